Source: an optimization exercise on an open RTL-to-GDS flow (aim: small area, a short achievable clock period and few clock cycles). Production flows keep margins and buffers that such runs may drop.
At most, simulation tests tie the RTL to the original design; equivalence was not proved.
Runs are listed by start time; runs that overlapped did not see each other's results, and the first one shown may already differ from the original design.
The series may have gaps, and a smaller design here may also do less where the tests do not look.
The RTL of runs 2 to 4, 11 to 13, 16 to 19, 26 to 29 and 40 was laid out without a check of its function.

## design/flow/constraint.sdc

```tcl
create_clock -name core_clock -period 6.0 [get_ports {clk}]
set_input_delay 1.2000 -clock core_clock [delete_from_list [all_inputs] [get_ports {clk}]]
set_output_delay 1.2000 -clock core_clock [all_outputs]
set_load 0.01 [all_outputs]
```

## design/flow/design.v

```verilog
`timescale 1ns / 1ps
module iterative_divider (
    input  wire        clk,
    input  wire        resetn,
    input  wire        start,           
    input  wire [23:0] dividend,        
    input  wire [15:0] divisor,         
    output reg         valid,           
    output reg [15:0]  quotient         
);
    localparam ST_IDLE = 2'd0;
    localparam ST_DIV  = 2'd1;
    localparam ST_DONE = 2'd2;
    reg [1:0]  state;
    reg [4:0]  count;
    reg [23:0] dividend_reg;
    reg [16:0] divisor_reg;
    reg [16:0] remainder_reg;
    reg [23:0] quotient_reg;
    wire [16:0] next_rem = {remainder_reg[15:0], dividend_reg[23]};
    always @(posedge clk) begin
        if (!resetn) begin
            state    <= ST_IDLE;
            valid    <= 1'b0;
            quotient <= 16'd0;
        end else begin
            valid <= 1'b0;  
            case (state)
                ST_IDLE: begin
                    if (start) begin
                        if (divisor == 16'd0) begin
                            quotient <= 16'd0;
                            valid    <= 1'b1;
                        end else begin
                            dividend_reg  <= dividend;
                            divisor_reg   <= {1'b0, divisor};
                            remainder_reg <= 17'd0;
                            quotient_reg  <= 24'd0;
                            count         <= 5'd24;
                            state         <= ST_DIV;
                        end
                    end
                end
                ST_DIV: begin
                    if (next_rem >= divisor_reg) begin
                        remainder_reg <= next_rem - divisor_reg;
                        quotient_reg  <= {quotient_reg[22:0], 1'b1};
                    end else begin
                        remainder_reg <= next_rem;
                        quotient_reg  <= {quotient_reg[22:0], 1'b0};
                    end
                    dividend_reg <= {dividend_reg[22:0], 1'b0};
                    if (count == 5'd1) begin
                        state <= ST_DONE;
                    end else begin
                        count <= count - 5'd1;
                    end
                end
                ST_DONE: begin
                    quotient <= quotient_reg[15:0];
                    valid    <= 1'b1;
                    state    <= ST_IDLE;
                end
                default: state <= ST_IDLE;
            endcase
        end
    end
endmodule
`timescale 1ns / 1ps
module physics_engine #(
    parameter SCREEN_WIDTH = 320,
    parameter SCREEN_HEIGHT = 240
    ) (
    input  wire        clk,
    input  wire        resetn,
    input  wire        fire,            
    input  wire [15:0] axi_Z_dist,      
    input  wire [15:0] axi_arrow_vel,   
    input  wire [7:0]  wind_x_in,
    input  wire [7:0]  wind_y_in,
    input  wire [8:0]  aim_x,           
    input  wire [7:0]  aim_y,           
    output reg         result_valid,
    output reg [8:0]   land_x,          
    output reg [7:0]   land_y           
);
    localparam CENTER_X = SCREEN_WIDTH / 2;
    localparam CENTER_Y = SCREEN_HEIGHT / 2;
wire        div_valid;
wire [15:0] div_quotient;
iterative_divider divider_inst (
    .clk(clk),
    .resetn(resetn),
    .start(fire),
    .dividend({axi_Z_dist, 8'd0}),
    .divisor(axi_arrow_vel),
    .valid(div_valid),
    .quotient(div_quotient)
);
reg [6:0] cap_wx_mag, cap_wy_mag;
reg       cap_wx_neg, cap_wy_neg;
reg [8:0] cap_aim_x;
reg [7:0] cap_aim_y;
always @(posedge clk) begin
    if (!resetn) begin
        cap_wx_mag <= 7'd0;
        cap_wy_mag <= 7'd0;
        cap_wx_neg <= 1'b0;
        cap_wy_neg <= 1'b0;
        cap_aim_x  <= 9'd0;
        cap_aim_y  <= 8'd0;
    end else if (fire) begin
        cap_wx_mag <= wind_x_in[6:0];
        cap_wy_mag <= wind_y_in[6:0];
        cap_wx_neg <= wind_x_in[7];
        cap_wy_neg <= wind_y_in[7];
        cap_aim_x  <= aim_x;
        cap_aim_y  <= aim_y;
    end
end
reg [15:0] s1_inv_v;
reg [6:0]  s1_wx_mag, s1_wy_mag;
reg        s1_wx_neg, s1_wy_neg;
reg [8:0]  s1_aim_x;
reg [7:0]  s1_aim_y;
reg        s1_valid;
always @(posedge clk) begin
    if (!resetn) begin
        s1_valid <= 1'b0;
    end else begin
        s1_valid  <= div_valid;
        if (div_valid) begin
            s1_inv_v  <= div_quotient;
            s1_wx_mag <= cap_wx_mag;
            s1_wy_mag <= cap_wy_mag;
            s1_wx_neg <= cap_wx_neg;
            s1_wy_neg <= cap_wy_neg;
            s1_aim_x  <= cap_aim_x;
            s1_aim_y  <= cap_aim_y;
        end
    end
end
wire [22:0] dx_prod = s1_wx_mag * s1_inv_v;   
reg [22:0] s2_delta_x;   
reg [6:0]  s2_wy_mag;
reg        s2_wy_neg, s2_wx_neg;
reg [15:0] s2_inv_v;
reg [8:0]  s2_aim_x;
reg [7:0]  s2_aim_y;
reg        s2_valid;
always @(posedge clk) begin
    if (!resetn) begin
        s2_valid <= 1'b0;
    end else begin
        s2_valid   <= s1_valid;
        s2_delta_x <= dx_prod;          
        s2_wy_mag  <= s1_wy_mag;
        s2_wy_neg  <= s1_wy_neg;
        s2_wx_neg  <= s1_wx_neg;
        s2_inv_v   <= s1_inv_v;
        s2_aim_x   <= s1_aim_x;
        s2_aim_y   <= s1_aim_y;
    end
end
wire [22:0] dy_prod = s2_wy_mag * s2_inv_v;
reg [22:0] s3_delta_x, s3_delta_y;
reg        s3_wx_neg,  s3_wy_neg;
reg [8:0]  s3_aim_x;
reg [7:0]  s3_aim_y;
reg        s3_valid;
always @(posedge clk) begin
    if (!resetn) begin
        s3_valid <= 1'b0;
    end else begin
        s3_valid   <= s2_valid;
        s3_delta_x <= s2_delta_x;
        s3_delta_y <= dy_prod;          
        s3_wx_neg  <= s2_wx_neg;
        s3_wy_neg  <= s2_wy_neg;
        s3_aim_x   <= s2_aim_x;
        s3_aim_y   <= s2_aim_y;
    end
end
wire [14:0] dx_px = s3_delta_x[22:8];
wire [14:0] dy_px = s3_delta_y[22:8];
wire [15:0] x_add = {7'd0, s3_aim_x} + {1'b0, dx_px};
wire [15:0] x_sub = ({7'd0, s3_aim_x} >= {1'b0, dx_px}) ?
                    ({7'd0, s3_aim_x} -  {1'b0, dx_px}) : 16'd0;
wire [15:0] land_x_raw = s3_wx_neg ? x_sub : x_add;
wire [15:0] y_add = {8'd0, s3_aim_y} + {1'b0, dy_px};
wire [15:0] y_sub = ({8'd0, s3_aim_y} >= {1'b0, dy_px}) ?
                    ({8'd0, s3_aim_y} -  {1'b0, dy_px}) : 16'd0;
wire [15:0] land_y_raw = s3_wy_neg ? y_sub : y_add;
always @(posedge clk) begin
    if (!resetn) begin
        result_valid <= 1'b0;
        land_x       <= 9'd0;
        land_y       <= 8'd0;
    end else begin
        result_valid <= s3_valid;
        land_x <= (land_x_raw >= SCREEN_WIDTH) ? (SCREEN_WIDTH - 1) : land_x_raw[8:0];
        land_y <= (land_y_raw >= SCREEN_HEIGHT) ? (SCREEN_HEIGHT - 1) : land_y_raw[7:0];
    end
end
endmodule
```

## design/flow/config.mk

```make
export PLATFORM = sky130hd
export DESIGN_NAME = physics_engine
export DESIGN_NICKNAME = physics_engine
export VERILOG_FILES = /design/flow/design.v
export SDC_FILE = /design/flow/constraint.sdc
export NUM_CORES = 4
export LEC_CHECK = 0
export CAP_MARGIN = 20
export CORE_MARGIN = 2
export CORE_UTILIZATION = 40
export SLEW_MARGIN = 20
```

## design/flow/run.sh

```bash
#!/bin/bash
# synth_recipe.tcl (not shown) runs the flow's synth.tcl, then flattens the netlist and writes it again
# the make line also repeats each setting of config.mk as NAME=value (left out here)
make -C /OpenROAD-flow-scripts/flow DESIGN_CONFIG=/design/flow/config.mk WORK_HOME=/design/flow/orfs CLKGATE_MAP_FILE= SYNTH_SCRIPT=/design/flow/synth_recipe.tcl finish
```

==> reports/metrics.csv, run 1 <==
stage,metric,value,unit
run_status,status,timing/DRC/antenna clean,
timing,final_max_slew_viol_count,0,
drt,vias_per_cell,5.05,
global_route,grt_pass1_wl,66200,um
drt,dr.pass1.iters,5,
worst_setup_path,cp.depth,18,
worst_setup_path,critical-path-top-delay-family,adder cells,
drt,drt_iter0_drc,617,
global_route,grt_use_met2,0.283,
die,die-area,49800,sq um
min_path,hold_path_class,flip-flop to flip-flop,
worst_setup_path,worst_setup_path_start_kind,flip-flop,
logic_synthesis,synth.distinct_cells,72,
timing,finalSetupTns,0,ns
timing,setup_violations,0,
logic_synthesis,synth_commonest_cells,"224 x edfxtp_1, 218 x inv_1, 193 x and2_1, 154 x nand2_1, 141 x fa_1",
timing,final-hold-violation-count,0,
layout,nets,2193,
logic_synthesis,synth_fp_nets,2110,
worst_setup_path,crit_arrival,5.92,ns
cts,clock_latency,0.55,ns
worst_setup_path,critPathLaunch,s1_wx_mag[3],
global_route,grt.met1_usage,0.212,
die,die_w,223,um
placement,portBuffers,85,
worst_setup_path,path_buf_inv,4,
placement,gp_congestion,0.853,
global_route,grt.met3_usage,0.0273,
logic_synthesis,synth_top_flop_cell,edfxtp_1,
cts,h-tree-depth,2,
drt,via_count,12600,
worst_setup_path,slowest_stage,fa_1,
min_path,hold_depth,0,
die,dieHeight,223,um
logic_synthesis,synthTopCellsByArea,"edfxtp_1 35%, fa_1 15%, ha_1 8.5%, dfxtp_1 7.6%, and2_1 6.3%",
logic_synthesis,synth_seq_area_share,0.426,
layout,layout-drive-gt1-share,0.0553,
drt,ant_nets,0,
die,initial_core_util,0.404,
global_route,grt_antenna_before_repair,0,
cts,cts_made_buffers,36,
logic_synthesis,synth_top_area_share,0.350,
worst_setup_path,path_common_cell,fa_1,
logic_synthesis,syn-cell-area,19200,sq um
logic_synthesis,synth_edf_count,224,
global_route,grt-ovfl-total,0,
worst_setup_path,worst-r2r-cell-count,18,
logic_synthesis,synthCells,1771,
timing,finalCriticalPeriod,5.63,ns
placement,hpwl,29600,um
logic_synthesis,yosys.area.top_type,edfxtp_1,
layout,area_growth,14.7,%
drt,wire_per_inst,16.0,um
timing,period_share,0.938,
worst_setup_path,crit_type,flip-flop to flip-flop,
cts,clkSlewWorstSetupHoldPaths,0.06,ns
layout,n_antenna_cell,0,
logic_synthesis,synth-seq-cells,297,
timing,skew,0.0209,ns
die,ioPinCount,86,
cts,clk_root_buffer_cell,clkbuf_16,
logic_synthesis,async_reset_ff_frac,0,
cts,tritoncts,done,
cts,cts_hold_buf,0,
worst_setup_path,crit_chain,buf_4 > and2_1 > fa_1 > fa_1 > fa_1 > inv_1 > fa_1 > inv_1 > ha_1 > a2111oi_1 > nand2b_1 > o211ai_1 > a31oi_1 > a31o_2 > o41ai_1 > buf_4 > o21bai_1 > xor2_1,
logic_synthesis,syn_avg_cell_area,10.9,sq um
logic_synthesis,yosysMostFrequentCell,edfxtp_1,
global_route,grt_util_all_layers,0.165,
flow_run,cap_violations,0,
worst_setup_path,crit_fanout,12,
timing,slew_headroom,0.459,
min_path,hold_start,s1_wy_neg,
global_route,grt_pass1_vias,12900,
drt,drcViolationCount,0,
global_route,grt_start_max_net_pins,57,
worst_setup_path,worstSetupEndpointType,flip-flop,
global_route,grt-busiest-layer,met2,
timing,rsz0062_at_grt,false,
cts,clk_path_buf_depth,3,
timing,worst_pin_slew,0.812,ns
drt,routed_wl,40000,um
logic_synthesis,ys_warn_count,2,
timing,clock.fmax,178,MHz
layout,largest_reg_flops,32,
cts,cts_sinks,297,
die,core_area,47500,sq um
worst_setup_path,critPathRequiredTime,6.29,ns
layout,n_fill_cell,4374,
worst_setup_path,slowest_delay,0.56,ns
worst_setup_path,r2r-start,s1_wx_mag[3],
die,row_count,80,
cells by family after synthesis:
kind of cell | count (synthesis) | synth area share
muxes | 37 | 0.0193
and+or+nand+nor | 602 | 0.160
xor gates and xnor gates | 43 | 0.0196
AOI/OAI and AO/OA | 248 | 0.0901
DFF | 297 | 0.426
buffers and inverters | 273 | 0.0533
adders and majority gates | 271 | 0.231
stage by stage:
step / cells / instance area, sq um / hold slack, ns / utilization / worst slack (ns)
floorplan: 1771 / 19200 / 0.400 / - / 0.144
detailed placement: 2430 / 20800 / 0.405 / 0.437 / 0.258
global route: 2497 / 22000 / 0.422 / 0.464 / 0.0185
CTS: 2496 / 22000 / 0.418 / 0.463 / 0.244
global placement: 2430 / 20800 / 0.401 / 0.436 / 0.373
finish: 2497 / 22000 / 0.416 / 0.464 / 0.372
cell usage in the layout, fill, tap and decap left out, types with 64 or more instances in the layout:
cell             instances
edfxtp_1               224
inv_1                  217
and2_1                 192
nand2_1                154
fa_1                   141
ha_1                   130
nor2_1                 117
clkdlybuf4s50_1         83
dfxtp_1                 73
a21oi_1                 64
metal layers:
layer  up-vias  share of wire
met5         -              0
met4         0          0.025
met3        66          0.035
met2       208           0.48
met1      6145           0.46
li1       6192              -
final cells by class:
cell class	count	area, sq um	share of cell area
clock inverters	15	176	0.00800
well taps	615	769	0.0349
repair buffers	100	956	0.0434
flip-flops and latches	297	8190	0.371
multi-input cells	1201	10000	0.455
inverters	218	818	0.0371
clock buffers	51	1100	0.0501
what timing repair did:
action | 4_1_cts | 5_1_grt
resized for setup | 0 | 1
endpoints found under the hold margin | 0 | 0
buffers inserted | 0 | 1
endpoints found under the setup margin | 0 | 4
final timing paths:
| check | slack (ns) | endpoint |
|---|---|---|
| setup / recovery | 0.37 | s2_delta_x[21] |
| hold / removal | 0.42 | s2_wy_neg |
| setup reg to reg | 0.37 | s2_delta_x[21] |
| hold reg to reg | 0.42 | s2_wy_neg |
Testbench counts, summed over its fixed seeds: cycles 48,000.
Power of run 1 is not shown: the default activity estimate is doubtful for this run.
==> run 2: changes to the inputs <==
==> design/flow/design.v (replaced) <==
`timescale 1ns / 1ps
module iterative_divider #(
    parameter K = 2
) (
    input  wire [16:0] t_in,       
    input  wire [15:0] v,          
    input  wire [4:0]  pos,        
    input  wire [6:0]  wx,
    input  wire [6:0]  wy,
    input  wire [16:0] accx_in,
    input  wire        satx_in,
    input  wire [15:0] accy_in,
    input  wire        saty_in,
    output reg  [16:0] t_out,
    output reg  [16:0] accx_out,
    output reg         satx_out,
    output reg  [15:0] accy_out,
    output reg         saty_out
);
    integer i;
    reg [17:0] d;
    reg        q, qa;
    reg [18:0] ax;
    reg [17:0] ay;
    always @* begin
        t_out    = t_in;
        accx_out = accx_in;
        satx_out = satx_in;
        accy_out = accy_in;
        saty_out = saty_in;
        for (i = 0; i < K; i = i + 1) begin
            d  = {1'b0, t_out} - {2'b0, v};
            q  = ~d[17];
            t_out = q ? {d[15:0], 1'b0} : {t_out[15:0], 1'b0};
            qa = q & (pos < 5'd16 + i);
            ax = {1'b0, accx_out, 1'b0} + (qa ? {12'd0, wx} : 19'd0);
            ay = {1'b0, accy_out, 1'b0} + (qa ? {11'd0, wy} : 18'd0);
            if (pos >= i) begin
                accx_out = ax[16:0];
                satx_out = satx_out | (|ax[18:17]);
                accy_out = ay[15:0];
                saty_out = saty_out | (|ay[17:16]);
            end
        end
    end
endmodule
`timescale 1ns / 1ps
module physics_engine #(
    parameter SCREEN_WIDTH = 320,
    parameter SCREEN_HEIGHT = 240
    ) (
    input  wire        clk,
    input  wire        resetn,
    input  wire        fire,
    input  wire [15:0] axi_Z_dist,
    input  wire [15:0] axi_arrow_vel,
    input  wire [7:0]  wind_x_in,
    input  wire [7:0]  wind_y_in,
    input  wire [8:0]  aim_x,
    input  wire [7:0]  aim_y,
    output reg         result_valid,
    output reg [8:0]   land_x,
    output reg [7:0]   land_y
);
    localparam K = 3;
    function [19:0] norm16;      
        input [15:0] x;
        reg   [15:0] y;
        reg   [3:0]  n;
        begin
            y = x; n = 4'd0;
            if (y[15:8] == 8'd0) begin y = {y[7:0], 8'd0};  n[3] = 1'b1; end
            if (y[15:12] == 4'd0) begin y = {y[11:0], 4'd0}; n[2] = 1'b1; end
            if (y[15:14] == 2'd0) begin y = {y[13:0], 2'd0}; n[1] = 1'b1; end
            if (y[15] == 1'b0)    begin y = {y[14:0], 1'b0}; n[0] = 1'b1; end
            norm16 = {n, y};
        end
    endfunction
    wire [19:0] nz = norm16(axi_Z_dist);
    wire [19:0] nv = norm16(axi_arrow_vel);
    wire [5:0]  s  = 6'd8 + {2'b0, nv[19:16]} - {2'b0, nz[19:16]};
    wire        zero_q = (axi_arrow_vel == 16'd0) || (axi_Z_dist == 16'd0) || s[5];
    reg         busy;
    reg  [4:0]  pos;
    reg  [16:0] t;
    reg  [15:0] vn;
    reg  [6:0]  wxm, wym;
    reg         wxn, wyn;
    reg  [8:0]  ax;
    reg  [7:0]  ay;
    reg  [16:0] accx;
    reg  [15:0] accy;
    reg         satx, saty;
    wire [16:0] t_nx;
    wire [16:0] accx_nx;
    wire [15:0] accy_nx;
    wire        satx_nx, saty_nx;
    iterative_divider #(.K(K)) core (
        .t_in(t), .v(vn), .pos(pos), .wx(wxm), .wy(wym),
        .accx_in(accx), .satx_in(satx), .accy_in(accy), .saty_in(saty),
        .t_out(t_nx), .accx_out(accx_nx), .satx_out(satx_nx),
        .accy_out(accy_nx), .saty_out(saty_nx));
    wire last = (pos < K);
    always @(posedge clk) begin
        if (!resetn) begin
            busy         <= 1'b0;
            result_valid <= 1'b0;
        end else begin
            result_valid <= 1'b0;
            if (fire) begin
                busy         <= ~zero_q;
                result_valid <= zero_q;
            end else if (busy) begin
                if (last) begin
                    busy         <= 1'b0;
                    result_valid <= 1'b1;
                end
            end
        end
    end
    always @(posedge clk) begin
        if (fire) begin
            t    <= {1'b0, nz[15:0]};
            vn   <= nv[15:0];
            pos  <= s[4:0];
            wxm  <= wind_x_in[6:0];
            wym  <= wind_y_in[6:0];
            wxn  <= wind_x_in[7];
            wyn  <= wind_y_in[7];
            ax   <= aim_x;
            ay   <= aim_y;
            accx <= 17'd0;
            accy <= 16'd0;
            satx <= 1'b0;
            saty <= 1'b0;
        end else if (busy) begin
            t    <= t_nx;
            pos  <= pos - K;
            accx <= accx_nx;
            accy <= accy_nx;
            satx <= satx_nx;
            saty <= saty_nx;
        end
    end
    wire [8:0] dx = accx[16:8];
    wire [7:0] dy = accy[15:8];
    wire [9:0] sum_x = {1'b0, ax} + {1'b0, dx};
    wire [8:0] sum_y = {1'b0, ay} + {1'b0, dy};
    wire [8:0] dif_x = ax - dx;
    wire [7:0] dif_y = ay - dy;
    always @* begin
        if (wxn)
            land_x = (satx || dx > ax) ? 9'd0 :
                     (dif_x >= SCREEN_WIDTH) ? SCREEN_WIDTH - 1 : dif_x;
        else
            land_x = (satx || sum_x >= SCREEN_WIDTH) ? SCREEN_WIDTH - 1 : sum_x[8:0];
        if (wyn)
            land_y = (saty || dy > ay) ? 8'd0 :
                     (dif_y >= SCREEN_HEIGHT) ? SCREEN_HEIGHT - 1 : dif_y;
        else
            land_y = (saty || sum_y >= SCREEN_HEIGHT) ? SCREEN_HEIGHT - 1 : sum_y[7:0];
    end
endmodule
==> run 2 against run 1 <==
Setup slack lost 2.2 ns. The layout now fails its checks (negative setup slack). Critical endpoint is now satx. Via count rose by 11%. Synthesized area down 31%. Sequential cell count shrank 189. Design area down 17%.
==> reports/metrics.csv, run 2 <==
stage,metric,value,unit
worst_setup_path,worst-r2r-cell-count,36,
die,core_area,32600,sq um
worst_setup_path,crit_arrival,8.10,ns
die,dieHeight,186,um
logic_synthesis,synthCells,1668,
layout,n_antenna_cell,0,
timing,skew,0.0162,ns
worst_setup_path,reg2reg_to,satx,
logic_synthesis,synth_seq_area_share,0.216,
layout,area_growth,38.3,%
layout,nets,2242,
worst_setup_path,slowest_stage,or4_4,
timing,final-hold-violation-count,0,
drt,drt_iter0_drc,669,
timing,finalCriticalPeriod,7.87,ns
min_path,hold_path_class,flip-flop to flip-flop,
drt,routed_wl,42800,um
logic_synthesis,synth_top_flop_cell,edfxtp_1,
logic_synthesis,synth-seq-cells,108,
cts,clock_latency,0.40,ns
cts,clk_path_buf_depth,2,
logic_synthesis,yosysMostFrequentCell,a21oi_1,
global_route,grt-ovfl-total,0,
die,die-area,34700,sq um
worst_setup_path,worstSetupEndpointType,flip-flop,
global_route,grt_antenna_before_repair,0,
cts,tritoncts,done,
layout,reg_top3,"accx x17, t x17",
placement,gp_congestion,0.896,
cts,clkSlewWorstSetupHoldPaths,0.09,ns
timing,worst_pin_slew,1.11,ns
logic_synthesis,ys_warn_count,2,
worst_setup_path,crit_type,flip-flop to flip-flop,
logic_synthesis,synth.distinct_cells,87,
layout,fin_util,0.563,
cts,cts_made_buffers,9,
worst_setup_path,critPathRequiredTime,6.23,ns
global_route,grt_start_max_net_pins,73,
layout,final_cell_mix,"322 x buf_4, 129 x nand2_1, 121 x nor2_1",
timing,slew_headroom,0.255,
global_route,grt.met3_usage,0.0292,
worst_setup_path,r2r-start,t[5],
global_route,grt_util_all_layers,0.248,
drt,drcViolationCount,0,
logic_synthesis,synth_fp_nets,1876,
logic_synthesis,synth_edf_count,70,
layout,final_common_cell,buf_4,
worst_setup_path,slowest_delay,0.52,ns
placement,portBuffers,85,
cts,cts_hold_buf,0,
die,row_count,66,
worst_setup_path,path_common_cell,a21o_1,
drt,ant_nets,0,
drt,dr.pass1.iters,5,
min_path,hold_start,accx[2],
logic_synthesis,syn_avg_cell_area,7.96,sq um
worst_setup_path,rrSetupSlack,-1.87,ns
global_route,grt-busiest-layer,met2,
run_status,so.violations,negative setup slack,
logic_synthesis,syn-cell-area,13300,sq um
cts,cts_sinks,108,
worst_setup_path,worst_setup_path_start_kind,flip-flop,
cts,h-tree-depth,3,
timing,setup_violations,48,
global_route,grt.met1_usage,0.284,
timing,period_share,1.31,
global_route,grt_use_met2,0.456,
global_route,grt_pass1_vias,13800,
die,initial_core_util,0.407,
layout,n_fill_cell,3005,
die,ioPinCount,86,
min_path,hold-path-endpoint,accx[2],
drt,via_count,14000,
layout,layout-drive-gt1-share,0.279,
timing,clock.fmax,127,MHz
min_path,hold_depth,2,
logic_synthesis,yosys.area.top_type,edfxtp_1,
logic_synthesis,async_reset_ff_frac,0,
logic_synthesis,synth_top_area_share,0.158,
drt,vias_per_cell,5.65,
global_route,grt_pass1_wl,68400,um
cts,clk_root_buffer_cell,clkbuf_16,
timing,final_max_slew_viol_count,0,
run_status,status,finished with violations,
timing,rsz0062_at_grt,true,
die,die_w,186,um
flow_run,cap_violations,0,
drt,wire_per_inst,17.2,um
timing,setup_ws,-1.87,ns
logic_synthesis,synthTopCellsByArea,"edfxtp_1 16%, ha_1 12%, dfxtp_1 5.7%, a21oi_1 5.4%, xnor2_1 4.6%",
logic_synthesis,synth_commonest_cells,"142 x a21oi_1, 131 x nand2_1, 129 x nor2_1, 127 x ha_1, 115 x o21ai_0",
worst_setup_path,crit_fanout,5,
placement,hpwl,32200,um
run 2: cell types whose count changed in the layout (fill, tap and decap cells not counted), moves of 32 or more:
cell,delta
buf_4,+306
and2_1,-155
edfxtp_1,-154
fa_1,-132
inv_1,-126
o21ai_0,+77
a21oi_1,+52
dfxtp_1,-36
clkbuf_16,-32
run 2: metal layers:
| layer | wire (um) | part of all wire |
|---|---|---|
| met3 | 1410 | 0.033 |
| met5 | 0 | 0 |
| met2 | 21500 | 0.50 |
| met1 | 18000 | 0.42 |
| met4 | 1850 | 0.043 |
run 2: final cells by class:
class	instances	area (sq um)	share of cell area
Inverter	100	375	0.0204
Multi-Input combinational cell	1392	10800	0.590
Clock inverter	7	51.3	0.00279
Timing Repair Buffer	423	3460	0.188
Sequential cell	108	2860	0.156
Tap cell	442	553	0.0301
Clock buffer	9	225	0.0123
run 2: timing repair:
item | in CTS | in global routing
gates resized for setup | 95 | 69
buffers inserted | 58 | 15
pin swaps | 75 | 70
gates cloned | 1 | 0
setup endpoints to repair | 51 | 51
run 2: cell families (layout without fill, tap and decap cells):
group	count (synthesis)	after routing	synth area share
XOR/XNOR	97	97	0.0645
buffers and inverters	169	539	0.0486
AO/OA/AOI/OAI	559	559	0.278
adder cells (fa/ha/maj)	140	140	0.139
multiplexers	73	73	0.0586
flip-flops	108	108	0.216
AND/OR/NAND/NOR	522	523	0.195
run 2: worst max-delay path by stage:
stage / startpoint / to / slack, ns / depth (start not counted)
3_3_place_gp: vn[1] / saty / -2.08 / 40
4_1_cts: t[6] / satx / -1.74 / 36
2_1_floorplan: vn[1] / saty / -1.92 / 44
6_report: t[5] / satx / -1.87 / 36
5_1_grt: t[5] / accy[9] / -2.17 / 40
3_5_place_dp: vn[1] / saty / -2.26 / 40
run 2: through the flow:
stage          setup slack, ns  area (sq um)  cells  TNS [ns]  hold WS (ns)
4_1_cts                  -1.74         18100   2485    -42.28         0.486
3_5_place_dp             -2.26         16900   2412    -66.08         0.474
2_1_floorplan            -1.92         13700   1668    -43.93         0.432
3_3_place_gp             -2.08         16900   2412    -58.50         0.463
6_report                 -1.87         18400   2481    -46.97         0.483
5_1_grt                  -2.17         18400   2481    -61.84         0.518
run 2: worst max-delay path: cells and delay by family, from the launching register on:
kind,cells,cell delay (ns)
AO/OA/AOI/OAI,19,3.12
AND/OR/NAND/NOR,9,2.31
adder cells (fa/ha/maj),4,0.93
multiplexers,2,0.65
flip-flops,1,0.42
buffers and inverters,2,0.27
Power of run 2 is not shown: the default activity estimate is doubtful for this run.
==> run 3: changes to the inputs <==
--- a/design/flow/design.v
+++ b/design/flow/design.v
@@ -1,48 +1,63 @@
 `timescale 1ns / 1ps
-module iterative_divider #(
-    parameter K = 2
-) (
-    input  wire [16:0] t_in,       
-    input  wire [15:0] v,          
-    input  wire [4:0]  pos,        
+module iterative_divider (
+    input  wire [16:0] t_in,
+    input  wire        a_in,
+    input  wire [15:0] v,
+    input  wire        mask,       
     input  wire [6:0]  wx,
     input  wire [6:0]  wy,
     input  wire [16:0] accx_in,
     input  wire        satx_in,
     input  wire [15:0] accy_in,
     input  wire        saty_in,
-    output reg  [16:0] t_out,
-    output reg  [16:0] accx_out,
-    output reg         satx_out,
-    output reg  [15:0] accy_out,
-    output reg         saty_out
+    output wire [16:0] t_out,
+    output wire [16:0] accx_out,
+    output wire        satx_out,
+    output wire [15:0] accy_out,
+    output wire        saty_out
 );
-    integer i;
-    reg [17:0] d;
-    reg        q, qa;
-    reg [18:0] ax;
-    reg [17:0] ay;
+    wire [17:0] u  = {t_in, a_in};
+    wire [18:0] v1 = {3'b0, v};
+    wire [18:0] v2 = {2'b0, v, 1'b0};
+    wire [18:0] e1 = {1'b0, u} - v1;
+    wire [18:0] e2 = {1'b0, u} - v2;
+    wire [18:0] na = ~v1;
+    wire [18:0] nb = ~v2;
+    wire [18:0] uu = {1'b0, u};
+    wire [18:0] cs_s = uu ^ na ^ nb;
+    wire [18:0] cs_c = {(uu[17:0] & na[17:0]) | (uu[17:0] & nb[17:0]) | (na[17:0] & nb[17:0]), 1'b0};
+    wire [18:0] e3 = cs_s + cs_c + 19'd2;
+    wire g1 = ~e1[18];
+    wire g2 = ~e2[18];
+    wire g3 = ~e3[18];
+    wire [1:0] d = g3 ? 2'd3 : g2 ? 2'd2 : g1 ? 2'd1 : 2'd0;
+    wire [15:0] r = g3 ? e3[15:0] : g2 ? e2[15:0] : g1 ? e1[15:0] : u[15:0];
+    assign t_out = {r, 1'b0};
+    wire [8:0] wx3 = {2'b0, wx} + {1'b0, wx, 1'b0};
+    wire [8:0] wy3 = {2'b0, wy} + {1'b0, wy, 1'b0};
+    wire [19:0] cx0 = {1'b0, accx_in, 2'b0};
+    wire [19:0] cx1 = cx0 + {13'd0, wx};
+    wire [19:0] cx2 = cx0 + {12'd0, wx, 1'b0};
+    wire [19:0] cx3 = cx0 + {11'd0, wx3};
+    wire [18:0] cy0 = {1'b0, accy_in, 2'b0};
+    wire [18:0] cy1 = cy0 + {12'd0, wy};
+    wire [18:0] cy2 = cy0 + {11'd0, wy, 1'b0};
+    wire [18:0] cy3 = cy0 + {10'd0, wy3};
+    wire [1:0] dm = mask ? 2'd0 : d;
+    reg  [19:0] cx;
+    reg  [18:0] cy;
     always @* begin
-        t_out    = t_in;
-        accx_out = accx_in;
-        satx_out = satx_in;
-        accy_out = accy_in;
-        saty_out = saty_in;
-        for (i = 0; i < K; i = i + 1) begin
-            d  = {1'b0, t_out} - {2'b0, v};
-            q  = ~d[17];
-            t_out = q ? {d[15:0], 1'b0} : {t_out[15:0], 1'b0};
-            qa = q & (pos < 5'd16 + i);
-            ax = {1'b0, accx_out, 1'b0} + (qa ? {12'd0, wx} : 19'd0);
-            ay = {1'b0, accy_out, 1'b0} + (qa ? {11'd0, wy} : 18'd0);
-            if (pos >= i) begin
-                accx_out = ax[16:0];
-                satx_out = satx_out | (|ax[18:17]);
-                accy_out = ay[15:0];
-                saty_out = saty_out | (|ay[17:16]);
-            end
-        end
+        case (dm)
+            2'd0: begin cx = cx0; cy = cy0; end
+            2'd1: begin cx = cx1; cy = cy1; end
+            2'd2: begin cx = cx2; cy = cy2; end
+            default: begin cx = cx3; cy = cy3; end
+        endcase
     end
+    assign accx_out = cx[16:0];
+    assign satx_out = satx_in | (|cx[19:17]);
+    assign accy_out = cy[15:0];
+    assign saty_out = saty_in | (|cy[18:16]);
 endmodule
 `timescale 1ns / 1ps
 module physics_engine #(
@@ -62,7 +77,6 @@
     output reg [8:0]   land_x,
     output reg [7:0]   land_y
 );
-    localparam K = 3;
     function [19:0] norm16;      
         input [15:0] x;
         reg   [15:0] y;
@@ -81,9 +95,10 @@
     wire [5:0]  s  = 6'd8 + {2'b0, nv[19:16]} - {2'b0, nz[19:16]};
     wire        zero_q = (axi_arrow_vel == 16'd0) || (axi_Z_dist == 16'd0) || s[5];
     reg         busy;
-    reg  [4:0]  pos;
+    reg  [3:0]  cnt;         
     reg  [16:0] t;
-    reg  [15:0] vn;
+    reg         a;
+    reg  [14:0] vn;          
     reg  [6:0]  wxm, wym;
     reg         wxn, wyn;
     reg  [8:0]  ax;
@@ -95,12 +110,11 @@
     wire [16:0] accx_nx;
     wire [15:0] accy_nx;
     wire        satx_nx, saty_nx;
-    iterative_divider #(.K(K)) core (
-        .t_in(t), .v(vn), .pos(pos), .wx(wxm), .wy(wym),
+    iterative_divider core (
+        .t_in(t), .a_in(a), .v({1'b1, vn}), .mask(cnt[3]), .wx(wxm), .wy(wym),
         .accx_in(accx), .satx_in(satx), .accy_in(accy), .saty_in(saty),
         .t_out(t_nx), .accx_out(accx_nx), .satx_out(satx_nx),
         .accy_out(accy_nx), .saty_out(saty_nx));
-    wire last = (pos < K);
     always @(posedge clk) begin
         if (!resetn) begin
             busy         <= 1'b0;
@@ -110,19 +124,18 @@
             if (fire) begin
                 busy         <= ~zero_q;
                 result_valid <= zero_q;
-            end else if (busy) begin
-                if (last) begin
-                    busy         <= 1'b0;
-                    result_valid <= 1'b1;
-                end
+            end else if (busy && cnt == 4'd0) begin
+                busy         <= 1'b0;
+                result_valid <= 1'b1;
             end
         end
     end
     always @(posedge clk) begin
         if (fire) begin
-            t    <= {1'b0, nz[15:0]};
-            vn   <= nv[15:0];
-            pos  <= s[4:0];
+            t    <= s[0] ? {1'b0, nz[15:0]} : {2'b0, nz[15:1]};
+            a    <= s[0] ? 1'b0 : nz[0];
+            vn   <= nv[14:0];
+            cnt  <= s[4:1];
             wxm  <= wind_x_in[6:0];
             wym  <= wind_y_in[6:0];
             wxn  <= wind_x_in[7];
@@ -135,7 +148,8 @@
             saty <= 1'b0;
         end else if (busy) begin
             t    <= t_nx;
-            pos  <= pos - K;
+            a    <= 1'b0;
+            cnt  <= cnt - 4'd1;
             accx <= accx_nx;
             accy <= accy_nx;
             satx <= satx_nx;
--- a/design/flow/config.mk
+++ b/design/flow/config.mk
@@ -5,7 +5,9 @@
 export SDC_FILE = /design/flow/constraint.sdc
 export NUM_CORES = 4
 export LEC_CHECK = 0
+export ABC_CLOCK_PERIOD_IN_PS = 2500
 export CAP_MARGIN = 20
 export CORE_MARGIN = 2
 export CORE_UTILIZATION = 40
+export SETUP_SLACK_MARGIN = 3.5
 export SLEW_MARGIN = 20
==> run 3 against run 2 <==
The run now finishes clean. Cell count down 13%. Setup slack gained 2.3 ns. Die area shrank 4.4%. Hold slack better by 0.038 ns. Clock-buffer cell count rose by 3. Routed wire length is 5.7% lower. Via count down 11%. Clock skew up 0.0020 ns. Synthesized cell count fell by 10%. Critical path type unchanged. Critical endpoint is now accx[14]. Highest routed layer unchanged.
==> reports/metrics.csv, run 3 <==
stage,metric,value,unit
die,die_w,182,um
worst_setup_path,crit_fanout,7,
drt,vias_per_cell,5.79,
cts,clkSlewWorstSetupHoldPaths,0.08,ns
global_route,grt_util_all_layers,0.235,
layout,nets,1997,
timing,clock.fmax,180,MHz
worst_setup_path,worst_setup_path_start_kind,flip-flop,
global_route,grt_start_max_net_pins,56,
drt,dr.pass1.iters,5,
die,row_count,65,
logic_synthesis,yosys.area_share.simple,0.152,
layout,final_cell_mix,"148 x buf_4, 122 x inv_1, 112 x ha_1",
logic_synthesis,async_reset_ff_frac,0,
placement,hpwl,27600,um
layout,layout-drive-gt1-share,0.297,
timing,period_share,0.923,
logic_synthesis,synth_commonest_cells,"140 x ha_1, 139 x inv_1, 112 x nor2_1, 103 x a21oi_1, 101 x o21ai_0",
drt,wire_per_inst,18.7,um
die,initial_core_util,0.404,
timing,rsz0062_at_grt,true,
layout,finalNonFillerCells,2160,
logic_synthesis,syn_avg_cell_area,8.44,sq um
logic_synthesis,synth_fp_nets,1746,
logic_synthesis,synth_seq_area_share,0.224,
die,dieHeight,182,um
die,die-area,33100,sq um
logic_synthesis,yosys.area.top_type,edfxtp_1,
logic_synthesis,yosysMostFrequentCell,ha_1,
die,core_area,31400,sq um
placement,dp.cells,1954,
placement,gp_congestion,0.934,
timing,final_max_slew_viol_count,0,
logic_synthesis,synth_top_flop_cell,edfxtp_1,
cts,h-tree-depth,3,
global_route,grt_antenna_before_repair,0,
logic_synthesis,synthCells,1502,
global_route,grt_pass1_vias,12000,
logic_synthesis,synth_edf_count,70,
logic_synthesis,synth-seq-cells,107,
logic_synthesis,synth_compound_area_frac,0.269,
layout,n_antenna_cell,0,
logic_synthesis,synth_top_area_share,0.166,
timing,worst_pin_slew,1.21,ns
min_path,hold_path_class,flip-flop to flip-flop,
cts,clock_latency,0.38,ns
cts,cts_sinks,107,
global_route,grt_pass1_wl,63000,um
run_status,status,timing/DRC/antenna clean,
drt,drcViolationCount,0,
layout,final_common_cell,buf_4,
cts,clk_root_buffer_cell,clkbuf_16,
logic_synthesis,syn-cell-area,12700,sq um
drt,routed_wl,40300,um
logic_synthesis,synth_fa_ha_area_frac,0.195,
logic_synthesis,muxShareOfSynthArea,0.0475,
timing,setup_violations,0,
timing,slew_headroom,0.185,
timing,final-hold-violation-count,0,
die,ioPinCount,86,
cts,cts_hold_buf,0,
logic_synthesis,synth.distinct_cells,92,
layout,area_growth,36.9,%
logic_synthesis,ys_warn_count,2,
cts,tritoncts,done,
timing,finalSetupTns,0,ns
logic_synthesis,synthTopCellsByArea,"edfxtp_1 17%, ha_1 14%, dfxtp_1 5.8%, fa_1 5.7%, inv_1 4.1%",
timing,finalCriticalPeriod,5.54,ns
logic_synthesis,synthXorXnorAreaFrac,0.0497,
timing,skew,0.0182,ns
worst_setup_path,crit_type,flip-flop to flip-flop,
drt,ant_nets,0,
worst_setup_path,crit_arrival,5.83,ns
drt,via_count,12500,
timing,holdWs,0.521,ns
logic_synthesis,synth_top_family_by_area,compound AO/OA/AOI/OAI gates,
placement,portBuffers,85,
worst_setup_path,critPathRequiredTime,6.29,ns
global_route,grt-ovfl-total,0,
cts,cts_made_buffers,9,
worst_setup_path,worstSetupEndpointType,flip-flop,
drt,drt_iter0_drc,747,
flow_run,cap_violations,0,
cts,clk_path_buf_depth,2,
layout,reg_top3,"accx x17, t x17, accy x16",
## run 3: cell types whose count changed in the layout (fill, tap and decap cells not counted), moves of 16 or more
| cell | previous run | this run |
|---|---|---|
| buf_6 | 16 | 56 |
| buf_4 | 322 | 148 |
| o21ai_0 | 102 | 53 |
| clkdlybuf4s50_1 | 84 | 50 |
| fa_1 | 9 | 27 |
| buf_2 | 0 | 18 |
| inv_1 | 91 | 122 |
| a211oi_1 | 36 | 16 |
| nor2_1 | 121 | 105 |
| and2_1 | 37 | 9 |
| nand2_1 | 129 | 89 |
| o21ai_1 | 14 | 35 |
| a21oi_1 | 116 | 80 |
## run 3: cell families (layout without fill, tap and decap cells)
| family | count (synthesis) | count (layout) |
|---|---|---|
| AOI/OAI and AO/OA | 495 | 495 |
| xor gates and xnor gates | 72 | 72 |
| adders and majority gates | 176 | 176 |
| buffers and inverters | 203 | 459 |
| DFF | 107 | 107 |
| muxes | 58 | 58 |
| and+or+nand+nor | 391 | 391 |
## run 3: through the flow
step | setup slack, ns | area (sq um) | utilization
floorplan | 0.511 | 13100 | -
global placement | 0.155 | 14300 | 0.456
detailed placement | 0.105 | 14300 | 0.456
CTS | 0.487 | 16200 | 0.517
global route | 0.212 | 17400 | 0.553
finish | 0.459 | 17400 | 0.553
## run 3: critical path, stage by stage (launching register included)
cell,delay [ns]
edfxtp_1,0.46
fa_1,0.54
inv_2,0.04
ha_4,0.21
ha_4,0.16
fa_2,0.35
a211oi_2,0.21
o21ai_1,0.10
a31oi_2,0.18
buf_4,0.15
o211ai_1,0.10
a311oi_2,0.33
or2_4,0.19
nor3_4,0.04
buf_12,0.15
buf_6,0.11
mux2_4,0.19
ha_4,0.12
inv_2,0.03
fa_2,0.36
o21ai_4,0.17
a21o_1,0.14
a21o_1,0.14
and3_4,0.21
a32oi_4,0.12
or3_4,0.38
a311oi_2,0.27
## run 3: area by class of cell
class	count	area [sq um]
Clock inverter	4	23.8
Sequential cell	107	2870
Multi-Input combinational cell	1192	10500
Timing Repair inverter	1	6.26
Fill cell	2779	14000
Timing Repair Buffer	296	2660
Inverter	146	586
Tap cell	402	503
Clock buffer	12	268
## run 3: final timing paths
path / start / end / slack, ns / depth (start not counted)
hold reg to reg: accy[5] / accy[7] / 0.52 / 2
setup reg to reg: vn[2] / accx[14] / 0.46 / 26
setup / recovery: vn[2] / accx[14] / 0.46 / 26
hold / removal: accy[5] / accy[7] / 0.52 / 2
## run 3: timing repair
action / in CTS / in global routing
cloned: 2 / 0
setup buffers: 129 / 59
setup endpoints to repair: 113 / 92
gates resized for setup: 247 / 160
pin swaps: 112 / 104
## run 3: routing by layer
metal  wire length (um)  vias up  GRT usage  share of wire
met4                894        0     0.0603          0.022
met2              19400      352      0.404           0.48
met1              18100     6051      0.311           0.45
li1                   -     6052          -              -
met5                  0        -          0              0
met3               1950       61     0.0325          0.048
Power of run 3 is not shown: the default activity estimate is doubtful for this run.
==> run 4: changes to the inputs <==
==> design/flow/config.mk (replaced) <==
export PLATFORM = sky130hd
export DESIGN_NAME = physics_engine
export DESIGN_NICKNAME = physics_engine
export VERILOG_FILES = /design/flow/design.v
export SDC_FILE = /design/flow/constraint.sdc
export NUM_CORES = 4
export LEC_CHECK = 0
export ABC_CLOCK_PERIOD_IN_PS = 3000
export CAP_MARGIN = 20
export CORE_MARGIN = 2
export CORE_UTILIZATION = 40
export SLEW_MARGIN = 20
==> run 4 against run 3 <==
Sequential share of layout area grew 2.8 points. Fmax fell by 4.5%. Cell count shrank 7.5%. First-iteration DRC count fell by 6.6%. Critical path depth fell by 2. Core utilization is 8.5 points lower. Non-clock buffer count fell by 162. Synthesized area unchanged. Synthesized cell count stayed put. Critical path type unchanged. Largest cell class unchanged. Clock-buffer cell count is the same. Die area stayed put. Setup slack worse by 0.26 ns.
==> reports/metrics.csv, run 4 <==
stage,metric,value,unit
run_status,status,timing/DRC/antenna clean,
timing,rsz0062_at_grt,true,
logic_synthesis,synth_seq_area_share,0.224,
placement,portBuffers,85,
timing,final_max_slew_viol_count,0,
min_path,hold_path_class,flip-flop to flip-flop,
drt,routed_wl,36500,um
cts,cts_hold_buf,0,
global_route,grt-ovfl-total,0,
layout,layout-drive-gt1-share,0.102,
drt,vias_per_cell,5.84,
cts,clkSlewWorstSetupHoldPaths,0.08,ns
worst_setup_path,crit_arrival,6.07,ns
logic_synthesis,synth_edf_count,70,
die,die-area,33100,sq um
global_route,grt_util_all_layers,0.217,
logic_synthesis,synth.distinct_cells,92,
drt,wire_per_inst,18.3,um
layout,final_common_cell,inv_1,
die,die_w,182,um
cts,tritoncts,done,
timing,finalCriticalPeriod,5.80,ns
layout,area_growth,16.0,%
global_route,grt_pass1_vias,11200,
cts,h-tree-depth,3,
logic_synthesis,ys_warn_count,2,
worst_setup_path,slowest_delay,0.58,ns
drt,ant_nets,0,
logic_synthesis,synth_fp_nets,1746,
timing,setup_violations,0,
worst_setup_path,worst_setup_path_start_kind,flip-flop,
layout,n_antenna_cell,0,
timing,skew,0.0161,ns
die,core_area,31400,sq um
placement,gp_congestion,0.933,
die,dieHeight,182,um
flow_run,cap_violations,0,
die,initial_core_util,0.404,
min_path,hold_start,accy[5],
logic_synthesis,async_reset_ff_frac,0,
global_route,grt_pass1_wl,58000,um
layout,nets,1834,
layout,reg_top3,"accx x17, t x17, accy x16",
timing,worst_pin_slew,0.958,ns
cts,clk_root_buffer_cell,clkbuf_16,
layout,n_fill_cell,3085,
cts,cts_sinks,107,
worst_setup_path,crit_chain,fa_1 > inv_2 > ha_4 > ha_4 > fa_2 > a211oi_2 > o21ai_1 > a31oi_2 > o21a_1 > o22ai_2 > or2_4 > nor3_4 > buf_4 > mux2_2 > ha_1 > a21o_1 > a21o_1 > a2111oi_4 > buf_4 > nor3_4 > and3_1 > nand4_1 > a21oi_1 > a311o_1,
timing,final-hold-violation-count,0,
logic_synthesis,syn_avg_cell_area,8.44,sq um
worst_setup_path,worst-r2r-cell-count,24,
worst_setup_path,critPathRequiredTime,6.27,ns
layout,final_cell_mix,"136 x inv_1, 133 x ha_1, 112 x nor2_1",
cts,clk_path_buf_depth,2,
worst_setup_path,slowest_stage,fa_1,
worst_setup_path,worstSetupEndpointType,flip-flop,
worst_setup_path,crit_type,flip-flop to flip-flop,
drt,drt_iter0_drc,698,
logic_synthesis,synthTopCellsByArea,"edfxtp_1 17%, ha_1 14%, dfxtp_1 5.8%, fa_1 5.7%, inv_1 4.1%",
logic_synthesis,yosysMostFrequentCell,ha_1,
timing,period_share,0.967,
placement,placed_area,14000,sq um
timing,slew_headroom,0.359,
cts,clock_latency,0.39,ns
logic_synthesis,synth_top_area_share,0.166,
cts,cts_made_buffers,9,
worst_setup_path,r2r-start,vn[1],
logic_synthesis,synth_commonest_cells,"140 x ha_1, 139 x inv_1, 112 x nor2_1, 103 x a21oi_1, 101 x o21ai_0",
global_route,grt_antenna_before_repair,0,
placement,hpwl,27900,um
logic_synthesis,yosys.area.top_type,edfxtp_1,
worst_setup_path,crit_fanout,4,
worst_setup_path,rrSetupSlack,0.20,ns
logic_synthesis,synth_top_flop_cell,edfxtp_1,
min_path,hold-path-endpoint,accy[7],
timing,clock.fmax,172,MHz
die,row_count,65,
worst_setup_path,reg2reg_to,accx[13],
logic_synthesis,synth-seq-cells,107,
drt,via_count,11700,
logic_synthesis,syn-cell-area,12700,sq um
layout,finalInstanceArea,14700,sq um
min_path,hold_depth,2,
global_route,grt_start_max_net_pins,40,
drt,dr.pass1.iters,5,
drt,drcViolationCount,0,
logic_synthesis,synthCells,1502,
die,ioPinCount,86,
[run 4: cell counts after synthesis]
No cell type changed its count.
[run 4: final cells by class]
type | count | area, sq um | area share
clock buffer | 12 | 268 | 0.0182
sequential | 107 | 2840 | 0.193
tap | 402 | 503 | 0.0342
timing repair buffer | 134 | 1220 | 0.0830
inverter | 146 | 551 | 0.0374
multi-input combinational | 1192 | 9270 | 0.631
clock inverter | 4 | 47.5 | 0.00323
[run 4: routing by layer]
metal	GRT usage	wire, um
met5	0	0
met4	0.0658	753
met3	0.0307	1830
met2	0.357	16600
met1	0.296	17300
[run 4: how the worst max path moves through the flow]
stage / startpoint / to / cells past startpoint / slack (ns)
2_1_floorplan: vn[1] / accx[14] / 26 / 0.02
3_3_place_gp: vn[2] / accx[13] / 23 / 0.004
3_5_place_dp: vn[2] / accx[13] / 23 / -0.06
4_1_cts: vn[2] / accx[13] / 23 / 0.02
5_1_grt: vn[1] / accx[13] / 24 / -0.04
6_report: vn[1] / accx[13] / 24 / 0.20
[run 4: cell families (layout without fill, tap and decap cells)]
logic type               after synthesis  count (layout)  synth area share
AO/OA/AOI/OAI                        495             495             0.269
AND/OR/NAND/NOR                      391             391             0.152
buffers and inverters                203             296            0.0632
adder cells (fa/ha/maj)              176             176             0.195
flip-flops                           107             107             0.224
XOR/XNOR                              72              72            0.0497
multiplexers                          58              58            0.0475
[run 4: through the flow]
step                      setup slack, ns  instances  utilization  hold slack (ns)  setup TNS, ns
after floorplan                    0.0235       1502            -            0.471              0
after global placement            0.00441       1965        0.447            0.501              0
after detailed placement          -0.0596       1965        0.447            0.513        -0.0650
after CTS                          0.0178       1981        0.458            0.526              0
after global routing              -0.0383       1997        0.468            0.558        -0.0724
final                               0.201       1997        0.468            0.523              0
[run 4: what timing repair did]
| action | in CTS | in global routing |
|---|---|---|
| pin swaps | 0 | 24 |
| buffers inserted | 0 | 18 |
| endpoints found under the setup margin | 6 | 15 |
| resized for setup | 1 | 47 |
[run 4: worst max-delay path, delay by kind of cell (launching register included)]
kind / cells / cell delay, ns
AOI/OAI and AO/OA: 10 / 2.04
adders and majority gates: 5 / 1.59
muxes: 1 / 0.34
buffers and inverters: 3 / 0.41
DFF: 1 / 0.46
and+or+nand+nor: 5 / 0.87
Power of run 4 is not shown: the default activity estimate is doubtful for this run.
==> run 5: changes to the inputs <==
--- a/design/flow/design.v
+++ b/design/flow/design.v
@@ -30,34 +30,50 @@
     wire g1 = ~e1[18];
     wire g2 = ~e2[18];
     wire g3 = ~e3[18];
-    wire [1:0] d = g3 ? 2'd3 : g2 ? 2'd2 : g1 ? 2'd1 : 2'd0;
-    wire [15:0] r = g3 ? e3[15:0] : g2 ? e2[15:0] : g1 ? e1[15:0] : u[15:0];
+    wire s3 = g3;
+    wire s2 = g2 & ~g3;
+    wire s1 = g1 & ~g2;
+    wire s0 = ~g1;
+    wire [15:0] r = ({16{s3}} & e3[15:0]) | ({16{s2}} & e2[15:0]) |
+                    ({16{s1}} & e1[15:0]) | ({16{s0}} & u[15:0]);
     assign t_out = {r, 1'b0};
-    wire [8:0] wx3 = {2'b0, wx} + {1'b0, wx, 1'b0};
-    wire [8:0] wy3 = {2'b0, wy} + {1'b0, wy, 1'b0};
-    wire [19:0] cx0 = {1'b0, accx_in, 2'b0};
-    wire [19:0] cx1 = cx0 + {13'd0, wx};
-    wire [19:0] cx2 = cx0 + {12'd0, wx, 1'b0};
-    wire [19:0] cx3 = cx0 + {11'd0, wx3};
-    wire [18:0] cy0 = {1'b0, accy_in, 2'b0};
-    wire [18:0] cy1 = cy0 + {12'd0, wy};
-    wire [18:0] cy2 = cy0 + {11'd0, wy, 1'b0};
-    wire [18:0] cy3 = cy0 + {10'd0, wy3};
-    wire [1:0] dm = mask ? 2'd0 : d;
-    reg  [19:0] cx;
-    reg  [18:0] cy;
-    always @* begin
-        case (dm)
-            2'd0: begin cx = cx0; cy = cy0; end
-            2'd1: begin cx = cx1; cy = cy1; end
-            2'd2: begin cx = cx2; cy = cy2; end
-            default: begin cx = cx3; cy = cy3; end
-        endcase
-    end
-    assign accx_out = cx[16:0];
-    assign satx_out = satx_in | (|cx[19:17]);
-    assign accy_out = cy[15:0];
-    assign saty_out = saty_in | (|cy[18:16]);
+    wire m = ~mask;
+    horner4 #(.W(17)) hx (
+        .acc(accx_in), .sat(satx_in), .w(wx),
+        .s0(s0 | mask), .s1(s1 & m), .s2(s2 & m), .s3(s3 & m),
+        .acc_out(accx_out), .sat_out(satx_out));
+    horner4 #(.W(16)) hy (
+        .acc(accy_in), .sat(saty_in), .w(wy),
+        .s0(s0 | mask), .s1(s1 & m), .s2(s2 & m), .s3(s3 & m),
+        .acc_out(accy_out), .sat_out(saty_out));
+endmodule
+module horner4 #(
+    parameter W = 17
+) (
+    input  wire [W-1:0] acc,
+    input  wire         sat,
+    input  wire [6:0]   w,
+    input  wire         s0, s1, s2, s3,
+    output wire [W-1:0] acc_out,
+    output wire         sat_out
+);
+    localparam H = W - 7;                     
+    wire [8:0]   w1 = {2'b0, w};
+    wire [8:0]   w2 = {1'b0, w, 1'b0};
+    wire [8:0]   w3 = w1 + w2;
+    wire [7:0]   l1 = {1'b0, acc[6:0]} + {3'b0, w1[8:2]};
+    wire [7:0]   l2 = {1'b0, acc[6:0]} + {2'b0, w2[8:2]};
+    wire [7:0]   l3 = {1'b0, acc[6:0]} + {1'b0, w3[8:2]};
+    wire [H-1:0] hi  = acc[W-1:7];
+    wire [H-1:0] hi1 = hi + 1'b1;
+    wire top = |hi[H-1:H-2];
+    wire all1 = &hi[H-3:0];
+    wire [W-1:0] c0 = {hi[H-3:0], acc[6:0], 2'b00};
+    wire [W-1:0] c1 = {l1[7] ? hi1[H-3:0] : hi[H-3:0], l1[6:0], w1[1:0]};
+    wire [W-1:0] c2 = {l2[7] ? hi1[H-3:0] : hi[H-3:0], l2[6:0], w2[1:0]};
+    wire [W-1:0] c3 = {l3[7] ? hi1[H-3:0] : hi[H-3:0], l3[6:0], w3[1:0]};
+    assign acc_out = ({W{s0}} & c0) | ({W{s1}} & c1) | ({W{s2}} & c2) | ({W{s3}} & c3);
+    assign sat_out = sat | top | (all1 & ((s1 & l1[7]) | (s2 & l2[7]) | (s3 & l3[7])));
 endmodule
 `timescale 1ns / 1ps
 module physics_engine #(
@@ -93,7 +109,7 @@
     wire [19:0] nz = norm16(axi_Z_dist);
     wire [19:0] nv = norm16(axi_arrow_vel);
     wire [5:0]  s  = 6'd8 + {2'b0, nv[19:16]} - {2'b0, nz[19:16]};
-    wire        zero_q = (axi_arrow_vel == 16'd0) || (axi_Z_dist == 16'd0) || s[5];
+    wire        zero_q = ~nv[15] | ~nz[15] | s[5];
     reg         busy;
     reg  [3:0]  cnt;         
     reg  [16:0] t;
@@ -132,21 +148,25 @@
     end
     always @(posedge clk) begin
         if (fire) begin
-            t    <= s[0] ? {1'b0, nz[15:0]} : {2'b0, nz[15:1]};
-            a    <= s[0] ? 1'b0 : nz[0];
             vn   <= nv[14:0];
-            cnt  <= s[4:1];
             wxm  <= wind_x_in[6:0];
             wym  <= wind_y_in[6:0];
             wxn  <= wind_x_in[7];
             wyn  <= wind_y_in[7];
             ax   <= aim_x;
             ay   <= aim_y;
+        end
+    end
+    always @(posedge clk) begin
+        if (fire) begin
+            t    <= s[0] ? {1'b0, nz[15:0]} : {2'b0, nz[15:1]};
+            a    <= ~s[0] & nz[0];
+            cnt  <= s[4:1];
             accx <= 17'd0;
             accy <= 16'd0;
             satx <= 1'b0;
             saty <= 1'b0;
-        end else if (busy) begin
+        end else begin
             t    <= t_nx;
             a    <= 1'b0;
             cnt  <= cnt - 4'd1;
@@ -156,22 +176,24 @@
             saty <= saty_nx;
         end
     end
-    wire [8:0] dx = accx[16:8];
-    wire [7:0] dy = accy[15:8];
-    wire [9:0] sum_x = {1'b0, ax} + {1'b0, dx};
-    wire [8:0] sum_y = {1'b0, ay} + {1'b0, dy};
-    wire [8:0] dif_x = ax - dx;
-    wire [7:0] dif_y = ay - dy;
+    wire [10:0] px = wxn ? {2'b0, ax} - {2'b0, accx[16:8]} : {2'b0, ax} + {2'b0, accx[16:8]};
+    wire [9:0]  py = wyn ? {2'b0, ay} - {2'b0, accy[15:8]} : {2'b0, ay} + {2'b0, accy[15:8]};
     always @* begin
-        if (wxn)
-            land_x = (satx || dx > ax) ? 9'd0 :
-                     (dif_x >= SCREEN_WIDTH) ? SCREEN_WIDTH - 1 : dif_x;
+        if (satx)
+            land_x = wxn ? 9'd0 : SCREEN_WIDTH - 1;
+        else if (px[10])
+            land_x = 9'd0;
+        else if (px >= SCREEN_WIDTH)
+            land_x = SCREEN_WIDTH - 1;
         else
-            land_x = (satx || sum_x >= SCREEN_WIDTH) ? SCREEN_WIDTH - 1 : sum_x[8:0];
-        if (wyn)
-            land_y = (saty || dy > ay) ? 8'd0 :
-                     (dif_y >= SCREEN_HEIGHT) ? SCREEN_HEIGHT - 1 : dif_y;
+            land_x = px[8:0];
+        if (saty)
+            land_y = wyn ? 8'd0 : SCREEN_HEIGHT - 1;
+        else if (py[9])
+            land_y = 8'd0;
+        else if (py >= SCREEN_HEIGHT)
+            land_y = SCREEN_HEIGHT - 1;
         else
-            land_y = (saty || sum_y >= SCREEN_HEIGHT) ? SCREEN_HEIGHT - 1 : sum_y[7:0];
+            land_y = py[7:0];
     end
 endmodule
--- a/design/flow/config.mk
+++ b/design/flow/config.mk
@@ -5,7 +5,7 @@
 export SDC_FILE = /design/flow/constraint.sdc
 export NUM_CORES = 4
 export LEC_CHECK = 0
-export ABC_CLOCK_PERIOD_IN_PS = 3000
+export ABC_CLOCK_PERIOD_IN_PS = 3500
 export CAP_MARGIN = 20
 export CORE_MARGIN = 2
 export CORE_UTILIZATION = 40
==> run 5 against run 4 <==
Register-to-register slack improved by 1.1 ns. Largest cell class unchanged. Via count decreased by 7.1%. Hold slack got worse by 0.035 ns. Cell count down 4.0%. Critical path type is now flip-flop to output pin. Core utilization is 0.81 points lower. Non-clock buffer count is 39 lower. Highest routed layer unchanged. Synthesized cell count shrank 2.8%. Clock-buffer cell count decreased by 3.
==> reports/metrics.csv, run 5 <==
stage,metric,value,unit
run_status,status,timing/DRC/antenna clean,
worst_setup_path,critPathRequiredTime,4.80,ns
layout,reg_top3,"accx x17, t x17, accy x16",
worst_setup_path,path_common_cell,a21o_1,
layout,area_growth,12.5,%
die,die_w,179,um
logic_synthesis,synth_commonest_cells,"162 x ha_1, 142 x inv_1, 126 x o21ai_0, 122 x a21oi_1",
logic_synthesis,synth-seq-cells,107,
layout,layout-drive-gt1-share,0.0458,
drt,drcViolationCount,0,
cts,cts_hold_buf,0,
worst_setup_path,slowest_stage,clkdlybuf4s50_1,
logic_synthesis,synth_fp_nets,1720,
cts,cts_setup_buffers,0,
logic_synthesis,yosysMostFrequentCell,ha_1,
placement,portBuffers,85,
timing,setup_violations,0,
layout,final_cell_mix,"162 x ha_1, 142 x inv_1, 126 x o21ai_0",
flow_run,cap_violations,0,
logic_synthesis,ys_warn_count,1,
timing,skew,0.0102,ns
timing,finalSetupTns,0,ns
worst_setup_path,critical-path-top-delay-family,compound AO/OA/AOI/OAI gates,
cts,h-tree-depth,3,
worst_setup_path,worstSetupEndpointType,output pin,
logic_synthesis,syn_avg_cell_area,8.35,sq um
timing,period_share,0.855,
drt,ant_nets,0,
layout,nets,1782,
worst_setup_path,worst_setup_path_start_kind,flip-flop,
global_route,grt_pass1_vias,10500,
logic_synthesis,syn-cell-area,12200,sq um
cts,ctsResizeCount,0,
global_route,grt_util_all_layers,0.204,
drt,dr.pass1.iters,5,
die,core_area,29800,sq um
drt,drt_iter0_drc,640,
drt,via_count,10800,
timing,clock.fmax,195,MHz
drt,routed_wl,31700,um
cts,tritoncts,done,
cts,clk_path_buf_depth,2,
cts,cts_sinks,107,
logic_synthesis,synth.distinct_cells,92,
worst_setup_path,path_buf_inv,2,
cts,clk_root_buffer_cell,clkbuf_16,
cts,cts_made_buffers,9,
cts,clock_latency,0.37,ns
logic_synthesis,synth_edf_count,48,
timing,finalCriticalPeriod,5.13,ns
die,ioPinCount,86,
worst_setup_path,crit_type,flip-flop to output pin,
layout,n_antenna_cell,0,
global_route,grt-ovfl-total,0,
timing,slew_headroom,0.355,
die,die-area,31900,sq um
placement,gp_congestion,0.908,
global_route,grt_pass1_wl,52500,um
die,dieHeight,179,um
logic_synthesis,async_reset_ff_frac,0,
drt,wire_per_inst,16.5,um
layout,final_common_cell,ha_1,
die,row_count,63,
die,initial_core_util,0.409,
placement,hpwl,24800,um
worst_setup_path,crit_chain,inv_1 > fa_1 > a21o_1 > a21o_1 > a21o_1 > a21oi_1 > nor2b_1 > o311a_1 > a211oi_2 > o21ba_2 > o21ai_0 > clkdlybuf4s50_1,
global_route,grt_start_max_net_pins,66,
drt,vias_per_cell,5.65,
worst_setup_path,crit_fanout,8,
timing,final-hold-violation-count,0,
logic_synthesis,synth_top_flop_cell,dfxtp_1,
logic_synthesis,synth_seq_area_share,0.215,
logic_synthesis,synthCells,1460,
logic_synthesis,synthTopCellsByArea,"ha_1 17%, edfxtp_1 12%, dfxtp_1 9.7%, o21ai_0 5.2%, a21oi_1 5.0%",
logic_synthesis,yosys.area.top_type,ha_1,
cts,clkSlewWorstSetupHoldPaths,0.07,ns
global_route,grt_antenna_before_repair,0,
worst_setup_path,slowest_delay,0.56,ns
worst_setup_path,crit_arrival,3.93,ns
logic_synthesis,synth_top_area_share,0.166,
min_path,hold_path_class,flip-flop to flip-flop,
timing,worst_pin_slew,0.964,ns
timing,rsz0062_at_grt,false,
timing,final_max_slew_viol_count,0,
[run 5: worst reg2reg max path, cell delays in order, from the launching register on]
cell and delay [ns]:
edfxtp_1 0.43, inv_1 0.18, fa_1 0.54, inv_1 0.04
ha_1 0.16, inv_1 0.05, ha_1 0.18, inv_1 0.07
fa_1 0.45, nor2b_4 0.16, o31a_4 0.16, o21ai_4 0.09
o211a_1 0.27, nor3_4 0.29, or2_2 0.42, a311oi_2 0.33
or4_1 0.59, a41oi_1 0.21
[run 5: cell families after synthesis]
| logic type | after synthesis | synth area share |
|---|---|---|
| compound gates | 478 | 0.260 |
| xor+xnor | 80 | 0.0574 |
| mux | 36 | 0.0321 |
| simple gates | 380 | 0.159 |
| buf+inv | 187 | 0.0609 |
| flops | 107 | 0.215 |
| fa+ha+maj | 192 | 0.215 |
[run 5: final cells by class]
cell class              count  area, sq um
clock buffers               9          225
clock inverters             7         75.1
fillers                  2925        16100
inverters                 143          537
multi-input cells        1166         8840
flip-flops and latches    107         2620
well taps                 390          488
repair buffers             95          923
[run 5: worst paths after layout]
check | startpoint | end | slack (ns) | cells past startpoint
max | accy[9] | land_y[5] | 0.87 | 12
min | cnt[0] | cnt[0] | 0.49 | 1
max reg2reg | vn[1] | satx | 1.32 | 17
min reg2reg | cnt[0] | cnt[0] | 0.49 | 1
[run 5: per-stage QoR]
stage | setup slack, ns | cells | instance area [sq um] | hold slack (ns) | utilization
6_report | 0.870 | 1917 | 13700 | 0.488 | 0.460
5_1_grt | 0.551 | 1917 | 13700 | 0.545 | 0.460
4_1_cts | 0.846 | 1917 | 13700 | 0.492 | 0.460
3_5_place_dp | 0.929 | 1901 | 13400 | 0.479 | 0.450
3_3_place_gp | 1.07 | 1901 | 13400 | 0.483 | 0.450
2_1_floorplan | 1.76 | 1460 | 12200 | 0.450 | -
[run 5: layer usage]
metal  global-route usage  routed length (um)  vias to the layer above
li1                     -                   -                     5468
met1                0.267               14800                     5072
met2                0.351               14800                      260
met3               0.0279                1480                       36
met4               0.0528                 582                        0
met5                    0                   0                        -
Testbench counts for the RTL of run 5, summed over its fixed seeds: cycles 10,198.
Power of run 5 is not shown: the default activity estimate is doubtful for this run.
==> run 6: changes to the inputs <==
--- a/design/flow/config.mk
+++ b/design/flow/config.mk
@@ -8,5 +8,6 @@
 export ABC_CLOCK_PERIOD_IN_PS = 3500
 export CAP_MARGIN = 20
 export CORE_MARGIN = 2
-export CORE_UTILIZATION = 40
+export CORE_UTILIZATION = 60
+export SETUP_SLACK_MARGIN = 2.0
 export SLEW_MARGIN = 20
==> run 6 against run 5 <==
Highest routed layer unchanged. Still clean on timing, DRC and antenna. Global-route usage grew 9.1 points. Clock skew grew 0.0018 ns. Fmax grew 8.1%. Non-clock buffer count grew 79. Critical endpoint is now land_x[5].
==> reports/metrics.csv, run 6 <==
stage,metric,value,unit
run_status,status,timing/DRC/antenna clean,
logic_synthesis,ys_warn_count,1,
logic_synthesis,synthXorXnorAreaFrac,0.0574,
timing,worst_pin_slew,0.978,ns
logic_synthesis,synth-seq-cells,107,
layout,n_antenna_cell,0,
logic_synthesis,synth_compound_area_frac,0.260,
timing,finalSetupTns,0,ns
timing,final-hold-violation-count,0,
min_path,hold_depth,2,
global_route,grt_antenna_before_repair,0,
drt,ant_nets,0,
timing,period_share,0.791,
drt,wire_per_inst,17.5,um
layout,area_growth,20.5,%
min_path,hold_start,busy,
die,row_count,52,
global_route,grt_util_all_layers,0.295,
timing,rsz0062_at_grt,true,
drt,routed_wl,32800,um
cts,clkSlewWorstSetupHoldPaths,0.08,ns
worst_setup_path,crit_type,flip-flop to output pin,
logic_synthesis,synthCells,1460,
cts,cts_hold_buf,0,
cts,clk_path_buf_depth,2,
timing,clock.fmax,211,MHz
timing,slew_headroom,0.348,
die,die-area,21500,sq um
timing,finalCriticalPeriod,4.74,ns
placement,gp_congestion,0.911,
logic_synthesis,yosys.area.top_type,ha_1,
drt,via_count,11500,
die,ioPinCount,86,
worst_setup_path,crit_arrival,3.54,ns
layout,reg_top3,"accx x17, t x17, accy x16",
layout,nets,1862,
worst_setup_path,crit_fanout,5,
logic_synthesis,synth_commonest_cells,"162 x ha_1, 142 x inv_1, 126 x o21ai_0, 122 x a21oi_1",
logic_synthesis,async_reset_ff_frac,0,
drt,drcViolationCount,0,
die,die_w,147,um
drt,dr.pass1.iters,5,
layout,finalNonFillerCells,1877,
global_route,grt_pass1_vias,10900,
logic_synthesis,synth_edf_count,48,
timing,setup_violations,0,
die,core_area,20100,sq um
worst_setup_path,worst-r2r-cell-count,17,
logic_synthesis,synth_fa_ha_area_frac,0.215,
logic_synthesis,synth.distinct_cells,92,
worst_setup_path,reg2reg_to,accx[13],
global_route,grt-ovfl-total,0,
layout,final_cell_mix,"150 x ha_1, 132 x inv_1, 114 x a21oi_1",
worst_setup_path,r2r-start,vn[2],
drt,vias_per_cell,6.10,
logic_synthesis,yosysMostFrequentCell,ha_1,
logic_synthesis,yosys.area_share.simple,0.159,
layout,final_common_cell,ha_1,
worst_setup_path,slowest_stage,or4_4,
die,dieHeight,147,um
min_path,hold-path-endpoint,result_valid,
logic_synthesis,synth_top_flop_cell,dfxtp_1,
cts,clock_latency,0.38,ns
logic_synthesis,syn-cell-area,12200,sq um
global_route,grt_start_max_net_pins,70,
logic_synthesis,syn_avg_cell_area,8.35,sq um
placement,hpwl,23900,um
timing,final_max_slew_viol_count,0,
worst_setup_path,rrSetupSlack,1.98,ns
logic_synthesis,muxShareOfSynthArea,0.0321,
drt,drt_iter0_drc,638,
layout,n_fill_cell,1559,
logic_synthesis,synthTopCellsByArea,"ha_1 17%, edfxtp_1 12%, dfxtp_1 9.7%, o21ai_0 5.2%, a21oi_1 5.0%",
cts,tritoncts,done,
worst_setup_path,critPathRequiredTime,4.80,ns
min_path,hold_path_class,flip-flop to flip-flop,
die,initial_core_util,0.607,
cts,h-tree-depth,3,
worst_setup_path,worst_setup_path_start_kind,flip-flop,
placement,dp.cells,1781,
cts,cts_made_buffers,9,
layout,fin_util,0.731,
worst_setup_path,crit_chain,buf_4 > fa_2 > a21oi_2 > o21bai_2 > a21oi_2 > nor2b_1 > o311a_1 > or4_4 > o311ai_4 > a41oi_2 > buf_4 > o21bai_1 > buf_2,
logic_synthesis,synth_seq_area_share,0.215,
logic_synthesis,synth_fp_nets,1720,
logic_synthesis,synth_top_area_share,0.166,
layout,layout-drive-gt1-share,0.159,
global_route,grt_pass1_wl,52200,um
cts,clk_root_buffer_cell,clkbuf_16,
flow_run,cap_violations,0,
worst_setup_path,slowest_delay,0.51,ns
worst_setup_path,worstSetupEndpointType,output pin,
logic_synthesis,synth_top_family_by_area,compound AO/OA/AOI/OAI gates,
timing,skew,0.0119,ns
placement,portBuffers,85,
cts,cts_sinks,107,
run 6: cells by family (layout without fill, tap and decap cells):
group	count (synthesis)	after routing
mux	36	36
buf+inv	187	333
flops	107	107
xor+xnor	80	80
compound gates	478	479
simple gates	380	380
fa+ha+maj	192	192
run 6: metrics by stage:
step | setup slack, ns | hold WS (ns) | instance area [sq um]
floorplan | 2.01 | 0.450 | 12200
global placement | 1.08 | 0.480 | 13300
detailed placement | 1.01 | 0.489 | 13300
CTS | 1.28 | 0.507 | 14100
global route | 1.07 | 0.519 | 14700
finish | 1.26 | 0.505 | 14700
run 6: worst max-delay path by stage:
stage / from / slack, ns / depth (start not counted) / to
finish: ax[1] / 1.26 / 13 / land_x[5]
global route: ax[0] / 1.07 / 15 / land_x[5]
CTS: ax[0] / 1.28 / 15 / land_x[5]
detailed placement: axi_arrow_vel[8] / 1.01 / 12 / t[7]
global placement: axi_arrow_vel[8] / 1.08 / 13 / t[11]
floorplan: axi_arrow_vel[8] / 2.01 / 14 / result_valid
run 6: worst max-delay path, delay by kind of cell (launching register included):
| family | cells | cell delay [ns] |
|---|---|---|
| compound gates | 7 | 1.19 |
| buf+inv | 3 | 0.53 |
| flops | 1 | 0.48 |
| fa+ha+maj | 1 | 0.39 |
| simple gates | 2 | 0.58 |
run 6: final cells by class:
| class | instances | area (sq um) | area share |
|---|---|---|---|
| Multi-Input combinational cell | 1167 | 9350 | 0.636 |
| Sequential cell | 107 | 2630 | 0.179 |
| Timing Repair Buffer | 174 | 1550 | 0.105 |
| Inverter | 143 | 542 | 0.0368 |
| Tap cell | 270 | 338 | 0.0230 |
| Clock buffer | 9 | 225 | 0.0153 |
| Clock inverter | 7 | 66.3 | 0.00451 |
run 6: per-layer routing:
metal | vias up | GRT usage | routed length, um
met1 | 5359 | 0.375 | 14400
met4 | 0 | 0.101 | 1000
met3 | 76 | 0.0459 | 1720
met5 | - | 0 | 0
li1 | 5649 | - | -
met2 | 370 | 0.510 | 15700
run 6: timing repair:
action	CTS	global route
endpoints found under the setup margin	57	62
cloned	2	1
gates resized for setup	149	83
buffers inserted	44	33
pin swaps	45	55
Power of run 6 is not shown: the default activity estimate is doubtful for this run.
==> run 7: changes to the inputs <==
--- a/design/flow/config.mk
+++ b/design/flow/config.mk
@@ -8,6 +8,6 @@
 export ABC_CLOCK_PERIOD_IN_PS = 3500
 export CAP_MARGIN = 20
 export CORE_MARGIN = 2
-export CORE_UTILIZATION = 60
-export SETUP_SLACK_MARGIN = 2.0
+export CORE_UTILIZATION = 40
+export SETUP_SLACK_MARGIN = 3.0
 export SLEW_MARGIN = 20
==> run 7 against run 6 <==
Still clean on timing, DRC and antenna. Critical path depth rose by 3. Register-to-register slack got worse by 0.15 ns. Synthesized area is the same. Clock-buffer cell count increased by 1. Hold slack lost 0.0055 ns. Highest routed layer unchanged.
==> reports/metrics.csv, run 7 <==
stage,metric,value,unit
timing,finalCriticalPeriod,4.75,ns
layout,reg_top3,"accx x17, t x17, accy x16",
cts,tritoncts,done,
cts,clk_root_buffer_cell,clkbuf_16,
drt,wire_per_inst,18.1,um
worst_setup_path,critPathRequiredTime,4.80,ns
logic_synthesis,synth_edf_count,48,
drt,vias_per_cell,5.73,
min_path,hold-path-endpoint,result_valid,
placement,hpwl,25800,um
timing,clock.fmax,210,MHz
timing,worst_pin_slew,1.00,ns
global_route,grt_antenna_before_repair,0,
layout,nets,1923,
layout,n_antenna_cell,0,
layout,area_growth,36.6,%
worst_setup_path,r2r-start,vn[1],
layout,final_common_cell,ha_1,
die,initial_core_util,0.409,
global_route,grt-ovfl-total,0,
worst_setup_path,worst-r2r-cell-count,19,
cts,clock_latency,0.38,ns
run_status,status,timing/DRC/antenna clean,
min_path,hold_start,busy,
cts,cts_sinks,107,
die,dieHeight,179,um
worst_setup_path,worstSetupEndpointType,output pin,
layout,final_cell_mix,"149 x ha_1, 133 x inv_1, 99 x a21oi_1",
global_route,grt_util_all_layers,0.229,
die,ioPinCount,86,
layout,finalNonFillerCells,2058,
drt,via_count,11800,
die,die_w,179,um
drt,ant_nets,0,
logic_synthesis,syn_avg_cell_area,8.35,sq um
logic_synthesis,synth_seq_area_share,0.215,
min_path,hold_depth,2,
worst_setup_path,crit_type,flip-flop to output pin,
layout,layout-drive-gt1-share,0.263,
logic_synthesis,yosysMostFrequentCell,ha_1,
timing,setup_ws,1.25,ns
worst_setup_path,worst_setup_path_start_kind,flip-flop,
logic_synthesis,synthCells,1460,
global_route,grt_pass1_vias,11500,
worst_setup_path,reg2reg_to,accx[12],
layout,n_fill_cell,2625,
timing,finalSetupTns,0,ns
logic_synthesis,synth_top_flop_cell,dfxtp_1,
drt,drt_iter0_drc,832,
timing,final-hold-violation-count,0,
timing,period_share,0.792,
die,row_count,63,
logic_synthesis,synth_fp_nets,1720,
die,core_area,29800,sq um
cts,h-tree-depth,3,
logic_synthesis,synth-seq-cells,107,
logic_synthesis,async_reset_ff_frac,0,
logic_synthesis,synthTopCellsByArea,"ha_1 17%, edfxtp_1 12%, dfxtp_1 9.7%, o21ai_0 5.2%, a21oi_1 5.0%",
logic_synthesis,synth_top_area_share,0.166,
logic_synthesis,yosys.area.top_type,ha_1,
timing,slew_headroom,0.329,
placement,portBuffers,85,
worst_setup_path,rrSetupSlack,1.83,ns
placement,dpl_worst_slack,1.30,ns
timing,setup_violations,0,
drt,routed_wl,37200,um
worst_setup_path,crit_arrival,3.55,ns
cts,clkSlewWorstSetupHoldPaths,0.09,ns
placement,gp_congestion,0.869,
global_route,grt_start_max_net_pins,60,
drt,dr.pass1.iters,5,
logic_synthesis,synth.distinct_cells,92,
worst_setup_path,crit_fanout,6,
cts,cts_made_buffers,9,
global_route,grt_pass1_wl,58800,um
min_path,hold_path_class,flip-flop to flip-flop,
flow_run,cap_violations,0,
logic_synthesis,syn-cell-area,12200,sq um
die,die-area,31900,sq um
placement,dp.cells,1903,
logic_synthesis,synth_commonest_cells,"162 x ha_1, 142 x inv_1, 126 x o21ai_0, 122 x a21oi_1",
timing,final_max_slew_viol_count,0,
logic_synthesis,ys_warn_count,1,
cts,clk_path_buf_depth,2,
cts,cts_hold_buf,0,
timing,skew,0.0191,ns
drt,drcViolationCount,0,
timing,rsz0062_at_grt,true,
-- run 7: what timing repair did --
| item | in CTS | in global routing |
|---|---|---|
| resized for setup | 336 | 90 |
| setup buffers | 90 | 40 |
| cloned | 8 | 1 |
| setup endpoints to repair | 91 | 91 |
| pin swaps | 113 | 70 |
| endpoints found under the hold margin | 0 | 0 |
-- run 7: cells by family after synthesis --
family / Yosys count / share of synthesized area
multiplexers: 36 / 0.0321
flip-flops: 107 / 0.215
AND/OR/NAND/NOR: 380 / 0.159
AO/OA/AOI/OAI: 478 / 0.260
buffers and inverters: 187 / 0.0609
adder cells (fa/ha/maj): 192 / 0.215
XOR/XNOR: 80 / 0.0574
-- run 7: how the worst max path moves through the flow --
stage / from / to / slack (ns) / cells after the start
CTS: ax[0] / land_x[3] / 1.25 / 15
floorplan: axi_arrow_vel[8] / result_valid / 2.14 / 14
finish: ax[0] / land_x[0] / 1.25 / 16
global route: ax[0] / land_x[3] / 1.12 / 15
global placement: axi_Z_dist[8] / result_valid / 1.37 / 12
detailed placement: axi_Z_dist[8] / result_valid / 1.30 / 12
-- run 7: stage by stage --
step	util	cell area, sq um	hold WS [ns]
floorplan	-	12700	0.450
global route	0.559	16700	0.519
finish	0.559	16700	0.500
detailed placement	0.465	13800	0.478
CTS	0.534	15900	0.478
global placement	0.465	13800	0.473
-- run 7: critical path, cell delays in order (launching register included) --
cell	delay, ns
edfxtp_1	0.40
inv_1	0.08
ha_2	0.19
inv_2	0.04
fa_2	0.35
a21oi_2	0.12
o21bai_1	0.09
a21oi_1	0.18
nor2b_1	0.07
o311a_1	0.32
or4_4	0.55
o311ai_4	0.09
a41oi_2	0.15
buf_6	0.17
buf_4	0.12
o21bai_4	0.15
buf_6	0.12
-- run 7: area by class of cell --
cell class / count / area [sq um] / area share
Tap cell: 390 / 488 / 0.0293
Multi-Input combinational cell: 1169 / 10400 / 0.624
Clock buffer: 10 / 250 / 0.0150
Inverter: 143 / 544 / 0.0327
Clock inverter: 6 / 62.6 / 0.00375
Timing Repair Buffer: 233 / 2290 / 0.137
Sequential cell: 107 / 2630 / 0.158
-- run 7: routing by layer --
| metal | track usage | vias up | share of wire |
|---|---|---|---|
| met3 | 0.0239 | 74 | 0.041 |
| met1 | 0.300 | 5608 | 0.45 |
| met4 | 0.0888 | 0 | 0.032 |
| li1 | - | 5779 | - |
| met5 | 0 | - | 0 |
| met2 | 0.386 | 334 | 0.48 |
Power of run 7 is not shown: the default activity estimate is doubtful for this run.
==> run 8: changes to the inputs <==
==> design/flow/design.v (replaced) <==
`timescale 1ns / 1ps
module iterative_divider (
    input  wire [16:0] t_in,
    input  wire        a_in,
    input  wire [15:0] v,
    input  wire [3:0]  cnt,        
    input  wire [6:0]  wx,
    input  wire [6:0]  wy,
    input  wire [16:0] px_in,
    input  wire        satx_in,
    input  wire [15:0] py_in,
    input  wire        saty_in,
    output wire [16:0] t_out,
    output wire [16:0] px_out,
    output wire        satx_out,
    output wire [15:0] py_out,
    output wire        saty_out
);
    wire [17:0] u  = {t_in, a_in};
    wire [18:0] v1 = {3'b0, v};
    wire [18:0] v2 = {2'b0, v, 1'b0};
    wire [18:0] e1 = {1'b0, u} - v1;
    wire [18:0] e2 = {1'b0, u} - v2;
    wire [18:0] na = ~v1;
    wire [18:0] nb = ~v2;
    wire [18:0] uu = {1'b0, u};
    wire [18:0] cs_s = uu ^ na ^ nb;
    wire [18:0] cs_c = {(uu[17:0] & na[17:0]) | (uu[17:0] & nb[17:0]) | (na[17:0] & nb[17:0]), 1'b0};
    wire [18:0] e3 = cs_s + cs_c + 19'd2;
    wire g1 = ~e1[18];
    wire g2 = ~e2[18];
    wire g3 = ~e3[18];
    wire s3 = g3;
    wire s2 = g2 & ~g3;
    wire s1 = g1 & ~g2;
    wire s0 = ~g1;
    wire [15:0] r = ({16{s3}} & e3[15:0]) | ({16{s2}} & e2[15:0]) |
                    ({16{s1}} & e1[15:0]) | ({16{s0}} & u[15:0]);
    assign t_out = {r, 1'b0};
    wire m = ~cnt[3];
    mac4 #(.W(17)) mx (
        .p(px_in), .sat(satx_in), .w(wx), .sh(cnt[2:0]),
        .s0(s0 | ~m), .s1(s1 & m), .s2(s2 & m), .s3(s3 & m),
        .p_out(px_out), .sat_out(satx_out));
    mac4 #(.W(16)) my (
        .p(py_in), .sat(saty_in), .w(wy), .sh(cnt[2:0]),
        .s0(s0 | ~m), .s1(s1 & m), .s2(s2 & m), .s3(s3 & m),
        .p_out(py_out), .sat_out(saty_out));
endmodule
module mac4 #(
    parameter W = 17
) (
    input  wire [W-1:0] p,
    input  wire         sat,
    input  wire [6:0]   w,
    input  wire [2:0]   sh,
    input  wire         s0, s1, s2, s3,
    output wire [W-1:0] p_out,
    output wire         sat_out
);
    wire [8:0]  w3 = {2'b0, w} + {1'b0, w, 1'b0};
    wire [23:0] m1 = {17'd0, w} << {sh, 1'b0};
    wire [23:0] m2 = {16'd0, w, 1'b0} << {sh, 1'b0};
    wire [23:0] m3 = {15'd0, w3} << {sh, 1'b0};
    wire [W:0]  a1 = {1'b0, p} + {1'b0, m1[W-1:0]};
    wire [W:0]  a2 = {1'b0, p} + {1'b0, m2[W-1:0]};
    wire [W:0]  a3 = {1'b0, p} + {1'b0, m3[W-1:0]};
    wire        o1 = a1[W] | (|m1[23:W]);
    wire        o2 = a2[W] | (|m2[23:W]);
    wire        o3 = a3[W] | (|m3[23:W]);
    assign p_out = ({W{s0}} & p) | ({W{s1}} & a1[W-1:0]) |
                   ({W{s2}} & a2[W-1:0]) | ({W{s3}} & a3[W-1:0]);
    assign sat_out = sat | (s1 & o1) | (s2 & o2) | (s3 & o3);
endmodule
`timescale 1ns / 1ps
module physics_engine #(
    parameter SCREEN_WIDTH = 320,
    parameter SCREEN_HEIGHT = 240
    ) (
    input  wire        clk,
    input  wire        resetn,
    input  wire        fire,
    input  wire [15:0] axi_Z_dist,
    input  wire [15:0] axi_arrow_vel,
    input  wire [7:0]  wind_x_in,
    input  wire [7:0]  wind_y_in,
    input  wire [8:0]  aim_x,
    input  wire [7:0]  aim_y,
    output wire        result_valid,
    output reg [8:0]   land_x,
    output reg [7:0]   land_y
);
    function [19:0] norm16;      
        input [15:0] x;
        reg   [15:0] y;
        reg   [3:0]  n;
        begin
            y = x; n = 4'd0;
            if (y[15:8] == 8'd0) begin y = {y[7:0], 8'd0};  n[3] = 1'b1; end
            if (y[15:12] == 4'd0) begin y = {y[11:0], 4'd0}; n[2] = 1'b1; end
            if (y[15:14] == 2'd0) begin y = {y[13:0], 2'd0}; n[1] = 1'b1; end
            if (y[15] == 1'b0)    begin y = {y[14:0], 1'b0}; n[0] = 1'b1; end
            norm16 = {n, y};
        end
    endfunction
    wire [19:0] nz = norm16(axi_Z_dist);
    wire [19:0] nv = norm16(axi_arrow_vel);
    wire [5:0]  s  = 6'd8 + {2'b0, nv[19:16]} - {2'b0, nz[19:16]};
    wire        zero_q = ~nv[15] | ~nz[15] | s[5];
    reg         busy;        
    reg         fin;         
    reg  [3:0]  cnt;         
    reg  [16:0] t;
    reg         a;
    reg  [14:0] vn;          
    reg  [6:0]  wxm, wym;
    reg         wxn, wyn;
    reg  [8:0]  ax;
    reg  [7:0]  ay;
    reg  [16:0] prx;         
    reg  [15:0] pry;
    reg         satx, saty;  
    wire [16:0] t_nx;
    wire [16:0] prx_nx;
    wire [15:0] pry_nx;
    wire        satx_nx, saty_nx;
    iterative_divider core (
        .t_in(t), .a_in(a), .v({1'b1, vn}), .cnt(cnt), .wx(wxm), .wy(wym),
        .px_in(prx), .satx_in(satx), .py_in(pry), .saty_in(saty),
        .t_out(t_nx), .px_out(prx_nx), .satx_out(satx_nx),
        .py_out(pry_nx), .saty_out(saty_nx));
    wire [10:0] qx = wxn ? {2'b0, ax} - {2'b0, prx[16:8]} : {2'b0, ax} + {2'b0, prx[16:8]};
    wire [9:0]  qy = wyn ? {2'b0, ay} - {2'b0, pry[15:8]} : {2'b0, ay} + {2'b0, pry[15:8]};
    wire x_lo = wxn & (satx | qx[10]);
    wire x_hi = ~x_lo & ((~wxn & satx) | qx >= SCREEN_WIDTH);
    wire y_lo = wyn & (saty | qy[9]);
    wire y_hi = ~y_lo & ((~wyn & saty) | qy >= SCREEN_HEIGHT);
    always @* begin
        land_x = x_lo ? 9'd0 : x_hi ? SCREEN_WIDTH - 1 : qx[8:0];
        land_y = y_lo ? 8'd0 : y_hi ? SCREEN_HEIGHT - 1 : qy[7:0];
    end
    wire det_x = (wxm == 7'd0) | (wxn ? (x_lo | qx == 11'd0) : x_hi);
    wire det_y = (wym == 7'd0) | (wyn ? (y_lo | qy == 10'd0) : y_hi);
    wire det   = det_x & det_y;
    assign result_valid = fin | (busy & det);
    always @(posedge clk) begin
        if (!resetn) begin
            busy <= 1'b0;
            fin  <= 1'b0;
        end else if (fire) begin
            busy <= ~zero_q;
            fin  <= zero_q;
        end else begin
            busy <= busy & ~det & (cnt != 4'd0);
            fin  <= busy & ~det & (cnt == 4'd0);
        end
    end
    always @(posedge clk) begin
        if (fire) begin
            vn   <= nv[14:0];
            wxm  <= wind_x_in[6:0];
            wym  <= wind_y_in[6:0];
            wxn  <= wind_x_in[7];
            wyn  <= wind_y_in[7];
            ax   <= aim_x;
            ay   <= aim_y;
        end
    end
    always @(posedge clk) begin
        if (fire) begin
            t    <= s[0] ? {1'b0, nz[15:0]} : {2'b0, nz[15:1]};
            a    <= ~s[0] & nz[0];
            cnt  <= s[4:1];
            prx  <= 17'd0;
            pry  <= 16'd0;
            satx <= 1'b0;
            saty <= 1'b0;
        end else begin
            t    <= t_nx;
            a    <= 1'b0;
            cnt  <= cnt - 4'd1;
            prx  <= prx_nx;
            pry  <= pry_nx;
            satx <= satx_nx;
            saty <= saty_nx;
        end
    end
endmodule
--- a/design/flow/config.mk
+++ b/design/flow/config.mk
@@ -9,5 +9,5 @@
 export CAP_MARGIN = 20
 export CORE_MARGIN = 2
 export CORE_UTILIZATION = 40
-export SETUP_SLACK_MARGIN = 3.0
+export SETUP_SLACK_MARGIN = 1.5
 export SLEW_MARGIN = 20
==> run 8 against run 7 <==
Register-to-register slack got worse by 0.21 ns. Synthesized cell count increased by 38%. Critical path depth stayed put. Non-clock buffer count shrank 51. Fmax is 0.48% higher. Synthesized area is 29% higher. Critical endpoint is now result_valid. Largest cell class unchanged. Highest routed layer unchanged.
==> reports/metrics.csv, run 8 <==
stage,metric,value,unit
logic_synthesis,ys_warn_count,1,
logic_synthesis,synth-seq-cells,107,
logic_synthesis,synthTopCellsByArea,"ha_1 18%, edfxtp_1 9.1%, dfxtp_1 7.5%, a21oi_1 6.2%, xnor2_1 5.1%",
timing,setup_violations,0,
layout,n_antenna_cell,0,
placement,portBuffers,85,
logic_synthesis,synth_edf_count,48,
timing,finalCriticalPeriod,4.73,ns
worst_setup_path,r2r-start,wxm[1],
worst_setup_path,path_buf_inv,4,
timing,final-hold-violation-count,0,
placement,gp_congestion,0.883,
cts,cts_made_buffers,9,
run_status,status,timing/DRC/antenna clean,
timing,setup_ws,1.27,ns
logic_synthesis,muxShareOfSynthArea,0.0438,
drt,drcViolationCount,0,
cts,h-tree-depth,3,
timing,slew_headroom,0.415,
placement,dp.cells,2574,
logic_synthesis,synth_commonest_cells,"225 x ha_1, 195 x a21oi_1, 177 x nand2_1, 157 x nor2_1, 145 x inv_1",
worst_setup_path,worst-r2r-cell-count,20,
placement,hpwl,35000,um
timing,final_max_slew_viol_count,0,
logic_synthesis,synth_compound_area_frac,0.273,
layout,finalInstanceArea,18600,sq um
timing,worst_pin_slew,0.877,ns
logic_synthesis,yosysMostFrequentCell,ha_1,
timing,clock.fmax,211,MHz
cts,clk_root_buffer_cell,clkbuf_16,
logic_synthesis,yosys.area_share.simple,0.173,
layout,finalNonFillerCells,2667,
logic_synthesis,syn_avg_cell_area,7.81,sq um
cts,clock_latency,0.39,ns
worst_setup_path,slowest_delay,0.41,ns
die,initial_core_util,0.406,
worst_setup_path,slowest_stage,edfxtp_1,
logic_synthesis,yosys.area.top_type,ha_1,
placement,dpl_worst_slack,0.608,ns
logic_synthesis,synth_top_family_by_area,compound AO/OA/AOI/OAI gates,
worst_setup_path,crit_type,flip-flop to output pin,
placement,placed_area,17200,sq um
drt,routed_wl,46900,um
worst_setup_path,crit_chain,inv_2 > ha_4 > inv_2 > fa_2 > a21o_1 > a21oi_2 > o21a_1 > mux2i_1 > xnor2_1 > nand3_1 > buf_6 > a211oi_4 > or2_4 > a32oi_4 > a21o_1 > buf_6,
die,dieHeight,203,um
worst_setup_path,critical-path-top-delay-family,compound AO/OA/AOI/OAI gates,
cts,clkSlewWorstSetupHoldPaths,0.08,ns
layout,area_growth,18.0,%
min_path,hold_path_class,flip-flop to flip-flop,
layout,final_cell_mix,"212 x ha_1, 179 x a21oi_1, 176 x nand2_1",
min_path,hold_start,busy,
layout,nets,2467,
logic_synthesis,synth_fp_nets,2343,
timing,period_share,0.788,
global_route,grt_pass1_wl,74600,um
worst_setup_path,rrSetupSlack,1.62,ns
logic_synthesis,async_reset_ff_frac,0,
worst_setup_path,worstSetupEndpointType,output pin,
global_route,grt-ovfl-total,0,
logic_synthesis,synthCells,2020,
drt,wire_per_inst,17.6,um
cts,tritoncts,done,
layout,final_common_cell,ha_1,
layout,layout-drive-gt1-share,0.128,
timing,skew,0.0144,ns
global_route,grt_pass1_vias,14500,
global_route,grt_util_all_layers,0.222,
worst_setup_path,reg2reg_to,prx[16],
die,core_area,38800,sq um
die,die_w,203,um
drt,dr.pass1.iters,8,
global_route,grt_antenna_before_repair,0,
worst_setup_path,worst_setup_path_start_kind,flip-flop,
timing,finalSetupTns,0,ns
global_route,grt_start_max_net_pins,62,
timing,rsz0062_at_grt,true,
logic_synthesis,synth_top_area_share,0.178,
die,row_count,72,
drt,drt_iter0_drc,1081,
min_path,hold_depth,2,
logic_synthesis,synth.distinct_cells,87,
cts,cts_sinks,107,
worst_setup_path,crit_arrival,3.53,ns
die,ioPinCount,86,
layout,reg_top3,"prx x17, t x17, pry x16",
logic_synthesis,synthXorXnorAreaFrac,0.0738,
min_path,hold-path-endpoint,fin,
worst_setup_path,crit_fanout,2,
cts,clk_path_buf_depth,2,
flow_run,cap_violations,0,
logic_synthesis,synth_seq_area_share,0.166,
drt,ant_nets,0,
logic_synthesis,syn-cell-area,15800,sq um
drt,via_count,15400,
worst_setup_path,critPathRequiredTime,4.80,ns
logic_synthesis,synth_fa_ha_area_frac,0.216,
drt,vias_per_cell,5.77,
die,die-area,41100,sq um
logic_synthesis,synth_top_flop_cell,dfxtp_1,
==> run 8: changes by cell type after synthesis, moves of 12 or more <==
cell / before / now
o21ai_0: 126 / 141
clkbuf_1: 29 / 45
ha_1: 162 / 225
nand3_1: 30 / 42
nand2_1: 91 / 177
a21oi_1: 122 / 195
mux2i_1: 29 / 60
a31oi_1: 12 / 35
xor2_1: 27 / 42
nor3_1: 38 / 62
or3_1: 6 / 18
xnor2_1: 53 / 91
nor2_1: 91 / 157
==> run 8: layout make-up <==
class,count,area (sq um)
Fill cell,3782,20200
Tap cell,518,648
Inverter,149,568
Timing Repair Buffer,182,1610
Clock inverter,4,27.5
Clock buffer,12,236
Multi-Input combinational cell,1695,12900
Sequential cell,107,2640
==> run 8: worst min-delay path, delay by kind of cell, from the launching register on <==
family,cells,cell delay (ns)
compound gates,1,0.05
simple gates,1,0.06
flops,1,0.33
==> run 8: how the worst max path moves through the flow <==
stage / from / endpoint / slack, ns / cells past startpoint
2_1_floorplan: axi_arrow_vel[8] / fin / 1.56 / 15
3_3_place_gp: pry[8] / result_valid / 0.64 / 14
3_5_place_dp: axi_arrow_vel[12] / fin / 0.61 / 14
4_1_cts: ax[0] / result_valid / 1.30 / 14
5_1_grt: ax[1] / result_valid / 1.03 / 14
6_report: ax[0] / result_valid / 1.27 / 16
==> run 8: repair_timing <==
action                                  4_1_cts  5_1_grt
gates cloned                                  0        1
pin swaps                                    23       53
gates resized for setup                     113      111
setup buffers                                40       36
hold buffers                                  0        0
endpoints found under the setup margin       45       54
==> run 8: per-layer routing <==
metal / GRT usage / routed length (um) / up-vias
li1: - / - / 7673
met1: 0.297 / 21700 / 7311
met2: 0.380 / 22500 / 344
met3: 0.0228 / 1840 / 48
met4: 0.0592 / 889 / 0
met5: 0 / 0 / -
==> run 8: through the flow <==
stage | utilization | hold slack (ns)
floorplan | - | 0.454
global route | 0.480 | 0.510
CTS | 0.463 | 0.478
global placement | 0.442 | 0.464
finish | 0.480 | 0.476
detailed placement | 0.442 | 0.472
==> run 8: cell families (layout without fill, tap and decap cells) <==
group / after synthesis / count (layout)
adder cells (fa/ha/maj): 255 / 255
XOR/XNOR: 133 / 133
multiplexers: 68 / 68
AND/OR/NAND/NOR: 578 / 578
flip-flops: 107 / 107
buffers and inverters: 218 / 347
AO/OA/AOI/OAI: 661 / 661
Testbench counts for the RTL of run 8, summed over its fixed seeds: cycles 7,520.
Power of run 8 is not shown: the default activity estimate is doubtful for this run.
==> run 9: changes to the inputs <==
==> design/flow/config.mk (replaced) <==
export PLATFORM = sky130hd
export DESIGN_NAME = physics_engine
export DESIGN_NICKNAME = physics_engine
export VERILOG_FILES = /design/flow/design.v
export SDC_FILE = /design/flow/constraint.sdc
export NUM_CORES = 4
export LEC_CHECK = 0
export ABC_CLOCK_PERIOD_IN_PS = 3000
export CAP_MARGIN = 20
export CORE_MARGIN = 2
export CORE_UTILIZATION = 40
export SETUP_SLACK_MARGIN = 2.0
export SLEW_MARGIN = 20
==> run 9 against run 8 <==
Register-to-register slack worse by 0.04 ns. Global-route usage up 1.8 points. Setup slack better by 0.019 ns. Die area unchanged. Critical path type unchanged. Critical endpoint unchanged. Non-clock buffer count up 82. Fmax up 0.39%.
==> reports/metrics.csv, run 9 <==
stage,metric,value,unit
run_status,status,timing/DRC/antenna clean,
timing,final-hold-violation-count,0,
timing,finalSetupTns,0,ns
global_route,grt_util_all_layers,0.239,
die,row_count,72,
logic_synthesis,ys_warn_count,1,
drt,drcViolationCount,0,
layout,finalNonFillerCells,2749,
logic_synthesis,synth_seq_area_share,0.166,
worst_setup_path,rrSetupSlack,1.58,ns
die,die_w,203,um
cts,h-tree-depth,3,
logic_synthesis,yosys.area.top_type,ha_1,
cts,cts_sinks,107,
global_route,grt_start_max_net_pins,77,
layout,final_cell_mix,"190 x ha_1, 166 x nand2_1, 146 x a21oi_1",
drt,via_count,16000,
drt,vias_per_cell,5.83,
cts,cts_hold_buf,0,
worst_setup_path,worstSetupEndpointType,output pin,
logic_synthesis,synth_edf_count,48,
flow_run,cap_violations,0,
worst_setup_path,slowest_delay,0.44,ns
logic_synthesis,synth_top_area_share,0.178,
die,dieHeight,203,um
worst_setup_path,crit_arrival,3.51,ns
drt,drt_iter0_drc,1004,
logic_synthesis,async_reset_ff_frac,0,
logic_synthesis,synth_fp_nets,2343,
worst_setup_path,critPathRequiredTime,4.80,ns
logic_synthesis,syn_avg_cell_area,7.81,sq um
placement,hpwl,37100,um
worst_setup_path,slowest_stage,or4_1,
cts,clock_latency,0.39,ns
layout,fin_util,0.529,
timing,slew_headroom,0.298,
cts,clkSlewWorstSetupHoldPaths,0.08,ns
timing,finalCriticalPeriod,4.71,ns
global_route,grt-ovfl-total,0,
min_path,hold_path_class,flip-flop to flip-flop,
layout,reg_top3,"prx x17, t x17, pry x16",
worst_setup_path,crit_type,flip-flop to output pin,
placement,dp.cells,2576,
worst_setup_path,crit_fanout,3,
cts,cts_made_buffers,9,
timing,worst_pin_slew,1.05,ns
timing,clock.fmax,212,MHz
worst_setup_path,crit_chain,inv_1 > ha_1 > inv_1 > fa_2 > a21o_1 > a21oi_2 > o21a_1 > mux2i_1 > xnor2_1 > nand3_1 > or4_1 > a32oi_2 > buf_4 > a21o_1 > buf_4,
timing,holdWs,0.485,ns
timing,period_share,0.785,
layout,final_common_cell,ha_1,
placement,gp_congestion,0.928,
worst_setup_path,worst_setup_path_start_kind,flip-flop,
logic_synthesis,yosysMostFrequentCell,ha_1,
die,core_area,38800,sq um
logic_synthesis,syn-cell-area,15800,sq um
cts,clk_path_buf_depth,2,
logic_synthesis,synth_top_flop_cell,dfxtp_1,
die,initial_core_util,0.406,
cts,clk_root_buffer_cell,clkbuf_16,
timing,setup_violations,0,
placement,portBuffers,85,
layout,layout-drive-gt1-share,0.238,
die,ioPinCount,86,
drt,dr.pass1.iters,6,
logic_synthesis,synthTopCellsByArea,"ha_1 18%, edfxtp_1 9.1%, dfxtp_1 7.5%, a21oi_1 6.2%, xnor2_1 5.1%",
die,die-area,41100,sq um
logic_synthesis,synthCells,2020,
timing,skew,0.0158,ns
layout,n_antenna_cell,0,
logic_synthesis,synth.distinct_cells,87,
drt,ant_nets,0,
layout,area_growth,30.2,%
logic_synthesis,synth_commonest_cells,"225 x ha_1, 195 x a21oi_1, 177 x nand2_1, 157 x nor2_1, 145 x inv_1",
timing,final_max_slew_viol_count,0,
cts,tritoncts,done,
logic_synthesis,synth-seq-cells,107,
global_route,grt_pass1_vias,15500,
global_route,grt_pass1_wl,79900,um
drt,wire_per_inst,19.0,um
layout,nets,2549,
global_route,grt_antenna_before_repair,1,
timing,rsz0062_at_grt,true,
drt,routed_wl,52200,um
[run 9: cell types whose count changed in the layout (fill, tap and decap cells not counted), sizes merged]
cell / previous run / this run
bufinv: 0 / 1
clkinvlp: 4 / 1
clkinv: 2 / 3
buf: 107 / 191
bufbuf: 0 / 1
inv: 147 / 151
clkbuf: 16 / 22
dlymetal6s2s: 3 / 9
clkdlybuf4s50: 65 / 44
clkdlybuf4s15: 0 / 3
[run 9: routing by layer]
layer	track usage	vias up	routed length, um
li1	-	7820	-
met1	0.291	7635	21900
met2	0.429	473	25900
met3	0.0287	107	2470
met4	0.0954	2	1960
met5	0	-	12
[run 9: final cells by class]
type                    instances  area [sq um]
well taps                     518           648
flip-flops and latches        107          2650
inverters                     149           571
clock buffers                   9           225
fillers                      3637         18300
multi-input cells            1695         13800
clock inverters                 7          82.6
repair buffers                264          2530
[run 9: final timing paths]
check          from      endpoint  depth (start not counted)
min          pry[0]        pry[0]                          2
max reg2reg  wxm[1]       prx[15]                         21
min reg2reg  pry[0]        pry[0]                          2
max           ax[0]  result_valid                         15
[run 9: cell families after synthesis]
| logic type | synth area share |
|---|---|
| compound gates | 0.273 |
| xor+xnor | 0.0738 |
| fa+ha+maj | 0.216 |
| buf+inv | 0.0546 |
| flops | 0.166 |
| mux | 0.0438 |
| simple gates | 0.173 |
[run 9: stage by stage]
stage | setup slack, ns | area, sq um
after floorplan | 1.84 | 15900
after global placement | 0.876 | 17200
after detailed placement | 0.734 | 17200
after CTS | 1.32 | 19100
after global routing | 1.15 | 20500
final | 1.29 | 20500
[run 9: what timing repair did]
action,4_1_cts,5_1_grt
setup buffers,90,58
endpoints found under the setup margin,82,68
pin swaps,92,119
resized for setup,287,223
hold endpoints to repair,0,0
cloned,3,6
[run 9: critical path, delay by kind of cell, from the launching register on]
kind	cells	cell delay [ns]
AO/OA/AOI/OAI	5	0.80
XOR/XNOR	1	0.24
adder cells (fa/ha/maj)	2	0.52
buffers and inverters	4	0.45
flip-flops	1	0.41
multiplexers	1	0.08
AND/OR/NAND/NOR	2	0.61
Power of run 9 is not shown: the default activity estimate is doubtful for this run.
==> run 10: changes to the inputs <==
==> design/flow/design.v: back to that of run 5 <==
==> design/flow/config.mk (replaced) <==
export PLATFORM = sky130hd
export DESIGN_NAME = physics_engine
export DESIGN_NICKNAME = physics_engine
export VERILOG_FILES = /design/flow/design.v
export SDC_FILE = /design/flow/constraint.sdc
export NUM_CORES = 4
export LEC_CHECK = 0
export ABC_CLOCK_PERIOD_IN_PS = 3500
export CAP_MARGIN = 20
export CORE_MARGIN = 2
export CORE_UTILIZATION = 40
export SETUP_SLACK_MARGIN = 1.5
export SLEW_MARGIN = 20
==> run 10 against run 9 <==
Clock skew fell by 0.0067 ns. Critical path depth is 2 higher. Critical path type unchanged. Routed wire length shrank 38%. Setup slack improved by 0.078 ns. Highest routed layer is now met4. Cell count is 29% lower. Design area is 31% lower. Synthesized cell count decreased by 28%. Sequential cell count stayed put.
==> reports/metrics.csv, run 10 <==
stage,metric,value,unit
worst_setup_path,crit_type,flip-flop to output pin,
cts,cts_sinks,107,
logic_synthesis,async_reset_ff_frac,0,
worst_setup_path,worstSetupEndpointType,output pin,
worst_setup_path,crit_fanout,4,
logic_synthesis,synth_compound_area_frac,0.260,
logic_synthesis,yosys.area.top_type,ha_1,
layout,area_growth,15.7,%
drt,wl_met1,15000,um
drt,top_layer,met4,
worst_setup_path,crit_arrival,3.43,ns
timing,clock.fmax,216,MHz
die,initial_core_util,0.409,
drt,vias_per_cell,5.67,
die,die_w,179,um
logic_synthesis,synth.distinct_cells,92,
cts,clkSlewWorstSetupHoldPaths,0.08,ns
logic_synthesis,synth-seq-cells,107,
drt,routed_wl,32600,um
drt,dr.pass1.iters,5,
die,dieHeight,179,um
logic_synthesis,synth_top_flop_cell,dfxtp_1,
logic_synthesis,yosys.area_share.simple,0.159,
drt,wl_met3,1530,um
cts,cts_made_buffers,9,
logic_synthesis,muxShareOfSynthArea,0.0321,
cts,h-tree-depth,3,
worst_setup_path,path_common_cell,a21o_1,
global_route,grt_pass1_vias,10700,
timing,finalCriticalPeriod,4.63,ns
layout,nets,1809,
layout,final_common_cell,ha_1,
worst_setup_path,path_buf_inv,6,
logic_synthesis,synthXorXnorAreaFrac,0.0574,
worst_setup_path,slowest_delay,0.40,ns
logic_synthesis,synth_fp_nets,1720,
layout,final_cell_mix,"159 x ha_1, 138 x inv_1, 116 x a21oi_1, 116 x o21ai_0, 90 x nor2_1",
timing,slew_headroom,0.348,
layout,layout-drive-gt1-share,0.102,
layout,multi_input_area,9100,sq um
logic_synthesis,syn-cell-area,12200,sq um
layout,regArea,2630,sq um
drt,via_count,11000,
worst_setup_path,critPathRequiredTime,4.80,ns
timing,final_max_slew_viol_count,0,
logic_synthesis,synth_top_family_by_area,compound AO/OA/AOI/OAI gates,
global_route,grt-ovfl-total,0,
placement,gp_congestion,0.908,
drt,drcViolationCount,0,
logic_synthesis,synth_fa_ha_area_frac,0.215,
logic_synthesis,synthTopCellsByArea,"ha_1 17%, edfxtp_1 12%, dfxtp_1 9.7%, o21ai_0 5.2%, a21oi_1 5.0%",
timing,finalSetupTns,0,ns
drt,drt_iter0_drc,668,
cts,clk_root_buffer_cell,clkbuf_16,
logic_synthesis,yosysMostFrequentCell,ha_1,
timing,worst_pin_slew,0.974,ns
drt,wire_per_inst,16.8,um
placement,hpwl,24800,um
min_path,hold_path_class,flip-flop to flip-flop,
logic_synthesis,synth_seq_area_share,0.215,
logic_synthesis,synth_top_area_share,0.166,
flow_run,cap_violations,0,
layout,n_fill_cell,2904,
global_route,grt_start_max_net_pins,66,
die,die-area,31900,sq um
global_route,grt_util_all_layers,0.207,
cts,clk_path_buf_depth,2,
logic_synthesis,synth_commonest_cells,"162 x ha_1, 142 x inv_1, 126 x o21ai_0, 122 x a21oi_1",
global_route,grt_antenna_before_repair,0,
layout,n_antenna_cell,0,
logic_synthesis,ys_warn_count,1,
die,ioPinCount,86,
timing,rsz0062_at_grt,true,
cts,tritoncts,done,
worst_setup_path,worst_setup_path_start_kind,flip-flop,
timing,skew,0.00912,ns
drt,ant_nets,0,
run_status,status,timing/DRC/antenna clean,
timing,setup_violations,0,
worst_setup_path,critical-path-top-delay-family,compound AO/OA/AOI/OAI gates,
logic_synthesis,syn_avg_cell_area,8.35,sq um
cts,clock_latency,0.37,ns
logic_synthesis,synth_edf_count,48,
worst_setup_path,crit_chain,inv_1 > ha_2 > inv_2 > fa_2 > a21o_1 > a21o_1 > a21o_1 > a21oi_2 > nor2b_1 > o311a_1 > a211oi_4 > buf_4 > buf_6 > buf_6 > a21oi_2 > o221ai_2 > buf_2,
worst_setup_path,slowest_stage,edfxtp_1,
drt,met2WireLength,15500,um
logic_synthesis,synthCells,1460,
layout,reg_top3,"accx x17, t x17, accy x16",
timing,period_share,0.772,
cts,cts_hold_buf,0,
timing,final-hold-violation-count,0,
placement,portBuffers,85,
die,core_area,29800,sq um
die,row_count,63,
global_route,grt_pass1_wl,53400,um
## run 10: cell types whose count changed in the layout (fill, tap and decap cells not counted), sizes merged, moves of 15 or more
cell           change
a21oi             -73
a31oi             -25
buf              -141
clkdlybuf4s50     +20
ha                -63
mux2i             -31
nand2             -84
nor2              -64
nor3              -24
o21ai             -19
xnor2             -38
xor2              -15
## run 10: metrics by stage
step | utilization | hold WS, ns | instance area, sq um | instances | worst slack, ns
finish | 0.474 | 0.485 | 14100 | 1944 | 1.37
CTS | 0.465 | 0.492 | 13900 | 1929 | 1.36
global placement | 0.450 | 0.483 | 13400 | 1901 | 1.07
detailed placement | 0.450 | 0.479 | 13400 | 1901 | 0.929
global route | 0.474 | 0.541 | 14100 | 1944 | 1.15
floorplan | - | 0.450 | 12200 | 1460 | 1.76
## run 10: worst paths after layout
path | startpoint | to | slack [ns] | cells after the start
max reg2reg | vn[2] | t[10] | 1.70 | 16
min | cnt[0] | cnt[0] | 0.48 | 1
min reg2reg | cnt[0] | cnt[0] | 0.48 | 1
max | ay[0] | land_y[1] | 1.37 | 17
## run 10: cell families (layout without fill, tap and decap cells)
logic type | count (synthesis) | after routing
muxes | 36 | 36
adders and majority gates | 192 | 192
DFF | 107 | 107
AOI/OAI and AO/OA | 478 | 479
xor gates and xnor gates | 80 | 80
buffers and inverters | 187 | 279
and+or+nand+nor | 380 | 381
## run 10: area by class of cell
class / instances / share of cell area
clock buffer: 9 / 0.0160
clock inverter: 7 / 0.00532
inverter: 143 / 0.0380
multi-input combinational: 1168 / 0.645
sequential: 107 / 0.186
tap: 390 / 0.0346
timing repair buffer: 120 / 0.0745
## run 10: per-layer routing
layer  vias to the layer above  GRT usage
li1                       5527          -
met1                      5190      0.270
met2                       266      0.358
met3                        33     0.0296
met4                         0     0.0512
met5                         -          0
## run 10: repair_timing
| action | 4_1_cts | 5_1_grt |
|---|---|---|
| pin swaps | 14 | 24 |
| buffers inserted | 11 | 14 |
| gates cloned | 1 | 1 |
| resized for setup | 83 | 62 |
| setup endpoints to repair | 43 | 53 |
Testbench counts for the RTL of run 10, summed over its fixed seeds: cycles 10,198.
Power of run 10 is not shown: the default activity estimate is doubtful for this run.
==> run 11: changes to the inputs <==
--- a/design/flow/design.v
+++ b/design/flow/design.v
@@ -89,7 +89,7 @@
     input  wire [7:0]  wind_y_in,
     input  wire [8:0]  aim_x,
     input  wire [7:0]  aim_y,
-    output reg         result_valid,
+    output wire        result_valid,
     output reg [8:0]   land_x,
     output reg [7:0]   land_y
 );
@@ -106,11 +106,21 @@
             norm16 = {n, y};
         end
     endfunction
+    function [4:0] bitlen;
+        input [16:0] x;
+        integer i;
+        begin
+            bitlen = 5'd0;
+            for (i = 0; i < 17; i = i + 1)
+                if (x[i]) bitlen = i + 1;
+        end
+    endfunction
     wire [19:0] nz = norm16(axi_Z_dist);
     wire [19:0] nv = norm16(axi_arrow_vel);
     wire [5:0]  s  = 6'd8 + {2'b0, nv[19:16]} - {2'b0, nz[19:16]};
     wire        zero_q = ~nv[15] | ~nz[15] | s[5];
-    reg         busy;
+    reg         busy;        
+    reg         fin;         
     reg  [3:0]  cnt;         
     reg  [16:0] t;
     reg         a;
@@ -131,19 +141,54 @@
         .accx_in(accx), .satx_in(satx), .accy_in(accy), .saty_in(saty),
         .t_out(t_nx), .accx_out(accx_nx), .satx_out(satx_nx),
         .accy_out(accy_nx), .saty_out(saty_nx));
+    wire [8:0] tx_in = wind_x_in[7] ? aim_x : SCREEN_WIDTH - aim_x;
+    wire [8:0] ty_in = wind_y_in[7] ? {1'b0, aim_y} : SCREEN_HEIGHT - {1'b0, aim_y};
+    wire d0x_in = (wind_x_in[6:0] == 7'd0) |
+                  (wind_x_in[7] ? (aim_x == 9'd0) : (aim_x >= SCREEN_WIDTH));
+    wire d0y_in = (wind_y_in[6:0] == 7'd0) |
+                  (wind_y_in[7] ? (aim_y == 8'd0) : ({1'b0, aim_y} >= SCREEN_HEIGHT));
+    reg  [3:0] jx, jy;
+    reg        d0x, d0y;
+    always @(posedge clk) begin
+        if (fire) begin
+            jx  <= bitlen({8'd0, tx_in}) ;
+            jy  <= bitlen({8'd0, ty_in}) ;
+            d0x <= d0x_in;
+            d0y <= d0y_in;
+        end
+    end
+    wire [4:0] bx = bitlen(accx);
+    wire [4:0] by = bitlen({1'b0, accy});
+    wire [5:0] lx = {1'b0, bx} + {1'b0, cnt, 1'b0};
+    wire [5:0] ly = {1'b0, by} + {1'b0, cnt, 1'b0};
+    wire big_x = satx | ((bx != 5'd0) & (lx >= {2'b0, jx} + 6'd7));
+    wire big_y = saty | ((by != 5'd0) & (ly >= {2'b0, jy} + 6'd7));
+    wire det_x = d0x | big_x;
+    wire det_y = d0y | big_y;
+    wire det   = det_x & det_y;
+    assign result_valid = fin | (busy & det);
+    wire [10:0] qx = wxn ? {2'b0, ax} - {2'b0, accx[16:8]} : {2'b0, ax} + {2'b0, accx[16:8]};
+    wire [9:0]  qy = wyn ? {2'b0, ay} - {2'b0, accy[15:8]} : {2'b0, ay} + {2'b0, accy[15:8]};
+    wire fx = busy & big_x;
+    wire fy = busy & big_y;
+    wire x_lo = wxn & (satx | fx | qx[10]);
+    wire x_hi = ~x_lo & ((~wxn & (satx | fx)) | qx >= SCREEN_WIDTH);
+    wire y_lo = wyn & (saty | fy | qy[9]);
+    wire y_hi = ~y_lo & ((~wyn & (saty | fy)) | qy >= SCREEN_HEIGHT);
+    always @* begin
+        land_x = x_lo ? 9'd0 : x_hi ? SCREEN_WIDTH - 1 : qx[8:0];
+        land_y = y_lo ? 8'd0 : y_hi ? SCREEN_HEIGHT - 1 : qy[7:0];
+    end
     always @(posedge clk) begin
         if (!resetn) begin
-            busy         <= 1'b0;
-            result_valid <= 1'b0;
+            busy <= 1'b0;
+            fin  <= 1'b0;
+        end else if (fire) begin
+            busy <= ~zero_q;
+            fin  <= zero_q;
         end else begin
-            result_valid <= 1'b0;
-            if (fire) begin
-                busy         <= ~zero_q;
-                result_valid <= zero_q;
-            end else if (busy && cnt == 4'd0) begin
-                busy         <= 1'b0;
-                result_valid <= 1'b1;
-            end
+            busy <= busy & ~det & (cnt != 4'd0);
+            fin  <= busy & ~det & (cnt == 4'd0);
         end
     end
     always @(posedge clk) begin
@@ -176,24 +221,4 @@
             saty <= saty_nx;
         end
     end
-    wire [10:0] px = wxn ? {2'b0, ax} - {2'b0, accx[16:8]} : {2'b0, ax} + {2'b0, accx[16:8]};
-    wire [9:0]  py = wyn ? {2'b0, ay} - {2'b0, accy[15:8]} : {2'b0, ay} + {2'b0, accy[15:8]};
-    always @* begin
-        if (satx)
-            land_x = wxn ? 9'd0 : SCREEN_WIDTH - 1;
-        else if (px[10])
-            land_x = 9'd0;
-        else if (px >= SCREEN_WIDTH)
-            land_x = SCREEN_WIDTH - 1;
-        else
-            land_x = px[8:0];
-        if (saty)
-            land_y = wyn ? 8'd0 : SCREEN_HEIGHT - 1;
-        else if (py[9])
-            land_y = 8'd0;
-        else if (py >= SCREEN_HEIGHT)
-            land_y = SCREEN_HEIGHT - 1;
-        else
-            land_y = py[7:0];
-    end
 endmodule
==> run 11 against run 10 <==
Critical path depth increased by 1. Synthesized cell count increased by 13%. Routed wire length increased by 23%. Core utilization increased by 0.58 points. Highest routed layer unchanged. Clock-buffer cell count increased by 11. Cell count increased by 15%. Setup slack got worse by 0.79 ns. Non-clock buffer count increased by 28. Die area increased by 13%. Hold slack improved by 0.031 ns. Global-route usage increased by 1.3 points. Fmax decreased by 15%.
==> reports/metrics.csv, run 11 <==
stage,metric,value,unit
layout,fin_util,0.479,
timing,clock.fmax,184,MHz
layout,final_common_cell,ha_1,
logic_synthesis,synth_fp_nets,1942,
logic_synthesis,synth-seq-cells,117,
logic_synthesis,syn_avg_cell_area,8.33,sq um
drt,wire_per_inst,17.8,um
placement,gp_congestion,0.936,
global_route,grt_start_max_net_pins,68,
die,core_area,34300,sq um
layout,nets,2060,
global_route,grt_pass1_vias,12200,
drt,routed_wl,40000,um
global_route,grt_pass1_wl,63400,um
logic_synthesis,synth_seq_area_share,0.212,
drt,ant_nets,0,
layout,n_antenna_cell,0,
worst_setup_path,worstSetupEndpointType,output pin,
drt,dr.pass1.iters,5,
layout,layout-drive-gt1-share,0.132,
flow_run,cap_violations,0,
min_path,hold_path_class,flip-flop to flip-flop,
die,row_count,68,
drt,vias_per_cell,5.76,
die,dieHeight,190,um
die,initial_core_util,0.403,
timing,setup_ws,0.576,ns
worst_setup_path,crit_type,flip-flop to output pin,
logic_synthesis,synthTopCellsByArea,"ha_1 17%, edfxtp_1 13%, dfxtp_1 8.6%, a21oi_1 5.5%, fa_1 4.6%",
global_route,grt_util_all_layers,0.219,
logic_synthesis,ys_warn_count,1,
logic_synthesis,async_reset_ff_frac,0,
worst_setup_path,worst_setup_path_start_kind,flip-flop,
cts,clk_root_buffer_cell,clkbuf_16,
global_route,grt-ovfl-total,0,
global_route,grt_antenna_before_repair,0,
placement,portBuffers,85,
timing,slew_headroom,0.249,
cts,clk_path_buf_depth,2,
logic_synthesis,synth.distinct_cells,98,
run_status,status,timing/DRC/antenna clean,
logic_synthesis,synth_edf_count,58,
timing,finalCriticalPeriod,5.42,ns
cts,clkSlewWorstSetupHoldPaths,0.06,ns
logic_synthesis,synth_commonest_cells,"185 x ha_1, 153 x a21oi_1, 138 x nor2_1, 114 x inv_1, 107 x o21ai_0",
cts,clock_latency,0.45,ns
timing,worst_pin_slew,1.12,ns
timing,final_max_slew_viol_count,0,
cts,cts_made_buffers,17,
layout,reg_top3,"accx x17, t x17, accy x16",
logic_synthesis,synth_top_area_share,0.168,
placement,hpwl,30000,um
die,ioPinCount,86,
cts,cts_hold_buf,0,
timing,final-hold-violation-count,0,
layout,final_cell_mix,"182 x ha_1, 142 x a21oi_1, 132 x nor2_1",
placement,dpl_worst_slack,0.365,ns
cts,h-tree-depth,4,
timing,finalSetupTns,0,ns
timing,setup_violations,0,
timing,rsz0062_at_grt,true,
cts,tritoncts,done,
logic_synthesis,synthCells,1657,
logic_synthesis,yosysMostFrequentCell,ha_1,
layout,area_growth,19.0,%
worst_setup_path,crit_fanout,4,
cts,cts_sinks,117,
drt,drcViolationCount,0,
worst_setup_path,crit_arrival,4.22,ns
logic_synthesis,syn-cell-area,13800,sq um
die,die_w,190,um
timing,period_share,0.904,
die,die-area,36000,sq um
timing,skew,0.0144,ns
drt,via_count,12900,
worst_setup_path,critPathRequiredTime,4.80,ns
logic_synthesis,yosys.area.top_type,ha_1,
logic_synthesis,synth_top_flop_cell,dfxtp_1,
drt,drt_iter0_drc,1054,
[run 11: worst paths after layout]
check / startpoint / to / slack (ns) / depth (start not counted)
worst max register to register: vn[1] / accx[14] / 1.67 / 15
worst min-delay path: wym[0] / accy[0] / 0.52 / 1
worst max-delay path: accx[3] / land_x[1] / 0.58 / 18
worst min register to register: wym[0] / accy[0] / 0.52 / 1
[run 11: cell type report]
type	instances	area (sq um)
multi-input cells	1374	10600
repair buffers	148	1280
flip-flops and latches	117	2950
fillers	3311	17900
clock buffers	20	437
well taps	455	569
clock inverters	12	139
inverters	117	448
[run 11: metrics by stage]
stage                     cells  area, sq um  hold WS (ns)
after floorplan            1657        13900         0.473
after global placement     2164        15200         0.494
after detailed placement   2164        15200         0.510
after CTS                  2223        16100         0.520
after global routing       2243        16400         0.567
final                      2243        16400         0.516
[run 11: per-layer routing]
metal,part of all wire,global-route usage,up-vias
met3,0.051,0.0273,48
met2,0.44,0.338,352
met4,0.016,0.0626,0
met1,0.50,0.320,6139
li1,-,-,6378
met5,0,0,-
[run 11: cell families (layout without fill, tap and decap cells)]
family | after synthesis | in the layout | share of synthesized area
simple gates | 471 | 472 | 0.173
xor+xnor | 101 | 101 | 0.0641
compound gates | 550 | 550 | 0.263
buf+inv | 167 | 297 | 0.0495
flops | 117 | 117 | 0.212
fa+ha+maj | 217 | 217 | 0.214
mux | 34 | 34 | 0.0251
[run 11: critical path, cell delays in order, from the launching register on]
cell	delay, ns
dfxtp_4	0.35
nor2_4	0.11
o21ai_2	0.06
a211o_1	0.28
a211oi_2	0.25
nor3_2	0.05
nor2_1	0.11
ha_2	0.19
fa_1	0.41
ha_1	0.28
a21o_1	0.15
a21o_1	0.18
a221oi_2	0.24
a31oi_1	0.09
a211o_2	0.38
nor3_4	0.23
buf_4	0.16
a22oi_2	0.07
buf_2	0.17
[run 11: what timing repair did]
| action | in CTS | in global routing |
|---|---|---|
| buffers inserted | 27 | 18 |
| gates cloned | 0 | 2 |
| resized for setup | 134 | 42 |
| pin swaps | 14 | 18 |
| setup endpoints to repair | 63 | 47 |
Power of run 11 is not shown: the default activity estimate is doubtful for this run.
==> run 12: changes to the inputs <==
--- a/design/flow/design.v
+++ b/design/flow/design.v
@@ -157,12 +157,17 @@
             d0y <= d0y_in;
         end
     end
-    wire [4:0] bx = bitlen(accx);
-    wire [4:0] by = bitlen({1'b0, accy});
-    wire [5:0] lx = {1'b0, bx} + {1'b0, cnt, 1'b0};
-    wire [5:0] ly = {1'b0, by} + {1'b0, cnt, 1'b0};
-    wire big_x = satx | ((bx != 5'd0) & (lx >= {2'b0, jx} + 6'd7));
-    wire big_y = saty | ((by != 5'd0) & (ly >= {2'b0, jy} + 6'd7));
+    wire signed [6:0] ex = $signed({3'b0, jx}) + 7'sd6 - $signed({2'b0, cnt, 1'b0});
+    wire signed [6:0] ey = $signed({3'b0, jy}) + 7'sd6 - $signed({2'b0, cnt, 1'b0});
+    reg  [16:0] mkx;
+    reg  [15:0] mky;
+    integer i;
+    always @* begin
+        for (i = 0; i < 17; i = i + 1) mkx[i] = (ex <= i);
+        for (i = 0; i < 16; i = i + 1) mky[i] = (ey <= i);
+    end
+    wire big_x = satx | (|(accx & mkx));
+    wire big_y = saty | (|(accy & mky));
     wire det_x = d0x | big_x;
     wire det_y = d0y | big_y;
     wire det   = det_x & det_y;
==> run 12 against run 11 <==
Critical path type unchanged. Design area is 1.5% higher. Sequential cell count stayed put. Hold slack better by 0.020 ns. Still clean on timing, DRC and antenna. Critical endpoint is now land_y[4]. Synthesized cell count is 3.3% higher. Largest cell class unchanged.
==> reports/metrics.csv, run 12 <==
stage,metric,value,unit
run_status,status,timing/DRC/antenna clean,
placement,gp_congestion,0.878,
die,core_area,34500,sq um
drt,dr.pass1.iters,5,
logic_synthesis,yosys.area.top_type,ha_1,
logic_synthesis,synth_top_flop_cell,dfxtp_1,
layout,n_fill_cell,3349,
global_route,grt_pass1_wl,64900,um
layout,n_antenna_cell,0,
logic_synthesis,synth-seq-cells,117,
logic_synthesis,ys_warn_count,1,
cts,clock_latency,0.43,ns
worst_setup_path,critPathRequiredTime,4.80,ns
die,dieHeight,191,um
timing,slew_headroom,0.317,
worst_setup_path,rrSetupSlack,1.71,ns
timing,period_share,0.831,
worst_setup_path,crit_arrival,3.78,ns
worst_setup_path,crit_fanout,5,
logic_synthesis,synth.distinct_cells,88,
logic_synthesis,syn_avg_cell_area,8.20,sq um
timing,final-hold-violation-count,0,
drt,drcViolationCount,0,
global_route,grt_start_max_net_pins,69,
layout,multi_input_area,10800,sq um
cts,tritoncts,done,
cts,clkSlewWorstSetupHoldPaths,0.06,ns
drt,via_count,13300,
logic_synthesis,synth_fp_nets,1992,
die,ioPinCount,86,
timing,final_max_slew_viol_count,0,
drt,ant_nets,0,
placement,dp.cells,2213,
die,initial_core_util,0.406,
worst_setup_path,crit_type,flip-flop to output pin,
logic_synthesis,synth_edf_count,58,
layout,layout-drive-gt1-share,0.110,
drt,vias_per_cell,5.80,
logic_synthesis,synthTopCellsByArea,"ha_1 16%, edfxtp_1 12%, dfxtp_1 8.4%, a21oi_1 5.3%, fa_1 4.6%",
logic_synthesis,synth_commonest_cells,"181 x ha_1, 148 x a21oi_1, 133 x inv_1, 132 x nor2_1, 125 x nand2_1",
die,die_w,191,um
min_path,hold_path_class,flip-flop to flip-flop,
timing,skew,0.0124,ns
logic_synthesis,yosysMostFrequentCell,ha_1,
logic_synthesis,syn-cell-area,14000,sq um
drt,routed_wl,40400,um
timing,finalCriticalPeriod,4.98,ns
layout,final_cell_mix,"174 x ha_1, 146 x a21oi_1, 129 x nor2_1",
logic_synthesis,synthCells,1711,
cts,clk_root_buffer_cell,clkbuf_16,
placement,portBuffers,85,
timing,setup_violations,0,
cts,cts_made_buffers,17,
worst_setup_path,worstSetupEndpointType,output pin,
worst_setup_path,worst_setup_path_start_kind,flip-flop,
layout,reg_top3,"accx x17, t x17, accy x16",
global_route,grt_util_all_layers,0.220,
layout,final_common_cell,ha_1,
layout,finalNonFillerCells,2285,
cts,h-tree-depth,4,
layout,regArea,2930,sq um
die,row_count,68,
timing,finalSetupTns,0,ns
timing,worst_pin_slew,1.03,ns
timing,rsz0062_at_grt,true,
cts,clk_path_buf_depth,2,
global_route,grt_pass1_vias,12700,
timing,clock.fmax,201,MHz
cts,cts_sinks,117,
logic_synthesis,synth_seq_area_share,0.208,
logic_synthesis,synth_top_area_share,0.161,
layout,nets,2098,
flow_run,cap_violations,0,
logic_synthesis,async_reset_ff_frac,0,
drt,drt_iter0_drc,1084,
global_route,grt-ovfl-total,0,
drt,wire_per_inst,17.7,um
layout,area_growth,18.9,%
die,die-area,36600,sq um
placement,hpwl,31000,um
global_route,grt_antenna_before_repair,1,
-- run 12: cell types whose count changed after synthesis, moves of 7 or more --
cell,delta
and2_1,+7
a21o_1,-11
nand2_1,+33
clkbuf_1,+8
a211oi_1,+8
or4_1,+12
xor2_1,-12
o21ai_0,-9
a222oi_1,+13
a31oi_1,+8
nor3_1,-13
inv_1,+19
o211ai_1,+12
-- run 12: metrics by stage --
stage | hold slack (ns) | instance area, sq um | setup WS [ns] | util
finish | 0.536 | 16700 | 1.02 | 0.483
global route | 0.576 | 16700 | 0.888 | 0.483
CTS | 0.535 | 16300 | 1.05 | 0.472
detailed placement | 0.537 | 15300 | 0.554 | 0.444
global placement | 0.521 | 15300 | 0.649 | 0.444
floorplan | 0.477 | 14000 | 1.56 | -
-- run 12: final cells by class --
| class | instances | area share |
|---|---|---|
| multi-input combinational | 1407 | 0.650 |
| sequential | 117 | 0.176 |
| timing repair buffer | 138 | 0.0723 |
| tap | 455 | 0.0341 |
| inverter | 136 | 0.0311 |
| clock buffer | 18 | 0.0257 |
| clock inverter | 14 | 0.0107 |
-- run 12: worst max-delay path: stages, from the launching register on --
cell and delay (ns):
edfxtp_1 0.37, inv_2 0.07, ha_4 0.20, fa_2 0.51
nor4b_2 0.28, o2bb2ai_1 0.14, a21oi_1 0.08, o32ai_1 0.29
o211ai_1 0.17, buf_4 0.20, a2111oi_4 0.41, buf_4 0.18
o21ba_4 0.16, and3_4 0.18, buf_6 0.09
-- run 12: logic make-up (layout without fill, tap and decap cells) --
logic type	Yosys count	count (layout)	synth area share
compound gates	573	573	0.276
simple gates	493	494	0.173
fa+ha+maj	213	213	0.207
buf+inv	188	306	0.0513
flops	117	117	0.208
xor+xnor	87	87	0.0543
mux	40	40	0.0302
-- run 12: what timing repair did --
action,in CTS,in global routing
setup endpoints to repair,41,50
pin swaps,26,19
resized for setup,110,42
hold buffers,0,0
setup buffers,18,19
hold endpoints to repair,0,0
gates cloned,0,2
-- run 12: metal layers --
layer / track usage / part of all wire / routed length [um]
met4: 0.0657 / 0.023 / 916
met1: 0.286 / 0.46 / 18600
met2: 0.369 / 0.47 / 18900
met5: 0 / 0 / 0
met3: 0.0404 / 0.052 / 2110
-- run 12: path summary, 6_finish.rpt --
check	endpoint	depth (start not counted)	from
setup / recovery	land_y[4]	14	jy[2]
hold / removal	accx[15]	2	accx[13]
setup reg to reg	accx[16]	15	vn[7]
hold reg to reg	accx[15]	2	accx[13]
Power of run 12 is not shown: the default activity estimate is doubtful for this run.
==> run 13: changes to the inputs <==
--- a/design/flow/config.mk
+++ b/design/flow/config.mk
@@ -9,5 +9,5 @@
 export CAP_MARGIN = 20
 export CORE_MARGIN = 2
 export CORE_UTILIZATION = 40
-export SETUP_SLACK_MARGIN = 1.5
+export SETUP_SLACK_MARGIN = 1.0
 export SLEW_MARGIN = 20
==> run 13 against run 12 <==
Setup slack improved by 0.047 ns. Still clean. First-iteration DRC count fell by 6.5%. Clock-buffer cell count is 1 higher. Design area decreased by 2.1%. Register-to-register slack worse by 0.32 ns.
==> reports/metrics.csv, run 13 <==
stage,metric,value,unit
layout,n_fill_cell,3400,
layout,multi_input_area,10700,sq um
logic_synthesis,syn-cell-area,14000,sq um
global_route,grt_pass1_wl,65100,um
worst_setup_path,crit_arrival,3.74,ns
global_route,grt_start_max_net_pins,73,
timing,finalSetupTns,0,ns
layout,area_growth,16.4,%
worst_setup_path,worstSetupEndpointType,output pin,
die,die_w,191,um
placement,hpwl,31000,um
drt,ant_nets,0,
die,core_area,34500,sq um
cts,cts_hold_buf,0,
worst_setup_path,critPathLaunch,jy[1],
logic_synthesis,synth_seq_area_share,0.208,
logic_synthesis,yosys.area.top_type,ha_1,
global_route,grt-ovfl-total,0,
worst_setup_path,worst_setup_path_start_kind,flip-flop,
timing,finalCriticalPeriod,4.94,ns
drt,routed_wl,40200,um
drt,drt_iter0_drc,1013,
timing,slew_headroom,0.318,
die,row_count,68,
layout,regArea,2930,sq um
logic_synthesis,synth_edf_count,58,
logic_synthesis,syn_avg_cell_area,8.20,sq um
placement,gp_congestion,0.890,
timing,period_share,0.823,
layout,final_common_cell,ha_1,
worst_setup_path,endpoint,land_y[1],
logic_synthesis,ys_warn_count,1,
logic_synthesis,synth_fp_nets,1992,
drt,via_count,13200,
layout,layout-drive-gt1-share,0.0786,
timing,clock.fmax,203,MHz
cts,h-tree-depth,4,
timing,setup_violations,0,
layout,finalInstanceArea,16300,sq um
logic_synthesis,async_reset_ff_frac,0,
die,ioPinCount,86,
logic_synthesis,synth-seq-cells,117,
layout,fin_util,0.473,
logic_synthesis,synth_top_flop_cell,dfxtp_1,
worst_setup_path,crit_fanout,6,
timing,final-hold-violation-count,0,
run_status,status,timing/DRC/antenna clean,
cts,clkSlewWorstSetupHoldPaths,0.06,ns
logic_synthesis,synth_top_area_share,0.161,
worst_setup_path,r2r-start,vn[1],
timing,worst_pin_slew,1.02,ns
global_route,grt_antenna_before_repair,1,
worst_setup_path,critPathRequiredTime,4.80,ns
cts,clk_root_buffer_cell,clkbuf_16,
worst_setup_path,worst-r2r-cell-count,15,
die,initial_core_util,0.406,
cts,clock_latency,0.42,ns
global_route,grt-busiest-layer,met2,
layout,final_cell_mix,"173 x ha_1, 146 x a21oi_1, 132 x nor2_1",
logic_synthesis,synth.distinct_cells,88,
global_route,grt.met3_usage,0.0336,
cts,clk_path_buf_depth,2,
logic_synthesis,yosysMostFrequentCell,ha_1,
timing,final_max_slew_viol_count,0,
worst_setup_path,reg2reg_to,accx[13],
die,die-area,36600,sq um
die,dieHeight,191,um
logic_synthesis,synth_commonest_cells,"181 x ha_1, 148 x a21oi_1, 133 x inv_1, 132 x nor2_1, 125 x nand2_1",
min_path,hold_path_class,flip-flop to flip-flop,
logic_synthesis,synthTopCellsByArea,"ha_1 16%, edfxtp_1 12%, dfxtp_1 8.4%, a21oi_1 5.3%, fa_1 4.6%",
worst_setup_path,rrSetupSlack,1.39,ns
layout,reg_top3,"accx x17, t x17, accy x16",
logic_synthesis,synthCells,1711,
drt,dr.pass1.iters,5,
global_route,grt_util_all_layers,0.220,
timing,skew,0.0103,ns
global_route,grt_pass1_vias,12900,
placement,portBuffers,85,
placement,placed_area,15400,sq um
cts,cts_sinks,117,
flow_run,cap_violations,0,
drt,wire_per_inst,17.8,um
global_route,grt_use_met2,0.376,
cts,tritoncts,done,
drt,vias_per_cell,5.84,
cts,cts_made_buffers,17,
layout,nets,2074,
drt,drcViolationCount,0,
global_route,grt.met1_usage,0.284,
worst_setup_path,crit_type,flip-flop to output pin,
timing,rsz0062_at_grt,true,
==> run 13: cell counts after synthesis <==
No cell type changed its count.
==> run 13: layout make-up <==
type | instances | area share
diodes | 1 | 0.000153
clock buffers | 19 | 0.0265
clock inverters | 13 | 0.0112
inverters | 136 | 0.0312
multi-input cells | 1406 | 0.653
flip-flops and latches | 117 | 0.179
well taps | 455 | 0.0348
repair buffers | 115 | 0.0641
==> run 13: routing by layer <==
metal | routed length [um] | share of wire
met1 | 18300 | 0.46
met2 | 19300 | 0.48
met3 | 1790 | 0.045
met4 | 815 | 0.020
met5 | 0 | 0
==> run 13: how the worst min path moves through the flow <==
stage	start	endpoint	slack, ns	cells after the start
3_5_place_dp	accx[13]	accx[15]	0.52	2
5_1_grt	accx[13]	accx[15]	0.55	2
6_report	accx[13]	accx[15]	0.52	2
2_1_floorplan	accy[7]	accy[9]	0.48	2
3_3_place_gp	accx[13]	accx[15]	0.51	2
4_1_cts	accx[13]	accx[15]	0.53	2
==> run 13: through the flow <==
step | setup WS, ns | std cells | hold WS (ns)
4_1_cts | 0.921 | 2256 | 0.526
3_3_place_gp | 0.828 | 2214 | 0.513
3_5_place_dp | 0.659 | 2214 | 0.520
2_1_floorplan | 1.46 | 1711 | 0.477
6_report | 1.06 | 2262 | 0.524
5_1_grt | 0.897 | 2262 | 0.546
==> run 13: critical path, stage by stage, from the launching register on <==
cell       delay [ns]
edfxtp_1         0.37
inv_2            0.08
ha_4             0.21
fa_2             0.51
nor4b_2          0.23
o2bb2ai_1        0.15
a21oi_1          0.12
o32ai_2          0.30
o211ai_1         0.15
buf_4            0.19
a2111oi_4        0.28
buf_4            0.17
buf_4            0.10
nand2b_1         0.05
a211o_1          0.29
clkbuf_2         0.13
==> run 13: cells by family (layout without fill, tap and decap cells) <==
logic type,count (synthesis),after routing,synth area share
flip-flops,117,117,0.208
AND/OR/NAND/NOR,493,493,0.173
other,0,1,0
XOR/XNOR,87,87,0.0543
buffers and inverters,188,283,0.0513
multiplexers,40,40,0.0302
adder cells (fa/ha/maj),213,213,0.207
AO/OA/AOI/OAI,573,573,0.276
==> run 13: what timing repair did <==
action | in CTS | in global routing
pin swaps | 10 | 13
setup endpoints to repair | 26 | 30
resized for setup | 43 | 43
buffers inserted | 10 | 5
Power of run 13 is not shown: the default activity estimate is doubtful for this run.
==> run 14: changes to the inputs <==
==> design/flow/design.v: back to that of run 5 <==
==> run 14 against run 13 <==
Synthesized cell count is 15% lower. Register-to-register slack lost 0.09 ns. Hold slack worse by 0.039 ns. Design area down 16%. Via count decreased by 18%. Synthesized area fell by 13%. Global-route usage is 1.6 points lower. Critical path depth decreased by 3. Sequential cell count is 10 lower. Sequential share of layout area increased by 1.1 points. Critical path type unchanged. Critical endpoint is now land_x[0]. Highest routed layer unchanged.
==> reports/metrics.csv, run 14 <==
stage,metric,value,unit
logic_synthesis,yosys.area.top_type,ha_1,
timing,finalCriticalPeriod,4.97,ns
placement,gp_congestion,0.908,
logic_synthesis,ys_warn_count,1,
layout,final_cell_mix,"162 x ha_1, 142 x inv_1, 125 x o21ai_0",
layout,n_antenna_cell,0,
timing,finalSetupTns,0,ns
die,die_w,179,um
drt,wl_met1,14900,um
logic_synthesis,synth_top_flop_cell,dfxtp_1,
global_route,grt_pass1_vias,10500,
layout,reg_top3,"accx x17, t x17, accy x16",
drt,wl_met3,1510,um
die,row_count,63,
logic_synthesis,async_reset_ff_frac,0,
worst_setup_path,crit_chain,ha_1 > inv_1 > fa_1 > o21bai_1 > a21oi_1 > o211ai_1 > a2111oi_1 > or4_1 > o311ai_1 > a41oi_2 > o21bai_1 > clkdlybuf4s50_1,
die,ioPinCount,86,
worst_setup_path,crit_arrival,3.77,ns
cts,cts_hold_buf,0,
die,dieHeight,179,um
worst_setup_path,slowest_stage,or4_1,
drt,wire_per_inst,16.6,um
logic_synthesis,synth_top_area_share,0.166,
die,core_area,29800,sq um
global_route,grt-ovfl-total,0,
global_route,grt_pass1_wl,52600,um
global_route,grt_antenna_before_repair,0,
cts,tritoncts,done,
drt,routed_wl,31900,um
drt,vias_per_cell,5.64,
drt,drcViolationCount,0,
cts,clk_path_buf_depth,2,
placement,portBuffers,85,
timing,final_max_slew_viol_count,0,
logic_synthesis,synth_edf_count,48,
cts,clkSlewWorstSetupHoldPaths,0.08,ns
cts,cts_sinks,107,
worst_setup_path,crit_type,flip-flop to output pin,
drt,met2WireLength,14900,um
cts,clock_latency,0.37,ns
placement,dp.cells,1901,
die,die-area,31900,sq um
logic_synthesis,synth_seq_area_share,0.215,
timing,period_share,0.828,
run_status,status,timing/DRC/antenna clean,
layout,finalInstanceArea,13800,sq um
layout,nets,1787,
drt,ant_nets,0,
cts,h-tree-depth,3,
worst_setup_path,critical-path-top-delay-family,compound AO/OA/AOI/OAI gates,
logic_synthesis,synth-seq-cells,107,
logic_synthesis,syn-cell-area,12200,sq um
logic_synthesis,synthCells,1460,
drt,via_count,10800,
global_route,grt_start_max_net_pins,66,
cts,clk_root_buffer_cell,clkbuf_16,
cts,cts_made_buffers,9,
layout,area_growth,13.2,%
timing,skew,0.0119,ns
worst_setup_path,worst_setup_path_start_kind,flip-flop,
global_route,grt_util_all_layers,0.204,
logic_synthesis,synth_commonest_cells,"162 x ha_1, 142 x inv_1, 126 x o21ai_0, 122 x a21oi_1",
layout,n_fill_cell,2914,
timing,final-hold-violation-count,0,
layout,fin_util,0.463,
placement,placed_area,13400,sq um
logic_synthesis,synth_fp_nets,1720,
min_path,hold_path_class,flip-flop to flip-flop,
layout,layout-drive-gt1-share,0.0542,
worst_setup_path,worstSetupEndpointType,output pin,
timing,clock.fmax,201,MHz
timing,slew_headroom,0.358,
timing,setup_violations,0,
die,initial_core_util,0.409,
worst_setup_path,slowest_delay,0.57,ns
layout,finalNonFillerCells,1922,
worst_setup_path,crit_fanout,5,
placement,hpwl,24800,um
drt,top_layer,met4,
timing,worst_pin_slew,0.959,ns
drt,dr.pass1.iters,5,
layout,final_common_cell,ha_1,
logic_synthesis,synth.distinct_cells,92,
worst_setup_path,path_buf_inv,2,
worst_setup_path,path_common_cell,o21bai_1,
logic_synthesis,synthTopCellsByArea,"ha_1 17%, edfxtp_1 12%, dfxtp_1 9.7%, o21ai_0 5.2%, a21oi_1 5.0%",
timing,rsz0062_at_grt,true,
drt,drt_iter0_drc,634,
flow_run,cap_violations,0,
worst_setup_path,critPathRequiredTime,4.80,ns
logic_synthesis,yosysMostFrequentCell,ha_1,
logic_synthesis,syn_avg_cell_area,8.35,sq um
[run 14: cell count changes in the layout (fill, tap and decap cells not counted), sizes merged, moves of 12 or more]
cell	previous run	this run
a21oi	148	123
a222oi	18	3
a31oi	39	12
buf	33	16
clkbuf	24	11
ha	181	162
nand2	125	93
nand2b	30	17
nor2	133	93
o211ai	24	9
o21ai	104	133
o31ai	16	4
[run 14: metal layers]
layer / up-vias / global-route usage
met1: 5047 / 0.267
met2: 274 / 0.351
met3: 38 / 0.0279
met5: - / 0
li1: 5479 / -
met4: 0 / 0.0528
[run 14: kinds of logic after synthesis]
logic type,after synthesis,share of synthesized area
AO/OA/AOI/OAI,478,0.260
AND/OR/NAND/NOR,380,0.159
adder cells (fa/ha/maj),192,0.215
buffers and inverters,187,0.0609
flip-flops,107,0.215
XOR/XNOR,80,0.0574
multiplexers,36,0.0321
[run 14: final timing paths]
path,start,slack (ns),endpoint,cells past startpoint
worst max register to register,vn[1],1.30,t[13],18
worst min-delay path,cnt[0],0.48,cnt[0],1
worst min register to register,cnt[0],0.48,cnt[0],1
worst max-delay path,accx[8],1.03,land_x[0],12
[run 14: repair_timing]
item	CTS	global route
gates resized for setup	6	22
endpoints found under the setup margin	11	17
pin swaps	2	2
endpoints found under the hold margin	0	0
cloned	0	0
setup buffers	0	5
[run 14: area by class of cell]
cell class                      count  area (sq um)  share of cell area
Inverter                          143           537              0.0389
Multi-Input combinational cell   1166          8880               0.643
Tap cell                          390           488              0.0354
Clock inverter                      7          75.1             0.00544
Clock buffer                        9           225              0.0163
Timing Repair Buffer              100           973              0.0705
Sequential cell                   107          2620               0.190
[run 14: stage by stage]
step / hold WS [ns] / setup slack (ns)
detailed placement: 0.479 / 0.929
floorplan: 0.450 / 1.76
global placement: 0.483 / 1.07
global route: 0.545 / 0.767
CTS: 0.492 / 0.971
finish: 0.485 / 1.03
Testbench counts for the RTL of run 14, summed over its fixed seeds: cycles 10,198.
Power of run 14 is not shown: the default activity estimate is doubtful for this run.
==> run 15: changes to the inputs <==
--- a/design/flow/config.mk
+++ b/design/flow/config.mk
@@ -9,5 +9,6 @@
 export CAP_MARGIN = 20
 export CORE_MARGIN = 2
 export CORE_UTILIZATION = 40
-export SETUP_SLACK_MARGIN = 1.0
+export CTS_BUF_LIST = sky130_fd_sc_hd__clkbuf_4 sky130_fd_sc_hd__clkbuf_8
+export SETUP_SLACK_MARGIN = 1.5
 export SLEW_MARGIN = 20
==> run 15 against run 14 <==
Routed wire length rose by 2.6%. Critical path depth rose by 3. Global-route usage rose by 0.24 points. Non-clock buffer count rose by 17. Cell count rose by 1.0%. Via count rose by 1.7%. Register-to-register slack improved by 0.39 ns.
==> reports/metrics.csv, run 15 <==
stage,metric,value,unit
run_status,status,timing/DRC/antenna clean,
logic_synthesis,synthCells,1460,
drt,routed_wl,32700,um
timing,holdWs,0.490,ns
worst_setup_path,crit_fanout,5,
timing,final_max_slew_viol_count,0,
die,dieHeight,179,um
cts,clkSlewWorstSetupHoldPaths,0.12,ns
worst_setup_path,critPathRequiredTime,4.80,ns
worst_setup_path,slowest_delay,0.46,ns
global_route,grt_util_all_layers,0.206,
layout,area_growth,14.8,%
worst_setup_path,worst-r2r-cell-count,16,
logic_synthesis,synth.distinct_cells,92,
cts,h-tree-depth,3,
logic_synthesis,async_reset_ff_frac,0,
min_path,hold_depth,1,
placement,portBuffers,85,
cts,clock_latency,0.41,ns
timing,finalSetupTns,0,ns
placement,dpl_worst_slack,0.929,ns
global_route,grt_pass1_wl,53200,um
cts,cts_hold_buf,0,
logic_synthesis,ys_warn_count,1,
timing,setup_ws,1.31,ns
worst_setup_path,crit_chain,inv_1 > ha_2 > inv_2 > fa_2 > a21oi_2 > o21bai_2 > a21oi_2 > nor2b_1 > o311a_1 > or4_4 > o311ai_4 > a41oi_2 > buf_4 > o21bai_1 > buf_2,
die,die-area,31900,sq um
logic_synthesis,synth_fp_nets,1720,
layout,nets,1807,
logic_synthesis,synth_commonest_cells,"162 x ha_1, 142 x inv_1, 126 x o21ai_0, 122 x a21oi_1",
cts,clk_root_buffer_cell,clkbuf_8,
die,row_count,63,
worst_setup_path,rrSetupSlack,1.69,ns
die,initial_core_util,0.409,
cts,clk_path_buf_depth,2,
layout,layout-drive-gt1-share,0.101,
layout,reg_top3,"accx x17, t x17, accy x16",
worst_setup_path,reg2reg_to,t[10],
worst_setup_path,slowest_stage,or4_4,
layout,final_cell_mix,"159 x ha_1, 138 x inv_1, 116 x a21oi_1, 116 x o21ai_0, 90 x nor2_1",
worst_setup_path,path_buf_inv,4,
timing,period_share,0.782,
drt,drt_iter0_drc,657,
worst_setup_path,cp.depth,15,
worst_setup_path,crit_arrival,3.49,ns
drt,wire_per_inst,16.8,um
logic_synthesis,synth_seq_area_share,0.215,
placement,hpwl,24800,um
min_path,hold_start,cnt[0],
cts,cts_made_buffers,9,
layout,fin_util,0.470,
timing,slew_headroom,0.346,
layout,final_common_cell,ha_1,
worst_setup_path,critical-path-top-delay-family,compound AO/OA/AOI/OAI gates,
worst_setup_path,crit_type,flip-flop to output pin,
drt,ant_nets,0,
placement,gp_congestion,0.908,
global_route,grt_pass1_vias,10700,
timing,finalCriticalPeriod,4.69,ns
drt,via_count,11000,
logic_synthesis,synth_edf_count,48,
die,core_area,29800,sq um
drt,vias_per_cell,5.67,
logic_synthesis,yosys.area.top_type,ha_1,
logic_synthesis,syn-cell-area,12200,sq um
flow_run,cap_violations,0,
logic_synthesis,synth_top_area_share,0.166,
drt,drcViolationCount,0,
timing,setup_violations,0,
timing,final-hold-violation-count,0,
logic_synthesis,synthTopCellsByArea,"ha_1 17%, edfxtp_1 12%, dfxtp_1 9.7%, o21ai_0 5.2%, a21oi_1 5.0%",
timing,clock.fmax,213,MHz
cts,tritoncts,done,
timing,rsz0062_at_grt,true,
logic_synthesis,synth-seq-cells,107,
timing,skew,0.0133,ns
logic_synthesis,synth_top_flop_cell,dfxtp_1,
cts,cts_sinks,107,
layout,n_antenna_cell,0,
global_route,grt_start_max_net_pins,66,
global_route,grt_antenna_before_repair,0,
timing,worst_pin_slew,0.977,ns
logic_synthesis,yosysMostFrequentCell,ha_1,
die,ioPinCount,86,
global_route,grt-ovfl-total,0,
min_path,hold_path_class,flip-flop to flip-flop,
min_path,hold-path-endpoint,cnt[0],
drt,dr.pass1.iters,7,
worst_setup_path,r2r-start,vn[2],
logic_synthesis,syn_avg_cell_area,8.35,sq um
worst_setup_path,worstSetupEndpointType,output pin,
worst_setup_path,path_common_cell,a21oi_2,
worst_setup_path,worst_setup_path_start_kind,flip-flop,
die,die_w,179,um
## run 15: cell counts after synthesis
Identical to the previous run, type by type.
## run 15: worst max-delay path by stage
| stage | slack, ns | end | startpoint |
|---|---|---|---|
| 3_3_place_gp | 1.07 | result_valid | axi_Z_dist[8] |
| 2_1_floorplan | 1.76 | result_valid | axi_arrow_vel[8] |
| 6_report | 1.31 | land_x[0] | ax[0] |
| 5_1_grt | 1.11 | land_y[2] | ay[0] |
| 3_5_place_dp | 0.93 | result_valid | axi_Z_dist[8] |
| 4_1_cts | 1.32 | land_x[0] | ax[0] |
## run 15: per-layer routing
layer / vias up / global-route usage / part of all wire
met2: 288 / 0.358 / 0.47
met3: 36 / 0.0286 / 0.051
li1: 5519 / - / -
met5: - / 0 / 0
met4: 0 / 0.0512 / 0.017
met1: 5177 / 0.269 / 0.46
## run 15: repair_timing
item                       4_1_cts  5_1_grt
setup endpoints to repair       42       53
pin swaps                       16       24
buffers inserted                 9       13
gates cloned                     0        3
resized for setup               82       58
## run 15: per-stage QoR
step                cells  instance area (sq um)
finish               1942                  14000
global route         1942                  14000
CTS                  1926                  13700
detailed placement   1901                  13400
global placement     1901                  13400
floorplan            1460                  12200
## run 15: final cells by class
cell class	count	area, sq um
tap	390	488
clock inverter	7	75.1
timing repair buffer	117	1030
fill	2916	15800
inverter	143	537
sequential	107	2630
multi-input combinational	1169	9120
clock buffer	9	124
## run 15: cell families after synthesis
kind of cell             Yosys count  share of synthesized area
buffers and inverters            187                     0.0609
flip-flops                       107                      0.215
adder cells (fa/ha/maj)          192                      0.215
AND/OR/NAND/NOR                  380                      0.159
XOR/XNOR                          80                     0.0574
multiplexers                      36                     0.0321
AO/OA/AOI/OAI                    478                      0.260
Power of run 15 is not shown: the default activity estimate is doubtful for this run.
==> run 16: changes to the inputs <==
==> design/flow/design.v: back to that of run 12 <==
==> design/flow/config.mk (replaced) <==
export PLATFORM = sky130hd
export DESIGN_NAME = physics_engine
export DESIGN_NICKNAME = physics_engine
export VERILOG_FILES = /design/flow/design.v
export SDC_FILE = /design/flow/constraint.sdc
export NUM_CORES = 4
export LEC_CHECK = 0
export ABC_CLOCK_PERIOD_IN_PS = 4500
export CAP_MARGIN = 20
export CORE_MARGIN = 2
export CORE_UTILIZATION = 40
export SETUP_SLACK_MARGIN = 1.0
export SLEW_MARGIN = 20
==> run 16 against run 15 <==
Sequential cell count up 10. Cell count is 16% higher. Via count grew 20%. Sequential share of layout area shrank 0.83 points. Critical path depth unchanged. Fmax decreased by 5.0%. Setup slack worse by 0.25 ns. Clock-buffer cell count grew 10.
==> reports/metrics.csv, run 16 <==
stage,metric,value,unit
run_status,status,timing/DRC/antenna clean,
layout,reg_top3,"accx x17, t x17, accy x16",
logic_synthesis,synth_top_flop_cell,dfxtp_1,
logic_synthesis,synth_fa_ha_area_frac,0.207,
logic_synthesis,synth_compound_area_frac,0.276,
placement,portBuffers,85,
logic_synthesis,synth.distinct_cells,88,
global_route,grt_pass1_wl,65100,um
layout,area_growth,16.4,%
logic_synthesis,synth_commonest_cells,"181 x ha_1, 148 x a21oi_1, 133 x inv_1, 132 x nor2_1, 125 x nand2_1",
layout,finalInstanceArea,16300,sq um
timing,rsz0062_at_grt,true,
logic_synthesis,yosysMostFrequentCell,ha_1,
drt,vias_per_cell,5.84,
drt,drcViolationCount,0,
logic_synthesis,async_reset_ff_frac,0,
cts,tritoncts,done,
placement,dpl_worst_slack,0.659,ns
logic_synthesis,synth_top_area_share,0.161,
cts,cts_made_buffers,17,
timing,final-hold-violation-count,0,
drt,drt_iter0_drc,1013,
timing,finalSetupTns,0,ns
drt,wire_per_inst,17.8,um
worst_setup_path,crit_fanout,6,
cts,clkSlewWorstSetupHoldPaths,0.06,ns
placement,hpwl,31000,um
die,initial_core_util,0.406,
logic_synthesis,yosys.area.top_type,ha_1,
logic_synthesis,synth_edf_count,58,
drt,routed_wl,40200,um
placement,placed_area,15400,sq um
logic_synthesis,synthXorXnorAreaFrac,0.0543,
layout,final_cell_mix,"173 x ha_1, 146 x a21oi_1, 132 x nor2_1",
logic_synthesis,ys_warn_count,1,
global_route,grt_util_all_layers,0.220,
global_route,grt-ovfl-total,0,
timing,slew_headroom,0.318,
cts,cts_sinks,117,
worst_setup_path,worst_setup_path_start_kind,flip-flop,
logic_synthesis,synthTopCellsByArea,"ha_1 16%, edfxtp_1 12%, dfxtp_1 8.4%, a21oi_1 5.3%, fa_1 4.6%",
timing,final_max_slew_viol_count,0,
cts,clock_latency,0.42,ns
cts,cts_hold_buf,0,
logic_synthesis,synthCells,1711,
worst_setup_path,crit_type,flip-flop to output pin,
timing,skew,0.0103,ns
die,core_area,34500,sq um
cts,clk_root_buffer_cell,clkbuf_16,
cts,h-tree-depth,4,
die,dieHeight,191,um
timing,period_share,0.823,
logic_synthesis,synth_top_family_by_area,compound AO/OA/AOI/OAI gates,
die,die-area,36600,sq um
drt,via_count,13200,
timing,setup_ws,1.06,ns
logic_synthesis,muxShareOfSynthArea,0.0302,
worst_setup_path,worstSetupEndpointType,output pin,
global_route,grt_pass1_vias,12900,
global_route,grt_start_max_net_pins,73,
layout,final_common_cell,ha_1,
worst_setup_path,crit_arrival,3.74,ns
cts,clk_path_buf_depth,2,
die,ioPinCount,86,
placement,gp_congestion,0.890,
timing,clock.fmax,203,MHz
timing,finalCriticalPeriod,4.94,ns
logic_synthesis,synth-seq-cells,117,
die,die_w,191,um
drt,dr.pass1.iters,5,
worst_setup_path,critPathRequiredTime,4.80,ns
drt,ant_nets,0,
layout,nets,2074,
logic_synthesis,synth_seq_area_share,0.208,
logic_synthesis,yosys.area_share.simple,0.173,
flow_run,cap_violations,0,
timing,worst_pin_slew,1.02,ns
layout,layout-drive-gt1-share,0.0786,
die,row_count,68,
min_path,hold_path_class,flip-flop to flip-flop,
global_route,grt_antenna_before_repair,1,
logic_synthesis,syn-cell-area,14000,sq um
logic_synthesis,synth_fp_nets,1992,
timing,setup_violations,0,
logic_synthesis,syn_avg_cell_area,8.20,sq um
run 16: cell count changes after synthesis, sizes merged, moves of 13 or more:
cell	before	now
nor2	93	133
nand2	93	125
o21ai	133	104
a31oi	12	39
a21oi	123	148
ha	162	181
a222oi	3	18
o211ai	9	24
clkbuf	29	43
nand2b	17	30
run 16: through the flow:
step	hold WS (ns)	std cells	utilization
3_3_place_gp	0.513	2214	0.445
3_5_place_dp	0.520	2214	0.445
6_report	0.524	2262	0.473
4_1_cts	0.526	2256	0.468
5_1_grt	0.546	2262	0.473
2_1_floorplan	0.477	1711	-
run 16: logic make-up after synthesis:
kind of cell               after synthesis
buffers and inverters                  188
and+or+nand+nor                        493
AOI/OAI and AO/OA                      573
xor gates and xnor gates                87
muxes                                   40
DFF                                    117
adders and majority gates              213
run 16: worst paths after layout:
path / startpoint / to / slack, ns / cells past startpoint
setup / recovery: jy[1] / land_y[1] / 1.06 / 15
hold reg to reg: accx[13] / accx[15] / 0.52 / 2
hold / removal: accx[13] / accx[15] / 0.52 / 2
setup reg to reg: vn[1] / accx[13] / 1.39 / 15
run 16: final cells by class:
cell class / instances / area (sq um)
Clock buffer: 19 / 433
Sequential cell: 117 / 2930
Antenna cell: 1 / 2.50
Timing Repair Buffer: 115 / 1050
Clock inverter: 13 / 183
Inverter: 136 / 510
Multi-Input combinational cell: 1406 / 10700
Fill cell: 3400 / 18200
Tap cell: 455 / 569
run 16: repair_timing:
item | CTS | global route
resized for setup | 43 | 43
setup buffers | 10 | 5
setup endpoints to repair | 26 | 30
pin swaps | 10 | 13
run 16: critical path, stage by stage, from the launching register on:
cell and delay, ns:
edfxtp_1 0.37, inv_2 0.08, ha_4 0.21, fa_2 0.51, nor4b_2 0.23, o2bb2ai_1 0.15
a21oi_1 0.12, o32ai_2 0.30, o211ai_1 0.15, buf_4 0.19, a2111oi_4 0.28, buf_4 0.17
buf_4 0.10, nand2b_1 0.05, a211o_1 0.29, clkbuf_2 0.13
run 16: metal layers:
| metal | track usage | up-vias | part of all wire |
|---|---|---|---|
| li1 | - | 6572 | - |
| met1 | 0.284 | 6244 | 0.46 |
| met2 | 0.376 | 340 | 0.48 |
| met3 | 0.0336 | 56 | 0.045 |
| met4 | 0.0686 | 0 | 0.020 |
| met5 | 0 | - | 0 |
Power of run 16 is not shown: the default activity estimate is doubtful for this run.
==> run 17: changes to the inputs <==
==> design/flow/config.mk (replaced) <==
export PLATFORM = sky130hd
export DESIGN_NAME = physics_engine
export DESIGN_NICKNAME = physics_engine
export VERILOG_FILES = /design/flow/design.v
export SDC_FILE = /design/flow/constraint.sdc
export NUM_CORES = 4
export LEC_CHECK = 0
export ABC_CLOCK_PERIOD_IN_PS = 3500
export CAP_MARGIN = 20
export CORE_MARGIN = 2
export CORE_UTILIZATION = 40
export SETUP_SLACK_MARGIN = 0.7
export SLEW_MARGIN = 20
==> run 17 against run 16 <==
Clock skew fell by 0.00054 ns. Synthesized area did not move. Core utilization fell by 0.46 points. Critical path depth fell by 2. Synthesized cell count did not move. Non-clock buffer count fell by 8. Global-route usage fell by 0.20 points. Clock-buffer cell count did not move. Critical path type unchanged. Largest cell class unchanged.
==> reports/metrics.csv, run 17 <==
stage,metric,value,unit
drt,met2WireLength,19200,um
timing,skew,0.00975,ns
global_route,grt_start_max_net_pins,73,
drt,wl_met3,1700,um
drt,drcViolationCount,0,
drt,wl_met1,18400,um
die,core_area,34500,sq um
placement,dp.cells,2214,
global_route,grt_pass1_wl,64500,um
drt,drt_iter0_drc,1008,
layout,nets,2066,
worst_setup_path,slowest_stage,clkdlybuf4s50_1,
timing,finalSetupTns,0,ns
timing,rsz0062_at_grt,true,
die,die-area,36600,sq um
global_route,grt_antenna_before_repair,1,
worst_setup_path,crit_arrival,4.15,ns
cts,cts_hold_buf,0,
layout,final_cell_mix,"178 x ha_1, 146 x a21oi_1, 133 x inv_1",
flow_run,cap_violations,0,
worst_setup_path,critPathRequiredTime,4.80,ns
global_route,grt_pass1_vias,12700,
logic_synthesis,synth_top_area_share,0.161,
layout,reg_top3,"accx x17, t x17, accy x16",
cts,h-tree-depth,4,
timing,final-hold-violation-count,0,
die,die_w,191,um
global_route,grt_util_all_layers,0.218,
timing,finalCriticalPeriod,5.35,ns
logic_synthesis,synth.distinct_cells,88,
logic_synthesis,yosysMostFrequentCell,ha_1,
cts,cts_made_buffers,17,
logic_synthesis,synth_top_flop_cell,dfxtp_1,
logic_synthesis,async_reset_ff_frac,0,
logic_synthesis,synth_seq_area_share,0.208,
worst_setup_path,worstSetupEndpointType,output pin,
logic_synthesis,yosys.area.top_type,ha_1,
logic_synthesis,synth-seq-cells,117,
logic_synthesis,ys_warn_count,1,
timing,final_max_slew_viol_count,0,
timing,clock.fmax,187,MHz
logic_synthesis,synth_edf_count,58,
logic_synthesis,synthCells,1711,
min_path,hold_path_class,flip-flop to flip-flop,
cts,clk_root_buffer_cell,clkbuf_16,
logic_synthesis,synth_fp_nets,1992,
timing,slew_headroom,0.322,
die,ioPinCount,86,
cts,tritoncts,done,
drt,vias_per_cell,5.84,
worst_setup_path,worst_setup_path_start_kind,flip-flop,
drt,wire_per_inst,17.7,um
drt,routed_wl,39900,um
placement,hpwl,31000,um
drt,dr.pass1.iters,5,
layout,finalNonFillerCells,2254,
layout,area_growth,15.3,%
cts,clock_latency,0.42,ns
timing,worst_pin_slew,1.01,ns
placement,gp_congestion,0.890,
cts,clkSlewWorstSetupHoldPaths,0.06,ns
placement,portBuffers,85,
drt,via_count,13200,
die,initial_core_util,0.406,
drt,top_layer,met4,
layout,final_common_cell,ha_1,
logic_synthesis,synthTopCellsByArea,"ha_1 16%, edfxtp_1 12%, dfxtp_1 8.4%, a21oi_1 5.3%, fa_1 4.6%",
timing,period_share,0.891,
worst_setup_path,crit_chain,inv_1 > ha_1 > ha_2 > xor2_1 > nor4_2 > a21oi_1 > o32ai_2 > o211ai_1 > buf_4 > a2111oi_4 > o21ba_2 > a21oi_1 > clkdlybuf4s50_1,
worst_setup_path,path_common_cell,a21oi_1,
drt,ant_nets,0,
worst_setup_path,crit_fanout,7,
run_status,status,timing/DRC/antenna clean,
logic_synthesis,synth_commonest_cells,"181 x ha_1, 148 x a21oi_1, 133 x inv_1, 132 x nor2_1, 125 x nand2_1",
logic_synthesis,syn-cell-area,14000,sq um
logic_synthesis,syn_avg_cell_area,8.20,sq um
global_route,grt-ovfl-total,0,
timing,setup_violations,0,
die,dieHeight,191,um
cts,cts_sinks,117,
worst_setup_path,slowest_delay,0.55,ns
die,row_count,68,
worst_setup_path,crit_type,flip-flop to output pin,
layout,layout-drive-gt1-share,0.0612,
cts,clk_path_buf_depth,2,
[run 17: cell types whose count changed in the layout (fill, tap and decap cells not counted), moves of 4 or more]
cell,previous run,this run
clkdlybuf4s50_1,66,77
ha_4,6,2
ha_1,173,178
dlygate4sd2_1,6,0
buf_4,30,22
clkbuf_2,5,1
[run 17: through the flow]
stage	worst slack (ns)	utilization	instance area [sq um]	hold WS (ns)
floorplan	1.46	-	14000	0.477
global placement	0.828	0.445	15400	0.513
detailed placement	0.659	0.445	15400	0.520
CTS	0.701	0.465	16100	0.526
global route	0.446	0.468	16200	0.547
finish	0.655	0.468	16200	0.523
[run 17: timing repair]
item | in CTS | in global routing
buffers inserted | 4 | 2
resized for setup | 12 | 20
endpoints found under the hold margin | 0 | 0
pin swaps | 4 | 4
endpoints found under the setup margin | 18 | 17
cloned | 0 | 0
[run 17: layout make-up]
class                           count  area (sq um)
Tap cell                          455           569
Clock inverter                     13           183
Sequential cell                   117          2930
Antenna cell                        1          2.50
Multi-Input combinational cell   1406         10500
Inverter                          136           510
Timing Repair Buffer              107          1030
Fill cell                        3408         18400
Clock buffer                       19           433
[run 17: kinds of logic (layout without fill, tap and decap cells)]
kind of cell | after synthesis | in the layout | share of synthesized area
AND/OR/NAND/NOR | 493 | 493 | 0.173
multiplexers | 40 | 40 | 0.0302
AO/OA/AOI/OAI | 573 | 573 | 0.276
other | 0 | 1 | 0
buffers and inverters | 188 | 275 | 0.0513
adder cells (fa/ha/maj) | 213 | 213 | 0.207
XOR/XNOR | 87 | 87 | 0.0543
flip-flops | 117 | 117 | 0.208
[run 17: worst paths after layout]
check	start	endpoint	slack, ns	cells after the start
setup / recovery	cnt[2]	land_y[0]	0.65	13
hold / removal	accx[13]	accx[15]	0.52	2
setup reg to reg	vn[1]	accx[14]	1.19	15
hold reg to reg	accx[13]	accx[15]	0.52	2
[run 17: worst max-delay path: cells and delay by family, from the launching register on]
family / cells / cell delay [ns]
and+or+nand+nor: 1 / 0.37
buffers and inverters: 3 / 0.84
AOI/OAI and AO/OA: 6 / 1.32
DFF: 1 / 0.36
xor gates and xnor gates: 1 / 0.21
adders and majority gates: 2 / 0.64
[run 17: routing by layer]
metal | vias up | global-route usage
met5 | - | 0
met4 | 0 | 0.0607
met3 | 42 | 0.0312
met2 | 333 | 0.375
met1 | 6252 | 0.284
li1 | 6545 | -
Power of run 17 is not shown: the default activity estimate is doubtful for this run.
==> run 18: changes to the inputs <==
--- a/design/flow/design.v
+++ b/design/flow/design.v
@@ -170,16 +170,22 @@
     wire big_y = saty | (|(accy & mky));
     wire det_x = d0x | big_x;
     wire det_y = d0y | big_y;
-    wire det   = det_x & det_y;
-    assign result_valid = fin | (busy & det);
+    reg  done;
+    always @(posedge clk) begin
+        if (!resetn)
+            done <= 1'b0;
+        else if (fire)
+            done <= d0x_in & d0y_in;
+        else
+            done <= busy & ~done & det_x & det_y;
+    end
+    assign result_valid = fin | (busy & done);
     wire [10:0] qx = wxn ? {2'b0, ax} - {2'b0, accx[16:8]} : {2'b0, ax} + {2'b0, accx[16:8]};
     wire [9:0]  qy = wyn ? {2'b0, ay} - {2'b0, accy[15:8]} : {2'b0, ay} + {2'b0, accy[15:8]};
-    wire fx = busy & big_x;
-    wire fy = busy & big_y;
-    wire x_lo = wxn & (satx | fx | qx[10]);
-    wire x_hi = ~x_lo & ((~wxn & (satx | fx)) | qx >= SCREEN_WIDTH);
-    wire y_lo = wyn & (saty | fy | qy[9]);
-    wire y_hi = ~y_lo & ((~wyn & (saty | fy)) | qy >= SCREEN_HEIGHT);
+    wire x_lo = wxn & (satx | qx[10]);
+    wire x_hi = ~x_lo & ((~wxn & satx) | qx >= SCREEN_WIDTH);
+    wire y_lo = wyn & (saty | qy[9]);
+    wire y_hi = ~y_lo & ((~wyn & saty) | qy >= SCREEN_HEIGHT);
     always @* begin
         land_x = x_lo ? 9'd0 : x_hi ? SCREEN_WIDTH - 1 : qx[8:0];
         land_y = y_lo ? 8'd0 : y_hi ? SCREEN_HEIGHT - 1 : qy[7:0];
@@ -192,8 +198,8 @@
             busy <= ~zero_q;
             fin  <= zero_q;
         end else begin
-            busy <= busy & ~det & (cnt != 4'd0);
-            fin  <= busy & ~det & (cnt == 4'd0);
+            busy <= busy & ~done & (cnt != 4'd0);
+            fin  <= busy & ~done & (cnt == 4'd0);
         end
     end
     always @(posedge clk) begin
@@ -222,8 +228,8 @@
             cnt  <= cnt - 4'd1;
             accx <= accx_nx;
             accy <= accy_nx;
-            satx <= satx_nx;
-            saty <= saty_nx;
+            satx <= satx_nx | big_x;
+            saty <= saty_nx | big_y;
         end
     end
 endmodule
--- a/design/flow/config.mk
+++ b/design/flow/config.mk
@@ -9,5 +9,5 @@
 export CAP_MARGIN = 20
 export CORE_MARGIN = 2
 export CORE_UTILIZATION = 40
-export SETUP_SLACK_MARGIN = 0.7
+export SETUP_SLACK_MARGIN = 1.0
 export SLEW_MARGIN = 20
==> run 18 against run 17 <==
Design area decreased by 0.76%. Clock-buffer cell count increased by 1. Routed wire length increased by 0.64%. Critical endpoint is now land_y[4]. Clock skew about the same. Global-route usage increased by 0.31 points. Die area decreased by 1.0%. Hold slack got worse by 0.0097 ns. Core utilization decreased by 0.12 points. Sequential share of layout area increased by 0.30 points. Critical path depth decreased by 2. Non-clock buffer count increased by 8.
==> reports/metrics.csv, run 18 <==
stage,metric,value,unit
run_status,status,timing/DRC/antenna clean,
timing,clock.fmax,207,MHz
logic_synthesis,synth_top_area_share,0.163,
logic_synthesis,syn-cell-area,13900,sq um
layout,reg_top3,"accx x17, t x17, accy x16",
worst_setup_path,crit_chain,ha_1 > nor2b_1 > o21ai_1 > a21oi_1 > o21a_1 > o21ai_0 > a221oi_2 > or3_1 > a41oi_2 > and3_1 > clkdlybuf4s50_1,
worst_setup_path,worst_setup_path_start_kind,flip-flop,
timing,finalSetupTns,0,ns
logic_synthesis,synth_seq_area_share,0.212,
cts,clk_path_buf_depth,2,
drt,routed_wl,40200,um
flow_run,cap_violations,0,
logic_synthesis,synth-seq-cells,118,
global_route,grt_pass1_vias,12500,
drt,via_count,13000,
global_route,grt_util_all_layers,0.221,
worst_setup_path,worst-r2r-cell-count,18,
layout,final_cell_mix,"180 x ha_1, 155 x inv_1, 143 x a21oi_1",
drt,drt_iter0_drc,796,
cts,h-tree-depth,4,
die,core_area,34400,sq um
worst_setup_path,crit_arrival,3.63,ns
layout,finalNonFillerCells,2251,
worst_setup_path,crit_type,flip-flop to output pin,
die,die_w,190,um
worst_setup_path,critPathRequiredTime,4.80,ns
drt,ant_nets,0,
layout,nets,2064,
timing,slew_headroom,0.338,
drt,dr.pass1.iters,5,
placement,hpwl,31500,um
logic_synthesis,yosys.area.top_type,ha_1,
worst_setup_path,reg2reg_to,accy[12],
logic_synthesis,async_reset_ff_frac,0,
timing,worst_pin_slew,0.984,ns
layout,n_antenna_cell,0,
logic_synthesis,synth_fp_nets,1976,
layout,final_common_cell,ha_1,
logic_synthesis,synth_edf_count,58,
global_route,grt_antenna_before_repair,0,
worst_setup_path,crit_fanout,4,
logic_synthesis,synthCells,1695,
logic_synthesis,ys_warn_count,1,
global_route,grt_pass1_wl,64100,um
timing,skew,0.00989,ns
layout,n_fill_cell,3372,
timing,final_max_slew_viol_count,0,
cts,cts_sinks,118,
drt,vias_per_cell,5.77,
die,ioPinCount,86,
cts,cts_hold_buf,0,
worst_setup_path,r2r-start,vn[1],
placement,dp.cells,2213,
global_route,grt-ovfl-total,0,
logic_synthesis,syn_avg_cell_area,8.19,sq um
min_path,hold_start,a,
layout,layout-drive-gt1-share,0.0685,
die,row_count,68,
timing,setup_violations,0,
worst_setup_path,slowest_delay,0.52,ns
logic_synthesis,synthTopCellsByArea,"ha_1 16%, edfxtp_1 13%, dfxtp_1 8.7%, a21oi_1 5.4%, fa_1 4.6%",
die,initial_core_util,0.404,
worst_setup_path,path_buf_inv,1,
logic_synthesis,synth.distinct_cells,91,
die,die-area,36200,sq um
layout,fin_util,0.467,
cts,clkSlewWorstSetupHoldPaths,0.06,ns
min_path,hold_depth,2,
logic_synthesis,yosysMostFrequentCell,ha_1,
timing,period_share,0.805,
placement,portBuffers,85,
global_route,grt_start_max_net_pins,67,
worst_setup_path,critical-path-top-delay-family,compound AO/OA/AOI/OAI gates,
min_path,hold-path-endpoint,t[1],
min_path,hold_path_class,flip-flop to flip-flop,
die,dieHeight,190,um
logic_synthesis,synth_commonest_cells,"181 x ha_1, 155 x inv_1, 150 x a21oi_1, 125 x nor2_1, 102 x nand2_1",
logic_synthesis,synth_top_flop_cell,dfxtp_1,
timing,finalCriticalPeriod,4.83,ns
worst_setup_path,slowest_stage,edfxtp_1,
placement,gp_congestion,0.912,
cts,cts_made_buffers,17,
cts,clock_latency,0.44,ns
worst_setup_path,rrSetupSlack,1.31,ns
layout,area_growth,15.6,%
timing,final-hold-violation-count,0,
cts,clk_root_buffer_cell,clkbuf_16,
cts,tritoncts,done,
worst_setup_path,worstSetupEndpointType,output pin,
drt,wire_per_inst,17.9,um
drt,drcViolationCount,0,
timing,rsz0062_at_grt,false,
[run 18: cell count changes in the layout (fill, tap and decap cells not counted), moves of 12 or more]
cell      change
a222oi_1     -17
nand2_1      -23
a221oi_1     +12
or4_1        -13
nor3_1       +13
inv_1        +22
[run 18: final cells by class]
type                    count  area [sq um]  share of cell area
multi-input cells        1370         10300               0.640
flip-flops and latches    118          2950               0.184
repair buffers            115          1090              0.0681
inverters                 161           607              0.0378
well taps                 455           569              0.0355
clock buffers              20           457              0.0284
clock inverters            12           103             0.00639
[run 18: cell families after synthesis]
family,count (synthesis),share of synthesized area
buffers and inverters,207,0.0574
AOI/OAI and AO/OA,551,0.263
and+or+nand+nor,478,0.172
adders and majority gates,213,0.209
muxes,41,0.0310
DFF,118,0.212
xor gates and xnor gates,87,0.0549
[run 18: routing by layer]
metal	GRT usage	wire, um	up-vias
met5	0	0	-
met4	0.0671	820	0
met3	0.0293	1550	56
met2	0.394	19900	282
met1	0.277	17900	6187
li1	-	-	6463
[run 18: metrics by stage]
step	cell area (sq um)	setup WS (ns)	hold slack, ns
after CTS	15900	1.02	0.515
after detailed placement	15300	0.615	0.502
after global placement	15300	0.658	0.497
after global routing	16100	1.00	0.570
final	16100	1.17	0.513
after floorplan	13900	1.43	0.474
[run 18: worst register-to-register path: stages, from the launching register on]
cell,delay (ns)
edfxtp_1,0.44
inv_1,0.19
fa_1,0.53
inv_1,0.04
ha_1,0.16
inv_1,0.05
ha_1,0.15
inv_1,0.05
fa_1,0.39
nand2b_1,0.18
a21oi_1,0.15
buf_4,0.15
o2111ai_1,0.22
a21oi_2,0.33
or3_1,0.22
nand3_2,0.36
a221o_1,0.55
a221oi_1,0.25
a211oi_1,0.11
[run 18: timing repair]
item / CTS / global route
buffers inserted: 0 / 6
pin swaps: 0 / 6
endpoints found under the setup margin: 10 / 37
endpoints found under the hold margin: 0 / 0
cloned: 0 / 0
gates resized for setup: 5 / 38
[run 18: worst max-delay path by stage]
stage	slack (ns)	startpoint	cells after the start	end
after floorplan	1.43	axi_arrow_vel[12]	13	t[9]
after global placement	0.66	axi_Z_dist[15]	12	t[9]
after detailed placement	0.62	axi_Z_dist[15]	12	t[9]
after CTS	1.02	accy[9]	12	land_y[4]
after global routing	1.00	ay[1]	11	land_y[4]
final	1.17	ay[1]	11	land_y[4]
Power of run 18 is not shown: the default activity estimate is doubtful for this run.
==> run 19: changes to the inputs <==
--- a/design/flow/config.mk
+++ b/design/flow/config.mk
@@ -9,5 +9,5 @@
 export CAP_MARGIN = 20
 export CORE_MARGIN = 2
 export CORE_UTILIZATION = 40
-export SETUP_SLACK_MARGIN = 1.0
+export SETUP_SLACK_MARGIN = 1.5
 export SLEW_MARGIN = 20
==> run 19 against run 18 <==
Die area stayed put. Setup slack better by 0.40 ns. Largest cell class unchanged. Global-route usage is 0.57 points higher. Sequential share of layout area is 0.33 points lower. Synthesized cell count stayed put. Routed wire length is 1.9% higher. Sequential cell count stayed put. Register-to-register slack better by 0.39 ns. Still clean. First-iteration DRC count is 14% lower. Clock skew is 0.0057 ns higher.
==> reports/metrics.csv, run 19 <==
stage,metric,value,unit
cts,clkSlewWorstSetupHoldPaths,0.06,ns
logic_synthesis,synth_fp_nets,1976,
cts,tritoncts,done,
die,dieHeight,190,um
logic_synthesis,synth_edf_count,58,
layout,final_cell_mix,"178 x ha_1, 150 x inv_1, 135 x a21oi_1",
logic_synthesis,synthTopCellsByArea,"ha_1 16%, edfxtp_1 13%, dfxtp_1 8.7%, a21oi_1 5.4%, fa_1 4.6%",
drt,ant_nets,0,
timing,period_share,0.738,
logic_synthesis,yosys.area.top_type,ha_1,
die,ioPinCount,86,
global_route,grt-ovfl-total,0,
drt,dr.pass1.iters,5,
layout,nets,2090,
placement,placed_area,15300,sq um
worst_setup_path,worstSetupEndpointType,output pin,
layout,n_antenna_cell,0,
timing,final-hold-violation-count,0,
layout,final_common_cell,ha_1,
timing,setup_violations,0,
placement,portBuffers,85,
logic_synthesis,yosysMostFrequentCell,ha_1,
timing,finalSetupTns,0,ns
run_status,status,timing/DRC/antenna clean,
drt,routed_wl,41000,um
cts,cts_hold_buf,0,
worst_setup_path,crit_type,flip-flop to output pin,
logic_synthesis,async_reset_ff_frac,0,
logic_synthesis,synthCells,1695,
drt,vias_per_cell,5.76,
logic_synthesis,synth_top_flop_cell,dfxtp_1,
layout,area_growth,17.9,%
global_route,grt_pass1_vias,12700,
placement,gp_congestion,0.900,
worst_setup_path,crit_arrival,3.23,ns
timing,clock.fmax,226,MHz
drt,drcViolationCount,0,
timing,finalCriticalPeriod,4.43,ns
cts,clk_root_buffer_cell,clkbuf_16,
layout,finalInstanceArea,16400,sq um
worst_setup_path,crit_fanout,4,
worst_setup_path,critPathRequiredTime,4.80,ns
flow_run,cap_violations,0,
timing,slew_headroom,0.358,
cts,cts_made_buffers,17,
cts,clk_path_buf_depth,2,
timing,worst_pin_slew,0.963,ns
die,initial_core_util,0.404,
logic_synthesis,syn_avg_cell_area,8.19,sq um
logic_synthesis,synth_seq_area_share,0.212,
logic_synthesis,synth_commonest_cells,"181 x ha_1, 155 x inv_1, 150 x a21oi_1, 125 x nor2_1, 102 x nand2_1",
layout,layout-drive-gt1-share,0.115,
logic_synthesis,synth_top_area_share,0.163,
min_path,hold_path_class,flip-flop to flip-flop,
die,core_area,34400,sq um
global_route,grt_pass1_wl,66000,um
drt,drt_iter0_drc,681,
timing,rsz0062_at_grt,true,
global_route,grt_start_max_net_pins,76,
placement,hpwl,31800,um
global_route,grt_util_all_layers,0.227,
die,row_count,68,
logic_synthesis,syn-cell-area,13900,sq um
cts,clock_latency,0.44,ns
die,die-area,36200,sq um
drt,via_count,13100,
timing,final_max_slew_viol_count,0,
drt,wire_per_inst,18.0,um
die,die_w,190,um
worst_setup_path,worst_setup_path_start_kind,flip-flop,
logic_synthesis,synth-seq-cells,118,
cts,cts_sinks,118,
global_route,grt_antenna_before_repair,0,
layout,n_fill_cell,3404,
logic_synthesis,ys_warn_count,1,
timing,skew,0.0155,ns
layout,reg_top3,"accx x17, t x17, accy x16",
cts,h-tree-depth,4,
logic_synthesis,synth.distinct_cells,91,
## run 19: cell counts after synthesis
Identical to the previous run, type by type.
## run 19: logic make-up after synthesis
logic type                 count (synthesis)  synth area share
AOI/OAI and AO/OA                        551             0.263
xor gates and xnor gates                  87            0.0549
adders and majority gates                213             0.209
buffers and inverters                    207            0.0574
DFF                                      118             0.212
muxes                                     41            0.0310
and+or+nand+nor                          478             0.172
## run 19: worst paths after layout
kind	startpoint	endpoint	slack (ns)	cells after the start
max	ay[1]	land_y[3]	1.57	13
max reg2reg	vn[1]	accy[12]	1.70	20
min reg2reg	accx[10]	accx[12]	0.51	1
min	accx[10]	accx[12]	0.51	1
## run 19: critical path: stages (launching register included)
cell	delay (ns)
edfxtp_1	0.47
buf_4	0.18
fa_2	0.39
a21oi_2	0.13
o21bai_1	0.09
a21oi_1	0.15
o21bai_1	0.08
and2_1	0.16
or3_1	0.35
o2111a_2	0.17
a41oi_4	0.26
buf_6	0.13
o221ai_2	0.06
buf_2	0.16
## run 19: per-layer routing
metal / vias to the layer above / global-route usage / share of wire
met5: - / 0 / 0
met4: 0 / 0.0793 / 0.027
met3: 74 / 0.0280 / 0.036
met2: 289 / 0.406 / 0.50
met1: 6258 / 0.280 / 0.43
li1: 6487 / - / -
## run 19: what timing repair did
| item | in CTS | in global routing |
|---|---|---|
| buffers inserted | 18 | 17 |
| resized for setup | 73 | 88 |
| endpoints found under the setup margin | 61 | 65 |
| pin swaps | 13 | 27 |
## run 19: layout make-up
type	count	area (sq um)	share of cell area
clock buffers	20	437	0.0267
clock inverters	12	81.3	0.00497
inverters	161	614	0.0375
multi-input cells	1370	10500	0.641
flip-flops and latches	118	2960	0.181
well taps	455	569	0.0348
repair buffers	141	1220	0.0747
## run 19: stage by stage
| step | hold WS [ns] | std cells | setup WS [ns] | utilization |
|---|---|---|---|---|
| 2_1_floorplan | 0.474 | 1695 | 1.50 | - |
| 3_3_place_gp | 0.492 | 2210 | 0.761 | 0.445 |
| 3_5_place_dp | 0.518 | 2210 | 0.707 | 0.445 |
| 4_1_cts | 0.526 | 2260 | 1.48 | 0.468 |
| 5_1_grt | 0.540 | 2277 | 1.37 | 0.476 |
| 6_report | 0.513 | 2277 | 1.57 | 0.476 |
Power of run 19 is not shown: the default activity estimate is doubtful for this run.
==> run 20: changes to the inputs <==
--- a/design/flow/design.v
+++ b/design/flow/design.v
@@ -157,14 +157,14 @@
             d0y <= d0y_in;
         end
     end
-    wire signed [6:0] ex = $signed({3'b0, jx}) + 7'sd6 - $signed({2'b0, cnt, 1'b0});
-    wire signed [6:0] ey = $signed({3'b0, jy}) + 7'sd6 - $signed({2'b0, cnt, 1'b0});
+    wire [5:0] fx = {2'b0, jx} + 6'd22 - {1'b0, cnt, 1'b0};
+    wire [5:0] fy = {2'b0, jy} + 6'd22 - {1'b0, cnt, 1'b0};
     reg  [16:0] mkx;
     reg  [15:0] mky;
     integer i;
     always @* begin
-        for (i = 0; i < 17; i = i + 1) mkx[i] = (ex <= i);
-        for (i = 0; i < 16; i = i + 1) mky[i] = (ey <= i);
+        for (i = 0; i < 17; i = i + 1) mkx[i] = (fx <= i + 16);
+        for (i = 0; i < 16; i = i + 1) mky[i] = (fy <= i + 16);
     end
     wire big_x = satx | (|(accx & mkx));
     wire big_y = saty | (|(accy & mky));
==> run 20 against run 19 <==
Sequential share of layout area increased by 0.24 points. Die area about the same. Non-clock buffer count decreased by 20. Clock skew decreased by 0.0021 ns. Register-to-register slack got worse by 0.07 ns. Hold slack got worse by 0.013 ns. Largest cell class unchanged.
==> reports/metrics.csv, run 20 <==
stage,metric,value,unit
run_status,status,timing/DRC/antenna clean,
global_route,grt_pass1_vias,12500,
layout,final_common_cell,ha_1,
die,row_count,68,
logic_synthesis,synth_compound_area_frac,0.268,
worst_setup_path,crit_chain,clkdlybuf4s50_1 > or4_4 > nor3_4 > buf_4 > a21oi_1 > o31ai_2 > nor2_2 > buf_4 > ha_1 > ha_1 > fa_1 > a211oi_1 > a211o_1 > a32o_1,
layout,reg_top3,"accx x17, t x17, accy x16",
layout,multi_input_area,10300,sq um
drt,dr.pass1.iters,6,
logic_synthesis,synth_top_area_share,0.163,
cts,clkSlewWorstSetupHoldPaths,0.06,ns
cts,cts_made_buffers,17,
cts,tritoncts,done,
logic_synthesis,yosys.area.top_type,ha_1,
die,die_w,190,um
logic_synthesis,synth_commonest_cells,"181 x ha_1, 168 x inv_1, 167 x a21oi_1, 124 x nor2_1, 101 x o21ai_0",
die,dieHeight,190,um
die,core_area,34400,sq um
cts,clk_path_buf_depth,2,
timing,final_max_slew_viol_count,0,
logic_synthesis,syn_avg_cell_area,8.22,sq um
drt,drt_iter0_drc,870,
layout,area_growth,16.7,%
logic_synthesis,synth_edf_count,58,
worst_setup_path,crit_arrival,4.77,ns
timing,clock.fmax,228,MHz
global_route,grt_antenna_before_repair,0,
layout,n_antenna_cell,0,
global_route,grt-ovfl-total,0,
placement,hpwl,29600,um
min_path,hold_path_class,flip-flop to flip-flop,
worst_setup_path,crit_type,input pin to flip-flop,
logic_synthesis,yosysMostFrequentCell,ha_1,
logic_synthesis,synthTopCellsByArea,"ha_1 16%, edfxtp_1 13%, dfxtp_1 8.7%, a21oi_1 6.0%, fa_1 4.6%",
drt,routed_wl,38600,um
worst_setup_path,worstSetupEndpointType,flip-flop,
timing,rsz0062_at_grt,true,
timing,finalCriticalPeriod,4.39,ns
layout,layout-drive-gt1-share,0.0970,
drt,top_layer,met4,
logic_synthesis,yosys.area_share.simple,0.157,
global_route,grt_start_max_net_pins,77,
cts,clock_latency,0.44,ns
logic_synthesis,synthCells,1687,
cts,cts_hold_buf,0,
drt,wl_met1,18300,um
worst_setup_path,worst_setup_path_start_kind,input pin,
worst_setup_path,rrSetupSlack,1.63,ns
timing,period_share,0.732,
worst_setup_path,slowest_stage,or4_4,
drt,ant_nets,0,
drt,met2WireLength,18100,um
drt,vias_per_cell,5.70,
flow_run,cap_violations,0,
timing,finalSetupTns,0,ns
worst_setup_path,slowest_delay,0.54,ns
layout,final_cell_mix,"178 x ha_1, 165 x inv_1, 153 x a21oi_1",
timing,setup_violations,0,
drt,wl_met3,1520,um
cts,cts_sinks,118,
worst_setup_path,critical-path-top-delay-family,compound AO/OA/AOI/OAI gates,
timing,slew_headroom,0.325,
placement,portBuffers,85,
worst_setup_path,path_buf_inv,3,
die,initial_core_util,0.403,
logic_synthesis,synth_seq_area_share,0.212,
timing,skew,0.0134,ns
cts,clk_root_buffer_cell,clkbuf_16,
logic_synthesis,synth_fa_ha_area_frac,0.209,
logic_synthesis,syn-cell-area,13900,sq um
logic_synthesis,synth.distinct_cells,88,
logic_synthesis,synth_top_family_by_area,compound AO/OA/AOI/OAI gates,
layout,n_fill_cell,3358,
timing,worst_pin_slew,1.01,ns
cts,h-tree-depth,4,
drt,drcViolationCount,0,
die,die-area,36200,sq um
global_route,grt_pass1_wl,62500,um
worst_setup_path,crit_fanout,17,
worst_setup_path,critPathRequiredTime,6.38,ns
drt,wire_per_inst,17.1,um
global_route,grt_util_all_layers,0.213,
drt,via_count,12800,
layout,regArea,2960,sq um
logic_synthesis,synth_top_flop_cell,dfxtp_1,
layout,nets,2062,
logic_synthesis,synth-seq-cells,118,
logic_synthesis,synthXorXnorAreaFrac,0.0606,
placement,gp_congestion,0.886,
logic_synthesis,muxShareOfSynthArea,0.0309,
logic_synthesis,ys_warn_count,1,
die,ioPinCount,86,
logic_synthesis,synth_fp_nets,1968,
logic_synthesis,async_reset_ff_frac,0,
timing,final-hold-violation-count,0,
run 20: changes by cell type in the layout (fill, tap and decap cells not counted), sizes merged, moves of 9 or more:
cell    delta
a31oi     -20
a21o      +12
a211oi     -9
a21oi     +19
o211ai    -10
nand3     -16
o22ai     +11
nor2b     -10
nor3      -17
o21ai     +11
buf       -27
inv       +10
run 20: path summary, 6_finish.rpt:
| kind | from | end | depth (start not counted) |
|---|---|---|---|
| setup reg to reg | vn[6] | accx[13] | 16 |
| hold / removal | accx[12] | accx[14] | 1 |
| setup / recovery | axi_arrow_vel[15] | fin | 14 |
| hold reg to reg | accx[12] | accx[14] | 1 |
run 20: cell families (layout without fill, tap and decap cells):
kind of cell               Yosys count  after routing
DFF                                118            118
buffers and inverters              217            324
muxes                               42             42
and+or+nand+nor                    435            435
adders and majority gates          213            213
xor gates and xnor gates            96             96
AOI/OAI and AO/OA                  566            566
run 20: through the flow:
step | hold slack (ns) | area, sq um | setup slack (ns) | std cells | utilization
3_5_place_dp | 0.528 | 15200 | 0.564 | 2193 | 0.441
2_1_floorplan | 0.459 | 13900 | 1.58 | 1687 | -
5_1_grt | 0.535 | 16200 | 1.44 | 2249 | 0.471
6_report | 0.499 | 16200 | 1.61 | 2249 | 0.471
3_3_place_gp | 0.514 | 15200 | 0.680 | 2193 | 0.441
4_1_cts | 0.529 | 16000 | 1.37 | 2237 | 0.464
run 20: final cells by class:
class	instances	area share
repair buffers	121	0.0666
flip-flops and latches	118	0.183
inverters	171	0.0399
well taps	455	0.0352
clock buffers	22	0.0326
multi-input cells	1352	0.637
clock inverters	10	0.00541
run 20: what timing repair did:
item / CTS / global route
gates resized for setup: 44 / 74
setup endpoints to repair: 62 / 65
setup buffers: 12 / 12
pin swaps: 10 / 23
run 20: layer usage:
| metal | track usage | up-vias |
|---|---|---|
| met4 | 0.0614 | 0 |
| met1 | 0.286 | 6092 |
| met3 | 0.0253 | 49 |
| met5 | 0 | - |
| met2 | 0.361 | 298 |
| li1 | - | 6377 |
run 20: worst register-to-register path: stages (launching register included):
cell and delay [ns]:
edfxtp_1 0.44, buf_4 0.18, fa_1 0.39, inv_1 0.07, ha_1 0.23, ha_1 0.34
a21o_1 0.20, or3_1 0.33, o211a_1 0.28, or4_4 0.56, a32oi_2 0.21, buf_6 0.21
nand2_8 0.12, o21ai_4 0.28, buf_4 0.17, nand3_1 0.09, o22ai_1 0.21
Testbench counts for the RTL of run 20, summed over its fixed seeds: cycles 8,553.
Power of run 20 is not shown: the default activity estimate is doubtful for this run.
==> run 21: changes to the inputs <==
--- a/design/flow/config.mk
+++ b/design/flow/config.mk
@@ -8,6 +8,6 @@
 export ABC_CLOCK_PERIOD_IN_PS = 3500
 export CAP_MARGIN = 20
 export CORE_MARGIN = 2
-export CORE_UTILIZATION = 40
+export CORE_UTILIZATION = 50
 export SETUP_SLACK_MARGIN = 1.5
 export SLEW_MARGIN = 20
==> run 21 against run 20 <==
Still clean on timing, DRC and antenna. Synthesized area did not move. Synthesized cell count did not move. Design area fell by 0.21%. Die area fell by 20%. Routed wire length down 1.3%. Largest cell class unchanged.
==> reports/metrics.csv, run 21 <==
stage,metric,value,unit
placement,gp_congestion,0.890,
logic_synthesis,synth_commonest_cells,"181 x ha_1, 168 x inv_1, 167 x a21oi_1, 124 x nor2_1, 101 x o21ai_0",
drt,via_count,12700,
drt,wire_per_inst,17.5,um
global_route,grt.met1_usage,0.368,
cts,clock_latency,0.43,ns
layout,layout-drive-gt1-share,0.100,
worst_setup_path,crit_fanout,5,
cts,h-tree-depth,4,
layout,reg_top3,"accx x17, t x17, accy x16",
worst_setup_path,worst_setup_path_start_kind,flip-flop,
worst_setup_path,critPathRequiredTime,4.80,ns
worst_setup_path,crit_chain,buf_6 > fa_2 > nand2b_1 > a21oi_2 > o21ai_2 > a31oi_2 > o41ai_2 > buf_4 > o21a_1 > nor3_4 > buf_6 > a21oi_4 > a21oi_1 > clkbuf_2,
global_route,grt_util_all_layers,0.265,
layout,area_growth,16.5,%
worst_setup_path,reg2reg_to,t[3],
worst_setup_path,crit_arrival,3.23,ns
layout,nets,2068,
logic_synthesis,syn-cell-area,13900,sq um
timing,slew_headroom,0.394,
drt,dr.pass1.iters,7,
die,dieHeight,171,um
die,core_area,27100,sq um
cts,clk_path_buf_depth,2,
worst_setup_path,crit_type,flip-flop to output pin,
logic_synthesis,synthTopCellsByArea,"ha_1 16%, edfxtp_1 13%, dfxtp_1 8.7%, a21oi_1 6.0%, fa_1 4.6%",
global_route,grt-busiest-layer,met2,
timing,skew,0.00857,ns
timing,holdWs,0.505,ns
worst_setup_path,worstSetupEndpointType,output pin,
worst_setup_path,path_common_cell,buf_6,
logic_synthesis,synth_edf_count,58,
drt,routed_wl,38100,um
timing,rsz0062_at_grt,true,
worst_setup_path,path_buf_inv,4,
timing,final_max_slew_viol_count,0,
cts,clkSlewWorstSetupHoldPaths,0.06,ns
logic_synthesis,async_reset_ff_frac,0,
min_path,hold_path_class,flip-flop to flip-flop,
cts,cts_hold_buf,0,
timing,setup_violations,0,
min_path,hold-path-endpoint,accx[12],
drt,ant_nets,0,
drt,drcViolationCount,0,
worst_setup_path,worst-r2r-cell-count,12,
placement,placed_area,15100,sq um
timing,finalSetupTns,0,ns
logic_synthesis,yosysMostFrequentCell,ha_1,
logic_synthesis,synth_seq_area_share,0.212,
global_route,grt_start_max_net_pins,71,
timing,clock.fmax,226,MHz
placement,hpwl,29400,um
worst_setup_path,rrSetupSlack,1.69,ns
die,initial_core_util,0.512,
global_route,grt_use_met2,0.437,
worst_setup_path,slowest_stage,edfxtp_1,
logic_synthesis,ys_warn_count,1,
die,die_w,171,um
worst_setup_path,critical-path-top-delay-family,compound AO/OA/AOI/OAI gates,
cts,clk_root_buffer_cell,clkbuf_16,
drt,vias_per_cell,5.83,
drt,drt_iter0_drc,771,
die,ioPinCount,86,
global_route,grt-ovfl-total,0,
logic_synthesis,synth_top_area_share,0.163,
logic_synthesis,syn_avg_cell_area,8.22,sq um
die,row_count,60,
timing,final-hold-violation-count,0,
global_route,grt_pass1_vias,12100,
placement,portBuffers,85,
cts,cts_sinks,118,
min_path,hold_start,accx[10],
timing,worst_pin_slew,0.900,ns
logic_synthesis,synth_top_flop_cell,dfxtp_1,
logic_synthesis,yosys.area.top_type,ha_1,
layout,n_antenna_cell,0,
layout,final_common_cell,ha_1,
cts,tritoncts,done,
cts,cts_made_buffers,17,
global_route,grt_pass1_wl,62000,um
logic_synthesis,synth_fp_nets,1968,
global_route,grt.met3_usage,0.0289,
layout,finalInstanceArea,16200,sq um
min_path,hold_depth,1,
layout,final_cell_mix,"177 x ha_1, 163 x inv_1, 152 x a21oi_1",
logic_synthesis,synth.distinct_cells,88,
timing,period_share,0.739,
run_status,status,timing/DRC/antenna clean,
placement,dp.cells,2111,
layout,finalNonFillerCells,2172,
logic_synthesis,synthCells,1687,
timing,finalCriticalPeriod,4.43,ns
die,die-area,29100,sq um
flow_run,cap_violations,0,
worst_setup_path,slowest_delay,0.44,ns
worst_setup_path,r2r-start,vn[6],
logic_synthesis,synth-seq-cells,118,
global_route,grt_antenna_before_repair,0,
==> run 21: kinds of logic after synthesis <==
group | count (synthesis) | share of synthesized area
muxes | 42 | 0.0309
AOI/OAI and AO/OA | 566 | 0.268
DFF | 118 | 0.212
xor gates and xnor gates | 96 | 0.0606
adders and majority gates | 213 | 0.209
buffers and inverters | 217 | 0.0616
and+or+nand+nor | 435 | 0.157
==> run 21: through the flow <==
step,util,setup slack (ns)
after CTS,0.583,1.40
after detailed placement,0.556,0.466
after global routing,0.596,1.38
after global placement,0.556,0.594
final,0.596,1.57
after floorplan,-,1.58
==> run 21: cell type report <==
type                            instances  area [sq um]
Fill cell                            2463         10900
Multi-Input combinational cell       1352         10300
Sequential cell                       118          2950
Timing Repair Buffer                  127          1140
Inverter                              171           648
Tap cell                              372           465
Clock buffer                           17           425
Clock inverter                         15           178
==> run 21: per-layer routing <==
layer	part of all wire	wire [um]
met1	0.49	18500
met2	0.47	17700
met3	0.031	1170
met4	0.018	671
met5	0	0
==> run 21: how the worst max path moves through the flow <==
stage / start / to / slack [ns] / cells after the start
3_5_place_dp: axi_arrow_vel[12] / fin / 0.47 / 15
3_3_place_gp: axi_arrow_vel[12] / fin / 0.59 / 15
2_1_floorplan: axi_arrow_vel[12] / fin / 1.58 / 13
6_report: ax[1] / land_x[0] / 1.57 / 14
4_1_cts: ax[0] / land_x[2] / 1.40 / 13
5_1_grt: ax[0] / land_x[0] / 1.38 / 14
==> run 21: timing repair <==
item                       in CTS  in global routing
pin swaps                       7                 22
buffers inserted               10                 19
gates resized for setup        34                 83
setup endpoints to repair      46                 70
Power of run 21 is not shown: the default activity estimate is doubtful for this run.
==> run 22: changes to the inputs <==
--- a/design/flow/design.v
+++ b/design/flow/design.v
@@ -141,22 +141,30 @@
         .accx_in(accx), .satx_in(satx), .accy_in(accy), .saty_in(saty),
         .t_out(t_nx), .accx_out(accx_nx), .satx_out(satx_nx),
         .accy_out(accy_nx), .saty_out(saty_nx));
-    wire [8:0] tx_in = wind_x_in[7] ? aim_x : SCREEN_WIDTH - aim_x;
-    wire [8:0] ty_in = wind_y_in[7] ? {1'b0, aim_y} : SCREEN_HEIGHT - {1'b0, aim_y};
-    wire d0x_in = (wind_x_in[6:0] == 7'd0) |
-                  (wind_x_in[7] ? (aim_x == 9'd0) : (aim_x >= SCREEN_WIDTH));
-    wire d0y_in = (wind_y_in[6:0] == 7'd0) |
-                  (wind_y_in[7] ? (aim_y == 8'd0) : ({1'b0, aim_y} >= SCREEN_HEIGHT));
-    reg  [3:0] jx, jy;
-    reg        d0x, d0y;
-    always @(posedge clk) begin
-        if (fire) begin
-            jx  <= bitlen({8'd0, tx_in}) ;
-            jy  <= bitlen({8'd0, ty_in}) ;
-            d0x <= d0x_in;
-            d0y <= d0y_in;
-        end
-    end
+    function [3:0] jpos_x;       
+        input [8:0] a;
+        begin
+            jpos_x = (a <= 9'd64)  ? 4'd9 : (a <= 9'd192) ? 4'd8 :
+                     (a <= 9'd256) ? 4'd7 : (a <= 9'd288) ? 4'd6 :
+                     (a <= 9'd304) ? 4'd5 : (a <= 9'd312) ? 4'd4 :
+                     (a <= 9'd316) ? 4'd3 : (a <= 9'd318) ? 4'd2 : 4'd1;
+        end
+    endfunction
+    function [3:0] jpos_y;       
+        input [7:0] a;
+        begin
+            jpos_y = (a <= 8'd112) ? 4'd8 : (a <= 8'd176) ? 4'd7 :
+                     (a <= 8'd208) ? 4'd6 : (a <= 8'd224) ? 4'd5 :
+                     (a <= 8'd232) ? 4'd4 : (a <= 8'd236) ? 4'd3 :
+                     (a <= 8'd238) ? 4'd2 : 4'd1;
+        end
+    endfunction
+    wire [3:0] jx = wxn ? bitlen({8'd0, ax}) : jpos_x(ax);
+    wire [3:0] jy = wyn ? bitlen({9'd0, ay}) : jpos_y(ay);
+    wire d0x = (wxm == 7'd0);
+    wire d0y = (wym == 7'd0);
+    wire d0x_in = (wind_x_in[6:0] == 7'd0);
+    wire d0y_in = (wind_y_in[6:0] == 7'd0);
     wire [5:0] fx = {2'b0, jx} + 6'd22 - {1'b0, cnt, 1'b0};
     wire [5:0] fy = {2'b0, jy} + 6'd22 - {1'b0, cnt, 1'b0};
     reg  [16:0] mkx;
--- a/design/flow/config.mk
+++ b/design/flow/config.mk
@@ -8,6 +8,6 @@
 export ABC_CLOCK_PERIOD_IN_PS = 3500
 export CAP_MARGIN = 20
 export CORE_MARGIN = 2
-export CORE_UTILIZATION = 50
+export CORE_UTILIZATION = 40
 export SETUP_SLACK_MARGIN = 1.5
 export SLEW_MARGIN = 20
==> run 22 against run 21 <==
Core utilization decreased by 11 points. Cell count increased by 3.8%. Synthesized cell count decreased by 0.71%. Critical path type unchanged. Clock skew increased by 0.0076 ns. Still clean on timing, DRC and antenna.
==> reports/metrics.csv, run 22 <==
stage,metric,value,unit
worst_setup_path,r2r-start,ax[0],
layout,layout-drive-gt1-share,0.123,
layout,n_fill_cell,3295,
flow_run,cap_violations,0,
die,core_area,33500,sq um
timing,final_max_slew_viol_count,0,
worst_setup_path,rrSetupSlack,1.48,ns
logic_synthesis,synth_edf_count,48,
die,row_count,67,
min_path,hold_start,a,
worst_setup_path,reg2reg_to,done,
logic_synthesis,synth_commonest_cells,"185 x ha_1, 146 x a21oi_1, 124 x inv_1, 121 x nand2_1, 114 x nor2_1",
worst_setup_path,crit_arrival,3.38,ns
cts,clkSlewWorstSetupHoldPaths,0.08,ns
cts,clk_root_buffer_cell,clkbuf_16,
logic_synthesis,synth-seq-cells,108,
layout,final_cell_mix,"177 x ha_1, 141 x a21oi_1, 119 x inv_1",
timing,finalCriticalPeriod,4.58,ns
logic_synthesis,synth_seq_area_share,0.194,
worst_setup_path,worstSetupEndpointType,output pin,
worst_setup_path,crit_chain,buf_6 > inv_4 > ha_4 > inv_2 > fa_2 > a21oi_2 > o21bai_2 > a21o_1 > a21o_1 > a22oi_2 > xnor2_1 > and3_1 > o21a_1 > buf_6 > buf_6 > o211ai_1 > buf_2,
min_path,hold-path-endpoint,t[1],
timing,period_share,0.764,
cts,cts_hold_buf,0,
global_route,grt_pass1_vias,12500,
cts,cts_made_buffers,9,
worst_setup_path,slowest_delay,0.46,ns
drt,vias_per_cell,5.76,
logic_synthesis,synth_top_flop_cell,dfxtp_1,
logic_synthesis,synthTopCellsByArea,"ha_1 17%, edfxtp_1 11%, dfxtp_1 8.8%, a21oi_1 5.4%, fa_1 4.7%",
timing,clock.fmax,218,MHz
logic_synthesis,syn_avg_cell_area,8.14,sq um
placement,hpwl,29300,um
timing,slew_headroom,0.374,
cts,tritoncts,done,
placement,portBuffers,85,
min_path,hold_path_class,flip-flop to flip-flop,
global_route,grt_antenna_before_repair,0,
die,initial_core_util,0.407,
global_route,grt-ovfl-total,0,
cts,clock_latency,0.38,ns
run_status,status,timing/DRC/antenna clean,
layout,n_antenna_cell,0,
worst_setup_path,critPathRequiredTime,4.80,ns
worst_setup_path,crit_type,flip-flop to output pin,
timing,finalSetupTns,0,ns
logic_synthesis,synth_fp_nets,1960,
worst_setup_path,path_buf_inv,6,
logic_synthesis,async_reset_ff_frac,0,
cts,clk_path_buf_depth,2,
drt,wire_per_inst,17.3,um
timing,worst_pin_slew,0.939,ns
timing,setup_violations,0,
drt,routed_wl,39000,um
cts,h-tree-depth,3,
worst_setup_path,path_common_cell,buf_6,
cts,cts_sinks,108,
layout,nets,2086,
drt,drt_iter0_drc,745,
die,dieHeight,189,um
die,die_w,189,um
worst_setup_path,slowest_stage,edfxtp_1,
min_path,hold_depth,2,
layout,reg_top3,"accx x17, t x17, accy x16",
logic_synthesis,synthCells,1675,
placement,gp_congestion,0.901,
global_route,grt_pass1_wl,64300,um
global_route,grt_start_max_net_pins,65,
logic_synthesis,syn-cell-area,13600,sq um
worst_setup_path,critical-path-top-delay-family,compound AO/OA/AOI/OAI gates,
layout,final_common_cell,ha_1,
die,ioPinCount,86,
timing,rsz0062_at_grt,true,
die,die-area,35600,sq um
layout,area_growth,18.6,%
global_route,grt_util_all_layers,0.219,
logic_synthesis,synth.distinct_cells,87,
logic_synthesis,yosysMostFrequentCell,ha_1,
drt,drcViolationCount,0,
logic_synthesis,ys_warn_count,1,
drt,dr.pass1.iters,5,
drt,via_count,13000,
worst_setup_path,worst-r2r-cell-count,18,
timing,final-hold-violation-count,0,
worst_setup_path,worst_setup_path_start_kind,flip-flop,
timing,skew,0.0162,ns
drt,ant_nets,0,
logic_synthesis,synth_top_area_share,0.170,
worst_setup_path,crit_fanout,3,
logic_synthesis,yosys.area.top_type,ha_1,
run 22: cell types whose count changed in the layout (fill, tap and decap cells not counted), sizes merged, moves of 19 or more:
cell   before  now
nand3      32   51
nand2      97  121
buf        44   89
inv       172  126
a21oi     170  147
run 22: how the worst max path moves through the flow:
stage,cells past startpoint,endpoint,startpoint
after floorplan,14,busy,axi_arrow_vel[8]
after global placement,13,busy,axi_arrow_vel[8]
after detailed placement,13,busy,axi_arrow_vel[8]
after CTS,16,land_x[3],ax[0]
after global routing,17,land_x[4],ax[0]
final,17,land_x[4],ax[0]
run 22: layout make-up:
class / count / area, sq um / share of cell area
repair buffers: 165 / 1440 / 0.0891
inverters: 127 / 492 / 0.0304
flip-flops and latches: 108 / 2660 / 0.165
multi-input cells: 1390 / 10700 / 0.661
clock inverters: 5 / 63.8 / 0.00394
well taps: 448 / 561 / 0.0347
clock buffers: 11 / 264 / 0.0163
run 22: repair_timing:
action | CTS | global route
buffers inserted | 29 | 33
resized for setup | 97 | 69
setup endpoints to repair | 60 | 65
pin swaps | 22 | 26
run 22: stage by stage:
step | std cells | setup slack, ns | utilization | instance area (sq um) | hold WS [ns]
floorplan | 1675 | 1.67 | - | 13600 | 0.474
global placement | 2176 | 0.560 | 0.447 | 15000 | 0.523
detailed placement | 2176 | 0.485 | 0.447 | 15000 | 0.538
CTS | 2221 | 1.40 | 0.470 | 15800 | 0.548
global route | 2254 | 1.27 | 0.482 | 16200 | 0.558
finish | 2254 | 1.42 | 0.482 | 16200 | 0.539
run 22: kinds of logic after synthesis:
family	synth area share
AOI/OAI and AO/OA	0.261
xor gates and xnor gates	0.0584
adders and majority gates	0.217
buffers and inverters	0.0503
DFF	0.194
muxes	0.0386
and+or+nand+nor	0.181
run 22: tightest hold or removal path, stage by stage (launching register included):
cell,delay (ns)
dfxtp_1,0.33
o21ai_0,0.08
a31oi_1,0.08
run 22: routing by layer:
metal	up-vias	wire, um	track usage
met4	0	682	0.0529
met5	-	0	0
li1	6463	-	-
met2	355	18300	0.367
met3	39	1880	0.0296
met1	6132	18200	0.299
Testbench counts for the RTL of run 22, summed over its fixed seeds: cycles 8,553.
Power of run 22 is not shown: the default activity estimate is doubtful for this run.
==> run 23: changes to the inputs <==
--- a/design/flow/design.v
+++ b/design/flow/design.v
@@ -141,30 +141,22 @@
         .accx_in(accx), .satx_in(satx), .accy_in(accy), .saty_in(saty),
         .t_out(t_nx), .accx_out(accx_nx), .satx_out(satx_nx),
         .accy_out(accy_nx), .saty_out(saty_nx));
-    function [3:0] jpos_x;       
-        input [8:0] a;
-        begin
-            jpos_x = (a <= 9'd64)  ? 4'd9 : (a <= 9'd192) ? 4'd8 :
-                     (a <= 9'd256) ? 4'd7 : (a <= 9'd288) ? 4'd6 :
-                     (a <= 9'd304) ? 4'd5 : (a <= 9'd312) ? 4'd4 :
-                     (a <= 9'd316) ? 4'd3 : (a <= 9'd318) ? 4'd2 : 4'd1;
-        end
-    endfunction
-    function [3:0] jpos_y;       
-        input [7:0] a;
-        begin
-            jpos_y = (a <= 8'd112) ? 4'd8 : (a <= 8'd176) ? 4'd7 :
-                     (a <= 8'd208) ? 4'd6 : (a <= 8'd224) ? 4'd5 :
-                     (a <= 8'd232) ? 4'd4 : (a <= 8'd236) ? 4'd3 :
-                     (a <= 8'd238) ? 4'd2 : 4'd1;
-        end
-    endfunction
-    wire [3:0] jx = wxn ? bitlen({8'd0, ax}) : jpos_x(ax);
-    wire [3:0] jy = wyn ? bitlen({9'd0, ay}) : jpos_y(ay);
-    wire d0x = (wxm == 7'd0);
-    wire d0y = (wym == 7'd0);
-    wire d0x_in = (wind_x_in[6:0] == 7'd0);
-    wire d0y_in = (wind_y_in[6:0] == 7'd0);
+    wire [8:0] tx_in = wind_x_in[7] ? aim_x : SCREEN_WIDTH - aim_x;
+    wire [8:0] ty_in = wind_y_in[7] ? {1'b0, aim_y} : SCREEN_HEIGHT - {1'b0, aim_y};
+    wire d0x_in = (wind_x_in[6:0] == 7'd0) |
+                  (wind_x_in[7] ? (aim_x == 9'd0) : (aim_x >= SCREEN_WIDTH));
+    wire d0y_in = (wind_y_in[6:0] == 7'd0) |
+                  (wind_y_in[7] ? (aim_y == 8'd0) : ({1'b0, aim_y} >= SCREEN_HEIGHT));
+    reg  [3:0] jx, jy;
+    reg        d0x, d0y;
+    always @(posedge clk) begin
+        if (fire) begin
+            jx  <= bitlen({8'd0, tx_in}) ;
+            jy  <= bitlen({8'd0, ty_in}) ;
+            d0x <= d0x_in;
+            d0y <= d0y_in;
+        end
+    end
     wire [5:0] fx = {2'b0, jx} + 6'd22 - {1'b0, cnt, 1'b0};
     wire [5:0] fy = {2'b0, jy} + 6'd22 - {1'b0, cnt, 1'b0};
     reg  [16:0] mkx;
--- a/design/flow/config.mk
+++ b/design/flow/config.mk
@@ -9,5 +9,5 @@
 export CAP_MARGIN = 20
 export CORE_MARGIN = 2
 export CORE_UTILIZATION = 40
-export SETUP_SLACK_MARGIN = 1.5
+export SETUP_SLACK_MARGIN = 1.25
 export SLEW_MARGIN = 20
==> run 23 against run 22 <==
Critical endpoint is now fin. Synthesized area rose by 1.7%. Core utilization is 1.8 points lower. Critical path depth decreased by 3. Sequential share of layout area is 2.1 points higher. Design area fell by 1.4%. Register-to-register slack worse by 0.02 ns.
==> reports/metrics.csv, run 23 <==
stage,metric,value,unit
run_status,status,timing/DRC/antenna clean,
logic_synthesis,ys_warn_count,1,
cts,clk_root_buffer_cell,clkbuf_16,
die,initial_core_util,0.403,
layout,final_cell_mix,"180 x ha_1, 166 x inv_1, 163 x a21oi_1",
drt,drt_iter0_drc,773,
cts,tritoncts,done,
logic_synthesis,synth_fp_nets,1968,
timing,rsz0062_at_grt,true,
logic_synthesis,synthTopCellsByArea,"ha_1 16%, edfxtp_1 13%, dfxtp_1 8.7%, a21oi_1 6.0%, fa_1 4.6%",
die,ioPinCount,86,
worst_setup_path,crit_arrival,4.99,ns
timing,clock.fmax,217,MHz
logic_synthesis,yosysMostFrequentCell,ha_1,
placement,portBuffers,85,
global_route,grt_antenna_before_repair,0,
timing,finalCriticalPeriod,4.61,ns
worst_setup_path,r2r-start,vn[6],
timing,period_share,0.768,
timing,worst_pin_slew,1.04,ns
timing,final_max_slew_viol_count,0,
logic_synthesis,synth-seq-cells,118,
die,die_w,190,um
layout,final_common_cell,ha_1,
cts,cts_sinks,118,
worst_setup_path,crit_fanout,17,
drt,routed_wl,38200,um
layout,area_growth,15.0,%
worst_setup_path,worst-r2r-cell-count,14,
worst_setup_path,critPathRequiredTime,6.38,ns
worst_setup_path,reg2reg_to,accx[16],
global_route,grt_util_all_layers,0.212,
drt,via_count,12700,
cts,clk_path_buf_depth,2,
drt,wire_per_inst,17.1,um
layout,n_antenna_cell,0,
logic_synthesis,synth_top_area_share,0.163,
min_path,hold_depth,1,
worst_setup_path,worst_setup_path_start_kind,input pin,
placement,gp_congestion,0.886,
timing,finalSetupTns,0,ns
die,die-area,36200,sq um
min_path,hold_path_class,flip-flop to flip-flop,
die,core_area,34400,sq um
cts,clkSlewWorstSetupHoldPaths,0.06,ns
cts,clock_latency,0.44,ns
die,row_count,68,
timing,final-hold-violation-count,0,
placement,hpwl,29600,um
timing,slew_headroom,0.294,
worst_setup_path,critPathLaunch,axi_arrow_vel[12],
logic_synthesis,async_reset_ff_frac,0,
logic_synthesis,synthCells,1687,
drt,ant_nets,0,
global_route,grt_pass1_vias,12400,
logic_synthesis,synth_commonest_cells,"181 x ha_1, 168 x inv_1, 167 x a21oi_1, 124 x nor2_1, 101 x o21ai_0",
layout,reg_top3,"accx x17, t x17, accy x16",
layout,multi_input_area,10200,sq um
logic_synthesis,synth_top_flop_cell,dfxtp_1,
drt,dr.pass1.iters,5,
cts,h-tree-depth,4,
logic_synthesis,syn_avg_cell_area,8.22,sq um
layout,finalInstanceArea,16000,sq um
global_route,grt_pass1_wl,62400,um
worst_setup_path,worstSetupEndpointType,flip-flop,
worst_setup_path,rrSetupSlack,1.46,ns
global_route,grt-ovfl-total,0,
layout,regArea,2950,sq um
layout,fin_util,0.464,
drt,drcViolationCount,0,
die,dieHeight,190,um
layout,n_fill_cell,3373,
logic_synthesis,synth_edf_count,58,
global_route,grt_start_max_net_pins,77,
timing,skew,0.0124,ns
layout,nets,2046,
worst_setup_path,crit_type,input pin to flip-flop,
layout,finalNonFillerCells,2233,
logic_synthesis,yosys.area.top_type,ha_1,
flow_run,cap_violations,0,
placement,placed_area,15200,sq um
worst_setup_path,endpoint,fin,
cts,cts_made_buffers,17,
placement,dp.cells,2193,
logic_synthesis,synth_seq_area_share,0.212,
drt,vias_per_cell,5.70,
layout,layout-drive-gt1-share,0.0641,
logic_synthesis,syn-cell-area,13900,sq um
logic_synthesis,synth.distinct_cells,88,
timing,setup_violations,0,
[run 23: cell count changes after synthesis, moves of 12 or more]
cell and change:
nand2_1 -27, a221oi_1 +13, inv_1 +44, a31oi_1 -13
or3_1 -12, nand3_1 -19, a21oi_1 +21
[run 23: layout make-up]
type                    count  area share
flip-flops and latches    118       0.185
well taps                 455      0.0357
clock buffers              22      0.0331
inverters                 171      0.0402
repair buffers            105      0.0631
clock inverters            10     0.00549
multi-input cells        1352       0.637
[run 23: stage by stage]
step	setup slack, ns	hold slack [ns]
floorplan	1.58	0.459
global placement	0.680	0.514
detailed placement	0.564	0.528
CTS	1.27	0.529
global route	1.23	0.542
finish	1.39	0.515
[run 23: worst min-delay path by stage]
| stage | end | start | slack (ns) |
|---|---|---|---|
| CTS | accx[14] | accx[12] | 0.53 |
| global placement | accx[14] | accx[12] | 0.51 |
| global route | accx[12] | accx[10] | 0.54 |
| detailed placement | accx[14] | accx[12] | 0.53 |
| finish | accx[12] | accx[10] | 0.52 |
| floorplan | accx[14] | accx[12] | 0.46 |
[run 23: worst max-delay path: stages]
cell and delay (ns):
clkdlybuf4s50_1 0.46, or4_4 0.59, nor3_4 0.29, buf_4 0.21
a21oi_1 0.10, o31ai_2 0.33, nor2_2 0.07, buf_4 0.20
ha_1 0.30, ha_1 0.24, fa_1 0.40, a211oi_1 0.26
a211o_1 0.17, a32o_1 0.16
[run 23: cells by family after synthesis]
family | synth area share
mux | 0.0309
buf+inv | 0.0616
compound gates | 0.268
xor+xnor | 0.0606
fa+ha+maj | 0.209
flops | 0.212
simple gates | 0.157
[run 23: layer usage]
metal | up-vias | global-route usage | wire length [um]
met3 | 45 | 0.0251 | 1490
met4 | 0 | 0.0540 | 585
li1 | 6354 | - | -
met5 | - | 0 | 0
met1 | 6040 | 0.285 | 18400
met2 | 294 | 0.362 | 17700
[run 23: what timing repair did]
action / in CTS / in global routing
setup buffers: 2 / 6
hold buffers: 0 / 0
setup endpoints to repair: 32 / 62
cloned: 0 / 0
pin swaps: 2 / 6
resized for setup: 20 / 21
Testbench counts for the RTL of run 23, summed over its fixed seeds: cycles 8,553.
Power of run 23 is not shown: the default activity estimate is doubtful for this run.
==> run 24: changes to the inputs <==
--- a/design/flow/config.mk
+++ b/design/flow/config.mk
@@ -9,5 +9,5 @@
 export CAP_MARGIN = 20
 export CORE_MARGIN = 2
 export CORE_UTILIZATION = 40
-export SETUP_SLACK_MARGIN = 1.25
+export SETUP_SLACK_MARGIN = 1.75
 export SLEW_MARGIN = 20
==> run 24 against run 23 <==
Synthesized area stayed put. Sequential cell count did not move. Design area increased by 4.2%. Largest cell class unchanged.
==> reports/metrics.csv, run 24 <==
stage,metric,value,unit
cts,cts_made_buffers,17,
drt,routed_wl,38900,um
placement,portBuffers,85,
global_route,grt_util_all_layers,0.217,
cts,h-tree-depth,4,
timing,skew,0.0169,ns
worst_setup_path,worst_setup_path_start_kind,flip-flop,
worst_setup_path,critPathLaunch,accx[8],
logic_synthesis,synth_top_area_share,0.163,
global_route,grt_pass1_vias,12600,
global_route,grt_antenna_before_repair,2,
worst_setup_path,worst-r2r-cell-count,15,
timing,finalSetupTns,0,ns
timing,setup_violations,0,
logic_synthesis,ys_warn_count,1,
layout,final_cell_mix,"170 x ha_1, 159 x inv_1, 152 x a21oi_1",
drt,drcViolationCount,0,
cts,cts_hold_buf,0,
run_status,status,timing/DRC/antenna clean,
layout,multi_input_area,10500,sq um
logic_synthesis,async_reset_ff_frac,0,
logic_synthesis,yosys.area.top_type,ha_1,
global_route,grt_pass1_wl,63700,um
timing,finalCriticalPeriod,4.35,ns
die,initial_core_util,0.403,
die,die-area,36200,sq um
worst_setup_path,r2r-start,vn[6],
layout,area_growth,19.9,%
placement,gp_congestion,0.912,
timing,worst_pin_slew,1.11,ns
worst_setup_path,rrSetupSlack,1.86,ns
min_path,hold_path_class,flip-flop to flip-flop,
worst_setup_path,crit_arrival,3.15,ns
drt,drt_iter0_drc,878,
min_path,hold_start,accx[10],
worst_setup_path,worstSetupEndpointType,output pin,
drt,ant_nets,0,
cts,cts_sinks,118,
logic_synthesis,synth_top_flop_cell,dfxtp_1,
timing,final-hold-violation-count,0,
layout,n_fill_cell,3329,
die,die_w,190,um
logic_synthesis,syn-cell-area,13900,sq um
logic_synthesis,synthTopCellsByArea,"ha_1 16%, edfxtp_1 13%, dfxtp_1 8.7%, a21oi_1 6.0%, fa_1 4.6%",
layout,final_common_cell,ha_1,
logic_synthesis,synth_commonest_cells,"181 x ha_1, 168 x inv_1, 167 x a21oi_1, 124 x nor2_1, 101 x o21ai_0",
drt,wire_per_inst,17.1,um
logic_synthesis,synth-seq-cells,118,
die,dieHeight,190,um
timing,clock.fmax,230,MHz
drt,vias_per_cell,5.67,
layout,regArea,2960,sq um
logic_synthesis,yosysMostFrequentCell,ha_1,
layout,nets,2085,
worst_setup_path,crit_fanout,6,
drt,dr.pass1.iters,5,
timing,period_share,0.726,
logic_synthesis,synth.distinct_cells,88,
logic_synthesis,synth_seq_area_share,0.212,
logic_synthesis,synth_fp_nets,1968,
timing,rsz0062_at_grt,true,
worst_setup_path,reg2reg_to,accy[15],
layout,layout-drive-gt1-share,0.132,
global_route,grt_start_max_net_pins,64,
drt,via_count,12900,
die,row_count,68,
timing,final_max_slew_viol_count,0,
flow_run,cap_violations,0,
global_route,grt-ovfl-total,0,
timing,slew_headroom,0.249,
logic_synthesis,synthCells,1687,
cts,clk_path_buf_depth,2,
layout,reg_top3,"accx x17, t x17, accy x16",
cts,clock_latency,0.45,ns
worst_setup_path,crit_type,flip-flop to output pin,
placement,hpwl,29600,um
cts,clkSlewWorstSetupHoldPaths,0.06,ns
worst_setup_path,critPathRequiredTime,4.80,ns
logic_synthesis,synth_edf_count,58,
min_path,hold_depth,1,
min_path,hold-path-endpoint,accx[12],
die,core_area,34400,sq um
cts,clk_root_buffer_cell,clkbuf_16,
cts,tritoncts,done,
logic_synthesis,syn_avg_cell_area,8.22,sq um
die,ioPinCount,86,
==> run 24: cell types whose count changed in the layout (fill, tap and decap cells not counted), moves of 6 or more <==
cell | previous run | this run
buf_4 | 21 | 50
buf_2 | 0 | 9
buf_6 | 0 | 10
ha_1 | 180 | 170
a21oi_2 | 5 | 15
nand2_1 | 94 | 88
clkdlybuf4s50_1 | 73 | 62
a21oi_1 | 163 | 152
inv_1 | 166 | 159
==> run 24: how the worst max path moves through the flow <==
stage,endpoint,cells past startpoint
finish,land_x[0],14
global route,land_x[0],15
CTS,land_x[4],19
detailed placement,fin,13
global placement,fin,13
floorplan,fin,13
==> run 24: kinds of logic after synthesis <==
logic type | synth area share
multiplexers | 0.0309
flip-flops | 0.212
buffers and inverters | 0.0616
XOR/XNOR | 0.0606
AND/OR/NAND/NOR | 0.157
adder cells (fa/ha/maj) | 0.209
AO/OA/AOI/OAI | 0.268
==> run 24: critical path: stages (launching register included) <==
cell	delay (ns)
dfxtp_2	0.43
ha_2	0.22
inv_2	0.04
fa_2	0.38
a21o_1	0.17
a21oi_2	0.20
o21ai_2	0.10
a21oi_2	0.15
a21oi_2	0.08
nor3_2	0.29
nor3_4	0.09
buf_6	0.13
a21oi_4	0.19
a21oi_1	0.09
buf_2	0.14
==> run 24: layer usage <==
| metal | part of all wire | vias to the layer above | GRT usage |
|---|---|---|---|
| li1 | - | 6439 | - |
| met2 | 0.48 | 245 | 0.365 |
| met5 | 0 | - | 0 |
| met1 | 0.46 | 6156 | 0.283 |
| met3 | 0.038 | 59 | 0.0349 |
| met4 | 0.027 | 0 | 0.0748 |
==> run 24: per-stage QoR <==
| step | instance area [sq um] | worst slack [ns] | utilization | cells | hold slack [ns] |
|---|---|---|---|---|---|
| after global routing | 16600 | 1.51 | 0.484 | 2272 | 0.525 |
| after global placement | 15200 | 0.705 | 0.442 | 2192 | 0.504 |
| after CTS | 16200 | 1.69 | 0.471 | 2254 | 0.503 |
| after floorplan | 13900 | 1.79 | - | 1687 | 0.459 |
| after detailed placement | 15200 | 0.612 | 0.442 | 2192 | 0.517 |
| final | 16600 | 1.65 | 0.484 | 2273 | 0.500 |
==> run 24: layout make-up <==
cell class / count / area share
flip-flops and latches: 118 / 0.178
well taps: 455 / 0.0342
repair buffers: 144 / 0.0780
multi-input cells: 1352 / 0.634
diodes: 1 / 0.000151
inverters: 171 / 0.0391
clock inverters: 10 / 0.00715
clock buffers: 22 / 0.0292
==> run 24: repair_timing <==
item | CTS | global route
setup buffers | 30 | 18
resized for setup | 109 | 82
pin swaps | 31 | 45
setup endpoints to repair | 76 | 66
Power of run 24 is not shown: the default activity estimate is doubtful for this run.
==> run 25: changes to the inputs <==
--- a/design/flow/config.mk
+++ b/design/flow/config.mk
@@ -8,6 +8,6 @@
 export ABC_CLOCK_PERIOD_IN_PS = 3500
 export CAP_MARGIN = 20
 export CORE_MARGIN = 2
-export CORE_UTILIZATION = 40
-export SETUP_SLACK_MARGIN = 1.75
+export CORE_UTILIZATION = 30
+export SETUP_SLACK_MARGIN = 1.5
 export SLEW_MARGIN = 20
==> run 25 against run 24 <==
Fmax is 1.1% lower. Synthesized cell count stayed put. Still clean. Routed wire length is 0.58% higher. Critical endpoint is now land_x[5]. Core utilization is 12 points lower. Via count is 0.90% lower. Highest routed layer unchanged. Clock-buffer cell count is 2 lower. Sequential cell count stayed put. Register-to-register slack worse by 0.25 ns. Die area is 33% higher. Cell count is 5.2% higher.
==> reports/metrics.csv, run 25 <==
stage,metric,value,unit
run_status,status,timing/DRC/antenna clean,
timing,final_max_slew_viol_count,0,
timing,finalCriticalPeriod,4.41,ns
layout,nets,2059,
die,ioPinCount,86,
timing,holdWs,0.516,ns
worst_setup_path,worst_setup_path_start_kind,flip-flop,
logic_synthesis,synth_commonest_cells,"181 x ha_1, 168 x inv_1, 167 x a21oi_1, 124 x nor2_1, 101 x o21ai_0",
timing,setup_violations,0,
layout,layout-drive-gt1-share,0.0955,
layout,n_antenna_cell,0,
cts,clk_path_buf_depth,2,
die,core_area,45500,sq um
timing,skew,0.00798,ns
cts,clk_root_buffer_cell,clkbuf_16,
drt,via_count,12800,
placement,portBuffers,85,
placement,gp_congestion,0.926,
drt,routed_wl,39100,um
global_route,grt_pass1_wl,63400,um
die,row_count,78,
global_route,grt_pass1_vias,12500,
worst_setup_path,path_buf_inv,5,
worst_setup_path,slowest_stage,edfxtp_1,
timing,finalSetupTns,0,ns
timing,period_share,0.734,
logic_synthesis,synth-seq-cells,118,
worst_setup_path,crit_type,flip-flop to output pin,
logic_synthesis,yosysMostFrequentCell,ha_1,
drt,drt_iter0_drc,778,
global_route,grt_start_max_net_pins,65,
logic_synthesis,ys_warn_count,1,
global_route,grt-ovfl-total,0,
layout,multi_input_area,10400,sq um
logic_synthesis,synth_fp_nets,1968,
timing,rsz0062_at_grt,true,
worst_setup_path,crit_arrival,3.21,ns
cts,tritoncts,done,
timing,setup_ws,1.59,ns
drt,ant_nets,0,
logic_synthesis,syn_avg_cell_area,8.22,sq um
worst_setup_path,slowest_delay,0.40,ns
worst_setup_path,path_common_cell,a21oi_2,
worst_setup_path,critPathRequiredTime,4.80,ns
timing,worst_pin_slew,1.07,ns
timing,clock.fmax,227,MHz
logic_synthesis,synth_top_area_share,0.163,
logic_synthesis,synth_edf_count,58,
layout,reg_top3,"accx x17, t x17, accy x16",
layout,final_cell_mix,"177 x ha_1, 164 x inv_1, 154 x a21oi_1",
worst_setup_path,worstSetupEndpointType,output pin,
worst_setup_path,crit_fanout,5,
logic_synthesis,async_reset_ff_frac,0,
cts,cts_made_buffers,17,
cts,clock_latency,0.44,ns
cts,h-tree-depth,4,
logic_synthesis,syn-cell-area,13900,sq um
cts,cts_sinks,118,
layout,final_common_cell,ha_1,
logic_synthesis,synth_seq_area_share,0.212,
logic_synthesis,synthCells,1687,
die,initial_core_util,0.305,
logic_synthesis,synthTopCellsByArea,"ha_1 16%, edfxtp_1 13%, dfxtp_1 8.7%, a21oi_1 6.0%, fa_1 4.6%",
placement,hpwl,30600,um
flow_run,cap_violations,0,
min_path,hold_path_class,flip-flop to flip-flop,
die,die_w,219,um
worst_setup_path,crit_chain,inv_1 > ha_2 > inv_1 > fa_2 > a21o_1 > a21oi_2 > o21ai_2 > a21oi_2 > a21oi_2 > o21a_1 > nor3_4 > buf_6 > a21oi_4 > buf_4 > a21oi_2 > buf_2,
logic_synthesis,synth.distinct_cells,88,
timing,slew_headroom,0.286,
global_route,grt_antenna_before_repair,0,
worst_setup_path,critical-path-top-delay-family,compound AO/OA/AOI/OAI gates,
drt,drcViolationCount,0,
global_route,grt_util_all_layers,0.163,
logic_synthesis,synth_top_flop_cell,dfxtp_1,
layout,n_fill_cell,4655,
die,dieHeight,219,um
layout,area_growth,18.5,%
timing,final-hold-violation-count,0,
worst_setup_path,rrSetupSlack,1.61,ns
drt,dr.pass1.iters,4,
layout,regArea,2950,sq um
layout,fin_util,0.361,
drt,wire_per_inst,16.4,um
die,die-area,48000,sq um
drt,vias_per_cell,5.35,
placement,dpl_worst_slack,0.610,ns
logic_synthesis,yosys.area.top_type,ha_1,
cts,clkSlewWorstSetupHoldPaths,0.06,ns
-- run 25: cells by family after synthesis --
logic type | count (synthesis) | share of synthesized area
DFF | 118 | 0.212
buffers and inverters | 217 | 0.0616
muxes | 42 | 0.0309
xor gates and xnor gates | 96 | 0.0606
AOI/OAI and AO/OA | 566 | 0.268
and+or+nand+nor | 435 | 0.157
adders and majority gates | 213 | 0.209
-- run 25: worst reg2reg max path: stages, from the launching register on --
cell	delay, ns
edfxtp_1	0.51
fa_1	0.55
inv_1	0.04
ha_1	0.26
ha_1	0.23
inv_1	0.07
fa_1	0.20
nand2b_1	0.18
a21oi_1	0.14
o211a_1	0.31
or4_4	0.56
and2_2	0.34
a221o_1	0.38
a221oi_1	0.38
a221oi_1	0.10
-- run 25: worst paths after layout --
kind             from        end  cells past startpoint
max             ax[0]  land_x[5]                     16
min          accx[11]   accx[13]                      1
max reg2reg     vn[2]       t[3]                     14
min reg2reg  accx[11]   accx[13]                      1
-- run 25: cell type report --
cell class / instances / share of cell area
multi-input cells: 1352 / 0.630
flip-flops and latches: 118 / 0.180
inverters: 171 / 0.0393
clock buffers: 20 / 0.0278
clock inverters: 12 / 0.0107
repair buffers: 118 / 0.0666
well taps: 600 / 0.0457
-- run 25: what timing repair did --
item / in CTS / in global routing
endpoints found under the hold margin: 0 / 0
hold buffers: 0 / 0
setup endpoints to repair: 40 / 69
buffers inserted: 9 / 11
gates cloned: 0 / 0
pin swaps: 9 / 28
gates resized for setup: 43 / 84
-- run 25: metal layers --
layer | wire length [um] | track usage
met5 | 0 | 0
met1 | 18300 | 0.212
met4 | 803 | 0.0559
met2 | 18500 | 0.275
met3 | 1570 | 0.0236
-- run 25: stage by stage --
step	cells	area [sq um]
2_1_floorplan	1687	13900
3_3_place_gp	2339	15400
3_5_place_dp	2339	15400
4_1_cts	2380	16100
5_1_grt	2391	16400
6_report	2391	16400
Power of run 25 is not shown: the default activity estimate is doubtful for this run.
==> run 26: changes to the inputs <==
--- a/design/flow/design.v
+++ b/design/flow/design.v
@@ -118,7 +118,10 @@
     wire [19:0] nz = norm16(axi_Z_dist);
     wire [19:0] nv = norm16(axi_arrow_vel);
     wire [5:0]  s  = 6'd8 + {2'b0, nv[19:16]} - {2'b0, nz[19:16]};
-    wire        zero_q = ~nv[15] | ~nz[15] | s[5];
+    wire [5:0]  s2 = 6'd6 + {2'b0, nv[19:16]} - {2'b0, nz[19:16]};
+    wire        lt = nz[14:12] < nv[14:12];
+    wire        skip = ~s[0] & lt;
+    wire        zero_q = ~nv[15] | ~nz[15] | s[5] | (skip & s2[5]);
     reg         busy;        
     reg         fin;         
     reg  [3:0]  cnt;         
@@ -215,9 +218,9 @@
     end
     always @(posedge clk) begin
         if (fire) begin
-            t    <= s[0] ? {1'b0, nz[15:0]} : {2'b0, nz[15:1]};
-            a    <= ~s[0] & nz[0];
-            cnt  <= s[4:1];
+            t    <= skip ? {nz[15:0], 1'b0} : s[0] ? {1'b0, nz[15:0]} : {2'b0, nz[15:1]};
+            a    <= ~s[0] & ~lt & nz[0];
+            cnt  <= skip ? s2[4:1] : s[4:1];
             accx <= 17'd0;
             accy <= 16'd0;
             satx <= 1'b0;
--- a/design/flow/config.mk
+++ b/design/flow/config.mk
@@ -8,6 +8,6 @@
 export ABC_CLOCK_PERIOD_IN_PS = 3500
 export CAP_MARGIN = 20
 export CORE_MARGIN = 2
-export CORE_UTILIZATION = 30
+export CORE_UTILIZATION = 40
 export SETUP_SLACK_MARGIN = 1.5
 export SLEW_MARGIN = 20
==> run 26 against run 25 <==
Still clean. Routed wire length up 10%. Clock skew up 0.0011 ns. First-iteration DRC count grew 35%. Sequential share of layout area is 0.89 points lower. Synthesized area grew 5.3%.
==> reports/metrics.csv, run 26 <==
stage,metric,value,unit
worst_setup_path,reg2reg_to,accy[11],
logic_synthesis,synth_seq_area_share,0.201,
timing,slew_headroom,0.384,
logic_synthesis,synth_fp_nets,2086,
die,dieHeight,195,um
worst_setup_path,slowest_stage,edfxtp_1,
drt,drcViolationCount,0,
logic_synthesis,yosys.area.top_type,ha_1,
cts,cts_made_buffers,17,
drt,routed_wl,43100,um
cts,clk_root_buffer_cell,clkbuf_16,
logic_synthesis,synth_commonest_cells,"189 x ha_1, 181 x inv_1, 156 x nor2_1, 153 x a21oi_1, 103 x o21ai_0",
flow_run,cap_violations,0,
worst_setup_path,critical-path-top-delay-family,compound AO/OA/AOI/OAI gates,
worst_setup_path,crit_arrival,3.38,ns
cts,cts_hold_buf,0,
timing,final-hold-violation-count,0,
worst_setup_path,worst_setup_path_start_kind,flip-flop,
worst_setup_path,worstSetupEndpointType,output pin,
logic_synthesis,synth_edf_count,58,
logic_synthesis,yosysMostFrequentCell,ha_1,
logic_synthesis,synth.distinct_cells,85,
worst_setup_path,slowest_delay,0.45,ns
timing,setup_violations,0,
min_path,hold_depth,2,
timing,clock.fmax,218,MHz
logic_synthesis,synthCells,1795,
logic_synthesis,syn-cell-area,14600,sq um
placement,portBuffers,85,
global_route,grt_antenna_before_repair,0,
die,row_count,69,
layout,n_antenna_cell,0,
die,die_w,195,um
cts,clk_path_buf_depth,2,
timing,period_share,0.763,
die,die-area,38100,sq um
run_status,status,timing/DRC/antenna clean,
cts,clkSlewWorstSetupHoldPaths,0.05,ns
layout,nets,2211,
worst_setup_path,r2r-start,t[1],
logic_synthesis,async_reset_ff_frac,0,
logic_synthesis,syn_avg_cell_area,8.14,sq um
global_route,grt_start_max_net_pins,69,
layout,reg_top3,"accx x17, t x17, accy x16",
drt,ant_nets,0,
layout,area_growth,18.7,%
cts,tritoncts,done,
timing,skew,0.00909,ns
die,core_area,35700,sq um
timing,finalSetupTns,0,ns
placement,gp_congestion,0.901,
layout,layout-drive-gt1-share,0.113,
drt,vias_per_cell,5.86,
logic_synthesis,synth-seq-cells,118,
min_path,hold-path-endpoint,accx[12],
worst_setup_path,rrSetupSlack,1.77,ns
global_route,grt_pass1_wl,68400,um
layout,final_cell_mix,"183 x ha_1, 175 x inv_1, 152 x nor2_1",
worst_setup_path,critPathRequiredTime,4.80,ns
placement,hpwl,32300,um
layout,final_common_cell,ha_1,
worst_setup_path,path_common_cell,o21a_1,
global_route,grt_util_all_layers,0.219,
cts,h-tree-depth,4,
logic_synthesis,ys_warn_count,1,
global_route,grt_pass1_vias,13100,
min_path,hold_start,accx[10],
logic_synthesis,synth_top_area_share,0.162,
die,initial_core_util,0.409,
global_route,grt-ovfl-total,0,
drt,drt_iter0_drc,1053,
worst_setup_path,path_buf_inv,2,
cts,cts_sinks,118,
logic_synthesis,synth_top_flop_cell,dfxtp_1,
drt,wire_per_inst,18.0,um
cts,clock_latency,0.44,ns
worst_setup_path,worst-r2r-cell-count,16,
min_path,hold_path_class,flip-flop to flip-flop,
worst_setup_path,crit_type,flip-flop to output pin,
die,ioPinCount,86,
timing,final_max_slew_viol_count,0,
timing,rsz0062_at_grt,true,
logic_synthesis,synthTopCellsByArea,"ha_1 16%, edfxtp_1 12%, dfxtp_1 8.2%, a21oi_1 5.2%, fa_1 4.7%",
worst_setup_path,crit_fanout,4,
worst_setup_path,crit_chain,ha_4 > nor2b_2 > o21ai_2 > a21boi_2 > o21a_1 > o21a_1 > or3_4 > a2111oi_4 > nand4_1 > buf_4 > a31oi_1 > buf_2,
layout,n_fill_cell,3511,
timing,worst_pin_slew,0.923,ns
drt,dr.pass1.iters,5,
timing,finalCriticalPeriod,4.58,ns
drt,via_count,14000,
## run 26: changes by cell type in the layout (fill, tap and decap cells not counted), moves of 11 or more
cell	change
nor2b_1	+15
clkdlybuf4s50_1	-11
inv_1	+11
a211oi_1	+14
nor2_1	+31
buf_4	+43
## run 26: how the worst max path moves through the flow
stage / startpoint / to / slack, ns / depth (start not counted)
floorplan: axi_Z_dist[12] / t[2] / 1.55 / 15
global placement: axi_Z_dist[7] / t[7] / 0.52 / 14
detailed placement: axi_Z_dist[7] / cnt[3] / 0.54 / 14
CTS: ax[0] / land_x[7] / 1.47 / 15
global route: ay[1] / land_y[2] / 1.26 / 14
finish: ay[1] / land_y[2] / 1.42 / 12
## run 26: cells by family after synthesis
logic type                 Yosys count  share of synthesized area
muxes                               42                     0.0319
adders and majority gates          224                      0.209
and+or+nand+nor                    483                      0.165
buffers and inverters              238                     0.0632
AOI/OAI and AO/OA                  600                      0.275
DFF                                118                      0.201
xor gates and xnor gates            90                     0.0540
## run 26: metal layers
layer	wire, um	vias to the layer above	share of wire	GRT usage
met4	821	0	0.019	0.0588
met2	20200	362	0.47	0.371
met1	20200	6741	0.47	0.292
met5	0	-	0	0
met3	1770	56	0.041	0.0320
li1	-	6875	-	-
## run 26: per-stage QoR
step                      cell area [sq um]  std cells  setup WS, ns  hold WS, ns  utilization
after floorplan                       14600       1795          1.55        0.468            -
after global placement                15900       2300         0.518        0.511        0.445
after detailed placement              15900       2300         0.538        0.517        0.445
after CTS                             17000       2368          1.47        0.518        0.475
after global routing                  17300       2394          1.26        0.531        0.485
final                                 17300       2394          1.42        0.518        0.485
## run 26: area by class of cell
type                       count  area, sq um  area share
clock buffer                  25          528      0.0304
clock inverter                 7         86.3     0.00498
inverter                     182          689      0.0398
multi-input combinational   1441        11100       0.640
sequential                   118         2960       0.171
tap                          461          577      0.0333
timing repair buffer         160         1410      0.0811
## run 26: worst reg2reg max path: stages, from the launching register on
cell      delay, ns
dfxtp_1        0.45
inv_1          0.09
fa_1           0.49
inv_1          0.04
ha_1           0.27
ha_1           0.19
inv_1          0.06
fa_1           0.40
nor2b_1        0.14
o21a_1         0.18
o21ai_2        0.10
a21oi_2        0.27
o31a_1         0.28
nand3_1        0.30
o221ai_2       0.40
nor2_1         0.14
o311ai_0       0.30
## run 26: what timing repair did
item                                    in CTS  in global routing
pin swaps                                   25                 37
resized for setup                           85                 79
endpoints found under the hold margin        0                  0
endpoints found under the setup margin      67                 57
gates cloned                                 0                  2
buffers inserted                            36                 24
Power of run 26 is not shown: the default activity estimate is doubtful for this run.
==> run 27: changes to the inputs <==
--- a/design/flow/design.v
+++ b/design/flow/design.v
@@ -118,10 +118,7 @@
     wire [19:0] nz = norm16(axi_Z_dist);
     wire [19:0] nv = norm16(axi_arrow_vel);
     wire [5:0]  s  = 6'd8 + {2'b0, nv[19:16]} - {2'b0, nz[19:16]};
-    wire [5:0]  s2 = 6'd6 + {2'b0, nv[19:16]} - {2'b0, nz[19:16]};
-    wire        lt = nz[14:12] < nv[14:12];
-    wire        skip = ~s[0] & lt;
-    wire        zero_q = ~nv[15] | ~nz[15] | s[5] | (skip & s2[5]);
+    wire        zero_q = ~nv[15] | ~nz[15] | s[5];
     reg         busy;        
     reg         fin;         
     reg  [3:0]  cnt;         
@@ -144,22 +141,30 @@
         .accx_in(accx), .satx_in(satx), .accy_in(accy), .saty_in(saty),
         .t_out(t_nx), .accx_out(accx_nx), .satx_out(satx_nx),
         .accy_out(accy_nx), .saty_out(saty_nx));
-    wire [8:0] tx_in = wind_x_in[7] ? aim_x : SCREEN_WIDTH - aim_x;
-    wire [8:0] ty_in = wind_y_in[7] ? {1'b0, aim_y} : SCREEN_HEIGHT - {1'b0, aim_y};
-    wire d0x_in = (wind_x_in[6:0] == 7'd0) |
-                  (wind_x_in[7] ? (aim_x == 9'd0) : (aim_x >= SCREEN_WIDTH));
-    wire d0y_in = (wind_y_in[6:0] == 7'd0) |
-                  (wind_y_in[7] ? (aim_y == 8'd0) : ({1'b0, aim_y} >= SCREEN_HEIGHT));
-    reg  [3:0] jx, jy;
-    reg        d0x, d0y;
-    always @(posedge clk) begin
-        if (fire) begin
-            jx  <= bitlen({8'd0, tx_in}) ;
-            jy  <= bitlen({8'd0, ty_in}) ;
-            d0x <= d0x_in;
-            d0y <= d0y_in;
-        end
-    end
+    function [3:0] jpos_x;       
+        input [8:0] a;
+        begin
+            jpos_x = (a <= 9'd64)  ? 4'd9 : (a <= 9'd192) ? 4'd8 :
+                     (a <= 9'd256) ? 4'd7 : (a <= 9'd288) ? 4'd6 :
+                     (a <= 9'd304) ? 4'd5 : (a <= 9'd312) ? 4'd4 :
+                     (a <= 9'd316) ? 4'd3 : (a <= 9'd318) ? 4'd2 : 4'd1;
+        end
+    endfunction
+    function [3:0] jpos_y;       
+        input [7:0] a;
+        begin
+            jpos_y = (a <= 8'd112) ? 4'd8 : (a <= 8'd176) ? 4'd7 :
+                     (a <= 8'd208) ? 4'd6 : (a <= 8'd224) ? 4'd5 :
+                     (a <= 8'd232) ? 4'd4 : (a <= 8'd236) ? 4'd3 :
+                     (a <= 8'd238) ? 4'd2 : 4'd1;
+        end
+    endfunction
+    wire [3:0] jx = wxn ? bitlen({8'd0, ax}) : jpos_x(ax);
+    wire [3:0] jy = wyn ? bitlen({9'd0, ay}) : jpos_y(ay);
+    wire d0x = (wxm == 7'd0);
+    wire d0y = (wym == 7'd0);
+    wire d0x_in = (wind_x_in[6:0] == 7'd0);
+    wire d0y_in = (wind_y_in[6:0] == 7'd0);
     wire [5:0] fx = {2'b0, jx} + 6'd22 - {1'b0, cnt, 1'b0};
     wire [5:0] fy = {2'b0, jy} + 6'd22 - {1'b0, cnt, 1'b0};
     reg  [16:0] mkx;
@@ -183,8 +188,8 @@
             done <= busy & ~done & det_x & det_y;
     end
     assign result_valid = fin | (busy & done);
-    wire [10:0] qx = wxn ? {2'b0, ax} - {2'b0, accx[16:8]} : {2'b0, ax} + {2'b0, accx[16:8]};
-    wire [9:0]  qy = wyn ? {2'b0, ay} - {2'b0, accy[15:8]} : {2'b0, ay} + {2'b0, accy[15:8]};
+    wire [10:0] qx = {2'b0, ax} + ({2'b0, accx[16:8]} ^ {11{wxn}}) + {10'd0, wxn};
+    wire [9:0]  qy = {2'b0, ay} + ({2'b0, accy[15:8]} ^ {10{wyn}}) + {9'd0, wyn};
     wire x_lo = wxn & (satx | qx[10]);
     wire x_hi = ~x_lo & ((~wxn & satx) | qx >= SCREEN_WIDTH);
     wire y_lo = wyn & (saty | qy[9]);
@@ -218,9 +223,9 @@
     end
     always @(posedge clk) begin
         if (fire) begin
-            t    <= skip ? {nz[15:0], 1'b0} : s[0] ? {1'b0, nz[15:0]} : {2'b0, nz[15:1]};
-            a    <= ~s[0] & ~lt & nz[0];
-            cnt  <= skip ? s2[4:1] : s[4:1];
+            t    <= s[0] ? {1'b0, nz[15:0]} : {2'b0, nz[15:1]};
+            a    <= ~s[0] & nz[0];
+            cnt  <= s[4:1];
             accx <= 17'd0;
             accy <= 16'd0;
             satx <= 1'b0;
==> run 27 against run 26 <==
Critical endpoint is now land_x[3]. Synthesized cell count is 8.9% lower. Critical path depth rose by 2. Hold slack improved by 0.039 ns. Sequential share of layout area shrank 0.47 points. Setup slack worse by 0.048 ns. Sequential cell count shrank 10. Synthesized area is 7.9% lower.
==> reports/metrics.csv, run 27 <==
stage,metric,value,unit
run_status,status,timing/DRC/antenna clean,
cts,cts_made_buffers,9,
timing,holdWs,0.557,ns
timing,final_max_slew_viol_count,0,
drt,dr.pass1.iters,6,
drt,wire_per_inst,18.2,um
worst_setup_path,worst_setup_path_start_kind,flip-flop,
worst_setup_path,crit_type,flip-flop to output pin,
timing,finalSetupTns,0,ns
worst_setup_path,slowest_stage,edfxtp_1,
drt,drcViolationCount,0,
cts,clk_path_buf_depth,2,
layout,area_growth,18.6,%
global_route,grt.met3_usage,0.0308,
logic_synthesis,synth_seq_area_share,0.196,
logic_synthesis,synth_fp_nets,1899,
global_route,grt_antenna_before_repair,0,
logic_synthesis,syn_avg_cell_area,8.23,sq um
timing,setup_violations,0,
global_route,grt_pass1_vias,12300,
cts,h-tree-depth,3,
logic_synthesis,synth.distinct_cells,93,
min_path,hold_depth,1,
layout,final_common_cell,ha_1,
global_route,grt_pass1_wl,63700,um
global_route,grt-busiest-layer,met2,
worst_setup_path,crit_fanout,7,
layout,layout-drive-gt1-share,0.132,
worst_setup_path,rrSetupSlack,1.64,ns
die,die-area,35100,sq um
timing,skew,0.0193,ns
worst_setup_path,worstSetupEndpointType,output pin,
min_path,hold_start,wym[0],
worst_setup_path,worst-r2r-cell-count,15,
layout,reg_top3,"accx x17, t x17, accy x16",
worst_setup_path,reg2reg_to,accy[15],
timing,clock.fmax,216,MHz
timing,finalCriticalPeriod,4.63,ns
worst_setup_path,r2r-start,vn[0],
logic_synthesis,syn-cell-area,13500,sq um
global_route,grt_util_all_layers,0.221,
min_path,hold-path-endpoint,accy[0],
logic_synthesis,synth_edf_count,48,
die,dieHeight,187,um
layout,nets,2013,
worst_setup_path,critPathRequiredTime,4.80,ns
die,initial_core_util,0.403,
cts,cts_sinks,108,
logic_synthesis,synthTopCellsByArea,"ha_1 15%, edfxtp_1 11%, dfxtp_1 8.9%, a21oi_1 5.0%, fa_1 4.5%",
timing,slew_headroom,0.387,
layout,n_antenna_cell,0,
global_route,grt_use_met2,0.339,
cts,clock_latency,0.38,ns
logic_synthesis,synthCells,1635,
layout,finalNonFillerCells,2202,
cts,tritoncts,done,
global_route,grt_start_max_net_pins,74,
cts,cts_hold_buf,0,
drt,drt_iter0_drc,913,
worst_setup_path,crit_chain,buf_6 > xor2_2 > fa_2 > a21o_1 > a21oi_2 > o21bai_2 > buf_4 > a2111oi_4 > o31ai_2 > a21oi_4 > o21ai_2 > buf_6 > o21a_1 > clkbuf_2,
logic_synthesis,synth_top_flop_cell,dfxtp_1,
cts,clkSlewWorstSetupHoldPaths,0.09,ns
die,core_area,33400,sq um
logic_synthesis,ys_warn_count,1,
timing,final-hold-violation-count,0,
die,die_w,187,um
drt,vias_per_cell,5.97,
logic_synthesis,async_reset_ff_frac,0,
worst_setup_path,crit_arrival,3.43,ns
placement,portBuffers,85,
worst_setup_path,path_common_cell,buf_6,
timing,period_share,0.771,
layout,final_cell_mix,"164 x ha_1, 125 x a21oi_1, 115 x nor2_1",
drt,via_count,13100,
logic_synthesis,yosysMostFrequentCell,ha_1,
placement,gp_congestion,0.934,
global_route,grt-ovfl-total,0,
logic_synthesis,synth_commonest_cells,"166 x ha_1, 135 x a21oi_1, 116 x nor2_1, 110 x nand2_1, 108 x inv_1",
logic_synthesis,synth-seq-cells,108,
timing,worst_pin_slew,0.918,ns
logic_synthesis,yosys.area.top_type,ha_1,
timing,rsz0062_at_grt,true,
die,row_count,67,
cts,clk_root_buffer_cell,clkbuf_16,
worst_setup_path,slowest_delay,0.50,ns
drt,routed_wl,40100,um
flow_run,cap_violations,0,
placement,dp.cells,2126,
drt,ant_nets,0,
placement,hpwl,29300,um
min_path,hold_path_class,flip-flop to flip-flop,
logic_synthesis,synth_top_area_share,0.154,
die,ioPinCount,86,
global_route,grt.met1_usage,0.322,
run 27: how the worst max path moves through the flow:
stage	startpoint	end	slack [ns]	cells past startpoint
2_1_floorplan	wxn	land_x[0]	1.50	12
4_1_cts	wxn	land_x[2]	1.32	15
3_3_place_gp	ax[0]	land_x[5]	0.87	12
5_1_grt	wxn	land_x[2]	1.26	13
6_report	wxn	land_x[3]	1.37	14
3_5_place_dp	ax[0]	land_x[2]	0.68	12
run 27: worst max-delay path: cells and delay by family, from the launching register on:
family                   cells  cell delay (ns)
flip-flops                   1             0.50
XOR/XNOR                     1             0.15
buffers and inverters        4             0.60
AO/OA/AOI/OAI                8             1.40
adder cells (fa/ha/maj)      1             0.40
run 27: per-stage QoR:
stage	utilization	worst slack [ns]	cell area [sq um]
3_5_place_dp	0.441	0.676	14700
5_1_grt	0.479	1.26	16000
4_1_cts	0.463	1.32	15500
2_1_floorplan	-	1.50	13500
3_3_place_gp	0.441	0.867	14700
6_report	0.479	1.37	16000
run 27: logic make-up (layout without fill, tap and decap cells):
group                    after synthesis  count (layout)  synth area share
multiplexers                          44              44            0.0351
AND/OR/NAND/NOR                      447             448             0.165
flip-flops                           108             108             0.196
adder cells (fa/ha/maj)              196             196             0.199
AO/OA/AOI/OAI                        566             566             0.285
XOR/XNOR                             107             107            0.0696
buffers and inverters                167             285            0.0498
run 27: area by class of cell:
cell class	count	area, sq um
repair buffers	159	1390
well taps	448	561
fillers	3256	17400
flip-flops and latches	108	2650
clock buffers	10	229
repair inverters	1	7.51
clock inverters	6	68.8
multi-input cells	1361	10600
inverters	109	422
run 27: routing by layer:
metal | vias up | wire length (um)
li1 | 6369 | -
met1 | 6236 | 19500
met2 | 469 | 17300
met3 | 66 | 2560
met4 | 0 | 752
met5 | - | 0
run 27: timing repair:
action,CTS,global route
setup buffers,28,30
gates resized for setup,73,100
endpoints found under the hold margin,0,0
endpoints found under the setup margin,67,53
pin swaps,13,37
cloned,0,2
Power of run 27 is not shown: the default activity estimate is doubtful for this run.
==> run 28: changes to the inputs <==
--- a/design/flow/design.v
+++ b/design/flow/design.v
@@ -14,7 +14,10 @@
     output wire [16:0] accx_out,
     output wire        satx_out,
     output wire [15:0] accy_out,
-    output wire        saty_out
+    output wire        saty_out,
+    output wire        acc_any,    
+    output wire [16:0] accx_lo1,   
+    output wire [15:0] accy_lo1    
 );
     wire [17:0] u  = {t_in, a_in};
     wire [18:0] v1 = {3'b0, v};
@@ -38,14 +41,15 @@
                     ({16{s1}} & e1[15:0]) | ({16{s0}} & u[15:0]);
     assign t_out = {r, 1'b0};
     wire m = ~mask;
+    assign acc_any = g1 & m;
     horner4 #(.W(17)) hx (
         .acc(accx_in), .sat(satx_in), .w(wx),
         .s0(s0 | mask), .s1(s1 & m), .s2(s2 & m), .s3(s3 & m),
-        .acc_out(accx_out), .sat_out(satx_out));
+        .acc_out(accx_out), .sat_out(satx_out), .c1_out(accx_lo1));
     horner4 #(.W(16)) hy (
         .acc(accy_in), .sat(saty_in), .w(wy),
         .s0(s0 | mask), .s1(s1 & m), .s2(s2 & m), .s3(s3 & m),
-        .acc_out(accy_out), .sat_out(saty_out));
+        .acc_out(accy_out), .sat_out(saty_out), .c1_out(accy_lo1));
 endmodule
 module horner4 #(
     parameter W = 17
@@ -55,7 +59,8 @@
     input  wire [6:0]   w,
     input  wire         s0, s1, s2, s3,
     output wire [W-1:0] acc_out,
-    output wire         sat_out
+    output wire         sat_out,
+    output wire [W-1:0] c1_out
 );
     localparam H = W - 7;                     
     wire [8:0]   w1 = {2'b0, w};
@@ -72,6 +77,7 @@
     wire [W-1:0] c1 = {l1[7] ? hi1[H-3:0] : hi[H-3:0], l1[6:0], w1[1:0]};
     wire [W-1:0] c2 = {l2[7] ? hi1[H-3:0] : hi[H-3:0], l2[6:0], w2[1:0]};
     wire [W-1:0] c3 = {l3[7] ? hi1[H-3:0] : hi[H-3:0], l3[6:0], w3[1:0]};
+    assign c1_out = c1;
     assign acc_out = ({W{s0}} & c0) | ({W{s1}} & c1) | ({W{s2}} & c2) | ({W{s3}} & c3);
     assign sat_out = sat | top | (all1 & ((s1 & l1[7]) | (s2 & l2[7]) | (s3 & l3[7])));
 endmodule
@@ -118,7 +124,10 @@
     wire [19:0] nz = norm16(axi_Z_dist);
     wire [19:0] nv = norm16(axi_arrow_vel);
     wire [5:0]  s  = 6'd8 + {2'b0, nv[19:16]} - {2'b0, nz[19:16]};
-    wire        zero_q = ~nv[15] | ~nz[15] | s[5];
+    wire [5:0]  s2 = 6'd6 + {2'b0, nv[19:16]} - {2'b0, nz[19:16]};
+    wire        lt = nz[14:12] < nv[14:12];
+    wire        skip = ~s[0] & lt;
+    wire        zero_q = ~nv[15] | ~nz[15] | s[5] | (skip & s2[5]);
     reg         busy;        
     reg         fin;         
     reg  [3:0]  cnt;         
@@ -136,37 +145,33 @@
     wire [16:0] accx_nx;
     wire [15:0] accy_nx;
     wire        satx_nx, saty_nx;
+    wire        acc_any;
+    wire [16:0] accx_lo1;
+    wire [15:0] accy_lo1;
     iterative_divider core (
         .t_in(t), .a_in(a), .v({1'b1, vn}), .mask(cnt[3]), .wx(wxm), .wy(wym),
         .accx_in(accx), .satx_in(satx), .accy_in(accy), .saty_in(saty),
         .t_out(t_nx), .accx_out(accx_nx), .satx_out(satx_nx),
-        .accy_out(accy_nx), .saty_out(saty_nx));
-    function [3:0] jpos_x;       
-        input [8:0] a;
-        begin
-            jpos_x = (a <= 9'd64)  ? 4'd9 : (a <= 9'd192) ? 4'd8 :
-                     (a <= 9'd256) ? 4'd7 : (a <= 9'd288) ? 4'd6 :
-                     (a <= 9'd304) ? 4'd5 : (a <= 9'd312) ? 4'd4 :
-                     (a <= 9'd316) ? 4'd3 : (a <= 9'd318) ? 4'd2 : 4'd1;
-        end
-    endfunction
-    function [3:0] jpos_y;       
-        input [7:0] a;
-        begin
-            jpos_y = (a <= 8'd112) ? 4'd8 : (a <= 8'd176) ? 4'd7 :
-                     (a <= 8'd208) ? 4'd6 : (a <= 8'd224) ? 4'd5 :
-                     (a <= 8'd232) ? 4'd4 : (a <= 8'd236) ? 4'd3 :
-                     (a <= 8'd238) ? 4'd2 : 4'd1;
-        end
-    endfunction
-    wire [3:0] jx = wxn ? bitlen({8'd0, ax}) : jpos_x(ax);
-    wire [3:0] jy = wyn ? bitlen({9'd0, ay}) : jpos_y(ay);
-    wire d0x = (wxm == 7'd0);
-    wire d0y = (wym == 7'd0);
-    wire d0x_in = (wind_x_in[6:0] == 7'd0);
-    wire d0y_in = (wind_y_in[6:0] == 7'd0);
-    wire [5:0] fx = {2'b0, jx} + 6'd22 - {1'b0, cnt, 1'b0};
-    wire [5:0] fy = {2'b0, jy} + 6'd22 - {1'b0, cnt, 1'b0};
+        .accy_out(accy_nx), .saty_out(saty_nx),
+        .acc_any(acc_any), .accx_lo1(accx_lo1), .accy_lo1(accy_lo1));
+    wire [8:0] tx_in = wind_x_in[7] ? aim_x : SCREEN_WIDTH - aim_x;
+    wire [8:0] ty_in = wind_y_in[7] ? {1'b0, aim_y} : SCREEN_HEIGHT - {1'b0, aim_y};
+    wire d0x_in = (wind_x_in[6:0] == 7'd0) |
+                  (wind_x_in[7] ? (aim_x == 9'd0) : (aim_x >= SCREEN_WIDTH));
+    wire d0y_in = (wind_y_in[6:0] == 7'd0) |
+                  (wind_y_in[7] ? (aim_y == 8'd0) : ({1'b0, aim_y} >= SCREEN_HEIGHT));
+    reg  [3:0] jx, jy;
+    reg        d0x, d0y;
+    always @(posedge clk) begin
+        if (fire) begin
+            jx  <= bitlen({8'd0, tx_in}) ;
+            jy  <= bitlen({8'd0, ty_in}) ;
+            d0x <= d0x_in;
+            d0y <= d0y_in;
+        end
+    end
+    wire [5:0] fx = {2'b0, jx} + 6'd24 - {1'b0, cnt, 1'b0};
+    wire [5:0] fy = {2'b0, jy} + 6'd24 - {1'b0, cnt, 1'b0};
     reg  [16:0] mkx;
     reg  [15:0] mky;
     integer i;
@@ -174,8 +179,10 @@
         for (i = 0; i < 17; i = i + 1) mkx[i] = (fx <= i + 16);
         for (i = 0; i < 16; i = i + 1) mky[i] = (fy <= i + 16);
     end
-    wire big_x = satx | (|(accx & mkx));
-    wire big_y = saty | (|(accy & mky));
+    wire [16:0] lbx = acc_any ? accx_lo1 : {accx[14:0], 2'b00};
+    wire [15:0] lby = acc_any ? accy_lo1 : {accy[13:0], 2'b00};
+    wire big_x = satx_nx | (|(lbx & mkx));
+    wire big_y = saty_nx | (|(lby & mky));
     wire det_x = d0x | big_x;
     wire det_y = d0y | big_y;
     reg  done;
@@ -188,8 +195,8 @@
             done <= busy & ~done & det_x & det_y;
     end
     assign result_valid = fin | (busy & done);
-    wire [10:0] qx = {2'b0, ax} + ({2'b0, accx[16:8]} ^ {11{wxn}}) + {10'd0, wxn};
-    wire [9:0]  qy = {2'b0, ay} + ({2'b0, accy[15:8]} ^ {10{wyn}}) + {9'd0, wyn};
+    wire [10:0] qx = wxn ? {2'b0, ax} - {2'b0, accx[16:8]} : {2'b0, ax} + {2'b0, accx[16:8]};
+    wire [9:0]  qy = wyn ? {2'b0, ay} - {2'b0, accy[15:8]} : {2'b0, ay} + {2'b0, accy[15:8]};
     wire x_lo = wxn & (satx | qx[10]);
     wire x_hi = ~x_lo & ((~wxn & satx) | qx >= SCREEN_WIDTH);
     wire y_lo = wyn & (saty | qy[9]);
@@ -223,9 +230,9 @@
     end
     always @(posedge clk) begin
         if (fire) begin
-            t    <= s[0] ? {1'b0, nz[15:0]} : {2'b0, nz[15:1]};
-            a    <= ~s[0] & nz[0];
-            cnt  <= s[4:1];
+            t    <= skip ? {nz[15:0], 1'b0} : s[0] ? {1'b0, nz[15:0]} : {2'b0, nz[15:1]};
+            a    <= ~s[0] & ~lt & nz[0];
+            cnt  <= skip ? s2[4:1] : s[4:1];
             accx <= 17'd0;
             accy <= 16'd0;
             satx <= 1'b0;
@@ -236,8 +243,8 @@
             cnt  <= cnt - 4'd1;
             accx <= accx_nx;
             accy <= accy_nx;
-            satx <= satx_nx | big_x;
-            saty <= saty_nx | big_y;
+            satx <= big_x;
+            saty <= big_y;
         end
     end
 endmodule
==> run 28 against run 27 <==
Register-to-register slack lost 0.03 ns. Fmax grew 1.0%. Hold slack lost 0.070 ns. Core utilization shrank 0.20 points. Routed wire length grew 13%. Synthesized cell count grew 14%. Design area grew 9.8%.
==> reports/metrics.csv, run 28 <==
stage,metric,value,unit
cts,clk_root_buffer_cell,clkbuf_16,
timing,setup_violations,0,
logic_synthesis,synth_edf_count,58,
drt,routed_wl,45400,um
timing,slew_headroom,0.353,
timing,final_max_slew_viol_count,0,
worst_setup_path,slowest_stage,edfxtp_1,
logic_synthesis,synth_commonest_cells,"189 x ha_1, 186 x inv_1, 182 x a21oi_1, 166 x nor2_1, 118 x nand2_1",
layout,nets,2260,
min_path,hold_start,cnt[0],
layout,final_cell_mix,"186 x ha_1, 183 x inv_1, 170 x a21oi_1",
global_route,grt_pass1_wl,71400,um
drt,dr.pass1.iters,5,
worst_setup_path,worstSetupEndpointType,output pin,
worst_setup_path,critical-path-top-delay-family,compound AO/OA/AOI/OAI gates,
die,core_area,36800,sq um
worst_setup_path,crit_type,flip-flop to output pin,
timing,rsz0062_at_grt,true,
logic_synthesis,synth.distinct_cells,93,
worst_setup_path,worst_setup_path_start_kind,flip-flop,
die,die-area,39100,sq um
die,row_count,70,
logic_synthesis,synth_top_area_share,0.157,
timing,skew,0.0126,ns
layout,n_fill_cell,3594,
worst_setup_path,r2r-start,vn[1],
worst_setup_path,crit_chain,inv_1 > ha_2 > inv_2 > fa_2 > a21o_1 > a21o_1 > a21o_1 > a21o_1 > a21oi_1 > a21oi_1 > a221oi_2 > xnor2_2 > a31oi_4 > buf_6 > a21oi_1 > buf_2,
timing,period_share,0.764,
logic_synthesis,ys_warn_count,1,
logic_synthesis,synthCells,1872,
timing,holdWs,0.487,ns
layout,n_antenna_cell,0,
worst_setup_path,worst-r2r-cell-count,17,
flow_run,cap_violations,0,
placement,gp_congestion,0.949,
cts,h-tree-depth,4,
timing,worst_pin_slew,0.961,ns
logic_synthesis,synthTopCellsByArea,"ha_1 16%, edfxtp_1 12%, dfxtp_1 8.0%, a21oi_1 6.1%, inv_1 4.6%",
timing,finalSetupTns,0,ns
layout,area_growth,16.6,%
timing,final-hold-violation-count,0,
placement,portBuffers,85,
layout,final_common_cell,ha_1,
worst_setup_path,path_common_cell,a21o_1,
layout,finalInstanceArea,17500,sq um
drt,drt_iter0_drc,1124,
min_path,hold_path_class,flip-flop to flip-flop,
drt,vias_per_cell,5.80,
placement,placed_area,16400,sq um
die,initial_core_util,0.409,
cts,cts_sinks,118,
worst_setup_path,critPathRequiredTime,4.80,ns
cts,clock_latency,0.44,ns
global_route,grt_start_max_net_pins,85,
cts,cts_hold_buf,0,
drt,wire_per_inst,18.5,um
logic_synthesis,syn-cell-area,15000,sq um
logic_synthesis,synth-seq-cells,118,
die,die_w,198,um
logic_synthesis,syn_avg_cell_area,8.03,sq um
placement,hpwl,35200,um
logic_synthesis,yosysMostFrequentCell,ha_1,
global_route,grt_antenna_before_repair,0,
worst_setup_path,crit_fanout,3,
worst_setup_path,crit_arrival,3.38,ns
die,ioPinCount,86,
die,dieHeight,198,um
min_path,hold_depth,1,
cts,clk_path_buf_depth,2,
worst_setup_path,path_buf_inv,4,
timing,clock.fmax,218,MHz
cts,clkSlewWorstSetupHoldPaths,0.06,ns
run_status,status,timing/DRC/antenna clean,
drt,drcViolationCount,0,
worst_setup_path,rrSetupSlack,1.61,ns
logic_synthesis,synth_fp_nets,2163,
logic_synthesis,synth_top_flop_cell,dfxtp_1,
logic_synthesis,synth_seq_area_share,0.196,
min_path,hold-path-endpoint,cnt[0],
cts,tritoncts,done,
cts,cts_made_buffers,17,
layout,layout-drive-gt1-share,0.116,
layout,reg_top3,"accx x17, t x17, accy x16",
drt,via_count,14200,
worst_setup_path,slowest_delay,0.43,ns
global_route,grt_pass1_vias,13200,
global_route,grt-ovfl-total,0,
worst_setup_path,reg2reg_to,accx[16],
drt,ant_nets,0,
timing,finalCriticalPeriod,4.58,ns
logic_synthesis,async_reset_ff_frac,0,
logic_synthesis,yosys.area.top_type,ha_1,
global_route,grt_util_all_layers,0.228,
-- run 28: changes by cell type after synthesis, moves of 16 or more --
cell | before | now
nor2_1 | 116 | 166
a221oi_1 | 13 | 29
a21oi_1 | 135 | 182
inv_1 | 108 | 186
ha_1 | 166 | 189
-- run 28: cells by family (layout without fill, tap and decap cells) --
group,count (synthesis),after routing,synth area share
compound gates,612,612,0.271
simple gates,517,517,0.170
buf+inv,246,356,0.0634
fa+ha+maj,223,223,0.203
flops,118,118,0.196
xor+xnor,107,107,0.0624
mux,49,49,0.0346
-- run 28: per-layer routing --
layer	track usage	vias up	wire length, um
li1	-	7045	-
met1	0.332	6740	22000
met2	0.366	395	20600
met3	0.0232	35	2300
met4	0.0457	0	477
met5	0	-	0
-- run 28: worst max path at each step --
stage                       from        end  slack (ns)  depth (start not counted)
2_1_floorplan  axi_arrow_vel[10]       busy        1.56                         16
3_3_place_gp   axi_arrow_vel[10]       t[3]        0.69                         18
3_5_place_dp   axi_arrow_vel[10]       t[3]        0.57                         18
4_1_cts                    ax[0]  land_x[0]        1.39                         16
5_1_grt                    ax[0]  land_x[4]        1.27                         16
6_report                   ax[0]  land_x[4]        1.42                         16
-- run 28: final cells by class --
cell class	instances	area, sq um	area share
well taps	468	586	0.0334
inverters	188	711	0.0405
flip-flops and latches	118	2960	0.169
repair buffers	136	1230	0.0703
clock buffers	19	443	0.0253
multi-input cells	1508	11500	0.655
clock inverters	13	121	0.00692
-- run 28: worst reg2reg max path, stage by stage (launching register included) --
cell	delay [ns]
edfxtp_1	0.43
fa_1	0.55
inv_1	0.04
ha_1	0.29
ha_1	0.22
inv_1	0.07
fa_1	0.41
nor2b_2	0.15
o31a_1	0.22
o2111ai_2	0.20
a31oi_2	0.26
o22ai_1	0.18
buf_6	0.21
o22ai_1	0.27
nand2_1	0.18
o21ai_2	0.17
a41oi_1	0.17
nor3_2	0.28
-- run 28: metrics by stage --
step / setup WS, ns / util / instances
after floorplan: 1.56 / - / 1872
after detailed placement: 0.574 / 0.445 / 2388
final: 1.42 / 0.476 / 2450
after global routing: 1.27 / 0.476 / 2450
after CTS: 1.39 / 0.467 / 2437
after global placement: 0.689 / 0.445 / 2388
-- run 28: what timing repair did --
action	CTS	global route
resized for setup	94	75
setup buffers	17	13
pin swaps	22	25
cloned	0	0
endpoints found under the setup margin	57	60
Power of run 28 is not shown: the default activity estimate is doubtful for this run.
==> run 29: changes to the inputs <==
--- a/design/flow/design.v
+++ b/design/flow/design.v
@@ -124,10 +124,7 @@
     wire [19:0] nz = norm16(axi_Z_dist);
     wire [19:0] nv = norm16(axi_arrow_vel);
     wire [5:0]  s  = 6'd8 + {2'b0, nv[19:16]} - {2'b0, nz[19:16]};
-    wire [5:0]  s2 = 6'd6 + {2'b0, nv[19:16]} - {2'b0, nz[19:16]};
-    wire        lt = nz[14:12] < nv[14:12];
-    wire        skip = ~s[0] & lt;
-    wire        zero_q = ~nv[15] | ~nz[15] | s[5] | (skip & s2[5]);
+    wire        zero_q = ~nv[15] | ~nz[15] | s[5];
     reg         busy;        
     reg         fin;         
     reg  [3:0]  cnt;         
@@ -230,9 +227,9 @@
     end
     always @(posedge clk) begin
         if (fire) begin
-            t    <= skip ? {nz[15:0], 1'b0} : s[0] ? {1'b0, nz[15:0]} : {2'b0, nz[15:1]};
-            a    <= ~s[0] & ~lt & nz[0];
-            cnt  <= skip ? s2[4:1] : s[4:1];
+            t    <= s[0] ? {1'b0, nz[15:0]} : {2'b0, nz[15:1]};
+            a    <= ~s[0] & nz[0];
+            cnt  <= s[4:1];
             accx <= 17'd0;
             accy <= 16'd0;
             satx <= 1'b0;
==> run 29 against run 28 <==
Still clean. Global-route usage is 0.17 points lower. Sequential cell count stayed put. Setup slack worse by 0.18 ns. Non-clock buffer count is 13 higher. Fmax is 3.8% lower. Routed wire length is 4.6% lower.
==> reports/metrics.csv, run 29 <==
stage,metric,value,unit
logic_synthesis,async_reset_ff_frac,0,
timing,final-hold-violation-count,0,
global_route,grt_pass1_wl,70200,um
die,core_area,35500,sq um
logic_synthesis,ys_warn_count,1,
min_path,hold_path_class,flip-flop to flip-flop,
layout,final_cell_mix,"178 x ha_1, 171 x a21oi_1, 155 x inv_1",
layout,n_fill_cell,3436,
timing,rsz0062_at_grt,true,
timing,final_max_slew_viol_count,0,
worst_setup_path,critPathRequiredTime,4.80,ns
logic_synthesis,syn-cell-area,14400,sq um
timing,clock.fmax,210,MHz
cts,cts_hold_buf,0,
die,row_count,69,
logic_synthesis,synth-seq-cells,118,
logic_synthesis,synth_edf_count,58,
layout,final_common_cell,ha_1,
logic_synthesis,synth_top_area_share,0.157,
timing,finalCriticalPeriod,4.76,ns
worst_setup_path,crit_fanout,3,
layout,multi_input_area,10900,sq um
layout,regArea,2950,sq um
die,die-area,37500,sq um
die,die_w,194,um
logic_synthesis,synth.distinct_cells,92,
layout,n_antenna_cell,0,
timing,finalSetupTns,0,ns
logic_synthesis,syn_avg_cell_area,8.06,sq um
cts,clkSlewWorstSetupHoldPaths,0.06,ns
cts,clock_latency,0.43,ns
placement,gp_congestion,0.934,
worst_setup_path,crit_type,flip-flop to output pin,
layout,layout-drive-gt1-share,0.115,
cts,tritoncts,done,
die,dieHeight,194,um
drt,via_count,13900,
placement,hpwl,33300,um
global_route,grt_pass1_vias,13600,
drt,drcViolationCount,0,
global_route,grt_start_max_net_pins,43,
cts,cts_made_buffers,17,
logic_synthesis,synth_seq_area_share,0.205,
worst_setup_path,crit_arrival,3.56,ns
timing,slew_headroom,0.231,
timing,period_share,0.794,
flow_run,cap_violations,0,
drt,dr.pass1.iters,6,
cts,clk_path_buf_depth,2,
logic_synthesis,synth_fp_nets,2066,
global_route,grt_antenna_before_repair,0,
layout,area_growth,18.2,%
drt,routed_wl,43300,um
run_status,status,timing/DRC/antenna clean,
min_path,hold_start,accy[10],
drt,vias_per_cell,5.83,
logic_synthesis,synth_commonest_cells,"182 x a21oi_1, 181 x ha_1, 160 x inv_1, 153 x nor2_1, 121 x nand2_1",
logic_synthesis,synth_top_flop_cell,dfxtp_1,
cts,h-tree-depth,4,
worst_setup_path,critPathLaunch,ax[0],
logic_synthesis,synthCells,1785,
worst_setup_path,worst_setup_path_start_kind,flip-flop,
layout,reg_top3,"accx x17, t x17, accy x16",
timing,worst_pin_slew,1.14,ns
logic_synthesis,yosys.area.top_type,ha_1,
global_route,grt_util_all_layers,0.227,
drt,drt_iter0_drc,1024,
worst_setup_path,worstSetupEndpointType,output pin,
logic_synthesis,synthTopCellsByArea,"ha_1 16%, edfxtp_1 12%, dfxtp_1 8.4%, a21oi_1 6.3%, fa_1 4.5%",
worst_setup_path,r2r-start,vn[1],
cts,clk_root_buffer_cell,clkbuf_16,
die,initial_core_util,0.405,
placement,portBuffers,85,
die,ioPinCount,86,
timing,skew,0.0141,ns
global_route,grt-ovfl-total,0,
logic_synthesis,yosysMostFrequentCell,a21oi_1,
layout,nets,2188,
timing,setup_violations,0,
drt,wire_per_inst,18.2,um
drt,ant_nets,0,
cts,cts_sinks,118,
-- run 29: cell count changes after synthesis, sizes merged, moves of 10 or more --
cell	change
nor2	-15
a221oi	-14
mux2i	+11
clkbuf	-19
mux2	-13
a31oi	-10
inv	-23
-- run 29: stage by stage --
step | instance area [sq um] | setup WS [ns] | std cells | util | hold slack, ns
5_1_grt | 17000 | 1.14 | 2381 | 0.479 | 0.569
4_1_cts | 16700 | 1.19 | 2361 | 0.470 | 0.559
3_3_place_gp | 15700 | 0.805 | 2307 | 0.443 | 0.554
3_5_place_dp | 15700 | 0.719 | 2307 | 0.444 | 0.546
2_1_floorplan | 14400 | 1.54 | 1785 | - | 0.491
6_report | 17000 | 1.24 | 2381 | 0.479 | 0.542
-- run 29: kinds of logic (layout without fill, tap and decap cells) --
group	after synthesis	count (layout)	synth area share
AOI/OAI and AO/OA	599	599	0.272
and+or+nand+nor	492	492	0.164
xor gates and xnor gates	103	103	0.0627
buffers and inverters	212	347	0.0604
adders and majority gates	213	213	0.202
muxes	48	48	0.0349
DFF	118	118	0.205
-- run 29: layout make-up --
class,count,area share
tap,461,0.0339
sequential,118,0.174
clock inverter,15,0.0113
timing repair buffer,149,0.0781
inverter,166,0.0369
clock buffer,17,0.0250
multi-input combinational,1455,0.641
-- run 29: what timing repair did --
item                       in CTS  in global routing
resized for setup              89                 61
pin swaps                      22                 30
setup endpoints to repair      74                 51
buffers inserted               22                 20
-- run 29: layer usage --
layer | track usage | routed length [um] | vias to the layer above | share of wire
li1 | - | - | 6789 | -
met1 | 0.306 | 19600 | 6599 | 0.45
met2 | 0.379 | 20400 | 427 | 0.47
met3 | 0.0271 | 2260 | 75 | 0.052
met4 | 0.0687 | 1070 | 0 | 0.025
met5 | 0 | 0 | - | 0
-- run 29: critical path: stages, from the launching register on --
cell	delay, ns
edfxtp_1	0.40
inv_2	0.09
ha_4	0.13
inv_2	0.04
fa_2	0.35
a21o_1	0.16
a21o_1	0.17
a21o_1	0.16
a21o_1	0.17
a31o_2	0.20
a222oi_1	0.33
xnor2_1	0.18
o21ai_1	0.13
o21a_1	0.24
buf_6	0.13
a21oi_2	0.11
buf_2	0.14
-- run 29: path summary, 6_finish.rpt --
| kind | end | slack (ns) | cells after the start |
|---|---|---|---|
| setup / recovery | land_x[3] | 1.24 | 16 |
| hold / removal | accy[12] | 0.54 | 1 |
| setup reg to reg | accx[11] | 1.72 | 18 |
| hold reg to reg | accy[12] | 0.54 | 1 |
Power of run 29 is not shown: the default activity estimate is doubtful for this run.
==> run 30: changes to the inputs <==
==> design/flow/design.v: back to that of run 20 <==
--- a/design/flow/config.mk
+++ b/design/flow/config.mk
@@ -11,3 +11,4 @@
 export CORE_UTILIZATION = 40
 export SETUP_SLACK_MARGIN = 1.5
 export SLEW_MARGIN = 20
+export TNS_END_PERCENT = 20
==> run 30 against run 29 <==
Hold slack worse by 0.025 ns. Clock skew is 0.0037 ns lower. Clock-buffer cell count grew 5. Synthesized area is 3.6% lower. Still clean. Routed wire length decreased by 11%. Global-route usage fell by 1.4 points. Synthesized cell count fell by 5.5%.
==> reports/metrics.csv, run 30 <==
stage,metric,value,unit
layout,final_common_cell,ha_1,
drt,ant_nets,0,
logic_synthesis,syn_avg_cell_area,8.22,sq um
die,initial_core_util,0.403,
logic_synthesis,synth_seq_area_share,0.212,
logic_synthesis,syn-cell-area,13900,sq um
flow_run,cap_violations,0,
layout,final_cell_mix,"179 x ha_1, 164 x inv_1, 159 x a21oi_1",
timing,slew_headroom,0.289,
worst_setup_path,crit_arrival,3.36,ns
cts,clk_path_buf_depth,2,
global_route,grt_antenna_before_repair,0,
logic_synthesis,synthTopCellsByArea,"ha_1 16%, edfxtp_1 13%, dfxtp_1 8.7%, a21oi_1 6.0%, fa_1 4.6%",
timing,worst_pin_slew,1.05,ns
die,die_w,190,um
timing,period_share,0.760,
placement,hpwl,29600,um
drt,drcViolationCount,0,
global_route,grt_pass1_wl,62300,um
cts,h-tree-depth,4,
global_route,grt_util_all_layers,0.213,
drt,routed_wl,38400,um
worst_setup_path,worstSetupEndpointType,output pin,
layout,layout-drive-gt1-share,0.0783,
drt,via_count,12800,
cts,clk_root_buffer_cell,clkbuf_16,
cts,clock_latency,0.44,ns
cts,clkSlewWorstSetupHoldPaths,0.06,ns
worst_setup_path,worst_setup_path_start_kind,flip-flop,
placement,gp_congestion,0.886,
logic_synthesis,synth.distinct_cells,88,
timing,clock.fmax,219,MHz
worst_setup_path,crit_type,flip-flop to output pin,
logic_synthesis,synthCells,1687,
logic_synthesis,yosys.area.top_type,ha_1,
cts,tritoncts,done,
cts,cts_sinks,118,
die,dieHeight,190,um
global_route,grt_pass1_vias,12500,
logic_synthesis,async_reset_ff_frac,0,
layout,area_growth,15.9,%
layout,reg_top3,"accx x17, t x17, accy x16",
worst_setup_path,critPathRequiredTime,4.80,ns
drt,vias_per_cell,5.70,
logic_synthesis,synth_edf_count,58,
die,die-area,36200,sq um
timing,rsz0062_at_grt,true,
timing,setup_violations,0,
timing,final_max_slew_viol_count,0,
die,core_area,34400,sq um
logic_synthesis,synth_fp_nets,1968,
timing,finalSetupTns,0,ns
layout,n_antenna_cell,0,
logic_synthesis,synth_top_flop_cell,dfxtp_1,
cts,cts_made_buffers,17,
min_path,hold_path_class,flip-flop to flip-flop,
logic_synthesis,synth_top_area_share,0.163,
logic_synthesis,synth_commonest_cells,"181 x ha_1, 168 x inv_1, 167 x a21oi_1, 124 x nor2_1, 101 x o21ai_0",
die,row_count,68,
drt,wire_per_inst,17.1,um
timing,skew,0.0103,ns
logic_synthesis,ys_warn_count,1,
run_status,status,timing/DRC/antenna clean,
worst_setup_path,crit_fanout,5,
die,ioPinCount,86,
cts,cts_hold_buf,0,
global_route,grt_start_max_net_pins,77,
drt,dr.pass1.iters,5,
logic_synthesis,yosysMostFrequentCell,ha_1,
placement,portBuffers,85,
global_route,grt-ovfl-total,0,
drt,drt_iter0_drc,778,
timing,final-hold-violation-count,0,
layout,nets,2056,
logic_synthesis,synth-seq-cells,118,
timing,finalCriticalPeriod,4.56,ns
-- run 30: cell count changes in the layout (fill, tap and decap cells not counted), sizes merged, moves of 9 or more --
cell    before  now
nand2      122   97
a21oi      185  170
nor2       155  125
nor3        50   37
xnor2       67   58
a211oi      20   11
buf         77   32
-- run 30: cells by family (layout without fill, tap and decap cells) --
family                   after synthesis  in the layout  synth area share
AO/OA/AOI/OAI                        566            566             0.268
XOR/XNOR                              96             96            0.0606
adder cells (fa/ha/maj)              213            213             0.209
buffers and inverters                217            318            0.0616
flip-flops                           118            118             0.212
multiplexers                          42             42            0.0309
AND/OR/NAND/NOR                      435            435             0.157
-- run 30: final cells by class --
| type | count | area [sq um] |
|---|---|---|
| Fill cell | 3372 | 18300 |
| Timing Repair Buffer | 115 | 1070 |
| Multi-Input combinational cell | 1352 | 10200 |
| Inverter | 171 | 642 |
| Clock inverter | 10 | 87.6 |
| Clock buffer | 22 | 528 |
| Tap cell | 455 | 569 |
| Sequential cell | 118 | 2960 |
-- run 30: critical path, cell delays in order (launching register included) --
cell and delay, ns:
edfxtp_1 0.38, inv_1 0.07, ha_1 0.16, inv_1 0.06, fa_1 0.39, a21o_1 0.21, a21oi_2 0.16, o21ai_1 0.12
a21oi_1 0.18, a21oi_1 0.13, o21a_1 0.25, nor3_4 0.20, a21oi_2 0.13, a21oi_1 0.19, dlygate4sd2_1 0.29
-- run 30: repair_timing --
item	CTS	global route
resized for setup	32	35
endpoints found under the hold margin	0	0
pin swaps	8	13
setup buffers	8	10
endpoints found under the setup margin	62	66
-- run 30: final timing paths --
kind | end | depth (start not counted) | slack (ns) | from
setup / recovery | land_x[0] | 14 | 1.44 | ax[0]
hold / removal | accx[12] | 1 | 0.52 | accx[10]
setup reg to reg | t[11] | 14 | 1.60 | vn[6]
hold reg to reg | accx[12] | 1 | 0.52 | accx[10]
-- run 30: per-layer routing --
metal | vias up | GRT usage | part of all wire | routed length (um)
met5 | - | 0 | 0 | 0
met4 | 0 | 0.0614 | 0.020 | 750
met2 | 328 | 0.360 | 0.47 | 17900
met3 | 50 | 0.0253 | 0.042 | 1600
met1 | 6038 | 0.285 | 0.47 | 18200
li1 | 6365 | - | - | -
-- run 30: metrics by stage --
stage	area [sq um]	hold WS (ns)	util	worst slack (ns)	cells
floorplan	13900	0.459	-	1.58	1687
global placement	15200	0.514	0.441	0.680	2193
detailed placement	15200	0.528	0.441	0.564	2193
CTS	15900	0.529	0.463	1.31	2233
global route	16100	0.542	0.467	1.25	2243
finish	16100	0.516	0.467	1.44	2243
Testbench counts for the RTL of run 30, summed over its fixed seeds: cycles 8,553.
Power of run 30 is not shown: the default activity estimate is doubtful for this run.
==> run 31: changes to the inputs <==
--- a/design/flow/config.mk
+++ b/design/flow/config.mk
@@ -6,9 +6,8 @@
 export NUM_CORES = 4
 export LEC_CHECK = 0
 export ABC_CLOCK_PERIOD_IN_PS = 3500
-export CAP_MARGIN = 20
+export CAP_MARGIN = 10
 export CORE_MARGIN = 2
 export CORE_UTILIZATION = 40
 export SETUP_SLACK_MARGIN = 1.5
-export SLEW_MARGIN = 20
-export TNS_END_PERCENT = 20
+export SLEW_MARGIN = 10
==> run 31 against run 30 <==
Critical endpoint is now fin. Die area unchanged. First-iteration DRC count up 12%. Setup slack better by 0.17 ns. Synthesized cell count unchanged. Sequential share of layout area down 0.098 points. Highest routed layer unchanged. Routed wire length up 0.40%. Clock-buffer cell count unchanged. Register-to-register slack better by 0.03 ns.
==> reports/metrics.csv, run 31 <==
stage,metric,value,unit
cts,clk_path_buf_depth,2,
die,ioPinCount,86,
logic_synthesis,synth_top_flop_cell,dfxtp_1,
worst_setup_path,crit_fanout,17,
worst_setup_path,critPathRequiredTime,6.38,ns
layout,final_cell_mix,"178 x ha_1, 165 x inv_1, 153 x a21oi_1",
run_status,status,timing/DRC/antenna clean,
drt,ant_nets,0,
die,die_w,190,um
timing,rsz0062_at_grt,true,
layout,fin_util,0.471,
worst_setup_path,critPathLaunch,axi_arrow_vel[15],
logic_synthesis,synth_fp_nets,1968,
timing,final_max_slew_viol_count,0,
die,core_area,34400,sq um
die,initial_core_util,0.403,
global_route,grt_pass1_vias,12500,
global_route,grt_pass1_wl,62500,um
global_route,grt_util_all_layers,0.213,
worst_setup_path,worst_setup_path_start_kind,input pin,
layout,layout-drive-gt1-share,0.0970,
drt,drcViolationCount,0,
die,row_count,68,
worst_setup_path,crit_type,input pin to flip-flop,
worst_setup_path,worstSetupEndpointType,flip-flop,
cts,h-tree-depth,4,
die,die-area,36200,sq um
logic_synthesis,async_reset_ff_frac,0,
timing,slew_headroom,0.325,
layout,final_common_cell,ha_1,
logic_synthesis,synth_seq_area_share,0.212,
drt,vias_per_cell,5.70,
logic_synthesis,synthTopCellsByArea,"ha_1 16%, edfxtp_1 13%, dfxtp_1 8.7%, a21oi_1 6.0%, fa_1 4.6%",
timing,final-hold-violation-count,0,
layout,nets,2062,
cts,clkSlewWorstSetupHoldPaths,0.06,ns
logic_synthesis,yosys.area.top_type,ha_1,
logic_synthesis,synth-seq-cells,118,
drt,drt_iter0_drc,870,
placement,portBuffers,85,
logic_synthesis,syn-cell-area,13900,sq um
timing,setup_violations,0,
drt,dr.pass1.iters,6,
timing,finalCriticalPeriod,4.39,ns
drt,wire_per_inst,17.1,um
placement,hpwl,29600,um
logic_synthesis,synth.distinct_cells,88,
logic_synthesis,synth_top_area_share,0.163,
cts,cts_sinks,118,
placement,gp_congestion,0.886,
worst_setup_path,crit_chain,clkdlybuf4s50_1 > or4_4 > nor3_4 > buf_4 > a21oi_1 > o31ai_2 > nor2_2 > buf_4 > ha_1 > ha_1 > fa_1 > a211oi_1 > a211o_1 > a32o_1,
timing,finalSetupTns,0,ns
drt,routed_wl,38600,um
global_route,grt_start_max_net_pins,77,
worst_setup_path,crit_arrival,4.77,ns
global_route,grt_antenna_before_repair,0,
timing,clock.fmax,228,MHz
logic_synthesis,synth_edf_count,58,
cts,clk_root_buffer_cell,clkbuf_16,
cts,clock_latency,0.44,ns
logic_synthesis,yosysMostFrequentCell,ha_1,
logic_synthesis,syn_avg_cell_area,8.22,sq um
cts,cts_made_buffers,17,
worst_setup_path,slowest_delay,0.54,ns
drt,via_count,12800,
layout,reg_top3,"accx x17, t x17, accy x16",
logic_synthesis,synthCells,1687,
min_path,hold_start,accx[12],
logic_synthesis,ys_warn_count,1,
layout,area_growth,16.7,%
layout,n_antenna_cell,0,
worst_setup_path,slowest_stage,or4_4,
timing,period_share,0.732,
flow_run,cap_violations,0,
global_route,grt-ovfl-total,0,
die,dieHeight,190,um
worst_setup_path,r2r-start,vn[6],
cts,tritoncts,done,
logic_synthesis,synth_commonest_cells,"181 x ha_1, 168 x inv_1, 167 x a21oi_1, 124 x nor2_1, 101 x o21ai_0",
cts,cts_hold_buf,0,
min_path,hold_path_class,flip-flop to flip-flop,
timing,worst_pin_slew,1.01,ns
timing,skew,0.0134,ns
-- run 31: final timing paths --
path              cells after the start        to  slack, ns
setup / recovery                     14       fin       1.61
hold / removal                        1  accx[14]       0.50
hold reg to reg                       1  accx[14]       0.50
setup reg to reg                     16  accx[13]       1.63
-- run 31: timing repair --
item / CTS / global route
gates resized for setup: 44 / 74
setup endpoints to repair: 62 / 65
pin swaps: 10 / 23
setup buffers: 12 / 12
-- run 31: final cells by class --
cell class	count	area (sq um)
timing repair buffer	121	1080
inverter	171	646
tap	455	569
fill	3358	18200
sequential	118	2960
multi-input combinational	1352	10300
clock buffer	22	528
clock inverter	10	87.6
-- run 31: critical path, delay by kind of cell --
| kind | cells | cell delay, ns |
|---|---|---|
| simple gates | 3 | 0.77 |
| compound gates | 5 | 1.02 |
| buf+inv | 3 | 0.85 |
| fa+ha+maj | 3 | 0.93 |
-- run 31: layer usage --
metal / vias up / GRT usage / wire length [um]
met5: - / 0 / 0
met4: 0 / 0.0614 / 732
met3: 49 / 0.0253 / 1520
met2: 298 / 0.361 / 18100
met1: 6092 / 0.286 / 18300
li1: 6377 / - / -
-- run 31: metrics by stage --
step	setup slack [ns]	instances	area [sq um]	hold WS [ns]
floorplan	1.58	1687	13900	0.459
global placement	0.680	2193	15200	0.514
detailed placement	0.564	2193	15200	0.528
CTS	1.37	2237	16000	0.529
global route	1.44	2249	16200	0.535
finish	1.61	2249	16200	0.499
-- run 31: cell families after synthesis --
logic type               share of synthesized area
AO/OA/AOI/OAI                                0.268
adder cells (fa/ha/maj)                      0.209
XOR/XNOR                                    0.0606
buffers and inverters                       0.0616
multiplexers                                0.0309
flip-flops                                   0.212
AND/OR/NAND/NOR                              0.157
Power of run 31 is not shown: the default activity estimate is doubtful for this run.
==> run 32: changes to the inputs <==
--- a/design/flow/config.mk
+++ b/design/flow/config.mk
@@ -6,8 +6,9 @@
 export NUM_CORES = 4
 export LEC_CHECK = 0
 export ABC_CLOCK_PERIOD_IN_PS = 3500
-export CAP_MARGIN = 10
+export CAP_MARGIN = 20
 export CORE_MARGIN = 2
 export CORE_UTILIZATION = 40
 export SETUP_SLACK_MARGIN = 1.5
-export SLEW_MARGIN = 10
+export SLEW_MARGIN = 20
+export TNS_END_PERCENT = 5
==> run 32 against run 31 <==
Still clean. Clock skew fell by 0.0015 ns. Synthesized area did not move. Hold slack improved by 0.017 ns. Fmax fell by 6.4%. Setup slack got worse by 0.30 ns. Global-route usage fell by 0.075 points. Sequential cell count unchanged. Synthesized cell count unchanged. Core utilization decreased by 0.63 points. Via count down 0.50%. Critical path depth is the same. Critical path type is now flip-flop to output pin.
==> reports/metrics.csv, run 32 <==
stage,metric,value,unit
timing,slew_headroom,0.294,
worst_setup_path,worst_setup_path_start_kind,flip-flop,
timing,finalSetupTns,0,ns
flow_run,cap_violations,0,
global_route,grt_pass1_vias,12500,
global_route,grt-ovfl-total,0,
min_path,hold-path-endpoint,accx[12],
layout,reg_top3,"accx x17, t x17, accy x16",
timing,rsz0062_at_grt,true,
drt,drt_iter0_drc,754,
worst_setup_path,reg2reg_to,accy[2],
worst_setup_path,slowest_stage,clkdlybuf4s50_1,
timing,final-hold-violation-count,0,
cts,clock_latency,0.44,ns
logic_synthesis,synth_seq_area_share,0.212,
logic_synthesis,yosysMostFrequentCell,ha_1,
placement,portBuffers,85,
layout,fin_util,0.465,
logic_synthesis,async_reset_ff_frac,0,
logic_synthesis,synth_fp_nets,1968,
timing,setup_ws,1.31,ns
die,die_w,190,um
placement,dp.cells,2193,
cts,cts_sinks,118,
min_path,hold_start,accx[10],
worst_setup_path,crit_type,flip-flop to output pin,
cts,tritoncts,done,
logic_synthesis,synth_top_flop_cell,dfxtp_1,
logic_synthesis,yosys.area.top_type,ha_1,
worst_setup_path,critPathRequiredTime,4.80,ns
placement,gp_congestion,0.886,
worst_setup_path,crit_arrival,3.49,ns
cts,clkSlewWorstSetupHoldPaths,0.06,ns
worst_setup_path,critical-path-top-delay-family,compound AO/OA/AOI/OAI gates,
logic_synthesis,ys_warn_count,1,
global_route,grt_pass1_wl,62500,um
timing,worst_pin_slew,1.05,ns
cts,h-tree-depth,4,
worst_setup_path,rrSetupSlack,1.50,ns
drt,vias_per_cell,5.70,
layout,nets,2051,
drt,wire_per_inst,17.0,um
global_route,grt_antenna_before_repair,0,
die,initial_core_util,0.403,
worst_setup_path,worstSetupEndpointType,output pin,
logic_synthesis,synth_edf_count,58,
layout,n_fill_cell,3380,
layout,finalNonFillerCells,2238,
die,die-area,36200,sq um
timing,clock.fmax,213,MHz
layout,n_antenna_cell,0,
run_status,status,timing/DRC/antenna clean,
layout,final_common_cell,ha_1,
timing,period_share,0.782,
logic_synthesis,synthTopCellsByArea,"ha_1 16%, edfxtp_1 13%, dfxtp_1 8.7%, a21oi_1 6.0%, fa_1 4.6%",
timing,skew,0.0119,ns
worst_setup_path,path_buf_inv,3,
timing,finalCriticalPeriod,4.69,ns
worst_setup_path,crit_chain,inv_1 > ha_1 > inv_1 > fa_1 > a21o_1 > a21oi_2 > o21ai_1 > a21oi_1 > a21oi_1 > nor3_2 > nor3_4 > nor2_1 > and3_1 > clkdlybuf4s50_1,
logic_synthesis,synthCells,1687,
drt,dr.pass1.iters,5,
drt,ant_nets,0,
min_path,hold_depth,1,
drt,drcViolationCount,0,
drt,via_count,12800,
cts,clk_root_buffer_cell,clkbuf_16,
drt,routed_wl,38100,um
worst_setup_path,slowest_delay,0.53,ns
worst_setup_path,worst-r2r-cell-count,13,
worst_setup_path,crit_fanout,3,
timing,setup_violations,0,
min_path,hold_path_class,flip-flop to flip-flop,
logic_synthesis,syn-cell-area,13900,sq um
timing,final_max_slew_viol_count,0,
cts,cts_made_buffers,17,
logic_synthesis,syn_avg_cell_area,8.22,sq um
placement,dpl_worst_slack,0.564,ns
layout,layout-drive-gt1-share,0.0656,
worst_setup_path,r2r-start,vn[6],
logic_synthesis,synth_top_area_share,0.163,
logic_synthesis,synth.distinct_cells,88,
layout,final_cell_mix,"181 x ha_1, 166 x inv_1, 163 x a21oi_1",
cts,clk_path_buf_depth,2,
logic_synthesis,synth-seq-cells,118,
die,row_count,68,
die,core_area,34400,sq um
global_route,grt_start_max_net_pins,77,
global_route,grt_util_all_layers,0.213,
placement,hpwl,29600,um
die,dieHeight,190,um
die,ioPinCount,86,
logic_synthesis,synth_commonest_cells,"181 x ha_1, 168 x inv_1, 167 x a21oi_1, 124 x nor2_1, 101 x o21ai_0",
layout,area_growth,15.1,%
cts,cts_hold_buf,0,
run 32: cell types whose count changed in the layout (fill, tap and decap cells not counted), moves of 3 or more:
cell and change:
dfxtp_2 -4, clkdlybuf4s50_1 +8, clkbuf_2 -8, fa_1 +3, a21oi_2 -10, buf_4 -9
fa_2 -3, a21oi_1 +10, ha_1 +3, dfxtp_1 +5
run 32: cell families after synthesis:
logic type,share of synthesized area
buffers and inverters,0.0616
AOI/OAI and AO/OA,0.268
DFF,0.212
xor gates and xnor gates,0.0606
and+or+nand+nor,0.157
adders and majority gates,0.209
muxes,0.0309
run 32: cell type report:
cell class	instances	area [sq um]	share of cell area
clock buffers	22	528	0.0331
well taps	455	569	0.0356
inverters	171	642	0.0402
clock inverters	10	87.6	0.00548
multi-input cells	1352	10100	0.636
flip-flops and latches	118	2950	0.185
repair buffers	110	1040	0.0652
run 32: what timing repair did:
item	4_1_cts	5_1_grt
gates cloned	0	0
setup buffers	8	5
gates resized for setup	25	13
hold endpoints to repair	0	0
endpoints found under the setup margin	62	68
pin swaps	6	4
run 32: stage by stage:
stage	hold slack, ns	cell area [sq um]
detailed placement	0.528	15200
CTS	0.529	15900
global placement	0.514	15200
finish	0.516	16000
floorplan	0.459	13900
global route	0.542	16000
run 32: routing by layer:
layer  routed length, um  track usage  vias up
met5                   0            0        -
met2               17800        0.363      295
met3                1530       0.0251       43
met4                 597       0.0540        0
li1                    -            -     6358
met1               18200        0.285     6056
run 32: worst max path at each step:
stage                     cells past startpoint              start         to  slack, ns
after floorplan                              13  axi_arrow_vel[12]        fin       1.58
after global placement                       14  axi_arrow_vel[12]        fin       0.68
after detailed placement                     14  axi_arrow_vel[12]        fin       0.56
after CTS                                    14              ax[0]  land_x[6]       1.28
after global routing                         14              ax[0]  land_x[6]       1.13
final                                        14              ax[0]  land_x[6]       1.31
Power of run 32 is not shown: the default activity estimate is doubtful for this run.
==> run 33: changes to the inputs <==
--- a/design/flow/config.mk
+++ b/design/flow/config.mk
@@ -9,6 +9,6 @@
 export CAP_MARGIN = 20
 export CORE_MARGIN = 2
 export CORE_UTILIZATION = 40
+export CTS_BUF_LIST = sky130_fd_sc_hd__clkbuf_4 sky130_fd_sc_hd__clkbuf_8
 export SETUP_SLACK_MARGIN = 1.5
 export SLEW_MARGIN = 20
-export TNS_END_PERCENT = 5
==> run 33 against run 32 <==
Still clean on timing, DRC and antenna. Die area unchanged. Global-route usage about the same. Cell count increased by 0.80%. Synthesized area unchanged. Core utilization increased by 0.36 points.
==> reports/metrics.csv, run 33 <==
stage,metric,value,unit
run_status,status,timing/DRC/antenna clean,
worst_setup_path,crit_arrival,3.29,ns
layout,n_fill_cell,3375,
logic_synthesis,syn-cell-area,13900,sq um
logic_synthesis,syn_avg_cell_area,8.22,sq um
logic_synthesis,muxShareOfSynthArea,0.0309,
timing,slew_headroom,0.316,
logic_synthesis,synth_edf_count,58,
layout,n_antenna_cell,0,
global_route,grt_start_max_net_pins,77,
logic_synthesis,synth.distinct_cells,88,
drt,ant_nets,0,
timing,rsz0062_at_grt,true,
layout,layout-drive-gt1-share,0.103,
cts,clkSlewWorstSetupHoldPaths,0.09,ns
placement,portBuffers,85,
worst_setup_path,rrSetupSlack,1.70,ns
worst_setup_path,critPathRequiredTime,4.80,ns
cts,cts_sinks,118,
cts,h-tree-depth,4,
placement,gp_congestion,0.886,
cts,clk_path_buf_depth,2,
drt,vias_per_cell,5.71,
cts,clock_latency,0.50,ns
global_route,grt.met1_usage,0.285,
die,die_w,190,um
worst_setup_path,worst_setup_path_start_kind,flip-flop,
logic_synthesis,synthCells,1687,
logic_synthesis,synth_fa_ha_area_frac,0.209,
logic_synthesis,synth_top_flop_cell,dfxtp_1,
die,die-area,36200,sq um
logic_synthesis,synthTopCellsByArea,"ha_1 16%, edfxtp_1 13%, dfxtp_1 8.7%, a21oi_1 6.0%, fa_1 4.6%",
drt,routed_wl,38600,um
flow_run,cap_violations,0,
cts,tritoncts,done,
layout,regArea,2960,sq um
logic_synthesis,synth_seq_area_share,0.212,
timing,skew,0.0178,ns
drt,dr.pass1.iters,5,
logic_synthesis,synth-seq-cells,118,
layout,multi_input_area,10300,sq um
min_path,hold_path_class,flip-flop to flip-flop,
layout,nets,2069,
logic_synthesis,yosys.area_share.simple,0.157,
logic_synthesis,synthXorXnorAreaFrac,0.0606,
timing,worst_pin_slew,1.02,ns
layout,final_common_cell,ha_1,
global_route,grt-ovfl-total,0,
timing,final-hold-violation-count,0,
global_route,grt_use_met2,0.362,
logic_synthesis,yosysMostFrequentCell,ha_1,
cts,cts_hold_buf,0,
die,row_count,68,
logic_synthesis,async_reset_ff_frac,0,
logic_synthesis,ys_warn_count,1,
logic_synthesis,synth_compound_area_frac,0.268,
drt,wire_per_inst,17.1,um
die,initial_core_util,0.403,
placement,hpwl,29600,um
timing,period_share,0.749,
logic_synthesis,synth_top_area_share,0.163,
timing,clock.fmax,223,MHz
layout,final_cell_mix,"176 x ha_1, 163 x inv_1, 152 x a21oi_1",
worst_setup_path,crit_fanout,5,
drt,drt_iter0_drc,818,
drt,drcViolationCount,0,
timing,final_max_slew_viol_count,0,
global_route,grt_pass1_wl,62400,um
global_route,grt.met3_usage,0.0251,
cts,cts_made_buffers,17,
timing,setup_violations,0,
layout,area_growth,16.1,%
cts,clk_root_buffer_cell,clkbuf_8,
layout,reg_top3,"accx x17, t x17, accy x16",
logic_synthesis,synth_fp_nets,1968,
worst_setup_path,crit_type,flip-flop to output pin,
die,ioPinCount,86,
timing,finalSetupTns,0,ns
drt,via_count,12900,
global_route,grt_pass1_vias,12500,
global_route,grt_util_all_layers,0.213,
logic_synthesis,synth_top_family_by_area,compound AO/OA/AOI/OAI gates,
global_route,grt-busiest-layer,met2,
die,core_area,34400,sq um
worst_setup_path,worstSetupEndpointType,output pin,
timing,finalCriticalPeriod,4.49,ns
logic_synthesis,synth_commonest_cells,"181 x ha_1, 168 x inv_1, 167 x a21oi_1, 124 x nor2_1, 101 x o21ai_0",
logic_synthesis,yosys.area.top_type,ha_1,
die,dieHeight,190,um
global_route,grt_antenna_before_repair,0,
run 33: cell counts after synthesis:
No cell type changed its count.
run 33: final cells by class:
| type | count | share of cell area |
|---|---|---|
| inverter | 171 | 0.0401 |
| timing repair buffer | 128 | 0.0707 |
| clock buffer | 19 | 0.0162 |
| multi-input combinational | 1352 | 0.643 |
| sequential | 118 | 0.184 |
| clock inverter | 13 | 0.0110 |
| tap | 455 | 0.0354 |
run 33: path summary, 6_finish.rpt:
check | startpoint | end | depth (start not counted)
worst max-delay path | ax[0] | land_x[0] | 16
worst min-delay path | accx[11] | accx[13] | 1
worst max register to register | vn[6] | satx | 16
worst min register to register | accx[11] | accx[13] | 1
run 33: cells by family (layout without fill, tap and decap cells):
kind of cell,Yosys count,in the layout
multiplexers,42,42
XOR/XNOR,96,96
flip-flops,118,118
buffers and inverters,217,331
AO/OA/AOI/OAI,566,566
AND/OR/NAND/NOR,435,435
adder cells (fa/ha/maj),213,213
run 33: critical path, cell delays in order, from the launching register on:
cell	delay, ns
edfxtp_1	0.43
inv_1	0.08
ha_2	0.19
inv_2	0.04
fa_2	0.34
a21o_1	0.20
a21oi_2	0.16
o21ai_2	0.10
a21oi_2	0.17
a21oi_2	0.08
o21a_1	0.23
nor3_4	0.17
buf_6	0.14
a21oi_4	0.07
buf_4	0.15
a21oi_2	0.12
clkbuf_2	0.15
run 33: what timing repair did:
action,in CTS,in global routing
endpoints found under the hold margin,0,0
endpoints found under the setup margin,63,63
pin swaps,9,29
buffers inserted,14,17
resized for setup,59,69
run 33: routing by layer:
metal / share of wire / up-vias
met2: 0.47 / 311
li1: - / 6384
met3: 0.041 / 46
met4: 0.017 / 0
met5: 0 / -
met1: 0.47 / 6132
run 33: metrics by stage:
step                instances  hold WS (ns)  instance area, sq um  utilization  setup WS (ns)
floorplan                1687         0.459                 13900            -           1.58
global placement         2193         0.514                 15200        0.441          0.680
detailed placement       2193         0.528                 15200        0.441          0.564
CTS                      2239         0.533                 15800        0.460           1.37
global route             2256         0.543                 16100        0.468           1.34
finish                   2256         0.518                 16100        0.468           1.51
Power of run 33 is not shown: the default activity estimate is doubtful for this run.
==> run 34: changes to the inputs <==
--- a/design/flow/config.mk
+++ b/design/flow/config.mk
@@ -9,6 +9,6 @@
 export CAP_MARGIN = 20
 export CORE_MARGIN = 2
 export CORE_UTILIZATION = 40
-export CTS_BUF_LIST = sky130_fd_sc_hd__clkbuf_4 sky130_fd_sc_hd__clkbuf_8
+export GPL_TIMING_DRIVEN = 0
 export SETUP_SLACK_MARGIN = 1.5
 export SLEW_MARGIN = 20
==> run 34 against run 33 <==
Routed wire length is 3.8% higher. Synthesized area stayed put. Non-clock buffer count is 39 higher.
==> reports/metrics.csv, run 34 <==
stage,metric,value,unit
die,die-area,36200,sq um
logic_synthesis,synthCells,1687,
global_route,grt_util_all_layers,0.222,
layout,n_fill_cell,3387,
placement,hpwl,31300,um
layout,multi_input_area,10500,sq um
layout,nets,2108,
drt,drcViolationCount,0,
worst_setup_path,crit_type,flip-flop to output pin,
worst_setup_path,worst_setup_path_start_kind,flip-flop,
layout,final_cell_mix,"177 x ha_1, 163 x inv_1, 152 x a21oi_1",
layout,reg_top3,"accx x17, t x17, accy x16",
drt,vias_per_cell,5.66,
worst_setup_path,worstSetupEndpointType,output pin,
logic_synthesis,synth_edf_count,58,
drt,wire_per_inst,17.5,um
drt,routed_wl,40100,um
timing,rsz0062_at_grt,true,
layout,area_growth,19.7,%
global_route,grt_pass1_vias,12700,
flow_run,cap_violations,0,
cts,clock_latency,0.44,ns
logic_synthesis,synth.distinct_cells,88,
timing,skew,0.0121,ns
logic_synthesis,synthXorXnorAreaFrac,0.0606,
timing,finalSetupTns,0,ns
logic_synthesis,yosys.area.top_type,ha_1,
logic_synthesis,synth_commonest_cells,"181 x ha_1, 168 x inv_1, 167 x a21oi_1, 124 x nor2_1, 101 x o21ai_0",
cts,tritoncts,done,
die,core_area,34400,sq um
timing,period_share,0.732,
logic_synthesis,ys_warn_count,1,
logic_synthesis,synth_top_family_by_area,compound AO/OA/AOI/OAI gates,
run_status,status,timing/DRC/antenna clean,
timing,worst_pin_slew,0.866,ns
logic_synthesis,synth_top_flop_cell,dfxtp_1,
logic_synthesis,synth_fa_ha_area_frac,0.209,
global_route,grt-busiest-layer,met2,
placement,gp_congestion,0.905,
logic_synthesis,muxShareOfSynthArea,0.0309,
cts,clkSlewWorstSetupHoldPaths,0.06,ns
logic_synthesis,synth_top_area_share,0.163,
layout,regArea,2960,sq um
worst_setup_path,critPathRequiredTime,4.80,ns
logic_synthesis,yosysMostFrequentCell,ha_1,
worst_setup_path,crit_arrival,3.19,ns
die,die_w,190,um
layout,final_common_cell,ha_1,
timing,slew_headroom,0.418,
drt,dr.pass1.iters,5,
logic_synthesis,yosys.area_share.simple,0.157,
placement,portBuffers,85,
timing,final_max_slew_viol_count,0,
drt,drt_iter0_drc,887,
logic_synthesis,async_reset_ff_frac,0,
logic_synthesis,synth_fp_nets,1968,
die,ioPinCount,86,
logic_synthesis,syn-cell-area,13900,sq um
global_route,grt_start_max_net_pins,42,
timing,setup_violations,0,
global_route,grt_antenna_before_repair,0,
logic_synthesis,synth-seq-cells,118,
logic_synthesis,synth_compound_area_frac,0.268,
die,dieHeight,190,um
timing,finalCriticalPeriod,4.39,ns
cts,clk_root_buffer_cell,clkbuf_16,
global_route,grt_use_met2,0.372,
min_path,hold_path_class,flip-flop to flip-flop,
drt,ant_nets,0,
cts,h-tree-depth,4,
drt,via_count,13000,
die,initial_core_util,0.403,
global_route,grt-ovfl-total,0,
die,row_count,68,
global_route,grt_pass1_wl,64500,um
cts,cts_made_buffers,17,
layout,layout-drive-gt1-share,0.114,
timing,clock.fmax,228,MHz
logic_synthesis,synthTopCellsByArea,"ha_1 16%, edfxtp_1 13%, dfxtp_1 8.7%, a21oi_1 6.0%, fa_1 4.6%",
global_route,grt.met1_usage,0.296,
timing,final-hold-violation-count,0,
worst_setup_path,crit_fanout,3,
layout,n_antenna_cell,0,
cts,cts_sinks,118,
logic_synthesis,synth_seq_area_share,0.212,
cts,clk_path_buf_depth,2,
logic_synthesis,syn_avg_cell_area,8.22,sq um
global_route,grt.met3_usage,0.0271,
==> run 34: worst max-delay path, cell delays in order, from the launching register on <==
cell	delay [ns]
edfxtp_1	0.41
buf_6	0.14
ha_4	0.15
fa_2	0.35
nand2b_1	0.10
a21oi_2	0.07
o21bai_1	0.21
a21oi_2	0.10
nor3_2	0.19
a21oi_2	0.07
xnor2_2	0.18
nand4_1	0.16
buf_4	0.18
buf_4	0.12
a31oi_1	0.15
clkbuf_2	0.16
==> run 34: logic make-up (layout without fill, tap and decap cells) <==
family | count (synthesis) | in the layout
buffers and inverters | 217 | 370
adder cells (fa/ha/maj) | 213 | 213
multiplexers | 42 | 42
XOR/XNOR | 96 | 96
AO/OA/AOI/OAI | 566 | 566
AND/OR/NAND/NOR | 435 | 435
flip-flops | 118 | 118
==> run 34: timing repair <==
action	in CTS	in global routing
pin swaps	16	31
buffers inserted	14	21
hold endpoints to repair	0	0
hold buffers	0	0
endpoints found under the setup margin	50	61
gates resized for setup	73	99
==> run 34: metrics by stage <==
stage | hold slack [ns] | instance area (sq um) | std cells | setup slack (ns) | utilization
2_1_floorplan | 0.459 | 13900 | 1687 | 1.58 | -
4_1_cts | 0.539 | 16200 | 2274 | 1.42 | 0.471
3_5_place_dp | 0.542 | 15300 | 2228 | 0.349 | 0.446
6_report | 0.538 | 16600 | 2295 | 1.61 | 0.483
5_1_grt | 0.576 | 16600 | 2295 | 1.38 | 0.483
3_3_place_gp | 0.514 | 15300 | 2227 | 0.0687 | 0.445
==> run 34: cell type report <==
| cell class | instances | area share |
|---|---|---|
| Buffer | 46 | 0.0153 |
| Clock buffer | 18 | 0.0258 |
| Clock inverter | 14 | 0.00904 |
| Inverter | 171 | 0.0390 |
| Multi-Input combinational cell | 1352 | 0.630 |
| Sequential cell | 118 | 0.178 |
| Tap cell | 455 | 0.0343 |
| Timing Repair Buffer | 121 | 0.0683 |
==> run 34: per-layer routing <==
layer  up-vias  part of all wire
met2       285              0.47
met4         0             0.025
met3        61             0.038
met1      6169              0.47
met5         -                 0
li1       6485                 -
==> run 34: path summary, 6_finish.rpt <==
| check | from | end | slack, ns | cells after the start |
|---|---|---|---|---|
| max | ay[0] | land_y[0] | 1.61 | 15 |
| min | accx[10] | accx[12] | 0.54 | 1 |
| min reg2reg | accx[10] | accx[12] | 0.54 | 1 |
| max reg2reg | vn[6] | accx[15] | 1.69 | 15 |
Power of run 34 is not shown: the default activity estimate is doubtful for this run.
==> run 35: changes to the inputs <==
--- a/design/flow/config.mk
+++ b/design/flow/config.mk
@@ -9,6 +9,6 @@
 export CAP_MARGIN = 20
 export CORE_MARGIN = 2
 export CORE_UTILIZATION = 40
-export GPL_TIMING_DRIVEN = 0
+export PLACE_DENSITY = 0.6
 export SETUP_SLACK_MARGIN = 1.5
 export SLEW_MARGIN = 20
==> run 35 against run 34 <==
Via count down 1.4%. Fmax is essentially flat. Cell count is 2.0% lower. Still clean. Design area is 2.5% lower. Critical path type is now input pin to flip-flop. Clock-buffer cell count is 4 higher. Setup slack got worse by 0.0028 ns. Highest routed layer unchanged. Register-to-register slack lost 0.06 ns. Global-route usage shrank 0.87 points.
==> reports/metrics.csv, run 35 <==
stage,metric,value,unit
timing,slew_headroom,0.325,
die,die-area,36200,sq um
logic_synthesis,muxShareOfSynthArea,0.0309,
worst_setup_path,worst_setup_path_start_kind,input pin,
global_route,grt-ovfl-total,0,
flow_run,cap_violations,0,
logic_synthesis,synth-seq-cells,118,
timing,final_max_slew_viol_count,0,
drt,ant_nets,0,
logic_synthesis,synthXorXnorAreaFrac,0.0606,
global_route,grt_util_all_layers,0.213,
worst_setup_path,crit_fanout,17,
worst_setup_path,worstSetupEndpointType,flip-flop,
cts,h-tree-depth,4,
timing,worst_pin_slew,1.01,ns
logic_synthesis,synth_edf_count,58,
cts,cts_sinks,118,
timing,clock.fmax,228,MHz
logic_synthesis,yosysMostFrequentCell,ha_1,
logic_synthesis,async_reset_ff_frac,0,
cts,tritoncts,done,
global_route,grt_start_max_net_pins,77,
logic_synthesis,synth_top_area_share,0.163,
placement,dp.cells,2193,
die,core_area,34400,sq um
cts,clk_root_buffer_cell,clkbuf_16,
layout,finalNonFillerCells,2249,
die,dieHeight,190,um
die,ioPinCount,86,
drt,drt_iter0_drc,870,
global_route,grt_pass1_vias,12500,
placement,hpwl,29600,um
drt,routed_wl,38600,um
worst_setup_path,crit_type,input pin to flip-flop,
logic_synthesis,synth_top_family_by_area,compound AO/OA/AOI/OAI gates,
logic_synthesis,synth_commonest_cells,"181 x ha_1, 168 x inv_1, 167 x a21oi_1, 124 x nor2_1, 101 x o21ai_0",
timing,finalSetupTns,0,ns
timing,finalCriticalPeriod,4.39,ns
die,die_w,190,um
die,initial_core_util,0.403,
cts,clkSlewWorstSetupHoldPaths,0.06,ns
timing,holdWs,0.499,ns
cts,clk_path_buf_depth,2,
cts,cts_hold_buf,0,
timing,final-hold-violation-count,0,
logic_synthesis,ys_warn_count,1,
layout,final_common_cell,ha_1,
placement,portBuffers,85,
logic_synthesis,synth_fa_ha_area_frac,0.209,
worst_setup_path,crit_arrival,4.77,ns
layout,n_antenna_cell,0,
drt,vias_per_cell,5.70,
drt,via_count,12800,
logic_synthesis,synthTopCellsByArea,"ha_1 16%, edfxtp_1 13%, dfxtp_1 8.7%, a21oi_1 6.0%, fa_1 4.6%",
placement,gp_congestion,0.886,
logic_synthesis,synthCells,1687,
drt,dr.pass1.iters,6,
layout,nets,2062,
drt,wire_per_inst,17.1,um
layout,final_cell_mix,"178 x ha_1, 165 x inv_1, 153 x a21oi_1",
layout,reg_top3,"accx x17, t x17, accy x16",
global_route,grt_pass1_wl,62500,um
logic_synthesis,syn-cell-area,13900,sq um
logic_synthesis,synth_fp_nets,1968,
logic_synthesis,synth.distinct_cells,88,
global_route,grt_antenna_before_repair,0,
min_path,hold_path_class,flip-flop to flip-flop,
timing,skew,0.0134,ns
timing,period_share,0.732,
timing,rsz0062_at_grt,true,
logic_synthesis,synth_top_flop_cell,dfxtp_1,
logic_synthesis,synth_compound_area_frac,0.268,
run_status,status,timing/DRC/antenna clean,
cts,clock_latency,0.44,ns
layout,area_growth,16.7,%
drt,drcViolationCount,0,
logic_synthesis,yosys.area_share.simple,0.157,
die,row_count,68,
logic_synthesis,yosys.area.top_type,ha_1,
timing,setup_violations,0,
cts,cts_made_buffers,17,
logic_synthesis,syn_avg_cell_area,8.22,sq um
logic_synthesis,synth_seq_area_share,0.212,
worst_setup_path,critPathRequiredTime,6.38,ns
layout,layout-drive-gt1-share,0.0970,
==> run 35: through the flow <==
step                       util  instance area, sq um  setup WS [ns]
final                     0.471                 16200           1.61
after global routing      0.471                 16200           1.44
after CTS                 0.464                 16000           1.37
after detailed placement  0.441                 15200          0.564
after global placement    0.441                 15200          0.680
after floorplan               -                 13900           1.58
==> run 35: what timing repair did <==
item,CTS,global route
cloned,0,0
pin swaps,10,23
setup endpoints to repair,62,65
buffers inserted,12,12
gates resized for setup,44,74
==> run 35: area by class of cell <==
type / count / area (sq um)
clock buffers: 22 / 528
clock inverters: 10 / 87.6
fillers: 3358 / 18200
inverters: 171 / 646
multi-input cells: 1352 / 10300
flip-flops and latches: 118 / 2960
well taps: 455 / 569
repair buffers: 121 / 1080
==> run 35: kinds of logic (layout without fill, tap and decap cells) <==
group / count (synthesis) / after routing
buffers and inverters: 217 / 324
multiplexers: 42 / 42
adder cells (fa/ha/maj): 213 / 213
AND/OR/NAND/NOR: 435 / 435
AO/OA/AOI/OAI: 566 / 566
flip-flops: 118 / 118
XOR/XNOR: 96 / 96
==> run 35: per-layer routing <==
layer  GRT usage  vias up  wire (um)
met5           0        -          0
met4      0.0614        0        732
met3      0.0253       49       1520
met2       0.361      298      18100
met1       0.286     6092      18300
li1            -     6377          -
==> run 35: path summary, 6_finish.rpt <==
kind | start | end | slack, ns | cells after the start
max | axi_arrow_vel[15] | fin | 1.61 | 14
min | accx[12] | accx[14] | 0.50 | 1
max reg2reg | vn[6] | accx[13] | 1.63 | 16
min reg2reg | accx[12] | accx[14] | 0.50 | 1
==> run 35: critical path, cell delays in order <==
cell and delay, ns:
clkdlybuf4s50_1 0.47, or4_4 0.54, nor3_4 0.16, buf_4 0.17
a21oi_1 0.09, o31ai_2 0.34, nor2_2 0.07, buf_4 0.21
ha_1 0.30, ha_1 0.23, fa_1 0.40, a211oi_1 0.26
a211o_1 0.17, a32o_1 0.16
Power of run 35 is not shown: the default activity estimate is doubtful for this run.
==> run 36: changes to the inputs <==
--- a/design/flow/config.mk
+++ b/design/flow/config.mk
@@ -9,6 +9,6 @@
 export CAP_MARGIN = 20
 export CORE_MARGIN = 2
 export CORE_UTILIZATION = 40
-export PLACE_DENSITY = 0.6
-export SETUP_SLACK_MARGIN = 1.5
+export PLACE_DENSITY = 0.7
+export SETUP_SLACK_MARGIN = 1.6
 export SLEW_MARGIN = 20
==> run 36 against run 35 <==
Hold slack better by 0.011 ns. Register-to-register slack better by 0.05 ns. Via count increased by 2.5%. Cell count is 0.62% higher. Routed wire length shrank 1.2%. Core utilization is 0.53 points higher. Synthesized cell count did not move. Sequential share of layout area decreased by 0.20 points. Non-clock buffer count increased by 14. Sequential cell count stayed put. Clock skew is 0.0013 ns higher.
==> reports/metrics.csv, run 36 <==
stage,metric,value,unit
run_status,status,timing/DRC/antenna clean,
cts,cts_made_buffers,17,
layout,regArea,2960,sq um
logic_synthesis,synth_top_area_share,0.163,
worst_setup_path,worst_setup_path_start_kind,flip-flop,
worst_setup_path,crit_fanout,8,
timing,clock.fmax,231,MHz
global_route,grt_util_all_layers,0.208,
layout,layout-drive-gt1-share,0.113,
logic_synthesis,syn_avg_cell_area,8.22,sq um
layout,n_antenna_cell,0,
worst_setup_path,crit_type,flip-flop to output pin,
logic_synthesis,synth-seq-cells,118,
global_route,grt_antenna_before_repair,0,
placement,hpwl,29100,um
cts,clkSlewWorstSetupHoldPaths,0.06,ns
drt,drt_iter0_drc,898,
cts,tritoncts,done,
layout,area_growth,18.0,%
die,initial_core_util,0.403,
global_route,grt_pass1_wl,61900,um
timing,finalSetupTns,0,ns
global_route,grt_pass1_vias,12400,
timing,final-hold-violation-count,0,
placement,dpl_worst_slack,0.612,ns
drt,drcViolationCount,0,
die,die-area,36200,sq um
min_path,hold_path_class,flip-flop to flip-flop,
logic_synthesis,synth.distinct_cells,88,
timing,slew_headroom,0.392,
cts,clk_path_buf_depth,2,
timing,finalCriticalPeriod,4.33,ns
cts,cts_sinks,118,
logic_synthesis,synth_edf_count,58,
cts,cts_hold_buf,0,
die,dieHeight,190,um
timing,setup_ws,1.67,ns
timing,rsz0062_at_grt,true,
timing,setup_violations,0,
drt,vias_per_cell,5.80,
layout,nets,2076,
drt,wire_per_inst,16.8,um
timing,final_max_slew_viol_count,0,
cts,h-tree-depth,4,
drt,routed_wl,38100,um
logic_synthesis,ys_warn_count,1,
die,die_w,190,um
logic_synthesis,synthCells,1687,
worst_setup_path,critPathRequiredTime,4.80,ns
drt,dr.pass1.iters,5,
logic_synthesis,syn-cell-area,13900,sq um
logic_synthesis,synth_fp_nets,1968,
global_route,grt-ovfl-total,0,
logic_synthesis,synth_commonest_cells,"181 x ha_1, 168 x inv_1, 167 x a21oi_1, 124 x nor2_1, 101 x o21ai_0",
flow_run,cap_violations,0,
global_route,grt_start_max_net_pins,71,
logic_synthesis,async_reset_ff_frac,0,
placement,dp.cells,2193,
die,row_count,68,
die,ioPinCount,86,
logic_synthesis,synth_seq_area_share,0.212,
worst_setup_path,worstSetupEndpointType,output pin,
layout,reg_top3,"accx x17, t x17, accy x16",
layout,n_fill_cell,3285,
drt,via_count,13100,
timing,worst_pin_slew,0.912,ns
timing,skew,0.0147,ns
cts,clock_latency,0.43,ns
layout,finalNonFillerCells,2263,
drt,ant_nets,0,
logic_synthesis,synthTopCellsByArea,"ha_1 16%, edfxtp_1 13%, dfxtp_1 8.7%, a21oi_1 6.0%, fa_1 4.6%",
logic_synthesis,yosysMostFrequentCell,ha_1,
placement,gp_congestion,0.911,
placement,portBuffers,85,
layout,final_common_cell,ha_1,
cts,clk_root_buffer_cell,clkbuf_16,
logic_synthesis,synth_top_flop_cell,dfxtp_1,
logic_synthesis,yosys.area.top_type,ha_1,
layout,final_cell_mix,"176 x ha_1, 162 x inv_1, 152 x a21oi_1",
die,core_area,34400,sq um
timing,period_share,0.722,
worst_setup_path,crit_arrival,3.13,ns
layout,multi_input_area,10400,sq um
run 36: kinds of logic (layout without fill, tap and decap cells):
| group | after synthesis | count (layout) | synth area share |
|---|---|---|---|
| DFF | 118 | 118 | 0.212 |
| xor gates and xnor gates | 96 | 96 | 0.0606 |
| buffers and inverters | 217 | 338 | 0.0616 |
| muxes | 42 | 42 | 0.0309 |
| adders and majority gates | 213 | 213 | 0.209 |
| AOI/OAI and AO/OA | 566 | 566 | 0.268 |
| and+or+nand+nor | 435 | 435 | 0.157 |
run 36: final timing paths:
path                 start         to  slack (ns)  cells after the start
setup reg to reg     vn[6]       t[1]        1.68                     13
hold / removal    accx[10]   accx[12]        0.51                      1
hold reg to reg   accx[10]   accx[12]        0.51                      1
setup / recovery   accx[9]  land_x[5]        1.67                     15
run 36: per-layer routing:
metal	track usage	part of all wire
met1	0.277	0.46
met2	0.357	0.48
met3	0.0245	0.047
met4	0.0552	0.017
met5	0	0
run 36: what timing repair did:
action / 4_1_cts / 5_1_grt
setup buffers: 12 / 25
gates resized for setup: 79 / 67
gates cloned: 0 / 1
endpoints found under the setup margin: 66 / 66
pin swaps: 16 / 31
run 36: layout make-up:
cell class                      count  area share
Timing Repair Buffer              135      0.0735
Multi-Input combinational cell   1352       0.636
Tap cell                          455      0.0348
Inverter                          171      0.0394
Clock inverter                     11     0.00780
Clock buffer                       21      0.0275
Sequential cell                   118       0.181
run 36: per-stage QoR:
| step | area [sq um] | util | hold slack (ns) |
|---|---|---|---|
| after floorplan | 13900 | - | 0.459 |
| after global placement | 15200 | 0.441 | 0.516 |
| after detailed placement | 15200 | 0.441 | 0.535 |
| after CTS | 16000 | 0.465 | 0.550 |
| after global routing | 16400 | 0.476 | 0.535 |
| final | 16400 | 0.476 | 0.511 |
run 36: worst max-delay path: stages (launching register included):
cell and delay (ns):
dfxtp_4 0.39, inv_1 0.11, ha_1 0.30, nor2b_1 0.19
o21ai_2 0.09, a21oi_2 0.19, o41ai_2 0.08, buf_4 0.15
o2111ai_2 0.17, nand2b_1 0.17, nor3_4 0.26, buf_6 0.14
a21oi_4 0.07, buf_6 0.13, a21oi_2 0.11, buf_2 0.14
Power of run 36 is not shown: the default activity estimate is doubtful for this run.
==> run 37: changes to the inputs <==
--- a/design/flow/config.mk
+++ b/design/flow/config.mk
@@ -9,6 +9,6 @@
 export CAP_MARGIN = 20
 export CORE_MARGIN = 2
 export CORE_UTILIZATION = 40
-export PLACE_DENSITY = 0.7
-export SETUP_SLACK_MARGIN = 1.6
+export PLACE_DENSITY = 0.8
+export SETUP_SLACK_MARGIN = 1.5
 export SLEW_MARGIN = 20
==> run 37 against run 36 <==
Sequential share of layout area grew 0.17 points. Cell count decreased by 0.53%. Critical path depth fell by 1. Sequential cell count unchanged. Synthesized area stayed put. Critical path type is now flip-flop to flip-flop. Die area did not move. Via count down 0.22%. Design area down 1.2%. Routed wire length is 0.26% lower. Hold slack lost 0.0063 ns. Clock-buffer cell count is 3 lower.
==> reports/metrics.csv, run 37 <==
stage,metric,value,unit
run_status,status,timing/DRC/antenna clean,
logic_synthesis,synth_fp_nets,1968,
drt,dr.pass1.iters,5,
cts,cts_made_buffers,17,
logic_synthesis,synth_commonest_cells,"181 x ha_1, 168 x inv_1, 167 x a21oi_1, 124 x nor2_1, 101 x o21ai_0",
global_route,grt_start_max_net_pins,68,
global_route,grt-ovfl-total,0,
die,dieHeight,190,um
drt,routed_wl,38000,um
timing,finalSetupTns,0,ns
placement,portBuffers,85,
layout,finalInstanceArea,16200,sq um
layout,finalNonFillerCells,2251,
timing,worst_pin_slew,0.905,ns
cts,clk_root_buffer_cell,clkbuf_16,
placement,placed_area,15200,sq um
layout,reg_top3,"accx x17, t x17, accy x16",
die,die_w,190,um
timing,period_share,0.735,
worst_setup_path,crit_arrival,4.75,ns
logic_synthesis,synthTopCellsByArea,"ha_1 16%, edfxtp_1 13%, dfxtp_1 8.7%, a21oi_1 6.0%, fa_1 4.6%",
logic_synthesis,async_reset_ff_frac,0,
layout,area_growth,16.6,%
cts,tritoncts,done,
logic_synthesis,synth_edf_count,58,
cts,clkSlewWorstSetupHoldPaths,0.06,ns
drt,via_count,13100,
worst_setup_path,critPathRequiredTime,6.34,ns
timing,finalCriticalPeriod,4.41,ns
timing,slew_headroom,0.391,
logic_synthesis,synth_top_area_share,0.163,
timing,skew,0.00775,ns
timing,setup_violations,0,
layout,final_cell_mix,"176 x ha_1, 164 x inv_1, 154 x a21oi_1",
logic_synthesis,ys_warn_count,1,
flow_run,cap_violations,0,
timing,final_max_slew_viol_count,0,
placement,hpwl,28900,um
drt,ant_nets,0,
layout,layout-drive-gt1-share,0.0963,
drt,wire_per_inst,16.9,um
die,die-area,36200,sq um
layout,final_common_cell,ha_1,
placement,gp_congestion,0.976,
global_route,grt_util_all_layers,0.208,
logic_synthesis,synthCells,1687,
worst_setup_path,crit_fanout,10,
logic_synthesis,synth.distinct_cells,88,
timing,clock.fmax,227,MHz
cts,h-tree-depth,4,
worst_setup_path,worst_setup_path_start_kind,flip-flop,
die,initial_core_util,0.403,
logic_synthesis,yosys.area.top_type,ha_1,
timing,final-hold-violation-count,0,
logic_synthesis,syn_avg_cell_area,8.22,sq um
cts,clock_latency,0.43,ns
die,core_area,34400,sq um
layout,n_antenna_cell,0,
logic_synthesis,synth-seq-cells,118,
drt,vias_per_cell,5.82,
logic_synthesis,syn-cell-area,13900,sq um
placement,dp.cells,2192,
cts,cts_sinks,118,
cts,cts_hold_buf,0,
worst_setup_path,worstSetupEndpointType,flip-flop,
logic_synthesis,yosysMostFrequentCell,ha_1,
die,row_count,68,
drt,drcViolationCount,0,
worst_setup_path,crit_type,flip-flop to flip-flop,
global_route,grt_pass1_wl,62300,um
global_route,grt_pass1_vias,12900,
cts,clk_path_buf_depth,2,
die,ioPinCount,86,
layout,nets,2064,
logic_synthesis,synth_top_flop_cell,dfxtp_1,
logic_synthesis,synth_seq_area_share,0.212,
global_route,grt_antenna_before_repair,0,
timing,rsz0062_at_grt,true,
drt,drt_iter0_drc,947,
min_path,hold_path_class,flip-flop to flip-flop,
## run 37: area by class of cell
class	instances	area (sq um)
fillers	3254	18200
multi-input cells	1352	10300
flip-flops and latches	118	2950
repair buffers	123	1110
inverters	171	648
well taps	455	569
clock buffers	18	429
clock inverters	14	128
## run 37: path summary, 6_finish.rpt
path / start / slack [ns] / depth (start not counted) / end
min reg2reg: accx[10] / 0.50 / 1 / accx[12]
max: vn[6] / 1.59 / 14 / accy[7]
max reg2reg: vn[6] / 1.59 / 14 / accy[7]
min: accx[10] / 0.50 / 1 / accx[12]
## run 37: logic make-up (layout without fill, tap and decap cells)
kind of cell	after synthesis	after routing	synth area share
buf+inv	217	326	0.0616
xor+xnor	96	96	0.0606
simple gates	435	435	0.157
flops	118	118	0.212
fa+ha+maj	213	213	0.209
mux	42	42	0.0309
compound gates	566	566	0.268
## run 37: worst max-delay path: stages, from the launching register on
cell and delay [ns]:
edfxtp_1 0.46, fa_1 0.56, inv_1 0.04, ha_1 0.27, ha_1 0.34, a21o_1 0.21, or3_1 0.32, o211a_1 0.28
or4_4 0.55, nand2_2 0.24, nand2_1 0.30, nor2_4 0.38, buf_4 0.18, nand2_1 0.04, a21oi_1 0.16
## run 37: stage by stage
stage | worst slack (ns) | hold WS, ns | util
2_1_floorplan | 1.58 | 0.459 | -
3_3_place_gp | 0.822 | 0.504 | 0.441
3_5_place_dp | 0.744 | 0.513 | 0.441
4_1_cts | 1.36 | 0.529 | 0.461
5_1_grt | 1.43 | 0.548 | 0.470
6_report | 1.59 | 0.504 | 0.470
## run 37: timing repair
action                                  4_1_cts  5_1_grt
gates resized for setup                      54       58
endpoints found under the setup margin       62       66
pin swaps                                    11       25
setup buffers                                10       17
cloned                                        0        0
## run 37: per-layer routing
metal,vias to the layer above,GRT usage,wire (um)
met5,-,0,0
met4,0,0.0614,830
met3,71,0.0260,2200
met2,415,0.358,18100
met1,6247,0.273,16900
li1,6374,-,-
Power of run 37 is not shown: the default activity estimate is doubtful for this run.
==> run 38: changes to the inputs <==
--- a/design/flow/config.mk
+++ b/design/flow/config.mk
@@ -9,6 +9,6 @@
 export CAP_MARGIN = 20
 export CORE_MARGIN = 2
 export CORE_UTILIZATION = 40
-export PLACE_DENSITY = 0.8
+export PLACE_DENSITY = 0.7
 export SETUP_SLACK_MARGIN = 1.5
 export SLEW_MARGIN = 20
==> run 38 against run 37 <==
Non-clock buffer count fell by 7. Global-route usage fell by 0.081 points. Cell count fell by 0.31%. Fmax rose by 0.75%. Largest cell class unchanged. Highest routed layer unchanged.
==> reports/metrics.csv, run 38 <==
stage,metric,value,unit
run_status,status,timing/DRC/antenna clean,
worst_setup_path,worst_setup_path_start_kind,flip-flop,
cts,tritoncts,done,
drt,drcViolationCount,0,
worst_setup_path,crit_fanout,14,
die,die-area,36200,sq um
global_route,grt_antenna_before_repair,0,
placement,hpwl,28700,um
placement,portBuffers,85,
layout,n_antenna_cell,0,
die,row_count,68,
min_path,hold_path_class,flip-flop to flip-flop,
timing,slew_headroom,0.430,
global_route,grt.met3_usage,0.0260,
global_route,grt-busiest-layer,met2,
global_route,grt_use_met2,0.348,
logic_synthesis,synth_top_area_share,0.163,
global_route,grt_pass1_vias,12600,
drt,vias_per_cell,5.77,
cts,h-tree-depth,4,
logic_synthesis,ys_warn_count,1,
worst_setup_path,worstSetupEndpointType,flip-flop,
cts,clk_root_buffer_cell,clkbuf_16,
logic_synthesis,yosys.area.top_type,ha_1,
cts,cts_made_buffers,17,
logic_synthesis,async_reset_ff_frac,0,
worst_setup_path,worst-r2r-cell-count,14,
logic_synthesis,synthCells,1687,
logic_synthesis,synth-seq-cells,118,
die,core_area,34400,sq um
timing,clock.fmax,228,MHz
die,initial_core_util,0.403,
timing,rsz0062_at_grt,true,
logic_synthesis,synth_commonest_cells,"181 x ha_1, 168 x inv_1, 167 x a21oi_1, 124 x nor2_1, 101 x o21ai_0",
die,die_w,190,um
logic_synthesis,yosysMostFrequentCell,ha_1,
global_route,grt_util_all_layers,0.208,
timing,period_share,0.729,
layout,final_common_cell,ha_1,
die,ioPinCount,86,
layout,area_growth,16.3,%
timing,finalSetupTns,0,ns
drt,routed_wl,37500,um
worst_setup_path,critPathRequiredTime,6.33,ns
logic_synthesis,synth.distinct_cells,88,
global_route,grt.met1_usage,0.278,
logic_synthesis,synthTopCellsByArea,"ha_1 16%, edfxtp_1 13%, dfxtp_1 8.7%, a21oi_1 6.0%, fa_1 4.6%",
timing,setup_violations,0,
logic_synthesis,synth_seq_area_share,0.212,
timing,worst_pin_slew,0.847,ns
cts,cts_sinks,118,
worst_setup_path,crit_type,flip-flop to flip-flop,
layout,final_cell_mix,"178 x ha_1, 163 x inv_1, 155 x a21oi_1",
layout,nets,2057,
logic_synthesis,syn-cell-area,13900,sq um
placement,gp_congestion,0.902,
layout,layout-drive-gt1-share,0.0922,
drt,ant_nets,0,
timing,final_max_slew_viol_count,0,
logic_synthesis,synth_fp_nets,1968,
logic_synthesis,synth_edf_count,58,
global_route,grt_pass1_wl,61900,um
cts,clock_latency,0.43,ns
timing,skew,0.0133,ns
flow_run,cap_violations,0,
logic_synthesis,synth_top_flop_cell,dfxtp_1,
logic_synthesis,syn_avg_cell_area,8.22,sq um
global_route,grt_start_max_net_pins,66,
drt,drt_iter0_drc,974,
drt,dr.pass1.iters,5,
timing,final-hold-violation-count,0,
cts,clk_path_buf_depth,2,
die,dieHeight,190,um
drt,wire_per_inst,16.7,um
timing,finalCriticalPeriod,4.38,ns
drt,via_count,12900,
cts,clkSlewWorstSetupHoldPaths,0.06,ns
min_path,hold_depth,1,
global_route,grt-ovfl-total,0,
layout,reg_top3,"accx x17, t x17, accy x16",
worst_setup_path,crit_arrival,4.71,ns
## run 38: cell counts after synthesis
Identical to the previous run, type by type.
## run 38: per-stage QoR
stage / worst slack, ns / hold slack [ns] / cell area (sq um) / std cells / util
2_1_floorplan: 1.58 / 0.459 / 13900 / 1687 / -
3_3_place_gp: 0.792 / 0.516 / 15200 / 2193 / 0.441
3_5_place_dp: 0.678 / 0.518 / 15200 / 2193 / 0.441
4_1_cts: 1.47 / 0.531 / 15900 / 2233 / 0.463
5_1_grt: 1.43 / 0.526 / 16100 / 2244 / 0.469
6_report: 1.62 / 0.521 / 16100 / 2244 / 0.469
## run 38: path summary, 6_finish.rpt
kind	slack, ns	to	start
max	1.62	accx[16]	vn[6]
min	0.52	accx[12]	accx[10]
max reg2reg	1.62	accx[16]	vn[6]
min reg2reg	0.52	accx[12]	accx[10]
## run 38: layer usage
layer	routed length (um)	share of wire	vias to the layer above
met5	0	0	-
met4	723	0.019	0
met3	1850	0.049	56
met2	17900	0.48	393
met1	17100	0.45	6132
li1	-	-	6367
## run 38: kinds of logic after synthesis
family                   share of synthesized area
XOR/XNOR                                    0.0606
AND/OR/NAND/NOR                              0.157
flip-flops                                   0.212
AO/OA/AOI/OAI                                0.268
buffers and inverters                       0.0616
adder cells (fa/ha/maj)                      0.209
multiplexers                                0.0309
## run 38: layout make-up
cell class,instances,area [sq um]
clock buffer,19,433
sequential,118,2950
inverter,171,651
clock inverter,13,179
fill,3317,18200
tap,455,569
multi-input combinational,1352,10300
timing repair buffer,116,1030
## run 38: critical path: stages, from the launching register on
cell and delay (ns):
edfxtp_1 0.44, fa_1 0.56, inv_1 0.04, ha_1 0.27, ha_1 0.35, a21o_1 0.21
or3_1 0.32, o211a_1 0.28, or4_4 0.55, a32oi_2 0.22, buf_6 0.22, nand2_8 0.13
o21ai_4 0.34, nand2_4 0.09, o311ai_2 0.27
## run 38: what timing repair did
item                       CTS  global route
hold buffers                 0             0
gates resized for setup     42            73
setup endpoints to repair   63            68
pin swaps                   10            19
buffers inserted             8            11
Power of run 38 is not shown: the default activity estimate is doubtful for this run.
==> run 39: changes to the inputs <==
--- a/design/flow/config.mk
+++ b/design/flow/config.mk
@@ -5,7 +5,7 @@
 export SDC_FILE = /design/flow/constraint.sdc
 export NUM_CORES = 4
 export LEC_CHECK = 0
-export ABC_CLOCK_PERIOD_IN_PS = 3500
+export ABC_AREA = 1
 export CAP_MARGIN = 20
 export CORE_MARGIN = 2
 export CORE_UTILIZATION = 40
==> run 39 against run 38 <==
Via count up 14%. Non-clock buffer count decreased by 3. Design area increased by 4.8%. First-iteration DRC count rose by 12%. Critical path type is now input pin to flip-flop. Routed wire length rose by 8.3%. Global-route usage is 0.50 points higher. Clock-buffer cell count increased by 6. Synthesized area rose by 6.4%. Largest cell class unchanged. Sequential share of layout area fell by 0.83 points. Cell count up 25%.
==> reports/metrics.csv, run 39 <==
stage,metric,value,unit
cts,clk_root_buffer_cell,clkbuf_16,
layout,finalNonFillerCells,2801,
layout,final_cell_mix,"556 x nand2_1, 355 x inv_1, 230 x nand3_1",
layout,nets,2601,
global_route,grt_util_all_layers,0.213,
cts,clkSlewWorstSetupHoldPaths,0.05,ns
cts,clk_path_buf_depth,2,
timing,period_share,0.708,
drt,routed_wl,40600,um
worst_setup_path,crit_arrival,4.57,ns
worst_setup_path,crit_chain,clkdlybuf4s50_1 > inv_2 > nand4_1 > nor2_4 > inv_4 > o21ai_4 > nor2_4 > nand2_4 > o21bai_2 > nor2_4 > inv_2 > ha_1 > ha_1 > fa_1 > nand2_1 > nand3_1 > nand3_1 > nand2_1 > nand2_1 > nor2_1,
logic_synthesis,yosys.area.top_type,ha_1,
die,ioPinCount,86,
cts,h-tree-depth,4,
logic_synthesis,ys_warn_count,1,
logic_synthesis,synth_commonest_cells,"556 x nand2_1, 357 x inv_1, 233 x nand3_1, 181 x ha_1, 159 x nor2_1",
timing,finalCriticalPeriod,4.25,ns
placement,hpwl,32400,um
die,core_area,36400,sq um
drt,vias_per_cell,5.27,
layout,area_growth,14.6,%
die,initial_core_util,0.405,
drt,via_count,14800,
logic_synthesis,synth_seq_area_share,0.199,
placement,dpl_worst_slack,0.926,ns
timing,slew_headroom,0.315,
worst_setup_path,worstSetupEndpointType,flip-flop,
worst_setup_path,slowest_stage,clkdlybuf4s50_1,
layout,layout-drive-gt1-share,0.0707,
timing,worst_pin_slew,1.03,ns
cts,clock_latency,0.44,ns
worst_setup_path,slowest_delay,0.41,ns
drt,drcViolationCount,0,
global_route,grt-ovfl-total,0,
layout,regArea,2960,sq um
die,die_w,196,um
run_status,status,timing/DRC/antenna clean,
timing,final_max_slew_viol_count,0,
logic_synthesis,syn-cell-area,14800,sq um
die,dieHeight,196,um
worst_setup_path,rrSetupSlack,1.83,ns
logic_synthesis,synth_edf_count,58,
layout,n_fill_cell,3732,
min_path,hold_path_class,flip-flop to flip-flop,
drt,dr.pass1.iters,6,
timing,rsz0062_at_grt,false,
timing,skew,0.00983,ns
cts,tritoncts,done,
worst_setup_path,critPathRequiredTime,6.32,ns
worst_setup_path,worst_setup_path_start_kind,input pin,
die,row_count,70,
logic_synthesis,synth_top_flop_cell,dfxtp_1,
layout,final_common_cell,nand2_1,
cts,cts_sinks,118,
logic_synthesis,synth.distinct_cells,59,
placement,gp_congestion,0.942,
timing,setup_ws,1.75,ns
cts,cts_hold_buf,0,
worst_setup_path,crit_type,input pin to flip-flop,
drt,drt_iter0_drc,1092,
cts,cts_made_buffers,17,
timing,final-hold-violation-count,0,
flow_run,cap_violations,0,
drt,ant_nets,0,
timing,setup_violations,0,
logic_synthesis,synth_top_area_share,0.153,
layout,reg_top3,"accx x17, t x17, accy x16",
placement,portBuffers,85,
timing,finalSetupTns,0,ns
global_route,grt_pass1_wl,67100,um
layout,n_antenna_cell,0,
timing,clock.fmax,235,MHz
worst_setup_path,crit_fanout,22,
global_route,grt_start_max_net_pins,75,
logic_synthesis,syn_avg_cell_area,6.63,sq um
die,die-area,38400,sq um
logic_synthesis,synth-seq-cells,118,
logic_synthesis,synth_fp_nets,2507,
logic_synthesis,synthTopCellsByArea,"ha_1 15%, nand2_1 14%, edfxtp_1 12%, inv_1 9.1%, dfxtp_1 8.1%",
global_route,grt_pass1_vias,14100,
logic_synthesis,synthCells,2226,
layout,multi_input_area,10300,sq um
global_route,grt_antenna_before_repair,0,
drt,wire_per_inst,14.5,um
logic_synthesis,async_reset_ff_frac,0,
logic_synthesis,yosysMostFrequentCell,nand2_1,
placement,dp.cells,2745,
[run 39: logic make-up after synthesis]
kind of cell | count (synthesis) | synth area share
AO/OA/AOI/OAI | 346 | 0.137
flip-flops | 118 | 0.199
multiplexers | 6 | 0.00407
AND/OR/NAND/NOR | 1064 | 0.314
XOR/XNOR | 65 | 0.0386
buffers and inverters | 414 | 0.110
adder cells (fa/ha/maj) | 213 | 0.197
[run 39: worst max-delay path: cells and delay by family]
kind	cells	cell delay (ns)
simple gates	11	1.35
fa+ha+maj	3	0.95
buf+inv	4	0.75
compound gates	2	0.31
[run 39: stage by stage]
stage | cell area [sq um] | utilization | hold WS [ns]
floorplan | 14800 | - | 0.475
global placement | 16000 | 0.439 | 0.571
detailed placement | 16000 | 0.439 | 0.566
CTS | 16700 | 0.458 | 0.585
global route | 16900 | 0.464 | 0.626
finish | 16900 | 0.464 | 0.577
[run 39: what timing repair did]
item	CTS	global route
setup endpoints to repair	32	65
buffers inserted	3	21
pin swaps	2	8
gates resized for setup	30	30
[run 39: area by class of cell]
| cell class | instances | share of cell area |
|---|---|---|
| multi-input combinational | 1694 | 0.607 |
| sequential | 118 | 0.175 |
| inverter | 376 | 0.0840 |
| timing repair buffer | 113 | 0.0625 |
| tap | 468 | 0.0346 |
| clock buffer | 25 | 0.0338 |
| clock inverter | 7 | 0.00289 |
[run 39: final timing paths]
kind,start,depth (start not counted),to
worst max-delay path,axi_Z_dist[13],20,busy
worst min-delay path,cnt[0],1,cnt[0]
worst max register to register,vn[2],24,accy[9]
worst min register to register,cnt[0],1,cnt[0]
[run 39: routing by layer]
layer	track usage	up-vias	share of wire
li1	-	7507	-
met1	0.278	6755	0.46
met2	0.360	429	0.46
met3	0.0291	81	0.055
met4	0.0713	0	0.025
met5	0	-	0
Power of run 39 is not shown: the default activity estimate is doubtful for this run.
==> run 40: changes to the inputs <==
--- a/design/flow/design.v
+++ b/design/flow/design.v
@@ -117,8 +117,12 @@
     endfunction
     wire [19:0] nz = norm16(axi_Z_dist);
     wire [19:0] nv = norm16(axi_arrow_vel);
-    wire [5:0]  s  = 6'd8 + {2'b0, nv[19:16]} - {2'b0, nz[19:16]};
-    wire        zero_q = ~nv[15] | ~nz[15] | s[5];
+    wire        s_odd = nv[16] ^ nz[16];
+    wire        b0 = ~nv[16] & nz[16];
+    wire [4:0]  h0 = 5'd4 + {2'b0, nv[19:17]} - {2'b0, nz[19:17]};
+    wire [4:0]  h1 = 5'd3 + {2'b0, nv[19:17]} - {2'b0, nz[19:17]};
+    wire [4:0]  sh = b0 ? h1 : h0;       
+    wire        zero_q = ~nv[15] | ~nz[15] | sh[4];
     reg         busy;        
     reg         fin;         
     reg  [3:0]  cnt;         
@@ -215,9 +219,9 @@
     end
     always @(posedge clk) begin
         if (fire) begin
-            t    <= s[0] ? {1'b0, nz[15:0]} : {2'b0, nz[15:1]};
-            a    <= ~s[0] & nz[0];
-            cnt  <= s[4:1];
+            t    <= s_odd ? {1'b0, nz[15:0]} : {2'b0, nz[15:1]};
+            a    <= ~s_odd & nz[0];
+            cnt  <= sh[3:0];
             accx <= 17'd0;
             accy <= 16'd0;
             satx <= 1'b0;
--- a/design/flow/config.mk
+++ b/design/flow/config.mk
@@ -5,7 +5,7 @@
 export SDC_FILE = /design/flow/constraint.sdc
 export NUM_CORES = 4
 export LEC_CHECK = 0
-export ABC_AREA = 1
+export ABC_CLOCK_PERIOD_IN_PS = 3500
 export CAP_MARGIN = 20
 export CORE_MARGIN = 2
 export CORE_UTILIZATION = 40
==> run 40 against run 39 <==
Clock-buffer cell count down 7. Critical endpoint is now land_y[4]. Global-route usage decreased by 0.27 points. Cell count shrank 21%. Core utilization increased by 0.15 points. Hold slack worse by 0.049 ns. Clock skew rose by 0.0014 ns. Register-to-register slack worse by 0.14 ns. Setup slack got worse by 0.24 ns. Synthesized cell count fell by 25%.
==> reports/metrics.csv, run 40 <==
stage,metric,value,unit
run_status,status,timing/DRC/antenna clean,
worst_setup_path,crit_arrival,3.30,ns
drt,wl_met1,17400,um
flow_run,cap_violations,0,
timing,skew,0.0112,ns
die,initial_core_util,0.403,
worst_setup_path,worst_setup_path_start_kind,flip-flop,
worst_setup_path,worstSetupEndpointType,output pin,
timing,slew_headroom,0.339,
drt,via_count,12700,
layout,layout-drive-gt1-share,0.0745,
worst_setup_path,crit_fanout,3,
logic_synthesis,syn_avg_cell_area,8.32,sq um
logic_synthesis,synth_commonest_cells,"182 x ha_1, 169 x a21oi_1, 157 x inv_1, 116 x nor2_1",
logic_synthesis,yosysMostFrequentCell,ha_1,
logic_synthesis,synth_top_flop_cell,dfxtp_1,
timing,finalCriticalPeriod,4.50,ns
cts,clock_latency,0.43,ns
global_route,grt_pass1_vias,12300,
timing,setup_violations,0,
logic_synthesis,synthCells,1662,
logic_synthesis,synth_seq_area_share,0.213,
timing,period_share,0.749,
die,die_w,190,um
global_route,grt-ovfl-total,0,
timing,clock.fmax,222,MHz
placement,gp_congestion,0.895,
cts,clk_path_buf_depth,2,
timing,finalSetupTns,0,ns
layout,reg_top3,"accx x17, t x17, accy x16",
logic_synthesis,synthTopCellsByArea,"ha_1 16%, edfxtp_1 13%, dfxtp_1 8.7%, a21oi_1 6.1%, fa_1 4.8%",
cts,tritoncts,done,
drt,wire_per_inst,17.2,um
drt,routed_wl,38200,um
timing,rsz0062_at_grt,true,
timing,final-hold-violation-count,0,
drt,dr.pass1.iters,8,
layout,n_fill_cell,3293,
worst_setup_path,crit_type,flip-flop to output pin,
logic_synthesis,syn-cell-area,13800,sq um
cts,cts_sinks,118,
logic_synthesis,async_reset_ff_frac,0,
die,row_count,68,
die,ioPinCount,86,
logic_synthesis,synth_top_area_share,0.165,
global_route,grt_antenna_before_repair,0,
logic_synthesis,synth-seq-cells,118,
drt,vias_per_cell,5.75,
worst_setup_path,rrSetupSlack,1.69,ns
logic_synthesis,yosys.area.top_type,ha_1,
worst_setup_path,critPathRequiredTime,4.80,ns
drt,met2WireLength,17900,um
drt,top_layer,met4,
layout,final_common_cell,ha_1,
die,core_area,34300,sq um
drt,drt_iter0_drc,972,
placement,hpwl,29400,um
layout,area_growth,15.4,%
logic_synthesis,ys_warn_count,1,
placement,portBuffers,85,
cts,clkSlewWorstSetupHoldPaths,0.06,ns
logic_synthesis,synth.distinct_cells,89,
drt,drcViolationCount,0,
timing,final_max_slew_viol_count,0,
global_route,grt_util_all_layers,0.210,
die,dieHeight,190,um
timing,worst_pin_slew,0.991,ns
cts,h-tree-depth,4,
layout,nets,2029,
cts,cts_hold_buf,0,
layout,n_antenna_cell,0,
cts,clk_root_buffer_cell,clkbuf_16,
logic_synthesis,synth_edf_count,58,
global_route,grt_pass1_wl,62000,um
min_path,hold_path_class,flip-flop to flip-flop,
die,die-area,36100,sq um
drt,wl_met3,2200,um
global_route,grt_start_max_net_pins,64,
drt,ant_nets,0,
cts,cts_made_buffers,17,
logic_synthesis,synth_fp_nets,1945,
layout,final_cell_mix,"181 x ha_1, 164 x a21oi_1, 156 x inv_1",
-- run 40: cell families (layout without fill, tap and decap cells) --
group | count (synthesis) | in the layout | synth area share
AOI/OAI and AO/OA | 534 | 534 | 0.252
xor gates and xnor gates | 98 | 98 | 0.0621
DFF | 118 | 118 | 0.213
buffers and inverters | 208 | 305 | 0.0584
adders and majority gates | 215 | 215 | 0.212
muxes | 59 | 59 | 0.0443
and+or+nand+nor | 430 | 430 | 0.158
-- run 40: path summary, 6_finish.rpt --
| check | start | end | depth (start not counted) |
|---|---|---|---|
| worst max-delay path | ay[0] | land_y[4] | 15 |
| worst min-delay path | accx[10] | accx[12] | 1 |
| worst max register to register | t[1] | accx[14] | 16 |
| worst min register to register | accx[10] | accx[12] | 1 |
-- run 40: worst max-delay path, cell delays in order (launching register included) --
cell and delay, ns:
edfxtp_1 0.39, inv_1 0.07, ha_1 0.13, inv_1 0.06, fa_2 0.33, a21o_1 0.17, a21o_1 0.17, a21o_1 0.19
a21oi_2 0.18, nor2b_1 0.07, o21ai_1 0.18, a31oi_2 0.15, nor2_2 0.19, buf_4 0.14, and4b_1 0.17, dlygate4sd2_1 0.28
-- run 40: final cells by class --
class | count | area (sq um) | area share
sequential | 118 | 2950 | 0.185
inverter | 161 | 607 | 0.0380
clock inverter | 14 | 178 | 0.0111
timing repair buffer | 112 | 1020 | 0.0637
tap | 455 | 569 | 0.0357
clock buffer | 18 | 429 | 0.0269
multi-input combinational | 1336 | 10200 | 0.640
-- run 40: stage by stage --
step	cells	worst slack (ns)	hold slack (ns)	utilization	cell area (sq um)
final	2214	1.50	0.528	0.465	16000
after global routing	2214	1.35	0.552	0.465	16000
after CTS	2207	1.38	0.531	0.463	15900
after detailed placement	2168	0.853	0.540	0.442	15100
after global placement	2168	0.960	0.526	0.442	15100
after floorplan	1662	1.60	0.466	-	13800
-- run 40: what timing repair did --
| item | CTS | global route |
|---|---|---|
| setup buffers | 7 | 7 |
| setup endpoints to repair | 36 | 36 |
| pin swaps | 9 | 13 |
| gates resized for setup | 40 | 29 |
-- run 40: per-layer routing --
layer | track usage | up-vias
met4 | 0.0561 | 0
met3 | 0.0262 | 39
met1 | 0.288 | 6011
met5 | 0 | -
li1 | - | 6264
met2 | 0.348 | 425
Power of run 40 is not shown: the default activity estimate is doubtful for this run.

-- re-timing with driven ports --
No port has a modelled driver above. Below, the same layouts with a new extraction and two added sets of constraints. Step 1 sets driving cells, clkbuf_16 on the clock port and buf_2 on the other inputs (assumed; they add their load-dependent delay and slew). Step 2 times the ports against the registers' clock, not the clock port: input delays grow and output delays shrink by t, the midpoint of the rising clock arrivals with the driver on. Three values: ideal ports, drivers, drivers and shift; two values: the first two.
| run | shift t [ns] | setup slack, ns | worst setup path after step 2 | worst data-port slew with drivers (ns) |
|---|---|---|---|---|
| run 1 | 0.589 | 0.372 / 0.372 / 0.372 | register to register | 0.06 |
| run 2 | 0.444 | -1.874 / -1.874 / -1.874 | register to register | 0.06 |
| run 3 | 0.430 | 0.459 / 0.459 / 0.459 | register to register | 0.05 |
| run 4 | 0.430 | 0.201 / 0.201 / 0.201 | register to register | 0.06 |
| run 5 | 0.413 | 0.870 / 0.823 / 0.928 | input to register | 0.04 |
| run 6 | 0.417 | 1.256 / 1.209 / 1.626 | register to output | 0.04 |
| run 7 | 0.414 | 1.247 / 1.200 / 1.614 | register to output | 0.05 |
| run 8 | 0.439 | 1.270 / 1.213 / 1.236 | input to register | 0.08 |
| run 9 | 0.437 | 1.288 / 1.236 / 1.579 | register to register | 0.06 |
| run 10 | 0.412 | 1.366 / 1.319 / 1.288 | input to register | 0.04 |
| run 11 | 0.491 | 0.576 / 0.522 / 1.013 | register to output | 0.04 |
| run 12 | 0.472 | 1.016 / 0.966 / 1.260 | input to register | 0.07 |
| run 13 | 0.472 | 1.063 / 1.011 / 0.804 | input to register | 0.08 |
| run 14 | 0.413 | 1.034 / 0.988 / 0.921 | input to register | 0.04 |
| run 15 | 0.447 | 1.308 / 1.266 / 1.236 | input to register | 0.04 |
| run 16 | 0.472 | 1.063 / 1.011 / 0.804 | input to register | 0.08 |
| run 17 | 0.473 | 0.655 / 0.603 / 0.815 | input to register | 0.08 |
| run 18 | 0.484 | 1.170 / 1.122 / 0.746 | input to register | 0.04 |
| run 19 | 0.480 | 1.575 / 1.523 / 1.225 | input to register | 0.04 |
| run 20 | 0.487 | 1.608 / 1.581 / 1.149 | input to register | 0.04 |
| run 21 | 0.475 | 1.567 / 1.515 / 1.160 | input to register | 0.06 |
| run 22 | 0.423 | 1.417 / 1.367 / 1.214 | input to register | 0.04 |
| run 23 | 0.488 | 1.392 / 1.344 / 0.933 | input to register | 0.04 |
| run 24 | 0.489 | 1.645 / 1.594 / 1.428 | input to register | 0.06 |
| run 25 | 0.487 | 1.595 / 1.540 / 1.204 | input to register | 0.07 |
| run 26 | 0.484 | 1.419 / 1.367 / 1.105 | input to register | 0.04 |
| run 27 | 0.428 | 1.371 / 1.319 / 1.277 | input to register | 0.04 |
| run 28 | 0.485 | 1.418 / 1.362 / 1.235 | input to register | 0.06 |
| run 29 | 0.473 | 1.236 / 1.187 / 1.194 | input to register | 0.04 |
| run 30 | 0.487 | 1.440 / 1.389 / 1.040 | input to register | 0.04 |
| run 31 | 0.487 | 1.608 / 1.581 / 1.149 | input to register | 0.04 |
| run 32 | 0.487 | 1.308 / 1.258 / 0.924 | input to register | 0.04 |
| run 33 | 0.535 | 1.507 / 1.459 / 1.068 | input to register | 0.04 |
| run 34 | 0.481 | 1.611 / 1.559 / 1.195 | input to register | 0.04 |
| run 35 | 0.487 | 1.608 / 1.581 / 1.149 | input to register | 0.04 |
| run 36 | 0.474 | 1.668 / 1.617 / 1.243 | input to register | 0.04 |
| run 37 | 0.473 | 1.591 / 1.543 / 1.176 | input to register | 0.05 |
| run 38 | 0.476 | 1.623 / 1.590 / 1.256 | input to register | 0.05 |
| run 39 | 0.482 | 1.749 / 1.699 / 1.290 | input to register | 0.04 |
| run 40 | 0.470 | 1.505 / 1.459 / 1.247 | input to register | 0.06 |
